Context: an optimization exercise on an open-source flow, tuned for small area and a short achievable clock period. The choices shown serve that exercise and are no tape-out recipe.
RTL that was checked went through simulation tests only; none was proved equivalent to the original.
Runs are listed by start time; runs that overlapped did not see each other's results, and the first one shown may already differ from the original design.
Some runs may be left out. An edit can pass the tests and still lose a function that they never use.
The RTL of runs 2 to 8, 13, 20 to 22, 26 and 28 was laid out without a check of its function.
The flow treats the clock pin as an ideal source. Dropping or thinning the clock tree relies on that and would not hold on a real chip.

==> design/flow/config.mk <==
export PLATFORM = sky130hd
export DESIGN_NAME = ParallelFIR
export DESIGN_NICKNAME = ParallelFIR
export VERILOG_FILES = /design/flow/design.v
export SDC_FILE = /design/flow/constraint.sdc
export NUM_CORES = 4
export LEC_CHECK = 0
export CAP_MARGIN = 20
export CORE_MARGIN = 2
export CORE_UTILIZATION = 40
export SLEW_MARGIN = 20
==> design/flow/constraint.sdc <==
create_clock -name core_clock -period 11.0 [get_ports {clk}]
set_input_delay 2.2000 -clock core_clock [delete_from_list [all_inputs] [get_ports {clk}]]
set_output_delay 2.2000 -clock core_clock [all_outputs]
set_load 0.01 [all_outputs]
==> design/flow/design.v <==
`timescale 1ns/1ns
module ParallelFIR(input wire       		clk,
				   input wire signed [7:0]  x,
				   output reg signed [17:0] y);
	reg signed [7:0] x1, x2, x3, x4, x5, x6, x7, x8, x9, x10,
					x11, x12, x13, x14, x15, x16, x17, x18, x19, x20, x21;
	wire signed [7:0] mem[0:20];
	assign mem[0] = -2;
	assign mem[1] = 2;
	assign mem[2] = 1;
	assign mem[3] = -10;
	assign mem[4] = -8;
	assign mem[5] = 22;
	assign mem[6] = 20;
	assign mem[7] = -43;
	assign mem[8] = -56;
	assign mem[9] = 50;
	assign mem[10] = 127;
	assign mem[11] = 50;
	assign mem[12] = -56;
	assign mem[13] = -43;
	assign mem[14] = 20;
	assign mem[15] = 22;
	assign mem[16] = -8;
	assign mem[17] = -10;
	assign mem[18] = 1;
	assign mem[19] = 2;
	assign mem[20] = -2;
	always @(posedge clk)
	begin
		x1 <= x;
		x2 <= x1;
		x3 <= x2;
		x4 <= x3;
		x5 <= x4;
		x6 <= x5;
		x7 <= x6;
		x8 <= x7;
		x9 <= x8;
		x10 <= x9;
		x11 <= x10;
		x12 <= x11;
		x13 <= x12;
		x14 <= x13;
		x15 <= x14;
		x16 <= x15;
		x17 <= x16;
		x18 <= x17;
		x19 <= x18;
		x20 <= x19;
		x21 <= x20;
		y <= x1 * mem[0] + x2 * mem[1] + x3 * mem[2] + x4 * mem[3] + x5 * mem[4] +
			 x6 * mem[5] + x7 * mem[6] + x8 * mem[7] + x9 * mem[8] + x10 * mem[9] +
			 x11 * mem[10] + x12 * mem[11] + x13 * mem[12] + x14 * mem[13] + x15 * mem[14] +
			 x16 * mem[15] + x17 * mem[16] + x18 * mem[17] + x19 * mem[18] + x20 * mem[19] +
			 x21 * mem[20];
	end
endmodule
==> design/flow/run.sh <==
#!/bin/bash
# synth_recipe.tcl (not shown) runs the flow's synth.tcl, then flattens the netlist and writes it again
# the make line also repeats each setting of config.mk as NAME=value (left out here)
make -C /OpenROAD-flow-scripts/flow DESIGN_CONFIG=/design/flow/config.mk WORK_HOME=/design/flow/orfs CLKGATE_MAP_FILE= SYNTH_SCRIPT=/design/flow/synth_recipe.tcl finish
==> run summary, run 1 <==
* Status: complete, no violations
- CTS resizes: 0
* Number of max-slew violations in the final report: 0
* Highest metal layer with signal wires: met4
- The tool flagged a number of max-cap violations equal to 0.
* Clock latency of the later-clocked register in the worst-skew pair: roughly 0.50 ns
- Setup slack of the worst register-to-register path: 1.05 ns
- The first global-routing pass estimated 77200 µm of wire.
- The biggest area contributor in the post-synthesis netlist is sky130_fd_sc_hd__fa_1.
- Dividing the detail-routed via count by the number of cells gives around 4.6.
- Setup violation total in the final timing report: 0
- Detailed router's first-iteration violation count: 610
- Transition at the pin with the smallest max-transition slack: about 1.1 ns
* Number of synthesized register bits: 186
- Req. time, crit path: about 11 ns
* Fill cell count: just under 5000
* Number of buffers between clock root and the deepest sink: 2
- Post-Synthesis Mean Instance Area: roughly 11 µm²
* Post-layout min period: 9.95 ns
* Final weighted congestion in routability-driven placement: around 0.93
- After synthesis, the netlist uses 47 different library cells.
* Post-route antenna net violation count: 0
* Wire per inst: roughly 18 µm
* Peak fanout along the critical path: 5
- CTS tree: done
- Critical Path AT: roughly 10 ns
- Met2 wire length: about 23000 µm
- The H-tree was split into 4 levels.
- Share of post-route cells with drive strength above 1: between 2 and 3%
- Counting stages on the worst path, the most repeated cell is sky130_fd_sc_hd__inv_1.
- Clock-pin slew was measured on the worst setup and hold paths at roughly 0.090 ns.
* Initial antenna violation count: 1
- The number of failing hold endpoints at the final stage was 0.
* Critical setup path kind: flip-flop to flip-flop
- Starting Density: between 40% and 50%
* Site row count: 84
- Top cell type's share of synthesized area: a little under two fifths
- During I/O placement, the number of pins put on the boundary was 27.
- Leading cell type in the layout, fill and taps excluded: sky130_fd_sc_hd__inv_1
- In the routed design, unresolved DRC markers number 0.
* Critical-path top delay cell: sky130_fd_sc_hd__xnor2_1
* Detailed-routing iteration count for the pre-antenna-repair pass: 6
* GRT Resource Usage Total: between 10% and 20%
- Counting every sink on the clock net gives between 150 and 200.
- Largest stage delay on the critical path: about 0.85 ns
- After clock tree synthesis, the flow added hold-fix buffers numbering 0.
- Seq/Total Area, Yosys: between 10% and 20%
* Setup repair after global routing missed its margin: no
- Synth-to-layout area growth: 8.22%
* Routed WL: approximately 49000 µm
- Input and output buffers added on the ports amount to 26.
* Number of buffers inserted by post-CTS setup repair: 0
- Measured along the x axis, the die boundary spans about 230 µm.
- Fmax: 101 MHz
- By area the synthesized netlist is led by sky130_fd_sc_hd__fa_1 (38%), sky130_fd_sc_hd__ha_1 (19%), sky130_fd_sc_hd__dfxtp_1 (18%).
- Number of global-route vias before repair: about 14000
- Leaving out fill and tap cells, the most frequent cells in the layout are sky130_fd_sc_hd__inv_1 (592), sky130_fd_sc_hd__fa_1 (402), sky130_fd_sc_hd__ha_1 (327).
* Relative slew slack: 28.0%
* Largest register by flop count: y
* Max reg flops: 18
- Die area: roughly 0.055 mm²
* Warnings from Yosys: 1
* Wl on met1: around 22000 µm
- FFs w/ async S/R, synth: 0%
* Total via count in the routed design: 12356
- The HPWL after detailed placement is approximately 44000 µm.
* Root buffer cell: sky130_fd_sc_hd__clkbuf_16
* Final nets: around 2700
* Worst min-delay path category: flip-flop to flip-flop
- Post-Route Skew: about 0.021 ns
- Crit path launch type: flip-flop
* Core region area: 0.0526 mm²
- The die is between 200 and 250 µm tall.
- After technology mapping, the gate count stands at around 1900.
* CTS buffer count: 17
* Main flop type after synthesis: sky130_fd_sc_hd__dfxtp_1
- Portion of the clock cycle consumed by the worst path in the final layout: ~90%
- Global routing finished with a remaining overflow of 0.
* Area of the mapped netlist: about 0.021 mm²
- Type of destination of the critical path: flip-flop
- Routed wire length on met3: around 1900 µm
* EDFF count, synth: 0
* Sum Neg Setup Slack: 0 ns
- Entering global routing, the biggest net connects 20 pins.
-- area by class of cell --
type,count,area [µm²],area share [%]
multi-input cells,1153,15300,66.5
inverters,595,2230,9.73
well taps,688,861,3.75
diodes,2,5.00,0.0218
repair buffers,29,283,1.23
flip-flops and latches,186,3720,16.2
clock buffers,18,439,1.91
clock inverters,14,150,0.654
-- critical path, delay by kind of cell, from the launching register on --
family                     cells  cell delay [ns]
AOI/OAI and AO/OA              8             1.20
DFF                            1             0.38
buffers and inverters         10             0.70
and+or+nand+nor                4             0.52
adders and majority gates     13             5.68
xor gates and xnor gates       3             1.34
-- metal layers --
layer | vias up | track usage [%]
li1 | 5875 | -
met5 | - | 0
met3 | 59 | 3.47
met4 | 0 | 7.94
met1 | 6221 | 25.4
met2 | 201 | 31.9
-- logic make-up (layout without fill, tap and decap cells) --
group                    Yosys count  after routing  share of synthesized area, %
flip-flops                       186            186                          17.5
XOR/XNOR                         166            166                          7.23
buffers and inverters            595            656                          10.5
AND/OR/NAND/NOR                  106            106                          2.72
adder cells (fa/ha/maj)          729            729                          57.2
other                              0              2                             0
AO/OA/AOI/OAI                    142            142                          4.29
multiplexers                      10             10                         0.495
-- through the flow --
step | utilization, % | std cells | hold slack [ns] | instance area [µm²] | worst slack (ns)
3_5_place_dp | 42.6 | 2651 | 0.339 | 22400 | 1.05
4_1_cts | 43.7 | 2683 | 0.359 | 23000 | 1.03
3_3_place_gp | 42.6 | 2651 | 0.342 | 22400 | 1.13
5_1_grt | 43.7 | 2683 | 0.363 | 23000 | 0.531
2_1_floorplan | - | 1934 | 0.331 | 21200 | 2.00
6_report | 43.7 | 2685 | 0.357 | 23000 | 1.05
-- Yosys cell counts (all sizes together), types with 8 or more instances --
| cell | count |
|---|---|
| inv | 594 |
| o21a | 8 |
| nor2 | 31 |
| xnor2 | 125 |
| o21bai | 21 |
| nand2 | 16 |
| dfxtp | 186 |
| ha | 327 |
| xor2 | 39 |
| a21oi | 54 |
| nor3 | 11 |
| fa | 402 |
| a21o | 22 |
| nor2b | 15 |
| o21ai | 24 |
| nand2b | 9 |
-- path summary, 6_finish.rpt --
check	startpoint	cells after the start	to
min	x2[2]$_DFF_P_	0	x3[2]$_DFF_P_
max reg2reg	x18[1]$_DFF_P_	38	y[17]$_DFF_P_
max	x18[1]$_DFF_P_	38	y[17]$_DFF_P_
min reg2reg	x2[2]$_DFF_P_	0	x3[2]$_DFF_P_
Power of run 1 is not shown: default switching activity piles up to over one toggle a cycle in this logic, so the estimate is an artifact.
==> run 2, diff against run 1 <==
==> design/flow/design.v (replaced) <==
`timescale 1ns/1ns
module ParallelFIR(input wire clk,
                   input wire signed [7:0] x,
                   output reg signed [17:0] y);
  reg [7:0] x1, x2, x3, x4, x5, x6, x7, x8, x9, x10, x11, x12, x13, x14, x15, x16, x17, x18, x19, x20;
  reg p1_0_0, p1_0_1, p1_1_0, p1_1_1, p1_2_0, p1_2_1, p1_3_0, p1_3_1, p1_4_0, p1_4_1, p1_5_0, p1_5_1, p1_6_0, p1_6_1, p1_7_0, p1_7_1, p1_8_0, p1_8_1, p1_9_0, p1_9_1, p1_10_0, p1_10_1, p1_11_0, p1_11_1, p1_12_0, p1_12_1, p1_13_0, p1_13_1, p1_14_0, p1_14_1, p1_15_0, p1_15_1, p1_16_0;
  wire s1, c1;
  FullAdd u1 (.a(1'b1), .b(x8[1]), .c(x9[3]), .s(s1), .co(c1));
  wire s2, c2;
  FullAdd u2 (.a(x8[2]), .b(x9[4]), .c(x11[4]), .s(s2), .co(c2));
  wire s3 = x12[2] ^ x13[5];
  wire c3 = x12[2] & x13[5];
  wire s4, c4;
  FullAdd u4 (.a(1'b1), .b(x8[3]), .c(x9[5]), .s(s4), .co(c4));
  wire s5, c5;
  FullAdd u5 (.a(x8[0]), .b(x9[2]), .c(x10[6]), .s(s5), .co(c5));
  wire s6, c6;
  FullAdd u6 (.a(x9[0]), .b(x11[5]), .c(x11[0]), .s(s6), .co(c6));
  wire s7, c7;
  FullAdd u7 (.a(x12[3]), .b(x13[6]), .c(x13[4]), .s(s7), .co(c7));
  wire s8, c8;
  FullAdd u8 (.a(x11[2]), .b(x12[0]), .c(x13[0]), .s(s8), .co(c8));
  wire s9, c9;
  FullAdd u9 (.a(1'b1), .b(x8[4]), .c(x9[6]), .s(s9), .co(c9));
  wire s10, c10;
  FullAdd u10 (.a(x9[1]), .b(x10[7]), .c(x10[0]), .s(s10), .co(c10));
  wire s11, c11;
  FullAdd u11 (.a(x8[1]), .b(x9[3]), .c(x11[3]), .s(s11), .co(c11));
  wire s12, c12;
  FullAdd u12 (.a(x11[6]), .b(x11[1]), .c(x12[4]), .s(s12), .co(c12));
  wire s13, c13;
  FullAdd u13 (.a(x12[1]), .b(x13[7]), .c(x13[1]), .s(s13), .co(c13));
  wire s14, c14;
  FullAdd u14 (.a(x13[5]), .b(x13[3]), .c(x14[5]), .s(s14), .co(c14));
  wire s15, c15;
  FullAdd u15 (.a(x15[6]), .b(x15[4]), .c(x16[4]), .s(s15), .co(c15));
  wire s16, c16;
  FullAdd u16 (.a(x8[2]), .b(x9[7]), .c(x9[4]), .s(s16), .co(c16));
  wire s17, c17;
  FullAdd u17 (.a(x8[5]), .b(x9[2]), .c(x10[1]), .s(s17), .co(c17));
  wire s18, c18;
  FullAdd u18 (.a(x11[7]), .b(x11[4]), .c(x12[2]), .s(s18), .co(c18));
  wire s19, c19;
  FullAdd u19 (.a(x11[2]), .b(x12[5]), .c(x13[6]), .s(s19), .co(c19));
  wire s20, c20;
  FullAdd u20 (.a(x13[4]), .b(x14[6]), .c(x14[4]), .s(s20), .co(c20));
  wire s21, c21;
  FullAdd u21 (.a(x13[2]), .b(x15[5]), .c(x16[5]), .s(s21), .co(c21));
  wire s22, c22;
  FullAdd u22 (.a(x8[6]), .b(x9[3]), .c(x10[2]), .s(s22), .co(c22));
  wire s23, c23;
  FullAdd u23 (.a(x8[3]), .b(x9[5]), .c(x11[5]), .s(s23), .co(c23));
  wire s24 = x11[3] ^ x12[6];
  wire c24 = x11[3] & x12[6];
  wire s25 = 1'b1 ^ x9[4];
  wire c25 = 1'b1 & x9[4];
  wire s26, c26;
  FullAdd u26 (.a(1'b1), .b(x8[0]), .c(x9[2]), .s(s26), .co(c26));
  wire s27, c27;
  FullAdd u27 (.a(x11[2]), .b(x12[0]), .c(x13[3]), .s(s27), .co(c27));
  wire s28, c28;
  FullAdd u28 (.a(x9[0]), .b(x10[4]), .c(x11[0]), .s(s28), .co(c28));
  wire s29, c29;
  FullAdd u29 (.a(x11[3]), .b(x12[1]), .c(x13[4]), .s(s29), .co(c29));
  wire s30, c30;
  FullAdd u30 (.a(x13[2]), .b(x13[0]), .c(x14[2]), .s(s30), .co(c30));
  wire s31, c31;
  FullAdd u31 (.a(x15[3]), .b(x15[1]), .c(x16[1]), .s(s31), .co(c31));
  wire s32, c32;
  FullAdd u32 (.a(x9[1]), .b(x10[5]), .c(x11[1]), .s(s32), .co(c32));
  wire s33, c33;
  FullAdd u33 (.a(x13[3]), .b(x13[1]), .c(x14[3]), .s(s33), .co(c33));
  wire s34, c34;
  FullAdd u34 (.a(x15[4]), .b(x15[2]), .c(x16[2]), .s(s34), .co(c34));
  wire s35, c35;
  FullAdd u35 (.a(x14[1]), .b(x15[0]), .c(x18[5]), .s(s35), .co(c35));
  wire s36, c36;
  FullAdd u36 (.a(x17[4]), .b(x17[2]), .c(x20[4]), .s(s36), .co(c36));
  wire s37, c37;
  FullAdd u37 (.a(x13[2]), .b(x14[4]), .c(x14[2]), .s(s37), .co(c37));
  wire s38, c38;
  FullAdd u38 (.a(x15[5]), .b(x15[3]), .c(x16[3]), .s(s38), .co(c38));
  wire s39, c39;
  FullAdd u39 (.a(x15[1]), .b(x18[6]), .c(x19[5]), .s(s39), .co(c39));
  wire s40, c40;
  FullAdd u40 (.a(x17[5]), .b(x17[3]), .c(x20[5]), .s(s40), .co(c40));
  wire s41, c41;
  FullAdd u41 (.a(c3), .b(c2), .c(s4), .s(s41), .co(c41));
  wire s42 = s6 ^ s7;
  wire c42 = s6 & s7;
  wire s43, c43;
  FullAdd u43 (.a(x17[6]), .b(x17[4]), .c(x18[7]), .s(s43), .co(c43));
  wire s44, c44;
  FullAdd u44 (.a(x14[3]), .b(x15[2]), .c(x19[6]), .s(s44), .co(c44));
  wire s45, c45;
  FullAdd u45 (.a(c4), .b(c6), .c(c7), .s(s45), .co(c45));
  wire s46, c46;
  FullAdd u46 (.a(x20[6]), .b(c5), .c(c8), .s(s46), .co(c46));
  wire s47, c47;
  FullAdd u47 (.a(s9), .b(s10), .c(s12), .s(s47), .co(c47));
  wire s48, c48;
  FullAdd u48 (.a(s11), .b(s13), .c(s15), .s(s48), .co(c48));
  wire s49, c49;
  FullAdd u49 (.a(x15[7]), .b(x15[3]), .c(x17[7]), .s(s49), .co(c49));
  wire s50, c50;
  FullAdd u50 (.a(x20[7]), .b(c9), .c(c10), .s(s50), .co(c50));
  wire s51, c51;
  FullAdd u51 (.a(x17[5]), .b(x19[7]), .c(c11), .s(s51), .co(c51));
  wire s52, c52;
  FullAdd u52 (.a(c13), .b(c15), .c(s16), .s(s52), .co(c52));
  wire s53, c53;
  FullAdd u53 (.a(c12), .b(c14), .c(s17), .s(s53), .co(c53));
  wire n54 = ~s18;
  wire s55, c55;
  FullAdd u55 (.a(n54), .b(s19), .c(s20), .s(s55), .co(c55));
  wire s56, c56;
  FullAdd u56 (.a(x12[3]), .b(x13[7]), .c(x13[3]), .s(s56), .co(c56));
  wire s57, c57;
  FullAdd u57 (.a(x13[5]), .b(x14[5]), .c(x15[4]), .s(s57), .co(c57));
  wire s58, c58;
  FullAdd u58 (.a(x14[7]), .b(x15[6]), .c(x16[6]), .s(s58), .co(c58));
  wire s59, c59;
  FullAdd u59 (.a(x17[6]), .b(c16), .c(c18), .s(s59), .co(c59));
  wire s60, c60;
  FullAdd u60 (.a(s24), .b(c17), .c(c19), .s(s60), .co(c60));
  wire n61 = ~c21;
  wire s62, c62;
  FullAdd u62 (.a(c20), .b(n61), .c(s22), .s(s62), .co(c62));
  wire s63, c63;
  FullAdd u63 (.a(x8[7]), .b(x8[4]), .c(x9[6]), .s(s63), .co(c63));
  wire s64, c64;
  FullAdd u64 (.a(x11[6]), .b(x12[7]), .c(x12[4]), .s(s64), .co(c64));
  wire s65, c65;
  FullAdd u65 (.a(x10[3]), .b(x11[4]), .c(x13[6]), .s(s65), .co(c65));
  wire s66, c66;
  FullAdd u66 (.a(x14[6]), .b(x15[7]), .c(x15[5]), .s(s66), .co(c66));
  wire s67, c67;
  FullAdd u67 (.a(x16[7]), .b(x17[7]), .c(c24), .s(s67), .co(c67));
  wire n68 = ~x13[4];
  wire s69, c69;
  FullAdd u69 (.a(n68), .b(s25), .c(c22), .s(s69), .co(c69));
  wire s70, c70;
  FullAdd u70 (.a(1'b1), .b(x9[7]), .c(x9[5]), .s(s70), .co(c70));
  wire s71, c71;
  FullAdd u71 (.a(x10[4]), .b(x11[7]), .c(x11[5]), .s(s71), .co(c71));
  wire s72, c72;
  FullAdd u72 (.a(x8[5]), .b(x12[5]), .c(x13[7]), .s(s72), .co(c72));
  wire s73, c73;
  FullAdd u73 (.a(1'b1), .b(x9[1]), .c(x11[1]), .s(s73), .co(c73));
  wire s74 = x13[2] ^ x13[0];
  wire c74 = x13[2] & x13[0];
  wire s75, c75;
  FullAdd u75 (.a(x10[3]), .b(x15[2]), .c(x15[0]), .s(s75), .co(c75));
  wire s76, c76;
  FullAdd u76 (.a(x16[0]), .b(x17[2]), .c(x17[0]), .s(s76), .co(c76));
  wire s77, c77;
  FullAdd u77 (.a(x13[1]), .b(x14[1]), .c(x18[3]), .s(s77), .co(c77));
  wire s78, c78;
  FullAdd u78 (.a(x14[0]), .b(x18[4]), .c(x19[3]), .s(s78), .co(c78));
  wire s79, c79;
  FullAdd u79 (.a(x17[3]), .b(x17[1]), .c(x20[3]), .s(s79), .co(c79));
  wire s80, c80;
  FullAdd u80 (.a(c26), .b(c27), .c(s29), .s(s80), .co(c80));
  wire s81 = s30 ^ s1;
  wire c81 = s30 & s1;
  wire s82, c82;
  FullAdd u82 (.a(x19[4]), .b(s3), .c(c29), .s(s82), .co(c82));
  wire s83, c83;
  FullAdd u83 (.a(c28), .b(c31), .c(s32), .s(s83), .co(c83));
  wire s84, c84;
  FullAdd u84 (.a(c30), .b(c1), .c(s33), .s(s84), .co(c84));
  wire n85 = ~s35;
  wire s86, c86;
  FullAdd u86 (.a(s34), .b(n85), .c(s36), .s(s86), .co(c86));
  wire s87, c87;
  FullAdd u87 (.a(c32), .b(c34), .c(c36), .s(s87), .co(c87));
  wire s88, c88;
  FullAdd u88 (.a(c33), .b(c35), .c(s37), .s(s88), .co(c88));
  wire s89, c89;
  FullAdd u89 (.a(s38), .b(s40), .c(s5), .s(s89), .co(c89));
  wire s90, c90;
  FullAdd u90 (.a(s39), .b(s42), .c(s41), .s(s90), .co(c90));
  wire s91, c91;
  FullAdd u91 (.a(c38), .b(c40), .c(s43), .s(s91), .co(c91));
  wire s92, c92;
  FullAdd u92 (.a(c37), .b(c39), .c(s44), .s(s92), .co(c92));
  wire s93, c93;
  FullAdd u93 (.a(s14), .b(c42), .c(c41), .s(s93), .co(c93));
  wire n94 = ~s46;
  wire s95, c95;
  FullAdd u95 (.a(s45), .b(n94), .c(s47), .s(s95), .co(c95));
  wire s96, c96;
  FullAdd u96 (.a(c44), .b(s49), .c(c45), .s(s96), .co(c96));
  wire s97, c97;
  FullAdd u97 (.a(c43), .b(s21), .c(c46), .s(s97), .co(c97));
  wire s98, c98;
  FullAdd u98 (.a(c48), .b(s51), .c(s52), .s(s98), .co(c98));
  wire s99, c99;
  FullAdd u99 (.a(c47), .b(s50), .c(s53), .s(s99), .co(c99));
  wire s100, c100;
  FullAdd u100 (.a(s56), .b(s58), .c(s23), .s(s100), .co(c100));
  wire s101, c101;
  FullAdd u101 (.a(c49), .b(s57), .c(c50), .s(s101), .co(c101));
  wire s102, c102;
  FullAdd u102 (.a(c51), .b(c52), .c(s59), .s(s102), .co(c102));
  wire s103, c103;
  FullAdd u103 (.a(c53), .b(s60), .c(c55), .s(s103), .co(c103));
  wire s104, c104;
  FullAdd u104 (.a(c56), .b(c58), .c(c23), .s(s104), .co(c104));
  wire s105, c105;
  FullAdd u105 (.a(c57), .b(s65), .c(s66), .s(s105), .co(c105));
  wire s106, c106;
  FullAdd u106 (.a(s63), .b(s64), .c(c59), .s(s106), .co(c106));
  wire s107, c107;
  FullAdd u107 (.a(s67), .b(c60), .c(c62), .s(s107), .co(c107));
  wire s108, c108;
  FullAdd u108 (.a(x13[5]), .b(x14[7]), .c(c63), .s(s108), .co(c108));
  wire s109, c109;
  FullAdd u109 (.a(x15[6]), .b(c25), .c(c65), .s(s109), .co(c109));
  wire s110, c110;
  FullAdd u110 (.a(c66), .b(s70), .c(s71), .s(s110), .co(c110));
  wire n111 = ~c67;
  wire s112, c112;
  FullAdd u112 (.a(c64), .b(s72), .c(n111), .s(s112), .co(c112));
  wire s113, c113;
  FullAdd u113 (.a(1'b1), .b(x9[6]), .c(x10[5]), .s(s113), .co(c113));
  wire s114, c114;
  FullAdd u114 (.a(x8[6]), .b(x12[6]), .c(x13[6]), .s(s114), .co(c114));
  wire s115, c115;
  FullAdd u115 (.a(x11[6]), .b(c70), .c(c71), .s(s115), .co(c115));
  wire s116 = 1'b1 ^ x8[7];
  wire c116 = 1'b1 & x8[7];
  wire s117, c117;
  FullAdd u117 (.a(x9[0]), .b(x11[0]), .c(x13[1]), .s(s117), .co(c117));
  wire s118 = x18[1] ^ x19[0];
  wire c118 = x18[1] & x19[0];
  wire s119, c119;
  FullAdd u119 (.a(x10[2]), .b(x15[1]), .c(x17[1]), .s(s119), .co(c119));
  wire s120, c120;
  FullAdd u120 (.a(x14[0]), .b(x18[2]), .c(x19[1]), .s(s120), .co(c120));
  wire s121 = s74 ^ s73;
  wire c121 = s74 & s73;
  wire s122, c122;
  FullAdd u122 (.a(x19[2]), .b(c74), .c(c73), .s(s122), .co(c122));
  wire s123, c123;
  FullAdd u123 (.a(x20[2]), .b(s75), .c(s76), .s(s123), .co(c123));
  wire s124, c124;
  FullAdd u124 (.a(s77), .b(s26), .c(s27), .s(s124), .co(c124));
  wire s125, c125;
  FullAdd u125 (.a(c75), .b(c76), .c(s79), .s(s125), .co(c125));
  wire s126, c126;
  FullAdd u126 (.a(c77), .b(s78), .c(s81), .s(s126), .co(c126));
  wire n127 = ~s80;
  wire s128, c128;
  FullAdd u128 (.a(s28), .b(s31), .c(n127), .s(s128), .co(c128));
  wire s129, c129;
  FullAdd u129 (.a(c78), .b(s2), .c(c81), .s(s129), .co(c129));
  wire s130, c130;
  FullAdd u130 (.a(c80), .b(s82), .c(s84), .s(s130), .co(c130));
  wire s131, c131;
  FullAdd u131 (.a(c79), .b(s83), .c(s86), .s(s131), .co(c131));
  wire s132, c132;
  FullAdd u132 (.a(s8), .b(c83), .c(s87), .s(s132), .co(c132));
  wire s133, c133;
  FullAdd u133 (.a(c82), .b(c84), .c(s88), .s(s133), .co(c133));
  wire n134 = ~s90;
  wire s135, c135;
  FullAdd u135 (.a(s89), .b(c86), .c(n134), .s(s135), .co(c135));
  wire s136, c136;
  FullAdd u136 (.a(c87), .b(c89), .c(s91), .s(s136), .co(c136));
  wire s137, c137;
  FullAdd u137 (.a(c88), .b(s92), .c(c90), .s(s137), .co(c137));
  wire n138 = ~s48;
  wire s139, c139;
  FullAdd u139 (.a(n138), .b(s93), .c(s95), .s(s139), .co(c139));
  wire s140, c140;
  FullAdd u140 (.a(c92), .b(s55), .c(c93), .s(s140), .co(c140));
  wire s141, c141;
  FullAdd u141 (.a(c91), .b(s97), .c(s98), .s(s141), .co(c141));
  wire s142, c142;
  FullAdd u142 (.a(s96), .b(c95), .c(s99), .s(s142), .co(c142));
  wire s143, c143;
  FullAdd u143 (.a(s62), .b(c96), .c(s101), .s(s143), .co(c143));
  wire s144, c144;
  FullAdd u144 (.a(s100), .b(c97), .c(c98), .s(s144), .co(c144));
  wire n145 = ~s102;
  wire s146, c146;
  FullAdd u146 (.a(c99), .b(n145), .c(s103), .s(s146), .co(c146));
  wire s147, c147;
  FullAdd u147 (.a(s69), .b(s105), .c(c101), .s(s147), .co(c147));
  wire s148, c148;
  FullAdd u148 (.a(c100), .b(s104), .c(c102), .s(s148), .co(c148));
  wire n149 = ~s106;
  wire s150, c150;
  FullAdd u150 (.a(n149), .b(c103), .c(s107), .s(s150), .co(c150));
  wire s151, c151;
  FullAdd u151 (.a(c69), .b(c105), .c(s109), .s(s151), .co(c151));
  wire s152, c152;
  FullAdd u152 (.a(c104), .b(s108), .c(s112), .s(s152), .co(c152));
  wire n153 = ~c106;
  wire s154, c154;
  FullAdd u154 (.a(s110), .b(n153), .c(c107), .s(s154), .co(c154));
  wire s155, c155;
  FullAdd u155 (.a(x15[7]), .b(c72), .c(s114), .s(s155), .co(c155));
  wire s156, c156;
  FullAdd u156 (.a(s113), .b(c109), .c(c110), .s(s156), .co(c156));
  wire n157 = ~s115;
  wire s158, c158;
  FullAdd u158 (.a(c108), .b(n157), .c(c112), .s(s158), .co(c158));
  wire s159, c159;
  FullAdd u159 (.a(x10[6]), .b(x12[7]), .c(x13[7]), .s(s159), .co(c159));
  wire s160, c160;
  FullAdd u160 (.a(x9[7]), .b(x11[7]), .c(c114), .s(s160), .co(c160));
  wire s161, c161;
  FullAdd u161 (.a(s116), .b(c113), .c(c115), .s(s161), .co(c161));
  wire s162, c162;
  FullAdd u162 (.a(x10[1]), .b(x15[0]), .c(x17[0]), .s(s162), .co(c162));
  wire s163, c163;
  FullAdd u163 (.a(c118), .b(c117), .c(s120), .s(s163), .co(c163));
  wire n164 = ~x20[1];
  wire n165 = ~s119;
  wire s166 = n164 ^ n165;
  wire c166 = n164 & n165;
  wire s167, c167;
  FullAdd u167 (.a(c120), .b(c121), .c(s122), .s(s167), .co(c167));
  wire n168 = ~s124;
  wire s169, c169;
  FullAdd u169 (.a(c119), .b(s123), .c(n168), .s(s169), .co(c169));
  wire s170, c170;
  FullAdd u170 (.a(c122), .b(c124), .c(s126), .s(s170), .co(c170));
  wire s171, c171;
  FullAdd u171 (.a(c123), .b(s125), .c(s128), .s(s171), .co(c171));
  wire s172, c172;
  FullAdd u172 (.a(c126), .b(s129), .c(s130), .s(s172), .co(c172));
  wire s173, c173;
  FullAdd u173 (.a(c125), .b(c128), .c(s131), .s(s173), .co(c173));
  wire s174, c174;
  FullAdd u174 (.a(c129), .b(c130), .c(s133), .s(s174), .co(c174));
  wire s175, c175;
  FullAdd u175 (.a(s132), .b(c131), .c(s135), .s(s175), .co(c175));
  wire s176, c176;
  FullAdd u176 (.a(c132), .b(s136), .c(c135), .s(s176), .co(c176));
  wire s177, c177;
  FullAdd u177 (.a(c133), .b(s137), .c(s139), .s(s177), .co(c177));
  wire s178, c178;
  FullAdd u178 (.a(c137), .b(s140), .c(c139), .s(s178), .co(c178));
  wire n179 = ~s142;
  wire s180, c180;
  FullAdd u180 (.a(c136), .b(s141), .c(n179), .s(s180), .co(c180));
  wire s181, c181;
  FullAdd u181 (.a(c140), .b(s143), .c(c142), .s(s181), .co(c181));
  wire n182 = ~s146;
  wire s183, c183;
  FullAdd u183 (.a(s144), .b(c141), .c(n182), .s(s183), .co(c183));
  wire s184, c184;
  FullAdd u184 (.a(c143), .b(s147), .c(c146), .s(s184), .co(c184));
  wire n185 = ~s150;
  wire s186, c186;
  FullAdd u186 (.a(c144), .b(s148), .c(n185), .s(s186), .co(c186));
  wire s187, c187;
  FullAdd u187 (.a(s151), .b(c147), .c(s154), .s(s187), .co(c187));
  wire n188 = ~c150;
  wire s189, c189;
  FullAdd u189 (.a(s152), .b(c148), .c(n188), .s(s189), .co(c189));
  wire s190, c190;
  FullAdd u190 (.a(s155), .b(c152), .c(s158), .s(s190), .co(c190));
  wire s191, c191;
  FullAdd u191 (.a(c151), .b(s156), .c(c154), .s(s191), .co(c191));
  wire s192, c192;
  FullAdd u192 (.a(s159), .b(c156), .c(s161), .s(s192), .co(c192));
  wire s193, c193;
  FullAdd u193 (.a(c155), .b(s160), .c(c158), .s(s193), .co(c193));
  wire s194, c194;
  FullAdd u194 (.a(1'b1), .b(c116), .c(c159), .s(s194), .co(c194));
  wire n195 = ~c161;
  wire s196, c196;
  FullAdd u196 (.a(x10[7]), .b(c160), .c(n195), .s(s196), .co(c196));
  wire s197 = 1'b1 ^ x13[0];
  wire c197 = 1'b1 & x13[0];
  wire n198 = ~s118;
  wire s199, c199;
  FullAdd u199 (.a(x20[0]), .b(n198), .c(s162), .s(s199), .co(c199));
  wire s200, c200;
  FullAdd u200 (.a(s121), .b(s166), .c(s163), .s(s200), .co(c200));
  wire s201, c201;
  FullAdd u201 (.a(c166), .b(c163), .c(s167), .s(s201), .co(c201));
  wire n202 = ~c169;
  wire s203, c203;
  FullAdd u203 (.a(c167), .b(n202), .c(s170), .s(s203), .co(c203));
  wire n204 = ~c171;
  wire s205, c205;
  FullAdd u205 (.a(c170), .b(n204), .c(s172), .s(s205), .co(c205));
  wire n206 = ~c173;
  wire s207, c207;
  FullAdd u207 (.a(c172), .b(s174), .c(n206), .s(s207), .co(c207));
  wire n208 = ~c174;
  wire s209, c209;
  FullAdd u209 (.a(n208), .b(s176), .c(c175), .s(s209), .co(c209));
  wire n210 = ~c176;
  wire s211, c211;
  FullAdd u211 (.a(n210), .b(s178), .c(c177), .s(s211), .co(c211));
  wire n212 = ~c180;
  wire s213, c213;
  FullAdd u213 (.a(c178), .b(s181), .c(n212), .s(s213), .co(c213));
  wire n214 = ~s186;
  wire s215, c215;
  FullAdd u215 (.a(c181), .b(s184), .c(n214), .s(s215), .co(c215));
  wire n216 = ~c186;
  wire s217, c217;
  FullAdd u217 (.a(s187), .b(c184), .c(n216), .s(s217), .co(c217));
  wire n218 = ~s190;
  wire s219, c219;
  FullAdd u219 (.a(n218), .b(c187), .c(s191), .s(s219), .co(c219));
  wire n220 = ~s192;
  wire s221, c221;
  FullAdd u221 (.a(n220), .b(c190), .c(s193), .s(s221), .co(c221));
  wire n222 = ~s196;
  wire s223, c223;
  FullAdd u223 (.a(s194), .b(c192), .c(n222), .s(s223), .co(c223));
  wire s224 = x18[0] ^ s197;
  wire c224 = x18[0] & s197;
  wire n225 = ~s199;
  wire s226, c226;
  FullAdd u226 (.a(c197), .b(s117), .c(n225), .s(s226), .co(c226));
  wire n227 = ~s200;
  wire s228, c228;
  FullAdd u228 (.a(c162), .b(c199), .c(n227), .s(s228), .co(c228));
  wire n229 = ~s169;
  wire s230, c230;
  FullAdd u230 (.a(c200), .b(n229), .c(s201), .s(s230), .co(c230));
  wire n231 = ~s171;
  wire s232, c232;
  FullAdd u232 (.a(c201), .b(n231), .c(s203), .s(s232), .co(c232));
  wire n233 = ~s173;
  wire s234, c234;
  FullAdd u234 (.a(n233), .b(c203), .c(s205), .s(s234), .co(c234));
  wire n235 = ~s175;
  wire s236, c236;
  FullAdd u236 (.a(c205), .b(s207), .c(n235), .s(s236), .co(c236));
  wire n237 = ~s209;
  wire s238, c238;
  FullAdd u238 (.a(c207), .b(s177), .c(n237), .s(s238), .co(c238));
  wire n239 = ~s211;
  wire s240, c240;
  FullAdd u240 (.a(s180), .b(c209), .c(n239), .s(s240), .co(c240));
  wire n241 = ~s183;
  wire s242, c242;
  FullAdd u242 (.a(n241), .b(c211), .c(s213), .s(s242), .co(c242));
  wire n243 = ~c183;
  wire s244, c244;
  FullAdd u244 (.a(n243), .b(c213), .c(s215), .s(s244), .co(c244));
  wire n245 = ~s189;
  wire s246, c246;
  FullAdd u246 (.a(n245), .b(c215), .c(s217), .s(s246), .co(c246));
  wire n247 = ~c189;
  wire s248, c248;
  FullAdd u248 (.a(n247), .b(s219), .c(c217), .s(s248), .co(c248));
  wire n249 = ~s221;
  wire s250, c250;
  FullAdd u250 (.a(c191), .b(n249), .c(c219), .s(s250), .co(c250));
  wire n251 = ~s223;
  wire s252, c252;
  FullAdd u252 (.a(c193), .b(n251), .c(c221), .s(s252), .co(c252));
  wire n253 = ~c196;
  wire s254, c254;
  FullAdd u254 (.a(c194), .b(n253), .c(c223), .s(s254), .co(c254));
  wire s255, c255;
  FullAdd u255 (.a(p1_4_0), .b(p1_4_1), .c(x2[3]), .s(s255), .co(c255));
  wire s256, c256;
  FullAdd u256 (.a(p1_5_0), .b(p1_5_1), .c(x2[4]), .s(s256), .co(c256));
  wire s257, c257;
  FullAdd u257 (.a(x1[4]), .b(x4[4]), .c(x4[2]), .s(s257), .co(c257));
  wire s258, c258;
  FullAdd u258 (.a(p1_6_0), .b(p1_6_1), .c(x2[5]), .s(s258), .co(c258));
  wire s259, c259;
  FullAdd u259 (.a(x1[5]), .b(x4[5]), .c(x4[3]), .s(s259), .co(c259));
  wire s260, c260;
  FullAdd u260 (.a(x5[3]), .b(x6[5]), .c(x6[3]), .s(s260), .co(c260));
  wire s261, c261;
  FullAdd u261 (.a(p1_7_0), .b(p1_7_1), .c(x2[6]), .s(s261), .co(c261));
  wire s262, c262;
  FullAdd u262 (.a(x1[6]), .b(x3[7]), .c(x4[6]), .s(s262), .co(c262));
  wire s263, c263;
  FullAdd u263 (.a(x4[4]), .b(x5[4]), .c(x6[6]), .s(s263), .co(c263));
  wire s264 = x6[2] ^ x7[5];
  wire c264 = x6[2] & x7[5];
  wire s265, c265;
  FullAdd u265 (.a(p1_8_0), .b(x1[7]), .c(x4[7]), .s(s265), .co(c265));
  wire s266, c266;
  FullAdd u266 (.a(p1_8_1), .b(x2[7]), .c(x4[5]), .s(s266), .co(c266));
  wire s267, c267;
  FullAdd u267 (.a(x6[7]), .b(x6[3]), .c(x7[6]), .s(s267), .co(c267));
  wire n268 = ~p1_9_0;
  wire s269 = n268 ^ p1_9_1;
  wire c269 = n268 & p1_9_1;
  wire s270 = p1_2_0 ^ x2[1];
  wire c270 = p1_2_0 & x2[1];
  wire s271, c271;
  FullAdd u271 (.a(p1_3_1), .b(x2[2]), .c(x3[3]), .s(s271), .co(c271));
  wire s272, c272;
  FullAdd u272 (.a(p1_3_0), .b(x1[2]), .c(x4[2]), .s(s272), .co(c272));
  wire n273 = ~x4[0];
  wire n274 = ~x5[0];
  wire s275 = n273 ^ n274;
  wire c275 = n273 & n274;
  wire s276, c276;
  FullAdd u276 (.a(x1[3]), .b(x4[3]), .c(x4[1]), .s(s276), .co(c276));
  wire s277, c277;
  FullAdd u277 (.a(x5[1]), .b(x6[3]), .c(x6[1]), .s(s277), .co(c277));
  wire s278, c278;
  FullAdd u278 (.a(x3[4]), .b(x7[2]), .c(x7[0]), .s(s278), .co(c278));
  wire s279 = x8[4] ^ x8[2];
  wire c279 = x8[4] & x8[2];
  wire s280, c280;
  FullAdd u280 (.a(x5[2]), .b(x6[4]), .c(x6[2]), .s(s280), .co(c280));
  wire s281, c281;
  FullAdd u281 (.a(x3[5]), .b(x6[0]), .c(x7[3]), .s(s281), .co(c281));
  wire s282, c282;
  FullAdd u282 (.a(x7[1]), .b(x8[5]), .c(x8[3]), .s(s282), .co(c282));
  wire s283, c283;
  FullAdd u283 (.a(x8[1]), .b(c255), .c(s256), .s(s283), .co(c283));
  wire s284, c284;
  FullAdd u284 (.a(x3[6]), .b(x6[1]), .c(x7[4]), .s(s284), .co(c284));
  wire s285, c285;
  FullAdd u285 (.a(x7[2]), .b(x8[6]), .c(x8[4]), .s(s285), .co(c285));
  wire s286, c286;
  FullAdd u286 (.a(x8[2]), .b(c256), .c(s258), .s(s286), .co(c286));
  wire s287, c287;
  FullAdd u287 (.a(x8[0]), .b(c257), .c(s259), .s(s287), .co(c287));
  wire s288, c288;
  FullAdd u288 (.a(x7[3]), .b(x8[5]), .c(x8[3]), .s(s288), .co(c288));
  wire s289, c289;
  FullAdd u289 (.a(x6[4]), .b(x8[7]), .c(x8[1]), .s(s289), .co(c289));
  wire s290, c290;
  FullAdd u290 (.a(s264), .b(c258), .c(s261), .s(s290), .co(c290));
  wire s291, c291;
  FullAdd u291 (.a(c259), .b(c260), .c(s262), .s(s291), .co(c291));
  wire s292, c292;
  FullAdd u292 (.a(x7[4]), .b(x8[6]), .c(x8[4]), .s(s292), .co(c292));
  wire s293, c293;
  FullAdd u293 (.a(x5[5]), .b(x6[5]), .c(x8[2]), .s(s293), .co(c293));
  wire s294, c294;
  FullAdd u294 (.a(c264), .b(c261), .c(s265), .s(s294), .co(c294));
  wire s295, c295;
  FullAdd u295 (.a(c262), .b(c263), .c(s266), .s(s295), .co(c295));
  wire s296, c296;
  FullAdd u296 (.a(x4[6]), .b(x5[6]), .c(x6[6]), .s(s296), .co(c296));
  wire s297, c297;
  FullAdd u297 (.a(x6[4]), .b(x7[5]), .c(x8[5]), .s(s297), .co(c297));
  wire s298, c298;
  FullAdd u298 (.a(x7[7]), .b(x8[7]), .c(x8[3]), .s(s298), .co(c298));
  wire s299, c299;
  FullAdd u299 (.a(s269), .b(c265), .c(c267), .s(s299), .co(c299));
  wire s300, c300;
  FullAdd u300 (.a(p1_10_0), .b(p1_10_1), .c(x4[7]), .s(s300), .co(c300));
  wire s301, c301;
  FullAdd u301 (.a(x5[7]), .b(x6[7]), .c(x6[5]), .s(s301), .co(c301));
  wire s302 = x7[6] ^ x8[6];
  wire c302 = x7[6] & x8[6];
  wire s303, c303;
  FullAdd u303 (.a(p1_1_0), .b(p1_1_1), .c(x2[0]), .s(s303), .co(c303));
  wire s304, c304;
  FullAdd u304 (.a(p1_2_1), .b(x1[1]), .c(x4[1]), .s(s304), .co(c304));
  wire s305, c305;
  FullAdd u305 (.a(x3[2]), .b(x7[0]), .c(x8[2]), .s(s305), .co(c305));
  wire s306, c306;
  FullAdd u306 (.a(x7[1]), .b(x8[3]), .c(x8[1]), .s(s306), .co(c306));
  wire s307, c307;
  FullAdd u307 (.a(c270), .b(s275), .c(s271), .s(s307), .co(c307));
  wire n308 = ~x6[2];
  wire n309 = ~x6[0];
  wire s310 = n308 ^ n309;
  wire c310 = n308 & n309;
  wire s311, c311;
  FullAdd u311 (.a(x8[0]), .b(s279), .c(c275), .s(s311), .co(c311));
  wire s312, c312;
  FullAdd u312 (.a(c272), .b(s276), .c(s277), .s(s312), .co(c312));
  wire s313, c313;
  FullAdd u313 (.a(c271), .b(s278), .c(s255), .s(s313), .co(c313));
  wire s314, c314;
  FullAdd u314 (.a(c276), .b(c277), .c(s280), .s(s314), .co(c314));
  wire s315, c315;
  FullAdd u315 (.a(c279), .b(c278), .c(s281), .s(s315), .co(c315));
  wire n316 = ~s257;
  wire s317, c317;
  FullAdd u317 (.a(s282), .b(n316), .c(s283), .s(s317), .co(c317));
  wire s318, c318;
  FullAdd u318 (.a(c281), .b(c282), .c(s284), .s(s318), .co(c318));
  wire s319, c319;
  FullAdd u319 (.a(s285), .b(c283), .c(s286), .s(s319), .co(c319));
  wire s320, c320;
  FullAdd u320 (.a(c280), .b(s260), .c(s287), .s(s320), .co(c320));
  wire s321, c321;
  FullAdd u321 (.a(c284), .b(c285), .c(s288), .s(s321), .co(c321));
  wire s322, c322;
  FullAdd u322 (.a(s289), .b(s263), .c(c287), .s(s322), .co(c322));
  wire n323 = ~s291;
  wire s324, c324;
  FullAdd u324 (.a(c286), .b(s290), .c(n323), .s(s324), .co(c324));
  wire s325, c325;
  FullAdd u325 (.a(c288), .b(s292), .c(s267), .s(s325), .co(c325));
  wire s326, c326;
  FullAdd u326 (.a(c289), .b(s293), .c(c291), .s(s326), .co(c326));
  wire n327 = ~s295;
  wire s328, c328;
  FullAdd u328 (.a(c290), .b(s294), .c(n327), .s(s328), .co(c328));
  wire s329, c329;
  FullAdd u329 (.a(c293), .b(c266), .c(s296), .s(s329), .co(c329));
  wire s330, c330;
  FullAdd u330 (.a(c292), .b(s297), .c(c294), .s(s330), .co(c330));
  wire n331 = ~s299;
  wire s332, c332;
  FullAdd u332 (.a(s298), .b(c295), .c(n331), .s(s332), .co(c332));
  wire s333, c333;
  FullAdd u333 (.a(s302), .b(c269), .c(c297), .s(s333), .co(c333));
  wire s334, c334;
  FullAdd u334 (.a(x8[4]), .b(c296), .c(c298), .s(s334), .co(c334));
  wire s335, c335;
  FullAdd u335 (.a(s300), .b(s301), .c(c299), .s(s335), .co(c335));
  wire s336, c336;
  FullAdd u336 (.a(p1_11_0), .b(p1_11_1), .c(x6[6]), .s(s336), .co(c336));
  wire s337, c337;
  FullAdd u337 (.a(x7[7]), .b(x8[7]), .c(x8[5]), .s(s337), .co(c337));
  wire s338, c338;
  FullAdd u338 (.a(c302), .b(c300), .c(c301), .s(s338), .co(c338));
  wire s339 = p1_12_0 ^ p1_12_1;
  wire c339 = p1_12_0 & p1_12_1;
  wire s340, c340;
  FullAdd u340 (.a(x1[0]), .b(x4[0]), .c(x6[0]), .s(s340), .co(c340));
  wire s341, c341;
  FullAdd u341 (.a(x8[0]), .b(s270), .c(c303), .s(s341), .co(c341));
  wire n342 = ~x6[1];
  wire n343 = ~s304;
  wire s344 = n342 ^ n343;
  wire c344 = n342 & n343;
  wire s345, c345;
  FullAdd u345 (.a(s310), .b(c305), .c(s306), .s(s345), .co(c345));
  wire n346 = ~s307;
  wire s347, c347;
  FullAdd u347 (.a(c304), .b(s272), .c(n346), .s(s347), .co(c347));
  wire s348, c348;
  FullAdd u348 (.a(c310), .b(c306), .c(s311), .s(s348), .co(c348));
  wire n349 = ~s312;
  wire s350, c350;
  FullAdd u350 (.a(c307), .b(n349), .c(s313), .s(s350), .co(c350));
  wire s351, c351;
  FullAdd u351 (.a(c311), .b(c313), .c(s315), .s(s351), .co(c351));
  wire n352 = ~s317;
  wire s353, c353;
  FullAdd u353 (.a(c312), .b(s314), .c(n352), .s(s353), .co(c353));
  wire s354, c354;
  FullAdd u354 (.a(c315), .b(s318), .c(c317), .s(s354), .co(c354));
  wire n355 = ~s319;
  wire s356, c356;
  FullAdd u356 (.a(c314), .b(n355), .c(s320), .s(s356), .co(c356));
  wire s357, c357;
  FullAdd u357 (.a(c318), .b(s321), .c(c319), .s(s357), .co(c357));
  wire n358 = ~s324;
  wire s359, c359;
  FullAdd u359 (.a(c320), .b(s322), .c(n358), .s(s359), .co(c359));
  wire s360, c360;
  FullAdd u360 (.a(c321), .b(s325), .c(c324), .s(s360), .co(c360));
  wire n361 = ~s328;
  wire s362, c362;
  FullAdd u362 (.a(c322), .b(s326), .c(n361), .s(s362), .co(c362));
  wire s363, c363;
  FullAdd u363 (.a(c325), .b(s330), .c(c328), .s(s363), .co(c363));
  wire s364, c364;
  FullAdd u364 (.a(s329), .b(c326), .c(s332), .s(s364), .co(c364));
  wire s365, c365;
  FullAdd u365 (.a(s333), .b(c330), .c(s335), .s(s365), .co(c365));
  wire s366, c366;
  FullAdd u366 (.a(c329), .b(s334), .c(c332), .s(s366), .co(c366));
  wire s367, c367;
  FullAdd u367 (.a(s336), .b(c333), .c(s338), .s(s367), .co(c367));
  wire n368 = ~c335;
  wire s369, c369;
  FullAdd u369 (.a(s337), .b(c334), .c(n368), .s(s369), .co(c369));
  wire s370, c370;
  FullAdd u370 (.a(x6[7]), .b(x8[6]), .c(c337), .s(s370), .co(c370));
  wire s371, c371;
  FullAdd u371 (.a(s339), .b(c336), .c(c338), .s(s371), .co(c371));
  wire s372, c372;
  FullAdd u372 (.a(p1_13_0), .b(p1_13_1), .c(x8[7]), .s(s372), .co(c372));
  wire s373 = p1_0_0 ^ x3[0];
  wire c373 = p1_0_0 & x3[0];
  wire s374, c374;
  FullAdd u374 (.a(x3[1]), .b(x8[1]), .c(s303), .s(s374), .co(c374));
  wire s375, c375;
  FullAdd u375 (.a(s305), .b(s344), .c(s341), .s(s375), .co(c375));
  wire s376, c376;
  FullAdd u376 (.a(c344), .b(c341), .c(s345), .s(s376), .co(c376));
  wire s377, c377;
  FullAdd u377 (.a(c345), .b(s348), .c(s350), .s(s377), .co(c377));
  wire s378, c378;
  FullAdd u378 (.a(c348), .b(c350), .c(s351), .s(s378), .co(c378));
  wire n379 = ~c353;
  wire s380, c380;
  FullAdd u380 (.a(c351), .b(s354), .c(n379), .s(s380), .co(c380));
  wire n381 = ~c356;
  wire s382, c382;
  FullAdd u382 (.a(c354), .b(s357), .c(n381), .s(s382), .co(c382));
  wire n383 = ~c359;
  wire s384, c384;
  FullAdd u384 (.a(c357), .b(s360), .c(n383), .s(s384), .co(c384));
  wire n385 = ~s364;
  wire s386, c386;
  FullAdd u386 (.a(c360), .b(s363), .c(n385), .s(s386), .co(c386));
  wire n387 = ~c364;
  wire s388, c388;
  FullAdd u388 (.a(s365), .b(c363), .c(n387), .s(s388), .co(c388));
  wire n389 = ~s369;
  wire s390, c390;
  FullAdd u390 (.a(s367), .b(c365), .c(n389), .s(s390), .co(c390));
  wire n391 = ~s370;
  wire s392, c392;
  FullAdd u392 (.a(n391), .b(c367), .c(s371), .s(s392), .co(c392));
  wire s393, c393;
  FullAdd u393 (.a(c339), .b(s372), .c(c371), .s(s393), .co(c393));
  wire s394 = p1_14_0 ^ c372;
  wire c394 = p1_14_0 & c372;
  wire s395 = x8[0] ^ s373;
  wire c395 = x8[0] & s373;
  wire n396 = ~s340;
  wire s397, c397;
  FullAdd u397 (.a(c373), .b(n396), .c(s374), .s(s397), .co(c397));
  wire n398 = ~c340;
  wire s399, c399;
  FullAdd u399 (.a(n398), .b(c374), .c(s375), .s(s399), .co(c399));
  wire n400 = ~s347;
  wire s401, c401;
  FullAdd u401 (.a(c375), .b(s376), .c(n400), .s(s401), .co(c401));
  wire n402 = ~c347;
  wire s403, c403;
  FullAdd u403 (.a(c376), .b(n402), .c(s377), .s(s403), .co(c403));
  wire n404 = ~s353;
  wire s405, c405;
  FullAdd u405 (.a(c377), .b(s378), .c(n404), .s(s405), .co(c405));
  wire n406 = ~s356;
  wire s407, c407;
  FullAdd u407 (.a(c378), .b(n406), .c(s380), .s(s407), .co(c407));
  wire n408 = ~s359;
  wire s409, c409;
  FullAdd u409 (.a(n408), .b(c380), .c(s382), .s(s409), .co(c409));
  wire n410 = ~s362;
  wire s411, c411;
  FullAdd u411 (.a(n410), .b(c382), .c(s384), .s(s411), .co(c411));
  wire n412 = ~c362;
  wire s413, c413;
  FullAdd u413 (.a(n412), .b(c384), .c(s386), .s(s413), .co(c413));
  wire n414 = ~s366;
  wire s415, c415;
  FullAdd u415 (.a(n414), .b(s388), .c(c386), .s(s415), .co(c415));
  wire n416 = ~c366;
  wire s417, c417;
  FullAdd u417 (.a(n416), .b(s390), .c(c388), .s(s417), .co(c417));
  wire n418 = ~c369;
  wire s419, c419;
  FullAdd u419 (.a(n418), .b(s392), .c(c390), .s(s419), .co(c419));
  wire n420 = ~c370;
  wire s421, c421;
  FullAdd u421 (.a(n420), .b(c392), .c(s393), .s(s421), .co(c421));
  wire n422 = ~p1_14_1;
  wire s423, c423;
  FullAdd u423 (.a(n422), .b(s394), .c(c393), .s(s423), .co(c423));
  wire n424 = ~p1_15_0;
  wire s425, c425;
  FullAdd u425 (.a(n424), .b(p1_15_1), .c(c394), .s(s425), .co(c425));
  wire [17:0] r0 = {1'b1, c425, c423, c421, c419, c417, c415, c413, c411, c409, c407, c405, c403, c401, c399, c397, c395, s395};
  wire [17:0] r1 = {1'b0, p1_16_0, s425, s423, s421, s419, s417, s415, s413, s411, s409, s407, s405, s403, s401, s399, s397, ~p1_0_1};
  always @(posedge clk) begin
    x1 <= x;
    x2 <= x1;
    x3 <= x2;
    x4 <= x3;
    x5 <= x4;
    x6 <= x5;
    x7 <= x6;
    x8 <= x7;
    x9 <= x8;
    x10 <= x9;
    x11 <= x10;
    x12 <= x11;
    x13 <= x12;
    x14 <= x13;
    x15 <= x14;
    x16 <= x15;
    x17 <= x16;
    x18 <= x17;
    x19 <= x18;
    x20 <= x19;
    p1_0_0 <= s224;
    p1_0_1 <= x10[0];
    p1_1_0 <= c224;
    p1_1_1 <= s226;
    p1_2_0 <= c226;
    p1_2_1 <= s228;
    p1_3_0 <= c228;
    p1_3_1 <= s230;
    p1_4_0 <= c230;
    p1_4_1 <= s232;
    p1_5_0 <= c232;
    p1_5_1 <= s234;
    p1_6_0 <= c234;
    p1_6_1 <= s236;
    p1_7_0 <= c236;
    p1_7_1 <= s238;
    p1_8_0 <= c238;
    p1_8_1 <= s240;
    p1_9_0 <= c240;
    p1_9_1 <= s242;
    p1_10_0 <= c242;
    p1_10_1 <= s244;
    p1_11_0 <= c244;
    p1_11_1 <= s246;
    p1_12_0 <= c246;
    p1_12_1 <= s248;
    p1_13_0 <= c248;
    p1_13_1 <= s250;
    p1_14_0 <= c250;
    p1_14_1 <= s252;
    p1_15_0 <= c252;
    p1_15_1 <= s254;
    p1_16_0 <= c254;
    y <= r0 + r1;
  end
endmodule
module FullAdd(input wire a, input wire b, input wire c,
               output wire s, output wire co);
  assign s = a ^ b ^ c;
  assign co = (a & b) | (a & c) | (b & c);
endmodule
--- a/design/flow/config.mk
+++ b/design/flow/config.mk
@@ -7,5 +7,7 @@
 export LEC_CHECK = 0
 export CAP_MARGIN = 20
 export CORE_MARGIN = 2
-export CORE_UTILIZATION = 40
+export CORE_UTILIZATION = 50
 export SLEW_MARGIN = 20
+export SYNTH_HIERARCHICAL = 1
+export SYNTH_MINIMUM_KEEP_SIZE = 0
==> run 2 against run 1 <==
Against the previous run:
- design area shrank 41%
- sequential share of layout area rose by 15 points
- synthesized cell count down 61%
- worst setup slack better by 5.0 ns
- critical endpoint is now y[14]$_DFF_P_
- sequential cell count rose by 24
- utilization is 14 points higher
- register-to-register slack improved by 5.0 ns
- critical path depth is 24 lower
- largest cell class unchanged
- first-iteration DRC count fell by 53%
- hold slack lost 0.0011 ns
- die area fell by 54%
- count of clock-buffer cells in the layout grew 9
==> run summary, run 2 <==
* Status: complete, no violations
- The count of maximum capacitance violations came to 0 (unchanged).
* Warnings from Yosys: 7 (+6)
- The minimum setup slack among reg-to-reg paths came to 6.07 ns (+5.01 ns).
- The number of antenna violations at the first check in global routing came to 1 (unchanged).
* Number of max-slew violations in the final report: 0 (unchanged)
- Core region area: 0.0235 mm² (-55%)
- Wire per inst: 20.8 µm (+14%)
- The worst register-to-register path begins at x6[3]$_DFF_P_.
- Final nets: 1178 (-57%)
* Remaining global-route overflow: 0 (unchanged)
* Post-CTS Hold Buffers: 0 (unchanged)
- The fraction of layout cells with a size suffix above 1 was 6.11% (+3.2 points).
- Root buffer cell: sky130_fd_sc_hd__clkbuf_16
- Number of hold-slack violations in the final timing report: 0 (unchanged)
- Dominant cell type by area after synthesis: sky130_fd_sc_hd__fa_1
- The count of cell types in the netlist came to 39 (-17%).
- Area of the mapped netlist: 0.0120 mm² (-44%)
- The flip-flop and latch count after synthesis came to 210 (+13%).
- Drt via density: 4.92 (+7.0%)
- The maximum number of pins on one net before global-route repair is 15 (-25%).
- The count of vias placed by the detailed router was 5680 (-54%).
- CTS buffer count: 25 (+8)
- Max reg flops: 18 (unchanged)
- In this run the worst hold path is classified as flip-flop to flip-flop.
* Final weighted congestion in routability-driven placement: 0.971 (+4.2%)
* Post-layout min period: 4.93 ns (-5.01 ns)
- The smallest hold slack came to 0.356 ns (-0.00109 ns).
- The clock-pin slew of the registers on the worst-case setup and hold paths came to 0.06 ns (-0.03 ns).
- On the critical path the largest part of the delay comes from adder cells.
- Number of buffers inserted by post-CTS setup repair: 0 (unchanged)
- The worst setup path is launched from a flip-flop.
- Most numerous cell on the critical path: sky130_fd_sc_hd__fa_1
- After synthesis, the most frequently instantiated cells are sky130_fd_sc_hd__fa_1 (314), sky130_fd_sc_hd__dfxtp_1 (210), sky130_fd_sc_hd__inv_1 (98), sky130_fd_sc_hd__ha_1 (38), sky130_fd_sc_hd__nand2_1 (15).
- Clock sink count: 210 (+13%)
* Sum Neg Setup Slack: 0 ns (unchanged)
* Highest-count cells in the layout ignoring fill and taps: sky130_fd_sc_hd__fa_1 (314), sky130_fd_sc_hd__dfxtp_1 (210), sky130_fd_sc_hd__inv_1 (98)
- Largest register by flop count: y
- CTS resizes: 0 (unchanged)
- The library cell used most frequently in the layout, excluding fill and tap cells, is sky130_fd_sc_hd__fa_1.
* Setup violation total in the final timing report: 0 (unchanged)
- The number of ports placed on the die boundary is 27 (unchanged).
* Cell area after placement: 0.0126 mm² (-44%)
- Wire length of the first global-routing pass: 40100 µm (-48%)
* Clock latency of the later-clocked register in the worst-skew pair: 0.52 ns (+0.02 ns)
- In this run the worst setup path begins at x6[3]$_DFF_P_.
* EDFF count, synth: 0 (unchanged)
- The arrival time reported for the critical path endpoint came to 5.39 ns (-4.95 ns).
- Number of input and output port buffers inserted: 26 (unchanged)
- The site row count came to 56 (-33%).
- The count of antenna-violating nets left after detailed routing came to 0 (unchanged).
- Detailed-routing iteration count for the pre-antenna-repair pass: 4 (-2)
- Post-Synthesis Mean Instance Area: 15.7 µm² (+43%)
- Starting Density: 50.9% (+11 points)
- Peak fanout along the critical path: 5 (unchanged)
- Type of destination of the critical path: flip-flop
- Fmax: 203 MHz (+100%)
- TritonCTS built the clock tree.
* Routed WL: 24000 µm (-51%)
* Post-Route Skew: 0.0139 ns (-0.00685 ns)
- Cell types with the largest area share after synthesis: sky130_fd_sc_hd__fa_1 (53%), sky130_fd_sc_hd__dfxtp_1 (35%), sky130_fd_sc_hd__ha_1 (4.0%)
- The top cell type's share of synthesized area was 52.6% (+15 points).
* Portion of the clock cycle consumed by the worst path in the final layout: 44.9% (-46 points)
- Synth-to-layout area growth: 13.1%
- Die area: 0.0252 mm² (-54%)
- Critical path cell sequence: fa_1, fa_1, inv_1, fa_1, fa_1, inv_1, fa_1, fa_1, ha_1, a21oi_1, o21ai_0, a2111oi_0, mux2i_1, nand3_1
* Total buffers and inverters traversed by the critical path: 2 (-8)
* DRC: 0 (unchanged)
* GRT Resource Usage Total: 21.9% (+2.5 points)
* Number of antenna cells inserted: 0 (-2)
- Seq/Total Area, Yosys: 35.2% (+18 points)
* Main flop type after synthesis: sky130_fd_sc_hd__dfxtp_1
- Worst Min Path Start: x5[0]$_DFF_P_
- Req. time, crit path: 11.46 ns (+0.07 ns)
* Number of buffers between clock root and the deepest sink: 3 (+1)
* Number of global-route vias before repair: 6958 (-49%)
* FFs w/ async S/R, synth: 0% (unchanged)
* Critical-path top delay cell: sky130_fd_sc_hd__a2111oi_0
- The number of H-tree branching levels came to 1 (-3).
- The actual slew at the worst max-slew pin came to 0.690 ns (-0.382 ns).
- Post-synthesis instance total: 760 (-61%)
- Detailed router's first-iteration violation count: 289 (-53%)
* Horizontal die dimension: 159 µm (-32%)
- Largest stage delay on the critical path: 0.50 ns (-0.35 ns)
* Most common cell in the synthesized netlist: sky130_fd_sc_hd__fa_1
- The die extent in y was 159 µm (-32%).
- Summed area of non-filler cells in the final layout: 0.0135 mm² (-41%)
- Relative slew slack: 53.9% (+26 points)
- Setup repair after global routing left no endpoint under its margin.
- Detailed-placement wirelength estimate: 20700 µm (-53%)
- The setup path with the least slack is of type flip-flop to flip-flop.
[run 2: changes by cell type after synthesis, sizes merged, moves of 9 or more]
cell,delta
a21o,-19
fa,-88
xnor2,-117
ha,-289
a21oi,-42
o21ai,-17
dfxtp,+24
inv,-496
nor2b,-14
xor2,-35
nor2,-22
nor3,-9
o21bai,-20
[run 2: logic make-up after synthesis]
| group | Yosys count | synth area share [%] |
|---|---|---|
| adder cells (fa/ha/maj) | 352 | 56.6 |
| flip-flops | 210 | 35.2 |
| buffers and inverters | 101 | 3.19 |
| AO/OA/AOI/OAI | 43 | 2.55 |
| AND/OR/NAND/NOR | 40 | 1.55 |
| XOR/XNOR | 12 | 0.879 |
| other | 1 | 0.0314 |
| multiplexers | 1 | 0.0837 |
[run 2: layout make-up]
class                           instances  area (µm²)
Clock buffer                           27         653
Clock inverter                         18         245
Fill cell                            1844        9950
Inverter                               98         368
Multi-Input combinational cell        456        7400
Sequential cell                       210        4200
Tap cell                              319         399
Timing Repair Buffer                   26         260
[run 2: metrics by stage]
step / worst slack, ns / instances / util, %
final: 6.07 / 1154 / 57.6
after CTS: 6.08 / 1154 / 57.6
after global placement: 6.25 / 1109 / 53.8
after global routing: 5.84 / 1154 / 57.6
after floorplan: 6.51 / 767 / -
after detailed placement: 6.10 / 1109 / 53.8
[run 2: metal layers]
layer | vias up | routed length, µm | global-route usage (%) | part of all wire [%]
met4 | 0 | 514 | 5.36 | 2.1
met5 | - | 0 | 0 | 0
met3 | 35 | 1090 | 3.27 | 4.6
li1 | 2440 | - | - | -
met1 | 3094 | 10700 | 32.7 | 44
met2 | 111 | 11700 | 34.4 | 49
[run 2: modules after synthesis, one instance, submodules excluded]
module / flops+latches / cells inside
FullAdd: 0 / 1
ParallelFIR: 210 / 447
[run 2: worst paths after layout]
path                            depth (start not counted)             to
worst max register to register                         14  y[14]$_DFF_P_
worst min-delay path                                    0  x6[0]$_DFF_P_
worst max-delay path                                   14  y[14]$_DFF_P_
worst min register to register                          0  x6[0]$_DFF_P_
Power of run 2 is left out for the same reason.
==> run 3, diff against run 2 <==
==> design/flow/design.v (replaced) <==
`timescale 1ns/1ns
module ParallelFIR(input wire clk,
                   input wire signed [7:0] x,
                   output reg signed [17:0] y);
  reg [7:0] x1, x2, x3, x4, x5, x6, x7, x8, x9, x10, x11, x12, x13, x14, x15, x16, x17, x18, x19;
  reg p2_0_0, p2_0_1, p2_1_0, p2_1_1, p2_2_0, p2_2_1, p2_3_0, p2_3_1, p2_4_0, p2_4_1, p2_5_0, p2_5_1, p2_6_0, p2_6_1, p2_7_0, p2_7_1, p2_8_0, p2_8_1, p2_9_0, p2_9_1, p2_10_0, p2_10_1, p2_11_0, p2_11_1, p2_12_0, p2_12_1, p2_13_0, p2_13_1, p2_14_0, p2_14_1, p2_15_0, p2_15_1, p2_16_0, p1_0_0, p1_0_1, p1_1_0, p1_1_1, p1_2_0, p1_2_1, p1_3_0, p1_3_1, p1_4_0, p1_4_1, p1_5_0, p1_5_1, p1_6_0, p1_6_1, p1_7_0, p1_7_1, p1_8_0, p1_8_1, p1_9_0, p1_9_1, p1_10_0, p1_10_1, p1_11_0, p1_11_1, p1_12_0, p1_12_1, p1_13_0, p1_13_1, p1_14_0, p1_14_1, p1_15_0, p1_15_1, p1_16_0, p1_16_1;
  wire s1, c1;
  FullAdd u1 (.a(1'b1), .b(x7[1]), .c(x8[3]), .s(s1), .co(c1));
  wire s2, c2;
  FullAdd u2 (.a(x7[2]), .b(x8[4]), .c(x10[4]), .s(s2), .co(c2));
  wire s3 = x11[2] ^ x12[5];
  wire c3 = x11[2] & x12[5];
  wire s4, c4;
  FullAdd u4 (.a(1'b1), .b(x7[3]), .c(x8[5]), .s(s4), .co(c4));
  wire s5, c5;
  FullAdd u5 (.a(x7[0]), .b(x8[2]), .c(x9[6]), .s(s5), .co(c5));
  wire s6, c6;
  FullAdd u6 (.a(x8[0]), .b(x10[5]), .c(x10[0]), .s(s6), .co(c6));
  wire s7, c7;
  FullAdd u7 (.a(x11[3]), .b(x12[6]), .c(x12[4]), .s(s7), .co(c7));
  wire s8, c8;
  FullAdd u8 (.a(x10[2]), .b(x11[0]), .c(x12[0]), .s(s8), .co(c8));
  wire s9, c9;
  FullAdd u9 (.a(1'b1), .b(x7[4]), .c(x8[6]), .s(s9), .co(c9));
  wire s10, c10;
  FullAdd u10 (.a(x8[1]), .b(x9[7]), .c(x9[0]), .s(s10), .co(c10));
  wire s11, c11;
  FullAdd u11 (.a(x7[1]), .b(x8[3]), .c(x10[3]), .s(s11), .co(c11));
  wire s12, c12;
  FullAdd u12 (.a(x10[6]), .b(x10[1]), .c(x11[4]), .s(s12), .co(c12));
  wire s13, c13;
  FullAdd u13 (.a(x11[1]), .b(x12[7]), .c(x12[1]), .s(s13), .co(c13));
  wire s14, c14;
  FullAdd u14 (.a(x12[5]), .b(x12[3]), .c(x13[5]), .s(s14), .co(c14));
  wire s15, c15;
  FullAdd u15 (.a(x14[6]), .b(x14[4]), .c(x15[4]), .s(s15), .co(c15));
  wire s16, c16;
  FullAdd u16 (.a(x7[2]), .b(x8[7]), .c(x8[4]), .s(s16), .co(c16));
  wire s17, c17;
  FullAdd u17 (.a(x7[5]), .b(x8[2]), .c(x9[1]), .s(s17), .co(c17));
  wire s18, c18;
  FullAdd u18 (.a(x10[7]), .b(x10[4]), .c(x11[2]), .s(s18), .co(c18));
  wire s19, c19;
  FullAdd u19 (.a(x10[2]), .b(x11[5]), .c(x12[6]), .s(s19), .co(c19));
  wire s20, c20;
  FullAdd u20 (.a(x12[4]), .b(x13[6]), .c(x13[4]), .s(s20), .co(c20));
  wire s21, c21;
  FullAdd u21 (.a(x12[2]), .b(x14[5]), .c(x15[5]), .s(s21), .co(c21));
  wire s22, c22;
  FullAdd u22 (.a(x7[6]), .b(x8[3]), .c(x9[2]), .s(s22), .co(c22));
  wire s23, c23;
  FullAdd u23 (.a(x7[3]), .b(x8[5]), .c(x10[5]), .s(s23), .co(c23));
  wire s24 = x10[3] ^ x11[6];
  wire c24 = x10[3] & x11[6];
  wire s25 = 1'b1 ^ x8[4];
  wire c25 = 1'b1 & x8[4];
  wire s26, c26;
  FullAdd u26 (.a(1'b1), .b(x7[0]), .c(x8[2]), .s(s26), .co(c26));
  wire s27, c27;
  FullAdd u27 (.a(x10[2]), .b(x11[0]), .c(x12[3]), .s(s27), .co(c27));
  wire s28, c28;
  FullAdd u28 (.a(x8[0]), .b(x9[4]), .c(x10[0]), .s(s28), .co(c28));
  wire s29, c29;
  FullAdd u29 (.a(x10[3]), .b(x11[1]), .c(x12[4]), .s(s29), .co(c29));
  wire s30, c30;
  FullAdd u30 (.a(x12[2]), .b(x12[0]), .c(x13[2]), .s(s30), .co(c30));
  wire s31, c31;
  FullAdd u31 (.a(x14[3]), .b(x14[1]), .c(x15[1]), .s(s31), .co(c31));
  wire s32, c32;
  FullAdd u32 (.a(x8[1]), .b(x9[5]), .c(x10[1]), .s(s32), .co(c32));
  wire s33, c33;
  FullAdd u33 (.a(x12[3]), .b(x12[1]), .c(x13[3]), .s(s33), .co(c33));
  wire s34, c34;
  FullAdd u34 (.a(x14[4]), .b(x14[2]), .c(x15[2]), .s(s34), .co(c34));
  wire s35, c35;
  FullAdd u35 (.a(x13[1]), .b(x14[0]), .c(x17[5]), .s(s35), .co(c35));
  wire s36, c36;
  FullAdd u36 (.a(x16[4]), .b(x16[2]), .c(x19[4]), .s(s36), .co(c36));
  wire s37, c37;
  FullAdd u37 (.a(x12[2]), .b(x13[4]), .c(x13[2]), .s(s37), .co(c37));
  wire s38, c38;
  FullAdd u38 (.a(x14[5]), .b(x14[3]), .c(x15[3]), .s(s38), .co(c38));
  wire s39, c39;
  FullAdd u39 (.a(x14[1]), .b(x17[6]), .c(x18[5]), .s(s39), .co(c39));
  wire s40, c40;
  FullAdd u40 (.a(x16[5]), .b(x16[3]), .c(x19[5]), .s(s40), .co(c40));
  wire s41, c41;
  FullAdd u41 (.a(c3), .b(c2), .c(s4), .s(s41), .co(c41));
  wire s42 = s6 ^ s7;
  wire c42 = s6 & s7;
  wire s43, c43;
  FullAdd u43 (.a(x16[6]), .b(x16[4]), .c(x17[7]), .s(s43), .co(c43));
  wire s44, c44;
  FullAdd u44 (.a(x13[3]), .b(x14[2]), .c(x18[6]), .s(s44), .co(c44));
  wire s45, c45;
  FullAdd u45 (.a(c4), .b(c6), .c(c7), .s(s45), .co(c45));
  wire s46, c46;
  FullAdd u46 (.a(x19[6]), .b(c5), .c(c8), .s(s46), .co(c46));
  wire s47, c47;
  FullAdd u47 (.a(s9), .b(s10), .c(s12), .s(s47), .co(c47));
  wire s48, c48;
  FullAdd u48 (.a(s11), .b(s13), .c(s15), .s(s48), .co(c48));
  wire s49, c49;
  FullAdd u49 (.a(x14[7]), .b(x14[3]), .c(x16[7]), .s(s49), .co(c49));
  wire s50, c50;
  FullAdd u50 (.a(x19[7]), .b(c9), .c(c10), .s(s50), .co(c50));
  wire s51, c51;
  FullAdd u51 (.a(x16[5]), .b(x18[7]), .c(c11), .s(s51), .co(c51));
  wire s52, c52;
  FullAdd u52 (.a(c13), .b(c15), .c(s16), .s(s52), .co(c52));
  wire s53, c53;
  FullAdd u53 (.a(c12), .b(c14), .c(s17), .s(s53), .co(c53));
  wire n54 = ~s18;
  wire s55, c55;
  FullAdd u55 (.a(n54), .b(s19), .c(s20), .s(s55), .co(c55));
  wire s56, c56;
  FullAdd u56 (.a(x11[3]), .b(x12[7]), .c(x12[3]), .s(s56), .co(c56));
  wire s57, c57;
  FullAdd u57 (.a(x12[5]), .b(x13[5]), .c(x14[4]), .s(s57), .co(c57));
  wire s58, c58;
  FullAdd u58 (.a(x13[7]), .b(x14[6]), .c(x15[6]), .s(s58), .co(c58));
  wire s59, c59;
  FullAdd u59 (.a(x16[6]), .b(c16), .c(c18), .s(s59), .co(c59));
  wire s60, c60;
  FullAdd u60 (.a(s24), .b(c17), .c(c19), .s(s60), .co(c60));
  wire n61 = ~c21;
  wire s62, c62;
  FullAdd u62 (.a(c20), .b(n61), .c(s22), .s(s62), .co(c62));
  wire s63, c63;
  FullAdd u63 (.a(x7[7]), .b(x7[4]), .c(x8[6]), .s(s63), .co(c63));
  wire s64, c64;
  FullAdd u64 (.a(x10[6]), .b(x11[7]), .c(x11[4]), .s(s64), .co(c64));
  wire s65, c65;
  FullAdd u65 (.a(x9[3]), .b(x10[4]), .c(x12[6]), .s(s65), .co(c65));
  wire s66, c66;
  FullAdd u66 (.a(x13[6]), .b(x14[7]), .c(x14[5]), .s(s66), .co(c66));
  wire s67, c67;
  FullAdd u67 (.a(x15[7]), .b(x16[7]), .c(c24), .s(s67), .co(c67));
  wire n68 = ~x12[4];
  wire s69, c69;
  FullAdd u69 (.a(n68), .b(s25), .c(c22), .s(s69), .co(c69));
  wire s70, c70;
  FullAdd u70 (.a(1'b1), .b(x8[7]), .c(x8[5]), .s(s70), .co(c70));
  wire s71, c71;
  FullAdd u71 (.a(x9[4]), .b(x10[7]), .c(x10[5]), .s(s71), .co(c71));
  wire s72, c72;
  FullAdd u72 (.a(x7[5]), .b(x11[5]), .c(x12[7]), .s(s72), .co(c72));
  wire s73, c73;
  FullAdd u73 (.a(1'b1), .b(x8[1]), .c(x10[1]), .s(s73), .co(c73));
  wire s74 = x12[2] ^ x12[0];
  wire c74 = x12[2] & x12[0];
  wire s75, c75;
  FullAdd u75 (.a(x9[3]), .b(x14[2]), .c(x14[0]), .s(s75), .co(c75));
  wire s76, c76;
  FullAdd u76 (.a(x15[0]), .b(x16[2]), .c(x16[0]), .s(s76), .co(c76));
  wire s77, c77;
  FullAdd u77 (.a(x12[1]), .b(x13[1]), .c(x17[3]), .s(s77), .co(c77));
  wire s78, c78;
  FullAdd u78 (.a(x13[0]), .b(x17[4]), .c(x18[3]), .s(s78), .co(c78));
  wire s79, c79;
  FullAdd u79 (.a(x16[3]), .b(x16[1]), .c(x19[3]), .s(s79), .co(c79));
  wire s80, c80;
  FullAdd u80 (.a(c26), .b(c27), .c(s29), .s(s80), .co(c80));
  wire s81 = s30 ^ s1;
  wire c81 = s30 & s1;
  wire s82, c82;
  FullAdd u82 (.a(x18[4]), .b(s3), .c(c29), .s(s82), .co(c82));
  wire s83, c83;
  FullAdd u83 (.a(c28), .b(c31), .c(s32), .s(s83), .co(c83));
  wire s84, c84;
  FullAdd u84 (.a(c30), .b(c1), .c(s33), .s(s84), .co(c84));
  wire n85 = ~s35;
  wire s86, c86;
  FullAdd u86 (.a(s34), .b(n85), .c(s36), .s(s86), .co(c86));
  wire s87, c87;
  FullAdd u87 (.a(c32), .b(c34), .c(c36), .s(s87), .co(c87));
  wire s88, c88;
  FullAdd u88 (.a(c33), .b(c35), .c(s37), .s(s88), .co(c88));
  wire s89, c89;
  FullAdd u89 (.a(s38), .b(s40), .c(s5), .s(s89), .co(c89));
  wire s90, c90;
  FullAdd u90 (.a(s39), .b(s42), .c(s41), .s(s90), .co(c90));
  wire s91, c91;
  FullAdd u91 (.a(c38), .b(c40), .c(s43), .s(s91), .co(c91));
  wire s92, c92;
  FullAdd u92 (.a(c37), .b(c39), .c(s44), .s(s92), .co(c92));
  wire s93, c93;
  FullAdd u93 (.a(s14), .b(c42), .c(c41), .s(s93), .co(c93));
  wire n94 = ~s46;
  wire s95, c95;
  FullAdd u95 (.a(s45), .b(n94), .c(s47), .s(s95), .co(c95));
  wire s96, c96;
  FullAdd u96 (.a(c44), .b(s49), .c(c45), .s(s96), .co(c96));
  wire s97, c97;
  FullAdd u97 (.a(c43), .b(s21), .c(c46), .s(s97), .co(c97));
  wire s98, c98;
  FullAdd u98 (.a(c48), .b(s51), .c(s52), .s(s98), .co(c98));
  wire s99, c99;
  FullAdd u99 (.a(c47), .b(s50), .c(s53), .s(s99), .co(c99));
  wire s100, c100;
  FullAdd u100 (.a(s56), .b(s58), .c(s23), .s(s100), .co(c100));
  wire s101, c101;
  FullAdd u101 (.a(c49), .b(s57), .c(c50), .s(s101), .co(c101));
  wire s102, c102;
  FullAdd u102 (.a(c51), .b(c52), .c(s59), .s(s102), .co(c102));
  wire s103, c103;
  FullAdd u103 (.a(c53), .b(s60), .c(c55), .s(s103), .co(c103));
  wire s104, c104;
  FullAdd u104 (.a(c56), .b(c58), .c(c23), .s(s104), .co(c104));
  wire s105, c105;
  FullAdd u105 (.a(c57), .b(s65), .c(s66), .s(s105), .co(c105));
  wire s106, c106;
  FullAdd u106 (.a(s63), .b(s64), .c(c59), .s(s106), .co(c106));
  wire s107, c107;
  FullAdd u107 (.a(s67), .b(c60), .c(c62), .s(s107), .co(c107));
  wire s108, c108;
  FullAdd u108 (.a(x12[5]), .b(x13[7]), .c(c63), .s(s108), .co(c108));
  wire s109, c109;
  FullAdd u109 (.a(x14[6]), .b(c25), .c(c65), .s(s109), .co(c109));
  wire s110, c110;
  FullAdd u110 (.a(c66), .b(s70), .c(s71), .s(s110), .co(c110));
  wire n111 = ~c67;
  wire s112, c112;
  FullAdd u112 (.a(c64), .b(s72), .c(n111), .s(s112), .co(c112));
  wire s113, c113;
  FullAdd u113 (.a(1'b1), .b(x8[6]), .c(x9[5]), .s(s113), .co(c113));
  wire s114, c114;
  FullAdd u114 (.a(x7[6]), .b(x11[6]), .c(x12[6]), .s(s114), .co(c114));
  wire s115, c115;
  FullAdd u115 (.a(x10[6]), .b(c70), .c(c71), .s(s115), .co(c115));
  wire s116 = 1'b1 ^ x7[7];
  wire c116 = 1'b1 & x7[7];
  wire s117, c117;
  FullAdd u117 (.a(x8[0]), .b(x10[0]), .c(x12[1]), .s(s117), .co(c117));
  wire s118 = x17[1] ^ x18[0];
  wire c118 = x17[1] & x18[0];
  wire s119, c119;
  FullAdd u119 (.a(x9[2]), .b(x14[1]), .c(x16[1]), .s(s119), .co(c119));
  wire s120, c120;
  FullAdd u120 (.a(x13[0]), .b(x17[2]), .c(x18[1]), .s(s120), .co(c120));
  wire s121 = s74 ^ s73;
  wire c121 = s74 & s73;
  wire s122, c122;
  FullAdd u122 (.a(x18[2]), .b(c74), .c(c73), .s(s122), .co(c122));
  wire s123, c123;
  FullAdd u123 (.a(x19[2]), .b(s75), .c(s76), .s(s123), .co(c123));
  wire s124, c124;
  FullAdd u124 (.a(s77), .b(s26), .c(s27), .s(s124), .co(c124));
  wire s125, c125;
  FullAdd u125 (.a(c75), .b(c76), .c(s79), .s(s125), .co(c125));
  wire s126, c126;
  FullAdd u126 (.a(c77), .b(s78), .c(s81), .s(s126), .co(c126));
  wire n127 = ~s80;
  wire s128, c128;
  FullAdd u128 (.a(s28), .b(s31), .c(n127), .s(s128), .co(c128));
  wire s129, c129;
  FullAdd u129 (.a(c78), .b(s2), .c(c81), .s(s129), .co(c129));
  wire s130, c130;
  FullAdd u130 (.a(c80), .b(s82), .c(s84), .s(s130), .co(c130));
  wire s131, c131;
  FullAdd u131 (.a(c79), .b(s83), .c(s86), .s(s131), .co(c131));
  wire s132, c132;
  FullAdd u132 (.a(s8), .b(c83), .c(s87), .s(s132), .co(c132));
  wire s133, c133;
  FullAdd u133 (.a(c82), .b(c84), .c(s88), .s(s133), .co(c133));
  wire n134 = ~s90;
  wire s135, c135;
  FullAdd u135 (.a(s89), .b(c86), .c(n134), .s(s135), .co(c135));
  wire s136, c136;
  FullAdd u136 (.a(c87), .b(c89), .c(s91), .s(s136), .co(c136));
  wire s137, c137;
  FullAdd u137 (.a(c88), .b(s92), .c(c90), .s(s137), .co(c137));
  wire n138 = ~s48;
  wire s139, c139;
  FullAdd u139 (.a(n138), .b(s93), .c(s95), .s(s139), .co(c139));
  wire s140, c140;
  FullAdd u140 (.a(c92), .b(s55), .c(c93), .s(s140), .co(c140));
  wire s141, c141;
  FullAdd u141 (.a(c91), .b(s97), .c(s98), .s(s141), .co(c141));
  wire s142, c142;
  FullAdd u142 (.a(s96), .b(c95), .c(s99), .s(s142), .co(c142));
  wire s143, c143;
  FullAdd u143 (.a(s62), .b(c96), .c(s101), .s(s143), .co(c143));
  wire s144, c144;
  FullAdd u144 (.a(s100), .b(c97), .c(c98), .s(s144), .co(c144));
  wire n145 = ~s102;
  wire s146, c146;
  FullAdd u146 (.a(c99), .b(n145), .c(s103), .s(s146), .co(c146));
  wire s147, c147;
  FullAdd u147 (.a(s69), .b(s105), .c(c101), .s(s147), .co(c147));
  wire s148, c148;
  FullAdd u148 (.a(c100), .b(s104), .c(c102), .s(s148), .co(c148));
  wire n149 = ~s106;
  wire s150, c150;
  FullAdd u150 (.a(n149), .b(c103), .c(s107), .s(s150), .co(c150));
  wire s151, c151;
  FullAdd u151 (.a(c69), .b(c105), .c(s109), .s(s151), .co(c151));
  wire s152, c152;
  FullAdd u152 (.a(c104), .b(s108), .c(s112), .s(s152), .co(c152));
  wire n153 = ~c106;
  wire s154, c154;
  FullAdd u154 (.a(s110), .b(n153), .c(c107), .s(s154), .co(c154));
  wire s155, c155;
  FullAdd u155 (.a(x14[7]), .b(c72), .c(s114), .s(s155), .co(c155));
  wire s156, c156;
  FullAdd u156 (.a(s113), .b(c109), .c(c110), .s(s156), .co(c156));
  wire n157 = ~s115;
  wire s158, c158;
  FullAdd u158 (.a(c108), .b(n157), .c(c112), .s(s158), .co(c158));
  wire s159, c159;
  FullAdd u159 (.a(x9[6]), .b(x11[7]), .c(x12[7]), .s(s159), .co(c159));
  wire s160, c160;
  FullAdd u160 (.a(x8[7]), .b(x10[7]), .c(c114), .s(s160), .co(c160));
  wire s161, c161;
  FullAdd u161 (.a(s116), .b(c113), .c(c115), .s(s161), .co(c161));
  wire s162, c162;
  FullAdd u162 (.a(x9[1]), .b(x14[0]), .c(x16[0]), .s(s162), .co(c162));
  wire s163, c163;
  FullAdd u163 (.a(c118), .b(c117), .c(s120), .s(s163), .co(c163));
  wire n164 = ~x19[1];
  wire n165 = ~s119;
  wire s166 = n164 ^ n165;
  wire c166 = n164 & n165;
  wire s167, c167;
  FullAdd u167 (.a(c120), .b(c121), .c(s122), .s(s167), .co(c167));
  wire n168 = ~s124;
  wire s169, c169;
  FullAdd u169 (.a(c119), .b(s123), .c(n168), .s(s169), .co(c169));
  wire s170, c170;
  FullAdd u170 (.a(c122), .b(c124), .c(s126), .s(s170), .co(c170));
  wire s171, c171;
  FullAdd u171 (.a(c123), .b(s125), .c(s128), .s(s171), .co(c171));
  wire s172, c172;
  FullAdd u172 (.a(c126), .b(s129), .c(s130), .s(s172), .co(c172));
  wire s173, c173;
  FullAdd u173 (.a(c125), .b(c128), .c(s131), .s(s173), .co(c173));
  wire s174, c174;
  FullAdd u174 (.a(c129), .b(c130), .c(s133), .s(s174), .co(c174));
  wire s175, c175;
  FullAdd u175 (.a(s132), .b(c131), .c(s135), .s(s175), .co(c175));
  wire s176, c176;
  FullAdd u176 (.a(c132), .b(s136), .c(c135), .s(s176), .co(c176));
  wire s177, c177;
  FullAdd u177 (.a(c133), .b(s137), .c(s139), .s(s177), .co(c177));
  wire s178, c178;
  FullAdd u178 (.a(c137), .b(s140), .c(c139), .s(s178), .co(c178));
  wire n179 = ~s142;
  wire s180, c180;
  FullAdd u180 (.a(c136), .b(s141), .c(n179), .s(s180), .co(c180));
  wire s181, c181;
  FullAdd u181 (.a(c140), .b(s143), .c(c142), .s(s181), .co(c181));
  wire n182 = ~s146;
  wire s183, c183;
  FullAdd u183 (.a(s144), .b(c141), .c(n182), .s(s183), .co(c183));
  wire s184, c184;
  FullAdd u184 (.a(c143), .b(s147), .c(c146), .s(s184), .co(c184));
  wire n185 = ~s150;
  wire s186, c186;
  FullAdd u186 (.a(c144), .b(s148), .c(n185), .s(s186), .co(c186));
  wire s187, c187;
  FullAdd u187 (.a(s151), .b(c147), .c(s154), .s(s187), .co(c187));
  wire n188 = ~c150;
  wire s189, c189;
  FullAdd u189 (.a(s152), .b(c148), .c(n188), .s(s189), .co(c189));
  wire s190, c190;
  FullAdd u190 (.a(s155), .b(c152), .c(s158), .s(s190), .co(c190));
  wire s191, c191;
  FullAdd u191 (.a(c151), .b(s156), .c(c154), .s(s191), .co(c191));
  wire s192, c192;
  FullAdd u192 (.a(s159), .b(c156), .c(s161), .s(s192), .co(c192));
  wire s193, c193;
  FullAdd u193 (.a(c155), .b(s160), .c(c158), .s(s193), .co(c193));
  wire s194, c194;
  FullAdd u194 (.a(1'b1), .b(c116), .c(c159), .s(s194), .co(c194));
  wire n195 = ~c161;
  wire s196, c196;
  FullAdd u196 (.a(x9[7]), .b(c160), .c(n195), .s(s196), .co(c196));
  wire s197 = 1'b1 ^ x12[0];
  wire c197 = 1'b1 & x12[0];
  wire n198 = ~s118;
  wire s199, c199;
  FullAdd u199 (.a(x19[0]), .b(n198), .c(s162), .s(s199), .co(c199));
  wire s200, c200;
  FullAdd u200 (.a(s121), .b(s166), .c(s163), .s(s200), .co(c200));
  wire s201, c201;
  FullAdd u201 (.a(c166), .b(c163), .c(s167), .s(s201), .co(c201));
  wire n202 = ~c169;
  wire s203, c203;
  FullAdd u203 (.a(c167), .b(n202), .c(s170), .s(s203), .co(c203));
  wire n204 = ~c171;
  wire s205, c205;
  FullAdd u205 (.a(c170), .b(n204), .c(s172), .s(s205), .co(c205));
  wire n206 = ~c173;
  wire s207, c207;
  FullAdd u207 (.a(c172), .b(s174), .c(n206), .s(s207), .co(c207));
  wire n208 = ~c174;
  wire s209, c209;
  FullAdd u209 (.a(n208), .b(s176), .c(c175), .s(s209), .co(c209));
  wire n210 = ~c176;
  wire s211, c211;
  FullAdd u211 (.a(n210), .b(s178), .c(c177), .s(s211), .co(c211));
  wire n212 = ~c180;
  wire s213, c213;
  FullAdd u213 (.a(c178), .b(s181), .c(n212), .s(s213), .co(c213));
  wire n214 = ~s186;
  wire s215, c215;
  FullAdd u215 (.a(c181), .b(s184), .c(n214), .s(s215), .co(c215));
  wire n216 = ~c186;
  wire s217, c217;
  FullAdd u217 (.a(s187), .b(c184), .c(n216), .s(s217), .co(c217));
  wire n218 = ~s190;
  wire s219, c219;
  FullAdd u219 (.a(n218), .b(c187), .c(s191), .s(s219), .co(c219));
  wire n220 = ~s192;
  wire s221, c221;
  FullAdd u221 (.a(n220), .b(c190), .c(s193), .s(s221), .co(c221));
  wire n222 = ~s196;
  wire s223, c223;
  FullAdd u223 (.a(s194), .b(c192), .c(n222), .s(s223), .co(c223));
  wire s224 = x17[0] ^ s197;
  wire c224 = x17[0] & s197;
  wire n225 = ~s199;
  wire s226, c226;
  FullAdd u226 (.a(c197), .b(s117), .c(n225), .s(s226), .co(c226));
  wire n227 = ~s200;
  wire s228, c228;
  FullAdd u228 (.a(c162), .b(c199), .c(n227), .s(s228), .co(c228));
  wire n229 = ~s169;
  wire s230, c230;
  FullAdd u230 (.a(c200), .b(n229), .c(s201), .s(s230), .co(c230));
  wire n231 = ~s171;
  wire s232, c232;
  FullAdd u232 (.a(c201), .b(n231), .c(s203), .s(s232), .co(c232));
  wire n233 = ~s173;
  wire s234, c234;
  FullAdd u234 (.a(n233), .b(c203), .c(s205), .s(s234), .co(c234));
  wire n235 = ~s175;
  wire s236, c236;
  FullAdd u236 (.a(c205), .b(s207), .c(n235), .s(s236), .co(c236));
  wire n237 = ~s209;
  wire s238, c238;
  FullAdd u238 (.a(c207), .b(s177), .c(n237), .s(s238), .co(c238));
  wire n239 = ~s211;
  wire s240, c240;
  FullAdd u240 (.a(s180), .b(c209), .c(n239), .s(s240), .co(c240));
  wire n241 = ~s183;
  wire s242, c242;
  FullAdd u242 (.a(n241), .b(c211), .c(s213), .s(s242), .co(c242));
  wire n243 = ~c183;
  wire s244, c244;
  FullAdd u244 (.a(n243), .b(c213), .c(s215), .s(s244), .co(c244));
  wire n245 = ~s189;
  wire s246, c246;
  FullAdd u246 (.a(n245), .b(c215), .c(s217), .s(s246), .co(c246));
  wire n247 = ~c189;
  wire s248, c248;
  FullAdd u248 (.a(n247), .b(s219), .c(c217), .s(s248), .co(c248));
  wire n249 = ~s221;
  wire s250, c250;
  FullAdd u250 (.a(c191), .b(n249), .c(c219), .s(s250), .co(c250));
  wire n251 = ~s223;
  wire s252, c252;
  FullAdd u252 (.a(c193), .b(n251), .c(c221), .s(s252), .co(c252));
  wire n253 = ~c196;
  wire s254, c254;
  FullAdd u254 (.a(c194), .b(n253), .c(c223), .s(s254), .co(c254));
  wire s255 = p2_6_0 ^ p2_6_1;
  wire c255 = p2_6_0 & p2_6_1;
  wire s256, c256;
  FullAdd u256 (.a(x3[6]), .b(x3[4]), .c(x4[4]), .s(s256), .co(c256));
  wire s257 = p2_8_0 ^ x3[7];
  wire c257 = p2_8_0 & x3[7];
  wire n258 = ~p2_3_0;
  wire s259 = n258 ^ p2_3_1;
  wire c259 = n258 & p2_3_1;
  wire s260, c260;
  FullAdd u260 (.a(x3[3]), .b(x3[1]), .c(x4[1]), .s(s260), .co(c260));
  wire s261, c261;
  FullAdd u261 (.a(p2_4_0), .b(p2_4_1), .c(x6[2]), .s(s261), .co(c261));
  wire s262, c262;
  FullAdd u262 (.a(x3[4]), .b(x3[2]), .c(x4[2]), .s(s262), .co(c262));
  wire s263, c263;
  FullAdd u263 (.a(p2_5_0), .b(p2_5_1), .c(x5[0]), .s(s263), .co(c263));
  wire s264, c264;
  FullAdd u264 (.a(x6[3]), .b(x6[1]), .c(x7[5]), .s(s264), .co(c264));
  wire s265, c265;
  FullAdd u265 (.a(x3[5]), .b(x3[3]), .c(x4[3]), .s(s265), .co(c265));
  wire s266, c266;
  FullAdd u266 (.a(x5[1]), .b(x6[4]), .c(x6[2]), .s(s266), .co(c266));
  wire s267, c267;
  FullAdd u267 (.a(x7[6]), .b(x7[4]), .c(x7[2]), .s(s267), .co(c267));
  wire n268 = ~x5[5];
  wire n269 = ~x5[3];
  wire s270 = n268 ^ n269;
  wire c270 = n268 & n269;
  wire s271, c271;
  FullAdd u271 (.a(p2_7_0), .b(p2_7_1), .c(x5[2]), .s(s271), .co(c271));
  wire s272, c272;
  FullAdd u272 (.a(x5[6]), .b(x5[4]), .c(x7[7]), .s(s272), .co(c272));
  wire s273, c273;
  FullAdd u273 (.a(x6[5]), .b(x6[3]), .c(x7[5]), .s(s273), .co(c273));
  wire n274 = ~x7[1];
  wire s275, c275;
  FullAdd u275 (.a(x7[3]), .b(n274), .c(c255), .s(s275), .co(c275));
  wire s276, c276;
  FullAdd u276 (.a(p2_8_1), .b(x3[5]), .c(x4[5]), .s(s276), .co(c276));
  wire s277, c277;
  FullAdd u277 (.a(x5[7]), .b(x5[3]), .c(x6[6]), .s(s277), .co(c277));
  wire s278, c278;
  FullAdd u278 (.a(x6[4]), .b(x7[6]), .c(x7[4]), .s(s278), .co(c278));
  wire s279, c279;
  FullAdd u279 (.a(x5[5]), .b(x7[2]), .c(c256), .s(s279), .co(c279));
  wire s280, c280;
  FullAdd u280 (.a(p2_9_0), .b(x3[6]), .c(x4[6]), .s(s280), .co(c280));
  wire s281, c281;
  FullAdd u281 (.a(p2_9_1), .b(x5[4]), .c(x6[5]), .s(s281), .co(c281));
  wire s282, c282;
  FullAdd u282 (.a(x5[6]), .b(x6[7]), .c(x7[7]), .s(s282), .co(c282));
  wire s283 = x7[5] ^ c257;
  wire c283 = x7[5] & c257;
  wire s284, c284;
  FullAdd u284 (.a(p2_10_0), .b(p2_10_1), .c(x3[7]), .s(s284), .co(c284));
  wire s285, c285;
  FullAdd u285 (.a(x4[7]), .b(x5[7]), .c(x5[5]), .s(s285), .co(c285));
  wire s286 = p2_2_0 ^ x6[0];
  wire c286 = p2_2_0 & x6[0];
  wire s287, c287;
  FullAdd u287 (.a(x3[2]), .b(x3[0]), .c(x4[0]), .s(s287), .co(c287));
  wire s288, c288;
  FullAdd u288 (.a(x6[1]), .b(x7[3]), .c(x7[1]), .s(s288), .co(c288));
  wire s289, c289;
  FullAdd u289 (.a(x6[0]), .b(x7[4]), .c(x7[2]), .s(s289), .co(c289));
  wire s290, c290;
  FullAdd u290 (.a(x5[3]), .b(x5[1]), .c(s260), .s(s290), .co(c290));
  wire s291 = x7[0] ^ c259;
  wire c291 = x7[0] & c259;
  wire s292, c292;
  FullAdd u292 (.a(x5[4]), .b(x5[2]), .c(c260), .s(s292), .co(c292));
  wire s293, c293;
  FullAdd u293 (.a(x7[3]), .b(x7[1]), .c(c261), .s(s293), .co(c293));
  wire n294 = ~s262;
  wire s295, c295;
  FullAdd u295 (.a(n294), .b(s263), .c(s264), .s(s295), .co(c295));
  wire s296, c296;
  FullAdd u296 (.a(s255), .b(s270), .c(c263), .s(s296), .co(c296));
  wire s297, c297;
  FullAdd u297 (.a(x7[0]), .b(c262), .c(s265), .s(s297), .co(c297));
  wire s298, c298;
  FullAdd u298 (.a(c264), .b(s266), .c(s267), .s(s298), .co(c298));
  wire s299, c299;
  FullAdd u299 (.a(c270), .b(c266), .c(c267), .s(s299), .co(c299));
  wire s300, c300;
  FullAdd u300 (.a(c265), .b(s272), .c(s256), .s(s300), .co(c300));
  wire s301, c301;
  FullAdd u301 (.a(s271), .b(s273), .c(s275), .s(s301), .co(c301));
  wire s302, c302;
  FullAdd u302 (.a(s257), .b(c271), .c(c273), .s(s302), .co(c302));
  wire s303, c303;
  FullAdd u303 (.a(s277), .b(s278), .c(c275), .s(s303), .co(c303));
  wire s304, c304;
  FullAdd u304 (.a(c272), .b(s276), .c(s279), .s(s304), .co(c304));
  wire s305, c305;
  FullAdd u305 (.a(x7[3]), .b(c276), .c(s280), .s(s305), .co(c305));
  wire s306, c306;
  FullAdd u306 (.a(c277), .b(c278), .c(s281), .s(s306), .co(c306));
  wire n307 = ~s283;
  wire s308, c308;
  FullAdd u308 (.a(s282), .b(n307), .c(c279), .s(s308), .co(c308));
  wire s309, c309;
  FullAdd u309 (.a(x6[6]), .b(x7[6]), .c(c281), .s(s309), .co(c309));
  wire s310, c310;
  FullAdd u310 (.a(x7[4]), .b(c280), .c(c282), .s(s310), .co(c310));
  wire s311, c311;
  FullAdd u311 (.a(s284), .b(s285), .c(c283), .s(s311), .co(c311));
  wire s312, c312;
  FullAdd u312 (.a(p2_11_0), .b(p2_11_1), .c(x5[6]), .s(s312), .co(c312));
  wire s313, c313;
  FullAdd u313 (.a(x6[7]), .b(x7[7]), .c(x7[5]), .s(s313), .co(c313));
  wire s314 = c284 ^ c285;
  wire c314 = c284 & c285;
  wire s315 = p2_12_0 ^ p2_12_1;
  wire c315 = p2_12_0 & p2_12_1;
  wire s316 = p2_1_0 ^ p2_1_1;
  wire c316 = p2_1_0 & p2_1_1;
  wire s317, c317;
  FullAdd u317 (.a(p2_2_1), .b(x3[1]), .c(x5[1]), .s(s317), .co(c317));
  wire s318 = x7[2] ^ x7[0];
  wire c318 = x7[2] & x7[0];
  wire s319, c319;
  FullAdd u319 (.a(x5[2]), .b(x5[0]), .c(s287), .s(s319), .co(c319));
  wire s320, c320;
  FullAdd u320 (.a(c286), .b(s259), .c(s288), .s(s320), .co(c320));
  wire s321, c321;
  FullAdd u321 (.a(c288), .b(s289), .c(s261), .s(s321), .co(c321));
  wire n322 = ~s291;
  wire s323, c323;
  FullAdd u323 (.a(c287), .b(n322), .c(s290), .s(s323), .co(c323));
  wire s324, c324;
  FullAdd u324 (.a(c289), .b(c291), .c(s293), .s(s324), .co(c324));
  wire n325 = ~s295;
  wire s326, c326;
  FullAdd u326 (.a(c290), .b(s292), .c(n325), .s(s326), .co(c326));
  wire s327, c327;
  FullAdd u327 (.a(c293), .b(s296), .c(s298), .s(s327), .co(c327));
  wire n328 = ~c295;
  wire s329, c329;
  FullAdd u329 (.a(c292), .b(s297), .c(n328), .s(s329), .co(c329));
  wire s330, c330;
  FullAdd u330 (.a(c296), .b(c298), .c(s299), .s(s330), .co(c330));
  wire n331 = ~s301;
  wire s332, c332;
  FullAdd u332 (.a(c297), .b(s300), .c(n331), .s(s332), .co(c332));
  wire s333, c333;
  FullAdd u333 (.a(c299), .b(s302), .c(c301), .s(s333), .co(c333));
  wire n334 = ~s303;
  wire s335, c335;
  FullAdd u335 (.a(c300), .b(n334), .c(s304), .s(s335), .co(c335));
  wire s336, c336;
  FullAdd u336 (.a(c302), .b(s306), .c(c303), .s(s336), .co(c336));
  wire s337, c337;
  FullAdd u337 (.a(s305), .b(c304), .c(s308), .s(s337), .co(c337));
  wire s338, c338;
  FullAdd u338 (.a(c306), .b(s309), .c(s311), .s(s338), .co(c338));
  wire s339, c339;
  FullAdd u339 (.a(c305), .b(s310), .c(c308), .s(s339), .co(c339));
  wire s340, c340;
  FullAdd u340 (.a(s312), .b(s314), .c(c309), .s(s340), .co(c340));
  wire n341 = ~c311;
  wire s342, c342;
  FullAdd u342 (.a(s313), .b(c310), .c(n341), .s(s342), .co(c342));
  wire s343, c343;
  FullAdd u343 (.a(x5[7]), .b(x7[6]), .c(c313), .s(s343), .co(c343));
  wire s344, c344;
  FullAdd u344 (.a(s315), .b(c312), .c(c314), .s(s344), .co(c344));
  wire s345, c345;
  FullAdd u345 (.a(p2_13_0), .b(p2_13_1), .c(x7[7]), .s(s345), .co(c345));
  wire s346 = x7[1] ^ s316;
  wire c346 = x7[1] & s316;
  wire s347, c347;
  FullAdd u347 (.a(c316), .b(s318), .c(s286), .s(s347), .co(c347));
  wire n348 = ~c318;
  wire s349, c349;
  FullAdd u349 (.a(n348), .b(c317), .c(s319), .s(s349), .co(c349));
  wire n350 = ~c319;
  wire s351, c351;
  FullAdd u351 (.a(n350), .b(c320), .c(s321), .s(s351), .co(c351));
  wire n352 = ~c323;
  wire s353, c353;
  FullAdd u353 (.a(c321), .b(n352), .c(s324), .s(s353), .co(c353));
  wire n354 = ~c326;
  wire s355, c355;
  FullAdd u355 (.a(c324), .b(s327), .c(n354), .s(s355), .co(c355));
  wire n356 = ~c329;
  wire s357, c357;
  FullAdd u357 (.a(c327), .b(s330), .c(n356), .s(s357), .co(c357));
  wire n358 = ~c332;
  wire s359, c359;
  FullAdd u359 (.a(c330), .b(s333), .c(n358), .s(s359), .co(c359));
  wire n360 = ~s337;
  wire s361, c361;
  FullAdd u361 (.a(s336), .b(c333), .c(n360), .s(s361), .co(c361));
  wire n362 = ~c337;
  wire s363, c363;
  FullAdd u363 (.a(s338), .b(c336), .c(n362), .s(s363), .co(c363));
  wire n364 = ~s342;
  wire s365, c365;
  FullAdd u365 (.a(s340), .b(c338), .c(n364), .s(s365), .co(c365));
  wire n366 = ~s343;
  wire s367, c367;
  FullAdd u367 (.a(n366), .b(s344), .c(c340), .s(s367), .co(c367));
  wire s368, c368;
  FullAdd u368 (.a(c315), .b(s345), .c(c344), .s(s368), .co(c368));
  wire s369 = p2_14_0 ^ c345;
  wire c369 = p2_14_0 & c345;
  wire s370 = p2_0_0 ^ x7[0];
  wire c370 = p2_0_0 & x7[0];
  wire n371 = ~s346;
  wire s372, c372;
  FullAdd u372 (.a(x3[0]), .b(x5[0]), .c(n371), .s(s372), .co(c372));
  wire n373 = ~s317;
  wire s374, c374;
  FullAdd u374 (.a(n373), .b(c346), .c(s347), .s(s374), .co(c374));
  wire n375 = ~s349;
  wire s376, c376;
  FullAdd u376 (.a(c347), .b(s320), .c(n375), .s(s376), .co(c376));
  wire n377 = ~s351;
  wire s378, c378;
  FullAdd u378 (.a(c349), .b(s323), .c(n377), .s(s378), .co(c378));
  wire n379 = ~s326;
  wire s380, c380;
  FullAdd u380 (.a(c351), .b(n379), .c(s353), .s(s380), .co(c380));
  wire n381 = ~s329;
  wire s382, c382;
  FullAdd u382 (.a(n381), .b(c353), .c(s355), .s(s382), .co(c382));
  wire n383 = ~s332;
  wire s384, c384;
  FullAdd u384 (.a(n383), .b(c355), .c(s357), .s(s384), .co(c384));
  wire n385 = ~s335;
  wire s386, c386;
  FullAdd u386 (.a(n385), .b(c357), .c(s359), .s(s386), .co(c386));
  wire n387 = ~c335;
  wire s388, c388;
  FullAdd u388 (.a(n387), .b(c359), .c(s361), .s(s388), .co(c388));
  wire n389 = ~s339;
  wire s390, c390;
  FullAdd u390 (.a(n389), .b(c361), .c(s363), .s(s390), .co(c390));
  wire n391 = ~c339;
  wire s392, c392;
  FullAdd u392 (.a(n391), .b(s365), .c(c363), .s(s392), .co(c392));
  wire n393 = ~c342;
  wire s394, c394;
  FullAdd u394 (.a(n393), .b(s367), .c(c365), .s(s394), .co(c394));
  wire n395 = ~c343;
  wire s396, c396;
  FullAdd u396 (.a(n395), .b(s368), .c(c367), .s(s396), .co(c396));
  wire n397 = ~p2_14_1;
  wire s398, c398;
  FullAdd u398 (.a(n397), .b(s369), .c(c368), .s(s398), .co(c398));
  wire n399 = ~p2_15_0;
  wire s400, c400;
  FullAdd u400 (.a(n399), .b(p2_15_1), .c(c369), .s(s400), .co(c400));
  wire s401 = p1_1_0 ^ x2[0];
  wire c401 = p1_1_0 & x2[0];
  wire s402, c402;
  FullAdd u402 (.a(p1_2_1), .b(x2[1]), .c(x3[2]), .s(s402), .co(c402));
  wire s403, c403;
  FullAdd u403 (.a(p1_3_0), .b(p1_3_1), .c(x2[2]), .s(s403), .co(c403));
  wire s404, c404;
  FullAdd u404 (.a(p1_4_0), .b(x2[3]), .c(x3[4]), .s(s404), .co(c404));
  wire s405, c405;
  FullAdd u405 (.a(p1_5_1), .b(x2[4]), .c(x3[5]), .s(s405), .co(c405));
  wire s406, c406;
  FullAdd u406 (.a(p1_6_0), .b(p1_6_1), .c(x2[5]), .s(s406), .co(c406));
  wire s407, c407;
  FullAdd u407 (.a(p1_7_0), .b(p1_7_1), .c(x2[6]), .s(s407), .co(c407));
  wire s408 = p1_8_0 ^ p1_8_1;
  wire c408 = p1_8_0 & p1_8_1;
  wire s409 = x3[1] ^ s401;
  wire c409 = x3[1] & s401;
  wire n410 = ~c401;
  wire s411, c411;
  FullAdd u411 (.a(p1_2_0), .b(x1[1]), .c(n410), .s(s411), .co(c411));
  wire s412, c412;
  FullAdd u412 (.a(x3[3]), .b(c402), .c(s403), .s(s412), .co(c412));
  wire n413 = ~c403;
  wire s414, c414;
  FullAdd u414 (.a(p1_4_1), .b(x1[3]), .c(n413), .s(s414), .co(c414));
  wire n415 = ~c404;
  wire s416, c416;
  FullAdd u416 (.a(p1_5_0), .b(x1[4]), .c(n415), .s(s416), .co(c416));
  wire s417, c417;
  FullAdd u417 (.a(x3[6]), .b(c405), .c(s406), .s(s417), .co(c417));
  wire n418 = ~c406;
  wire s419, c419;
  FullAdd u419 (.a(x1[6]), .b(x3[7]), .c(n418), .s(s419), .co(c419));
  wire s420, c420;
  FullAdd u420 (.a(x1[7]), .b(s408), .c(c407), .s(s420), .co(c420));
  wire s421 = p1_9_0 ^ p1_9_1;
  wire c421 = p1_9_0 & p1_9_1;
  wire s422 = p1_0_0 ^ x3[0];
  wire c422 = p1_0_0 & x3[0];
  wire n423 = ~s409;
  wire s424, c424;
  FullAdd u424 (.a(p1_1_1), .b(x1[0]), .c(n423), .s(s424), .co(c424));
  wire n425 = ~s411;
  wire s426, c426;
  FullAdd u426 (.a(s402), .b(c409), .c(n425), .s(s426), .co(c426));
  wire n427 = ~s412;
  wire s428, c428;
  FullAdd u428 (.a(x1[2]), .b(c411), .c(n427), .s(s428), .co(c428));
  wire n429 = ~s414;
  wire s430, c430;
  FullAdd u430 (.a(s404), .b(c412), .c(n429), .s(s430), .co(c430));
  wire n431 = ~s405;
  wire s432, c432;
  FullAdd u432 (.a(n431), .b(c414), .c(s416), .s(s432), .co(c432));
  wire n433 = ~s417;
  wire s434, c434;
  FullAdd u434 (.a(x1[5]), .b(c416), .c(n433), .s(s434), .co(c434));
  wire n435 = ~s419;
  wire s436, c436;
  FullAdd u436 (.a(s407), .b(c417), .c(n435), .s(s436), .co(c436));
  wire n437 = ~s420;
  wire s438, c438;
  FullAdd u438 (.a(x2[7]), .b(c419), .c(n437), .s(s438), .co(c438));
  wire s439, c439;
  FullAdd u439 (.a(s421), .b(c408), .c(c420), .s(s439), .co(c439));
  wire s440, c440;
  FullAdd u440 (.a(p1_10_0), .b(p1_10_1), .c(c421), .s(s440), .co(c440));
  wire s441 = p1_11_0 ^ p1_11_1;
  wire c441 = p1_11_0 & p1_11_1;
  wire s442 = p1_12_0 ^ p1_12_1;
  wire c442 = p1_12_0 & p1_12_1;
  wire s443 = p1_13_0 ^ p1_13_1;
  wire c443 = p1_13_0 & p1_13_1;
  wire s444 = p1_14_0 ^ p1_14_1;
  wire c444 = p1_14_0 & p1_14_1;
  wire s445 = p1_15_0 ^ p1_15_1;
  wire c445 = p1_15_0 & p1_15_1;
  wire s446 = p1_16_0 ^ p1_16_1;
  wire c446 = p1_16_0 & p1_16_1;
  wire [17:0] r0 = {c446, c445, c444, c443, c442, c441, c440, c439, ~c438, c436, ~c434, ~c432, c430, ~c428, c426, ~c424, c422, s422};
  wire [17:0] r1 = {1'b1, s446, s445, s444, s443, s442, s441, s440, s439, ~s438, s436, ~s434, ~s432, s430, ~s428, s426, ~s424, ~p1_0_1};
  always @(posedge clk) begin
    x1 <= x;
    x2 <= x1;
    x3 <= x2;
    x4 <= x3;
    x5 <= x4;
    x6 <= x5;
    x7 <= x6;
    x8 <= x7;
    x9 <= x8;
    x10 <= x9;
    x11 <= x10;
    x12 <= x11;
    x13 <= x12;
    x14 <= x13;
    x15 <= x14;
    x16 <= x15;
    x17 <= x16;
    x18 <= x17;
    x19 <= x18;
    p2_0_0 <= s224;
    p2_0_1 <= x9[0];
    p2_1_0 <= c224;
    p2_1_1 <= s226;
    p2_2_0 <= c226;
    p2_2_1 <= s228;
    p2_3_0 <= c228;
    p2_3_1 <= s230;
    p2_4_0 <= c230;
    p2_4_1 <= s232;
    p2_5_0 <= c232;
    p2_5_1 <= s234;
    p2_6_0 <= c234;
    p2_6_1 <= s236;
    p2_7_0 <= c236;
    p2_7_1 <= s238;
    p2_8_0 <= c238;
    p2_8_1 <= s240;
    p2_9_0 <= c240;
    p2_9_1 <= s242;
    p2_10_0 <= c242;
    p2_10_1 <= s244;
    p2_11_0 <= c244;
    p2_11_1 <= s246;
    p2_12_0 <= c246;
    p2_12_1 <= s248;
    p2_13_0 <= c248;
    p2_13_1 <= s250;
    p2_14_0 <= c250;
    p2_14_1 <= s252;
    p2_15_0 <= c252;
    p2_15_1 <= s254;
    p2_16_0 <= c254;
    p1_0_0 <= s370;
    p1_0_1 <= p2_0_1;
    p1_1_0 <= c370;
    p1_1_1 <= s372;
    p1_2_0 <= c372;
    p1_2_1 <= s374;
    p1_3_0 <= c374;
    p1_3_1 <= s376;
    p1_4_0 <= c376;
    p1_4_1 <= s378;
    p1_5_0 <= c378;
    p1_5_1 <= s380;
    p1_6_0 <= c380;
    p1_6_1 <= s382;
    p1_7_0 <= c382;
    p1_7_1 <= s384;
    p1_8_0 <= c384;
    p1_8_1 <= s386;
    p1_9_0 <= c386;
    p1_9_1 <= s388;
    p1_10_0 <= c388;
    p1_10_1 <= s390;
    p1_11_0 <= c390;
    p1_11_1 <= s392;
    p1_12_0 <= c392;
    p1_12_1 <= s394;
    p1_13_0 <= c394;
    p1_13_1 <= s396;
    p1_14_0 <= c396;
    p1_14_1 <= s398;
    p1_15_0 <= c398;
    p1_15_1 <= s400;
    p1_16_0 <= c400;
    p1_16_1 <= p2_16_0;
    y <= r0 + r1;
  end
endmodule
module FullAdd(input wire a, input wire b, input wire c,
               output wire s, output wire co);
  assign s = a ^ b ^ c;
  assign co = (a & b) | (a & c) | (b & c);
endmodule
==> run 3 against run 2 <==
Against the previous run:
- maximum frequency rose by 18%
- hold slack got worse by 0.015 ns
- clock skew rose by 0.0037 ns
==> run summary, run 3 <==
- The max-slew violation count came to 0 (unchanged).
- Number of buffers inserted by post-CTS setup repair: 0 (unchanged)
- In the synthesized netlist, the cells that appear most often are sky130_fd_sc_hd__fa_1 (313), sky130_fd_sc_hd__dfxtp_1 (235), sky130_fd_sc_hd__inv_1 (116), sky130_fd_sc_hd__ha_1 (51), sky130_fd_sc_hd__nor2_1 (17).
- The remaining max-slew budget at the tightest pin was 60.5% (+6.6 points).
* Portion of the clock cycle consumed by the worst path in the final layout: 38.1% (-6.8 points)
* Count of distinct cell types in the synthesized netlist: 47 (+21%)
- The area share of fa/ha/maj cells after synthesis is 53.8% (-2.8 points).
- The flow ran to the end and the layout has no timing, DRC or antenna violations.
- The number of enable-type register cells in the synthesized netlist is 0 (unchanged).
- Sum Neg Setup Slack: 0 ns (unchanged)
* Total via count in the routed design: 6167 (+8.6%)
- The count of buffers from port buffering is 26 (unchanged).
* Setup violation total in the final timing report: 0 (unchanged)
- Critical Path AT: 4.60 ns (-0.79 ns)
- The post-synthesis xor/xnor area fraction was 0.614% (-0.26 points).
- The setup clock skew after layout came to 0.0177 ns (+0.00373 ns).
- The maximum clock frequency came to 239 MHz (+18%).
* Number of max-cap violations: 0 (unchanged)
- The number of global-route vias before repair is 7161 (+2.9%).
* Final nets: 1267 (+7.6%)
- Complex-gate fraction of the synthesized area: 2.92% (+0.36 points)
* GRT Resource Usage Total: 20.3% (-1.6 points)
- Highest-count cells in the layout ignoring fill and taps: sky130_fd_sc_hd__fa_1 (313), sky130_fd_sc_hd__dfxtp_1 (235), sky130_fd_sc_hd__inv_1 (116)
* Crit path launch type: flip-flop
* CTS buffer count: 26 (+4.0%)
- On the critical path, the stage with the largest delay is an instance of sky130_fd_sc_hd__dfxtp_1.
- By area the synthesized netlist is led by sky130_fd_sc_hd__fa_1 (49%), sky130_fd_sc_hd__dfxtp_1 (37%), sky130_fd_sc_hd__ha_1 (5.0%).
- The number of hold buffers added after CTS came to 0 (unchanged).
* Fill cell count: 1979 (+7.3%)
* Number of synthesized register bits: 235 (+12%)
- Number of antenna cells inserted: 0 (unchanged)
- FFs w/ async S/R, synth: 0% (unchanged)
- Detailed-placement wirelength estimate: 21200 µm (+2.3%)
- The cell count after placement is 1196 (+7.8%).
* Clock sink count: 235 (+12%)
* Synth-to-layout area growth: 12.3%
- The number of antenna violations at the first check in global routing is 0 (-1).
- Share of synthesized area spent on multiplexers: 0% (-0.084 points)
- Horizontal die dimension: 164 µm (+3.5%)
- Setup repair after global routing left no endpoint under its margin.
- The biggest area contributor in the post-synthesis netlist is sky130_fd_sc_hd__fa_1.
- The worst setup path is of the flip-flop to flip-flop kind.
* Hold path cells: 0 (unchanged)
- Largest stage delay on the critical path: 0.69 ns (+0.19 ns)
- Max reg flops: 18 (unchanged)
* Detailed-routing iteration count for the pre-antenna-repair pass: 4 (unchanged)
- Post-layout min period: 4.19 ns (-0.746 ns)
* CTS tree: done
- Most numerous cell on the critical path: sky130_fd_sc_hd__fa_1
* Number of hold-slack violations in the final timing report: 0 (unchanged)
* Peak fanout along the critical path: 7 (+2)
* Drt via density: 4.97 (+0.96%)
* Worst min-delay path category: flip-flop to flip-flop
- Seq/Total Area, Yosys: 36.7% (+1.5 points)
* Endpoint with the worst hold slack: p1_16_1$_DFF_P_
* Req. time, crit path: 11.41 ns (-0.05 ns)
- Detailed router's first-iteration violation count: 256 (-11%)
- Post-route antenna net violation count: 0 (unchanged)
- The fraction of layout cells with a size suffix above 1 was 6.15% (+0.039 points).
- The post-synthesis area per instance is 15.4 µm² (-2.3%).
- The count of synthesis-stage warnings from yosys was 7 (unchanged).
- The final routed wire length divided by cell count is 19.7 µm (-5.4%).
- Starting Density: 51.0% (about the same)
- The cell area after synthesis is 0.0128 mm² (+7.3%).
- Leading cell type in the layout, fill and taps excluded: sky130_fd_sc_hd__fa_1
* Main flop type after synthesis: sky130_fd_sc_hd__dfxtp_1
- Largest family of logic cells by synthesized area: adder cells
- Critical path cell sequence: fa_1, fa_1, fa_1, fa_1, inv_1, fa_1, inv_1, fa_1, fa_1
* Type of destination of the critical path: flip-flop
- The number of H-tree branching levels was 1 (unchanged).
* Non-filler instance count after layout: 1241 (+7.5%)
- IO Count: 27 (unchanged)
- Clock latency of the later-clocked register in the worst-skew pair: 0.54 ns (+0.02 ns)
- The post-route DRC violation count is 0 (unchanged).
- Wire length of the first global-routing pass: 40400 µm (+0.59%)
- The actual slew at the worst max-slew pin was 0.591 ns (-0.0986 ns).
* R2r endpoint: p2_10_1$_DFF_P_
- Site row count: 58 (+3.6%)
- The maximum number of pins on one net before global-route repair came to 14 (-1).
- The worst register-to-register path begins at x7[6]$_DFF_P_.
- CTS placed an instance of sky130_fd_sc_hd__clkbuf_16 at the clock tree root.
- Final weighted congestion in routability-driven placement: 0.916 (-5.6%)
* Remaining global-route overflow: 0 (unchanged)
- Post-synthesis instance total: 835 (+9.9%)
* CTS resizes: 0 (unchanged)
* Routed WL: 24400 µm (+1.8%)
* Die area: 0.0270 mm² (+7.1%)
- Setup slack of the worst register-to-register path: 6.81 ns (+0.75 ns)
- Total buffers and inverters traversed by the critical path: 2 (unchanged)
- CP delay by family, top: adder cells
* Top cell type's share of synthesized area: 48.8% (-3.7 points)
- The number of buffers between clock root and the deepest sink is 3 (unchanged).
- Largest register by flop count: y
- The worst hold path begins at p2_16_0$_DFF_P_.
- The clock-pin slew of the registers on the worst-case setup and hold paths came to 0.06 ns (about the same).
- Basic-gate share of the synthesized area counting and, or, nand and nor cells: 2.45% (+0.90 points)
- The die extent in y was 164 µm (+3.5%).
* Core region area: 0.0252 mm² (+7.3%)
* Worst Reg-to-Reg Cells: 9 (-5)
* Most common cell in the synthesized netlist: sky130_fd_sc_hd__fa_1
run 3: changes by cell type after synthesis, sizes merged, moves of 3 or more:
cell    change
nor3        +3
nand2       -3
a21boi      -3
xnor2       -3
nor2       +10
o21ai       +6
inv        +18
dfxtp      +25
nand3       +4
ha         +13
run 3: per-module statistics from Yosys, one instance, submodules excluded:
| module | times used | cells | cell area (µm²) |
|---|---|---|---|
| FullAdd | 312 | 1 | 20.0 |
| ParallelFIR | 1 | 523 | 6590 |
run 3: routing by layer:
layer	track usage, %	wire, µm	vias up
li1	-	-	2694
met1	29.8	10800	3340
met2	31.8	12000	99
met3	3.81	1210	34
met4	4.78	436	0
met5	0	0	-
run 3: cells by family (layout without fill, tap and decap cells):
| logic type | count (synthesis) | count (layout) |
|---|---|---|
| flops | 235 | 235 |
| buf+inv | 118 | 187 |
| compound gates | 49 | 49 |
| simple gates | 59 | 59 |
| fa+ha+maj | 364 | 364 |
| xor+xnor | 9 | 9 |
| other cells | 1 | 8 |
run 3: worst register-to-register path: stages, from the launching register on:
cell	delay [ns]
sky130_fd_sc_hd__dfxtp_1	0.69
sky130_fd_sc_hd__fa_1	0.51
sky130_fd_sc_hd__fa_1	0.39
sky130_fd_sc_hd__fa_1	0.48
sky130_fd_sc_hd__fa_1	0.49
sky130_fd_sc_hd__inv_1	0.05
sky130_fd_sc_hd__fa_1	0.48
sky130_fd_sc_hd__inv_1	0.05
sky130_fd_sc_hd__fa_1	0.50
sky130_fd_sc_hd__fa_1	0.42
run 3: worst max-delay path by stage:
stage                           end  depth (start not counted)  slack (ns)          start
floorplan            p2_8_1$_DFF_P_                          8        7.08  x7[4]$_DFF_P_
global placement    p2_10_1$_DFF_P_                          9        6.79  x7[6]$_DFF_P_
detailed placement  p2_10_1$_DFF_P_                          9        6.77  x7[6]$_DFF_P_
CTS                 p2_10_1$_DFF_P_                          9        6.75  x7[6]$_DFF_P_
global route        p2_10_1$_DFF_P_                          9        6.65  x7[6]$_DFF_P_
finish              p2_10_1$_DFF_P_                          9        6.81  x7[6]$_DFF_P_
run 3: cell type report:
type	count	area, µm²	share of cell area (%)
multi-input cells	489	7700	53.4
flip-flops and latches	235	4700	32.6
clock buffers	39	779	5.41
inverters	116	435	3.02
well taps	330	413	2.86
repair buffers	26	260	1.81
clock inverters	6	119	0.825
run 3: metrics by stage:
step	hold slack, ns	utilization, %	setup slack [ns]	area, µm²
floorplan	0.310	-	7.08	12900
global placement	0.321	53.7	6.79	13500
detailed placement	0.319	53.7	6.77	13500
CTS	0.343	57.2	6.75	14400
global route	0.345	57.2	6.65	14400
finish	0.341	57.2	6.81	14400
Power of run 3 is not shown: the default activity estimate is doubtful for this run.
==> run 4, diff against run 3 <==
==> design/flow/flow/run.sh (new file) <==
#!/bin/bash
set -e
cp standard.sh standard.sh.txt 2>/dev/null || true
export SETUP_SLACK_MARGIN=${MARGIN:-7.6}
bash standard.sh > standard.log 2>&1
==> design/flow/standard.sh (new file) <==
#!/bin/bash
# synth_recipe.tcl (not shown) runs the flow's synth.tcl, then flattens the netlist and writes it again
# the make line also repeats each setting of config.mk as NAME=value (left out here)
make -C /OpenROAD-flow-scripts/flow DESIGN_CONFIG=/design/flow/config.mk WORK_HOME=/design/flow/orfs CLKGATE_MAP_FILE= SYNTH_SCRIPT=/design/flow/synth_recipe.tcl "${@:-finish}"
removed: design/flow/run.sh
==> run 4 against run 3 <==
Against the previous run:
- still clean on timing, DRC and antenna
- first-iteration DRC count up 5.9%
- critical path depth decreased by 1
- hold slack worse by 0.011 ns
- clock skew shrank 0.0042 ns
- die area stayed put
- utilization up 2.7 points
- routed wire length grew 6.4%
- register-to-register slack better by 0.37 ns
- critical endpoint is now p2_8_1$_DFF_P_
- largest cell class unchanged
==> run summary, run 4 <==
- The area of the placeable core was 0.0252 mm² (unchanged).
* Critical Path AT: 4.24 ns (-0.36 ns)
- The commonest cells after synthesis are sky130_fd_sc_hd__fa_1 (313), sky130_fd_sc_hd__dfxtp_1 (235), sky130_fd_sc_hd__inv_1 (116), sky130_fd_sc_hd__ha_1 (51), sky130_fd_sc_hd__nor2_1 (17).
- CTS tree: done
* Highest-count cells in the layout ignoring fill and taps: sky130_fd_sc_hd__fa_1 (245), sky130_fd_sc_hd__dfxtp_1 (186), sky130_fd_sc_hd__inv_1 (114)
- Detailed router's first-iteration violation count: 271 (+5.9%)
* Total via count in the routed design: 6275 (+1.8%)
- In this run the most critical hold path is launched from p2_16_0$_DFF_P_.
- The max-slew violation count came to 0 (unchanged).
- EDFF count, synth: 0 (unchanged)
- FF/Latch Area: 0.00484 mm² (+2.8%)
* Most common cell in the synthesized netlist: sky130_fd_sc_hd__fa_1
- Setup repair after global routing missed its margin: yes
- Post-Synthesis Mean Instance Area: 15.4 µm² (unchanged)
* Worst Reg-to-Reg Cells: 8 (-1)
- Number of hold-slack violations in the final timing report: 0 (unchanged)
* Area of the mapped netlist: 0.0128 mm² (unchanged)
- CTS buffer count: 27 (+3.8%)
* Initial antenna violation count: 0 (unchanged)
- The final routed wire length divided by cell count came to 20.3 µm (+3.2%).
- From synthesis to final layout, the design area changed by 17.7%.
- The overflow left after global routing came to 0 (unchanged).
- The maximum clock frequency is 262 MHz (+9.8%).
- The path with the worst hold slack has its endpoint at p1_16_1$_DFF_P_.
* Final nets: 1302 (+2.8%)
* Status: complete, no violations
* Horizontal die dimension: 164 µm (unchanged)
- The worst setup slack after layout came to 7.19 ns (+0.374 ns).
- Leaving out fill and tap cells, the most frequent cell in the layout is sky130_fd_sc_hd__fa_1.
* Fill cell count: 1917 (-3.1%)
* Largest register by flop count: y
- The share of synthesized flip-flops with an asynchronous set or reset is 0% (unchanged).
- Chip Height: 164 µm (unchanged)
- The cell that appears most often on the critical path is sky130_fd_sc_hd__fa_2.
- The post-layout utilization of the core came to 60.0% (+2.7 points).
- Req. time, crit path: 11.42 ns (about the same)
- The initial core utilization came to 51.0% (unchanged).
* Number of input and output port buffers inserted: 26 (unchanged)
* Seq/Total Area, Yosys: 36.7% (unchanged)
- Clock latency of the later-clocked register in the worst-skew pair: 0.55 ns (about the same)
* Post-route antenna net violation count: 0 (unchanged)
- Number of max-cap violations: 0 (unchanged)
- The number of flip-flops under the largest register name is 18 (unchanged).
- The number of ports placed on the die boundary came to 27 (unchanged).
- The number of global-route vias before repair is 7407 (+3.4%).
- The number of instances on the worst hold path came to 0 (unchanged).
- The post-detailed-placement half-perimeter wirelength was 21300 µm (+0.58%).
- The number of H-tree branching levels is 1 (unchanged).
- The sum of negative setup slack came to 0 ns (unchanged).
- Post-Route Skew: 0.0135 ns (-0.00417 ns)
* Detailed-routing iteration count for the pre-antenna-repair pass: 4 (unchanged)
* Dominant cell type by area after synthesis: sky130_fd_sc_hd__fa_1
- The maximum number of pins on one net before global-route repair came to 15 (+1).
- Post-CTS Hold Buffers: 0 (unchanged)
- The final critical delay including setup and external delays was 3.81 ns (-0.374 ns).
* Top cell type's share of synthesized area: 48.8% (unchanged)
* DP Worst Slack: 7.13 ns (+0.361 ns)
* Drt via density: 4.91 (-1.3%)
- Main flop type after synthesis: sky130_fd_sc_hd__dfxtp_1
* Setup violation total in the final timing report: 0 (unchanged)
* R2r endpoint: p2_8_1$_DFF_P_
* Site row count: 58 (unchanged)
- Wire length of the first global-routing pass: 42300 µm (+4.8%)
- Count of distinct cell types in the synthesized netlist: 47 (unchanged)
- Root buffer cell: sky130_fd_sc_hd__clkbuf_16
- The count of synthesis-stage warnings from yosys is 7 (unchanged).
- Critical-path top delay cell: sky130_fd_sc_hd__fa_2
* Clock slew at the register clock pins of the worst setup and hold paths: 0.06 ns (about the same)
- Type of destination of the critical path: flip-flop
- The largest fanout on the critical path came to 4 (-3).
- Traced cell by cell, the critical path runs through fa_2, fa_1, fa_2, fa_2, fa_2, fa_1, inv_1, fa_1.
- Number of antenna cells inserted: 0 (unchanged)
- Share of post-route cells with drive strength above 1: 23.6% (+17 points)
* Crit Reg-Reg Startpoint: x10[6]$_DFF_P_
- The post-route DRC violation count is 0 (unchanged).
* Number of buffers between clock root and the deepest sink: 3 (unchanged)
* Worst min-delay path category: flip-flop to flip-flop
- The combined area of the multi-input logic cells came to 0.00791 mm² (+2.7%).
- Portion of the clock cycle consumed by the worst path in the final layout: 34.7% (-3.4 points)
- The die footprint is 0.0270 mm² (unchanged).
- Ranked by total cell area, the synthesized netlist is headed by sky130_fd_sc_hd__fa_1 (49%), sky130_fd_sc_hd__dfxtp_1 (37%), sky130_fd_sc_hd__ha_1 (5.0%).
- The critical path in this run is classified as flip-flop to flip-flop.
* Routed WL: 26000 µm (+6.4%)
* GRT Resource Usage Total: 21.4% (+1.0 points)
* Number of synthesized register bits: 235 (unchanged)
- Post-synthesis instance total: 835 (unchanged)
- Crit path launch type: flip-flop
* Setup slack of the worst register-to-register path: 7.19 ns (+0.37 ns)
- The number of sinks driven by the clock tree was 235 (unchanged).
* Final weighted congestion in routability-driven placement: 0.909 (-0.81%)
* Largest stage delay on the critical path: 0.58 ns (-0.11 ns)
## run 4: cell counts after synthesis
Identical to the previous run, type by type.
## run 4: cell families (layout without fill, tap and decap cells)
family	after synthesis	in the layout	synth area share [%]
AO/OA/AOI/OAI	49	49	2.92
XOR/XNOR	9	9	0.614
adder cells (fa/ha/maj)	364	364	53.8
buffers and inverters	118	225	3.54
flip-flops	235	235	36.7
other	1	8	0.0292
AND/OR/NAND/NOR	59	59	2.45
## run 4: critical path, delay by kind of cell (launching register included)
| kind | cells | cell delay, ns |
|---|---|---|
| adder cells (fa/ha/maj) | 7 | 3.27 |
| buffers and inverters | 1 | 0.06 |
| flip-flops | 1 | 0.38 |
## run 4: worst max-delay path by stage
stage | from | endpoint | depth (start not counted)
2_1_floorplan | x7[5]$_DFF_P_ | p2_9_1$_DFF_P_ | 7
3_3_place_gp | x7[7]$_DFF_P_ | p2_10_1$_DFF_P_ | 9
3_5_place_dp | x7[3]$_DFF_P_ | p2_8_1$_DFF_P_ | 8
4_1_cts | x10[4]$_DFF_P_ | p2_10_1$_DFF_P_ | 10
5_1_grt | x8[6]$_DFF_P_ | p2_8_1$_DFF_P_ | 8
6_report | x10[6]$_DFF_P_ | p2_8_1$_DFF_P_ | 8
## run 4: through the flow
stage	cells	area (µm²)	hold WS [ns]
after detailed placement	1196	13600	0.320
after floorplan	842	13000	0.310
after global routing	1279	15100	0.336
after CTS	1262	14900	0.335
final	1279	15100	0.330
after global placement	1196	13600	0.323
## run 4: cell type report
cell class / instances / share of cell area [%]
Tap cell: 330 / 2.73
Clock buffer: 34 / 5.12
Multi-Input combinational cell: 489 / 52.4
Timing Repair Buffer: 60 / 3.36
Inverter: 116 / 2.88
Clock inverter: 15 / 1.51
Sequential cell: 235 / 32.0
## run 4: Yosys stat by module, one instance, submodules excluded
module	flip-flops and latches	cells inside
ParallelFIR	235	523
FullAdd	0	1
## run 4: what timing repair did
item                                    CTS  global route
endpoints found under the setup margin   38            27
pin swaps                                22            19
buffers inserted                         17            17
gates resized for setup                  83            37
hold endpoints to repair                  0             0
## run 4: layer usage
layer  part of all wire (%)  GRT usage (%)  vias up
met5                      0              0        -
met4                    2.2           5.06        0
met3                    3.6           3.51       36
met2                     50           34.3      101
met1                     44           31.0     3375
li1                       -              -     2763
Power of run 4 is not shown: the default activity estimate is doubtful for this run.
--- run 5: outline of the changes from run 4 ---
design/flow/design.v: 898 -> 949 lines; modules unchanged: 1
  ParallelFIR: edited, 892 -> 943 lines, not shown
==> design/flow/flow/run.sh (replaced) <==
#!/bin/bash
# The standard layout, with repair_timing asked to keep extra setup margin
# (the SDC and its clock period are unchanged) so that it sizes the design for
# a shorter achieved period.  Each tool's output is in the ORFS logs; make's
# output is in standard.log.
set -e
export SETUP_SLACK_MARGIN=7.5
bash standard.sh > standard.log 2>&1
==> run 5 against run 4 <==
Against the previous run:
- global-route usage fell by 2.5 points
- maximum frequency is 10% higher
- sequential cell count rose by 13
- sequential share of layout area rose by 2.2 points
- non-clock buffer count shrank 34
- count of clock-buffer cells in the layout rose by 2
- final cell count down 0.86%
- still clean on timing, DRC and antenna
- utilization decreased by 3.1 points
- critical path type unchanged
- area after synthesis grew 2.0%
==> run summary, run 5 <==
* Status: complete, no violations
- The area share of fa/ha/maj cells after synthesis was 53.0% (-0.81 points).
- The number of buffers between clock root and the deepest sink was 3 (unchanged).
- Count of distinct cell types in the synthesized netlist: 42 (-11%)
- Transition at the pin with the smallest max-transition slack: ~0.65 ns
* Multi-input combinational cell area: 0.00766 mm² (-3.1%)
* Req. time, crit path: 11.45 ns (+0.03 ns)
* Largest family of logic cells by synthesized area: adder cells
- The maximum clock frequency was 290 MHz (+10%).
- The via density per instance is 4.88 (-0.43%).
* Pin count of the biggest net entering global routing: 14 (-1)
- Worst Min Path Start: x16[0]$_DFF_P_
- In this run the critical register-to-register path is launched from p1_3_0$_DFF_P_.
* Wl on met1: 10200 µm (-12%)
- The violation count after the first detailed-routing iteration came to 259 (-4.4%).
- Number of antenna cells inserted: 0 (unchanged)
- Number of max-cap violations: 0 (unchanged)
- In this run the clock root is driven by a sky130_fd_sc_hd__clkbuf_16.
- The smallest hold slack is 0.338 ns (+0.00852 ns).
* DP Worst Slack: 7.25 ns (+0.121 ns)
* DRC: 0 (unchanged)
- Worst Reg-to-Reg Cells: 11 (+3)
* Initial antenna violation count: 0 (unchanged)
* Hold path cells: 0 (unchanged)
- Post-route antenna net violation count: 0 (unchanged)
* GRT Resource Usage Total: 18.9% (-2.5 points)
- Chip Height: 166 µm (+0.96%)
* Number of input and output port buffers inserted: 26 (unchanged)
- The max-slew violation count is 0 (unchanged).
- Max reg flops: 18 (unchanged)
- The post-synthesis xor/xnor area fraction came to 0.870% (+0.26 points).
* Final nets: 1293 (-0.69%)
- Routed WL: 23600 µm (-9.2%)
- The sequential share of the synthesized area was 37.9% (+1.3 points).
- Among all cell types in the netlist, the one instantiated most often is sky130_fd_sc_hd__fa_1.
* Routed wire length on met3: 917 µm (-2.7%)
* Area of the mapped netlist: 0.0131 mm² (+2.0%)
- The worst setup slack after layout was 7.55 ns (+0.362 ns).
- The final routed wire length divided by cell count was 18.6 µm (-8.4%).
- Tracing the worst setup path back leads to its startpoint at p1_3_0$_DFF_P_.
- The number of sinks driven by the clock tree is 248 (+5.5%).
- Detailed-placement wirelength estimate: 19500 µm (-8.4%)
* Top cell type's share of synthesized area: 47.7% (-1.1 points)
- Clock latency of the later-clocked register in the worst-skew pair: 0.53 ns (-0.02 ns)
* Post-synthesis instance total: 860 (+3.0%)
- The horizontal die dimension was 166 µm (+0.96%).
- The overflow left after global routing was 0 (unchanged).
- IO Count: 27 (unchanged)
* Peak fanout along the critical path: 5 (+1)
- The fraction of layout cells with a size suffix above 1 was 10.4% (-13 points).
* Critical Path AT: 3.90 ns (-0.34 ns)
* Post-Route Skew: 0.0114 ns (-0.00205 ns)
- The path with the worst hold slack has its endpoint at x17[0]$_DFF_P_.
- The number of enable-type register cells in the synthesized netlist came to 0 (unchanged).
* Number of global-route vias before repair: 7305 (-1.4%)
* Basic-gate share of the synthesized area counting and, or, nand and nor cells: 1.67% (-0.77 points)
* Relative slew slack: between 50% and 60%
- Highest metal layer with signal wires: met4
- Leading cell types by count after synthesis: sky130_fd_sc_hd__fa_1 (312), sky130_fd_sc_hd__dfxtp_1 (248), sky130_fd_sc_hd__inv_1 (136), sky130_fd_sc_hd__ha_1 (55), sky130_fd_sc_hd__nor2_1 (14)
* Final weighted congestion in routability-driven placement: 0.893 (-1.8%)
- The worst setup path is captured at a flip-flop.
- For this run, the leading register cell type out of synthesis is sky130_fd_sc_hd__dfxtp_1.
- The count of vias placed by the detailed router came to 6194 (-1.3%).
- The worst setup path is launched from a flip-flop.
- The number of setup violations in the final report came to 0 (unchanged).
- The met2 wire length is 12000 µm (-6.8%).
- The flip-flop and latch count after synthesis was 248 (+5.5%).
- Post-Synthesis Mean Instance Area: 15.2 µm² (-0.99%)
- The library cells used most frequently in the layout, excluding fill and tap cells, are sky130_fd_sc_hd__fa_1 (310), sky130_fd_sc_hd__dfxtp_1 (206), sky130_fd_sc_hd__inv_1 (136).
- Core region area: 0.0259 mm² (+2.9%)
* Leading cell type in the layout, fill and taps excluded: sky130_fd_sc_hd__fa_1
* Wire length of the first global-routing pass: 40200 µm (-4.9%)
- The minimum setup slack among reg-to-reg paths came to 7.55 ns (+0.36 ns).
- Post-layout min period: 3.45 ns (-0.362 ns)
- Warnings from Yosys: 7 (unchanged)
* CTS tree: done
* FFs w/ async S/R, synth: 0% (unchanged)
- More flip-flops sit in one register than any other, and that register is y.
* Site row count: 59 (+1.7%)
- The number of detailed-route iterations in the first pass is 4 (unchanged).
- The number of H-tree branching levels came to 1 (unchanged).
- The final-layout fill cell count is 2104 (+9.8%).
- Die area: 0.0275 mm² (+1.9%)
* FF/Latch Area: 0.00504 mm² (+4.3%)
- Dominant cell type by area after synthesis: sky130_fd_sc_hd__fa_1
* Cell types with the largest area share after synthesis: sky130_fd_sc_hd__fa_1 (48%), sky130_fd_sc_hd__dfxtp_1 (38%), sky130_fd_sc_hd__ha_1 (5.3%)
* Sum Neg Setup Slack: 0 ns (unchanged)
- The compound-cell area share of the yosys netlist is 2.49% (-0.43 points).
- Critical setup path kind: flip-flop to flip-flop
- Setup repair after global routing could not meet its margin everywhere.
- Worst min-delay path category: flip-flop to flip-flop
- Starting Density: 50.5% (-0.45 points)
- The number of failing hold endpoints at the final stage came to 0 (unchanged).
- Clock slew at the register clock pins of the worst setup and hold paths: 0.06 ns (about the same)
- The mux cell area share after synthesis came to 0% (unchanged).
- The endpoint identified for the worst register-to-register timing path is y[15]$_DFF_P_.
* Synth-to-layout area growth: 12.5%
- The post-route clock period utilization was 31.4% (-3.3 points).
- CTS buffer count: 27 (unchanged)
-- run 5: cell count changes in the layout (fill, tap and decap cells not counted), moves of 11 or more --
| cell | change |
|---|---|
| sky130_fd_sc_hd__fa_2 | -66 |
| sky130_fd_sc_hd__fa_1 | +65 |
| sky130_fd_sc_hd__buf_4 | -30 |
| sky130_fd_sc_hd__inv_1 | +22 |
| sky130_fd_sc_hd__dfxtp_1 | +20 |
| sky130_fd_sc_hd__dfxtp_4 | -18 |
| sky130_fd_sc_hd__dfxtp_2 | +11 |
-- run 5: timing repair --
item | 4_1_cts | 5_1_grt
buffers inserted | 0 | 0
gates resized for setup | 42 | 40
endpoints found under the setup margin | 40 | 23
hold buffers | 0 | 0
-- run 5: metrics by stage --
step	instances	cell area, µm²	utilization [%]
final	1268	14700	56.8
after detailed placement	1223	13800	53.2
after global placement	1223	13800	53.2
after global routing	1268	14700	56.8
after CTS	1268	14600	56.5
after floorplan	866	13100	-
-- run 5: area by class of cell --
cell class              instances  share of cell area, %
multi-input cells             478                   52.1
flip-flops and latches        248                   34.2
clock buffers                  36                   5.23
inverters                     136                   3.47
well taps                     335                   2.85
repair buffers                 26                   1.61
clock inverters                 9                  0.544
-- run 5: kinds of logic after synthesis --
logic type,after synthesis
XOR/XNOR,13
flip-flops,248
AND/OR/NAND/NOR,45
AO/OA/AOI/OAI,46
other,1
adder cells (fa/ha/maj),367
buffers and inverters,140
-- run 5: worst max path at each step --
stage	end	slack [ns]	cells after the start
6_report	y[15]$_DFF_P_	7.55	11
5_1_grt	y[15]$_DFF_P_	7.43	11
4_1_cts	y[8]$_DFF_P_	7.49	9
3_5_place_dp	p1_7_1$_DFF_P_	7.25	8
3_3_place_gp	p1_7_1$_DFF_P_	7.36	8
2_1_floorplan	p1_7_1$_DFF_P_	7.58	8
-- run 5: critical path, stage by stage (launching register included) --
cell	delay [ns]
sky130_fd_sc_hd__dfxtp_1	0.32
sky130_fd_sc_hd__fa_1	0.48
sky130_fd_sc_hd__fa_1	0.49
sky130_fd_sc_hd__inv_1	0.05
sky130_fd_sc_hd__fa_1	0.48
sky130_fd_sc_hd__inv_1	0.05
sky130_fd_sc_hd__ha_2	0.36
sky130_fd_sc_hd__nand3_1	0.11
sky130_fd_sc_hd__nor2_2	0.17
sky130_fd_sc_hd__and4bb_4	0.29
sky130_fd_sc_hd__o41ai_2	0.36
sky130_fd_sc_hd__xor2_1	0.20
-- run 5: modules after synthesis (local to each module, per instance) --
module       flip-flops and latches  times used  area (µm²)
ParallelFIR                     248           1        6860
FullAdd                           0         311        20.0
-- run 5: routing by layer --
metal | global-route usage, % | vias up
met1 | 27.2 | 3344
met3 | 3.17 | 34
li1 | - | 2734
met5 | 0 | -
met4 | 4.57 | 0
met2 | 30.5 | 82
Power of run 5 is not shown: the default activity estimate is doubtful for this run.
## Run 6: large edit since run 5, in outline
design/flow/design.v: 949 -> 1029 lines; modules unchanged: 1
  ParallelFIR: edited, 943 -> 1023 lines, shown in part
==> module ParallelFIR as of run 6, first 4 of 1023 lines <==
module ParallelFIR(input wire clk,
                   input wire signed [7:0] x,
                   output reg signed [17:0] y);
  reg [7:0] x1, x2, x3, x4, x5, x6, x7, x8, x9, x10, x11, x12, x13, x14, x15, x16, x17;
--- a/design/flow/flow/run.sh
+++ b/design/flow/flow/run.sh
@@ -4,5 +4,5 @@
 # a shorter achieved period.  Each tool's output is in the ORFS logs; make's
 # output is in standard.log.
 set -e
-export SETUP_SLACK_MARGIN=7.5
+export SETUP_SLACK_MARGIN=7.7
 bash standard.sh > standard.log 2>&1
==> run 6 against run 5 <==
Against the previous run:
- worst setup slack better by 0.19 ns
- sequential cell count grew 28
- first-iteration DRC count fell by 25%
- critical path type is now flip-flop to output pin
- sequential share of layout area grew 1.3 points
- via count increased by 2.1%
- routed wire length is 3.9% lower
- critical path depth decreased by 10
- area after synthesis rose by 6.0%
- largest cell class unchanged
==> run summary, run 6 <==
* Relative slew slack: 63.1% (+6.3 points)
* Post-Synthesis Mean Instance Area: 15.3 µm² (+0.81%)
* Critical Path AT: 1.06 ns (-2.84 ns)
- The worst setup path is of the flip-flop to output pin kind.
- In this run the critical register-to-register path is captured at p3_8_1$_DFF_P_.
* Type of destination of the critical path: output pin
- The share of synthesized flip-flops with an asynchronous set or reset is 0% (unchanged).
- Clock slew at the register clock pins of the worst setup and hold paths: 0.06 ns (about the same)
- Portion of the clock cycle consumed by the worst path in the final layout: 29.6% (-1.7 points)
* Crit Reg-Reg Startpoint: x9[7]$_DFF_P_
* Level count of the clock H-tree: 1 (unchanged)
- In the post-synthesis netlist, the cell with the most instances is sky130_fd_sc_hd__fa_1.
- The final critical delay including setup and external delays is 3.26 ns (-0.192 ns).
* Top cell type's share of synthesized area: 45.0% (-2.7 points)
- Leading cell types by count after synthesis: sky130_fd_sc_hd__fa_1 (312), sky130_fd_sc_hd__dfxtp_1 (276), sky130_fd_sc_hd__inv_1 (149), sky130_fd_sc_hd__ha_1 (69), sky130_fd_sc_hd__xnor2_1 (14)
* Total buffers and inverters traversed by the critical path: 1 (-1)
- The number of setup violations in the final report is 0 (unchanged).
- The count of buffers from port buffering was 26 (unchanged).
- Main flop type after synthesis: sky130_fd_sc_hd__dfxtp_1
* Peak fanout along the critical path: 1 (-4)
* CTS buffer count: 30 (+11%)
- The final routed wire length divided by cell count came to 16.7 µm (-10%).
* Final weighted congestion in routability-driven placement: 0.777 (-13%)
* Seq/Total Area, Yosys: 39.8% (+1.9 points)
- The number of antenna violations at the first check in global routing came to 0 (unchanged).
- Site row count: 60 (+1.7%)
* Number of synthesized register bits: 276 (+11%)
- The maximum number of pins on one net before global-route repair is 15 (+1).
* Endpoint with the worst hold slack: x16[0]$_DFF_P_
- The worst setup path is launched from a flip-flop.
- Number of hold-slack violations in the final timing report: 0 (unchanged)
* Core region area: 0.0271 mm² (+4.6%)
- Drt via density: 4.65 (-4.7%)
- The number of buffers between clock root and the deepest sink was 3 (unchanged).
* DRC: 0 (unchanged)
* Status: complete, no violations
* Post-Route Skew: 0.0145 ns (+0.00304 ns)
* Starting Density: 51.2% (+0.66 points)
* Detailed-routing iteration count for the pre-antenna-repair pass: 4 (unchanged)
- Count of distinct cell types in the synthesized netlist: 39 (-7.1%)
* Area of the mapped netlist: 0.0139 mm² (+6.0%)
* Final nets: 1354 (+4.7%)
- The global-route wire length before repair came to 38700 µm (-3.8%).
- The synthesized design spends more area on one cell type than any other, namely sky130_fd_sc_hd__fa_1.
- CTS tree: done
* Post-synthesis instance total: 904 (+5.1%)
- The actual slew at the worst max-slew pin came to 0.553 ns (-0.0950 ns).
* Worst Min Path Start: x15[0]$_DFF_P_
- The number of flip-flops under the largest register name came to 18 (unchanged).
* Fmax: 307 MHz (+5.9%)
- CP delay by family, top: flip-flops
- Setup slack of the worst register-to-register path: 7.80 ns (+0.25 ns)
- The clock insertion delay at the later pin of the skew report was 0.55 ns (+0.02 ns).
- Sum Neg Setup Slack: 0 ns (unchanged)
* Post-layout util: 57.5% (+0.66 points)
- Largest register by flop count: y
* Critical path cell sequence: clkdlybuf4s15_2
- Post-CTS Hold Buffers: 0 (unchanged)
- Setup repair after global routing left no endpoint under its margin.
- Root buffer cell: sky130_fd_sc_hd__clkbuf_16
- The count of maximum capacitance violations is 0 (unchanged).
* Routed WL: 22700 µm (-3.9%)
- The number of inserted diodes was 0 (unchanged).
- The number of instances on the worst hold path is 0 (unchanged).
* Summed area of non-filler cells in the final layout: 0.0156 mm² (+5.8%)
- The worst hold path belongs to the class flip-flop to flip-flop.
- Die area: 0.0291 mm² (+5.8%)
- Number of max-slew violations in the final report: 0 (unchanged)
- The library cells used most frequently in the layout, excluding fill and tap cells, are sky130_fd_sc_hd__fa_1 (312), sky130_fd_sc_hd__dfxtp_1 (271), sky130_fd_sc_hd__inv_1 (149).
* Warnings from Yosys: 7 (unchanged)
* Remaining global-route overflow: 0 (unchanged)
* Critical-path top delay cell: sky130_fd_sc_hd__dfxtp_1
- The fraction of layout cells with a size suffix above 1 is 8.92% (-1.5 points).
* Number of placed instances with taps included: 1304 (+6.6%)
* EDFF count, synth: 0 (unchanged)
- Total via count in the routed design: 6326 (+2.1%)
- Non-filler instance count after layout: 1359 (+7.2%)
- The violation count after the first detailed-routing iteration is 195 (-25%).
- Post-route antenna net violation count: 0 (unchanged)
* Chip Height: 171 µm (+2.9%)
- Largest stage delay on the critical path: 0.31 ns (-0.18 ns)
- Horizontal die dimension: 171 µm (+2.9%)
- Worst Reg-to-Reg Cells: 5 (-6)
* Synth-to-layout area growth: 12.3%
* Number of global-route vias before repair: 7319 (+0.19%)
- Ranked by total cell area, the synthesized netlist is headed by sky130_fd_sc_hd__fa_1 (45%), sky130_fd_sc_hd__dfxtp_1 (40%), sky130_fd_sc_hd__ha_1 (6.2%).
* Cell area after placement: 0.0146 mm² (+5.9%)
- Leading cell type in the layout, fill and taps excluded: sky130_fd_sc_hd__fa_1
- Req. time, crit path: 8.80 ns (-2.65 ns)
- Fill cell count: 2227 (+5.8%)
- The number of ports placed on the die boundary was 27 (unchanged).
- The number of sinks driven by the clock tree came to 276 (+11%).
- Detailed-placement wirelength estimate: 18400 µm (-5.7%)
* GRT Resource Usage Total: 17.6% (-1.3 points)
run 6: changes by cell type in the layout (fill, tap and decap cells not counted), sizes merged, moves of 7 or more:
cell,change
dfxtp,+28
dlygate4sd2,-18
ha,+14
clkbuf,+12
inv,+12
buf,+9
xnor2,+7
run 6: stage by stage:
| step | setup slack, ns | hold slack [ns] |
|---|---|---|
| floorplan | 8.04 | 0.310 |
| global placement | 7.73 | 0.312 |
| detailed placement | 7.73 | 0.316 |
| CTS | 7.67 | 0.331 |
| global route | 7.70 | 0.358 |
| finish | 7.74 | 0.330 |
run 6: kinds of logic (layout without fill, tap and decap cells):
logic type | count (synthesis) | count (layout) | synth area share (%)
xor+xnor | 16 | 16 | 1.01
flops | 276 | 276 | 39.8
compound gates | 41 | 41 | 2.27
other cells | 1 | 8 | 0.0270
buf+inv | 154 | 230 | 4.30
fa+ha+maj | 381 | 381 | 51.3
simple gates | 35 | 35 | 1.28
run 6: cell type report:
class | count | area (µm²) | area share, %
Multi-Input combinational cell | 481 | 7770 | 49.9
Sequential cell | 276 | 5530 | 35.5
Clock buffer | 42 | 897 | 5.76
Inverter | 149 | 559 | 3.59
Tap cell | 372 | 465 | 2.99
Timing Repair Buffer | 26 | 189 | 1.21
Clock inverter | 13 | 165 | 1.06
run 6: modules after synthesis, one instance, submodules excluded:
module | cells inside | area, µm²
FullAdd | 1 | 20.0
ParallelFIR | 593 | 7640
run 6: timing repair:
action / 4_1_cts / 5_1_grt
gates resized for setup: 50 / 19
gates cloned: 0 / 0
setup endpoints to repair: 18 / 22
buffers inserted: 0 / 0
run 6: layer usage:
layer	part of all wire [%]	track usage (%)	vias up
met5	0	0	-
met4	2.0	3.98	0
met3	3.3	2.57	31
met2	50	28.6	71
met1	45	25.3	3363
li1	-	-	2861
run 6: worst max path at each step:
stage	startpoint	endpoint	slack, ns	depth (start not counted)
after floorplan	x9[2]$_DFF_P_	p3_8_1$_DFF_P_	8.04	5
after global placement	x9[2]$_DFF_P_	p3_8_1$_DFF_P_	7.73	5
after detailed placement	x9[4]$_DFF_P_	p3_8_1$_DFF_P_	7.73	6
after CTS	y[17]$_DFF_P_	y[17]	7.67	1
after global routing	y[4]$_DFF_P_	y[4]	7.70	1
final	y[4]$_DFF_P_	y[4]	7.74	1
Power of run 6 is not shown: the default activity estimate is doubtful for this run.
==> run 7, diff against run 6 <==
==> design/flow/flow/run.sh (replaced) <==
#!/bin/bash
# The standard layout, with repair_timing asked to keep extra setup margin
# (the SDC and its clock period are unchanged) so that it sizes the design for
# a shorter achieved period, and a clock tree of smaller buffers without dummy
# loads.  Each tool's output is in the ORFS logs; make's output is in standard.log.
set -e
export SETUP_SLACK_MARGIN=7.7
export CTS_ARGS="-sink_clustering_enable -repair_clock_nets -dont_use_dummy_load -buf_list {sky130_fd_sc_hd__clkbuf_4 sky130_fd_sc_hd__clkbuf_8} -sink_clustering_size 25"
bash standard.sh > standard.log 2>&1
==> run 7 against run 6 <==
Against the previous run:
- via count grew 0.57%
- register-to-register slack gained 0.02 ns
- global-route usage grew 0.13 points
- synthesized cell count is the same
- area after synthesis is the same
- first-iteration DRC count grew 5.1%
- routed wire length shrank 0.39%
- critical path depth is the same
- sequential share of layout area grew 0.97 points
- final cell count shrank 0.59%
- utilization shrank 1.5 points
- critical endpoint is now y[14]
- largest cell class unchanged
==> run summary, run 7 <==
- The run finished with no timing, DRC or antenna violations.
- Max reg flops: 18 (unchanged)
- The worst setup path is captured at an output pin.
- The startpoint identified for the worst hold timing path is x15[0]$_DFF_P_.
- Post-CTS Hold Buffers: 0 (unchanged)
* Top cell type's share of synthesized area: 45.0% (unchanged)
* Core region area: 0.0271 mm² (unchanged)
- Number of synthesized register bits: 276 (unchanged)
* DRC: 0 (unchanged)
- Final weighted congestion in routability-driven placement: 0.777 (unchanged)
- Instance count on the critical path: 1 (unchanged)
- Initial antenna violation count: 0 (unchanged)
* Adder and majority cell fraction of the synthesized area: 51.3% (unchanged)
- Dominant cell type by area after synthesis: sky130_fd_sc_hd__fa_1
* Remaining global-route overflow: 0 (unchanged)
- Critical Path AT: 1.05 ns (about the same)
- Site row count: 60 (unchanged)
* Main flop type after synthesis: sky130_fd_sc_hd__dfxtp_1
- Share of post-route cells with drive strength above 1: 8.17% (-0.74 points)
* Wire length of the first global-routing pass: 38600 µm (-0.18%)
- The cell sitting at the root of the clock tree is a sky130_fd_sc_hd__clkbuf_8.
- The number of enable-type register cells in the synthesized netlist is 0 (unchanged).
- The maximum single-stage delay on the critical path is 0.30 ns (about the same).
- Cell types with the largest area share after synthesis: sky130_fd_sc_hd__fa_1 (45%), sky130_fd_sc_hd__dfxtp_1 (40%), sky130_fd_sc_hd__ha_1 (6.2%)
- The max-slew violation count came to 0 (unchanged).
- The simple-gate share of the synthesized area came to 1.28% (unchanged).
- The required time of the critical path is 8.80 ns (about the same).
* CTS tree: done
- In this run the worst setup path terminates at y[14].
* Routed WL: 22600 µm (-0.39%)
- The overall routing resource usage is 17.7% (+0.13 points).
- The commonest cells after synthesis are sky130_fd_sc_hd__fa_1 (312), sky130_fd_sc_hd__dfxtp_1 (276), sky130_fd_sc_hd__inv_1 (149), sky130_fd_sc_hd__ha_1 (69), sky130_fd_sc_hd__xnor2_1 (14).
- The cell area after synthesis was 0.0139 mm² (unchanged).
* Drt via density: 4.71 (+1.2%)
* Post-layout min period: 3.25 ns (-0.00843 ns)
- By instance count, the leading cell after synthesis is sky130_fd_sc_hd__fa_1.
- From synthesis to final layout, the design area changed by 9.36%.
* Number of input and output port buffers inserted: 26 (unchanged)
- The initial core utilization is 51.2% (unchanged).
- CTS buffer count: 47 (+57%)
- The post-placement cell area came to 0.0146 mm² (unchanged).
- The post-route clock period utilization came to 29.6% (-0.077 points).
* Critical-path top delay cell: sky130_fd_sc_hd__dfxtp_1
- Clock slew at the register clock pins of the worst setup and hold paths: 0.05 ns (about the same)
- The number of buffer and inverter stages on the critical path came to 1 (unchanged).
* Level count of the clock H-tree: 2 (+1)
* Horizontal die dimension: 171 µm (unchanged)
- Fmax: 308 MHz (+0.26%)
* Post-Synthesis Mean Instance Area: 15.3 µm² (unchanged)
* Worst min-delay path category: flip-flop to flip-flop
- The number of setup violations in the final report is 0 (unchanged).
* Post-synthesis instance total: 904 (unchanged)
- Clock sink count: 276 (unchanged)
- Number of buffers between clock root and the deepest sink: 3 (unchanged)
- Critical path cell sequence: clkdlybuf4s15_1
- R2r endpoint: p3_8_1$_DFF_P_
- The compound-cell area share of the yosys netlist is 2.27% (unchanged).
- Summed area of non-filler cells in the final layout: 0.0152 mm² (-2.7%)
- The final-layout fill cell count is 2272 (+2.0%).
* Number of hold-slack violations in the final timing report: 0 (unchanged)
- The register with the most flip-flops in the final layout is y.
* Xor/xnor share of the synthesized area: 1.01% (unchanged)
- FF/Latch Area: 0.00553 mm² (unchanged)
* CP delay by family, top: flip-flops
- Peak fanout along the critical path: 1 (unchanged)
* Post-Route Skew: 0.0326 ns (+0.0181 ns)
- The number of inserted diodes was 0 (unchanged).
- Sum Neg Setup Slack: 0 ns (unchanged)
* FFs w/ async S/R, synth: 0% (unchanged)
- Post-route antenna net violation count: 0 (unchanged)
- Setup repair after global routing missed its margin: no
- Leading cell type in the layout, fill and taps excluded: sky130_fd_sc_hd__fa_1
- Detailed-routing iteration count for the pre-antenna-repair pass: 4 (unchanged)
* Transition at the pin with the smallest max-transition slack: 0.540 ns (-0.0132 ns)
- Worst Reg-to-Reg Cells: 5 (unchanged)
- Pin count of the biggest net entering global routing: 12 (-3)
* IO Count: 27 (unchanged)
* Detailed-placement wirelength estimate: 18400 µm (unchanged)
* Count of distinct cell types in the synthesized netlist: 39 (unchanged)
* Highest-count cells in the layout ignoring fill and taps: sky130_fd_sc_hd__fa_1 (312), sky130_fd_sc_hd__dfxtp_1 (271), sky130_fd_sc_hd__inv_1 (149)
- Crit path launch type: flip-flop
- Number of buffers inserted by post-CTS setup repair: 0 (unchanged)
- The sequential share of the synthesized area came to 39.8% (unchanged).
- Chip Height: 171 µm (unchanged)
- Multi-input combinational cell area: 0.00777 mm² (unchanged)
- Detailed router's first-iteration violation count: 205 (+5.1%)
- After synthesis, the largest family of logic cells by area is adder cells.
* Launch point of the critical path: y[14]$_DFF_P_
- In this run the critical register-to-register path is launched from x9[7]$_DFF_P_.
- Wire per inst: 16.7 µm (+0.20%)
- Share of synthesized area spent on multiplexers: 0% (unchanged)
- The clock insertion delay at the later pin of the skew report came to 0.55 ns (about the same).
- Total via count in the routed design: 6362 (+0.57%)
- The minimum setup slack among reg-to-reg paths is 7.82 ns (+0.02 ns).
* Warnings from Yosys: 7 (unchanged)
- Die area: 0.0291 mm² (unchanged)
- Relative slew slack: 64.0% (+0.88 points)
* Critical setup path kind: flip-flop to output pin
* Number of max-cap violations: 0 (unchanged)
* Number of global-route vias before repair: 7380 (+0.83%)
* Final nets: 1371 (+1.3%)
run 7: cell counts after synthesis:
Identical to the previous run, type by type.
run 7: final cells by class:
type / count / area share (%)
inverters: 149 / 3.69
well taps: 372 / 3.07
multi-input cells: 481 / 51.2
repair buffers: 26 / 1.26
flip-flops and latches: 276 / 36.5
clock buffers: 47 / 4.26
run 7: cell families after synthesis:
| kind of cell | Yosys count |
|---|---|
| AO/OA/AOI/OAI | 41 |
| XOR/XNOR | 16 |
| flip-flops | 276 |
| buffers and inverters | 154 |
| AND/OR/NAND/NOR | 35 |
| other | 1 |
| adder cells (fa/ha/maj) | 381 |
run 7: timing repair:
action / CTS / global route
hold endpoints to repair: 0 / 0
setup endpoints to repair: 18 / 17
resized for setup: 52 / 15
run 7: how the worst min path moves through the flow:
stage                      to  slack (ns)  cells after the start
2_1_floorplan  x16[0]$_DFF_P_        0.31                      0
3_5_place_dp   x16[0]$_DFF_P_        0.32                      0
5_1_grt        x16[0]$_DFF_P_        0.36                      0
3_3_place_gp   x16[0]$_DFF_P_        0.31                      0
4_1_cts        x16[0]$_DFF_P_        0.33                      0
6_report       x16[0]$_DFF_P_        0.33                      0
run 7: per-layer routing:
layer,track usage [%],vias to the layer above,share of wire (%),routed length (µm)
met5,0,-,0,0
met2,28.4,87,50,11300
met3,3.22,48,3.8,866
li1,-,2871,-,-
met4,5.24,0,2.4,545
met1,24.9,3356,44,9930
run 7: metrics by stage:
step	hold slack, ns	cells	setup slack [ns]	util [%]
floorplan	0.310	911	8.04	-
global placement	0.312	1304	7.73	53.8
detailed placement	0.316	1304	7.73	53.8
CTS	0.329	1351	7.68	56.1
global route	0.356	1351	7.70	56.0
finish	0.327	1351	7.75	56.0
run 7: modules after synthesis (local to each module, per instance):
module / cells inside / area (µm²) / flops+latches
FullAdd: 1 / 20.0 / 0
ParallelFIR: 593 / 7640 / 276
Power of run 7 is not shown: the default activity estimate is doubtful for this run.
==> run 8, diff against run 7 <==
==> design/flow/flow/run.sh (replaced) <==
#!/bin/bash
# The standard layout, with repair_timing asked to keep extra setup margin
# (the SDC and its clock period are unchanged) so that it sizes the design for
# a shorter achieved period, and a clock tree without dummy loads.  Each tool's
# output is in the ORFS logs; make's output is in standard.log.
set -e
export SETUP_SLACK_MARGIN=7.7
export CTS_ARGS="-sink_clustering_enable -repair_clock_nets -dont_use_dummy_load"
bash standard.sh > standard.log 2>&1
==> run 8 against run 7 <==
Against the previous run:
- maximum frequency is 0.28% lower
- worst setup slack lost 0.0091 ns
- final cell count down 1.3%
- sequential cell count unchanged
- synthesized cell count did not move
- global-route usage fell by 0.21 points
- area after synthesis unchanged
- register-to-register slack worse by 0.02 ns
- largest cell class unchanged
==> run summary, run 8 <==
* Status: complete, no violations
- Multi-input combinational cell area: 0.00777 mm² (unchanged)
- The clock insertion delay at the later pin of the skew report is 0.55 ns (about the same).
- The die footprint came to 0.0291 mm² (unchanged).
- Critical-path top delay cell: sky130_fd_sc_hd__dfxtp_1
* EDFF count, synth: 0 (unchanged)
* Detailed-placement wirelength estimate: 18400 µm (unchanged)
- The overall routing resource usage is 17.5% (-0.21 points).
* CTS buffer count: 30 (-36%)
- TritonCTS built the clock tree.
- The total routed wirelength is 22600 µm (-0.14%).
- Top cell type's share of synthesized area: 45.0% (unchanged)
- The post-synthesis xor/xnor area fraction was 1.01% (unchanged).
- Summed over all instances, the cell type with the most area after synthesis is sky130_fd_sc_hd__fa_1.
- Number of hold-slack violations in the final timing report: 0 (unchanged)
- Area of the mapped netlist: 0.0139 mm² (unchanged)
* Number of buffers between clock root and the deepest sink: 3 (unchanged)
- The count of buffers from port buffering was 26 (unchanged).
- Non-filler instance count after layout: 1334 (-1.3%)
- The global-route wire length before repair was 38500 µm (-0.34%).
- Clock sink count: 276 (unchanged)
- Critical Path AT: 1.06 ns (about the same)
- Number of global-route vias before repair: 7310 (-0.95%)
* Setup violation total in the final timing report: 0 (unchanged)
* Type of destination of the critical path: output pin
- Transition at the pin with the smallest max-transition slack: 0.530 ns (-0.0103 ns)
* Number of buffers inserted by post-CTS setup repair: 0 (unchanged)
* Post-Route Skew: 0.0214 ns (-0.0112 ns)
- The largest fanout on the critical path is 1 (unchanged).
- The number of inserted diodes came to 0 (unchanged).
- The count of maximum capacitance violations came to 0 (unchanged).
- Adder and majority cell fraction of the synthesized area: 51.3% (unchanged)
- CTS resizes: 42 (-19%)
- Portion of the clock cycle consumed by the worst path in the final layout: 29.6% (+0.083 points)
* Detailed router's first-iteration violation count: 199 (-2.9%)
- DRC: 0 (unchanged)
- The required time of the critical path is 8.80 ns (about the same).
- The number of detailed-route iterations in the first pass came to 4 (unchanged).
- The site row count is 60 (unchanged).
- Cell types with the largest area share after synthesis: sky130_fd_sc_hd__fa_1 (45%), sky130_fd_sc_hd__dfxtp_1 (40%), sky130_fd_sc_hd__ha_1 (6.2%)
- The number of ports placed on the die boundary is 27 (unchanged).
- The count of vias placed by the detailed router is 6232 (-2.0%).
- The count of antenna-violating nets left after detailed routing is 0 (unchanged).
- The maximum clock frequency is 307 MHz (-0.28%).
- The pre-CTS setup slack came to 7.73 ns (unchanged).
- Final weighted congestion in routability-driven placement: 0.777 (unchanged)
- In the layout the commonest cells are sky130_fd_sc_hd__fa_1 (312), sky130_fd_sc_hd__dfxtp_1 (271), sky130_fd_sc_hd__inv_1 (149).
- Fill cell count: 2247 (-1.1%)
* Worst min-delay path category: flip-flop to flip-flop
* Relative slew slack: 64.6% (+0.69 points)
- Max reg flops: 18 (unchanged)
* CP delay by family, top: flip-flops
- Drt via density: 4.67 (-0.80%)
- Level count of the clock H-tree: 1 (-1)
- The share of synthesized flip-flops with an asynchronous set or reset came to 0% (unchanged).
* Seq/Total Area, Yosys: 39.8% (unchanged)
- Walking the worst path, the cells encountered are clkdlybuf4s15_1.
- The sum of negative setup slack came to 0 ns (unchanged).
* Setup repair after global routing missed its margin: yes
- The die extent in y was 171 µm (unchanged).
- The flip-flop and latch count after synthesis came to 276 (unchanged).
- The library cell used most frequently in the layout, excluding fill and tap cells, is sky130_fd_sc_hd__fa_1.
* Post-layout min period: 3.26 ns (+0.00908 ns)
- The number of antenna violations at the first check in global routing is 0 (unchanged).
- Number of placed instances with taps included: 1304 (unchanged)
- Complex-gate fraction of the synthesized area: 2.27% (unchanged)
- FF/Latch Area: 0.00553 mm² (unchanged)
- Warnings from Yosys: 7 (unchanged)
- Final nets: 1354 (-1.2%)
* Critical setup path kind: flip-flop to output pin
* Remaining global-route overflow: 0 (unchanged)
- By area, the combinational part of the netlist is dominated by adder cells.
- Number of max-slew violations in the final report: 0 (unchanged)
- The mux cell area share after synthesis was 0% (unchanged).
- Horizontal die dimension: 171 µm (unchanged)
* Post-Synthesis Mean Instance Area: 15.3 µm² (unchanged)
- Wire per inst: 16.9 µm (+1.1%)
- Main flop type after synthesis: sky130_fd_sc_hd__dfxtp_1
- Largest register by flop count: y
* PnR worst setup slack: 7.74 ns (-0.00908 ns)
- Basic-gate share of the synthesized area counting and, or, nand and nor cells: 1.28% (unchanged)
- The number of hold buffers added after CTS is 0 (unchanged).
- The count of cell types in the netlist is 39 (unchanged).
- The clock-pin slew of the registers on the worst-case setup and hold paths came to 0.06 ns (about the same).
* Starting Density: 51.2% (unchanged)
- Pin count of the biggest net entering global routing: 15 (+3)
- The maximum single-stage delay on the critical path is 0.30 ns (about the same).
- Core region area: 0.0271 mm² (unchanged)
* Leading cell types by count after synthesis: sky130_fd_sc_hd__fa_1 (312), sky130_fd_sc_hd__dfxtp_1 (276), sky130_fd_sc_hd__inv_1 (149), sky130_fd_sc_hd__ha_1 (69), sky130_fd_sc_hd__xnor2_1 (14)
- Most common cell in the synthesized netlist: sky130_fd_sc_hd__fa_1
- The number of buffer and inverter stages on the critical path came to 1 (unchanged).
- The post-synthesis instance total is 904 (unchanged).
- Compared with the post-synthesis result, the final layout area differs by 10.1%.
* Crit path launch type: flip-flop
* Final-layout worst hold slack: 0.329 ns (+0.00184 ns)
- The tree is rooted in a sky130_fd_sc_hd__clkbuf_16.
* Share of post-route cells with drive strength above 1: 6.55% (-1.6 points)
## run 8: cell counts after synthesis
Identical to the previous run, type by type.
## run 8: final timing paths
path	from	endpoint	slack, ns	depth (start not counted)
hold reg to reg	x15[0]$_DFF_P_	x16[0]$_DFF_P_	0.33	0
hold / removal	x15[0]$_DFF_P_	x16[0]$_DFF_P_	0.33	0
setup reg to reg	x9[7]$_DFF_P_	p3_8_1$_DFF_P_	7.80	5
setup / recovery	y[14]$_DFF_P_	y[14]	7.74	1
## run 8: logic make-up (layout without fill, tap and decap cells)
logic type,after synthesis,in the layout
simple gates,35,35
buf+inv,154,205
xor+xnor,16,16
fa+ha+maj,381,381
compound gates,41,41
flops,276,276
other cells,1,8
## run 8: metal layers
layer / part of all wire [%] / GRT usage, % / up-vias
met5: 0 / 0 / -
met4: 2.5 / 4.38 / 0
met3: 2.7 / 2.17 / 32
met2: 50 / 28.7 / 61
met1: 45 / 25.1 / 3306
li1: - / - / 2833
## run 8: area by class of cell
type | instances | share of cell area, %
inverters | 149 | 3.66
clock buffers | 30 | 4.92
multi-input cells | 481 | 50.9
well taps | 372 | 3.05
flip-flops and latches | 276 | 36.2
repair buffers | 26 | 1.25
## run 8: metrics by stage
step / util, % / cell area, µm²
6_report: 56.3 / 15300
5_1_grt: 56.3 / 15300
4_1_cts: 56.6 / 15300
3_5_place_dp: 53.8 / 14600
3_3_place_gp: 53.8 / 14600
2_1_floorplan: - / 13900
## run 8: Yosys stat by module, one instance, submodules excluded
module	times used	flip-flops and latches	cells inside
FullAdd	311	0	1
ParallelFIR	1	276	593
Power of run 8 is not shown: the default activity estimate is doubtful for this run.
==> run 9, diff against run 8 <==
--- a/design/flow/design.v
+++ b/design/flow/design.v
@@ -7,16 +7,16 @@
   wire [7:0] xo = {~x[7], x[6:0]};
   wire s1 = 1'b1 ^ x12[1];
   wire c1 = 1'b1 & x12[1];
-  wire s2, c2;
-  FullAdd u2 (.a(1'b1), .b(x12[2]), .c(x15[7]), .s(s2), .co(c2));
-  wire s3, c3;
-  FullAdd u3 (.a(1'b1), .b(x15[3]), .c(x16[2]), .s(s3), .co(c3));
+  wire s2 = 1'b1 ^ x12[2] ^ x15[7];
+  wire c2 = (1'b1 & x12[2]) | (1'b1 & x15[7]) | (x12[2] & x15[7]);
+  wire s3 = 1'b1 ^ x15[3] ^ x16[2];
+  wire c3 = (1'b1 & x15[3]) | (1'b1 & x16[2]) | (x15[3] & x16[2]);
   wire n4 = ~x12[2];
   wire n5 = ~x12[0];
   wire s6 = n4 ^ n5;
   wire c6 = n4 & n5;
-  wire s7, c7;
-  FullAdd u7 (.a(1'b1), .b(x15[4]), .c(x16[3]), .s(s7), .co(c7));
+  wire s7 = 1'b1 ^ x15[4] ^ x16[3];
+  wire c7 = (1'b1 & x15[4]) | (1'b1 & x16[3]) | (x15[4] & x16[3]);
   wire s8, c8;
   FullAdd u8 (.a(x12[3]), .b(x12[1]), .c(x13[1]), .s(s8), .co(c8));
   wire n9 = ~x14[3];
@@ -52,8 +52,8 @@
   wire c25 = n24 & x12[4];
   wire s26 = x15[1] ^ x16[0];
   wire c26 = x15[1] & x16[0];
-  wire s27, c27;
-  FullAdd u27 (.a(1'b1), .b(x15[2]), .c(x16[1]), .s(s27), .co(c27));
+  wire s27 = 1'b1 ^ x15[2] ^ x16[1];
+  wire c27 = (1'b1 & x15[2]) | (1'b1 & x16[1]) | (x15[2] & x16[1]);
   wire n28 = ~x12[1];
   wire s29 = n28 ^ n10;
   wire c29 = n28 & n10;
@@ -93,8 +93,8 @@
   FullAdd u49 (.a(s25), .b(n48), .c(c23), .s(s49), .co(c49));
   wire s50, c50;
   FullAdd u50 (.a(x12[7]), .b(x13[7]), .c(x14[7]), .s(s50), .co(c50));
-  wire s51, c51;
-  FullAdd u51 (.a(1'b1), .b(x12[5]), .c(c25), .s(s51), .co(c51));
+  wire s51 = 1'b1 ^ x12[5] ^ c25;
+  wire c51 = (1'b1 & x12[5]) | (1'b1 & c25) | (x12[5] & c25);
   wire n52 = ~x14[0];
   wire s53 = n5 ^ n52;
   wire c53 = n5 & n52;
@@ -123,8 +123,8 @@
   wire n68 = ~s51;
   wire s69, c69;
   FullAdd u69 (.a(s50), .b(n68), .c(c47), .s(s69), .co(c69));
-  wire s70, c70;
-  FullAdd u70 (.a(1'b1), .b(x12[6]), .c(c51), .s(s70), .co(c70));
+  wire s70 = 1'b1 ^ x12[6] ^ c51;
+  wire c70 = (1'b1 & x12[6]) | (1'b1 & c51) | (x12[6] & c51);
   wire s71 = s26 ^ s53;
   wire c71 = s26 & s53;
   wire n72 = ~x17[1];
@@ -157,8 +157,8 @@
   wire n90 = ~s70;
   wire s91, c91;
   FullAdd u91 (.a(c50), .b(n90), .c(c69), .s(s91), .co(c91));
-  wire s92, c92;
-  FullAdd u92 (.a(1'b1), .b(x12[7]), .c(c70), .s(s92), .co(c92));
+  wire s92 = 1'b1 ^ x12[7] ^ c70;
+  wire c92 = (1'b1 & x12[7]) | (1'b1 & c70) | (x12[7] & c70);
   wire s93 = p4_4_0 ^ p4_4_1;
   wire c93 = p4_4_0 & p4_4_1;
   wire s94, c94;
@@ -344,8 +344,8 @@
   wire n194 = ~s179;
   wire s195, c195;
   FullAdd u195 (.a(s178), .b(n194), .c(c176), .s(s195), .co(c195));
-  wire s196, c196;
-  FullAdd u196 (.a(1'b1), .b(c149), .c(c178), .s(s196), .co(c196));
+  wire s196 = 1'b1 ^ c149 ^ c178;
+  wire c196 = (1'b1 & c149) | (1'b1 & c178) | (c149 & c178);
   wire s197 = 1'b1 ^ p4_0_0;
   wire c197 = 1'b1 & p4_0_0;
   wire n198 = ~p4_1_1;
==> design/flow/flow/run.sh (replaced) <==
#!/bin/bash
# The standard layout, with repair_timing asked to keep extra setup margin
# (the SDC and its clock period are unchanged) so that it sizes the design for
# a shorter achieved period, and a smaller clock tree without dummy loads.
# Each tool's output is in the ORFS logs; make's output is in standard.log.
set -e
export SETUP_SLACK_MARGIN=7.7
export CTS_ARGS="-sink_clustering_enable -repair_clock_nets -dont_use_dummy_load -buf_list sky130_fd_sc_hd__clkbuf_16 -sink_clustering_size 30 -sink_clustering_max_diameter 200"
bash standard.sh > standard.log 2>&1
==> run 9 against run 8 <==
Against the previous run:
- synthesized cell count is 0.44% higher
- first-iteration DRC count is 8.5% lower
- count of clock-buffer cells in the layout is 17 lower
- clock skew is 0.043 ns higher
- final cell count is 3.4% lower
- sequential cell count stayed put
- die area is 0.80% lower
- critical endpoint is now y[16]$_DFF_P_
- highest routed layer unchanged
==> run summary, run 9 <==
- Setup violation total in the final timing report: 0 (unchanged)
- Post-Route Skew: 0.0646 ns (+0.0432 ns)
- Fill cell count: 2246 (-0.045%)
- The worst setup path is captured at a flip-flop.
- Critical setup path kind: flip-flop to flip-flop
- Seq/Total Area, Yosys: 40.2% (+0.33 points)
- Routed WL: 21600 µm (-4.1%)
* Total via count in the routed design: 6089 (-2.3%)
- Dominant cell type by area after synthesis: sky130_fd_sc_hd__fa_1
- The clock insertion delay at the later pin of the skew report came to 0.49 ns (-0.06 ns).
- Highest-count cells in the layout ignoring fill and taps: sky130_fd_sc_hd__fa_1 (304), sky130_fd_sc_hd__dfxtp_1 (271), sky130_fd_sc_hd__inv_1 (170)
* Largest register by flop count: y
- The number of cells traversed by the worst register-to-register path came to 11 (+6).
- Crit path launch type: flip-flop
- TritonCTS built the clock tree.
- The number of detailed-route iterations in the first pass came to 4 (unchanged).
- Remaining global-route overflow: 0 (unchanged)
- Chip Height: 170 µm (-0.40%)
- Final weighted congestion in routability-driven placement: 0.764 (-1.7%)
* Most common cell in the synthesized netlist: sky130_fd_sc_hd__fa_1
- The count of antenna-violating nets left after detailed routing is 0 (unchanged).
- Site row count: 60 (unchanged)
- The flip-flop and latch count after synthesis is 276 (unchanged).
- The largest fanout on the critical path is 4 (+3).
- The share of synthesized flip-flops with an asynchronous set or reset was 0% (unchanged).
- PnR worst setup slack: 7.73 ns (-0.0133 ns)
* Number of max-slew violations in the final report: 0 (unchanged)
* Post-layout util: 54.8% (-1.5 points)
* Multi-input combinational cell area: 0.00759 mm² (-2.3%)
* Number of global-route vias before repair: 7007 (-4.1%)
- Leading cell type in the layout, fill and taps excluded: sky130_fd_sc_hd__fa_1
* Number of placed instances with taps included: 1274 (-2.3%)
- Count of distinct cell types in the synthesized netlist: 31 (-21%)
* Share of post-route cells with drive strength above 1: 2.64% (-3.9 points)
- The number of sinks driven by the clock tree is 276 (unchanged).
- The flow ran to the end and the layout has no timing, DRC or antenna violations.
- Setup repair after global routing could not meet its margin everywhere.
* Max reg flops: 18 (unchanged)
- The number of H-tree branching levels was 1 (unchanged).
* Number of buffers between clock root and the deepest sink: 3 (unchanged)
* FF/Latch Area: 0.00553 mm² (unchanged)
- CTS buffer count: 13 (-57%)
- The final-stage net count came to 1339 (-1.1%).
* Req. time, crit path: 11.38 ns (+2.58 ns)
- Relative slew slack: 64.4% (-0.24 points)
- The final routed wire length divided by cell count was 16.8 µm (-0.69%).
* Root buffer cell: sky130_fd_sc_hd__clkbuf_16
- The post-layout instance count excluding filler cells is 1288 (-3.4%).
- By area the synthesized netlist is led by sky130_fd_sc_hd__fa_1 (44%), sky130_fd_sc_hd__dfxtp_1 (40%), sky130_fd_sc_hd__ha_1 (7.0%).
* Number of max-cap violations: 0 (unchanged)
- Pin count of the biggest net entering global routing: 31 (+16)
- Horizontal die dimension: 170 µm (-0.40%)
- Initial antenna violation count: 0 (unchanged)
- The post-synthesis instance total is 908 (+0.44%).
- The number of instances on the worst hold path is 0 (unchanged).
- From synthesis to final layout, the design area changed by 7.43%.
- The global-route wire length before repair came to 37100 µm (-3.6%).
* DRC: 0 (unchanged)
* Critical path cell sequence: inv_1, fa_1, inv_1, fa_1, ha_1, and2b_1, o31ai_2, a211oi_4, a31oi_1, o31ai_2, xor2_1
* Leading cell types by count after synthesis: sky130_fd_sc_hd__fa_1 (304), sky130_fd_sc_hd__dfxtp_1 (276), sky130_fd_sc_hd__inv_1 (170), sky130_fd_sc_hd__ha_1 (77), sky130_fd_sc_hd__a21oi_1 (14)
* Portion of the clock cycle consumed by the worst path in the final layout: 29.8% (+0.12 points)
- The sum of negative setup slack came to 0 ns (unchanged).
- The number of enable-type register cells in the synthesized netlist is 0 (unchanged).
- Largest stage delay on the critical path: 0.49 ns (+0.19 ns)
- Drt via density: 4.73 (+1.2%)
- Warnings from Yosys: 7 (unchanged)
- Worst min-delay path category: flip-flop to flip-flop
* Critical-path top delay cell: sky130_fd_sc_hd__fa_1
- The initial core utilization was 51.0% (-0.13 points).
* Transition at the pin with the smallest max-transition slack: 0.533 ns (+0.00361 ns)
- Post-layout min period: 3.27 ns (+0.0133 ns)
- Number of hold-slack violations in the final timing report: 0 (unchanged)
- The arrival time reported for the critical path endpoint is 3.65 ns (+2.59 ns).
- The violation count after the first detailed-routing iteration came to 182 (-8.5%).
- Core region area: 0.0270 mm² (-0.55%)
- Main flop type after synthesis: sky130_fd_sc_hd__dfxtp_1
* Top cell type's share of synthesized area: 44.2% (-0.80 points)
- The post-synthesis area per instance came to 15.1 µm² (-1.2%).
- The cell area after synthesis is 0.0138 mm² (-0.81%).
- Number of input and output port buffers inserted: 26 (unchanged)
- The pre-CTS setup slack is 7.75 ns (+0.0180 ns).
- The number of inserted diodes was 0 (unchanged).
- Clock slew at the register clock pins of the worst setup and hold paths: 0.11 ns (+0.05 ns)
- Die area: 0.0289 mm² (-0.80%)
* Detailed-placement wirelength estimate: 18100 µm (-1.9%)
* GRT Resource Usage Total: 17.0% (-0.49 points)
- Fmax: 305 MHz (-0.41%)
* IO Count: 27 (unchanged)
## run 9: cell type report
| cell class | count | share of cell area (%) |
|---|---|---|
| multi-input cells | 461 | 51.4 |
| well taps | 341 | 2.89 |
| inverters | 170 | 4.32 |
| clock buffers | 13 | 2.20 |
| repair buffers | 27 | 1.77 |
| flip-flops and latches | 276 | 37.4 |
## run 9: cell families after synthesis
family	after synthesis	synth area share, %
adders and majority gates	381	51.2
DFF	276	40.2
buffers and inverters	171	4.68
AOI/OAI and AO/OA	43	2.12
and+or+nand+nor	22	0.837
xor gates and xnor gates	15	0.955
## run 9: path summary, 6_finish.rpt
check	slack, ns	start	to
worst min-delay path	0.34	x15[0]$_DFF_P_	x16[0]$_DFF_P_
worst max register to register	7.73	p1_2_1$_DFF_P_	y[16]$_DFF_P_
worst min register to register	0.34	x15[0]$_DFF_P_	x16[0]$_DFF_P_
worst max-delay path	7.73	p1_2_1$_DFF_P_	y[16]$_DFF_P_
## run 9: Yosys stat by module (local to each module, per instance)
module / copies in the design / flip-flops and latches
FullAdd: 303 / 0
ParallelFIR: 1 / 276
## run 9: timing repair
action | 4_1_cts | 5_1_grt
gates resized for setup | 18 | 24
setup endpoints to repair | 18 | 24
hold buffers | 0 | 0
pin swaps | 0 | 1
hold endpoints to repair | 0 | 0
setup buffers | 0 | 1
## run 9: worst max-delay path: cells and delay by family (launching register included)
kind	cells	cell delay, ns
fa+ha+maj	3	1.31
compound gates	4	1.08
flops	1	0.33
simple gates	1	0.21
xor+xnor	1	0.15
buf+inv	2	0.10
## run 9: routing by layer
layer | part of all wire (%) | up-vias | GRT usage (%) | wire (µm)
met2 | 50 | 54 | 27.3 | 10700
li1 | - | 2800 | - | -
met5 | 0 | - | 0 | 0
met1 | 47 | 3218 | 25.8 | 10100
met4 | 1.6 | 0 | 2.86 | 337
met3 | 2.1 | 17 | 1.77 | 456
## run 9: stage by stage
step,cell area [µm²],hold slack [ns]
2_1_floorplan,13800,0.310
3_3_place_gp,14400,0.310
3_5_place_dp,14400,0.319
4_1_cts,14700,0.341
5_1_grt,14800,0.358
6_report,14800,0.338
Power of run 9 is not shown: the default activity estimate is doubtful for this run.
## Run 10: large edit since run 9, in outline
design/flow/design.v: 1029 -> 1015 lines; modules unchanged: 1
  ParallelFIR: edited, 1023 -> 1009 lines, not shown
==> run 10 against run 9 <==
Against the previous run:
- maximum frequency is 1.0% higher
- critical path depth is 10 lower
- sequential share of layout area is 0.44 points lower
- worst setup slack better by 0.033 ns
- register-to-register slack better by 0.12 ns
- largest cell class unchanged
- still clean
- highest routed layer unchanged
==> run summary, run 10 <==
- The fraction of layout cells with a size suffix above 1 came to 2.00% (-0.64 points).
- Total buffers and inverters traversed by the critical path: 1 (-1)
- Req. time, crit path: 8.80 ns (-2.58 ns)
* Critical Path AT: 1.04 ns (-2.61 ns)
* Number of buffers between clock root and the deepest sink: 3 (unchanged)
* Number of placed instances with taps included: 1279 (+0.39%)
- The die footprint is 0.0286 mm² (-0.90%).
- The post-route DRC violation count came to 0 (unchanged).
- The share of synthesized flip-flops with an asynchronous set or reset was 0% (unchanged).
- The number of hold buffers added after CTS was 0 (unchanged).
- Detailed router's first-iteration violation count: 203 (+12%)
- Root buffer cell: sky130_fd_sc_hd__clkbuf_16
- Clock latency of the later-clocked register in the worst-skew pair: 0.49 ns (about the same)
- The count of vias placed by the detailed router was 6160 (+1.2%).
* CTS tree: done
- Post-layout min period: 3.24 ns (-0.0327 ns)
- By startpoint and endpoint, the worst setup path is classified as flip-flop to output pin.
- Horizontal die dimension: 169 µm (-0.45%)
* Critical-path top delay cell: sky130_fd_sc_hd__dfxtp_1
* Portion of the clock cycle consumed by the worst path in the final layout: 29.5% (-0.30 points)
- The number of detailed-route iterations in the first pass was 4 (unchanged).
* Number of global-route vias before repair: 7572 (+8.1%)
- The number of H-tree branching levels was 1 (unchanged).
- The maximum single-stage delay on the critical path came to 0.33 ns (-0.16 ns).
- The number of failing hold endpoints at the final stage was 0 (unchanged).
- Count of distinct cell types in the synthesized netlist: 36 (+16%)
- The worst setup slack after layout came to 7.76 ns (+0.0327 ns).
- The maximum number of pins on one net before global-route repair is 31 (unchanged).
- The largest fanout on the critical path was 1 (-3).
- EDFF count, synth: 0 (unchanged)
- The area of the placeable core came to 0.0269 mm² (-0.28%).
- After synthesis, the cell types taking the most area are sky130_fd_sc_hd__fa_1 (45%), sky130_fd_sc_hd__dfxtp_1 (40%), sky130_fd_sc_hd__ha_1 (6.2%).
- Leading cell type in the layout, fill and taps excluded: sky130_fd_sc_hd__fa_1
- The count of buffers from port buffering is 26 (unchanged).
* Type of destination of the critical path: output pin
* Post-Synthesis Mean Instance Area: 14.9 µm² (-1.4%)
- The number of flip-flops under the largest register name came to 18 (unchanged).
* Post-synthesis instance total: 912 (+0.44%)
* Non-filler instance count after layout: 1291 (+0.23%)
* CTS buffer count: 12 (-1)
- Chip Height: 169 µm (-0.45%)
- Top cell type's share of synthesized area: 44.8% (+0.56 points)
- The sequential share of the synthesized area is 39.7% (-0.51 points).
- Warnings from Yosys: 7 (unchanged)
* Most common cell in the synthesized netlist: sky130_fd_sc_hd__fa_1
* Setup repair after global routing missed its margin: no
- Post-route antenna net violation count: 0 (unchanged)
- Summed over all instances, the cell type with the most area after synthesis is sky130_fd_sc_hd__fa_1.
* Largest register by flop count: y
- The global-route wire length before repair came to 38600 µm (+4.1%).
- Sorting the synthesized cells by how often they occur yields sky130_fd_sc_hd__fa_1 (305), sky130_fd_sc_hd__dfxtp_1 (270), sky130_fd_sc_hd__inv_1 (188), sky130_fd_sc_hd__ha_1 (67), sky130_fd_sc_hd__a21oi_1 (12).
- Detailed-placement wirelength estimate: 17900 µm (-1.0%)
- Multi-input combinational cell area: 0.00752 mm² (-1.0%)
- The final-stage net count is 1333 (-0.45%).
- Initial antenna violation count: 0 (unchanged)
- Crit path launch type: flip-flop
- The clock-pin slew of the registers on the worst-case setup and hold paths came to 0.12 ns (about the same).
- DP Worst Slack: 7.82 ns (+0.0689 ns)
- The number of inserted diodes is 0 (unchanged).
* Synth-to-layout area growth: 7.21%
- The sum of negative setup slack came to 0 ns (unchanged).
- The area taken by flip-flops and latches came to 0.00541 mm² (-2.3%).
- Starting Density: 50.7% (-0.33 points)
- The number of ports placed on the die boundary is 27 (unchanged).
- Area of the mapped netlist: 0.0136 mm² (-0.93%)
* Relative slew slack: 51.7% (-13 points)
* Number of max-slew violations in the final report: 0 (unchanged)
- GRT Resource Usage Total: 17.6% (+0.65 points)
* Fmax: 309 MHz (+1.0%)
* Number of max-cap violations: 0 (unchanged)
- Number of synthesized register bits: 270 (-2.2%)
- The number of setup violations in the final report came to 0 (unchanged).
- The final-layout fill cell count is 2232 (-0.62%).
- Drt via density: 4.77 (+0.93%)
- The site row count came to 60 (unchanged).
- The overflow left after global routing was 0 (unchanged).
* Critical path cell sequence: clkdlybuf4s15_1
- The library cells used most frequently in the layout, excluding fill and tap cells, are sky130_fd_sc_hd__fa_1 (305), sky130_fd_sc_hd__dfxtp_1 (270), sky130_fd_sc_hd__inv_1 (188).
* Main flop type after synthesis: sky130_fd_sc_hd__dfxtp_1
- Clock sink count: 270 (-2.2%)
- The final routed wire length divided by cell count was 16.4 µm (-2.6%).
* Final weighted congestion in routability-driven placement: 0.780 (+2.1%)
- The run finished with no timing, DRC or antenna violations.
- The actual slew at the worst max-slew pin was 0.717 ns (+0.184 ns).
- Routed WL: 21100 µm (-2.4%)
- Post-Route Skew: 0.0307 ns (-0.0339 ns)
- CP delay by family, top: flip-flops
- The path class of the tightest hold or removal check is flip-flop to flip-flop.
-- run 10: cell types whose count changed after synthesis, sizes merged, moves of 2 or more --
| cell | change |
|---|---|
| a21oi | -2 |
| o31ai | -3 |
| nand2b | +2 |
| a211oi | +3 |
| nand2 | +2 |
| a21o | -2 |
| xnor2 | -2 |
| inv | +18 |
| or2 | -2 |
| o21ai | +2 |
| ha | -10 |
| dfxtp | -6 |
| a31oi | -4 |
| a211o | +2 |
-- run 10: stage by stage --
step	utilization, %	instance area, µm²	hold WS, ns
after floorplan	-	13600	0.310
after global placement	53.3	14300	0.312
after detailed placement	53.3	14300	0.315
after CTS	54.3	14600	0.344
after global routing	54.4	14600	0.353
final	54.4	14600	0.340
-- run 10: layout make-up --
class	instances	share of cell area, %
clock buffers	12	2.06
inverters	188	4.83
multi-input cells	454	51.5
flip-flops and latches	270	37.0
well taps	341	2.92
repair buffers	26	1.75
-- run 10: final timing paths --
kind | startpoint | to | slack [ns] | depth (start not counted)
setup / recovery | y[9]$_DFF_P_ | y[9] | 7.76 | 1
hold reg to reg | x15[0]$_DFF_P_ | x16[0]$_DFF_P_ | 0.34 | 0
setup reg to reg | x9[4]$_DFF_P_ | p3_8_1$_DFF_P_ | 7.85 | 5
hold / removal | x15[0]$_DFF_P_ | x16[0]$_DFF_P_ | 0.34 | 0
-- run 10: modules after synthesis (local to each module, per instance) --
module	area, µm²	cells	flops+latches
ParallelFIR	7540	608	270
FullAdd	20.0	1	0
-- run 10: cells by family (layout without fill, tap and decap cells) --
group	count (synthesis)	in the layout	share of synthesized area (%)
fa+ha+maj	372	372	51.0
mux	1	1	0.0735
buf+inv	188	226	5.18
xor+xnor	13	13	0.835
compound gates	43	43	2.19
simple gates	25	25	1.11
flops	270	270	39.7
-- run 10: repair_timing --
action                                  CTS  global route
setup buffers                             0             0
cloned                                    0             0
endpoints found under the hold margin     0             0
endpoints found under the setup margin   18            14
resized for setup                        18            14
-- run 10: routing by layer --
layer	vias up	wire length [µm]	part of all wire (%)	track usage, %
met5	-	0	0	0
met2	52	10800	51	30.5
met1	3294	9400	45	24.6
li1	2793	-	-	-
met4	0	455	2.2	3.49
met3	21	440	2.1	1.89
Power of run 10 is not shown: the default activity estimate is doubtful for this run.
==> run 11, diff against run 10 <==
==> design/flow/flow/run.sh (replaced) <==
#!/bin/bash
# The standard layout with three changes to how it is made (the SDC and
# its clock period are unchanged): repair_timing keeps extra setup margin, so
# that it sizes the design for a shorter achieved period; the clock tree uses
# larger clusters and no dummy loads; the port buffers are buf_2 cells.
# Each tool's output is in the ORFS logs; make's output is in standard.log.
set -e
export SETUP_SLACK_MARGIN=7.7
export CTS_ARGS="-sink_clustering_enable -repair_clock_nets -dont_use_dummy_load -buf_list sky130_fd_sc_hd__clkbuf_16 -sink_clustering_size 30 -sink_clustering_max_diameter 200"
export BUFFER_PORTS_ARGS="-buffer_cell sky130_fd_sc_hd__buf_2"
bash standard.sh > standard.log 2>&1
==> run 11 against run 10 <==
Against the previous run:
- highest routed layer unchanged
- final cell count unchanged
- worst setup slack better by 0.089 ns
- critical endpoint is now p3_8_1$_DFF_P_
- maximum frequency up 2.8%
- first-iteration DRC count up 15%
- utilization down 0.46 points
- non-clock buffer count unchanged
- count of clock-buffer cells in the layout unchanged
==> run summary, run 11 <==
- Number of buffers between clock root and the deepest sink: 3 (unchanged)
- Transition at the pin with the smallest max-transition slack: 0.663 ns (-0.0542 ns)
* Top cell type's share of synthesized area: 44.8% (unchanged)
- Clock sink count: 270 (unchanged)
* Pin count of the biggest net entering global routing: 31 (unchanged)
- The share of synthesized flip-flops with an asynchronous set or reset was 0% (unchanged).
- The worst hold path belongs to the class flip-flop to flip-flop.
- Wire per inst: 16.2 µm (-0.93%)
- The site row count came to 60 (unchanged).
- Core region area: 0.0269 mm² (unchanged)
* Detailed-routing iteration count for the pre-antenna-repair pass: 4 (unchanged)
- Clock latency of the later-clocked register in the worst-skew pair: 0.48 ns (about the same)
* Hold path cells: 0 (unchanged)
* Share of post-route cells with drive strength above 1: 4.84% (+2.8 points)
- The number of enable-type register cells in the synthesized netlist is 0 (unchanged).
* Cell types with the largest area share after synthesis: sky130_fd_sc_hd__fa_1 (45%), sky130_fd_sc_hd__dfxtp_1 (40%), sky130_fd_sc_hd__ha_1 (6.2%)
- Final weighted congestion in routability-driven placement: 0.764 (-2.0%)
* Peak fanout along the critical path: 6 (+5)
* Number of input and output port buffers inserted: 26 (unchanged)
* Critical path cell sequence: fa_1, fa_1, fa_1, fa_1, fa_1
- Fill cell count: 2260 (+1.3%)
- Critical Path AT: 3.52 ns (+2.48 ns)
- Seq/Total Area, Yosys: 39.7% (unchanged)
- The most used flip-flop cell after synthesis is sky130_fd_sc_hd__dfxtp_1.
- Largest register by flop count: y
- Count of distinct cell types in the synthesized netlist: 36 (unchanged)
- Portion of the clock cycle consumed by the worst path in the final layout: 28.7% (-0.81 points)
- The required time of the critical path was 11.37 ns (+2.57 ns).
* Leading cell types by count after synthesis: sky130_fd_sc_hd__fa_1 (305), sky130_fd_sc_hd__dfxtp_1 (270), sky130_fd_sc_hd__inv_1 (188), sky130_fd_sc_hd__ha_1 (67), sky130_fd_sc_hd__a21oi_1 (12)
* CP delay by family, top: adder cells
* IO Count: 27 (unchanged)
- The number of buffer and inverter stages on the critical path came to 0 (-1).
- Post-route antenna net violation count: 0 (unchanged)
* Number of max-cap violations: 0 (unchanged)
- The violation count after the first detailed-routing iteration is 234 (+15%).
- Max reg flops: 18 (unchanged)
- Setup slack of the worst register-to-register path: 7.85 ns (about the same)
- Final nets: 1333 (unchanged)
- Number of synthesized register bits: 270 (unchanged)
- Most numerous cell on the critical path: sky130_fd_sc_hd__fa_1
- The clock-pin slew of the registers on the worst-case setup and hold paths came to 0.11 ns (about the same).
* Level count of the clock H-tree: 1 (unchanged)
- The remaining max-slew budget at the tightest pin is 55.3% (+3.7 points).
- Chip Height: 169 µm (unchanged)
- Highest-count cells in the layout ignoring fill and taps: sky130_fd_sc_hd__fa_1 (305), sky130_fd_sc_hd__dfxtp_1 (269), sky130_fd_sc_hd__inv_1 (188)
- Total via count in the routed design: 6056 (-1.7%)
* GRT Resource Usage Total: 17.2% (-0.47 points)
* Number of max-slew violations in the final report: 0 (unchanged)
- The sum of negative setup slack came to 0 ns (unchanged).
- Detailed-placement wirelength estimate: 17600 µm (-1.7%)
- The maximum clock frequency came to 317 MHz (+2.8%).
* Post-CTS Hold Buffers: 0 (unchanged)
- Area of the mapped netlist: 0.0136 mm² (unchanged)
- The slowest stage of the critical path belongs to the cell sky130_fd_sc_hd__dfxtp_1.
- CTS buffer count: 12 (unchanged)
- Post-Synthesis Mean Instance Area: 14.9 µm² (unchanged)
- The root buffer cell chosen for the clock tree is sky130_fd_sc_hd__clkbuf_16.
- Worst Reg-to-Reg Cells: 5 (unchanged)
- Die area: 0.0286 mm² (unchanged)
* Leading cell type in the layout, fill and taps excluded: sky130_fd_sc_hd__fa_1
- The post-layout utilization of the core came to 53.9% (-0.46 points).
- Number of global-route vias before repair: 7295 (-3.7%)
- The initial core utilization is 50.7% (unchanged).
- The global-route wire length before repair is 37700 µm (-2.5%).
- The worst setup path is captured at a flip-flop.
* Number of hold-slack violations in the final timing report: 0 (unchanged)
- Remaining global-route overflow: 0 (unchanged)
- Synth-to-layout area growth: 6.30%
* Horizontal die dimension: 169 µm (unchanged)
- DRC: 0 (unchanged)
- Post-synthesis instance total: 912 (unchanged)
* Largest stage delay on the critical path: 0.65 ns (+0.32 ns)
- FF/Latch Area: 0.00541 mm² (about the same)
- The number of antenna violations at the first check in global routing was 0 (unchanged).
- Drt via density: 4.69 (-1.7%)
- The number of setup violations in the final report was 0 (unchanged).
- CTS tree: done
- The number of inserted diodes came to 0 (unchanged).
- Instance count on the critical path: 5 (+4)
* Post-Route Skew: 0.00906 ns (-0.0217 ns)
- Setup repair after global routing missed its margin: no
- Multi-input combinational cell area: 0.00752 mm² (unchanged)
- STA classifies the critical path startpoint as a flip-flop.
* Critical setup path kind: flip-flop to flip-flop
- Status: complete, no violations
- By instance count, the leading cell after synthesis is sky130_fd_sc_hd__fa_1.
- The count of synthesis-stage warnings from yosys was 7 (unchanged).
* Routed WL: 20900 µm (-0.93%)
- Of all cell types, the one taking the most synthesized area is sky130_fd_sc_hd__fa_1.
* Post-layout min period: 3.15 ns (-0.0891 ns)
## run 11: cell counts after synthesis
No cell type changed its count.
## run 11: final timing paths
path / end / from
min reg2reg: p1_16_1$_DFF_P_ / p2_16_0$_DFF_P_
max reg2reg: p3_8_1$_DFF_P_ / x9[3]$_DFF_P_
min: p1_16_1$_DFF_P_ / p2_16_0$_DFF_P_
max: p3_8_1$_DFF_P_ / x9[3]$_DFF_P_
## run 11: layout make-up
type | instances | area share [%]
Timing Repair Buffer | 26 | 0.898
Sequential cell | 270 | 37.3
Clock buffer | 12 | 2.07
Tap cell | 341 | 2.95
Multi-Input combinational cell | 454 | 51.9
Inverter | 188 | 4.87
## run 11: metal layers
layer	up-vias	wire length, µm	track usage [%]
met3	15	498	2.13
met1	3205	9490	23.9
met4	0	354	3.08
met2	49	10600	29.7
li1	2787	-	-
met5	-	0	0
## run 11: stage by stage
step | worst slack [ns] | area (µm²) | std cells | hold WS [ns]
floorplan | 8.06 | 13600 | 912 | 0.310
global placement | 7.88 | 14200 | 1279 | 0.312
detailed placement | 7.83 | 14200 | 1279 | 0.314
CTS | 7.79 | 14500 | 1291 | 0.342
global route | 7.72 | 14500 | 1291 | 0.357
finish | 7.85 | 14500 | 1291 | 0.339
## run 11: cell families (layout without fill, tap and decap cells)
group	after synthesis	after routing	synth area share [%]
multiplexers	1	1	0.0735
buffers and inverters	188	226	5.18
flip-flops	270	270	39.7
AO/OA/AOI/OAI	43	43	2.19
XOR/XNOR	13	13	0.835
AND/OR/NAND/NOR	25	25	1.11
adder cells (fa/ha/maj)	372	372	51.0
## run 11: repair_timing
action,in CTS,in global routing
gates resized for setup,0,1
buffers inserted,0,0
endpoints found under the setup margin,0,1
## run 11: Yosys stat by module, one instance, submodules excluded
module       cells  area [µm²]  copies in the design
FullAdd          1        20.0                   304
ParallelFIR    608        7540                     1
Power of run 11 is not shown: the default activity estimate is doubtful for this run.
==> run 12, diff against run 11 <==
--- a/design/flow/config.mk
+++ b/design/flow/config.mk
@@ -7,7 +7,7 @@
 export LEC_CHECK = 0
 export CAP_MARGIN = 20
 export CORE_MARGIN = 2
-export CORE_UTILIZATION = 50
+export CORE_UTILIZATION = 65
 export SLEW_MARGIN = 20
 export SYNTH_HIERARCHICAL = 1
 export SYNTH_MINIMUM_KEEP_SIZE = 0
==> run 12 against run 11 <==
Against the previous run:
- still clean
- synthesized cell count stayed put
- area after synthesis stayed put
- die area is 23% lower
- final cell count is 5.5% lower
- highest routed layer unchanged
==> run summary, run 12 <==
- The run finished with no timing, DRC or antenna violations.
* Number of placed instances with taps included: 1208 (-5.6%)
- Relative to the synthesized area, the layout overhead comes to 5.64%.
- TritonCTS built the clock tree.
- Number of buffers inserted by post-CTS setup repair: 0 (unchanged)
* FFs w/ async S/R, synth: 0% (unchanged)
* Seq/Total Area, Yosys: 39.7% (unchanged)
* Post-Synthesis Mean Instance Area: 14.9 µm² (unchanged)
* GRT Resource Usage Total: 23.1% (+5.9 points)
* CTS resizes: 0 (unchanged)
- The horizontal die dimension came to 149 µm (-12%).
- The setup clock skew after layout was 0.0250 ns (+0.0159 ns).
* Leading cell type in the layout, fill and taps excluded: sky130_fd_sc_hd__fa_1
- Critical path cell sequence: fa_1, fa_1, fa_1, fa_1, fa_1
- The global-route wire length before repair came to 38700 µm (+2.7%).
- The post-detailed-placement half-perimeter wirelength is 18100 µm (+3.1%).
- The post-layout utilization of the core was 70.5% (+17 points).
* Post-synthesis instance total: 912 (unchanged)
- The number of enable-type register cells in the synthesized netlist is 0 (unchanged).
* Number of buffers between clock root and the deepest sink: 3 (unchanged)
* Cell types with the largest area share after synthesis: sky130_fd_sc_hd__fa_1 (45%), sky130_fd_sc_hd__dfxtp_1 (40%), sky130_fd_sc_hd__ha_1 (6.2%)
* Number of global-route vias before repair: 7603 (+4.2%)
- Dominant cell type by area after synthesis: sky130_fd_sc_hd__fa_1
* Starting Density: 66.7% (+16 points)
- The post-route clock period utilization came to 29.1% (+0.40 points).
* Largest stage delay on the critical path: 0.68 ns (+0.03 ns)
- The final critical delay including setup and external delays is 3.20 ns (+0.0443 ns).
- The number of hold buffers added after CTS came to 0 (unchanged).
* FF/Latch Area: 0.00541 mm² (about the same)
- Initial antenna violation count: 0 (unchanged)
- The count of buffers from port buffering was 26 (unchanged).
* Total via count in the routed design: 6235 (+3.0%)
- The largest fanout on the critical path is 6 (unchanged).
- By instance count, the leading cell after synthesis is sky130_fd_sc_hd__fa_1.
- DRC: 0 (unchanged)
- Highest-count cells in the layout ignoring fill and taps: sky130_fd_sc_hd__fa_1 (305), sky130_fd_sc_hd__dfxtp_1 (270), sky130_fd_sc_hd__inv_1 (188)
* Routed WL: 21800 µm (+4.2%)
- Clock sink count: 270 (unchanged)
- Count of distinct cell types in the synthesized netlist: 36 (unchanged)
* Crit path launch type: flip-flop
- Multi-input combinational cell area: 0.00752 mm² (unchanged)
- The clock-pin slew of the registers on the worst-case setup and hold paths is 0.12 ns (about the same).
- The count of maximum capacitance violations came to 0 (unchanged).
- The number of setup violations in the final report is 0 (unchanged).
* Req. time, crit path: 11.36 ns (about the same)
- The number of H-tree branching levels is 1 (unchanged).
- Share of post-route cells with drive strength above 1: 4.74% (-0.11 points)
* Setup repair after global routing missed its margin: no
- The arrival time reported for the critical path endpoint was 3.56 ns (+0.04 ns).
* CTS buffer count: 12 (unchanged)
* Largest register by flop count: y
- The max-slew violation count was 0 (unchanged).
- Detailed-routing iteration count for the pre-antenna-repair pass: 6 (+2)
- The final-stage net count is 1333 (unchanged).
- Transition at the pin with the smallest max-transition slack: 0.575 ns (-0.0880 ns)
* Root buffer cell: sky130_fd_sc_hd__clkbuf_16
* Fill cell count: 1418 (-37%)
- Relative slew slack: 61.4% (+6.1 points)
* Top cell type's share of synthesized area: 44.8% (unchanged)
- Die area: 0.0221 mm² (-23%)
- Wire per inst: 17.9 µm (+10%)
* Number of synthesized register bits: 270 (unchanged)
- The area of the placeable core came to 0.0204 mm² (-24%).
- The cell area after synthesis was 0.0136 mm² (unchanged).
* Site row count: 52 (-13%)
- Non-filler instance count after layout: 1220 (-5.5%)
- Number of antenna cells inserted: 0 (unchanged)
- Detailed router's first-iteration violation count: 184 (-21%)
* Pin count of the biggest net entering global routing: 31 (unchanged)
* Final-layout worst hold slack: 0.338 ns (-0.00165 ns)
- Type of destination of the critical path: flip-flop
- Warnings from Yosys: 7 (unchanged)
- Drt via density: 5.11 (+8.9%)
- The number of ports placed on the die boundary came to 27 (unchanged).
* Post-route antenna net violation count: 0 (unchanged)
* Sum Neg Setup Slack: 0 ns (unchanged)
- Clock latency of the later-clocked register in the worst-skew pair: 0.48 ns (about the same)
- The maximum clock frequency came to 313 MHz (-1.4%).
- Most numerous cell on the critical path: sky130_fd_sc_hd__fa_1
- Leading cell types by count after synthesis: sky130_fd_sc_hd__fa_1 (305), sky130_fd_sc_hd__dfxtp_1 (270), sky130_fd_sc_hd__inv_1 (188), sky130_fd_sc_hd__ha_1 (67), sky130_fd_sc_hd__a21oi_1 (12)
- Remaining global-route overflow: 0 (unchanged)
- Main flop type after synthesis: sky130_fd_sc_hd__dfxtp_1
* Worst min-delay path category: flip-flop to flip-flop
* Final weighted congestion in routability-driven placement: 0.854 (+12%)
- Critical setup path kind: flip-flop to flip-flop
- For this design, the slowest cell found on the critical path is sky130_fd_sc_hd__dfxtp_1.
- The die extent in y was 149 µm (-12%).
- Max reg flops: 18 (unchanged)
- Number of hold-slack violations in the final timing report: 0 (unchanged)
==> run 12: cell counts after synthesis <==
Identical to the previous run, type by type.
==> run 12: worst paths after layout <==
path,from,end,slack (ns),cells past startpoint
worst max register to register,x9[4]$_DFF_P_,p3_8_1$_DFF_P_,7.80,5
worst max-delay path,x9[4]$_DFF_P_,p3_8_1$_DFF_P_,7.80,5
worst min-delay path,x15[0]$_DFF_P_,x16[0]$_DFF_P_,0.34,0
worst min register to register,x15[0]$_DFF_P_,x16[0]$_DFF_P_,0.34,0
==> run 12: logic make-up after synthesis <==
family                   count (synthesis)  synth area share [%]
adder cells (fa/ha/maj)                372                  51.0
flip-flops                             270                  39.7
buffers and inverters                  188                  5.18
AO/OA/AOI/OAI                           43                  2.19
AND/OR/NAND/NOR                         25                  1.11
XOR/XNOR                                13                 0.835
multiplexers                             1                0.0735
==> run 12: Yosys stat by module (local to each module, per instance) <==
module | copies in the design | flops+latches | cells inside | area [µm²]
ParallelFIR | 1 | 270 | 608 | 7540
FullAdd | 304 | 0 | 1 | 20.0
==> run 12: cell type report <==
class	count	share of cell area, %
clock buffers	12	2.09
inverters	188	4.90
multi-input cells	454	52.2
flip-flops and latches	270	37.5
well taps	270	2.35
repair buffers	26	0.904
==> run 12: metal layers <==
| metal | GRT usage, % | wire length (µm) |
|---|---|---|
| met5 | 0 | 0 |
| met4 | 4.86 | 450 |
| met3 | 3.00 | 608 |
| met2 | 41.6 | 11800 |
| met1 | 30.6 | 8980 |
==> run 12: stage by stage <==
step	cell area (µm²)	setup slack (ns)
2_1_floorplan	13600	8.06
3_3_place_gp	14100	7.88
3_5_place_dp	14100	7.81
4_1_cts	14400	7.79
5_1_grt	14400	7.71
6_report	14400	7.80
==> run 12: critical path, delay by kind of cell (launching register included) <==
kind,cells,cell delay (ns)
adders and majority gates,5,2.39
DFF,1,0.68
Power of run 12 is not shown: the default activity estimate is doubtful for this run.
==> run 13: too many edits to list; what changed since run 12 <==
design/flow/design.v: 1015 -> 970 lines; modules unchanged: 1
  ParallelFIR: edited, 1009 -> 964 lines, not shown
--- a/design/flow/flow/run.sh
+++ b/design/flow/flow/run.sh
@@ -5,7 +5,7 @@
 # larger clusters and no dummy loads; the port buffers are buf_2 cells.
 # Each tool's output is in the ORFS logs; make's output is in standard.log.
 set -e
-export SETUP_SLACK_MARGIN=7.7
+export SETUP_SLACK_MARGIN=8.0
 export CTS_ARGS="-sink_clustering_enable -repair_clock_nets -dont_use_dummy_load -buf_list sky130_fd_sc_hd__clkbuf_16 -sink_clustering_size 30 -sink_clustering_max_diameter 200"
 export BUFFER_PORTS_ARGS="-buffer_cell sky130_fd_sc_hd__buf_2"
 bash standard.sh > standard.log 2>&1
--- a/design/flow/config.mk
+++ b/design/flow/config.mk
@@ -7,7 +7,7 @@
 export LEC_CHECK = 0
 export CAP_MARGIN = 20
 export CORE_MARGIN = 2
-export CORE_UTILIZATION = 65
+export CORE_UTILIZATION = 50
 export SLEW_MARGIN = 20
 export SYNTH_HIERARCHICAL = 1
 export SYNTH_MINIMUM_KEEP_SIZE = 0
==> run 13 against run 12 <==
Against the previous run:
- area after synthesis about the same
- clock skew increased by 0.051 ns
- via count decreased by 3.2%
- sequential cell count increased by 2
- utilization decreased by 16 points
- hold slack improved by 0.0036 ns
- final cell count increased by 5.2%
- critical endpoint is now y[9]
- highest routed layer unchanged
==> run summary, run 13 <==
* CTS buffer count: 13 (+1)
- The final-layout fill cell count is 2245 (+58%).
- Final nets: 1325 (-0.60%)
* Die area: 0.0286 mm² (+29%)
- Chip Height: 169 µm (+14%)
* Adder and majority cell fraction of the synthesized area: 50.9% (about the same)
- Number of max-cap violations: 0 (unchanged)
* Core region area: 0.0269 mm² (+32%)
- Highest-count cells in the layout ignoring fill and taps: sky130_fd_sc_hd__fa_1 (304), sky130_fd_sc_hd__dfxtp_1 (238), sky130_fd_sc_hd__inv_1 (160)
- Clock tree synthesis selected as its root buffer the cell sky130_fd_sc_hd__clkbuf_16.
- The startpoint identified for the worst hold timing path is x15[0]$_DFF_P_.
* Post-Route Skew: 0.0758 ns (+0.0508 ns)
- Critical path cell sequence: buf_2
- Type of destination of the critical path: output pin
- The final critical delay including setup and external delays was 3.14 ns (-0.0513 ns).
* Horizontal die dimension: 169 µm (+14%)
- The max-slew violation count is 0 (unchanged).
- Initial antenna violation count: 0 (unchanged)
- The maximum clock frequency is 318 MHz (+1.6%).
- Post-Synthesis Mean Instance Area: 15.2 µm² (+1.7%)
* Number of buffers between clock root and the deepest sink: 3 (unchanged)
* Routed WL: 21800 µm (-0.20%)
- The number of setup violations in the final report came to 0 (unchanged).
* GRT Resource Usage Total: 17.2% (-5.8 points)
- Ranked by flip-flop count, first place goes to y.
- The count of vias placed by the detailed router was 6038 (-3.2%).
- The cell area after synthesis was 0.0136 mm² (about the same).
- Critical setup path kind: flip-flop to output pin
- The clock insertion delay at the later pin of the skew report was 0.49 ns (about the same).
- The flip-flop and latch count after synthesis came to 272 (+0.74%).
- Setup repair after global routing missed its margin: yes
- STA classifies the critical path startpoint as a flip-flop.
- The share of synthesized flip-flops with an asynchronous set or reset came to 0% (unchanged).
* Wire per inst: 17.0 µm (-5.1%)
- The post-synthesis instance total was 897 (-1.6%).
* Synth-to-layout area growth: 7.54%
* Clock sink count: 272 (+0.74%)
- The post-detailed-placement half-perimeter wirelength is 18000 µm (-0.87%).
- Cell types with the largest area share after synthesis: sky130_fd_sc_hd__fa_1 (45%), sky130_fd_sc_hd__dfxtp_1 (40%), sky130_fd_sc_hd__ha_1 (6.1%)
- The via density per instance came to 4.71 (-7.9%).
- Detailed router's first-iteration violation count: 234 (+27%)
- TritonCTS built the clock tree.
- Summed over all instances, the cell type with the most area after synthesis is sky130_fd_sc_hd__fa_1.
* Max reg flops: 18 (unchanged)
- The actual slew at the worst max-slew pin was 0.485 ns (-0.0897 ns).
* Seq/Total Area, Yosys: 39.9% (+0.28 points)
- The number of ports placed on the die boundary was 27 (unchanged).
* Top cell type's share of synthesized area: 44.8% (about the same)
* Peak fanout along the critical path: 1 (-5)
- The arrival time reported for the critical path endpoint came to 0.94 ns (-2.62 ns).
* Wire length of the first global-routing pass: 37800 µm (-2.4%)
- The count of cell types in the netlist was 37 (+2.8%).
- The sum of negative setup slack came to 0 ns (unchanged).
* Leading cell types by count after synthesis: sky130_fd_sc_hd__fa_1 (305), sky130_fd_sc_hd__dfxtp_1 (272), sky130_fd_sc_hd__inv_1 (160), sky130_fd_sc_hd__ha_1 (67), sky130_fd_sc_hd__nand2_1 (10)
- Among all flip-flop cells after synthesis, the most frequent one is sky130_fd_sc_hd__dfxtp_1.
- The critical path starts at y[9]$_DFF_P_.
- Site row count: 60 (+15%)
- The number of hold buffers added after CTS is 0 (unchanged).
* Number of input and output port buffers inserted: 26 (unchanged)
- The mux cell area share after synthesis is 0% (-0.073 points).
- The post-route DRC violation count was 0 (unchanged).
* EDFF count, synth: 0 (unchanged)
* Req. time, crit path: 8.80 ns (-2.56 ns)
- The number of global-route vias before repair is 7340 (-3.5%).
* Basic-gate share of the synthesized area counting and, or, nand and nor cells: 0.872% (-0.24 points)
- The fraction of layout cells with a size suffix above 1 came to 10.2% (+5.5 points).
* Clock slew at the register clock pins of the worst setup and hold paths: 0.12 ns (about the same)
* Total buffers and inverters traversed by the critical path: 1 (+1)
- Xor/xnor share of the synthesized area: 0.964% (+0.13 points)
* Portion of the clock cycle consumed by the worst path in the final layout: 28.6% (-0.47 points)
- Leading cell type in the layout, fill and taps excluded: sky130_fd_sc_hd__fa_1
- Complex-gate fraction of the synthesized area: 2.65% (+0.47 points)
* Most common cell in the synthesized netlist: sky130_fd_sc_hd__fa_1
- The startpoint identified for the worst register-to-register timing path is x6[5]$_DFF_P_.
- Number of antenna cells inserted: 0 (unchanged)
- Number of hold-slack violations in the final timing report: 0 (unchanged)
* Pin count of the biggest net entering global routing: 31 (unchanged)
* Post-route antenna net violation count: 0 (unchanged)
* Largest stage delay on the critical path: 0.33 ns (-0.35 ns)
* Starting Density: 50.7% (-16 points)
* Status: complete, no violations
* Remaining global-route overflow: 0 (unchanged)
* Relative slew slack: 67.5% (+6.0 points)
* Warnings from Yosys: 7 (unchanged)
- The cell family contributing the most delay on the critical path is flip-flops.
* Largest family of logic cells by synthesized area: adder cells
- The number of H-tree branching levels came to 1 (unchanged).
- Critical-path top delay cell: sky130_fd_sc_hd__dfxtp_1
- The number of detailed-route iterations in the first pass was 4 (-2).
* Worst min-delay path category: flip-flop to flip-flop
- Final weighted congestion in routability-driven placement: 0.810 (-5.2%)
-- run 13: worst paths after layout --
path	endpoint	slack, ns	cells past startpoint
setup / recovery	y[9]	7.86	1
hold / removal	x16[0]$_DFF_P_	0.34	0
setup reg to reg	p2_8_1$_DFF_P_	8.04	5
hold reg to reg	x16[0]$_DFF_P_	0.34	0
-- run 13: per-layer routing --
metal / vias up / wire length (µm) / part of all wire [%] / GRT usage, %
met2: 50 / 11500 / 53 / 31.2
li1: 2787 / - / - / -
met5: - / 0 / 0 / 0
met4: 0 / 331 / 1.5 / 2.86
met1: 3184 / 9380 / 43 / 23.1
met3: 17 / 521 / 2.4 / 1.64
-- run 13: metrics by stage --
stage,setup WS [ns],hold slack [ns],util [%],cell area (µm²),instances
final,7.86,0.341,54.6,14700,1283
after global placement,7.86,0.312,52.7,14200,1259
after floorplan,8.01,0.310,-,13600,897
after CTS,7.83,0.347,54.0,14500,1272
after global routing,7.82,0.350,54.6,14700,1283
after detailed placement,7.78,0.319,52.7,14200,1259
-- run 13: kinds of logic (layout without fill, tap and decap cells) --
logic type	count (synthesis)	count (layout)
AOI/OAI and AO/OA	48	48
xor gates and xnor gates	15	15
adders and majority gates	372	372
buffers and inverters	165	210
DFF	272	272
and+or+nand+nor	25	25
-- run 13: worst register-to-register path: stages, from the launching register on --
cell,delay (ns)
sky130_fd_sc_hd__dfxtp_4,0.40
sky130_fd_sc_hd__fa_1,0.58
sky130_fd_sc_hd__fa_2,0.46
sky130_fd_sc_hd__fa_1,0.50
sky130_fd_sc_hd__fa_1,0.52
sky130_fd_sc_hd__fa_1,0.41
-- run 13: repair_timing --
item | CTS | global route
setup buffers | 0 | 11
cloned | 0 | 0
setup endpoints to repair | 43 | 34
pin swaps | 0 | 0
resized for setup | 17 | 32
-- run 13: final cells by class --
cell class	instances	area [µm²]	share of cell area (%)
multi-input combinational	460	7560	51.6
sequential	272	5510	37.6
inverter	160	601	4.10
tap	341	427	2.91
clock buffer	13	325	2.22
timing repair buffer	37	238	1.62
-- run 13: per-module statistics from Yosys, one instance, submodules excluded --
module       area [µm²]  times used  cells
FullAdd            20.0         304      1
ParallelFIR        7550           1    593
Power of run 13 is not shown: the default activity estimate is doubtful for this run.
==> run 14, diff against run 13 <==
==> design/flow/design.v: back to that of run 10 <==
--- a/design/flow/flow/run.sh
+++ b/design/flow/flow/run.sh
@@ -5,7 +5,7 @@
 # larger clusters and no dummy loads; the port buffers are buf_2 cells.
 # Each tool's output is in the ORFS logs; make's output is in standard.log.
 set -e
-export SETUP_SLACK_MARGIN=8.0
+export SETUP_SLACK_MARGIN=8.2
 export CTS_ARGS="-sink_clustering_enable -repair_clock_nets -dont_use_dummy_load -buf_list sky130_fd_sc_hd__clkbuf_16 -sink_clustering_size 30 -sink_clustering_max_diameter 200"
 export BUFFER_PORTS_ARGS="-buffer_cell sky130_fd_sc_hd__buf_2"
 bash standard.sh > standard.log 2>&1
==> run 14 against run 13 <==
Against the previous run:
- still clean
- synthesized cell count grew 1.7%
- global-route usage grew 0.46 points
- register-to-register slack lost 0.03 ns
- highest routed layer unchanged
==> run summary, run 14 <==
- The run finished with no timing, DRC or antenna violations.
- The global routing usage on met2 is 30.8% (-0.48 points).
- The global routing usage on met1 was 24.6% (+1.5 points).
* Core region area: 0.0269 mm² (unchanged)
- The number of ports placed on the die boundary was 27 (unchanged).
* Basic-gate share of the synthesized area counting and, or, nand and nor cells: 1.11% (+0.24 points)
- Root buffer cell: sky130_fd_sc_hd__clkbuf_16
- Setup repair after global routing could not meet its margin everywhere.
- CTS buffer count: 12 (-1)
- Detailed-placement wirelength estimate: 17800 µm (-1.2%)
* Post-Route Skew: 0.0301 ns (-0.0457 ns)
- The compound-cell area share of the yosys netlist is 2.19% (-0.47 points).
- The overall routing resource usage is 17.7% (+0.46 points).
- The number of enable-type register cells in the synthesized netlist is 0 (unchanged).
* Total buffers and inverters traversed by the critical path: 1 (unchanged)
- Endpoint with the worst hold slack: p1_16_1$_DFF_P_
* Worst min-delay path category: flip-flop to flip-flop
- The minimum setup slack among reg-to-reg paths was 8.01 ns (-0.03 ns).
* Remaining global-route overflow: 0 (unchanged)
- The top cell type's share of synthesized area was 44.8% (about the same).
- Total via count in the routed design: 6337 (+5.0%)
* Post-route antenna net violation count: 0 (unchanged)
* Max reg flops: 18 (unchanged)
* Count of distinct cell types in the synthesized netlist: 36 (-2.7%)
- The clock-pin slew of the registers on the worst-case setup and hold paths was 0.11 ns (about the same).
- The arrival time reported for the critical path endpoint is 0.93 ns (about the same).
- sky130_fd_sc_hd__fa_1 is the most common cell in the netlist.
- The area of all placed cells without fillers is 0.0152 mm² (+3.8%).
- Largest stage delay on the critical path: 0.34 ns (about the same)
- The number of cells traversed by the worst register-to-register path came to 6 (+1).
- More flip-flops sit in one register than any other, and that register is y.
- Req. time, crit path: 8.80 ns (about the same)
- The post-placement cell area came to 0.0142 mm² (+0.36%).
* Area of the mapped netlist: 0.0136 mm² (about the same)
- The initial core utilization came to 50.7% (about the same).
* Drt via density: 4.74 (+0.79%)
- Portion of the clock cycle consumed by the worst path in the final layout: 28.5% (-0.093 points)
- Post-Synthesis Mean Instance Area: 14.9 µm² (-1.7%)
* CTS tree: done
- Detailed-routing iteration count for the pre-antenna-repair pass: 4 (unchanged)
- sky130_fd_sc_hd__fa_1 takes more of the synthesized area than any other cell.
- The number of global-route vias before repair was 7601 (+3.6%).
* FF/Latch Area: 0.00558 mm² (+1.3%)
- Adder and majority cell fraction of the synthesized area: 51.0% (about the same)
- The final-layout fill cell count is 2213 (-1.4%).
* Post-synthesis instance total: 912 (+1.7%)
- Type of destination of the critical path: output pin
* Highest-count cells in the layout ignoring fill and taps: sky130_fd_sc_hd__fa_1 (237), sky130_fd_sc_hd__dfxtp_1 (205), sky130_fd_sc_hd__inv_1 (172)
- The number of sinks driven by the clock tree is 270 (-0.74%).
- Crit path launch type: flip-flop
- The post-synthesis xor/xnor area fraction came to 0.835% (-0.13 points).
- Worst Min Path Start: p2_16_0$_DFF_P_
- Level count of the clock H-tree: 1 (unchanged)
- The pre-CTS setup slack is 7.98 ns (+0.204 ns).
* Site row count: 60 (unchanged)
- The fraction of layout cells with a size suffix above 1 came to 24.2% (+14 points).
- The maximum number of pins on one net before global-route repair is 31 (unchanged).
- Leading cell type in the layout, fill and taps excluded: sky130_fd_sc_hd__fa_1
- On the critical path, the stage with the largest delay is an instance of sky130_fd_sc_hd__dfxtp_2.
- Sum Neg Setup Slack: 0 ns (unchanged)
- Number of buffers between clock root and the deepest sink: 3 (unchanged)
- Setup violation total in the final timing report: 0 (unchanged)
- Post-layout min period: 3.13 ns (-0.0103 ns)
* Clock latency of the later-clocked register in the worst-skew pair: 0.49 ns (about the same)
* Final nets: 1378 (+4.0%)
* Number of synthesized register bits: 270 (-0.74%)
- The combined area of the multi-input logic cells was 0.00770 mm² (+1.9%).
* Largest family of logic cells by synthesized area: adder cells
* Critical setup path kind: flip-flop to output pin
* Initial antenna violation count: 0 (unchanged)
- Hold path cells: 0 (unchanged)
* Relative slew slack: 55.4% (-12 points)
- The critical path goes through buf_6.
* Detailed router's first-iteration violation count: 244 (+4.3%)
- Chip Height: 169 µm (about the same)
* Fmax: 319 MHz (+0.33%)
- Routed WL: 21900 µm (+0.40%)
* Horizontal die dimension: 169 µm (about the same)
- Most Crowded Layer GR: met2
- The actual slew at the worst max-slew pin is 0.662 ns (+0.177 ns).
- Met3 demand-to-capacity share in global routing: 1.78% (+0.14 points)
- The sequential share of the synthesized area is 39.7% (-0.28 points).
- Number of input and output port buffers inserted: 26 (unchanged)
* Number of antenna cells inserted: 0 (unchanged)
- In this run the critical register-to-register path is captured at p2_7_1$_DFF_P_.
- PnR worst setup slack: 7.87 ns (+0.0103 ns)
* Synth-to-layout area growth: 11.6%
- By area the synthesized netlist is led by sky130_fd_sc_hd__fa_1 (45%), sky130_fd_sc_hd__dfxtp_1 (40%), sky130_fd_sc_hd__ha_1 (6.2%).
* Post-CTS Hold Buffers: 0 (unchanged)
- Die area: 0.0286 mm² (about the same)
- The max-slew violation count is 0 (unchanged).
* Main flop type after synthesis: sky130_fd_sc_hd__dfxtp_1
* FFs w/ async S/R, synth: 0% (unchanged)
- The global-route wire length before repair was 38700 µm (+2.6%).
* DRC: 0 (unchanged)
- Warnings from Yosys: 7 (unchanged)
- The cell family contributing the most delay on the critical path is flip-flops.
- Wire per inst: 16.4 µm (-3.6%)
- Peak fanout along the critical path: 1 (unchanged)
- Leading cell types by count after synthesis: sky130_fd_sc_hd__fa_1 (305), sky130_fd_sc_hd__dfxtp_1 (270), sky130_fd_sc_hd__inv_1 (188), sky130_fd_sc_hd__ha_1 (67), sky130_fd_sc_hd__a21oi_1 (12)
* Final weighted congestion in routability-driven placement: 0.764 (-5.7%)
* Number of max-cap violations: 0 (unchanged)
- Crit Reg-Reg Startpoint: x8[6]$_DFF_P_
* Number of hold-slack violations in the final timing report: 0 (unchanged)
- The mux cell area share after synthesis came to 0.0734% (+0.073 points).
[run 14: area by class of cell]
type                            count  area share [%]
Tap cell                          341            2.80
Multi-Input combinational cell    454            50.6
Clock buffer                       12            1.97
Sequential cell                   270            36.7
Inverter                          188            4.64
Timing Repair Buffer               71            3.24
[run 14: cell families after synthesis]
family,Yosys count
adder cells (fa/ha/maj),372
XOR/XNOR,13
buffers and inverters,188
AO/OA/AOI/OAI,43
AND/OR/NAND/NOR,25
multiplexers,1
flip-flops,270
[run 14: metal layers]
layer / vias up / share of wire, %
met5: - / 0
met4: 0 / 2.1
met3: 24 / 1.9
met2: 51 / 52
met1: 3375 / 44
li1: 2887 / -
[run 14: Yosys stat by module, one instance, submodules excluded]
module       cell area, µm²  cells inside  flops+latches
FullAdd                20.0             1              0
ParallelFIR            7540           608            270
[run 14: how the worst max path moves through the flow]
stage,from,endpoint,slack [ns],cells after the start
2_1_floorplan,x8[6]$_DFF_P_,p2_7_1$_DFF_P_,8.15,6
3_3_place_gp,x7[4]$_DFF_P_,p2_7_1$_DFF_P_,7.97,6
3_5_place_dp,x7[4]$_DFF_P_,p2_7_1$_DFF_P_,7.98,6
4_1_cts,y[7]$_DFF_P_,y[7],7.84,1
5_1_grt,y[7]$_DFF_P_,y[7],7.81,1
6_report,y[12]$_DFF_P_,y[12],7.87,1
[run 14: metrics by stage]
stage               cells  utilization, %  hold slack [ns]
finish               1336            56.6            0.339
global placement     1279            52.9            0.311
CTS                  1318            55.7            0.346
floorplan             912               -            0.310
global route         1336            56.6            0.353
detailed placement   1279            52.9            0.319
[run 14: what timing repair did]
item | CTS | global route
pin swaps | 32 | 39
gates cloned | 0 | 0
gates resized for setup | 119 | 58
buffers inserted | 27 | 18
endpoints found under the setup margin | 57 | 56
Power of run 14 is not shown: the default activity estimate is doubtful for this run.
==> run 15, diff against run 14 <==
==> design/flow/flow/run.sh (replaced) <==
#!/bin/bash
# The standard layout with these changes to how it is made (the SDC and
# its clock period are unchanged):
#  - repair_timing keeps extra setup margin, so that it sizes the design for a
#    shorter achieved period;
#  - the clock tree uses larger sink clusters and no dummy loads, and after CTS
#    its branch level is removed (flatten_clock.tcl), so every register is
#    clocked through the root buffer and one leaf buffer;
#  - the port buffers are buf_2 cells.
# Each tool's full output is in the ORFS logs; make's output is in
# standard_cts.log and standard.log, the clock edit's in flatten_clock.log.
set -e
export SETUP_SLACK_MARGIN=8.0
export CTS_ARGS="-sink_clustering_enable -repair_clock_nets -dont_use_dummy_load -buf_list sky130_fd_sc_hd__clkbuf_16 -sink_clustering_size 30 -sink_clustering_max_diameter 200"
export BUFFER_PORTS_ARGS="-buffer_cell sky130_fd_sc_hd__buf_2"
bash standard.sh cts > standard_cts.log 2>&1
CTS_ODB=$PWD/orfs/results/$FLOW_PLATFORM/ParallelFIR/base/4_cts.odb openroad -no_init -exit flow/flatten_clock.tcl > flatten_clock.log 2>&1
bash standard.sh > standard.log 2>&1
==> design/flow/flow/flatten_clock.tcl (new file) <==
# Make the clock tree two levels deep: the leaf buffers that CTS hung below
# intermediate branch buffers are moved onto the root buffer's net, and the
# branch buffers removed.  Every register keeps the same number of buffers
# (root + leaf) between the clock port and its clock pin.
set odb_file $::env(CTS_ODB)
read_db $odb_file
set block [ord::get_db_block]
set clk [$block findNet clk]
set roots {}
foreach it [$clk getITerms] { lappend roots [$it getInst] }
if {[llength $roots] != 1} { puts "root count [llength $roots], nothing done"; exit 0 }
set root [lindex $roots 0]
set rootnet [[$root findITerm X] getNet]
puts "root [$root getName] ([[$root getMaster] getName]) net [$rootnet getName]"
set mids {}
foreach it [$rootnet getITerms] {
  set inst [$it getInst]
  if {$inst eq $root} continue
  set m [[$inst getMaster] getName]
  if {![string match "sky130_fd_sc_hd__clkbuf_*" $m]} { puts "non-buffer load [$inst getName] $m, nothing done"; exit 0 }
  lappend mids $inst
}
set moved 0
foreach mid $mids {
  set out [[$mid findITerm X] getNet]
  set loads {}
  foreach it [$out getITerms] {
    if {[$it getInst] ne $mid} { lappend loads $it }
  }
  # only flatten if every load below is itself a clock buffer (a leaf)
  set ok 1
  foreach it $loads {
    if {![string match "sky130_fd_sc_hd__clkbuf_*" [[[$it getInst] getMaster] getName]]} { set ok 0 }
  }
  if {!$ok} { puts "[$mid getName] drives registers, kept"; continue }
  foreach it $loads {
    $it disconnect
    $it connect $rootnet
    incr moved
  }
  puts "removed [$mid getName] ([llength $loads] leaves)"
  odb::dbInst_destroy $mid
  odb::dbNet_destroy $out
}
puts "moved $moved leaf buffers onto [$rootnet getName]"
write_db $odb_file
==> run 15 against run 14 <==
Against the previous run:
- synthesized cell count unchanged
- highest routed layer unchanged
- maximum frequency up 2.2%
- still clean on timing, DRC and antenna
- count of clock-buffer cells in the layout down 2
- die area unchanged
- hold slack about the same
- critical path depth unchanged
- final cell count down 3.0%
==> run summary, run 15 <==
* Req. time, crit path: 8.80 ns (about the same)
- Tracing the worst setup path back leads to its startpoint at y[5]$_DFF_P_.
- Wire per inst: 16.2 µm (-1.2%)
- The area of the placeable core is 0.0269 mm² (unchanged).
- Drt via density: 4.68 (-1.4%)
* Max reg flops: 18 (unchanged)
- Critical setup path kind: flip-flop to output pin
* Total via count in the routed design: 6062 (-4.3%)
- The violation count after the first detailed-routing iteration came to 260 (+6.6%).
* Relative slew slack: 55.5% (about the same)
- EDFF count, synth: 0 (unchanged)
- Final weighted congestion in routability-driven placement: 0.764 (about the same)
* Fmax: 326 MHz (+2.2%)
- Area of the mapped netlist: 0.0136 mm² (unchanged)
* Post-route antenna net violation count: 0 (unchanged)
- Share of post-route cells with drive strength above 1: 9.84% (-14 points)
- The global-route wire length before repair came to 37600 µm (-3.0%).
* Highest-count cells in the layout ignoring fill and taps: sky130_fd_sc_hd__fa_1 (304), sky130_fd_sc_hd__dfxtp_1 (228), sky130_fd_sc_hd__inv_1 (188)
- Horizontal die dimension: 169 µm (unchanged)
* Synth-to-layout area growth: 7.11%
* Worst Min Path Start: p2_16_0$_DFF_P_
- IO Count: 27 (unchanged)
- Critical-path top delay cell: sky130_fd_sc_hd__dfxtp_1
- The number of antenna violations at the first check in global routing is 0 (unchanged).
- The maximum number of pins on one net before global-route repair came to 31 (unchanged).
- The number of failing hold endpoints at the final stage was 0 (unchanged).
- Leading cell types by count after synthesis: sky130_fd_sc_hd__fa_1 (305), sky130_fd_sc_hd__dfxtp_1 (270), sky130_fd_sc_hd__inv_1 (188), sky130_fd_sc_hd__ha_1 (67), sky130_fd_sc_hd__a21oi_1 (12)
* Clock sink count: 270 (unchanged)
- Sum Neg Setup Slack: 0 ns (unchanged)
- Worst min-delay path category: flip-flop to flip-flop
- Site row count: 60 (unchanged)
- FFs w/ async S/R, synth: 0% (unchanged)
- Largest register by flop count: y
- The kind of cell with the highest combined delay along the critical path is flip-flops.
* Critical path cell sequence: buf_2
- The post-synthesis area per instance is 14.9 µm² (unchanged).
- Most common cell in the synthesized netlist: sky130_fd_sc_hd__fa_1
- The number of cells traversed by the worst register-to-register path came to 6 (unchanged).
- DRC: 0 (unchanged)
- The clock insertion delay at the later pin of the skew report came to 0.42 ns (-0.07 ns).
* Post-CTS Hold Buffers: 0 (unchanged)
- Top cell type's share of synthesized area: 44.8% (unchanged)
- Non-filler instance count after layout: 1296 (-3.0%)
* R2r endpoint: p2_7_1$_DFF_P_
* Met2 GRT Util: 29.7% (-1.1 points)
- Post-layout min period: 3.07 ns (-0.0689 ns)
- The minimum setup slack among reg-to-reg paths was 8.04 ns (+0.03 ns).
* Endpoint with the worst hold slack: p1_16_1$_DFF_P_
* Number of global-route vias before repair: 7264 (-4.4%)
- The initial core utilization was 50.7% (unchanged).
- In the synthesized netlist the dominant register cell turns out to be sky130_fd_sc_hd__dfxtp_1.
* Transition at the pin with the smallest max-transition slack: 0.661 ns (-0.000546 ns)
- Number of max-slew violations in the final report: 0 (unchanged)
- STA classifies the critical path endpoint as an output pin.
- Leaving out fill and tap cells, the most frequent cell in the layout is sky130_fd_sc_hd__fa_1.
* Count of distinct cell types in the synthesized netlist: 36 (unchanged)
* Critical Path AT: 0.87 ns (-0.06 ns)
- Routed WL: 20900 µm (-4.2%)
* Clock slew at the register clock pins of the worst setup and hold paths: 0.11 ns (about the same)
* Post-layout util: 54.3% (-2.3 points)
* Peak fanout along the critical path: 1 (unchanged)
- Setup repair after global routing could not meet its margin everywhere.
* Hold path cells: 0 (unchanged)
- The overall routing resource usage came to 17.7% (+0.020 points).
- The number of detailed-route iterations in the first pass came to 4 (unchanged).
- The post-detailed-placement half-perimeter wirelength was 17600 µm (-0.95%).
- The post-route clock period utilization came to 27.9% (-0.63 points).
- Setup violation total in the final timing report: 0 (unchanged)
* Number of placed instances with taps included: 1279 (unchanged)
- The global routing usage on met1 was 23.9% (-0.75 points).
- The flip-flop and latch count after synthesis was 270 (unchanged).
- Remaining global-route overflow: 0 (unchanged)
- Post-synthesis instance total: 912 (unchanged)
- The number of inserted diodes was 0 (unchanged).
- Status: complete, no violations
- The met3 layer usage reported by global route came to 3.34% (+1.6 points).
* Die area: 0.0286 mm² (unchanged)
- sky130_fd_sc_hd__fa_1 takes more of the synthesized area than any other cell.
- STA classifies the critical path startpoint as a flip-flop.
- Number of input and output port buffers inserted: 26 (unchanged)
- Seq/Total Area, Yosys: 39.7% (unchanged)
* Final nets: 1338 (-2.9%)
* Largest stage delay on the critical path: 0.32 ns (-0.02 ns)
* Number of max-cap violations: 0 (unchanged)
- Crit Reg-Reg Startpoint: x8[3]$_DFF_P_
- Cell types with the largest area share after synthesis: sky130_fd_sc_hd__fa_1 (45%), sky130_fd_sc_hd__dfxtp_1 (40%), sky130_fd_sc_hd__ha_1 (6.2%)
* Post-Route Skew: 0.00777 ns (-0.0223 ns)
* Most Crowded Layer GR: met2
- The die extent in y came to 169 µm (unchanged).
- The number of buffer and inverter stages on the critical path came to 1 (unchanged).
- Warnings from Yosys: 7 (unchanged)
-- run 15: worst max path at each step --
stage	slack, ns	cells after the start	end
after floorplan	8.06	5	p3_8_1$_DFF_P_
final	7.93	1	y[5]
after CTS	7.84	1	y[5]
after global placement	7.88	5	p3_8_1$_DFF_P_
after detailed placement	7.83	5	p3_7_1$_DFF_P_
after global routing	7.87	1	y[5]
-- run 15: repair_timing --
| item | in CTS | in global routing |
|---|---|---|
| endpoints found under the setup margin | 43 | 38 |
| resized for setup | 19 | 43 |
| setup buffers | 0 | 7 |
| pin swaps | 0 | 5 |
-- run 15: routing by layer --
metal / share of wire [%] / vias to the layer above
li1: - / 2798
met1: 46 / 3208
met2: 51 / 43
met3: 2.1 / 13
met4: 1.5 / 0
met5: 0 / -
-- run 15: final cells by class --
cell class / count / area [µm²]
inverters: 188 / 706
well taps: 341 / 427
clock buffers: 10 / 250
flip-flops and latches: 270 / 5500
fillers: 2243 / 12300
repair buffers: 33 / 189
multi-input cells: 454 / 7520
-- run 15: per-stage QoR --
step                hold WS [ns]  area [µm²]  worst slack (ns)
floorplan                  0.310       13600              8.06
global placement           0.312       14200              7.88
detailed placement         0.314       14200              7.83
CTS                        0.342       14500              7.84
global route               0.357       14600              7.87
finish                     0.339       14600              7.93
-- run 15: modules after synthesis (local to each module, per instance) --
module       cells  flip-flops and latches  area [µm²]
ParallelFIR    608                     270        7540
FullAdd          1                       0        20.0
-- run 15: worst register-to-register path, cell delays in order (launching register included) --
cell and delay, ns:
sky130_fd_sc_hd__dfxtp_4 0.37, sky130_fd_sc_hd__fa_1 0.56, sky130_fd_sc_hd__fa_1 0.45, sky130_fd_sc_hd__fa_2 0.59
sky130_fd_sc_hd__fa_1 0.40, sky130_fd_sc_hd__inv_1 0.07, sky130_fd_sc_hd__fa_1 0.41
-- run 15: kinds of logic (layout without fill, tap and decap cells) --
group                    count (synthesis)  after routing  share of synthesized area [%]
flip-flops                             270            270                           39.7
multiplexers                             1              1                         0.0735
AO/OA/AOI/OAI                           43             43                           2.19
adder cells (fa/ha/maj)                372            372                           51.0
AND/OR/NAND/NOR                         25             25                           1.11
XOR/XNOR                                13             13                          0.835
buffers and inverters                  188            231                           5.18
Power of run 15 is not shown: the default activity estimate is doubtful for this run.
==> run 16, diff against run 15 <==
==> design/flow/flow/run.sh (replaced) <==
#!/bin/bash
# The standard layout with three changes to how it is made (the SDC and
# its clock period are unchanged): repair_timing keeps extra setup margin, so
# that it sizes the design for a shorter achieved period; the clock tree uses
# larger clusters and no dummy loads; the port buffers are buf_2 cells.
# Each tool's output is in the ORFS logs; make's output is in standard.log.
set -e
export SETUP_SLACK_MARGIN=8.0
export CTS_ARGS="-sink_clustering_enable -repair_clock_nets -dont_use_dummy_load -buf_list sky130_fd_sc_hd__clkbuf_16 -sink_clustering_size 30 -sink_clustering_max_diameter 200"
export BUFFER_PORTS_ARGS="-buffer_cell sky130_fd_sc_hd__buf_2"
bash standard.sh > standard.log 2>&1
removed: design/flow/flow/flatten_clock.tcl
==> run 16 against run 15 <==
Against the previous run:
- still clean
- clock skew is 0.0031 ns higher
- synthesized cell count unchanged
- critical path depth unchanged
- maximum frequency down 1.9%
- sequential share of layout area fell by 0.16 points
- sequential cell count unchanged
- die area stayed put
- count of clock-buffer cells in the layout rose by 2
- final cell count up 0.15%
==> run summary, run 16 <==
- Post-synthesis instance total: 912 (unchanged)
- Level count of the clock H-tree: 1
- For hold timing, the worst endpoint is x16[0]$_DFF_P_.
* Wire per inst: 16.1 µm (-0.23%)
- The final-layout fill cell count was 2235 (-0.36%).
- The site row count is 60 (unchanged).
* Detailed router's first-iteration violation count: 238 (-8.5%)
- The count of synthesis-stage warnings from yosys came to 7 (unchanged).
- GRT Resource Usage Total: 17.2% (-0.55 points)
* Critical path cell sequence: buf_2
* Clock latency of the later-clocked register in the worst-skew pair: 0.49 ns (+0.07 ns)
- The run finished with no timing, DRC or antenna violations.
- The remaining max-slew budget at the tightest pin is 61.0% (+5.5 points).
- On the critical path the largest part of the delay comes from flip-flops.
- The final-stage net count came to 1340 (+0.15%).
- Share of post-route cells with drive strength above 1: 10.3% (+0.50 points)
- The combined area of the multi-input logic cells came to 0.00753 mm² (about the same).
- Hold path cells: 0 (unchanged)
* Worst Reg-to-Reg Cells: 6 (unchanged)
* Remaining global-route overflow: 0 (unchanged)
- The number of flip-flops under the largest register name is 18 (unchanged).
- The area share of fa/ha/maj cells after synthesis is 51.0% (unchanged).
- FFs w/ async S/R, synth: 0% (unchanged)
- The setup clock skew after layout was 0.0108 ns (+0.00306 ns).
* Largest register by flop count: y
- Crit Reg-Reg Startpoint: x8[6]$_DFF_P_
* Die area: 0.0286 mm² (unchanged)
- DRC: 0 (unchanged)
- Largest family of logic cells by synthesized area: adder cells
- TritonCTS created 12 clock buffers.
- The count of maximum capacitance violations is 0 (unchanged).
- CTS tree: done
- EDFF count, synth: 0 (unchanged)
- Area of the mapped netlist: 0.0136 mm² (unchanged)
* Number of global-route vias before repair: 7295 (+0.43%)
* Routed WL: 20900 µm (about the same)
* Wire length of the first global-routing pass: 37700 µm (+0.22%)
- Initial antenna violation count: 0 (unchanged)
- The post-route clock period utilization came to 28.4% (+0.55 points).
* Most common cell in the synthesized netlist: sky130_fd_sc_hd__fa_1
* Leading cell types by count after synthesis: sky130_fd_sc_hd__fa_1 (305), sky130_fd_sc_hd__dfxtp_1 (270), sky130_fd_sc_hd__inv_1 (188), sky130_fd_sc_hd__ha_1 (67), sky130_fd_sc_hd__a21oi_1 (12)
- By area the synthesized netlist is led by sky130_fd_sc_hd__fa_1 (45%), sky130_fd_sc_hd__dfxtp_1 (40%), sky130_fd_sc_hd__ha_1 (6.2%).
- The sequential share of the synthesized area is 39.7% (unchanged).
- The worst setup slack after layout came to 7.87 ns (-0.0600 ns).
- Complex-gate fraction of the synthesized area: 2.19% (unchanged)
- Type of destination of the critical path: output pin
* Peak fanout along the critical path: 1 (unchanged)
- Synth-to-layout area growth: 7.45%
* Drt via density: 4.69 (+0.18%)
- The sum of negative setup slack came to 0 ns (unchanged).
- Launch point of the critical path: y[5]$_DFF_P_
- Number of hold-slack violations in the final timing report: 0 (unchanged)
* Xor/xnor share of the synthesized area: 0.835% (unchanged)
- Post-Synthesis Mean Instance Area: 14.9 µm² (unchanged)
* Critical-path top delay cell: sky130_fd_sc_hd__dfxtp_1
* Chip Height: 169 µm (unchanged)
- Total buffers and inverters traversed by the critical path: 1 (unchanged)
* Final weighted congestion in routability-driven placement: 0.764 (unchanged)
- Largest stage delay on the critical path: 0.32 ns (about the same)
- The worst hold path belongs to the class flip-flop to flip-flop.
* Post-layout min period: 3.13 ns (+0.0600 ns)
- The clock passes through at most 3 buffers.
* Root buffer cell: sky130_fd_sc_hd__clkbuf_16
* Basic-gate share of the synthesized area counting and, or, nand and nor cells: 1.11% (unchanged)
- The endpoint identified for the worst register-to-register timing path is p2_7_1$_DFF_P_.
- The minimum setup slack among reg-to-reg paths is 8.05 ns (about the same).
- The max-slew violation count came to 0 (unchanged).
* Core region area: 0.0269 mm² (unchanged)
- The number of detailed-route iterations in the first pass was 4 (unchanged).
* Critical setup path kind: flip-flop to output pin
* Post-route antenna net violation count: 0 (unchanged)
- Detailed-placement wirelength estimate: 17600 µm (unchanged)
* Fmax: 320 MHz (-1.9%)
- The number of inserted diodes is 0 (unchanged).
- The mux cell area share after synthesis came to 0.0734% (unchanged).
- Pin count of the biggest net entering global routing: 31 (unchanged)
- Leaving out fill and tap cells, the most frequent cell in the layout is sky130_fd_sc_hd__fa_1.
- Setup repair after global routing could not meet its margin everywhere.
- The flip-flop and latch count after synthesis is 270 (unchanged).
- Setup violation total in the final timing report: 0 (unchanged)
* Instance count on the critical path: 1 (unchanged)
- Clock sink count: 270 (unchanged)
- The clock-pin slew of the registers on the worst-case setup and hold paths is 0.11 ns (about the same).
- IO Count: 27 (unchanged)
* Number of input and output port buffers inserted: 26 (unchanged)
- Critical Path AT: 0.93 ns (+0.06 ns)
* Transition at the pin with the smallest max-transition slack: 0.580 ns (-0.0817 ns)
- The initial core utilization was 50.7% (unchanged).
- The area taken by flip-flops and latches was 0.00550 mm² (about the same).
- Horizontal die dimension: 169 µm (unchanged)
- In the layout the commonest cells are sky130_fd_sc_hd__fa_1 (303), sky130_fd_sc_hd__dfxtp_1 (226), sky130_fd_sc_hd__inv_1 (188).
- Total via count in the routed design: 6082 (+0.33%)
- The required time of the critical path is 8.80 ns (about the same).
- Top cell type's share of synthesized area: 44.8% (unchanged)
- STA classifies the critical path startpoint as a flip-flop.
- Main flop type after synthesis: sky130_fd_sc_hd__dfxtp_1
- Dominant cell type by area after synthesis: sky130_fd_sc_hd__fa_1
- The pre-CTS setup slack is 7.83 ns (unchanged).
- In this run the most critical hold path is launched from x15[0]$_DFF_P_.
- Count of distinct cell types in the synthesized netlist: 36 (unchanged)
run 16: cell types whose count changed in the layout (fill, tap and decap cells not counted):
cell / previous run / this run
sky130_fd_sc_hd__fa_1: 304 / 303
sky130_fd_sc_hd__clkbuf_16: 10 / 12
sky130_fd_sc_hd__dfxtp_1: 228 / 226
sky130_fd_sc_hd__dfxtp_2: 25 / 30
sky130_fd_sc_hd__dfxtp_4: 17 / 14
sky130_fd_sc_hd__fa_2: 1 / 2
run 16: what timing repair did:
| action | CTS | global route |
|---|---|---|
| endpoints found under the hold margin | 0 | 0 |
| resized for setup | 19 | 43 |
| setup endpoints to repair | 43 | 38 |
| buffers inserted | 0 | 7 |
| hold buffers | 0 | 0 |
run 16: worst max-delay path by stage:
stage | to | slack, ns
2_1_floorplan | p3_8_1$_DFF_P_ | 8.06
3_3_place_gp | p3_8_1$_DFF_P_ | 7.88
3_5_place_dp | p3_7_1$_DFF_P_ | 7.83
4_1_cts | y[5] | 7.84
5_1_grt | y[5] | 7.82
6_report | y[5] | 7.87
run 16: cells by family after synthesis:
group                    Yosys count
adder cells (fa/ha/maj)          372
flip-flops                       270
buffers and inverters            188
AO/OA/AOI/OAI                     43
AND/OR/NAND/NOR                   25
XOR/XNOR                          13
multiplexers                       1
run 16: through the flow:
step                hold slack [ns]  util [%]  area (µm²)  std cells
detailed placement            0.314      52.8       14200       1279
finish                        0.340      54.5       14600       1298
CTS                           0.342      54.0       14500       1291
floorplan                     0.310         -       13600        912
global route                  0.357      54.5       14600       1298
global placement              0.312      52.8       14200       1279
run 16: cell type report:
| class | instances | share of cell area, % |
|---|---|---|
| Multi-Input combinational cell | 454 | 51.4 |
| Sequential cell | 270 | 37.5 |
| Inverter | 188 | 4.82 |
| Tap cell | 341 | 2.91 |
| Clock buffer | 12 | 2.05 |
| Timing Repair Buffer | 33 | 1.29 |
run 16: routing by layer:
layer	up-vias	GRT usage, %	share of wire, %
li1	2800	-	-
met1	3226	23.9	45
met2	43	29.7	51
met3	13	2.13	2.2
met4	0	3.08	1.6
met5	-	0	0
run 16: per-module statistics from Yosys (local to each module, per instance):
module / cell area, µm² / times used / flops+latches / cells inside
ParallelFIR: 7540 / 1 / 270 / 608
FullAdd: 20.0 / 304 / 0 / 1
Power of run 16 is not shown: the default activity estimate is doubtful for this run.
==> run 17, diff against run 16 <==
==> design/flow/flow/run.sh (replaced) <==
#!/bin/bash
# The standard layout with these changes to how it is made (the SDC and
# its clock period are unchanged):
#  - repair_timing keeps extra setup margin, so that it sizes the design for a
#    shorter achieved period;
#  - the clock tree uses larger sink clusters and no dummy loads, and after CTS
#    its branch level is removed (flatten_clock.tcl), so every register is
#    clocked through the root buffer and one leaf buffer;
#  - the port buffers are buf_2 cells.
# Each tool's full output is in the ORFS logs; make's output is in
# standard_cts.log and standard.log, the clock edit's in flatten_clock.log.
set -e
export SETUP_SLACK_MARGIN=7.95
export CTS_ARGS="-sink_clustering_enable -repair_clock_nets -dont_use_dummy_load -buf_list sky130_fd_sc_hd__clkbuf_16 -sink_clustering_size 30 -sink_clustering_max_diameter 200"
export BUFFER_PORTS_ARGS="-buffer_cell sky130_fd_sc_hd__buf_2"
bash standard.sh cts > standard_cts.log 2>&1
CTS_ODB=$PWD/orfs/results/$FLOW_PLATFORM/ParallelFIR/base/4_cts.odb openroad -no_init -exit flow/flatten_clock.tcl > flatten_clock.log 2>&1
bash standard.sh > standard.log 2>&1
==> design/flow/flow/flatten_clock.tcl (new file) <==
# Make the clock tree two levels deep: the leaf buffers that CTS hung below
# intermediate branch buffers are moved onto the root buffer's net, and the
# branch buffers removed.  Every register keeps the same number of buffers
# (root + leaf) between the clock port and its clock pin.
set odb_file $::env(CTS_ODB)
read_db $odb_file
set block [ord::get_db_block]
set clk [$block findNet clk]
set roots {}
foreach it [$clk getITerms] { lappend roots [$it getInst] }
if {[llength $roots] != 1} { puts "root count [llength $roots], nothing done"; exit 0 }
set root [lindex $roots 0]
set rootnet [[$root findITerm X] getNet]
puts "root [$root getName] ([[$root getMaster] getName]) net [$rootnet getName]"
set mids {}
foreach it [$rootnet getITerms] {
  set inst [$it getInst]
  if {$inst eq $root} continue
  set m [[$inst getMaster] getName]
  if {![string match "sky130_fd_sc_hd__clkbuf_*" $m]} { puts "non-buffer load [$inst getName] $m, nothing done"; exit 0 }
  lappend mids $inst
}
set moved 0
foreach mid $mids {
  set out [[$mid findITerm X] getNet]
  set loads {}
  foreach it [$out getITerms] {
    if {[$it getInst] ne $mid} { lappend loads $it }
  }
  # only flatten if every load below is itself a clock buffer (a leaf)
  set ok 1
  foreach it $loads {
    if {![string match "sky130_fd_sc_hd__clkbuf_*" [[[$it getInst] getMaster] getName]]} { set ok 0 }
  }
  if {!$ok} { puts "[$mid getName] drives registers, kept"; continue }
  foreach it $loads {
    $it disconnect
    $it connect $rootnet
    incr moved
  }
  puts "removed [$mid getName] ([llength $loads] leaves)"
  odb::dbInst_destroy $mid
  odb::dbNet_destroy $out
}
puts "moved $moved leaf buffers onto [$rootnet getName]"
write_db $odb_file
==> run 17 against run 16 <==
Against the previous run:
- still clean on timing, DRC and antenna
- area after synthesis stayed put
- utilization decreased by 0.54 points
- maximum frequency is 2.0% higher
- non-clock buffer count shrank 7
- final cell count is 0.69% lower
- register-to-register slack about the same
- highest routed layer unchanged
==> run summary, run 17 <==
- The run finished with no timing, DRC or antenna violations.
- The post-route clock period utilization is 27.9% (-0.54 points).
* Pin count of the biggest net entering global routing: 31 (unchanged)
- Peak fanout along the critical path: 1 (unchanged)
- Clock slew at the register clock pins of the worst setup and hold paths: 0.11 ns (about the same)
- The biggest area contributor in the post-synthesis netlist is sky130_fd_sc_hd__fa_1.
* Highest-count cells in the layout ignoring fill and taps: sky130_fd_sc_hd__fa_1 (305), sky130_fd_sc_hd__dfxtp_1 (236), sky130_fd_sc_hd__inv_1 (188)
* Critical path cell sequence: buf_2
- The initial core utilization was 50.7% (unchanged).
- Post-route antenna net violation count: 0 (unchanged)
- The horizontal die dimension came to 169 µm (unchanged).
* FFs w/ async S/R, synth: 0% (unchanged)
- Leaving out fill and tap cells, the most frequent cell in the layout is sky130_fd_sc_hd__fa_1.
* FF/Latch Area: 0.00546 mm² (-0.59%)
* Top cell type's share of synthesized area: 44.8% (unchanged)
- Setup repair after global routing could not meet its margin everywhere.
- The count of synthesis-stage warnings from yosys came to 7 (unchanged).
- Detailed-routing iteration count for the pre-antenna-repair pass: 4 (unchanged)
* Transition at the pin with the smallest max-transition slack: 0.649 ns (+0.0698 ns)
* Setup violation total in the final timing report: 0 (unchanged)
- Cell types with the largest area share after synthesis: sky130_fd_sc_hd__fa_1 (45%), sky130_fd_sc_hd__dfxtp_1 (40%), sky130_fd_sc_hd__ha_1 (6.2%)
- The final critical delay including setup and external delays is 3.07 ns (-0.0599 ns).
- The post-synthesis instance total came to 912 (unchanged).
- The maximum single-stage delay on the critical path is 0.32 ns (about the same).
- The post-route DRC violation count came to 0 (unchanged).
- The largest individual stage delay along the critical path comes from the cell sky130_fd_sc_hd__dfxtp_1.
- Number of max-cap violations: 0 (unchanged)
* Total via count in the routed design: 6047 (-0.58%)
- The maximum clock frequency was 326 MHz (+2.0%).
- The sum of negative setup slack came to 0 ns (unchanged).
* Final weighted congestion in routability-driven placement: 0.764 (unchanged)
* Worst min-delay path category: flip-flop to flip-flop
- Clock sink count: 270 (unchanged)
- Relative slew slack: 56.2% (-4.7 points)
- Critical setup path kind: flip-flop to output pin
* Most common cell in the synthesized netlist: sky130_fd_sc_hd__fa_1
- The violation count after the first detailed-routing iteration came to 233 (-2.1%).
- Crit path launch type: flip-flop
- The number of failing hold endpoints at the final stage came to 0 (unchanged).
* Share of post-route cells with drive strength above 1: 8.12% (-2.2 points)
- GRT Resource Usage Total: 17.7% (+0.55 points)
* Initial antenna violation count: 0 (unchanged)
* Core region area: 0.0269 mm² (unchanged)
* IO Count: 27 (unchanged)
- Site row count: 60 (unchanged)
- The combined area of the multi-input logic cells came to 0.00752 mm² (-0.13%).
* EDFF count, synth: 0 (unchanged)
- Number of antenna cells inserted: 0 (unchanged)
- Remaining global-route overflow: 0 (unchanged)
- The required time of the critical path came to 8.80 ns (about the same).
- Number of max-slew violations in the final report: 0 (unchanged)
- In the synthesized netlist the dominant register cell turns out to be sky130_fd_sc_hd__dfxtp_1.
- Wire length of the first global-routing pass: 37600 µm (-0.22%)
* Final nets: 1331 (-0.67%)
* Number of synthesized register bits: 270 (unchanged)
- The number of global-route vias before repair is 7264 (-0.42%).
- The final routed wire length divided by cell count was 16.2 µm (+0.40%).
- The die footprint is 0.0286 mm² (unchanged).
* Chip Height: 169 µm (unchanged)
- Area of the mapped netlist: 0.0136 mm² (unchanged)
- By count the netlist is led by sky130_fd_sc_hd__fa_1 (305), sky130_fd_sc_hd__dfxtp_1 (270), sky130_fd_sc_hd__inv_1 (188), sky130_fd_sc_hd__ha_1 (67), sky130_fd_sc_hd__a21oi_1 (12).
- The final-layout fill cell count came to 2251 (+0.72%).
- Seq/Total Area, Yosys: 39.7% (unchanged)
- y holds more flip-flops than any other register.
- Post-Synthesis Mean Instance Area: 14.9 µm² (unchanged)
- Relative to the synthesized area, the layout overhead comes to 6.39%.
- Clock latency of the later-clocked register in the worst-skew pair: 0.43 ns (-0.06 ns)
* Count of distinct cell types in the synthesized netlist: 36 (unchanged)
- Number of input and output port buffers inserted: 26 (unchanged)
- CP delay by family, top: flip-flops
- The post-detailed-placement half-perimeter wirelength came to 17600 µm (unchanged).
* Post-CTS Hold Buffers: 0 (unchanged)
- The setup clock skew after layout came to 0.00797 ns (-0.00286 ns).
- Drt via density: 4.69 (+0.12%)
* Type of destination of the critical path: output pin
* Total buffers and inverters traversed by the critical path: 1 (unchanged)
- The total routed wirelength came to 20900 µm (-0.30%).
* Max reg flops: 18 (unchanged)
- The arrival time reported for the critical path endpoint came to 0.87 ns (-0.06 ns).
-- run 17: area by class of cell --
type / count / area share, %
clock buffer: 10 / 1.73
sequential: 270 / 37.7
tap: 341 / 2.94
inverter: 188 / 4.87
multi-input combinational: 454 / 51.8
timing repair buffer: 26 / 0.941
-- run 17: path summary, 6_finish.rpt --
kind | from | endpoint | slack (ns) | depth (start not counted)
worst min-delay path | p2_16_0$_DFF_P_ | p1_16_1$_DFF_P_ | 0.34 | 0
worst min register to register | p2_16_0$_DFF_P_ | p1_16_1$_DFF_P_ | 0.34 | 0
worst max-delay path | y[5]$_DFF_P_ | y[5] | 7.93 | 1
worst max register to register | x7[3]$_DFF_P_ | p2_7_1$_DFF_P_ | 8.04 | 6
-- run 17: kinds of logic (layout without fill, tap and decap cells) --
group           Yosys count  in the layout  synth area share [%]
fa+ha+maj               372            372                  51.0
flops                   270            270                  39.7
buf+inv                 188            224                  5.18
compound gates           43             43                  2.19
simple gates             25             25                  1.11
xor+xnor                 13             13                 0.835
mux                       1              1                0.0735
-- run 17: metrics by stage --
| step | worst slack (ns) | hold slack (ns) | util (%) | std cells | instance area, µm² |
|---|---|---|---|---|---|
| final | 7.93 | 0.339 | 53.9 | 1289 | 14500 |
| after global routing | 7.87 | 0.357 | 53.9 | 1289 | 14500 |
| after CTS | 7.84 | 0.342 | 54.0 | 1291 | 14500 |
| after detailed placement | 7.83 | 0.314 | 52.8 | 1279 | 14200 |
| after global placement | 7.88 | 0.312 | 52.8 | 1279 | 14200 |
| after floorplan | 8.06 | 0.310 | - | 912 | 13600 |
-- run 17: timing repair --
item,CTS,global route
endpoints found under the setup margin,36,28
resized for setup,15,26
buffers inserted,0,0
-- run 17: per-layer routing --
| layer | vias to the layer above | part of all wire [%] | GRT usage [%] |
|---|---|---|---|
| li1 | 2782 | - | - |
| met1 | 3201 | 45 | 23.9 |
| met4 | 0 | 1.5 | 5.13 |
| met2 | 51 | 51 | 29.7 |
| met5 | - | 0 | 0 |
| met3 | 13 | 2.6 | 3.34 |
-- run 17: modules after synthesis (local to each module, per instance) --
module | copies in the design | flops+latches | cell area [µm²]
FullAdd | 304 | 0 | 20.0
ParallelFIR | 1 | 270 | 7540
-- run 17: worst register-to-register path, cell delays in order, from the launching register on --
cell                      delay (ns)
sky130_fd_sc_hd__dfxtp_1        0.38
sky130_fd_sc_hd__fa_1           0.46
sky130_fd_sc_hd__fa_1           0.57
sky130_fd_sc_hd__fa_1           0.44
sky130_fd_sc_hd__fa_1           0.51
sky130_fd_sc_hd__inv_1          0.04
sky130_fd_sc_hd__fa_1           0.43
Power of run 17 is not shown: the default activity estimate is doubtful for this run.
==> run 18, diff against run 17 <==
--- a/design/flow/flow/run.sh
+++ b/design/flow/flow/run.sh
@@ -10,8 +10,8 @@
 # Each tool's full output is in the ORFS logs; make's output is in
 # standard_cts.log and standard.log, the clock edit's in flatten_clock.log.
 set -e
-export SETUP_SLACK_MARGIN=7.95
-export CTS_ARGS="-sink_clustering_enable -repair_clock_nets -dont_use_dummy_load -buf_list sky130_fd_sc_hd__clkbuf_16 -sink_clustering_size 30 -sink_clustering_max_diameter 200"
+export SETUP_SLACK_MARGIN=8.0
+export CTS_ARGS="-sink_clustering_enable -repair_clock_nets -dont_use_dummy_load -buf_list sky130_fd_sc_hd__clkbuf_16 -sink_clustering_size 24 -sink_clustering_max_diameter 200"
 export BUFFER_PORTS_ARGS="-buffer_cell sky130_fd_sc_hd__buf_2"
 bash standard.sh cts > standard_cts.log 2>&1
 CTS_ODB=$PWD/orfs/results/$FLOW_PLATFORM/ParallelFIR/base/4_cts.odb openroad -no_init -exit flow/flatten_clock.tcl > flatten_clock.log 2>&1
==> run 18 against run 17 <==
Against the previous run:
- still clean on timing, DRC and antenna
- sequential share of layout area shrank 0.21 points
- count of clock-buffer cells in the layout grew 3
- final cell count grew 0.85%
- synthesized cell count is the same
- global-route usage grew 0.18 points
- hold slack lost 0.018 ns
- first-iteration DRC count shrank 22%
- non-clock buffer count grew 8
- largest cell class unchanged
- highest routed layer unchanged
==> run summary, run 18 <==
- The post-synthesis area per instance came to 14.9 µm² (unchanged).
- Number of global-route vias before repair: 7314 (+0.69%)
- Wire length of the first global-routing pass: 37800 µm (+0.57%)
* Total buffers and inverters traversed by the critical path: 1 (unchanged)
- The biggest area contributor in the post-synthesis netlist is sky130_fd_sc_hd__fa_1.
- Site row count: 60 (unchanged)
* Portion of the clock cycle consumed by the worst path in the final layout: 27.9% (+0.069 points)
- The area of the placeable core came to 0.0269 mm² (unchanged).
- Final-layout worst hold slack: 0.321 ns (-0.0184 ns)
* Post-Route Skew: 0.0502 ns (+0.0422 ns)
- IO Count: 27 (unchanged)
* DRC: 0 (unchanged)
- Largest family of logic cells by synthesized area: adder cells
- Sum Neg Setup Slack: 0 ns (unchanged)
- The largest fanout on the critical path came to 1 (unchanged).
- The worst register-to-register path begins at x8[3]$_DFF_P_.
- Transition at the pin with the smallest max-transition slack: 0.667 ns (+0.0176 ns)
- Relative slew slack: 55.1% (-1.2 points)
- Main flop type after synthesis: sky130_fd_sc_hd__dfxtp_1
- The compound-cell area share of the yosys netlist is 2.19% (unchanged).
- Starting Density: 50.7% (unchanged)
- Setup repair after global routing missed its margin: yes
- Number of input and output port buffers inserted: 26 (unchanged)
- The cell count after placement was 1279 (unchanged).
- Routed WL: 21000 µm (+0.79%)
* Endpoint with the worst hold slack: x14[6]$_DFF_P_
* FFs w/ async S/R, synth: 0% (unchanged)
* Warnings from Yosys: 7 (unchanged)
* Most Crowded Layer GR: met2
- Worst min-delay path category: flip-flop to flip-flop
* Final weighted congestion in routability-driven placement: 0.764 (unchanged)
- The overflow left after global routing came to 0 (unchanged).
- Total via count in the routed design: 6092 (+0.74%)
* Non-filler instance count after layout: 1300 (+0.85%)
* R2r endpoint: p2_7_1$_DFF_P_
* Die area: 0.0286 mm² (unchanged)
- The maximum number of pins on one net before global-route repair was 25 (-19%).
- Cell types with the largest area share after synthesis: sky130_fd_sc_hd__fa_1 (45%), sky130_fd_sc_hd__dfxtp_1 (40%), sky130_fd_sc_hd__ha_1 (6.2%)
- Hold path cells: 0 (unchanged)
- The top cell type's share of synthesized area came to 44.8% (unchanged).
- Crit path launch type: flip-flop
- The flip-flop and latch count after synthesis was 270 (unchanged).
- Setup slack of the worst register-to-register path: 8.04 ns (about the same)
- The cell area after synthesis was 0.0136 mm² (unchanged).
- Horizontal die dimension: 169 µm (unchanged)
- The simple-gate share of the synthesized area is 1.11% (unchanged).
* Worst Reg-to-Reg Cells: 6 (unchanged)
* GRT Resource Usage Total: 17.9% (+0.18 points)
- Max reg flops: 18 (unchanged)
* Clock sink count: 270 (unchanged)
- The required time of the critical path is 8.80 ns (about the same).
* Seq/Total Area, Yosys: 39.7% (unchanged)
- Leading cell type in the layout, fill and taps excluded: sky130_fd_sc_hd__fa_1
- In this run the most critical hold path is launched from x13[6]$_DFF_P_.
* Most common cell in the synthesized netlist: sky130_fd_sc_hd__fa_1
- Xor/xnor share of the synthesized area: 0.835% (unchanged)
* Post-layout min period: 3.07 ns (+0.00761 ns)
- Highest-count cells in the layout ignoring fill and taps: sky130_fd_sc_hd__fa_1 (302), sky130_fd_sc_hd__dfxtp_1 (227), sky130_fd_sc_hd__inv_1 (187)
* Number of max-cap violations: 0 (unchanged)
- The slowest stage of the critical path is the sky130_fd_sc_hd__dfxtp_1 cell.
- The area share of fa/ha/maj cells after synthesis was 51.0% (unchanged).
- Fmax: 325 MHz (-0.25%)
- The number of hold buffers added after CTS came to 0 (unchanged).
- Number of antenna cells inserted: 0 (unchanged)
- The number of setup violations in the final report came to 0 (unchanged).
* Count of distinct cell types in the synthesized netlist: 36 (unchanged)
* Synth-to-layout area growth: 7.76%
* Initial antenna violation count: 0 (unchanged)
- The violation count after the first detailed-routing iteration was 181 (-22%).
- Critical setup path kind: flip-flop to output pin
- The global routing usage on met1 came to 24.0% (+0.10 points).
* Detailed-routing iteration count for the pre-antenna-repair pass: 4 (unchanged)
* EDFF count, synth: 0 (unchanged)
* Post-synthesis instance total: 912 (unchanged)
- Final nets: 1342 (+0.83%)
* Met3 demand-to-capacity share in global routing: 3.46% (+0.12 points)
- Critical path cell sequence: buf_2
* Detailed-placement wirelength estimate: 17600 µm (unchanged)
- Number of hold-slack violations in the final timing report: 0 (unchanged)
- The die extent in y came to 169 µm (unchanged).
- Largest stage delay on the critical path: 0.31 ns (about the same)
- The kind of cell with the highest combined delay along the critical path is flip-flops.
- The max-slew violation count came to 0 (unchanged).
* Largest register by flop count: y
- STA classifies the critical path endpoint as an output pin.
- Met2 GRT Util: 29.8% (+0.14 points)
- The via density per instance was 4.69 (-0.11%).
- Clock latency of the later-clocked register in the worst-skew pair: 0.44 ns (about the same)
- Leading cell types by count after synthesis: sky130_fd_sc_hd__fa_1 (305), sky130_fd_sc_hd__dfxtp_1 (270), sky130_fd_sc_hd__inv_1 (188), sky130_fd_sc_hd__ha_1 (67), sky130_fd_sc_hd__a21oi_1 (12)
* Share of synthesized area spent on multiplexers: 0.0734% (unchanged)
- The count of antenna-violating nets left after detailed routing was 0 (unchanged).
- The fraction of layout cells with a size suffix above 1 was 10.6% (+2.5 points).
- Critical Path AT: 0.87 ns (about the same)
- Clock slew at the register clock pins of the worst setup and hold paths: 0.09 ns (-0.02 ns)
- The flow ran to the end and the layout has no timing, DRC or antenna violations.
- Wire per inst: 16.2 µm (about the same)
## run 18: cell counts after synthesis
Identical to the previous run, type by type.
## run 18: worst max path at each step
stage | start | cells after the start | endpoint | slack, ns
after global placement | x9[4]$_DFF_P_ | 5 | p3_8_1$_DFF_P_ | 7.88
after floorplan | x9[3]$_DFF_P_ | 5 | p3_8_1$_DFF_P_ | 8.06
final | y[5]$_DFF_P_ | 1 | y[5] | 7.93
after detailed placement | x9[5]$_DFF_P_ | 5 | p3_7_1$_DFF_P_ | 7.83
after CTS | y[8]$_DFF_P_ | 1 | y[8] | 7.85
after global routing | y[5]$_DFF_P_ | 1 | y[5] | 7.87
## run 18: cell families after synthesis
group / Yosys count
fa+ha+maj: 372
flops: 270
buf+inv: 188
compound gates: 43
simple gates: 25
xor+xnor: 13
mux: 1
## run 18: per-module statistics from Yosys (local to each module, per instance)
module	copies in the design	cell area [µm²]	flip-flops and latches
ParallelFIR	1	7540	270
FullAdd	304	20.0	0
## run 18: per-layer routing
layer | share of wire [%] | up-vias
met5 | 0 | -
met4 | 1.6 | 0
met3 | 2.6 | 19
met2 | 51 | 43
met1 | 45 | 3218
li1 | - | 2812
## run 18: area by class of cell
class	instances	area (µm²)
sequential	270	5500
timing repair buffer	34	196
fill	2236	12200
clock buffer	13	325
tap	341	427
inverter	188	706
multi-input combinational	454	7530
## run 18: metrics by stage
step                util (%)  instance area [µm²]  worst slack, ns
finish                  54.6                14700             7.93
CTS                     54.3                14600             7.85
global placement        52.8                14200             7.88
detailed placement      52.8                14200             7.83
floorplan                  -                13600             8.06
global route            54.6                14700             7.87
## run 18: repair_timing
action | in CTS | in global routing
hold endpoints to repair | 0 | 0
buffers inserted | 0 | 8
pin swaps | 0 | 7
gates cloned | 0 | 0
setup endpoints to repair | 43 | 38
gates resized for setup | 19 | 47
Power of run 18 is not shown: the default activity estimate is doubtful for this run.
==> run 19, diff against run 18 <==
==> design/flow/flow/run.sh (replaced) <==
#!/bin/bash
# The standard layout with these changes to how it is made (the SDC and
# its clock period are unchanged):
#  - repair_timing keeps extra setup margin, so that it sizes the design for a
#    shorter achieved period;
#  - the clock tree uses larger sink clusters and no dummy loads, and after CTS
#    its branch level is removed and the root split in two (flatten_clock.tcl),
#    so every register is clocked through one root buffer and one leaf buffer;
#  - the port buffers are buf_2 cells.
# Each tool's full output is in the ORFS logs; make's output is in
# standard_cts.log and standard.log, the clock edit's in flatten_clock.log.
set -e
export SETUP_SLACK_MARGIN=7.95
export CTS_ARGS="-sink_clustering_enable -repair_clock_nets -dont_use_dummy_load -buf_list sky130_fd_sc_hd__clkbuf_16 -sink_clustering_size 30 -sink_clustering_max_diameter 200"
export BUFFER_PORTS_ARGS="-buffer_cell sky130_fd_sc_hd__buf_2"
bash standard.sh cts > standard_cts.log 2>&1
CLK_TWO_ROOTS=1 CTS_ODB=$PWD/orfs/results/$FLOW_PLATFORM/ParallelFIR/base/4_cts.odb openroad -no_init -exit flow/flatten_clock.tcl > flatten_clock.log 2>&1
bash standard.sh > standard.log 2>&1
--- a/design/flow/flow/flatten_clock.tcl
+++ b/design/flow/flow/flatten_clock.tcl
@@ -1,7 +1,9 @@
 # Make the clock tree two levels deep: the leaf buffers that CTS hung below
-# intermediate branch buffers are moved onto the root buffer's net, and the
-# branch buffers removed.  Every register keeps the same number of buffers
-# (root + leaf) between the clock port and its clock pin.
+# intermediate branch buffers are moved onto the root, and the branch buffers
+# removed; then the leaves are split between two root buffers (east and west
+# halves), each placed at the middle of its leaves.  Every register keeps the
+# same structure (one root buffer + one leaf buffer) between the clock port and
+# its clock pin.
 set odb_file $::env(CTS_ODB)
 read_db $odb_file
 set block [ord::get_db_block]
@@ -27,7 +29,6 @@
   foreach it [$out getITerms] {
     if {[$it getInst] ne $mid} { lappend loads $it }
   }
-  # only flatten if every load below is itself a clock buffer (a leaf)
   set ok 1
   foreach it $loads {
     if {![string match "sky130_fd_sc_hd__clkbuf_*" [[[$it getInst] getMaster] getName]]} { set ok 0 }
@@ -43,4 +44,45 @@
   odb::dbNet_destroy $out
 }
 puts "moved $moved leaf buffers onto [$rootnet getName]"
+
+if {[info exists ::env(CLK_TWO_ROOTS)] && $::env(CLK_TWO_ROOTS)} {
+  set leaves {}
+  foreach it [$rootnet getITerms] {
+    if {[$it getInst] ne $root} { lappend leaves $it }
+  }
+  if {[llength $leaves] >= 4} {
+    # split by x at the median
+    set xs {}
+    foreach it $leaves { lappend xs [list [lindex [[$it getInst] getLocation] 0] $it] }
+    set xs [lsort -integer -index 0 $xs]
+    set half [expr {[llength $xs] / 2}]
+    set west [lrange $xs 0 [expr {$half - 1}]]
+    set east [lrange $xs $half end]
+    set master [$root getMaster]
+    set root2 [odb::dbInst_create $block $master "clkbuf_0b_clk"]
+    set net2 [odb::dbNet_create $block "clknet_0b_clk"]
+    $net2 setSigType CLOCK
+    [$root2 findITerm A] connect $clk
+    [$root2 findITerm X] connect $net2
+    foreach e $east {
+      set it [lindex $e 1]
+      $it disconnect
+      $it connect $net2
+    }
+    # place each root at the centroid of its leaves
+    foreach pair [list [list $root $west] [list $root2 $east]] {
+      set inst [lindex $pair 0]
+      set sx 0; set sy 0; set n 0
+      foreach e [lindex $pair 1] {
+        set loc [[[lindex $e 1] getInst] getLocation]
+        incr sx [lindex $loc 0]; incr sy [lindex $loc 1]; incr n
+      }
+      $inst setLocation [expr {$sx / $n}] [expr {$sy / $n}]
+      $inst setPlacementStatus PLACED
+    }
+    puts "two roots: [llength $west] west, [llength $east] east leaves"
+    detailed_placement
+    check_placement
+  }
+}
 write_db $odb_file
==> run 19 against run 18 <==
Against the previous run:
- still clean on timing, DRC and antenna
- count of clock-buffer cells in the layout down 3
- hold slack better by 0.018 ns
- die area unchanged
- sequential cell count unchanged
- register-to-register slack barely moved
- worst setup slack improved by 0.079 ns
- area after synthesis is the same
- critical path type unchanged
==> run summary, run 19 <==
* Post-synthesis instance total: 912 (unchanged)
- Detailed-routing iteration count for the pre-antenna-repair pass: 4 (unchanged)
* Pin count of the biggest net entering global routing: 31 (+24%)
- The flip-flop and latch count after synthesis was 270 (unchanged).
- The share of synthesized flip-flops with an asynchronous set or reset is 0% (unchanged).
* Cell types with the largest area share after synthesis: sky130_fd_sc_hd__fa_1 (45%), sky130_fd_sc_hd__dfxtp_1 (40%), sky130_fd_sc_hd__ha_1 (6.2%)
- Drt via density: 4.69 (about the same)
* Core region area: 0.0269 mm² (unchanged)
* Top cell type's share of synthesized area: 44.8% (unchanged)
- Peak fanout along the critical path: 1 (unchanged)
- The maximum single-stage delay on the critical path came to 0.32 ns (about the same).
- The critical path is of the flip-flop to output pin type.
- Met2 wire length: 10600 µm (-1.7%)
- Wire per inst: 16.2 µm (about the same)
* Fill cell count: 2252 (+0.72%)
- Detailed router's first-iteration violation count: 239 (+32%)
- The number of buffers added for setup after CTS came to 0 (unchanged).
- The number of flip-flops under the largest register name was 18 (unchanged).
* Setup violation total in the final timing report: 0 (unchanged)
- Sum Neg Setup Slack: 0 ns (unchanged)
- DRC: 0 (unchanged)
- Share of post-route cells with drive strength above 1: 8.01% (-2.6 points)
- The number of antenna violations at the first check in global routing was 0 (unchanged).
- The post-synthesis area per instance came to 14.9 µm² (unchanged).
* Routed wire length on met3: 452 µm (-17%)
- Counting flops per register, the top entry is y.
* Seq/Total Area, Yosys: 39.7% (unchanged)
* Count of distinct cell types in the synthesized netlist: 36 (unchanged)
* Area of the mapped netlist: 0.0136 mm² (unchanged)
* GRT Resource Usage Total: 17.5% (-0.45 points)
- Setup repair after global routing missed its margin: yes
- Worst min-delay path category: flip-flop to flip-flop
* Final weighted congestion in routability-driven placement: 0.764 (unchanged)
- IO Count: 27 (unchanged)
* Clock sink count: 270 (unchanged)
- The maximum clock frequency was 334 MHz (+2.6%).
* Number of max-slew violations in the final report: 0 (unchanged)
* Type of destination of the critical path: output pin
* Post-Route Skew: 0.0185 ns (-0.0317 ns)
* Number of input and output port buffers inserted: 26 (unchanged)
- CP delay by family, top: flip-flops
* Die area: 0.0286 mm² (unchanged)
- Critical path cell sequence: buf_2
- The number of enable-type register cells in the synthesized netlist was 0 (unchanged).
* Multi-input combinational cell area: 0.00752 mm² (-0.17%)
- Worst Reg-to-Reg Cells: 6 (unchanged)
- The required time of the critical path came to 8.80 ns (about the same).
* Status: complete, no violations
* Crit path launch type: flip-flop
- Leading cell types by count after synthesis: sky130_fd_sc_hd__fa_1 (305), sky130_fd_sc_hd__dfxtp_1 (270), sky130_fd_sc_hd__inv_1 (188), sky130_fd_sc_hd__ha_1 (67), sky130_fd_sc_hd__a21oi_1 (12)
- Instance count on the critical path: 1 (unchanged)
* Critical Path AT: 0.79 ns (-0.08 ns)
- Compared with the post-synthesis result, the final layout area differs by 6.49%.
- Highest-count cells in the layout ignoring fill and taps: sky130_fd_sc_hd__fa_1 (305), sky130_fd_sc_hd__dfxtp_1 (238), sky130_fd_sc_hd__inv_1 (188)
* Final nets: 1332 (-0.75%)
- The post-route clock period utilization was 27.2% (-0.72 points).
- Site row count: 60 (unchanged)
* Main flop type after synthesis: sky130_fd_sc_hd__dfxtp_1
* Post-route antenna net violation count: 0 (unchanged)
* Total via count in the routed design: 6051 (-0.67%)
* Wl on met1: 9520 µm (+1.4%)
- The actual slew at the worst max-slew pin was 0.648 ns (-0.0191 ns).
* Remaining global-route overflow: 0 (unchanged)
* Number of global-route vias before repair: 7263 (-0.70%)
- The count of maximum capacitance violations is 0 (unchanged).
- Detailed-placement wirelength estimate: 17600 µm (unchanged)
- Most common cell in the synthesized netlist: sky130_fd_sc_hd__fa_1
* Critical-path top delay cell: sky130_fd_sc_hd__dfxtp_1
- The global-route wire length before repair came to 37600 µm (-0.49%).
- The remaining max-slew budget at the tightest pin was 56.3% (+1.3 points).
- Post-CTS Hold Buffers: 0 (unchanged)
- The clock insertion delay at the later pin of the skew report is 0.35 ns (-0.09 ns).
- Highest metal layer with signal wires: met4
- Post-layout min period: 2.99 ns (-0.0792 ns)
- Starting Density: 50.7% (unchanged)
- The clock-pin slew of the registers on the worst-case setup and hold paths was 0.11 ns (+0.02 ns).
- Leaving out fill and tap cells, the most frequent cell in the layout is sky130_fd_sc_hd__fa_1.
- Warnings from Yosys: 7 (unchanged)
- The area taken by flip-flops and latches came to 0.00546 mm² (-0.80%).
- Number of hold-slack violations in the final timing report: 0 (unchanged)
- The die extent in y was 169 µm (unchanged).
* Hold path cells: 0 (unchanged)
* Total buffers and inverters traversed by the critical path: 1 (unchanged)
* Routed WL: 20900 µm (-0.81%)
* Dominant cell type by area after synthesis: sky130_fd_sc_hd__fa_1
- The number of inserted diodes came to 0 (unchanged).
- The horizontal die dimension is 169 µm (unchanged).
==> run 19: changes by cell type in the layout (fill, tap and decap cells not counted), moves of 2 or more <==
cell and delta:
sky130_fd_sc_hd__clkbuf_16 -2, sky130_fd_sc_hd__fa_2 -3, sky130_fd_sc_hd__dfxtp_1 +11, sky130_fd_sc_hd__buf_4 -8, sky130_fd_sc_hd__dfxtp_4 -12, sky130_fd_sc_hd__fa_1 +3
==> run 19: layer usage <==
layer / vias up / GRT usage [%]
met1: 3214 / 24.0
li1: 2788 / -
met5: - / 0
met2: 36 / 29.8
met3: 13 / 2.38
met4: 0 / 4.31
==> run 19: path summary, 6_finish.rpt <==
kind,from,endpoint,slack (ns)
min reg2reg,p2_16_0$_DFF_P_,p1_16_1$_DFF_P_,0.34
min,p2_16_0$_DFF_P_,p1_16_1$_DFF_P_,0.34
max,y[5]$_DFF_P_,y[5],8.01
max reg2reg,x7[3]$_DFF_P_,p2_7_1$_DFF_P_,8.04
==> run 19: final cells by class <==
type,instances,share of cell area (%)
clock buffers,10,1.72
plain buffers,1,0.172
well taps,341,2.94
flip-flops and latches,270,37.6
multi-input cells,454,51.8
repair buffers,26,0.897
inverters,188,4.86
==> run 19: worst register-to-register path, delay by kind of cell, from the launching register on <==
| family | cells | cell delay, ns |
|---|---|---|
| adders and majority gates | 5 | 2.42 |
| buffers and inverters | 1 | 0.04 |
| DFF | 1 | 0.38 |
==> run 19: through the flow <==
stage | util [%] | cells | area, µm² | hold WS, ns | setup WS, ns
floorplan | - | 912 | 13600 | 0.310 | 8.06
global placement | 52.8 | 1279 | 14200 | 0.312 | 7.88
detailed placement | 52.8 | 1279 | 14200 | 0.314 | 7.83
CTS | 54.0 | 1291 | 14500 | 0.342 | 7.84
global route | 54.0 | 1290 | 14500 | 0.357 | 7.94
finish | 54.0 | 1290 | 14500 | 0.339 | 8.01
==> run 19: what timing repair did <==
| item | CTS | global route |
|---|---|---|
| cloned | 0 | 0 |
| gates resized for setup | 15 | 22 |
| setup endpoints to repair | 36 | 10 |
| endpoints found under the hold margin | 0 | 0 |
==> run 19: cells by family (layout without fill, tap and decap cells) <==
group	after synthesis	in the layout	share of synthesized area, %
adder cells (fa/ha/maj)	372	372	51.0
flip-flops	270	270	39.7
buffers and inverters	188	225	5.18
AO/OA/AOI/OAI	43	43	2.19
AND/OR/NAND/NOR	25	25	1.11
XOR/XNOR	13	13	0.835
multiplexers	1	1	0.0735
==> run 19: per-module statistics from Yosys, one instance, submodules excluded <==
module / cells / area, µm² / flip-flops and latches / times used
ParallelFIR: 608 / 7540 / 270 / 1
FullAdd: 1 / 20.0 / 0 / 304
Power of run 19 is not shown: the default activity estimate is doubtful for this run.
==> run 20, diff against run 19 <==
--- a/design/flow/design.v
+++ b/design/flow/design.v
@@ -866,6 +866,51 @@
   wire c502 = p1_16_0 & p1_16_1;
   wire [17:0] r0 = {c502, c501, c500, c499, c498, c497, c496, c495, c494, c492, ~c490, ~c488, c486, c484, c482, c480, s480, p1_0_0};
   wire [17:0] r1 = {1'b1, s502, s501, s500, s499, s498, s497, s496, s495, s494, s492, ~s490, ~s488, s486, s484, s482, ~x1[0], ~p1_0_1};
+  wire [17:0] gp = r0 & r1;
+  wire [17:0] pp = r0 ^ r1;
+  wire g503 = gp[1] | (pp[1] & gp[0]);
+  wire g504 = gp[3] | (pp[3] & gp[2]);
+  wire q504 = pp[3] & pp[2];
+  wire g505 = gp[5] | (pp[5] & gp[4]);
+  wire q505 = pp[5] & pp[4];
+  wire g506 = gp[7] | (pp[7] & gp[6]);
+  wire q506 = pp[7] & pp[6];
+  wire g507 = gp[9] | (pp[9] & gp[8]);
+  wire q507 = pp[9] & pp[8];
+  wire g508 = gp[11] | (pp[11] & gp[10]);
+  wire q508 = pp[11] & pp[10];
+  wire g509 = gp[13] | (pp[13] & gp[12]);
+  wire q509 = pp[13] & pp[12];
+  wire g510 = gp[15] | (pp[15] & gp[14]);
+  wire q510 = pp[15] & pp[14];
+  wire g511 = gp[17] | (pp[17] & gp[16]);
+  wire q511 = pp[17] & pp[16];
+  wire g512 = g504 | (q504 & g503);
+  wire g513 = g506 | (q506 & g505);
+  wire q513 = q506 & q505;
+  wire g514 = g508 | (q508 & g507);
+  wire q514 = q508 & q507;
+  wire g515 = g510 | (q510 & g509);
+  wire q515 = q510 & q509;
+  wire g516 = g513 | (q513 & g512);
+  wire g517 = g515 | (q515 & g514);
+  wire q517 = q515 & q514;
+  wire g518 = g517 | (q517 & g516);
+  wire g519 = g514 | (q514 & g516);
+  wire g520 = g505 | (q505 & g512);
+  wire g521 = g507 | (q507 & g516);
+  wire g522 = g509 | (q509 & g519);
+  wire g523 = g511 | (q511 & g518);
+  wire g524 = gp[2] | (pp[2] & g503);
+  wire g525 = gp[4] | (pp[4] & g512);
+  wire g526 = gp[6] | (pp[6] & g520);
+  wire g527 = gp[8] | (pp[8] & g516);
+  wire g528 = gp[10] | (pp[10] & g521);
+  wire g529 = gp[12] | (pp[12] & g519);
+  wire g530 = gp[14] | (pp[14] & g522);
+  wire g531 = gp[16] | (pp[16] & g518);
+  wire [17:0] cy = {g531, g518, g530, g522, g529, g519, g528, g521, g527, g516, g526, g520, g525, g512, g524, g503, gp[0], 1'b0};
+  wire [17:0] sum = pp ^ cy;
   always @(posedge clk) begin
     x1 <= xo;
     x2 <= x1;
@@ -1005,7 +1050,7 @@
     p1_15_1 <= s479;
     p1_16_0 <= c479;
     p1_16_1 <= p2_16_0;
-    y <= r0 + r1;
+    y <= sum;
   end
 endmodule
 module FullAdd(input wire a, input wire b, input wire c,
==> run 20 against run 19 <==
Against the previous run:
- still clean
- clock skew is 0.0094 ns higher
- maximum frequency hardly changed
- final cell count is 2.0% lower
- utilization hardly changed
- worst setup slack better by 0.0018 ns
- first-iteration DRC count is 21% lower
- sequential share of layout area is 0.35 points higher
==> run summary, run 20 <==
* Post-layout min period: 2.99 ns (-0.00185 ns)
- Post-layout util: 54.0% (about the same)
- The required time of the critical path came to 8.80 ns (about the same).
* Fmax: 334 MHz (about the same)
* Final weighted congestion in routability-driven placement: 0.765 (about the same)
- Status: complete, no violations
- The number of buffer and inverter stages on the critical path is 1 (unchanged).
* Cell types with the largest area share after synthesis: sky130_fd_sc_hd__fa_1 (46%), sky130_fd_sc_hd__dfxtp_1 (40%), sky130_fd_sc_hd__ha_1 (6.0%)
- Clock sink count: 270 (unchanged)
- Pin count of the biggest net entering global routing: 31 (unchanged)
- Site row count: 60 (unchanged)
- In this design, the largest share of critical-path delay is due to flip-flops.
- Setup repair after global routing missed its margin: yes
- The count of antenna-violating nets left after detailed routing was 0 (unchanged).
* Routed WL: 20200 µm (-3.3%)
- The worst hold path begins at p2_16_0$_DFF_P_.
- FF/Latch Area: 0.00547 mm² (+0.30%)
- Starting Density: 50.5% (-0.23 points)
- The share of synthesized flip-flops with an asynchronous set or reset came to 0% (unchanged).
- Critical Path AT: 0.79 ns (about the same)
* R2r endpoint: p3_8_1$_DFF_P_
* Multi-input combinational cell area: 0.00735 mm² (-2.2%)
* Critical-path top delay cell: sky130_fd_sc_hd__dfxtp_1
* Warnings from Yosys: 7 (unchanged)
- Endpoint with the worst hold slack: p1_16_1$_DFF_P_
- The sequential share of the synthesized area is 40.1% (+0.40 points).
- Type of destination of the critical path: output pin
- Drt via density: 4.62 (-1.5%)
- The post-synthesis area per instance came to 15.3 µm² (+2.1%).
- The library cells used most frequently in the layout, excluding fill and tap cells, are sky130_fd_sc_hd__fa_1 (312), sky130_fd_sc_hd__dfxtp_1 (233), sky130_fd_sc_hd__inv_1 (199).
- EDFF count, synth: 0 (unchanged)
- The final-layout fill cell count is 2244 (-0.36%).
- The top cell type's share of synthesized area came to 46.4% (+1.6 points).
- The number of antenna violations at the first check in global routing came to 0 (unchanged).
- Number of max-slew violations in the final report: 0 (unchanged)
- Worst min-delay path category: flip-flop to flip-flop
- Core region area: 0.0267 mm² (-0.56%)
* Number of antenna cells inserted: 0 (unchanged)
- The final routed wire length divided by cell count was 16.0 µm (-1.3%).
* Detailed-placement wirelength estimate: 16900 µm (-3.8%)
* Total via count in the routed design: 5843 (-3.4%)
- Most common cell in the synthesized netlist: sky130_fd_sc_hd__fa_1
- The count of maximum capacitance violations was 0 (unchanged).
- The die footprint is 0.0283 mm² (-0.99%).
- The violation count after the first detailed-routing iteration came to 188 (-21%).
* Setup violation total in the final timing report: 0 (unchanged)
- Area of the mapped netlist: 0.0135 mm² (-1.0%)
- The area of all placed cells without fillers came to 0.0144 mm² (-0.64%).
- The biggest area contributor in the post-synthesis netlist is sky130_fd_sc_hd__fa_1.
- The number of instances on the worst hold path was 0 (unchanged).
* Number of placed instances with taps included: 1251 (-2.2%)
* Crit Reg-Reg Startpoint: x9[3]$_DFF_P_
- Largest stage delay on the critical path: 0.32 ns (about the same)
- Critical setup path kind: flip-flop to output pin
- Largest register by flop count: y
- Crit path launch type: flip-flop
- Counting instances in the post-synthesis netlist gives the leading cell types as sky130_fd_sc_hd__fa_1 (313), sky130_fd_sc_hd__dfxtp_1 (270), sky130_fd_sc_hd__inv_1 (199), sky130_fd_sc_hd__ha_1 (65), sky130_fd_sc_hd__xnor2_1 (5).
* Max reg flops: 18 (unchanged)
- Count of distinct cell types in the synthesized netlist: 22 (-39%)
* Transition at the pin with the smallest max-transition slack: 0.481 ns (-0.167 ns)
- The setup clock skew after layout was 0.0280 ns (+0.00944 ns).
- The overflow left after global routing is 0 (unchanged).
* Horizontal die dimension: 168 µm (-0.49%)
* Cell area after placement: 0.0140 mm² (-0.97%)
- Detailed-routing iteration count for the pre-antenna-repair pass: 4 (unchanged)
* Number of input and output port buffers inserted: 26 (unchanged)
- The signal on the critical path passes through buf_2.
- Share of post-route cells with drive strength above 1: 8.56% (+0.55 points)
- The post-route clock period utilization was 27.2% (about the same).
* Relative slew slack: 67.9% (+12 points)
- Leading cell type in the layout, fill and taps excluded: sky130_fd_sc_hd__fa_1
* Number of synthesized register bits: 270 (unchanged)
- The number of cells traversed by the worst register-to-register path was 5 (-1).
- The clock insertion delay at the later pin of the skew report came to 0.36 ns (about the same).
- Synth-to-layout area growth: 6.89%
- The post-synthesis instance total came to 884 (-3.1%).
- The post-layout instance count excluding filler cells came to 1264 (-2.0%).
- Number of global-route vias before repair: 7236 (-0.37%)
- Chip Height: 168 µm (-0.49%)
* Final nets: 1312 (-1.5%)
- The number of ports placed on the die boundary came to 27 (unchanged).
- Among all flip-flop cells after synthesis, the most frequent one is sky130_fd_sc_hd__dfxtp_1.
- The number of failing hold endpoints at the final stage came to 0 (unchanged).
* Wire length of the first global-routing pass: 36600 µm (-2.7%)
- The post-route DRC violation count was 0 (unchanged).
* Clock slew at the register clock pins of the worst setup and hold paths: 0.11 ns (about the same)
- The overall routing resource usage came to 16.9% (-0.59 points).
* Peak fanout along the critical path: 1 (unchanged)
- The sum of negative setup slack was 0 ns (unchanged).
- Setup slack of the worst register-to-register path: 8.03 ns (about the same)
[run 20: worst reg2reg max path, stage by stage, from the launching register on]
cell and delay [ns]:
sky130_fd_sc_hd__dfxtp_4 0.42, sky130_fd_sc_hd__fa_1 0.48, sky130_fd_sc_hd__fa_1 0.57, sky130_fd_sc_hd__fa_2 0.45, sky130_fd_sc_hd__fa_1 0.53, sky130_fd_sc_hd__fa_1 0.40
[run 20: cell families after synthesis]
logic type | share of synthesized area (%)
buf+inv | 5.54
compound gates | 1.17
xor+xnor | 0.519
fa+ha+maj | 52.5
flops | 40.1
simple gates | 0.232
[run 20: cell type report]
class,instances,share of cell area [%]
repair buffers,28,1.01
flip-flops and latches,270,38.0
well taps,341,2.96
multi-input cells,415,51.0
inverters,199,5.18
clock buffers,10,1.74
plain buffers,1,0.174
[run 20: worst max path at each step]
stage | end | startpoint | cells after the start | slack (ns)
2_1_floorplan | p3_8_1$_DFF_P_ | x9[3]$_DFF_P_ | 5 | 8.06
3_3_place_gp | p3_8_1$_DFF_P_ | x9[4]$_DFF_P_ | 5 | 7.85
3_5_place_dp | p3_8_1$_DFF_P_ | x9[3]$_DFF_P_ | 5 | 7.78
4_1_cts | y[2] | y[2]$_DFF_P_ | 1 | 7.84
5_1_grt | p3_8_1$_DFF_P_ | x9[3]$_DFF_P_ | 5 | 7.91
6_report | y[11] | y[11]$_DFF_P_ | 1 | 8.01
[run 20: per-layer routing]
metal	vias up	part of all wire, %	global-route usage (%)
met2	45	54	30.5
li1	2651	-	-
met4	0	1.4	3.97
met1	3130	43	21.7
met5	-	0	0
met3	17	2.0	2.23
[run 20: modules after synthesis, one instance, submodules excluded]
module | cells inside | flops+latches | area [µm²] | copies in the design
ParallelFIR | 580 | 270 | 7400 | 1
FullAdd | 1 | 0 | 20.0 | 304
[run 20: what timing repair did]
item	4_1_cts	5_1_grt
hold endpoints to repair	0	0
setup endpoints to repair	39	22
pin swaps	1	4
gates resized for setup	14	34
setup buffers	1	1
hold buffers	0	0
[run 20: through the flow]
step           setup slack (ns)  hold WS [ns]
2_1_floorplan              8.06         0.310
3_3_place_gp               7.85         0.313
3_5_place_dp               7.78         0.318
4_1_cts                    7.84         0.344
5_1_grt                    7.91         0.344
6_report                   8.01         0.339
Power of run 20 is not shown: the default activity estimate is doubtful for this run.
==> run 21, diff against run 20 <==
--- a/design/flow/design.v
+++ b/design/flow/design.v
@@ -885,31 +885,43 @@
   wire q510 = pp[15] & pp[14];
   wire g511 = gp[17] | (pp[17] & gp[16]);
   wire q511 = pp[17] & pp[16];
-  wire g512 = g504 | (q504 & g503);
-  wire g513 = g506 | (q506 & g505);
-  wire q513 = q506 & q505;
-  wire g514 = g508 | (q508 & g507);
-  wire q514 = q508 & q507;
-  wire g515 = g510 | (q510 & g509);
-  wire q515 = q510 & q509;
-  wire g516 = g513 | (q513 & g512);
-  wire g517 = g515 | (q515 & g514);
-  wire q517 = q515 & q514;
-  wire g518 = g517 | (q517 & g516);
-  wire g519 = g514 | (q514 & g516);
-  wire g520 = g505 | (q505 & g512);
-  wire g521 = g507 | (q507 & g516);
-  wire g522 = g509 | (q509 & g519);
-  wire g523 = g511 | (q511 & g518);
-  wire g524 = gp[2] | (pp[2] & g503);
-  wire g525 = gp[4] | (pp[4] & g512);
-  wire g526 = gp[6] | (pp[6] & g520);
-  wire g527 = gp[8] | (pp[8] & g516);
-  wire g528 = gp[10] | (pp[10] & g521);
-  wire g529 = gp[12] | (pp[12] & g519);
-  wire g530 = gp[14] | (pp[14] & g522);
-  wire g531 = gp[16] | (pp[16] & g518);
-  wire [17:0] cy = {g531, g518, g530, g522, g529, g519, g528, g521, g527, g516, g526, g520, g525, g512, g524, g503, gp[0], 1'b0};
+  wire g512 = gp[2] | (pp[2] & g503);
+  wire g513 = g504 | (q504 & g503);
+  wire g514 = gp[6] | (pp[6] & g505);
+  wire q514 = pp[6] & q505;
+  wire g515 = g506 | (q506 & g505);
+  wire q515 = q506 & q505;
+  wire g516 = gp[10] | (pp[10] & g507);
+  wire q516 = pp[10] & q507;
+  wire g517 = g508 | (q508 & g507);
+  wire q517 = q508 & q507;
+  wire g518 = gp[14] | (pp[14] & g509);
+  wire q518 = pp[14] & q509;
+  wire g519 = g510 | (q510 & g509);
+  wire q519 = q510 & q509;
+  wire g520 = gp[4] | (pp[4] & g513);
+  wire g521 = g505 | (q505 & g513);
+  wire g522 = g514 | (q514 & g513);
+  wire g523 = g515 | (q515 & g513);
+  wire g524 = gp[12] | (pp[12] & g517);
+  wire q524 = pp[12] & q517;
+  wire g525 = g509 | (q509 & g517);
+  wire q525 = q509 & q517;
+  wire g526 = g518 | (q518 & g517);
+  wire q526 = q518 & q517;
+  wire g527 = g519 | (q519 & g517);
+  wire q527 = q519 & q517;
+  wire g528 = gp[8] | (pp[8] & g523);
+  wire g529 = g507 | (q507 & g523);
+  wire g530 = g516 | (q516 & g523);
+  wire g531 = g517 | (q517 & g523);
+  wire g532 = g524 | (q524 & g523);
+  wire g533 = g525 | (q525 & g523);
+  wire g534 = g526 | (q526 & g523);
+  wire g535 = g527 | (q527 & g523);
+  wire g536 = gp[16] | (pp[16] & g535);
+  wire g537 = g511 | (q511 & g535);
+  wire [17:0] cy = {g536, g535, g534, g533, g532, g531, g530, g529, g528, g523, g522, g521, g520, g513, g512, g503, gp[0], 1'b0};
   wire [17:0] sum = pp ^ cy;
   always @(posedge clk) begin
     x1 <= xo;
==> run 21 against run 20 <==
Against the previous run:
- die area about the same
- first-iteration DRC count is 23% lower
- area after synthesis about the same
- critical path depth is the same
- worst setup slack got worse by 0.0097 ns
- global-route usage grew 0.075 points
- register-to-register slack barely moved
- largest cell class unchanged
- utilization about the same
- sequential cell count stayed put
- routed wire length is 1.1% lower
- non-clock buffer count down 2
- synthesized cell count increased by 0.68%
==> run summary, run 21 <==
- Final weighted congestion in routability-driven placement: 0.783 (+2.5%)
* DRC: 0 (unchanged)
- The fraction of layout cells with a size suffix above 1 came to 8.63% (+0.071 points).
- The final routed wire length divided by cell count came to 15.7 µm (-1.4%).
- Final nets: 1312 (unchanged)
- Req. time, crit path: 8.80 ns (about the same)
* Remaining global-route overflow: 0 (unchanged)
* Post-route antenna net violation count: 0 (unchanged)
* Clock latency of the later-clocked register in the worst-skew pair: 0.35 ns (about the same)
- Post-layout min period: 3.00 ns (+0.00973 ns)
* Worst Reg-to-Reg Cells: 5 (unchanged)
- The post-detailed-placement half-perimeter wirelength is 16500 µm (-2.7%).
* DP Worst Slack: 7.71 ns (-0.0645 ns)
* Routed WL: 20000 µm (-1.1%)
- FFs w/ async S/R, synth: 0% (unchanged)
- The number of instances on the worst hold path is 0 (unchanged).
* Peak fanout along the critical path: 1 (unchanged)
* Transition at the pin with the smallest max-transition slack: 0.698 ns (+0.216 ns)
* IO Count: 27 (unchanged)
- Pin count of the biggest net entering global routing: 31 (unchanged)
* CP delay by family, top: flip-flops
- Warnings from Yosys: 7 (unchanged)
- The overall routing resource usage came to 16.9% (+0.075 points).
- The violation count after the first detailed-routing iteration is 145 (-23%).
- Leading cell types by count after synthesis: sky130_fd_sc_hd__fa_1 (309), sky130_fd_sc_hd__dfxtp_1 (270), sky130_fd_sc_hd__inv_1 (190), sky130_fd_sc_hd__ha_1 (65)
- The maximum clock frequency was 333 MHz (-0.32%).
* Synth-to-layout area growth: 6.83% (about the same)
- The startpoint identified for the worst hold timing path is x15[0]$_DFF_P_.
* Chip Height: 168 µm (about the same)
- The smallest hold slack was 0.341 ns (+0.00156 ns).
- The cell area after synthesis is 0.0135 mm² (about the same).
* Setup repair after global routing missed its margin: yes
* Worst min-delay path category: flip-flop to flip-flop
- The endpoint identified for the worst register-to-register timing path is p3_8_1$_DFF_P_.
- Portion of the clock cycle consumed by the worst path in the final layout: 27.3% (+0.088 points)
* Setup violation total in the final timing report: 0 (unchanged)
- The number of flip-flops under the largest register name was 18 (unchanged).
* Wire length of the first global-routing pass: 36900 µm (+0.77%)
- STA classifies the critical path startpoint as a flip-flop.
- The number of global-route vias before repair came to 7322 (+1.2%).
* Number of synthesized register bits: 270 (unchanged)
- The library cells used most frequently in the layout, excluding fill and tap cells, are sky130_fd_sc_hd__fa_1 (309), sky130_fd_sc_hd__dfxtp_1 (235), sky130_fd_sc_hd__inv_1 (190).
* Sum Neg Setup Slack: 0 ns (unchanged)
* Clock sink count: 270 (unchanged)
- Detailed-routing iteration count for the pre-antenna-repair pass: 4 (unchanged)
* Summed area of non-filler cells in the final layout: 0.0144 mm² (about the same)
* Largest register by flop count: y
- The post-synthesis instance total came to 890 (+0.68%).
- The number of enable-type register cells in the synthesized netlist is 0 (unchanged).
- Seq/Total Area, Yosys: 40.1% (about the same)
* Initial antenna violation count: 0 (unchanged)
* Critical path cell sequence: buf_2
- Fill cell count: 2250 (+0.27%)
- Cell area after placement: 0.0140 mm² (about the same)
- Largest stage delay on the critical path: 0.33 ns (about the same)
- Setup slack of the worst register-to-register path: 8.02 ns (about the same)
- The via density per instance is 4.66 (+0.88%).
* Total buffers and inverters traversed by the critical path: 1 (unchanged)
- Number of antenna cells inserted: 0 (unchanged)
- Post-CTS Hold Buffers: 0 (unchanged)
* Number of max-cap violations: 0 (unchanged)
- Critical-path top delay cell: sky130_fd_sc_hd__dfxtp_2
- Total via count in the routed design: 5913 (+1.2%)
* Number of input and output port buffers inserted: 26 (unchanged)
* Starting Density: 50.5% (about the same)
- Horizontal die dimension: 168 µm (about the same)
* Number of hold-slack violations in the final timing report: 0 (unchanged)
- The site row count is 60 (unchanged).
- In this run the critical register-to-register path is launched from x9[7]$_DFF_P_.
* Post-Route Skew: 0.0222 ns (-0.00577 ns)
* Die area: 0.0283 mm² (about the same)
- In this run the worst setup path begins at y[3]$_DFF_P_.
- The number of buffers added for setup after CTS is 0 (-1).
* PnR worst setup slack: 8.00 ns (-0.00973 ns)
- Number of max-slew violations in the final report: 0 (unchanged)
* Core region area: 0.0267 mm² (unchanged)
* Endpoint with the worst hold slack: x16[0]$_DFF_P_
- Among all flip-flop cells after synthesis, the most frequent one is sky130_fd_sc_hd__dfxtp_1.
- STA classifies the critical path endpoint as an output pin.
* Cell types with the largest area share after synthesis: sky130_fd_sc_hd__fa_1 (46%), sky130_fd_sc_hd__dfxtp_1 (40%), sky130_fd_sc_hd__ha_1 (6.0%)
* Critical setup path kind: flip-flop to output pin
- Status: complete, no violations
- Leaving out fill and tap cells, the most frequent cell in the layout is sky130_fd_sc_hd__fa_1.
- Most common cell in the synthesized netlist: sky130_fd_sc_hd__fa_1
* Post-Synthesis Mean Instance Area: 15.2 µm² (-0.68%)
* Top cell type's share of synthesized area: 45.9% (-0.59 points)
- Of all cell types, the one taking the most synthesized area is sky130_fd_sc_hd__fa_1.
- The count of cell types in the netlist is 29 (+32%).
* Relative slew slack: 53.2% (-15 points)
- The arrival time reported for the critical path endpoint came to 0.80 ns (about the same).
* Clock slew at the register clock pins of the worst setup and hold paths: 0.11 ns (about the same)
run 21: cell types whose count changed in the layout (fill, tap and decap cells not counted), sizes merged, moves of 3 or more:
cell / before / now
fa: 313 / 309
inv: 199 / 190
nor2: 3 / 6
xor2: 3 / 6
run 21: final cells by class:
cell class | count | area (µm²) | share of cell area [%]
inverter | 190 | 713 | 4.95
multi-input combinational | 430 | 7390 | 51.3
sequential | 270 | 5470 | 37.9
clock buffer | 10 | 250 | 1.74
tap | 341 | 427 | 2.96
buffer | 1 | 25.0 | 0.174
timing repair buffer | 26 | 136 | 0.946
run 21: how the worst max path moves through the flow:
stage          cells after the start  slack [ns]             end
2_1_floorplan                      5        8.06  p3_8_1$_DFF_P_
3_3_place_gp                      10        7.76   y[16]$_DFF_P_
3_5_place_dp                      10        7.71   y[16]$_DFF_P_
4_1_cts                            1        7.84            y[3]
5_1_grt                           10        7.91   y[16]$_DFF_P_
6_report                           1        8.00            y[3]
run 21: through the flow:
step                utilization (%)  cells
finish                         53.9   1268
global route                   53.9   1268
CTS                            53.8   1269
detailed placement             52.6   1257
global placement               52.6   1257
floorplan                         -    890
run 21: metal layers:
| layer | global-route usage [%] | vias up | wire [µm] |
|---|---|---|---|
| li1 | - | 2692 | - |
| met1 | 22.6 | 3161 | 8720 |
| met2 | 29.5 | 41 | 10300 |
| met3 | 2.54 | 19 | 532 |
| met4 | 4.20 | 0 | 366 |
| met5 | 0 | - | 0 |
run 21: cells by family after synthesis:
| family | synth area share (%) |
|---|---|
| AO/OA/AOI/OAI | 1.10 |
| XOR/XNOR | 0.584 |
| adder cells (fa/ha/maj) | 51.9 |
| buffers and inverters | 5.29 |
| flip-flops | 40.1 |
| multiplexers | 0.148 |
| AND/OR/NAND/NOR | 0.918 |
run 21: timing repair:
action                                  in CTS  in global routing
cloned                                       0                  0
endpoints found under the setup margin      38                 17
pin swaps                                    0                  1
gates resized for setup                     17                 31
run 21: modules after synthesis, one instance, submodules excluded:
| module | cell area (µm²) | cells inside | times used | flops+latches |
|---|---|---|---|---|
| ParallelFIR | 7400 | 586 | 1 | 270 |
| FullAdd | 20.0 | 1 | 304 | 0 |
Power of run 21 is not shown: the default activity estimate is doubtful for this run.
==> run 22: too many edits to list; what changed since run 21 <==
design/flow/design.v: 1072 -> 986 lines; modules unchanged: 1
  ParallelFIR: edited, 1066 -> 980 lines, not shown
==> run 22 against run 21 <==
Against the previous run:
- still clean on timing, DRC and antenna
- maximum frequency about the same
- register-to-register slack about the same
- sequential share of layout area increased by 0.53 points
- final cell count decreased by 3.2%
- largest cell class unchanged
- highest routed layer unchanged
==> run summary, run 22 <==
- Status: complete, no violations
- Share of post-route cells with drive strength above 1: 8.41% (-0.22 points)
* Synth-to-layout area growth: 6.96%
- The overall routing resource usage came to 17.3% (+0.33 points).
- Highest-count cells in the layout ignoring fill and taps: sky130_fd_sc_hd__fa_1 (309), sky130_fd_sc_hd__dfxtp_1 (246), sky130_fd_sc_hd__inv_1 (149)
- Post-Route Skew: 0.0646 ns (+0.0424 ns)
* Number of max-slew violations in the final report: 0 (unchanged)
* Routed WL: 20600 µm (+3.3%)
- Leaving out fill and tap cells, the most frequent cell in the layout is sky130_fd_sc_hd__fa_1.
- Horizontal die dimension: 168 µm (-0.25%)
- The count of maximum capacitance violations is 0 (unchanged).
- Die area: 0.0282 mm² (-0.50%)
* Clock latency of the later-clocked register in the worst-skew pair: 0.35 ns (about the same)
- Post-Synthesis Mean Instance Area: 15.8 µm² (+3.9%)
* Seq/Total Area, Yosys: 40.9% (+0.81 points)
- The flip-flop and latch count after synthesis came to 274 (+1.5%).
- The number of inserted diodes came to 0 (unchanged).
- Crit Reg-Reg Startpoint: x9[7]$_DFF_P_
- The share of synthesized flip-flops with an asynchronous set or reset is 0% (unchanged).
- Non-filler instance count after layout: 1227 (-3.2%)
- IO Count: 27 (unchanged)
- The initial core utilization came to 51.2% (+0.73 points).
* Post-synthesis instance total: 852 (-4.3%)
- The violation count after the first detailed-routing iteration came to 176 (+21%).
* Type of destination of the critical path: output pin
- Cell types with the largest area share after synthesis: sky130_fd_sc_hd__fa_1 (46%), sky130_fd_sc_hd__dfxtp_1 (41%), sky130_fd_sc_hd__ha_1 (6.1%)
- The number of hold buffers added after CTS came to 0 (unchanged).
- The cell area after synthesis is 0.0134 mm² (-0.52%).
* Max reg flops: 18 (unchanged)
- The number of enable-type register cells in the synthesized netlist is 0 (unchanged).
- The count of buffers from port buffering came to 26 (unchanged).
- Warnings from Yosys: 7 (unchanged)
* Main flop type after synthesis: sky130_fd_sc_hd__dfxtp_1
- CP delay by family, top: flip-flops
* Sum Neg Setup Slack: 0 ns (unchanged)
- The critical path goes through buf_2.
* Most common cell in the synthesized netlist: sky130_fd_sc_hd__fa_1
- Total via count in the routed design: 5817 (-1.6%)
- The via density per instance is 4.74 (+1.7%).
- Post-route antenna net violation count: 0 (unchanged)
* Critical-path top delay cell: sky130_fd_sc_hd__dfxtp_2
* Critical Path AT: 0.80 ns (about the same)
* Peak fanout along the critical path: 1 (unchanged)
- Largest stage delay on the critical path: 0.33 ns (about the same)
- The worst hold path begins at x13[6]$_DFF_P_.
- The actual slew at the worst max-slew pin is 0.698 ns (-0.00000215 ns).
- The tightest min-delay check is of the flip-flop to flip-flop type.
* Wire per inst: 16.8 µm (+6.8%)
- The post-detailed-placement half-perimeter wirelength is 17100 µm (+4.1%).
* Number of hold-slack violations in the final timing report: 0 (unchanged)
- Core region area: 0.0262 mm² (-1.9%)
* Largest register by flop count: y
- The number of setup violations in the final report was 0 (unchanged).
- Site row count: 59 (-1.7%)
* Detailed-routing iteration count for the pre-antenna-repair pass: 4 (unchanged)
- Clock sink count: 274 (+1.5%)
- The required time of the critical path was 8.80 ns (about the same).
* Launch point of the critical path: y[15]$_DFF_P_
* Initial antenna violation count: 0 (unchanged)
- The remaining max-slew budget at the tightest pin is 53.2% (about the same).
- The worst setup path is launched from a flip-flop.
* Dominant cell type by area after synthesis: sky130_fd_sc_hd__fa_1
* Top cell type's share of synthesized area: 46.1% (+0.24 points)
* Number of global-route vias before repair: 7293 (-0.40%)
* Post-layout min period: 3.00 ns (+0.00245 ns)
* Chip Height: 168 µm (-0.25%)
* Fmax: 333 MHz (about the same)
* Count of distinct cell types in the synthesized netlist: 27 (-6.9%)
- The overflow left after global routing was 0 (unchanged).
- Setup repair after global routing could not meet its margin everywhere.
- DRC: 0 (unchanged)
- The number of buffer and inverter stages on the critical path is 1 (unchanged).
- The final-stage net count is 1277 (-2.7%).
* Number of placed instances with taps included: 1213 (-3.5%)
- Pin count of the biggest net entering global routing: 31 (unchanged)
- Final weighted congestion in routability-driven placement: 0.759 (-3.1%)
- Critical setup path kind: flip-flop to output pin
- Wire length of the first global-routing pass: 37500 µm (+1.8%)
- The clock-pin slew of the registers on the worst-case setup and hold paths came to 0.11 ns (about the same).
- After synthesis, the most frequently instantiated cells are sky130_fd_sc_hd__fa_1 (309), sky130_fd_sc_hd__dfxtp_1 (274), sky130_fd_sc_hd__inv_1 (149), sky130_fd_sc_hd__ha_1 (65), sky130_fd_sc_hd__a21oi_1 (7).
- Portion of the clock cycle consumed by the worst path in the final layout: 27.3% (about the same)
run 22: cell count changes after synthesis, sizes merged, moves of 2 or more:
cell,previous run,this run
dfxtp,270,274
inv,190,149
nand2,5,3
nor3,2,4
run 22: final timing paths:
check	to	slack, ns	depth (start not counted)
setup / recovery	y[15]	8.00	1
hold / removal	x14[6]$_DFF_P_	0.29	0
setup reg to reg	p3_9_1$_DFF_P_	8.03	5
hold reg to reg	x14[6]$_DFF_P_	0.29	0
run 22: per-layer routing:
metal	vias up	global-route usage (%)	wire, µm
li1	2621	-	-
met1	3145	23.5	9260
met2	37	29.9	10600
met3	14	2.42	412
met4	0	3.97	312
met5	-	0	0
run 22: cells by family (layout without fill, tap and decap cells):
logic type	after synthesis	count (layout)	share of synthesized area, %
compound gates	22	22	1.22
simple gates	23	23	0.914
fa+ha+maj	374	374	52.2
xor+xnor	9	9	0.587
flops	274	274	40.9
buf+inv	149	189	4.17
mux	1	1	0.0746
run 22: timing repair:
item | CTS | global route
setup buffers | 0 | 2
endpoints found under the setup margin | 38 | 13
pin swaps | 0 | 2
gates resized for setup | 17 | 18
run 22: cell type report:
| type | count | area (µm²) |
|---|---|---|
| clock buffers | 11 | 275 |
| fillers | 2125 | 11900 |
| multi-input cells | 429 | 7400 |
| repair buffers | 28 | 158 |
| inverters | 149 | 559 |
| flip-flops and latches | 274 | 5520 |
| well taps | 335 | 419 |
| plain buffers | 1 | 25.0 |
run 22: modules after synthesis, one instance, submodules excluded:
module       times used  flops+latches  area (µm²)  cells
FullAdd             304              0        20.0      1
ParallelFIR           1            274        7330    548
run 22: per-stage QoR:
step	setup WS, ns	area, µm²	hold slack (ns)	utilization, %
after floorplan	8.08	13400	0.310	-
after detailed placement	7.69	14000	0.314	53.3
after global routing	7.92	14400	0.303	54.8
after global placement	7.75	14000	0.315	53.3
after CTS	7.83	14300	0.294	54.7
final	8.00	14400	0.292	54.8
Power of run 22 is not shown: the default activity estimate is doubtful for this run.
==> run 23, diff against run 22 <==
--- a/design/flow/design.v
+++ b/design/flow/design.v
@@ -799,43 +799,31 @@
   wire q424 = pp[15] & pp[14];
   wire g425 = gp[17] | (pp[17] & gp[16]);
   wire q425 = pp[17] & pp[16];
-  wire g426 = gp[2] | (pp[2] & g417);
-  wire g427 = g418 | (q418 & g417);
-  wire g428 = gp[6] | (pp[6] & g419);
-  wire q428 = pp[6] & q419;
-  wire g429 = g420 | (q420 & g419);
-  wire q429 = q420 & q419;
-  wire g430 = gp[10] | (pp[10] & g421);
-  wire q430 = pp[10] & q421;
-  wire g431 = g422 | (q422 & g421);
-  wire q431 = q422 & q421;
-  wire g432 = gp[14] | (pp[14] & g423);
-  wire q432 = pp[14] & q423;
-  wire g433 = g424 | (q424 & g423);
-  wire q433 = q424 & q423;
-  wire g434 = gp[4] | (pp[4] & g427);
-  wire g435 = g419 | (q419 & g427);
-  wire g436 = g428 | (q428 & g427);
-  wire g437 = g429 | (q429 & g427);
-  wire g438 = gp[12] | (pp[12] & g431);
-  wire q438 = pp[12] & q431;
-  wire g439 = g423 | (q423 & g431);
-  wire q439 = q423 & q431;
-  wire g440 = g432 | (q432 & g431);
-  wire q440 = q432 & q431;
-  wire g441 = g433 | (q433 & g431);
-  wire q441 = q433 & q431;
-  wire g442 = gp[8] | (pp[8] & g437);
-  wire g443 = g421 | (q421 & g437);
-  wire g444 = g430 | (q430 & g437);
-  wire g445 = g431 | (q431 & g437);
-  wire g446 = g438 | (q438 & g437);
-  wire g447 = g439 | (q439 & g437);
-  wire g448 = g440 | (q440 & g437);
-  wire g449 = g441 | (q441 & g437);
-  wire g450 = gp[16] | (pp[16] & g449);
-  wire g451 = g425 | (q425 & g449);
-  wire [17:0] cy = {g450, g449, g448, g447, g446, g445, g444, g443, g442, g437, g436, g435, g434, g427, g426, g417, gp[0], 1'b0};
+  wire g426 = g418 | (q418 & g417);
+  wire g427 = g420 | (q420 & g419);
+  wire q427 = q420 & q419;
+  wire g428 = g422 | (q422 & g421);
+  wire q428 = q422 & q421;
+  wire g429 = g424 | (q424 & g423);
+  wire q429 = q424 & q423;
+  wire g430 = g427 | (q427 & g426);
+  wire g431 = g429 | (q429 & g428);
+  wire q431 = q429 & q428;
+  wire g432 = g431 | (q431 & g430);
+  wire g433 = g428 | (q428 & g430);
+  wire g434 = g419 | (q419 & g426);
+  wire g435 = g421 | (q421 & g430);
+  wire g436 = g423 | (q423 & g433);
+  wire g437 = g425 | (q425 & g432);
+  wire g438 = gp[2] | (pp[2] & g417);
+  wire g439 = gp[4] | (pp[4] & g426);
+  wire g440 = gp[6] | (pp[6] & g434);
+  wire g441 = gp[8] | (pp[8] & g430);
+  wire g442 = gp[10] | (pp[10] & g435);
+  wire g443 = gp[12] | (pp[12] & g433);
+  wire g444 = gp[14] | (pp[14] & g436);
+  wire g445 = gp[16] | (pp[16] & g432);
+  wire [17:0] cy = {g445, g432, g444, g436, g443, g433, g442, g435, g441, g430, g440, g434, g439, g426, g438, g417, gp[0], 1'b0};
   wire [17:0] sum = pp ^ cy;
   always @(posedge clk) begin
     x1 <= xo;
==> run 23 against run 22 <==
Against the previous run:
- worst setup slack gained 0.0065 ns
- routed wire length shrank 1.2%
- global-route usage grew 0.26 points
- non-clock buffer count shrank 1
- sequential cell count is the same
- critical path type unchanged
- largest cell class unchanged
==> run summary, run 23 <==
- The worst hold path belongs to the class flip-flop to flip-flop.
- The largest fanout on the critical path came to 1 (unchanged).
- The global-route wire length before repair is 38200 µm (+1.9%).
* Horizontal die dimension: 168 µm (about the same)
- Setup violation total in the final timing report: 0 (unchanged)
* Chip Height: 168 µm (about the same)
- In this run the worst setup path terminates at y[11].
* Launch point of the critical path: y[11]$_DFF_P_
- R2r endpoint: p3_9_1$_DFF_P_
- Final-layout worst hold slack: 0.345 ns (+0.0532 ns)
- The clock-pin slew of the registers on the worst-case setup and hold paths is 0.11 ns (about the same).
* Cell types with the largest area share after synthesis: sky130_fd_sc_hd__fa_1 (47%), sky130_fd_sc_hd__dfxtp_1 (41%), sky130_fd_sc_hd__ha_1 (6.1%)
- Leaving out fill and tap cells, the most frequent cell in the layout is sky130_fd_sc_hd__fa_1.
- Relative slew slack: 66.1% (+13 points)
- CP delay by family, top: flip-flops
- The final-stage net count was 1277 (unchanged).
* DRC: 0 (unchanged)
- Top cell type's share of synthesized area: 46.7% (+0.58 points)
- In the post-synthesis netlist, the cell with the most instances is sky130_fd_sc_hd__fa_1.
- The count of antenna-violating nets left after detailed routing was 0 (unchanged).
- Crit path launch type: flip-flop
- Number of input and output port buffers inserted: 26 (unchanged)
- The critical path is of the flip-flop to output pin type.
- Critical path cell sequence: buf_2
* PnR worst setup slack: 8.00 ns (+0.00647 ns)
- Number of max-slew violations in the final report: 0 (unchanged)
- The number of enable-type register cells in the synthesized netlist came to 0 (unchanged).
- The post-route clock period utilization was 27.3% (-0.059 points).
- Worst Reg-to-Reg Cells: 5 (unchanged)
* Sum Neg Setup Slack: 0 ns (unchanged)
* Total buffers and inverters traversed by the critical path: 1 (unchanged)
- Count of distinct cell types in the synthesized netlist: 22 (-19%)
- Type of destination of the critical path: output pin
* Drt via density: 4.68 (-1.3%)
* Max reg flops: 18 (unchanged)
* Crit Reg-Reg Startpoint: x9[3]$_DFF_P_
* Largest stage delay on the critical path: 0.32 ns (about the same)
- The final routed wire length divided by cell count is 16.7 µm (-0.88%).
* Main flop type after synthesis: sky130_fd_sc_hd__dfxtp_1
* Status: complete, no violations
- The die footprint came to 0.0282 mm² (about the same).
- The flip-flop and latch count after synthesis was 274 (unchanged).
* Post-Synthesis Mean Instance Area: 15.8 µm² (+0.39%)
- Routed WL: 20400 µm (-1.2%)
- The pre-CTS setup slack is 7.87 ns (+0.182 ns).
- The site row count was 59 (unchanged).
* Seq/Total Area, Yosys: 40.9% (about the same)
* Instance count on the critical path: 1 (unchanged)
- The fraction of layout cells with a size suffix above 1 came to 7.43% (-0.98 points).
- The number of ports placed on the die boundary is 27 (unchanged).
- Detailed router's first-iteration violation count: 155 (-12%)
- The weighted congestion reported at the end of routability-driven placement came to 0.803 (+5.7%).
- The post-synthesis instance total is 849 (-0.35%).
- The number of sinks driven by the clock tree was 274 (unchanged).
- The number of detailed-route iterations in the first pass came to 4 (unchanged).
* Pin count of the biggest net entering global routing: 31 (unchanged)
* Post-Route Skew: 0.0658 ns (+0.00119 ns)
- The combined area of the multi-input logic cells came to 0.00736 mm² (-0.51%).
- Ranked by flip-flop count, first place goes to y.
* Transition at the pin with the smallest max-transition slack: 0.507 ns (-0.191 ns)
- The post-detailed-placement half-perimeter wirelength came to 17200 µm (+0.35%).
- Area of the mapped netlist: 0.0134 mm² (about the same)
- The initial core utilization was 51.2% (about the same).
- The final critical delay including setup and external delays was 3.00 ns (-0.00647 ns).
- Number of max-cap violations: 0 (unchanged)
- Critical Path AT: 0.80 ns (about the same)
* Non-filler instance count after layout: 1223 (-0.33%)
- The overall routing resource usage is 17.5% (+0.26 points).
- FFs w/ async S/R, synth: 0% (unchanged)
* Fill cell count: 2165 (+1.9%)
- Initial antenna violation count: 0 (unchanged)
- Synth-to-layout area growth: 6.78%
- After synthesis, the most frequently instantiated cells are sky130_fd_sc_hd__fa_1 (313), sky130_fd_sc_hd__dfxtp_1 (274), sky130_fd_sc_hd__inv_1 (160), sky130_fd_sc_hd__ha_1 (65), sky130_fd_sc_hd__xnor2_1 (5).
* Setup repair after global routing missed its margin: no
- Remaining global-route overflow: 0 (unchanged)
- The area taken by flip-flops and latches is 0.00552 mm² (about the same).
- Clock latency of the later-clocked register in the worst-skew pair: 0.35 ns (about the same)
- Number of global-route vias before repair: 7336 (+0.59%)
- The cell count after placement is 1210 (-0.25%).
* Req. time, crit path: 8.80 ns (about the same)
- The largest individual stage delay along the critical path comes from the cell sky130_fd_sc_hd__dfxtp_1.
* Fmax: 334 MHz (+0.22%)
* Setup slack of the worst register-to-register path: 8.06 ns (+0.03 ns)
- The number of inserted diodes is 0 (unchanged).
* Number of hold-slack violations in the final timing report: 0 (unchanged)
- Dominant cell type by area after synthesis: sky130_fd_sc_hd__fa_1
* Highest-count cells in the layout ignoring fill and taps: sky130_fd_sc_hd__fa_1 (313), sky130_fd_sc_hd__dfxtp_1 (250), sky130_fd_sc_hd__inv_1 (160)
- The count of synthesis-stage warnings from yosys came to 7 (unchanged).
* Core region area: 0.0262 mm² (unchanged)
- Total via count in the routed design: 5723 (-1.6%)
## run 23: worst min path at each step
| stage | start | endpoint | slack, ns | cells past startpoint |
|---|---|---|---|---|
| floorplan | p2_16_0$_DFF_P_ | p1_16_1$_DFF_P_ | 0.31 | 0 |
| finish | x15[0]$_DFF_P_ | x16[0]$_DFF_P_ | 0.35 | 0 |
| CTS | x15[0]$_DFF_P_ | x16[0]$_DFF_P_ | 0.35 | 0 |
| global placement | x15[0]$_DFF_P_ | x16[0]$_DFF_P_ | 0.32 | 0 |
| global route | x15[0]$_DFF_P_ | x16[0]$_DFF_P_ | 0.36 | 0 |
| detailed placement | x15[0]$_DFF_P_ | x16[0]$_DFF_P_ | 0.32 | 0 |
## run 23: what timing repair did
| action | CTS | global route |
|---|---|---|
| hold buffers | 0 | 0 |
| setup buffers | 1 | 0 |
| gates resized for setup | 12 | 15 |
| setup endpoints to repair | 33 | 14 |
| endpoints found under the hold margin | 0 | 0 |
| pin swaps | 1 | 2 |
## run 23: cell families after synthesis
logic type                 synth area share [%]
AOI/OAI and AO/OA                          1.17
xor gates and xnor gates                  0.522
adders and majority gates                  52.7
buffers and inverters                      4.47
DFF                                        40.9
and+or+nand+nor                           0.233
## run 23: layout make-up
type | instances | area share (%)
inverters | 160 | 4.19
plain buffers | 1 | 0.175
clock buffers | 11 | 1.92
multi-input cells | 415 | 51.3
well taps | 335 | 2.92
flip-flops and latches | 274 | 38.5
repair buffers | 27 | 0.960
## run 23: modules after synthesis, one instance, submodules excluded
module       flip-flops and latches  area, µm²
ParallelFIR                     274       7340
FullAdd                           0       20.0
## run 23: metrics by stage
step	cell area (µm²)	utilization (%)
after detailed placement	14000	53.3
after global placement	14000	53.3
after global routing	14300	54.7
final	14300	54.7
after floorplan	13400	-
after CTS	14300	54.6
## run 23: layer usage
layer / track usage, % / share of wire (%) / wire length [µm] / vias up
met4: 4.12 / 1.5 / 308 / 0
li1: - / - / - / 2580
met3: 2.37 / 2.2 / 440 / 15
met1: 24.7 / 45 / 9170 / 3088
met5: 0 / 0 / 0 / -
met2: 29.3 / 51 / 10500 / 40
Power of run 23 is not shown: the default activity estimate is doubtful for this run.
==> run 24, diff against run 23 <==
==> design/flow/flow/run.sh (replaced) <==
#!/bin/bash
# The standard layout with these changes to how it is made (the SDC and
# its clock period are unchanged):
#  - repair_timing keeps extra setup margin, so that it sizes the design for a
#    shorter achieved period;
#  - the clock tree uses larger sink clusters and no dummy loads, and after CTS
#    its branch level is removed and the root split in four (flatten_clock.tcl),
#    so every register is clocked through one root buffer and one leaf buffer;
#  - the port buffers are buf_2 cells.
# Each tool's full output is in the ORFS logs; make's output is in
# standard_cts.log and standard.log, the clock edit's in flatten_clock.log.
set -e
export SETUP_SLACK_MARGIN=8.05
export CTS_ARGS="-sink_clustering_enable -repair_clock_nets -dont_use_dummy_load -buf_list sky130_fd_sc_hd__clkbuf_16 -sink_clustering_size 30 -sink_clustering_max_diameter 200"
export BUFFER_PORTS_ARGS="-buffer_cell sky130_fd_sc_hd__buf_2"
bash standard.sh cts > standard_cts.log 2>&1
CLK_ROOTS=4 CTS_ODB=$PWD/orfs/results/$FLOW_PLATFORM/ParallelFIR/base/4_cts.odb openroad -no_init -exit flow/flatten_clock.tcl > flatten_clock.log 2>&1
bash standard.sh > standard.log 2>&1
==> design/flow/flow/flatten_clock.tcl (replaced) <==
# Make the clock tree two levels deep: the leaf buffers that CTS hung below
# intermediate branch buffers are moved onto the root, and the branch buffers
# removed; then the leaves are split between CLK_ROOTS root buffers (2: west and
# east halves, 4: quarters), each placed at the middle of its leaves.  Every register keeps the
# same structure (one root buffer + one leaf buffer) between the clock port and
# its clock pin.
set odb_file $::env(CTS_ODB)
read_db $odb_file
set block [ord::get_db_block]
set clk [$block findNet clk]
set roots {}
foreach it [$clk getITerms] { lappend roots [$it getInst] }
if {[llength $roots] != 1} { puts "root count [llength $roots], nothing done"; exit 0 }
set root [lindex $roots 0]
set rootnet [[$root findITerm X] getNet]
puts "root [$root getName] ([[$root getMaster] getName]) net [$rootnet getName]"
set mids {}
foreach it [$rootnet getITerms] {
  set inst [$it getInst]
  if {$inst eq $root} continue
  set m [[$inst getMaster] getName]
  if {![string match "sky130_fd_sc_hd__clkbuf_*" $m]} { puts "non-buffer load [$inst getName] $m, nothing done"; exit 0 }
  lappend mids $inst
}
set moved 0
foreach mid $mids {
  set out [[$mid findITerm X] getNet]
  set loads {}
  foreach it [$out getITerms] {
    if {[$it getInst] ne $mid} { lappend loads $it }
  }
  set ok 1
  foreach it $loads {
    if {![string match "sky130_fd_sc_hd__clkbuf_*" [[[$it getInst] getMaster] getName]]} { set ok 0 }
  }
  if {!$ok} { puts "[$mid getName] drives registers, kept"; continue }
  foreach it $loads {
    $it disconnect
    $it connect $rootnet
    incr moved
  }
  puts "removed [$mid getName] ([llength $loads] leaves)"
  odb::dbInst_destroy $mid
  odb::dbNet_destroy $out
}
puts "moved $moved leaf buffers onto [$rootnet getName]"

set nroots 1
if {[info exists ::env(CLK_ROOTS)]} { set nroots $::env(CLK_ROOTS) }
if {$nroots > 1} {
  set leaves {}
  foreach it [$rootnet getITerms] {
    if {[$it getInst] ne $root} { lappend leaves $it }
  }
  if {[llength $leaves] >= 2 * $nroots} {
    # split the leaves into nroots groups of neighbours: by x, then each
    # half by y when there are four
    set xs {}
    foreach it $leaves { lappend xs [list [lindex [[$it getInst] getLocation] 0] [lindex [[$it getInst] getLocation] 1] $it] }
    set xs [lsort -integer -index 0 $xs]
    set half [expr {[llength $xs] / 2}]
    set groups [list [lrange $xs 0 [expr {$half - 1}]] [lrange $xs $half end]]
    if {$nroots == 4} {
      set g4 {}
      foreach g $groups {
        set g [lsort -integer -index 1 $g]
        set h [expr {[llength $g] / 2}]
        lappend g4 [lrange $g 0 [expr {$h - 1}]] [lrange $g $h end]
      }
      set groups $g4
    }
    set master [$root getMaster]
    set k 0
    foreach g $groups {
      if {$k == 0} {
        set inst $root
      } else {
        set inst [odb::dbInst_create $block $master "clkbuf_0_${k}_clk"]
        set net [odb::dbNet_create $block "clknet_0_${k}_clk"]
        $net setSigType CLOCK
        [$inst findITerm A] connect $clk
        [$inst findITerm X] connect $net
        foreach e $g {
          set it [lindex $e 2]
          $it disconnect
          $it connect $net
        }
      }
      set sx 0; set sy 0; set n 0
      foreach e $g { incr sx [lindex $e 0]; incr sy [lindex $e 1]; incr n }
      $inst setLocation [expr {$sx / $n}] [expr {$sy / $n}]
      $inst setPlacementStatus PLACED
      incr k
    }
    puts "$nroots roots: [join [lmap g $groups {llength $g}] { }] leaves"
    detailed_placement
    check_placement
  }
}
write_db $odb_file
==> run 24 against run 23 <==
Against the previous run:
- critical path depth did not move
- worst setup slack improved by 0.035 ns
- final cell count rose by 1.5%
- clock skew rose by 0.015 ns
- maximum frequency rose by 1.2%
- utilization rose by 1.1 points
- highest routed layer unchanged
- first-iteration DRC count fell by 5.2%
- area after synthesis did not move
- hold slack barely moved
- sequential cell count did not move
- via count rose by 1.6%
==> run summary, run 24 <==
- Total via count in the routed design: 5815 (+1.6%)
- The die footprint was 0.0282 mm² (unchanged).
- Synth-to-layout area growth: 8.86%
* Max reg flops: 18 (unchanged)
- By area the synthesized netlist is led by sky130_fd_sc_hd__fa_1 (47%), sky130_fd_sc_hd__dfxtp_1 (41%), sky130_fd_sc_hd__ha_1 (6.1%).
* Number of synthesized register bits: 274 (unchanged)
- The count of antenna-violating nets left after detailed routing was 0 (unchanged).
* Area of the mapped netlist: 0.0134 mm² (unchanged)
* Horizontal die dimension: 168 µm (unchanged)
- By area, the combinational part of the netlist is dominated by adder cells.
* Detailed router's first-iteration violation count: 147 (-5.2%)
- Leading cell types by count after synthesis: sky130_fd_sc_hd__fa_1 (313), sky130_fd_sc_hd__dfxtp_1 (274), sky130_fd_sc_hd__inv_1 (160), sky130_fd_sc_hd__ha_1 (65), sky130_fd_sc_hd__xnor2_1 (5)
* Main flop type after synthesis: sky130_fd_sc_hd__dfxtp_1
- The number of failing hold endpoints at the final stage was 0 (unchanged).
- The maximum clock frequency was 338 MHz (+1.2%).
- The actual slew at the worst max-slew pin was 0.490 ns (-0.0168 ns).
- Share of post-route cells with drive strength above 1: 12.6% (+5.2 points)
* Adder and majority cell fraction of the synthesized area: 52.7% (unchanged)
- The max-slew violation count is 0 (unchanged).
- Number of max-cap violations: 0 (unchanged)
- Routed WL: 20600 µm (+1.1%)
- The top cell type's share of synthesized area was 46.7% (unchanged).
* Detailed-routing iteration count for the pre-antenna-repair pass: 4 (unchanged)
* Share of synthesized area spent on multiplexers: 0% (unchanged)
- Number of input and output port buffers inserted: 26 (unchanged)
- Crit path launch type: flip-flop
- The signal on the critical path passes through buf_2.
- DRC: 0 (unchanged)
* Final nets: 1295 (+1.4%)
- Setup repair after global routing could not meet its margin everywhere.
- The simple-gate share of the synthesized area is 0.233% (unchanged).
- The number of enable-type register cells in the synthesized netlist came to 0 (unchanged).
- DP Worst Slack: 7.87 ns (unchanged)
- Critical Path AT: 0.76 ns (-0.04 ns)
* Wire length of the first global-routing pass: 38400 µm (+0.49%)
- IO Count: 27 (unchanged)
- Peak fanout along the critical path: 1 (unchanged)
* Type of destination of the critical path: output pin
- The count of synthesis-stage warnings from yosys was 7 (unchanged).
- The number of inserted diodes came to 0 (unchanged).
- The share of synthesized flip-flops with an asynchronous set or reset was 0% (unchanged).
- Xor/xnor share of the synthesized area: 0.522% (unchanged)
- The final routed wire length divided by cell count came to 16.6 µm (-0.39%).
- Seq/Total Area, Yosys: 40.9% (unchanged)
- Count of distinct cell types in the synthesized netlist: 22 (unchanged)
* CP delay by family, top: flip-flops
* Highest-count cells in the layout ignoring fill and taps: sky130_fd_sc_hd__fa_1 (309), sky130_fd_sc_hd__dfxtp_1 (226), sky130_fd_sc_hd__inv_1 (160)
- The post-synthesis instance total was 849 (unchanged).
* Final weighted congestion in routability-driven placement: 0.803 (unchanged)
- Detailed-placement wirelength estimate: 17200 µm (unchanged)
* Portion of the clock cycle consumed by the worst path in the final layout: 26.9% (-0.32 points)
- Number of global-route vias before repair: 7392 (+0.76%)
- Starting Density: 51.2% (unchanged)
* Cell area after placement: 0.0140 mm² (unchanged)
- The number of buffer and inverter stages on the critical path came to 1 (unchanged).
- Worst min-delay path category: flip-flop to flip-flop
* Drt via density: 4.69 (+0.13%)
* Initial antenna violation count: 0 (unchanged)
- The maximum single-stage delay on the critical path was 0.32 ns (about the same).
- Ranked by flip-flop count, first place goes to y.
- Req. time, crit path: 8.80 ns (about the same)
- The area of all placed cells without fillers was 0.0146 mm² (+2.0%).
* Status: complete, no violations
* Critical setup path kind: flip-flop to output pin
- Site row count: 59 (unchanged)
* PnR worst setup slack: 8.04 ns (+0.0354 ns)
* Post-CTS Hold Buffers: 0 (unchanged)
- Relative slew slack: 67.3% (+1.1 points)
* Clock sink count: 274 (unchanged)
- The overflow left after global routing is 0 (unchanged).
- The overall routing resource usage is 17.6% (+0.062 points).
* Most common cell in the synthesized netlist: sky130_fd_sc_hd__fa_1
- Setup violation total in the final timing report: 0 (unchanged)
- Post-Route Skew: 0.0812 ns (+0.0153 ns)
- The final critical delay including setup and external delays was 2.96 ns (-0.0354 ns).
- The post-synthesis area per instance is 15.8 µm² (unchanged).
- Clock latency of the later-clocked register in the worst-skew pair: 0.32 ns (-0.03 ns)
- The largest total area in the synthesized netlist belongs to sky130_fd_sc_hd__fa_1.
* Chip Height: 168 µm (unchanged)
* Critical-path top delay cell: sky130_fd_sc_hd__dfxtp_1
- Sum Neg Setup Slack: 0 ns (unchanged)
- Core region area: 0.0262 mm² (unchanged)
* Complex-gate fraction of the synthesized area: 1.17% (unchanged)
- The clock-pin slew of the registers on the worst-case setup and hold paths is 0.11 ns (about the same).
- Leaving out fill and tap cells, the most frequent cell in the layout is sky130_fd_sc_hd__fa_1.
- Pin count of the biggest net entering global routing: 31 (unchanged)
run 24: cell types whose count changed in the layout (fill, tap and decap cells not counted), sizes merged:
cell,before,now
clkbuf,12,14
buf,27,43
run 24: modules after synthesis (local to each module, per instance):
| module | area, µm² | flops+latches | times used |
|---|---|---|---|
| FullAdd | 20.0 | 0 | 304 |
| ParallelFIR | 7340 | 274 | 1 |
run 24: worst paths after layout:
path	from	end	slack, ns	depth (start not counted)
hold / removal	x15[0]$_DFF_P_	x16[0]$_DFF_P_	0.35	0
setup reg to reg	x8[6]$_DFF_P_	p2_7_1$_DFF_P_	8.08	5
hold reg to reg	x15[0]$_DFF_P_	x16[0]$_DFF_P_	0.35	0
setup / recovery	y[11]$_DFF_P_	y[11]	8.04	1
run 24: stage by stage:
| stage | utilization, % | instances | hold WS, ns |
|---|---|---|---|
| after CTS | 54.8 | 1225 | 0.353 |
| after floorplan | - | 849 | 0.310 |
| after global routing | 55.8 | 1241 | 0.359 |
| final | 55.8 | 1241 | 0.345 |
| after detailed placement | 53.3 | 1210 | 0.322 |
| after global placement | 53.3 | 1210 | 0.315 |
run 24: cell families after synthesis:
family / after synthesis
AND/OR/NAND/NOR: 8
adder cells (fa/ha/maj): 378
XOR/XNOR: 8
AO/OA/AOI/OAI: 21
flip-flops: 274
buffers and inverters: 160
run 24: final cells by class:
class,instances,area (µm²)
fillers,2141,11600
multi-input cells,415,7390
flip-flops and latches,274,5580
inverters,160,601
well taps,335,419
repair buffers,43,277
clock buffers,11,275
plain buffers,3,75.1
run 24: repair_timing:
item / in CTS / in global routing
setup endpoints to repair: 44 / 42
pin swaps: 5 / 2
resized for setup: 28 / 45
setup buffers: 2 / 15
run 24: per-layer routing:
layer / up-vias / part of all wire (%) / GRT usage, % / routed length, µm
li1: 2620 / - / - / -
met1: 3135 / 45 / 24.7 / 9280
met2: 39 / 51 / 29.4 / 10500
met3: 21 / 2.1 / 2.40 / 429
met4: 0 / 1.7 / 4.42 / 340
met5: - / 0 / 0 / 0
Power of run 24 is not shown: the default activity estimate is doubtful for this run.
==> run 25, diff against run 24 <==
--- a/design/flow/flow/run.sh
+++ b/design/flow/flow/run.sh
@@ -10,7 +10,7 @@
 # Each tool's full output is in the ORFS logs; make's output is in
 # standard_cts.log and standard.log, the clock edit's in flatten_clock.log.
 set -e
-export SETUP_SLACK_MARGIN=8.05
+export SETUP_SLACK_MARGIN=7.95
 export CTS_ARGS="-sink_clustering_enable -repair_clock_nets -dont_use_dummy_load -buf_list sky130_fd_sc_hd__clkbuf_16 -sink_clustering_size 30 -sink_clustering_max_diameter 200"
 export BUFFER_PORTS_ARGS="-buffer_cell sky130_fd_sc_hd__buf_2"
 bash standard.sh cts > standard_cts.log 2>&1
==> run 25 against run 24 <==
Against the previous run:
- register-to-register slack got worse by 0.02 ns
- design area fell by 1.6%
- sequential cell count did not move
- utilization fell by 0.87 points
- worst setup slack got worse by 0.0011 ns
- final cell count fell by 1.3%
- critical path type unchanged
- largest cell class unchanged
- highest routed layer unchanged
==> run summary, run 25 <==
- Broken down by cell family, the worst path's largest delay share belongs to flip-flops.
- Crit path launch type: flip-flop
- Setup repair after global routing missed its margin: no
- Detailed-routing iteration count for the pre-antenna-repair pass: 4 (unchanged)
* Number of max-slew violations in the final report: 0 (unchanged)
* DRC: 0 (unchanged)
- Type of destination of the critical path: output pin
- The setup clock skew after layout was 0.0826 ns (+0.00146 ns).
* Post-layout min period: 2.96 ns (+0.00112 ns)
- Post-Synthesis Mean Instance Area: 15.8 µm² (unchanged)
- Final weighted congestion in routability-driven placement: 0.803 (unchanged)
- The via density per instance was 4.69 (+0.12%).
- The site row count is 59 (unchanged).
- Routed WL: 20500 µm (-0.59%)
- Clock latency of the later-clocked register in the worst-skew pair: 0.32 ns (about the same)
* Horizontal die dimension: 168 µm (unchanged)
- The final-layout fill cell count is 2160 (+0.89%).
- Remaining global-route overflow: 0 (unchanged)
- Count of distinct cell types in the synthesized netlist: 22 (unchanged)
- The maximum number of pins on one net before global-route repair came to 31 (unchanged).
- The number of inserted diodes came to 0 (unchanged).
- The signal on the critical path passes through buf_2.
- The remaining max-slew budget at the tightest pin is 66.4% (-0.82 points).
- The die extent in y came to 168 µm (unchanged).
- FFs w/ async S/R, synth: 0% (unchanged)
- The flip-flop and latch count after synthesis was 274 (unchanged).
- Relative to the synthesized area, the layout overhead comes to 7.17%.
- Post-CTS Hold Buffers: 0 (unchanged)
- Total buffers and inverters traversed by the critical path: 1 (unchanged)
* Critical-path top delay cell: sky130_fd_sc_hd__dfxtp_1
- The maximum clock frequency came to 337 MHz (about the same).
- The number of ports placed on the die boundary is 27 (unchanged).
- Number of hold-slack violations in the final timing report: 0 (unchanged)
- Total via count in the routed design: 5747 (-1.2%)
* Leading cell type in the layout, fill and taps excluded: sky130_fd_sc_hd__fa_1
- The final-stage net count is 1279 (-1.2%).
- Area of the mapped netlist: 0.0134 mm² (unchanged)
- The actual slew at the worst max-slew pin is 0.503 ns (+0.0123 ns).
* Top cell type's share of synthesized area: 46.7% (unchanged)
- The biggest area contributor in the post-synthesis netlist is sky130_fd_sc_hd__fa_1.
- The violation count after the first detailed-routing iteration came to 144 (-2.0%).
* Number of global-route vias before repair: 7361 (-0.42%)
- Portion of the clock cycle consumed by the worst path in the final layout: 26.9% (about the same)
- In this run the worst hold path is classified as flip-flop to flip-flop.
- The arrival time reported for the critical path endpoint came to 0.76 ns (about the same).
* Share of post-route cells with drive strength above 1: 7.64% (-4.9 points)
* Seq/Total Area, Yosys: 40.9% (unchanged)
- Peak fanout along the critical path: 1 (unchanged)
- The die footprint came to 0.0282 mm² (unchanged).
* Max reg flops: 18 (unchanged)
- The smallest hold slack is 0.346 ns (+0.0000230 ns).
* Clock slew at the register clock pins of the worst setup and hold paths: 0.11 ns (about the same)
- The post-detailed-placement half-perimeter wirelength came to 17200 µm (unchanged).
* EDFF count, synth: 0 (unchanged)
- The required time of the critical path came to 8.80 ns (about the same).
* Clock sink count: 274 (unchanged)
* Setup violation total in the final timing report: 0 (unchanged)
* Highest-count cells in the layout ignoring fill and taps: sky130_fd_sc_hd__fa_1 (313), sky130_fd_sc_hd__dfxtp_1 (250), sky130_fd_sc_hd__inv_1 (160)
* Initial antenna violation count: 0 (unchanged)
- Post-synthesis instance total: 849 (unchanged)
* Critical setup path kind: flip-flop to output pin
- Number of input and output port buffers inserted: 26 (unchanged)
- The count of maximum capacitance violations came to 0 (unchanged).
* GRT Resource Usage Total: 17.5% (-0.047 points)
- The run finished with no timing, DRC or antenna violations.
* Wire per inst: 16.7 µm (+0.71%)
* Core region area: 0.0262 mm² (unchanged)
- Starting Density: 51.2% (unchanged)
- Among all cell types in the netlist, the one instantiated most often is sky130_fd_sc_hd__fa_1.
- Cell types with the largest area share after synthesis: sky130_fd_sc_hd__fa_1 (47%), sky130_fd_sc_hd__dfxtp_1 (41%), sky130_fd_sc_hd__ha_1 (6.1%)
- By count the netlist is led by sky130_fd_sc_hd__fa_1 (313), sky130_fd_sc_hd__dfxtp_1 (274), sky130_fd_sc_hd__inv_1 (160), sky130_fd_sc_hd__ha_1 (65), sky130_fd_sc_hd__xnor2_1 (5).
* Warnings from Yosys: 7 (unchanged)
* Wire length of the first global-routing pass: 38300 µm (-0.23%)
* Sum Neg Setup Slack: 0 ns (unchanged)
* Largest stage delay on the critical path: 0.32 ns (about the same)
- Counting flops per register, the top entry is y.
* Main flop type after synthesis: sky130_fd_sc_hd__dfxtp_1
* Post-route antenna net violation count: 0 (unchanged)
run 25: cell count changes in the layout (fill, tap and decap cells not counted):
cell	delta
sky130_fd_sc_hd__dfxtp_4	-12
sky130_fd_sc_hd__buf_2	+3
sky130_fd_sc_hd__fa_1	+4
sky130_fd_sc_hd__ha_1	+1
sky130_fd_sc_hd__buf_4	-16
sky130_fd_sc_hd__dfxtp_2	-12
sky130_fd_sc_hd__buf_6	-3
sky130_fd_sc_hd__ha_4	-1
sky130_fd_sc_hd__o2bb2ai_1	+1
sky130_fd_sc_hd__fa_2	-4
sky130_fd_sc_hd__dfxtp_1	+24
sky130_fd_sc_hd__o2bb2ai_2	-1
run 25: cells by family after synthesis:
group	synth area share [%]
fa+ha+maj	52.7
flops	40.9
buf+inv	4.47
compound gates	1.17
xor+xnor	0.522
simple gates	0.233
run 25: modules after synthesis, one instance, submodules excluded:
module	copies in the design	cells	flops+latches	cell area [µm²]
ParallelFIR	1	545	274	7340
FullAdd	304	1	0	20.0
run 25: metal layers:
metal  up-vias  GRT usage, %  wire length [µm]
met2        43          29.2             10500
li1       2587             -                 -
met1      3098          24.8              9190
met5         -             0                 0
met3        19          2.40               450
met4         0          4.42               338
run 25: final timing paths:
check                                    start        endpoint  slack [ns]  cells after the start
worst max register to register   x9[2]$_DFF_P_  p3_8_1$_DFF_P_        8.06                      5
worst max-delay path             y[11]$_DFF_P_           y[11]        8.04                      1
worst min-delay path            x15[0]$_DFF_P_  x16[0]$_DFF_P_        0.35                      0
worst min register to register  x15[0]$_DFF_P_  x16[0]$_DFF_P_        0.35                      0
run 25: final cells by class:
class                           instances  area (µm²)  share of cell area (%)
Timing Repair Buffer                   27         138                   0.957
Multi-Input combinational cell        415        7360                    51.1
Clock buffer                           11         275                    1.91
Buffer                                  3        75.1                   0.522
Inverter                              160         601                    4.17
Tap cell                              335         419                    2.91
Sequential cell                       274        5520                    38.4
run 25: per-stage QoR:
| stage | instance area, µm² | worst slack, ns | std cells | utilization, % |
|---|---|---|---|---|
| after detailed placement | 14000 | 7.87 | 1210 | 53.3 |
| final | 14400 | 8.04 | 1225 | 54.9 |
| after floorplan | 13400 | 8.08 | 849 | - |
| after global placement | 14000 | 7.94 | 1210 | 53.3 |
| after CTS | 14300 | 7.83 | 1224 | 54.6 |
| after global routing | 14400 | 7.95 | 1225 | 54.9 |
run 25: repair_timing:
| action | CTS | global route |
|---|---|---|
| setup buffers | 1 | 0 |
| pin swaps | 1 | 2 |
| endpoints found under the hold margin | 0 | 0 |
| gates resized for setup | 12 | 16 |
| gates cloned | 0 | 0 |
| endpoints found under the setup margin | 33 | 14 |
Power of run 25 is not shown: the default activity estimate is doubtful for this run.
==> run 26, diff against run 25 <==
==> design/flow/design.v (replaced) <==
`timescale 1ns/1ns
module ParallelFIR(input wire clk,
                   input wire signed [7:0] x,
                   output reg signed [17:0] y);
  reg [7:0] x1, x2, x3, x4, x5, x6, x7, x8, x9, x10, x11, x12, x13, x14, x15, x16, x17;
  reg p4_1_0, p4_2_0, p4_3_0, p4_4_0, p4_5_0, p4_6_0, p4_7_0, p4_8_0, p3_0_0, p3_1_0, p3_1_1, p3_2_0, p3_2_1, p3_3_0, p3_3_1, p3_4_0, p3_4_1, p3_5_0, p3_5_1, p3_6_0, p3_6_1, p3_7_0, p3_7_1, p3_8_0, p3_8_1, p3_9_0, p3_9_1, p3_10_0, p3_10_1, p3_11_0, p3_11_1, p3_12_0, p2_0_0, p2_0_1, p2_1_0, p2_1_1, p2_2_0, p2_2_1, p2_3_0, p2_3_1, p2_4_0, p2_4_1, p2_5_0, p2_5_1, p2_6_0, p2_6_1, p2_7_0, p2_7_1, p2_8_0, p2_8_1, p2_9_0, p2_9_1, p2_10_0, p2_10_1, p2_11_0, p2_11_1, p2_12_0, p2_12_1, p2_13_0, p2_13_1, p2_14_0, p2_14_1, p2_15_0, p2_15_1, p1_0_0, p1_0_1, p1_1_0, p1_1_1, p1_2_0, p1_2_1, p1_3_0, p1_3_1, p1_4_0, p1_4_1, p1_5_0, p1_5_1, p1_6_0, p1_6_1, p1_7_0, p1_7_1, p1_8_0, p1_8_1, p1_9_0, p1_9_1, p1_10_0, p1_10_1, p1_11_0, p1_11_1, p1_12_0, p1_12_1, p1_13_0, p1_13_1, p1_14_0, p1_14_1, p1_15_0, p1_15_1, p1_16_0, p1_16_1;
  reg [8:0] pa7;
  reg [8:0] pa5;
  reg [8:0] pa9;
  wire [8:0] pa7_d = {1'b0, x5} + {1'b0, x11};
  wire [8:0] pa5_d = {1'b0, x4} + {1'b0, x14};
  wire [8:0] pa9_d = {1'b0, x7} + {1'b0, x9};
  wire [7:0] xo = {~x[7], x[6:0]};
  wire s1 = x12[1] ^ x16[3];
  wire c1 = x12[1] & x16[3];
  wire s2, c2;
  FullAdd u2 (.a(x12[2]), .b(x12[0]), .c(x16[4]), .s(s2), .co(c2));
  wire n3 = ~p4_4_0;
  wire n4 = ~x14[1];
  wire s5 = n3 ^ n4;
  wire c5 = n3 & n4;
  wire s6, c6;
  FullAdd u6 (.a(x12[3]), .b(x12[1]), .c(x16[5]), .s(s6), .co(c6));
  wire s7, c7;
  FullAdd u7 (.a(p4_5_0), .b(x14[2]), .c(x15[4]), .s(s7), .co(c7));
  wire s8, c8;
  FullAdd u8 (.a(x12[4]), .b(x12[2]), .c(x16[6]), .s(s8), .co(c8));
  wire s9, c9;
  FullAdd u9 (.a(p4_6_0), .b(x14[3]), .c(x15[5]), .s(s9), .co(c9));
  wire s10, c10;
  FullAdd u10 (.a(x12[5]), .b(x12[3]), .c(x16[7]), .s(s10), .co(c10));
  wire s11, c11;
  FullAdd u11 (.a(p4_7_0), .b(x14[4]), .c(x15[6]), .s(s11), .co(c11));
  wire s12, c12;
  FullAdd u12 (.a(p4_8_0), .b(x14[5]), .c(x15[7]), .s(s12), .co(c12));
  wire s13 = x12[6] ^ x12[4];
  wire c13 = x12[6] & x12[4];
  wire s14 = x12[0] ^ x16[2];
  wire c14 = x12[0] & x16[2];
  wire s15, c15;
  FullAdd u15 (.a(p4_3_0), .b(x14[0]), .c(x15[2]), .s(s15), .co(c15));
  wire s16 = x17[2] ^ s1;
  wire c16 = x17[2] & s1;
  wire s17, c17;
  FullAdd u17 (.a(x17[3]), .b(c1), .c(s5), .s(s17), .co(c17));
  wire n18 = ~s2;
  wire s19, c19;
  FullAdd u19 (.a(x15[3]), .b(x15[1]), .c(n18), .s(s19), .co(c19));
  wire s20, c20;
  FullAdd u20 (.a(x17[4]), .b(c5), .c(c2), .s(s20), .co(c20));
  wire n21 = ~s6;
  wire s22, c22;
  FullAdd u22 (.a(x15[2]), .b(n21), .c(s7), .s(s22), .co(c22));
  wire s23, c23;
  FullAdd u23 (.a(x17[5]), .b(c6), .c(s8), .s(s23), .co(c23));
  wire s24, c24;
  FullAdd u24 (.a(x15[3]), .b(c7), .c(s9), .s(s24), .co(c24));
  wire s25, c25;
  FullAdd u25 (.a(x17[6]), .b(c8), .c(s10), .s(s25), .co(c25));
  wire s26, c26;
  FullAdd u26 (.a(x15[4]), .b(c9), .c(s11), .s(s26), .co(c26));
  wire s27, c27;
  FullAdd u27 (.a(x17[7]), .b(s13), .c(c10), .s(s27), .co(c27));
  wire s28, c28;
  FullAdd u28 (.a(x15[5]), .b(c11), .c(s12), .s(s28), .co(c28));
  wire s29, c29;
  FullAdd u29 (.a(x12[7]), .b(x12[5]), .c(c13), .s(s29), .co(c29));
  wire s30, c30;
  FullAdd u30 (.a(x14[6]), .b(x15[6]), .c(c12), .s(s30), .co(c30));
  wire n31 = ~x14[7];
  wire s32 = x12[6] ^ n31;
  wire c32 = x12[6] & n31;
  wire s33 = x16[1] ^ x17[0];
  wire c33 = x16[1] & x17[0];
  wire n34 = ~x17[1];
  wire s35, c35;
  FullAdd u35 (.a(p4_2_0), .b(x15[1]), .c(n34), .s(s35), .co(c35));
  wire n36 = ~c14;
  wire s37, c37;
  FullAdd u37 (.a(x15[0]), .b(n36), .c(s15), .s(s37), .co(c37));
  wire n38 = ~c15;
  wire s39, c39;
  FullAdd u39 (.a(n38), .b(c16), .c(s17), .s(s39), .co(c39));
  wire n40 = ~c19;
  wire s41, c41;
  FullAdd u41 (.a(c17), .b(s20), .c(n40), .s(s41), .co(c41));
  wire n42 = ~s24;
  wire s43, c43;
  FullAdd u43 (.a(c20), .b(s23), .c(n42), .s(s43), .co(c43));
  wire n44 = ~c24;
  wire s45, c45;
  FullAdd u45 (.a(c23), .b(n44), .c(s25), .s(s45), .co(c45));
  wire n46 = ~c26;
  wire s47, c47;
  FullAdd u47 (.a(c25), .b(n46), .c(s27), .s(s47), .co(c47));
  wire n48 = ~c28;
  wire s49, c49;
  FullAdd u49 (.a(s29), .b(c27), .c(n48), .s(s49), .co(c49));
  wire n50 = ~x15[7];
  wire s51, c51;
  FullAdd u51 (.a(n50), .b(s32), .c(c29), .s(s51), .co(c51));
  wire n52 = ~p4_1_0;
  wire n53 = ~x15[0];
  wire s54 = n52 ^ n53;
  wire c54 = n52 & n53;
  wire n55 = ~s35;
  wire s56, c56;
  FullAdd u56 (.a(c33), .b(s14), .c(n55), .s(s56), .co(c56));
  wire n57 = ~s16;
  wire s58, c58;
  FullAdd u58 (.a(c35), .b(n57), .c(s37), .s(s58), .co(c58));
  wire n59 = ~s39;
  wire s60, c60;
  FullAdd u60 (.a(c37), .b(s19), .c(n59), .s(s60), .co(c60));
  wire n61 = ~s22;
  wire s62, c62;
  FullAdd u62 (.a(n61), .b(c39), .c(s41), .s(s62), .co(c62));
  wire n63 = ~c22;
  wire s64, c64;
  FullAdd u64 (.a(n63), .b(c41), .c(s43), .s(s64), .co(c64));
  wire n65 = ~s26;
  wire s66, c66;
  FullAdd u66 (.a(n65), .b(c43), .c(s45), .s(s66), .co(c66));
  wire n67 = ~s28;
  wire s68, c68;
  FullAdd u68 (.a(n67), .b(c45), .c(s47), .s(s68), .co(c68));
  wire n69 = ~s30;
  wire s70, c70;
  FullAdd u70 (.a(n69), .b(c47), .c(s49), .s(s70), .co(c70));
  wire n71 = ~c30;
  wire s72, c72;
  FullAdd u72 (.a(n71), .b(s51), .c(c49), .s(s72), .co(c72));
  wire s73, c73;
  FullAdd u73 (.a(x12[7]), .b(c32), .c(c51), .s(s73), .co(c73));
  wire s74, c74;
  FullAdd u74 (.a(p3_5_1), .b(pa9[4]), .c(pa9[1]), .s(s74), .co(c74));
  wire s75, c75;
  FullAdd u75 (.a(p3_6_0), .b(p3_6_1), .c(pa9[5]), .s(s75), .co(c75));
  wire s76, c76;
  FullAdd u76 (.a(pa7[6]), .b(pa7[5]), .c(pa7[3]), .s(s76), .co(c76));
  wire s77, c77;
  FullAdd u77 (.a(p3_7_0), .b(p3_7_1), .c(pa9[6]), .s(s77), .co(c77));
  wire s78, c78;
  FullAdd u78 (.a(pa9[3]), .b(pa9[2]), .c(x9[0]), .s(s78), .co(c78));
  wire s79, c79;
  FullAdd u79 (.a(pa7[7]), .b(pa7[6]), .c(pa7[4]), .s(s79), .co(c79));
  wire s80, c80;
  FullAdd u80 (.a(p3_8_0), .b(p3_8_1), .c(pa9[7]), .s(s80), .co(c80));
  wire s81, c81;
  FullAdd u81 (.a(pa7[8]), .b(pa7[7]), .c(pa7[5]), .s(s81), .co(c81));
  wire s82, c82;
  FullAdd u82 (.a(pa9[4]), .b(pa9[3]), .c(x9[1]), .s(s82), .co(c82));
  wire s83, c83;
  FullAdd u83 (.a(p3_9_0), .b(p3_9_1), .c(pa9[8]), .s(s83), .co(c83));
  wire s84, c84;
  FullAdd u84 (.a(pa9[5]), .b(pa9[4]), .c(x9[2]), .s(s84), .co(c84));
  wire n85 = ~pa7[8];
  wire n86 = ~pa7[6];
  wire s87 = n85 ^ n86;
  wire c87 = n85 & n86;
  wire s88, c88;
  FullAdd u88 (.a(p3_10_0), .b(p3_10_1), .c(pa9[6]), .s(s88), .co(c88));
  wire s89 = pa9[5] ^ x9[3];
  wire c89 = pa9[5] & x9[3];
  wire s90 = p3_11_0 ^ p3_11_1;
  wire c90 = p3_11_0 & p3_11_1;
  wire s91, c91;
  FullAdd u91 (.a(p3_3_1), .b(pa7[3]), .c(pa7[2]), .s(s91), .co(c91));
  wire s92, c92;
  FullAdd u92 (.a(p3_4_0), .b(p3_4_1), .c(pa7[4]), .s(s92), .co(c92));
  wire s93, c93;
  FullAdd u93 (.a(pa9[3]), .b(pa9[0]), .c(x11[1]), .s(s93), .co(c93));
  wire s94, c94;
  FullAdd u94 (.a(p3_5_0), .b(pa7[5]), .c(pa7[4]), .s(s94), .co(c94));
  wire s95, c95;
  FullAdd u95 (.a(pa9[0]), .b(x11[2]), .c(s74), .s(s95), .co(c95));
  wire n96 = ~pa7[2];
  wire n97 = ~pa7[0];
  wire s98 = n96 ^ n97;
  wire c98 = n96 & n97;
  wire s99, c99;
  FullAdd u99 (.a(pa9[2]), .b(pa9[1]), .c(x11[3]), .s(s99), .co(c99));
  wire s100, c100;
  FullAdd u100 (.a(pa7[1]), .b(x9[6]), .c(x11[0]), .s(s100), .co(c100));
  wire n101 = ~s76;
  wire s102, c102;
  FullAdd u102 (.a(c74), .b(s75), .c(n101), .s(s102), .co(c102));
  wire s103, c103;
  FullAdd u103 (.a(pa7[2]), .b(x9[7]), .c(x11[1]), .s(s103), .co(c103));
  wire s104, c104;
  FullAdd u104 (.a(x11[4]), .b(c75), .c(s77), .s(s104), .co(c104));
  wire n105 = ~s78;
  wire s106, c106;
  FullAdd u106 (.a(c76), .b(n105), .c(s79), .s(s106), .co(c106));
  wire s107, c107;
  FullAdd u107 (.a(x11[5]), .b(c77), .c(c78), .s(s107), .co(c107));
  wire s108, c108;
  FullAdd u108 (.a(pa7[3]), .b(x11[2]), .c(c79), .s(s108), .co(c108));
  wire n109 = ~s81;
  wire s110, c110;
  FullAdd u110 (.a(s80), .b(n109), .c(s82), .s(s110), .co(c110));
  wire s111, c111;
  FullAdd u111 (.a(x11[6]), .b(s87), .c(c80), .s(s111), .co(c111));
  wire s112, c112;
  FullAdd u112 (.a(c82), .b(s83), .c(s84), .s(s112), .co(c112));
  wire s113, c113;
  FullAdd u113 (.a(pa7[4]), .b(x11[3]), .c(c81), .s(s113), .co(c113));
  wire s114, c114;
  FullAdd u114 (.a(x11[7]), .b(s89), .c(c87), .s(s114), .co(c114));
  wire s115, c115;
  FullAdd u115 (.a(c83), .b(c84), .c(s88), .s(s115), .co(c115));
  wire s116, c116;
  FullAdd u116 (.a(pa7[7]), .b(pa7[5]), .c(x11[4]), .s(s116), .co(c116));
  wire s117, c117;
  FullAdd u117 (.a(pa9[7]), .b(pa9[6]), .c(x9[4]), .s(s117), .co(c117));
  wire s118, c118;
  FullAdd u118 (.a(c89), .b(s90), .c(c88), .s(s118), .co(c118));
  wire s119, c119;
  FullAdd u119 (.a(pa7[8]), .b(pa7[6]), .c(x11[5]), .s(s119), .co(c119));
  wire s120, c120;
  FullAdd u120 (.a(p3_12_0), .b(pa9[8]), .c(pa9[7]), .s(s120), .co(c120));
  wire n121 = ~x9[5];
  wire s122, c122;
  FullAdd u122 (.a(pa7[7]), .b(n121), .c(x11[6]), .s(s122), .co(c122));
  wire s123, c123;
  FullAdd u123 (.a(p3_1_0), .b(p3_1_1), .c(pa9[0]), .s(s123), .co(c123));
  wire s124, c124;
  FullAdd u124 (.a(p3_2_0), .b(p3_2_1), .c(pa9[1]), .s(s124), .co(c124));
  wire n125 = ~pa7[1];
  wire s126 = n96 ^ n125;
  wire c126 = n96 & n125;
  wire s127, c127;
  FullAdd u127 (.a(p3_3_0), .b(pa9[2]), .c(x11[0]), .s(s127), .co(c127));
  wire s128, c128;
  FullAdd u128 (.a(pa7[0]), .b(x9[3]), .c(s91), .s(s128), .co(c128));
  wire s129, c129;
  FullAdd u129 (.a(pa7[3]), .b(pa7[1]), .c(x9[4]), .s(s129), .co(c129));
  wire n130 = ~s93;
  wire s131, c131;
  FullAdd u131 (.a(c91), .b(s92), .c(n130), .s(s131), .co(c131));
  wire s132, c132;
  FullAdd u132 (.a(s98), .b(c93), .c(s95), .s(s132), .co(c132));
  wire s133, c133;
  FullAdd u133 (.a(x9[5]), .b(c92), .c(s94), .s(s133), .co(c133));
  wire s134, c134;
  FullAdd u134 (.a(c98), .b(s99), .c(c95), .s(s134), .co(c134));
  wire n135 = ~s102;
  wire s136, c136;
  FullAdd u136 (.a(c94), .b(s100), .c(n135), .s(s136), .co(c136));
  wire s137, c137;
  FullAdd u137 (.a(c99), .b(s104), .c(c102), .s(s137), .co(c137));
  wire s138, c138;
  FullAdd u138 (.a(c100), .b(s103), .c(s106), .s(s138), .co(c138));
  wire s139, c139;
  FullAdd u139 (.a(c104), .b(s107), .c(s110), .s(s139), .co(c139));
  wire s140, c140;
  FullAdd u140 (.a(c103), .b(s108), .c(c106), .s(s140), .co(c140));
  wire s141, c141;
  FullAdd u141 (.a(c107), .b(s111), .c(s112), .s(s141), .co(c141));
  wire n142 = ~c110;
  wire s143, c143;
  FullAdd u143 (.a(c108), .b(s113), .c(n142), .s(s143), .co(c143));
  wire s144, c144;
  FullAdd u144 (.a(s114), .b(c111), .c(c112), .s(s144), .co(c144));
  wire n145 = ~s115;
  wire s146, c146;
  FullAdd u146 (.a(s116), .b(c113), .c(n145), .s(s146), .co(c146));
  wire s147, c147;
  FullAdd u147 (.a(s117), .b(c114), .c(c115), .s(s147), .co(c147));
  wire n148 = ~s118;
  wire s149, c149;
  FullAdd u149 (.a(c116), .b(s119), .c(n148), .s(s149), .co(c149));
  wire s150, c150;
  FullAdd u150 (.a(c90), .b(c117), .c(s120), .s(s150), .co(c150));
  wire n151 = ~c118;
  wire s152, c152;
  FullAdd u152 (.a(c119), .b(s122), .c(n151), .s(s152), .co(c152));
  wire s153, c153;
  FullAdd u153 (.a(pa9[8]), .b(x9[6]), .c(c120), .s(s153), .co(c153));
  wire s154, c154;
  FullAdd u154 (.a(pa7[8]), .b(x11[7]), .c(c122), .s(s154), .co(c154));
  wire s155 = n125 ^ n97;
  wire c155 = n125 & n97;
  wire s156, c156;
  FullAdd u156 (.a(s126), .b(c123), .c(s124), .s(s156), .co(c156));
  wire s157, c157;
  FullAdd u157 (.a(c126), .b(c124), .c(s127), .s(s157), .co(c157));
  wire s158, c158;
  FullAdd u158 (.a(s129), .b(c128), .c(s131), .s(s158), .co(c158));
  wire s159, c159;
  FullAdd u159 (.a(c129), .b(s133), .c(c131), .s(s159), .co(c159));
  wire n160 = ~c133;
  wire s161, c161;
  FullAdd u161 (.a(n160), .b(c132), .c(s134), .s(s161), .co(c161));
  wire n162 = ~c136;
  wire s163, c163;
  FullAdd u163 (.a(c134), .b(s137), .c(n162), .s(s163), .co(c163));
  wire n164 = ~c137;
  wire s165, c165;
  FullAdd u165 (.a(n164), .b(c138), .c(s140), .s(s165), .co(c165));
  wire n166 = ~c140;
  wire s167, c167;
  FullAdd u167 (.a(n166), .b(s141), .c(c139), .s(s167), .co(c167));
  wire n168 = ~c143;
  wire s169, c169;
  FullAdd u169 (.a(c141), .b(s144), .c(n168), .s(s169), .co(c169));
  wire n170 = ~c146;
  wire s171, c171;
  FullAdd u171 (.a(c144), .b(s147), .c(n170), .s(s171), .co(c171));
  wire n172 = ~c149;
  wire s173, c173;
  FullAdd u173 (.a(s150), .b(c147), .c(n172), .s(s173), .co(c173));
  wire n174 = ~s154;
  wire s175, c175;
  FullAdd u175 (.a(c150), .b(s153), .c(n174), .s(s175), .co(c175));
  wire s176 = x9[7] ^ c153;
  wire c176 = x9[7] & c153;
  wire s177 = p3_0_0 ^ n97;
  wire c177 = p3_0_0 & n97;
  wire n178 = ~x9[1];
  wire s179, c179;
  FullAdd u179 (.a(n178), .b(s155), .c(s123), .s(s179), .co(c179));
  wire n180 = ~x9[2];
  wire s181, c181;
  FullAdd u181 (.a(n180), .b(c155), .c(s156), .s(s181), .co(c181));
  wire n182 = ~s128;
  wire s183, c183;
  FullAdd u183 (.a(c156), .b(s157), .c(n182), .s(s183), .co(c183));
  wire n184 = ~s158;
  wire s185, c185;
  FullAdd u185 (.a(c127), .b(c157), .c(n184), .s(s185), .co(c185));
  wire n186 = ~s132;
  wire s187, c187;
  FullAdd u187 (.a(n186), .b(c158), .c(s159), .s(s187), .co(c187));
  wire n188 = ~s161;
  wire s189, c189;
  FullAdd u189 (.a(c159), .b(s136), .c(n188), .s(s189), .co(c189));
  wire n190 = ~s138;
  wire s191, c191;
  FullAdd u191 (.a(n190), .b(c161), .c(s163), .s(s191), .co(c191));
  wire n192 = ~s165;
  wire s193, c193;
  FullAdd u193 (.a(s139), .b(n192), .c(c163), .s(s193), .co(c193));
  wire n194 = ~s167;
  wire s195, c195;
  FullAdd u195 (.a(s143), .b(c165), .c(n194), .s(s195), .co(c195));
  wire n196 = ~s146;
  wire s197, c197;
  FullAdd u197 (.a(n196), .b(c167), .c(s169), .s(s197), .co(c197));
  wire n198 = ~s149;
  wire s199, c199;
  FullAdd u199 (.a(n198), .b(c169), .c(s171), .s(s199), .co(c199));
  wire n200 = ~s152;
  wire s201, c201;
  FullAdd u201 (.a(n200), .b(c171), .c(s173), .s(s201), .co(c201));
  wire n202 = ~c152;
  wire s203, c203;
  FullAdd u203 (.a(n202), .b(s175), .c(c173), .s(s203), .co(c203));
  wire n204 = ~c154;
  wire s205, c205;
  FullAdd u205 (.a(n204), .b(s176), .c(c175), .s(s205), .co(c205));
  wire s206 = 1'b1 ^ p2_4_0 ^ p2_4_1;
  wire c206 = (1'b1 & p2_4_0) | (1'b1 & p2_4_1) | (p2_4_0 & p2_4_1);
  wire s207 = pa5[3] ^ pa5[2];
  wire c207 = pa5[3] & pa5[2];
  wire s208, c208;
  FullAdd u208 (.a(p2_5_0), .b(pa5[4]), .c(pa5[3]), .s(s208), .co(c208));
  wire s209, c209;
  FullAdd u209 (.a(pa5[1]), .b(x6[3]), .c(x6[1]), .s(s209), .co(c209));
  wire s210 = 1'b1 ^ pa5[5] ^ pa5[4];
  wire c210 = (1'b1 & pa5[5]) | (1'b1 & pa5[4]) | (pa5[5] & pa5[4]);
  wire s211, c211;
  FullAdd u211 (.a(pa5[2]), .b(x6[4]), .c(x6[2]), .s(s211), .co(c211));
  wire s212, c212;
  FullAdd u212 (.a(p2_6_0), .b(p2_6_1), .c(x3[5]), .s(s212), .co(c212));
  wire s213, c213;
  FullAdd u213 (.a(p2_7_1), .b(pa5[6]), .c(pa5[5]), .s(s213), .co(c213));
  wire s214, c214;
  FullAdd u214 (.a(p2_7_0), .b(x3[6]), .c(x3[4]), .s(s214), .co(c214));
  wire s215, c215;
  FullAdd u215 (.a(pa5[3]), .b(x6[5]), .c(x6[3]), .s(s215), .co(c215));
  wire s216, c216;
  FullAdd u216 (.a(p2_8_0), .b(p2_8_1), .c(pa5[7]), .s(s216), .co(c216));
  wire s217, c217;
  FullAdd u217 (.a(pa5[6]), .b(pa5[4]), .c(x6[6]), .s(s217), .co(c217));
  wire s218, c218;
  FullAdd u218 (.a(x3[7]), .b(x3[5]), .c(x4[5]), .s(s218), .co(c218));
  wire s219 = 1'b1 ^ p2_9_0 ^ pa5[8];
  wire c219 = (1'b1 & p2_9_0) | (1'b1 & pa5[8]) | (p2_9_0 & pa5[8]);
  wire s220, c220;
  FullAdd u220 (.a(pa5[7]), .b(pa5[5]), .c(x6[7]), .s(s220), .co(c220));
  wire s221, c221;
  FullAdd u221 (.a(p2_9_1), .b(x3[6]), .c(x4[6]), .s(s221), .co(c221));
  wire s222, c222;
  FullAdd u222 (.a(p2_10_1), .b(pa5[8]), .c(pa5[6]), .s(s222), .co(c222));
  wire s223 = x6[6] ^ x8[7];
  wire c223 = x6[6] & x8[7];
  wire s224 = 1'b1 ^ p2_2_0;
  wire c224 = 1'b1 & p2_2_0;
  wire s225, c225;
  FullAdd u225 (.a(p2_3_0), .b(p2_3_1), .c(pa5[2]), .s(s225), .co(c225));
  wire s226, c226;
  FullAdd u226 (.a(pa5[1]), .b(x6[1]), .c(x8[0]), .s(s226), .co(c226));
  wire s227, c227;
  FullAdd u227 (.a(pa5[0]), .b(x6[2]), .c(x6[0]), .s(s227), .co(c227));
  wire s228, c228;
  FullAdd u228 (.a(x8[1]), .b(s207), .c(s206), .s(s228), .co(c228));
  wire n229 = ~x3[3];
  wire n230 = ~x3[1];
  wire s231 = n229 ^ n230;
  wire c231 = n229 & n230;
  wire s232, c232;
  FullAdd u232 (.a(x8[2]), .b(c207), .c(c206), .s(s232), .co(c232));
  wire s233, c233;
  FullAdd u233 (.a(p2_5_1), .b(x3[4]), .c(x3[2]), .s(s233), .co(c233));
  wire n234 = ~x4[2];
  wire s235, c235;
  FullAdd u235 (.a(n234), .b(s208), .c(s209), .s(s235), .co(c235));
  wire s236, c236;
  FullAdd u236 (.a(x8[3]), .b(c208), .c(c209), .s(s236), .co(c236));
  wire s237, c237;
  FullAdd u237 (.a(x3[3]), .b(x4[3]), .c(x8[0]), .s(s237), .co(c237));
  wire n238 = ~s212;
  wire s239, c239;
  FullAdd u239 (.a(s210), .b(s211), .c(n238), .s(s239), .co(c239));
  wire s240, c240;
  FullAdd u240 (.a(x8[4]), .b(c210), .c(c211), .s(s240), .co(c240));
  wire s241, c241;
  FullAdd u241 (.a(x4[4]), .b(x8[1]), .c(c212), .s(s241), .co(c241));
  wire n242 = ~s214;
  wire s243, c243;
  FullAdd u243 (.a(s213), .b(n242), .c(s215), .s(s243), .co(c243));
  wire s244, c244;
  FullAdd u244 (.a(x6[4]), .b(x8[5]), .c(c213), .s(s244), .co(c244));
  wire s245, c245;
  FullAdd u245 (.a(c215), .b(s216), .c(s217), .s(s245), .co(c245));
  wire s246, c246;
  FullAdd u246 (.a(x8[2]), .b(c214), .c(s218), .s(s246), .co(c246));
  wire s247, c247;
  FullAdd u247 (.a(x6[5]), .b(x8[6]), .c(c216), .s(s247), .co(c247));
  wire s248, c248;
  FullAdd u248 (.a(c217), .b(s219), .c(s220), .s(s248), .co(c248));
  wire s249, c249;
  FullAdd u249 (.a(x8[3]), .b(c218), .c(s221), .s(s249), .co(c249));
  wire s250, c250;
  FullAdd u250 (.a(p2_10_0), .b(x3[7]), .c(x4[7]), .s(s250), .co(c250));
  wire s251, c251;
  FullAdd u251 (.a(s223), .b(c219), .c(c220), .s(s251), .co(c251));
  wire n252 = ~s222;
  wire s253, c253;
  FullAdd u253 (.a(x8[4]), .b(c221), .c(n252), .s(s253), .co(c253));
  wire s254 = 1'b1 ^ p2_11_0 ^ p2_11_1;
  wire c254 = (1'b1 & p2_11_0) | (1'b1 & p2_11_1) | (p2_11_0 & p2_11_1);
  wire s255, c255;
  FullAdd u255 (.a(pa5[7]), .b(x6[7]), .c(c223), .s(s255), .co(c255));
  wire n256 = ~x8[5];
  wire s257 = n256 ^ c222;
  wire c257 = n256 & c222;
  wire s258 = 1'b1 ^ p2_12_0 ^ p2_12_1;
  wire c258 = (1'b1 & p2_12_0) | (1'b1 & p2_12_1) | (p2_12_0 & p2_12_1);
  wire s259, c259;
  FullAdd u259 (.a(p2_2_1), .b(pa5[1]), .c(pa5[0]), .s(s259), .co(c259));
  wire s260, c260;
  FullAdd u260 (.a(c224), .b(s225), .c(s226), .s(s260), .co(c260));
  wire n261 = ~x3[2];
  wire n262 = ~x3[0];
  wire s263 = n261 ^ n262;
  wire c263 = n261 & n262;
  wire s264, c264;
  FullAdd u264 (.a(s231), .b(c225), .c(c226), .s(s264), .co(c264));
  wire n265 = ~x4[1];
  wire s266, c266;
  FullAdd u266 (.a(n265), .b(s227), .c(s228), .s(s266), .co(c266));
  wire s267, c267;
  FullAdd u267 (.a(c231), .b(c227), .c(c228), .s(s267), .co(c267));
  wire n268 = ~s233;
  wire s269, c269;
  FullAdd u269 (.a(n268), .b(s232), .c(s235), .s(s269), .co(c269));
  wire s270, c270;
  FullAdd u270 (.a(c232), .b(c235), .c(s236), .s(s270), .co(c270));
  wire n271 = ~s239;
  wire s272, c272;
  FullAdd u272 (.a(c233), .b(s237), .c(n271), .s(s272), .co(c272));
  wire s273, c273;
  FullAdd u273 (.a(c236), .b(s240), .c(c239), .s(s273), .co(c273));
  wire n274 = ~s243;
  wire s275, c275;
  FullAdd u275 (.a(c237), .b(s241), .c(n274), .s(s275), .co(c275));
  wire s276, c276;
  FullAdd u276 (.a(c240), .b(s244), .c(s245), .s(s276), .co(c276));
  wire n277 = ~c243;
  wire s278, c278;
  FullAdd u278 (.a(c241), .b(s246), .c(n277), .s(s278), .co(c278));
  wire s279, c279;
  FullAdd u279 (.a(c244), .b(c245), .c(s247), .s(s279), .co(c279));
  wire n280 = ~s248;
  wire s281, c281;
  FullAdd u281 (.a(c246), .b(n280), .c(s249), .s(s281), .co(c281));
  wire s282, c282;
  FullAdd u282 (.a(c247), .b(c248), .c(s251), .s(s282), .co(c282));
  wire s283, c283;
  FullAdd u283 (.a(s250), .b(c249), .c(s253), .s(s283), .co(c283));
  wire s284, c284;
  FullAdd u284 (.a(s254), .b(s257), .c(s255), .s(s284), .co(c284));
  wire n285 = ~c251;
  wire s286, c286;
  FullAdd u286 (.a(c250), .b(n285), .c(c253), .s(s286), .co(c286));
  wire s287, c287;
  FullAdd u287 (.a(pa5[8]), .b(c254), .c(s258), .s(s287), .co(c287));
  wire n288 = ~x8[6];
  wire s289, c289;
  FullAdd u289 (.a(n288), .b(c255), .c(c257), .s(s289), .co(c289));
  wire s290, c290;
  FullAdd u290 (.a(p2_13_0), .b(p2_13_1), .c(c258), .s(s290), .co(c290));
  wire s291 = p2_1_0 ^ p2_1_1;
  wire c291 = p2_1_0 & p2_1_1;
  wire s292, c292;
  FullAdd u292 (.a(x6[0]), .b(s224), .c(s259), .s(s292), .co(c292));
  wire s293, c293;
  FullAdd u293 (.a(s263), .b(c259), .c(s260), .s(s293), .co(c293));
  wire s294, c294;
  FullAdd u294 (.a(c263), .b(c260), .c(s264), .s(s294), .co(c294));
  wire s295, c295;
  FullAdd u295 (.a(c264), .b(c266), .c(s267), .s(s295), .co(c295));
  wire s296, c296;
  FullAdd u296 (.a(c267), .b(c269), .c(s270), .s(s296), .co(c296));
  wire n297 = ~c272;
  wire s298, c298;
  FullAdd u298 (.a(c270), .b(s273), .c(n297), .s(s298), .co(c298));
  wire n299 = ~c275;
  wire s300, c300;
  FullAdd u300 (.a(c273), .b(s276), .c(n299), .s(s300), .co(c300));
  wire n301 = ~c278;
  wire s302, c302;
  FullAdd u302 (.a(c276), .b(s279), .c(n301), .s(s302), .co(c302));
  wire n303 = ~c281;
  wire s304, c304;
  FullAdd u304 (.a(c279), .b(s282), .c(n303), .s(s304), .co(c304));
  wire n305 = ~c283;
  wire s306, c306;
  FullAdd u306 (.a(s284), .b(c282), .c(n305), .s(s306), .co(c306));
  wire s307, c307;
  FullAdd u307 (.a(s287), .b(c284), .c(s289), .s(s307), .co(c307));
  wire s308, c308;
  FullAdd u308 (.a(c287), .b(s290), .c(c289), .s(s308), .co(c308));
  wire s309 = 1'b1 ^ p2_14_0 ^ p2_14_1;
  wire c309 = (1'b1 & p2_14_0) | (1'b1 & p2_14_1) | (p2_14_0 & p2_14_1);
  wire s310 = 1'b1 ^ p2_15_0;
  wire c310 = 1'b1 & p2_15_0;
  wire s311 = pa5[0] ^ s291;
  wire c311 = pa5[0] & s291;
  wire s312, c312;
  FullAdd u312 (.a(n230), .b(c291), .c(s292), .s(s312), .co(c312));
  wire n313 = ~x4[0];
  wire s314, c314;
  FullAdd u314 (.a(n313), .b(c292), .c(s293), .s(s314), .co(c314));
  wire s315, c315;
  FullAdd u315 (.a(c293), .b(s294), .c(s266), .s(s315), .co(c315));
  wire s316, c316;
  FullAdd u316 (.a(c294), .b(s269), .c(s295), .s(s316), .co(c316));
  wire n317 = ~s272;
  wire s318, c318;
  FullAdd u318 (.a(n317), .b(c295), .c(s296), .s(s318), .co(c318));
  wire n319 = ~s275;
  wire s320, c320;
  FullAdd u320 (.a(n319), .b(c296), .c(s298), .s(s320), .co(c320));
  wire n321 = ~s278;
  wire s322, c322;
  FullAdd u322 (.a(n321), .b(c298), .c(s300), .s(s322), .co(c322));
  wire n323 = ~s281;
  wire s324, c324;
  FullAdd u324 (.a(n323), .b(c300), .c(s302), .s(s324), .co(c324));
  wire n325 = ~s283;
  wire s326, c326;
  FullAdd u326 (.a(n325), .b(c302), .c(s304), .s(s326), .co(c326));
  wire n327 = ~s286;
  wire s328, c328;
  FullAdd u328 (.a(n327), .b(c304), .c(s306), .s(s328), .co(c328));
  wire n329 = ~c286;
  wire s330, c330;
  FullAdd u330 (.a(n329), .b(s307), .c(c306), .s(s330), .co(c330));
  wire n331 = ~x8[7];
  wire s332, c332;
  FullAdd u332 (.a(n331), .b(c307), .c(s308), .s(s332), .co(c332));
  wire s333, c333;
  FullAdd u333 (.a(s309), .b(c290), .c(c308), .s(s333), .co(c333));
  wire s334, c334;
  FullAdd u334 (.a(p2_15_1), .b(s310), .c(c309), .s(s334), .co(c334));
  wire s335 = p1_1_0 ^ x2[0];
  wire c335 = p1_1_0 & x2[0];
  wire s336, c336;
  FullAdd u336 (.a(p1_2_0), .b(p1_2_1), .c(x2[1]), .s(s336), .co(c336));
  wire s337, c337;
  FullAdd u337 (.a(p1_3_0), .b(p1_3_1), .c(x2[2]), .s(s337), .co(c337));
  wire s338, c338;
  FullAdd u338 (.a(p1_4_0), .b(p1_4_1), .c(x2[3]), .s(s338), .co(c338));
  wire s339, c339;
  FullAdd u339 (.a(p1_5_0), .b(p1_5_1), .c(x2[4]), .s(s339), .co(c339));
  wire s340, c340;
  FullAdd u340 (.a(p1_6_0), .b(p1_6_1), .c(x2[5]), .s(s340), .co(c340));
  wire s341, c341;
  FullAdd u341 (.a(p1_7_0), .b(p1_7_1), .c(x2[6]), .s(s341), .co(c341));
  wire s342 = p1_8_0 ^ p1_8_1;
  wire c342 = p1_8_0 & p1_8_1;
  wire s343 = x3[1] ^ s335;
  wire c343 = x3[1] & s335;
  wire s344, c344;
  FullAdd u344 (.a(x3[2]), .b(c335), .c(s336), .s(s344), .co(c344));
  wire s345, c345;
  FullAdd u345 (.a(x3[3]), .b(c336), .c(s337), .s(s345), .co(c345));
  wire s346, c346;
  FullAdd u346 (.a(x3[4]), .b(c337), .c(s338), .s(s346), .co(c346));
  wire s347, c347;
  FullAdd u347 (.a(x3[5]), .b(c338), .c(s339), .s(s347), .co(c347));
  wire s348, c348;
  FullAdd u348 (.a(x3[6]), .b(c339), .c(s340), .s(s348), .co(c348));
  wire s349, c349;
  FullAdd u349 (.a(x3[7]), .b(c340), .c(s341), .s(s349), .co(c349));
  wire s350, c350;
  FullAdd u350 (.a(x2[7]), .b(s342), .c(c341), .s(s350), .co(c350));
  wire s351 = p1_9_0 ^ p1_9_1;
  wire c351 = p1_9_0 & p1_9_1;
  wire s352 = p1_0_0 ^ x3[0];
  wire c352 = p1_0_0 & x3[0];
  wire n353 = ~s343;
  wire s354, c354;
  FullAdd u354 (.a(p1_1_1), .b(x1[0]), .c(n353), .s(s354), .co(c354));
  wire n355 = ~x1[1];
  wire s356, c356;
  FullAdd u356 (.a(n355), .b(c343), .c(s344), .s(s356), .co(c356));
  wire n357 = ~x1[2];
  wire s358, c358;
  FullAdd u358 (.a(n357), .b(c344), .c(s345), .s(s358), .co(c358));
  wire n359 = ~x1[3];
  wire s360, c360;
  FullAdd u360 (.a(n359), .b(c345), .c(s346), .s(s360), .co(c360));
  wire n361 = ~x1[4];
  wire s362, c362;
  FullAdd u362 (.a(n361), .b(c346), .c(s347), .s(s362), .co(c362));
  wire n363 = ~x1[5];
  wire s364, c364;
  FullAdd u364 (.a(n363), .b(c347), .c(s348), .s(s364), .co(c364));
  wire n365 = ~x1[6];
  wire s366, c366;
  FullAdd u366 (.a(n365), .b(c348), .c(s349), .s(s366), .co(c366));
  wire n367 = ~x1[7];
  wire s368, c368;
  FullAdd u368 (.a(n367), .b(c349), .c(s350), .s(s368), .co(c368));
  wire s369, c369;
  FullAdd u369 (.a(s351), .b(c342), .c(c350), .s(s369), .co(c369));
  wire s370, c370;
  FullAdd u370 (.a(p1_10_0), .b(p1_10_1), .c(c351), .s(s370), .co(c370));
  wire s371 = p1_11_0 ^ p1_11_1;
  wire c371 = p1_11_0 & p1_11_1;
  wire s372 = p1_12_0 ^ p1_12_1;
  wire c372 = p1_12_0 & p1_12_1;
  wire s373 = p1_13_0 ^ p1_13_1;
  wire c373 = p1_13_0 & p1_13_1;
  wire s374 = p1_14_0 ^ p1_14_1;
  wire c374 = p1_14_0 & p1_14_1;
  wire s375 = p1_15_0 ^ p1_15_1;
  wire c375 = p1_15_0 & p1_15_1;
  wire s376 = p1_16_0 ^ p1_16_1;
  wire c376 = p1_16_0 & p1_16_1;
  wire [17:0] r0 = {c376, c375, c374, c373, c372, c371, c370, c369, c368, c366, c364, c362, c360, c358, c356, ~c354, c352, s352};
  wire [17:0] r1 = {1'b1, s376, s375, s374, s373, s372, s371, s370, s369, s368, s366, s364, s362, s360, s358, s356, ~s354, ~p1_0_1};
  wire [17:0] gp = r0 & r1;
  wire [17:0] pp = r0 ^ r1;
  wire g377 = gp[1] | (pp[1] & gp[0]);
  wire g378 = gp[3] | (pp[3] & gp[2]);
  wire q378 = pp[3] & pp[2];
  wire g379 = gp[5] | (pp[5] & gp[4]);
  wire q379 = pp[5] & pp[4];
  wire g380 = gp[7] | (pp[7] & gp[6]);
  wire q380 = pp[7] & pp[6];
  wire g381 = gp[9] | (pp[9] & gp[8]);
  wire q381 = pp[9] & pp[8];
  wire g382 = gp[11] | (pp[11] & gp[10]);
  wire q382 = pp[11] & pp[10];
  wire g383 = gp[13] | (pp[13] & gp[12]);
  wire q383 = pp[13] & pp[12];
  wire g384 = gp[15] | (pp[15] & gp[14]);
  wire q384 = pp[15] & pp[14];
  wire g385 = gp[17] | (pp[17] & gp[16]);
  wire q385 = pp[17] & pp[16];
  wire g386 = g378 | (q378 & g377);
  wire g387 = g380 | (q380 & g379);
  wire q387 = q380 & q379;
  wire g388 = g382 | (q382 & g381);
  wire q388 = q382 & q381;
  wire g389 = g384 | (q384 & g383);
  wire q389 = q384 & q383;
  wire g390 = g387 | (q387 & g386);
  wire g391 = g389 | (q389 & g388);
  wire q391 = q389 & q388;
  wire g392 = g391 | (q391 & g390);
  wire g393 = g388 | (q388 & g390);
  wire g394 = g379 | (q379 & g386);
  wire g395 = g381 | (q381 & g390);
  wire g396 = g383 | (q383 & g393);
  wire g397 = g385 | (q385 & g392);
  wire g398 = gp[2] | (pp[2] & g377);
  wire g399 = gp[4] | (pp[4] & g386);
  wire g400 = gp[6] | (pp[6] & g394);
  wire g401 = gp[8] | (pp[8] & g390);
  wire g402 = gp[10] | (pp[10] & g395);
  wire g403 = gp[12] | (pp[12] & g393);
  wire g404 = gp[14] | (pp[14] & g396);
  wire g405 = gp[16] | (pp[16] & g392);
  wire [17:0] cy = {g405, g392, g404, g396, g403, g393, g402, g395, g401, g390, g400, g394, g399, g386, g398, g377, gp[0], 1'b0};
  wire [17:0] sum = pp ^ cy;
  always @(posedge clk) begin
    x1 <= xo;
    x2 <= x1;
    x3 <= x2;
    x4 <= x3;
    x5 <= x4;
    x6 <= x5;
    x7 <= x6;
    x8 <= x7;
    x9 <= x8;
    x10 <= x9;
    x11 <= x10;
    x12 <= x11;
    x13 <= x12;
    x14 <= x13;
    x15 <= x14;
    x16 <= x15;
    x17 <= x16;
    p4_1_0 <= x17[0];
    p4_2_0 <= x17[1];
    p4_3_0 <= x17[2];
    p4_4_0 <= x17[3];
    p4_5_0 <= x17[4];
    p4_6_0 <= x17[5];
    p4_7_0 <= x17[6];
    p4_8_0 <= x17[7];
    p3_0_0 <= x16[0];
    p3_1_0 <= s54;
    p3_1_1 <= s33;
    p3_2_0 <= c54;
    p3_2_1 <= s56;
    p3_3_0 <= c56;
    p3_3_1 <= s58;
    p3_4_0 <= c58;
    p3_4_1 <= s60;
    p3_5_0 <= c60;
    p3_5_1 <= s62;
    p3_6_0 <= c62;
    p3_6_1 <= s64;
    p3_7_0 <= c64;
    p3_7_1 <= s66;
    p3_8_0 <= c66;
    p3_8_1 <= s68;
    p3_9_0 <= c68;
    p3_9_1 <= s70;
    p3_10_0 <= c70;
    p3_10_1 <= s72;
    p3_11_0 <= c72;
    p3_11_1 <= s73;
    p3_12_0 <= c73;
    p2_0_0 <= s177;
    p2_0_1 <= x9[0];
    p2_1_0 <= c177;
    p2_1_1 <= s179;
    p2_2_0 <= c179;
    p2_2_1 <= s181;
    p2_3_0 <= c181;
    p2_3_1 <= s183;
    p2_4_0 <= c183;
    p2_4_1 <= s185;
    p2_5_0 <= c185;
    p2_5_1 <= s187;
    p2_6_0 <= c187;
    p2_6_1 <= s189;
    p2_7_0 <= c189;
    p2_7_1 <= s191;
    p2_8_0 <= c191;
    p2_8_1 <= s193;
    p2_9_0 <= c193;
    p2_9_1 <= s195;
    p2_10_0 <= c195;
    p2_10_1 <= s197;
    p2_11_0 <= c197;
    p2_11_1 <= s199;
    p2_12_0 <= c199;
    p2_12_1 <= s201;
    p2_13_0 <= c201;
    p2_13_1 <= s203;
    p2_14_0 <= c203;
    p2_14_1 <= s205;
    p2_15_0 <= c205;
    p2_15_1 <= c176;
    p1_0_0 <= p2_0_0;
    p1_0_1 <= p2_0_1;
    p1_1_0 <= s311;
    p1_1_1 <= x3[0];
    p1_2_0 <= c311;
    p1_2_1 <= s312;
    p1_3_0 <= c312;
    p1_3_1 <= s314;
    p1_4_0 <= c314;
    p1_4_1 <= s315;
    p1_5_0 <= c315;
    p1_5_1 <= s316;
    p1_6_0 <= c316;
    p1_6_1 <= s318;
    p1_7_0 <= c318;
    p1_7_1 <= s320;
    p1_8_0 <= c320;
    p1_8_1 <= s322;
    p1_9_0 <= c322;
    p1_9_1 <= s324;
    p1_10_0 <= c324;
    p1_10_1 <= s326;
    p1_11_0 <= c326;
    p1_11_1 <= s328;
    p1_12_0 <= c328;
    p1_12_1 <= s330;
    p1_13_0 <= c330;
    p1_13_1 <= s332;
    p1_14_0 <= c332;
    p1_14_1 <= s333;
    p1_15_0 <= c333;
    p1_15_1 <= s334;
    p1_16_0 <= c334;
    p1_16_1 <= c310;
    pa7 <= pa7_d;
    pa5 <= pa5_d;
    pa9 <= pa9_d;
    y <= sum;
  end
endmodule
module FullAdd(input wire a, input wire b, input wire c,
               output wire s, output wire co);
  assign s = a ^ b ^ c;
  assign co = (a & b) | (a & c) | (b & c);
endmodule
==> run 26 against run 25 <==
Against the previous run:
- non-clock buffer count rose by 2
- clock skew fell by 0.010 ns
- die area fell by 4.6%
- count of clock-buffer cells in the layout did not move
- critical path type is now flip-flop to flip-flop
- critical path depth rose by 10
- maximum frequency fell by 21%
- still clean on timing, DRC and antenna
- sequential share of layout area rose by 1.8 points
- register-to-register slack got worse by 0.82 ns
- worst setup slack got worse by 0.80 ns
- global-route usage rose by 0.65 points
==> run summary, run 26 <==
* Status: complete, no violations
- The sequential share of the synthesized area came to 43.0% (+2.2 points).
- The post-placement cell area is 0.0134 mm² (-4.4%).
- The area growth from synthesis to layout is 7.88%.
* Wire length of the first global-routing pass: 35900 µm (-6.4%)
- In this run the most critical hold path is launched from x10[6]$_DFF_P_.
- Detailed-routing iteration count for the pre-antenna-repair pass: 4 (unchanged)
- Yosys attributes the largest share of cell area to sky130_fd_sc_hd__dfxtp_1 (43%), sky130_fd_sc_hd__fa_1 (38%), sky130_fd_sc_hd__ha_1 (7.7%).
* Remaining global-route overflow: 0 (unchanged)
- Number of max-cap violations: 0 (unchanged)
- Wire per inst: 16.9 µm (+1.1%)
* Share of post-route cells with drive strength above 1: 8.50% (+0.86 points)
- The post-synthesis area per instance is 14.4 µm² (-8.7%).
* Die area: 0.0269 mm² (-4.6%)
* DRC: 0 (unchanged)
- Final nets: 1264 (-1.2%)
- In the layout the commonest cells are sky130_fd_sc_hd__dfxtp_1 (255), sky130_fd_sc_hd__fa_1 (239), sky130_fd_sc_hd__inv_1 (166).
* Area of the mapped netlist: 0.0128 mm² (-4.7%)
- The number of enable-type register cells in the synthesized netlist was 0 (unchanged).
* Core region area: 0.0252 mm² (-3.9%)
* Starting Density: 50.8% (-0.43 points)
* FFs w/ async S/R, synth: 0% (unchanged)
- The remaining max-slew budget at the tightest pin was 70.0% (+3.5 points).
* R2r endpoint: y[14]$_DFF_P_
- Pin count of the biggest net entering global routing: 31 (unchanged)
- GRT Resource Usage Total: 18.2% (+0.65 points)
- STA classifies the critical path endpoint as a flip-flop.
- The area taken by flip-flops and latches is 0.00554 mm² (+0.32%).
- Warnings from Yosys: 7 (unchanged)
* Post-layout min period: 3.76 ns (+0.796 ns)
- The number of cells traversed by the worst register-to-register path is 11 (+6).
- Number of input and output port buffers inserted: 26 (unchanged)
- Transition at the pin with the smallest max-transition slack: 0.444 ns (-0.0583 ns)
* Top cell type's share of synthesized area: 43.0% (-3.6 points)
- Number of hold-slack violations in the final timing report: 0 (unchanged)
* Critical Path AT: 4.04 ns (+3.28 ns)
* Setup repair after global routing missed its margin: yes
* Site row count: 58 (-1.7%)
- Number of max-slew violations in the final report: 0 (unchanged)
- Among all cell types in the netlist, the one instantiated most often is sky130_fd_sc_hd__dfxtp_1.
- The post-synthesis instance total came to 886 (+4.4%).
- Leading cell type in the layout, fill and taps excluded: sky130_fd_sc_hd__dfxtp_1
- In this run the critical register-to-register path is launched from p1_2_0$_DFF_P_.
- Multi-input combinational cell area: 0.00671 mm² (-8.8%)
- The post-route clock period utilization came to 34.2% (+7.2 points).
* Critical-path top delay cell: sky130_fd_sc_hd__fa_1
* Fill cell count: 2119 (-1.9%)
- The violation count after the first detailed-routing iteration is 214 (+49%).
- Post-route antenna net violation count: 0 (unchanged)
- The total routed wirelength came to 21300 µm (+3.9%).
- The area of all placed cells without fillers was 0.0138 mm² (-4.1%).
* Largest register by flop count: y
- The flip-flop and latch count after synthesis came to 275 (+0.36%).
- Dominant cell type by area after synthesis: sky130_fd_sc_hd__dfxtp_1
- The worst setup path is of the flip-flop to flip-flop kind.
- The minimum setup slack among reg-to-reg paths was 7.24 ns (-0.82 ns).
- The horizontal die dimension was 164 µm (-2.3%).
- Clock latency of the later-clocked register in the worst-skew pair: 0.32 ns (about the same)
- Fmax: 266 MHz (-21%)
- The number of buffer and inverter stages on the critical path is 1 (unchanged).
- The die extent in y was 164 µm (-2.3%).
- The sum of negative setup slack was 0 ns (unchanged).
* Crit path launch type: flip-flop
- On the critical path the largest part of the delay comes from adder cells.
- Most numerous cell on the critical path: sky130_fd_sc_hd__fa_1
* Number of global-route vias before repair: 6796 (-7.7%)
* Detailed-placement wirelength estimate: 18000 µm (+4.6%)
- Initial antenna violation count: 0 (unchanged)
- Critical path cell sequence: fa_1, fa_1, fa_1, ha_1, nor2b_4, o211ai_2, a21oi_2, a2111o_1, a31oi_2, fa_1, inv_1
- The clock-pin slew of the registers on the worst-case setup and hold paths came to 0.12 ns (about the same).
- Total via count in the routed design: 5862 (+2.0%)
- Main flop type after synthesis: sky130_fd_sc_hd__dfxtp_1
- Post-Route Skew: 0.0724 ns (-0.0102 ns)
* Drt via density: 4.66 (-0.75%)
- The number of setup violations in the final report came to 0 (unchanged).
- The worst hold path terminates at x11[6]$_DFF_P_.
- Largest stage delay on the critical path: 0.55 ns (+0.23 ns)
- Worst min-delay path category: flip-flop to flip-flop
- Clock sink count: 275 (+0.36%)
- IO Count: 27 (unchanged)
* Leading cell types by count after synthesis: sky130_fd_sc_hd__dfxtp_1 (275), sky130_fd_sc_hd__fa_1 (245), sky130_fd_sc_hd__inv_1 (167), sky130_fd_sc_hd__ha_1 (79), sky130_fd_sc_hd__xnor2_1 (16)
- The count of cell types in the netlist came to 31 (+41%).
- The largest fanout on the critical path came to 3 (+2).
- Final weighted congestion in routability-driven placement: 0.771 (-3.9%)
- Hold path cells: 0 (unchanged)
- Max reg flops: 18 (unchanged)
- The required time of the critical path came to 11.28 ns (+2.48 ns).
* Post-CTS Hold Buffers: 0 (unchanged)
- The number of inserted diodes came to 0 (unchanged).
## run 26: changes by cell type in the layout (fill, tap and decap cells not counted), sizes merged, moves of 8 or more
| cell | change |
|---|---|
| a21oi | +8 |
| xnor2 | +11 |
| fa | -68 |
| ha | +14 |
| nor2b | +8 |
| nor3 | +10 |
## run 26: worst register-to-register path: cells and delay by family, from the launching register on
kind                       cells  cell delay, ns
AOI/OAI and AO/OA              4            1.03
and+or+nand+nor                1            0.13
buffers and inverters          1            0.05
DFF                            1            0.34
adders and majority gates      5            2.16
## run 26: layout make-up
cell class | instances | area share (%)
Inverter | 167 | 4.54
Sequential cell | 275 | 40.1
Timing Repair Buffer | 29 | 1.18
Buffer | 3 | 0.544
Clock buffer | 11 | 1.99
Tap cell | 330 | 2.99
Multi-Input combinational cell | 444 | 48.6
## run 26: how the worst max path moves through the flow
stage | start | to | slack, ns | cells after the start
2_1_floorplan | p1_2_0$_DFF_P_ | y[14]$_DFF_P_ | 7.54 | 11
3_3_place_gp | p1_2_0$_DFF_P_ | y[14]$_DFF_P_ | 7.30 | 11
3_5_place_dp | p1_2_0$_DFF_P_ | y[14]$_DFF_P_ | 7.27 | 11
4_1_cts | p1_2_0$_DFF_P_ | y[14]$_DFF_P_ | 7.25 | 11
5_1_grt | p1_2_0$_DFF_P_ | y[14]$_DFF_P_ | 7.09 | 11
6_report | p1_2_0$_DFF_P_ | y[14]$_DFF_P_ | 7.24 | 11
## run 26: cell families after synthesis
| group | share of synthesized area [%] |
|---|---|
| simple gates | 2.17 |
| compound gates | 2.02 |
| fa+ha+maj | 46.1 |
| xor+xnor | 1.78 |
| buf+inv | 4.90 |
| flops | 43.0 |
## run 26: routing by layer
layer  global-route usage [%]  wire [µm]  vias up
li1                         -          -     2764
met1                     23.8       9450     3030
met2                     32.5      11100       50
met3                     2.17        364       18
met4                     4.35        321        0
met5                        0          0        -
## run 26: per-module statistics from Yosys (local to each module, per instance)
module	times used	cells	cell area [µm²]	flops+latches
ParallelFIR	1	653	8130	275
FullAdd	233	1	20.0	0
## run 26: metrics by stage
| stage | instances | hold WS (ns) | setup WS [ns] | utilization (%) |
|---|---|---|---|---|
| 3_3_place_gp | 1242 | 0.310 | 7.30 | 53.0 |
| 4_1_cts | 1255 | 0.321 | 7.25 | 54.4 |
| 2_1_floorplan | 886 | 0.310 | 7.54 | - |
| 5_1_grt | 1259 | 0.337 | 7.09 | 54.8 |
| 3_5_place_dp | 1242 | 0.312 | 7.27 | 53.0 |
| 6_report | 1259 | 0.322 | 7.24 | 54.8 |
## run 26: timing repair
action	in CTS	in global routing
gates cloned	0	0
setup buffers	0	3
resized for setup	17	17
endpoints found under the setup margin	36	22
pin swaps	1	4
Power of run 26 is left out: the tool's default activity adds up to more than one toggle a clock period on the data nets, which glitch-free logic cannot reach.
==> run 27, diff against run 26 <==
==> design/flow/design.v (replaced) <==
`timescale 1ns/1ns
module ParallelFIR(input wire clk,
                   input wire signed [7:0] x,
                   output reg signed [17:0] y);
  reg [7:0] x1, x2, x3, x4, x5, x6, x7, x8, x9, x10, x11, x12, x13, x14, x15, x16, x17;
  reg p4_1_0, p4_2_0, p4_3_0, p4_4_0, p4_5_0, p4_6_0, p4_7_0, p4_8_0, p3_0_0, p3_1_0, p3_1_1, p3_2_0, p3_2_1, p3_3_0, p3_3_1, p3_4_0, p3_4_1, p3_5_0, p3_5_1, p3_6_0, p3_6_1, p3_7_0, p3_7_1, p3_8_0, p3_8_1, p3_9_0, p3_9_1, p3_10_0, p3_10_1, p3_11_0, p3_11_1, p3_12_0, p3_12_1, p3_13_0, p2_0_0, p2_0_1, p2_1_0, p2_1_1, p2_2_0, p2_2_1, p2_3_0, p2_3_1, p2_4_0, p2_4_1, p2_5_0, p2_5_1, p2_6_0, p2_6_1, p2_7_0, p2_7_1, p2_8_0, p2_8_1, p2_9_0, p2_9_1, p2_10_0, p2_10_1, p2_11_0, p2_11_1, p2_12_0, p2_12_1, p2_13_0, p2_13_1, p2_14_0, p2_14_1, p2_15_0, p1_0_0, p1_0_1, p1_1_0, p1_1_1, p1_2_0, p1_2_1, p1_3_0, p1_3_1, p1_4_0, p1_4_1, p1_5_0, p1_5_1, p1_6_0, p1_6_1, p1_7_0, p1_7_1, p1_8_0, p1_8_1, p1_9_0, p1_9_1, p1_10_0, p1_10_1, p1_11_0, p1_11_1, p1_12_0, p1_12_1, p1_13_0, p1_13_1, p1_14_0, p1_14_1, p1_15_0, p1_15_1, p1_16_0, p1_16_1;
  reg [8:0] pa7;
  reg [8:0] pa5;
  reg [8:0] pa9;
  wire [8:0] pa7_d = {1'b0, x5} + {1'b0, x11};
  wire [8:0] pa5_d = {1'b0, x2} + {1'b0, x12};
  wire [8:0] pa9_d = {1'b0, x7} + {1'b0, x9};
  wire [7:0] xo = {~x[7], x[6:0]};
  wire s1, c1;
  FullAdd u1 (.a(pa5[2]), .b(pa5[1]), .c(x16[3]), .s(s1), .co(c1));
  wire s2, c2;
  FullAdd u2 (.a(pa5[3]), .b(pa5[2]), .c(pa5[0]), .s(s2), .co(c2));
  wire s3, c3;
  FullAdd u3 (.a(p4_4_0), .b(x14[1]), .c(x15[3]), .s(s3), .co(c3));
  wire s4, c4;
  FullAdd u4 (.a(pa5[4]), .b(pa5[3]), .c(pa5[1]), .s(s4), .co(c4));
  wire s5, c5;
  FullAdd u5 (.a(p4_5_0), .b(x14[2]), .c(x15[4]), .s(s5), .co(c5));
  wire s6 = x16[5] ^ x17[4];
  wire c6 = x16[5] & x17[4];
  wire s7, c7;
  FullAdd u7 (.a(pa5[5]), .b(pa5[4]), .c(pa5[2]), .s(s7), .co(c7));
  wire s8, c8;
  FullAdd u8 (.a(p4_6_0), .b(x14[3]), .c(x15[5]), .s(s8), .co(c8));
  wire n9 = ~x15[3];
  wire s10, c10;
  FullAdd u10 (.a(n9), .b(x16[6]), .c(x17[5]), .s(s10), .co(c10));
  wire s11, c11;
  FullAdd u11 (.a(pa5[6]), .b(pa5[5]), .c(pa5[3]), .s(s11), .co(c11));
  wire s12, c12;
  FullAdd u12 (.a(p4_7_0), .b(x14[4]), .c(x15[6]), .s(s12), .co(c12));
  wire n13 = ~x15[4];
  wire s14, c14;
  FullAdd u14 (.a(n13), .b(x16[7]), .c(x17[6]), .s(s14), .co(c14));
  wire s15, c15;
  FullAdd u15 (.a(pa5[7]), .b(pa5[6]), .c(pa5[4]), .s(s15), .co(c15));
  wire s16, c16;
  FullAdd u16 (.a(p4_8_0), .b(x14[5]), .c(x15[7]), .s(s16), .co(c16));
  wire n17 = ~x15[5];
  wire s18 = n17 ^ x17[7];
  wire c18 = n17 & x17[7];
  wire s19, c19;
  FullAdd u19 (.a(pa5[8]), .b(pa5[7]), .c(pa5[5]), .s(s19), .co(c19));
  wire s20 = pa5[0] ^ x16[1];
  wire c20 = pa5[0] & x16[1];
  wire s21, c21;
  FullAdd u21 (.a(pa5[1]), .b(pa5[0]), .c(x16[2]), .s(s21), .co(c21));
  wire n22 = ~p4_2_0;
  wire n23 = ~x15[1];
  wire s24 = n22 ^ n23;
  wire c24 = n22 & n23;
  wire s25, c25;
  FullAdd u25 (.a(p4_3_0), .b(x14[0]), .c(x15[2]), .s(s25), .co(c25));
  wire n26 = ~x15[0];
  wire s27, c27;
  FullAdd u27 (.a(n26), .b(x17[2]), .c(s1), .s(s27), .co(c27));
  wire s28, c28;
  FullAdd u28 (.a(x16[4]), .b(x17[3]), .c(c1), .s(s28), .co(c28));
  wire n29 = ~s2;
  wire s30, c30;
  FullAdd u30 (.a(x15[1]), .b(n29), .c(s3), .s(s30), .co(c30));
  wire s31, c31;
  FullAdd u31 (.a(s6), .b(c2), .c(s4), .s(s31), .co(c31));
  wire s32, c32;
  FullAdd u32 (.a(x15[2]), .b(c3), .c(s5), .s(s32), .co(c32));
  wire s33, c33;
  FullAdd u33 (.a(c6), .b(c4), .c(s7), .s(s33), .co(c33));
  wire n34 = ~s10;
  wire s35, c35;
  FullAdd u35 (.a(c5), .b(s8), .c(n34), .s(s35), .co(c35));
  wire s36, c36;
  FullAdd u36 (.a(c7), .b(c10), .c(s11), .s(s36), .co(c36));
  wire n37 = ~s14;
  wire s38, c38;
  FullAdd u38 (.a(c8), .b(s12), .c(n37), .s(s38), .co(c38));
  wire s39, c39;
  FullAdd u39 (.a(s18), .b(c11), .c(c14), .s(s39), .co(c39));
  wire n40 = ~s15;
  wire s41, c41;
  FullAdd u41 (.a(c12), .b(n40), .c(s16), .s(s41), .co(c41));
  wire s42, c42;
  FullAdd u42 (.a(c18), .b(c15), .c(s19), .s(s42), .co(c42));
  wire s43, c43;
  FullAdd u43 (.a(x14[6]), .b(x15[6]), .c(c16), .s(s43), .co(c43));
  wire s44, c44;
  FullAdd u44 (.a(pa5[8]), .b(pa5[6]), .c(c19), .s(s44), .co(c44));
  wire n45 = ~x14[7];
  wire n46 = ~x15[7];
  wire s47 = n45 ^ n46;
  wire c47 = n45 & n46;
  wire s48 = x17[0] ^ s20;
  wire c48 = x17[0] & s20;
  wire s49, c49;
  FullAdd u49 (.a(x17[1]), .b(c20), .c(s24), .s(s49), .co(c49));
  wire s50, c50;
  FullAdd u50 (.a(c24), .b(c21), .c(s27), .s(s50), .co(c50));
  wire n51 = ~c25;
  wire s52, c52;
  FullAdd u52 (.a(n51), .b(c27), .c(s28), .s(s52), .co(c52));
  wire n53 = ~s32;
  wire s54, c54;
  FullAdd u54 (.a(c28), .b(s31), .c(n53), .s(s54), .co(c54));
  wire n55 = ~c32;
  wire s56, c56;
  FullAdd u56 (.a(c31), .b(n55), .c(s33), .s(s56), .co(c56));
  wire n57 = ~c35;
  wire s58, c58;
  FullAdd u58 (.a(c33), .b(s36), .c(n57), .s(s58), .co(c58));
  wire n59 = ~c38;
  wire s60, c60;
  FullAdd u60 (.a(c36), .b(s39), .c(n59), .s(s60), .co(c60));
  wire n61 = ~s43;
  wire s62, c62;
  FullAdd u62 (.a(c39), .b(n61), .c(s42), .s(s62), .co(c62));
  wire s63, c63;
  FullAdd u63 (.a(s47), .b(c42), .c(s44), .s(s63), .co(c63));
  wire s64 = pa5[7] ^ c47;
  wire c64 = pa5[7] & c47;
  wire n65 = ~p4_1_0;
  wire s66 = n65 ^ n26;
  wire c66 = n65 & n26;
  wire s67, c67;
  FullAdd u67 (.a(s21), .b(c48), .c(s49), .s(s67), .co(c67));
  wire n68 = ~s25;
  wire s69, c69;
  FullAdd u69 (.a(n68), .b(c49), .c(s50), .s(s69), .co(c69));
  wire n70 = ~s30;
  wire s71, c71;
  FullAdd u71 (.a(n70), .b(c50), .c(s52), .s(s71), .co(c71));
  wire n72 = ~c30;
  wire s73, c73;
  FullAdd u73 (.a(n72), .b(c52), .c(s54), .s(s73), .co(c73));
  wire n74 = ~s35;
  wire s75, c75;
  FullAdd u75 (.a(n74), .b(c54), .c(s56), .s(s75), .co(c75));
  wire n76 = ~s38;
  wire s77, c77;
  FullAdd u77 (.a(n76), .b(c56), .c(s58), .s(s77), .co(c77));
  wire n78 = ~s41;
  wire s79, c79;
  FullAdd u79 (.a(n78), .b(c58), .c(s60), .s(s79), .co(c79));
  wire n80 = ~c41;
  wire s81, c81;
  FullAdd u81 (.a(n80), .b(s62), .c(c60), .s(s81), .co(c81));
  wire n82 = ~c43;
  wire s83, c83;
  FullAdd u83 (.a(n82), .b(c62), .c(s63), .s(s83), .co(c83));
  wire s84, c84;
  FullAdd u84 (.a(s64), .b(c44), .c(c63), .s(s84), .co(c84));
  wire s85 = pa5[8] ^ c64;
  wire c85 = pa5[8] & c64;
  wire s86 = p3_4_0 ^ p3_4_1;
  wire c86 = p3_4_0 & p3_4_1;
  wire s87, c87;
  FullAdd u87 (.a(p3_5_0), .b(p3_5_1), .c(pa9[4]), .s(s87), .co(c87));
  wire s88, c88;
  FullAdd u88 (.a(pa9[1]), .b(pa9[0]), .c(x11[2]), .s(s88), .co(c88));
  wire s89, c89;
  FullAdd u89 (.a(p3_6_0), .b(p3_6_1), .c(pa9[5]), .s(s89), .co(c89));
  wire s90, c90;
  FullAdd u90 (.a(pa9[2]), .b(pa9[1]), .c(x11[3]), .s(s90), .co(c90));
  wire s91, c91;
  FullAdd u91 (.a(pa7[6]), .b(pa7[5]), .c(pa7[3]), .s(s91), .co(c91));
  wire s92, c92;
  FullAdd u92 (.a(p3_7_0), .b(p3_7_1), .c(pa9[6]), .s(s92), .co(c92));
  wire s93, c93;
  FullAdd u93 (.a(pa9[3]), .b(pa9[2]), .c(x11[4]), .s(s93), .co(c93));
  wire s94, c94;
  FullAdd u94 (.a(pa7[7]), .b(pa7[6]), .c(pa7[4]), .s(s94), .co(c94));
  wire s95 = x13[5] ^ x13[3];
  wire c95 = x13[5] & x13[3];
  wire s96, c96;
  FullAdd u96 (.a(p3_8_0), .b(p3_8_1), .c(pa9[7]), .s(s96), .co(c96));
  wire s97, c97;
  FullAdd u97 (.a(pa9[4]), .b(pa9[3]), .c(x11[5]), .s(s97), .co(c97));
  wire s98, c98;
  FullAdd u98 (.a(pa7[8]), .b(pa7[7]), .c(pa7[5]), .s(s98), .co(c98));
  wire n99 = ~x13[6];
  wire s100, c100;
  FullAdd u100 (.a(pa7[3]), .b(x11[2]), .c(n99), .s(s100), .co(c100));
  wire s101, c101;
  FullAdd u101 (.a(p3_9_0), .b(p3_9_1), .c(pa9[8]), .s(s101), .co(c101));
  wire s102, c102;
  FullAdd u102 (.a(pa9[5]), .b(pa9[4]), .c(x11[6]), .s(s102), .co(c102));
  wire s103, c103;
  FullAdd u103 (.a(pa7[8]), .b(pa7[6]), .c(pa7[4]), .s(s103), .co(c103));
  wire s104 = x13[7] ^ x13[5];
  wire c104 = x13[7] & x13[5];
  wire s105, c105;
  FullAdd u105 (.a(p3_10_0), .b(p3_10_1), .c(pa9[6]), .s(s105), .co(c105));
  wire s106, c106;
  FullAdd u106 (.a(pa9[5]), .b(x11[7]), .c(x13[6]), .s(s106), .co(c106));
  wire s107 = p3_11_0 ^ p3_11_1;
  wire c107 = p3_11_0 & p3_11_1;
  wire s108, c108;
  FullAdd u108 (.a(p3_3_0), .b(p3_3_1), .c(pa9[2]), .s(s108), .co(c108));
  wire s109, c109;
  FullAdd u109 (.a(pa9[3]), .b(pa9[0]), .c(x11[1]), .s(s109), .co(c109));
  wire s110, c110;
  FullAdd u110 (.a(x13[2]), .b(x13[0]), .c(s86), .s(s110), .co(c110));
  wire s111, c111;
  FullAdd u111 (.a(x13[3]), .b(x13[1]), .c(c86), .s(s111), .co(c111));
  wire s112, c112;
  FullAdd u112 (.a(pa7[5]), .b(pa7[4]), .c(pa7[2]), .s(s112), .co(c112));
  wire s113 = s87 ^ s88;
  wire c113 = s87 & s88;
  wire s114, c114;
  FullAdd u114 (.a(x13[4]), .b(x13[2]), .c(c87), .s(s114), .co(c114));
  wire s115, c115;
  FullAdd u115 (.a(c88), .b(s89), .c(s90), .s(s115), .co(c115));
  wire s116, c116;
  FullAdd u116 (.a(pa7[1]), .b(x11[0]), .c(s91), .s(s116), .co(c116));
  wire s117, c117;
  FullAdd u117 (.a(s95), .b(c89), .c(c90), .s(s117), .co(c117));
  wire s118, c118;
  FullAdd u118 (.a(pa7[2]), .b(x11[1]), .c(c91), .s(s118), .co(c118));
  wire n119 = ~s94;
  wire s120, c120;
  FullAdd u120 (.a(s92), .b(s93), .c(n119), .s(s120), .co(c120));
  wire s121, c121;
  FullAdd u121 (.a(x13[4]), .b(c95), .c(c92), .s(s121), .co(c121));
  wire s122, c122;
  FullAdd u122 (.a(c93), .b(s96), .c(s97), .s(s122), .co(c122));
  wire s123, c123;
  FullAdd u123 (.a(c94), .b(s98), .c(s100), .s(s123), .co(c123));
  wire s124, c124;
  FullAdd u124 (.a(s104), .b(c96), .c(c97), .s(s124), .co(c124));
  wire s125, c125;
  FullAdd u125 (.a(x11[3]), .b(c98), .c(c100), .s(s125), .co(c125));
  wire n126 = ~s103;
  wire s127, c127;
  FullAdd u127 (.a(s101), .b(s102), .c(n126), .s(s127), .co(c127));
  wire s128, c128;
  FullAdd u128 (.a(c104), .b(c101), .c(c102), .s(s128), .co(c128));
  wire s129, c129;
  FullAdd u129 (.a(pa7[7]), .b(pa7[5]), .c(x11[4]), .s(s129), .co(c129));
  wire n130 = ~c103;
  wire s131, c131;
  FullAdd u131 (.a(n130), .b(s105), .c(s106), .s(s131), .co(c131));
  wire s132, c132;
  FullAdd u132 (.a(pa9[7]), .b(pa9[6]), .c(x13[7]), .s(s132), .co(c132));
  wire s133, c133;
  FullAdd u133 (.a(s107), .b(c105), .c(c106), .s(s133), .co(c133));
  wire s134, c134;
  FullAdd u134 (.a(pa7[8]), .b(pa7[6]), .c(x11[5]), .s(s134), .co(c134));
  wire s135, c135;
  FullAdd u135 (.a(p3_12_0), .b(p3_12_1), .c(pa9[8]), .s(s135), .co(c135));
  wire n136 = ~pa9[7];
  wire s137, c137;
  FullAdd u137 (.a(pa7[7]), .b(n136), .c(x11[6]), .s(s137), .co(c137));
  wire s138 = p3_1_0 ^ p3_1_1;
  wire c138 = p3_1_0 & p3_1_1;
  wire s139, c139;
  FullAdd u139 (.a(p3_2_0), .b(p3_2_1), .c(pa9[1]), .s(s139), .co(c139));
  wire n140 = ~pa7[2];
  wire n141 = ~pa7[1];
  wire s142 = n140 ^ n141;
  wire c142 = n140 & n141;
  wire s143, c143;
  FullAdd u143 (.a(x11[0]), .b(x13[1]), .c(s108), .s(s143), .co(c143));
  wire s144, c144;
  FullAdd u144 (.a(pa7[3]), .b(pa7[2]), .c(pa7[0]), .s(s144), .co(c144));
  wire s145, c145;
  FullAdd u145 (.a(c108), .b(s109), .c(s110), .s(s145), .co(c145));
  wire s146, c146;
  FullAdd u146 (.a(pa7[4]), .b(pa7[3]), .c(pa7[1]), .s(s146), .co(c146));
  wire s147, c147;
  FullAdd u147 (.a(c109), .b(c110), .c(s111), .s(s147), .co(c147));
  wire n148 = ~s113;
  wire s149, c149;
  FullAdd u149 (.a(pa7[0]), .b(s112), .c(n148), .s(s149), .co(c149));
  wire s150, c150;
  FullAdd u150 (.a(c111), .b(c113), .c(s114), .s(s150), .co(c150));
  wire n151 = ~s115;
  wire s152, c152;
  FullAdd u152 (.a(c112), .b(n151), .c(s116), .s(s152), .co(c152));
  wire s153, c153;
  FullAdd u153 (.a(c114), .b(c115), .c(s117), .s(s153), .co(c153));
  wire n154 = ~s120;
  wire s155, c155;
  FullAdd u155 (.a(c116), .b(s118), .c(n154), .s(s155), .co(c155));
  wire s156, c156;
  FullAdd u156 (.a(c117), .b(s121), .c(s122), .s(s156), .co(c156));
  wire n157 = ~c120;
  wire s158, c158;
  FullAdd u158 (.a(c118), .b(n157), .c(s123), .s(s158), .co(c158));
  wire s159, c159;
  FullAdd u159 (.a(c121), .b(c122), .c(s124), .s(s159), .co(c159));
  wire n160 = ~s127;
  wire s161, c161;
  FullAdd u161 (.a(c123), .b(s125), .c(n160), .s(s161), .co(c161));
  wire s162, c162;
  FullAdd u162 (.a(c124), .b(s128), .c(c127), .s(s162), .co(c162));
  wire n163 = ~s131;
  wire s164, c164;
  FullAdd u164 (.a(s129), .b(c125), .c(n163), .s(s164), .co(c164));
  wire s165, c165;
  FullAdd u165 (.a(s132), .b(c128), .c(c131), .s(s165), .co(c165));
  wire n166 = ~s133;
  wire s167, c167;
  FullAdd u167 (.a(c129), .b(s134), .c(n166), .s(s167), .co(c167));
  wire s168, c168;
  FullAdd u168 (.a(c107), .b(c132), .c(s135), .s(s168), .co(c168));
  wire n169 = ~c133;
  wire s170, c170;
  FullAdd u170 (.a(c134), .b(s137), .c(n169), .s(s170), .co(c170));
  wire s171, c171;
  FullAdd u171 (.a(p3_13_0), .b(pa9[8]), .c(c135), .s(s171), .co(c171));
  wire s172, c172;
  FullAdd u172 (.a(pa7[8]), .b(x11[7]), .c(c137), .s(s172), .co(c172));
  wire s173 = pa9[0] ^ s138;
  wire c173 = pa9[0] & s138;
  wire s174, c174;
  FullAdd u174 (.a(x13[0]), .b(c138), .c(s142), .s(s174), .co(c174));
  wire s175, c175;
  FullAdd u175 (.a(c142), .b(c139), .c(s143), .s(s175), .co(c175));
  wire n176 = ~c143;
  wire s177, c177;
  FullAdd u177 (.a(c144), .b(s146), .c(n176), .s(s177), .co(c177));
  wire n178 = ~c146;
  wire s179, c179;
  FullAdd u179 (.a(n178), .b(c145), .c(s147), .s(s179), .co(c179));
  wire n180 = ~c149;
  wire s181, c181;
  FullAdd u181 (.a(c147), .b(n180), .c(s150), .s(s181), .co(c181));
  wire n182 = ~c152;
  wire s183, c183;
  FullAdd u183 (.a(c150), .b(s153), .c(n182), .s(s183), .co(c183));
  wire n184 = ~c155;
  wire s185, c185;
  FullAdd u185 (.a(c153), .b(s156), .c(n184), .s(s185), .co(c185));
  wire n186 = ~c158;
  wire s187, c187;
  FullAdd u187 (.a(c156), .b(s159), .c(n186), .s(s187), .co(c187));
  wire n188 = ~c161;
  wire s189, c189;
  FullAdd u189 (.a(c159), .b(s162), .c(n188), .s(s189), .co(c189));
  wire n190 = ~c164;
  wire s191, c191;
  FullAdd u191 (.a(c162), .b(s165), .c(n190), .s(s191), .co(c191));
  wire n192 = ~c167;
  wire s193, c193;
  FullAdd u193 (.a(s168), .b(c165), .c(n192), .s(s193), .co(c193));
  wire n194 = ~s172;
  wire s195, c195;
  FullAdd u195 (.a(c168), .b(s171), .c(n194), .s(s195), .co(c195));
  wire n196 = ~pa7[0];
  wire s197 = n141 ^ n196;
  wire c197 = n141 & n196;
  wire s198, c198;
  FullAdd u198 (.a(s139), .b(c173), .c(s174), .s(s198), .co(c198));
  wire n199 = ~s144;
  wire s200, c200;
  FullAdd u200 (.a(n199), .b(c174), .c(s175), .s(s200), .co(c200));
  wire n201 = ~s177;
  wire s202, c202;
  FullAdd u202 (.a(s145), .b(c175), .c(n201), .s(s202), .co(c202));
  wire n203 = ~s179;
  wire s204, c204;
  FullAdd u204 (.a(s149), .b(c177), .c(n203), .s(s204), .co(c204));
  wire n205 = ~s152;
  wire s206, c206;
  FullAdd u206 (.a(n205), .b(c179), .c(s181), .s(s206), .co(c206));
  wire n207 = ~s155;
  wire s208, c208;
  FullAdd u208 (.a(n207), .b(c181), .c(s183), .s(s208), .co(c208));
  wire n209 = ~s158;
  wire s210, c210;
  FullAdd u210 (.a(n209), .b(c183), .c(s185), .s(s210), .co(c210));
  wire n211 = ~s161;
  wire s212, c212;
  FullAdd u212 (.a(n211), .b(c185), .c(s187), .s(s212), .co(c212));
  wire n213 = ~s164;
  wire s214, c214;
  FullAdd u214 (.a(n213), .b(c187), .c(s189), .s(s214), .co(c214));
  wire n215 = ~s167;
  wire s216, c216;
  FullAdd u216 (.a(n215), .b(c189), .c(s191), .s(s216), .co(c216));
  wire n217 = ~s170;
  wire s218, c218;
  FullAdd u218 (.a(n217), .b(c191), .c(s193), .s(s218), .co(c218));
  wire n219 = ~c170;
  wire s220, c220;
  FullAdd u220 (.a(n219), .b(s195), .c(c193), .s(s220), .co(c220));
  wire n221 = ~c172;
  wire s222, c222;
  FullAdd u222 (.a(c171), .b(n221), .c(c195), .s(s222), .co(c222));
  wire s223 = p2_3_0 ^ p2_3_1;
  wire c223 = p2_3_0 & p2_3_1;
  wire s224 = 1'b1 ^ p2_4_0 ^ p2_4_1;
  wire c224 = (1'b1 & p2_4_0) | (1'b1 & p2_4_1) | (p2_4_0 & p2_4_1);
  wire s225, c225;
  FullAdd u225 (.a(x1[3]), .b(x2[4]), .c(x6[2]), .s(s225), .co(c225));
  wire s226, c226;
  FullAdd u226 (.a(p2_5_1), .b(x3[4]), .c(x3[2]), .s(s226), .co(c226));
  wire s227, c227;
  FullAdd u227 (.a(p2_5_0), .b(x1[4]), .c(x2[5]), .s(s227), .co(c227));
  wire s228 = 1'b1 ^ p2_6_1 ^ x1[5];
  wire c228 = (1'b1 & p2_6_1) | (1'b1 & x1[5]) | (p2_6_1 & x1[5]);
  wire s229, c229;
  FullAdd u229 (.a(x2[6]), .b(x6[4]), .c(x6[2]), .s(s229), .co(c229));
  wire s230, c230;
  FullAdd u230 (.a(p2_6_0), .b(x3[5]), .c(x3[3]), .s(s230), .co(c230));
  wire s231, c231;
  FullAdd u231 (.a(p2_7_0), .b(p2_7_1), .c(x1[6]), .s(s231), .co(c231));
  wire s232, c232;
  FullAdd u232 (.a(x2[7]), .b(x6[5]), .c(x6[3]), .s(s232), .co(c232));
  wire s233, c233;
  FullAdd u233 (.a(x3[6]), .b(x3[4]), .c(x4[4]), .s(s233), .co(c233));
  wire s234 = x8[4] ^ x10[0];
  wire c234 = x8[4] & x10[0];
  wire s235, c235;
  FullAdd u235 (.a(p2_8_0), .b(p2_8_1), .c(x1[7]), .s(s235), .co(c235));
  wire s236, c236;
  FullAdd u236 (.a(x6[6]), .b(x6[4]), .c(x8[5]), .s(s236), .co(c236));
  wire s237, c237;
  FullAdd u237 (.a(x3[7]), .b(x3[5]), .c(x4[5]), .s(s237), .co(c237));
  wire s238 = 1'b1 ^ p2_9_0 ^ p2_9_1;
  wire c238 = (1'b1 & p2_9_0) | (1'b1 & p2_9_1) | (p2_9_0 & p2_9_1);
  wire s239, c239;
  FullAdd u239 (.a(x6[7]), .b(x6[5]), .c(x8[6]), .s(s239), .co(c239));
  wire s240 = p2_10_0 ^ p2_10_1;
  wire c240 = p2_10_0 & p2_10_1;
  wire s241 = 1'b1 ^ p2_2_0 ^ p2_2_1;
  wire c241 = (1'b1 & p2_2_0) | (1'b1 & p2_2_1) | (p2_2_0 & p2_2_1);
  wire s242, c242;
  FullAdd u242 (.a(x1[2]), .b(x2[3]), .c(x6[1]), .s(s242), .co(c242));
  wire s243, c243;
  FullAdd u243 (.a(x3[2]), .b(x3[0]), .c(x4[0]), .s(s243), .co(c243));
  wire s244, c244;
  FullAdd u244 (.a(x6[0]), .b(x8[1]), .c(c223), .s(s244), .co(c244));
  wire s245, c245;
  FullAdd u245 (.a(x3[3]), .b(x3[1]), .c(x4[1]), .s(s245), .co(c245));
  wire s246 = s224 ^ s225;
  wire c246 = s224 & s225;
  wire s247, c247;
  FullAdd u247 (.a(x6[3]), .b(x6[1]), .c(x8[2]), .s(s247), .co(c247));
  wire s248, c248;
  FullAdd u248 (.a(c224), .b(c225), .c(s227), .s(s248), .co(c248));
  wire s249, c249;
  FullAdd u249 (.a(x4[2]), .b(x10[5]), .c(s226), .s(s249), .co(c249));
  wire s250, c250;
  FullAdd u250 (.a(x4[3]), .b(x8[0]), .c(x10[6]), .s(s250), .co(c250));
  wire s251, c251;
  FullAdd u251 (.a(x8[3]), .b(c227), .c(s228), .s(s251), .co(c251));
  wire n252 = ~s229;
  wire s253, c253;
  FullAdd u253 (.a(c226), .b(n252), .c(s230), .s(s253), .co(c253));
  wire s254, c254;
  FullAdd u254 (.a(s234), .b(c228), .c(c229), .s(s254), .co(c254));
  wire s255, c255;
  FullAdd u255 (.a(x8[1]), .b(x10[7]), .c(c230), .s(s255), .co(c255));
  wire n256 = ~s233;
  wire s257, c257;
  FullAdd u257 (.a(s231), .b(s232), .c(n256), .s(s257), .co(c257));
  wire s258, c258;
  FullAdd u258 (.a(x10[1]), .b(c234), .c(c231), .s(s258), .co(c258));
  wire s259, c259;
  FullAdd u259 (.a(c232), .b(s235), .c(s236), .s(s259), .co(c259));
  wire s260, c260;
  FullAdd u260 (.a(x8[2]), .b(c233), .c(s237), .s(s260), .co(c260));
  wire s261, c261;
  FullAdd u261 (.a(x10[2]), .b(c235), .c(c236), .s(s261), .co(c261));
  wire s262, c262;
  FullAdd u262 (.a(x3[6]), .b(x4[6]), .c(x8[3]), .s(s262), .co(c262));
  wire n263 = ~c237;
  wire s264, c264;
  FullAdd u264 (.a(n263), .b(s238), .c(s239), .s(s264), .co(c264));
  wire s265, c265;
  FullAdd u265 (.a(x6[6]), .b(x8[7]), .c(x10[3]), .s(s265), .co(c265));
  wire s266, c266;
  FullAdd u266 (.a(s240), .b(c238), .c(c239), .s(s266), .co(c266));
  wire s267, c267;
  FullAdd u267 (.a(x3[7]), .b(x4[7]), .c(x8[4]), .s(s267), .co(c267));
  wire s268 = 1'b1 ^ p2_11_0 ^ p2_11_1;
  wire c268 = (1'b1 & p2_11_0) | (1'b1 & p2_11_1) | (p2_11_0 & p2_11_1);
  wire s269, c269;
  FullAdd u269 (.a(x6[7]), .b(x10[4]), .c(c240), .s(s269), .co(c269));
  wire s270 = 1'b1 ^ p2_12_0;
  wire c270 = 1'b1 & p2_12_0;
  wire s271, c271;
  FullAdd u271 (.a(p2_1_0), .b(p2_1_1), .c(x1[0]), .s(s271), .co(c271));
  wire s272, c272;
  FullAdd u272 (.a(x1[1]), .b(x2[2]), .c(x6[0]), .s(s272), .co(c272));
  wire n273 = ~x3[1];
  wire n274 = ~x10[2];
  wire s275 = n273 ^ n274;
  wire c275 = n273 & n274;
  wire s276, c276;
  FullAdd u276 (.a(x8[0]), .b(s223), .c(c241), .s(s276), .co(c276));
  wire n277 = ~s242;
  wire s278, c278;
  FullAdd u278 (.a(x10[3]), .b(n277), .c(s243), .s(s278), .co(c278));
  wire s279, c279;
  FullAdd u279 (.a(c242), .b(s244), .c(s246), .s(s279), .co(c279));
  wire s280, c280;
  FullAdd u280 (.a(x10[4]), .b(c243), .c(s245), .s(s280), .co(c280));
  wire s281, c281;
  FullAdd u281 (.a(s247), .b(c244), .c(c246), .s(s281), .co(c281));
  wire n282 = ~s248;
  wire s283, c283;
  FullAdd u283 (.a(c245), .b(n282), .c(s249), .s(s283), .co(c283));
  wire s284, c284;
  FullAdd u284 (.a(c247), .b(c248), .c(s251), .s(s284), .co(c284));
  wire s285, c285;
  FullAdd u285 (.a(s250), .b(c249), .c(s253), .s(s285), .co(c285));
  wire s286, c286;
  FullAdd u286 (.a(c251), .b(s254), .c(s257), .s(s286), .co(c286));
  wire s287, c287;
  FullAdd u287 (.a(c250), .b(s255), .c(c253), .s(s287), .co(c287));
  wire s288, c288;
  FullAdd u288 (.a(c254), .b(s258), .c(s259), .s(s288), .co(c288));
  wire n289 = ~c257;
  wire s290, c290;
  FullAdd u290 (.a(c255), .b(s260), .c(n289), .s(s290), .co(c290));
  wire s291, c291;
  FullAdd u291 (.a(c258), .b(c259), .c(s261), .s(s291), .co(c291));
  wire n292 = ~s264;
  wire s293, c293;
  FullAdd u293 (.a(s262), .b(c260), .c(n292), .s(s293), .co(c293));
  wire s294, c294;
  FullAdd u294 (.a(s265), .b(c261), .c(c264), .s(s294), .co(c294));
  wire n295 = ~s266;
  wire s296, c296;
  FullAdd u296 (.a(c262), .b(s267), .c(n295), .s(s296), .co(c296));
  wire s297, c297;
  FullAdd u297 (.a(c265), .b(s268), .c(s269), .s(s297), .co(c297));
  wire n298 = ~c266;
  wire s299, c299;
  FullAdd u299 (.a(x8[5]), .b(c267), .c(n298), .s(s299), .co(c299));
  wire s300, c300;
  FullAdd u300 (.a(p2_12_1), .b(x10[5]), .c(s270), .s(s300), .co(c300));
  wire n301 = ~x8[6];
  wire s302, c302;
  FullAdd u302 (.a(n301), .b(c268), .c(c269), .s(s302), .co(c302));
  wire s303, c303;
  FullAdd u303 (.a(p2_13_0), .b(p2_13_1), .c(x10[6]), .s(s303), .co(c303));
  wire n304 = ~x8[7];
  wire s305 = n304 ^ c270;
  wire c305 = n304 & c270;
  wire s306 = 1'b1 ^ p2_14_0 ^ p2_14_1;
  wire c306 = (1'b1 & p2_14_0) | (1'b1 & p2_14_1) | (p2_14_0 & p2_14_1);
  wire s307 = p2_0_0 ^ x2[0];
  wire c307 = p2_0_0 & x2[0];
  wire n308 = ~x2[1];
  wire s309, c309;
  FullAdd u309 (.a(n308), .b(x3[0]), .c(x10[1]), .s(s309), .co(c309));
  wire s310, c310;
  FullAdd u310 (.a(s275), .b(c271), .c(s272), .s(s310), .co(c310));
  wire s311, c311;
  FullAdd u311 (.a(c275), .b(c272), .c(s276), .s(s311), .co(c311));
  wire n312 = ~c276;
  wire s313, c313;
  FullAdd u313 (.a(n312), .b(s280), .c(c278), .s(s313), .co(c313));
  wire n314 = ~c280;
  wire s315, c315;
  FullAdd u315 (.a(n314), .b(c279), .c(s281), .s(s315), .co(c315));
  wire n316 = ~c283;
  wire s317, c317;
  FullAdd u317 (.a(c281), .b(n316), .c(s284), .s(s317), .co(c317));
  wire n318 = ~c284;
  wire s319, c319;
  FullAdd u319 (.a(n318), .b(c285), .c(s287), .s(s319), .co(c319));
  wire n320 = ~c287;
  wire s321, c321;
  FullAdd u321 (.a(n320), .b(s288), .c(c286), .s(s321), .co(c321));
  wire n322 = ~c290;
  wire s323, c323;
  FullAdd u323 (.a(c288), .b(s291), .c(n322), .s(s323), .co(c323));
  wire n324 = ~c293;
  wire s325, c325;
  FullAdd u325 (.a(c291), .b(s294), .c(n324), .s(s325), .co(c325));
  wire n326 = ~c296;
  wire s327, c327;
  FullAdd u327 (.a(s297), .b(c294), .c(n326), .s(s327), .co(c327));
  wire s328, c328;
  FullAdd u328 (.a(s300), .b(c297), .c(s302), .s(s328), .co(c328));
  wire s329, c329;
  FullAdd u329 (.a(s303), .b(s305), .c(c300), .s(s329), .co(c329));
  wire s330, c330;
  FullAdd u330 (.a(x10[7]), .b(c303), .c(s306), .s(s330), .co(c330));
  wire s331 = 1'b1 ^ p2_15_0;
  wire c331 = 1'b1 & p2_15_0;
  wire n332 = ~p2_0_1;
  wire n333 = ~x10[0];
  wire s334 = n332 ^ n333;
  wire c334 = n332 & n333;
  wire n335 = ~s309;
  wire s336, c336;
  FullAdd u336 (.a(c307), .b(s271), .c(n335), .s(s336), .co(c336));
  wire n337 = ~c309;
  wire s338, c338;
  FullAdd u338 (.a(n337), .b(s241), .c(s310), .s(s338), .co(c338));
  wire n339 = ~s278;
  wire s340, c340;
  FullAdd u340 (.a(c310), .b(n339), .c(s311), .s(s340), .co(c340));
  wire n341 = ~s313;
  wire s342, c342;
  FullAdd u342 (.a(s279), .b(c311), .c(n341), .s(s342), .co(c342));
  wire n343 = ~s315;
  wire s344, c344;
  FullAdd u344 (.a(c313), .b(s283), .c(n343), .s(s344), .co(c344));
  wire n345 = ~s285;
  wire s346, c346;
  FullAdd u346 (.a(n345), .b(c315), .c(s317), .s(s346), .co(c346));
  wire n347 = ~s319;
  wire s348, c348;
  FullAdd u348 (.a(s286), .b(c317), .c(n347), .s(s348), .co(c348));
  wire n349 = ~s321;
  wire s350, c350;
  FullAdd u350 (.a(s290), .b(c319), .c(n349), .s(s350), .co(c350));
  wire n351 = ~s293;
  wire s352, c352;
  FullAdd u352 (.a(n351), .b(c321), .c(s323), .s(s352), .co(c352));
  wire n353 = ~s296;
  wire s354, c354;
  FullAdd u354 (.a(n353), .b(c323), .c(s325), .s(s354), .co(c354));
  wire n355 = ~s299;
  wire s356, c356;
  FullAdd u356 (.a(n355), .b(c325), .c(s327), .s(s356), .co(c356));
  wire n357 = ~c299;
  wire s358, c358;
  FullAdd u358 (.a(n357), .b(s328), .c(c327), .s(s358), .co(c358));
  wire s359, c359;
  FullAdd u359 (.a(c302), .b(s329), .c(c328), .s(s359), .co(c359));
  wire s360, c360;
  FullAdd u360 (.a(c305), .b(s330), .c(c329), .s(s360), .co(c360));
  wire s361, c361;
  FullAdd u361 (.a(s331), .b(c306), .c(c330), .s(s361), .co(c361));
  wire s362 = p1_1_0 ^ p1_1_1;
  wire c362 = p1_1_0 & p1_1_1;
  wire n363 = ~x1[1];
  wire s364, c364;
  FullAdd u364 (.a(p1_2_0), .b(p1_2_1), .c(n363), .s(s364), .co(c364));
  wire n365 = ~x1[2];
  wire s366, c366;
  FullAdd u366 (.a(p1_3_0), .b(p1_3_1), .c(n365), .s(s366), .co(c366));
  wire n367 = ~x1[3];
  wire s368, c368;
  FullAdd u368 (.a(p1_4_0), .b(p1_4_1), .c(n367), .s(s368), .co(c368));
  wire n369 = ~p1_5_0;
  wire s370, c370;
  FullAdd u370 (.a(n369), .b(p1_5_1), .c(x1[4]), .s(s370), .co(c370));
  wire n371 = ~p1_6_1;
  wire s372, c372;
  FullAdd u372 (.a(p1_6_0), .b(n371), .c(x1[5]), .s(s372), .co(c372));
  wire n373 = ~x1[6];
  wire s374, c374;
  FullAdd u374 (.a(p1_7_0), .b(p1_7_1), .c(n373), .s(s374), .co(c374));
  wire n375 = ~p1_8_0;
  wire s376, c376;
  FullAdd u376 (.a(n375), .b(p1_8_1), .c(x1[7]), .s(s376), .co(c376));
  wire n377 = ~p1_9_0;
  wire s378 = n377 ^ p1_9_1;
  wire c378 = n377 & p1_9_1;
  wire s379 = p1_10_0 ^ p1_10_1;
  wire c379 = p1_10_0 & p1_10_1;
  wire s380 = p1_11_0 ^ p1_11_1;
  wire c380 = p1_11_0 & p1_11_1;
  wire s381 = p1_12_0 ^ p1_12_1;
  wire c381 = p1_12_0 & p1_12_1;
  wire s382 = p1_13_0 ^ p1_13_1;
  wire c382 = p1_13_0 & p1_13_1;
  wire s383 = p1_14_0 ^ p1_14_1;
  wire c383 = p1_14_0 & p1_14_1;
  wire s384 = p1_15_0 ^ p1_15_1;
  wire c384 = p1_15_0 & p1_15_1;
  wire s385 = p1_16_0 ^ p1_16_1;
  wire c385 = p1_16_0 & p1_16_1;
  wire [17:0] r0 = {c385, c384, c383, c382, c381, c380, c379, c378, ~c376, c374, ~c372, ~c370, c368, c366, c364, c362, s362, p1_0_0};
  wire [17:0] r1 = {1'b1, s385, s384, s383, s382, s381, s380, s379, s378, ~s376, s374, ~s372, ~s370, s368, s366, s364, ~x1[0], p1_0_1};
  wire [17:0] gp = r0 & r1;
  wire [17:0] pp = r0 ^ r1;
  wire g386 = gp[1] | (pp[1] & gp[0]);
  wire g387 = gp[3] | (pp[3] & gp[2]);
  wire q387 = pp[3] & pp[2];
  wire g388 = gp[5] | (pp[5] & gp[4]);
  wire q388 = pp[5] & pp[4];
  wire g389 = gp[7] | (pp[7] & gp[6]);
  wire q389 = pp[7] & pp[6];
  wire g390 = gp[9] | (pp[9] & gp[8]);
  wire q390 = pp[9] & pp[8];
  wire g391 = gp[11] | (pp[11] & gp[10]);
  wire q391 = pp[11] & pp[10];
  wire g392 = gp[13] | (pp[13] & gp[12]);
  wire q392 = pp[13] & pp[12];
  wire g393 = gp[15] | (pp[15] & gp[14]);
  wire q393 = pp[15] & pp[14];
  wire g394 = gp[17] | (pp[17] & gp[16]);
  wire q394 = pp[17] & pp[16];
  wire g395 = g387 | (q387 & g386);
  wire g396 = g389 | (q389 & g388);
  wire q396 = q389 & q388;
  wire g397 = g391 | (q391 & g390);
  wire q397 = q391 & q390;
  wire g398 = g393 | (q393 & g392);
  wire q398 = q393 & q392;
  wire g399 = g396 | (q396 & g395);
  wire g400 = g398 | (q398 & g397);
  wire q400 = q398 & q397;
  wire g401 = g400 | (q400 & g399);
  wire g402 = g397 | (q397 & g399);
  wire g403 = g388 | (q388 & g395);
  wire g404 = g390 | (q390 & g399);
  wire g405 = g392 | (q392 & g402);
  wire g406 = g394 | (q394 & g401);
  wire g407 = gp[2] | (pp[2] & g386);
  wire g408 = gp[4] | (pp[4] & g395);
  wire g409 = gp[6] | (pp[6] & g403);
  wire g410 = gp[8] | (pp[8] & g399);
  wire g411 = gp[10] | (pp[10] & g404);
  wire g412 = gp[12] | (pp[12] & g402);
  wire g413 = gp[14] | (pp[14] & g405);
  wire g414 = gp[16] | (pp[16] & g401);
  wire [17:0] cy = {g414, g401, g413, g405, g412, g402, g411, g404, g410, g399, g409, g403, g408, g395, g407, g386, gp[0], 1'b0};
  wire [17:0] sum = pp ^ cy;
  always @(posedge clk) begin
    x1 <= xo;
    x2 <= x1;
    x3 <= x2;
    x4 <= x3;
    x5 <= x4;
    x6 <= x5;
    x7 <= x6;
    x8 <= x7;
    x9 <= x8;
    x10 <= x9;
    x11 <= x10;
    x12 <= x11;
    x13 <= x12;
    x14 <= x13;
    x15 <= x14;
    x16 <= x15;
    x17 <= x16;
    p4_1_0 <= x17[0];
    p4_2_0 <= x17[1];
    p4_3_0 <= x17[2];
    p4_4_0 <= x17[3];
    p4_5_0 <= x17[4];
    p4_6_0 <= x17[5];
    p4_7_0 <= x17[6];
    p4_8_0 <= x17[7];
    p3_0_0 <= x16[0];
    p3_1_0 <= s66;
    p3_1_1 <= s48;
    p3_2_0 <= c66;
    p3_2_1 <= s67;
    p3_3_0 <= c67;
    p3_3_1 <= s69;
    p3_4_0 <= c69;
    p3_4_1 <= s71;
    p3_5_0 <= c71;
    p3_5_1 <= s73;
    p3_6_0 <= c73;
    p3_6_1 <= s75;
    p3_7_0 <= c75;
    p3_7_1 <= s77;
    p3_8_0 <= c77;
    p3_8_1 <= s79;
    p3_9_0 <= c79;
    p3_9_1 <= s81;
    p3_10_0 <= c81;
    p3_10_1 <= s83;
    p3_11_0 <= c83;
    p3_11_1 <= s84;
    p3_12_0 <= c84;
    p3_12_1 <= s85;
    p3_13_0 <= c85;
    p2_0_0 <= p3_0_0;
    p2_0_1 <= pa7[0];
    p2_1_0 <= s197;
    p2_1_1 <= s173;
    p2_2_0 <= c197;
    p2_2_1 <= s198;
    p2_3_0 <= c198;
    p2_3_1 <= s200;
    p2_4_0 <= c200;
    p2_4_1 <= s202;
    p2_5_0 <= c202;
    p2_5_1 <= s204;
    p2_6_0 <= c204;
    p2_6_1 <= s206;
    p2_7_0 <= c206;
    p2_7_1 <= s208;
    p2_8_0 <= c208;
    p2_8_1 <= s210;
    p2_9_0 <= c210;
    p2_9_1 <= s212;
    p2_10_0 <= c212;
    p2_10_1 <= s214;
    p2_11_0 <= c214;
    p2_11_1 <= s216;
    p2_12_0 <= c216;
    p2_12_1 <= s218;
    p2_13_0 <= c218;
    p2_13_1 <= s220;
    p2_14_0 <= c220;
    p2_14_1 <= s222;
    p2_15_0 <= c222;
    p1_0_0 <= s334;
    p1_0_1 <= s307;
    p1_1_0 <= c334;
    p1_1_1 <= s336;
    p1_2_0 <= c336;
    p1_2_1 <= s338;
    p1_3_0 <= c338;
    p1_3_1 <= s340;
    p1_4_0 <= c340;
    p1_4_1 <= s342;
    p1_5_0 <= c342;
    p1_5_1 <= s344;
    p1_6_0 <= c344;
    p1_6_1 <= s346;
    p1_7_0 <= c346;
    p1_7_1 <= s348;
    p1_8_0 <= c348;
    p1_8_1 <= s350;
    p1_9_0 <= c350;
    p1_9_1 <= s352;
    p1_10_0 <= c352;
    p1_10_1 <= s354;
    p1_11_0 <= c354;
    p1_11_1 <= s356;
    p1_12_0 <= c356;
    p1_12_1 <= s358;
    p1_13_0 <= c358;
    p1_13_1 <= s359;
    p1_14_0 <= c359;
    p1_14_1 <= s360;
    p1_15_0 <= c360;
    p1_15_1 <= s361;
    p1_16_0 <= c361;
    p1_16_1 <= c331;
    pa7 <= pa7_d;
    pa5 <= pa5_d;
    pa9 <= pa9_d;
    y <= sum;
  end
endmodule
module FullAdd(input wire a, input wire b, input wire c,
               output wire s, output wire co);
  assign s = a ^ b ^ c;
  assign co = (a & b) | (a & c) | (b & c);
endmodule
==> run 27 against run 26 <==
Against the previous run:
- worst setup slack better by 0.80 ns
- area after synthesis increased by 0.74%
- die area grew 0.73%
- register-to-register slack better by 0.80 ns
- clock skew grew 0.011 ns
- sequential share of layout area increased by 0.30 points
- final cell count increased by 0.79%
- critical path type unchanged
- critical endpoint is now p1_7_1$_DFF_P_
==> run summary, run 27 <==
* Status: complete, no violations
- Seq/Total Area, Yosys: 43.2% (+0.15 points)
* Number of antenna cells inserted: 0 (unchanged)
- The setup clock skew after layout is 0.0834 ns (+0.0110 ns).
* GRT Resource Usage Total: 17.9% (-0.28 points)
- The horizontal die dimension was 165 µm (+0.36%).
- Warnings from Yosys: 7 (unchanged)
- The met2 wire length was 10700 µm (-3.5%).
- The post-synthesis instance total came to 898 (+1.4%).
- The actual slew at the worst max-slew pin is 0.429 ns (-0.0152 ns).
- Final weighted congestion in routability-driven placement: 0.799 (+3.6%)
- The largest individual stage delay along the critical path comes from the cell sky130_fd_sc_hd__fa_1.
- The number of global-route vias before repair was 6766 (-0.44%).
- The number of enable-type register cells in the synthesized netlist is 0 (unchanged).
* Leading cell types by count after synthesis: sky130_fd_sc_hd__dfxtp_1 (278), sky130_fd_sc_hd__fa_1 (245), sky130_fd_sc_hd__inv_1 (180), sky130_fd_sc_hd__ha_1 (80), sky130_fd_sc_hd__xnor2_1 (17)
* Worst Reg-to-Reg Cells: 7 (-4)
* Core region area: 0.0253 mm² (+0.29%)
* Wl on met1: 9910 µm (+4.9%)
- Drt via density: 4.65 (-0.18%)
- Critical Path AT: 3.15 ns (-0.89 ns)
- Dominant cell type by area after synthesis: sky130_fd_sc_hd__dfxtp_1
* Pin count of the biggest net entering global routing: 31 (unchanged)
- Total buffers and inverters traversed by the critical path: 2 (+1)
- The count of vias placed by the detailed router came to 5898 (+0.61%).
- Number of max-slew violations in the final report: 0 (unchanged)
* Starting Density: 51.0% (+0.23 points)
- Number of input and output port buffers inserted: 26 (unchanged)
* Clock sink count: 278 (+1.1%)
- The die extent in y came to 165 µm (+0.36%).
- Largest stage delay on the critical path: 0.51 ns (-0.04 ns)
- The final-layout fill cell count was 2116 (-0.14%).
* Count of distinct cell types in the synthesized netlist: 33 (+6.5%)
* Highest-count cells in the layout ignoring fill and taps: sky130_fd_sc_hd__dfxtp_1 (256), sky130_fd_sc_hd__fa_1 (245), sky130_fd_sc_hd__inv_1 (180)
- On the critical path the largest part of the delay comes from adder cells.
* Largest register by flop count: y
* Setup violation total in the final timing report: 0 (unchanged)
- Post-route antenna net violation count: 0 (unchanged)
- Detailed router's first-iteration violation count: 303 (+42%)
* Site row count: 58 (unchanged)
- The final routed wire length divided by cell count is 17.0 µm (+0.33%).
- Post-CTS Hold Buffers: 0 (unchanged)
- The die footprint came to 0.0271 mm² (+0.73%).
- Type of destination of the critical path: flip-flop
* Detailed-placement wirelength estimate: 18100 µm (+0.49%)
- The count of maximum capacitance violations is 0 (unchanged).
- Fmax: 338 MHz (+27%)
- The number of ports placed on the die boundary is 27 (unchanged).
* Hold path cells: 0 (unchanged)
- Initial antenna violation count: 0 (unchanged)
- The post-route clock period utilization is 26.9% (-7.3 points).
* Synth-to-layout area growth: 7.44%
- Worst Min Path Start: p2_15_0$_DFF_P_
- The sum of negative setup slack was 0 ns (unchanged).
- Crit path launch type: flip-flop
- The number of failing hold endpoints at the final stage was 0 (unchanged).
- The post-route DRC violation count came to 0 (unchanged).
- Remaining global-route overflow: 0 (unchanged)
- Critical path cell sequence: fa_1, inv_1, fa_1, fa_1, fa_1, inv_1, fa_1
- Highest metal layer with signal wires: met4
* FFs w/ async S/R, synth: 0% (unchanged)
- Worst min-delay path category: flip-flop to flip-flop
* Most common cell in the synthesized netlist: sky130_fd_sc_hd__dfxtp_1
- The required time of the critical path came to 11.19 ns (-0.09 ns).
- Relative slew slack: 71.0% (+1.0 points)
- Clock latency of the later-clocked register in the worst-skew pair: 0.33 ns (about the same)
- Clock slew at the register clock pins of the worst setup and hold paths: 0.11 ns (about the same)
- The flip-flop and latch count after synthesis was 278 (+1.1%).
- The top cell type's share of synthesized area is 43.2% (+0.15 points).
* Leading cell type in the layout, fill and taps excluded: sky130_fd_sc_hd__dfxtp_1
- The minimum setup slack among reg-to-reg paths was 8.04 ns (+0.80 ns).
- By instance count, the cell type seen most on the critical path is sky130_fd_sc_hd__fa_1.
- Final nets: 1275 (+0.87%)
- The final critical delay including setup and external delays came to 2.96 ns (-0.800 ns).
- For hold timing, the worst endpoint is p1_16_1$_DFF_P_.
- Max reg flops: 18 (unchanged)
- Routed WL: 21500 µm (+1.1%)
* Area of the mapped netlist: 0.0129 mm² (+0.74%)
- The sum of met3 wire segment lengths after detailed routing is 484 µm (+33%).
- By area the synthesized netlist is led by sky130_fd_sc_hd__dfxtp_1 (43%), sky130_fd_sc_hd__fa_1 (38%), sky130_fd_sc_hd__ha_1 (7.8%).
* Crit Reg-Reg Startpoint: x6[2]$_DFF_P_
- The number of detailed-route iterations in the first pass was 4 (unchanged).
- The post-synthesis area per instance is 14.3 µm² (-0.60%).
- Among all flip-flop cells after synthesis, the most frequent one is sky130_fd_sc_hd__dfxtp_1.
- Share of post-route cells with drive strength above 1: 7.03% (-1.5 points)
- Setup repair after global routing could not meet its margin everywhere.
- The worst setup path is of the flip-flop to flip-flop kind.
* Peak fanout along the critical path: 3 (unchanged)
- The global-route wire length before repair came to 35800 µm (-0.25%).
- R2r endpoint: p1_7_1$_DFF_P_
==> run 27: cell types whose count changed after synthesis, sizes merged, moves of 2 or more <==
cell	previous run	this run
inv	167	180
nor2b	8	3
a21o	3	6
dfxtp	275	278
nor3	11	8
a211oi	6	4
and2	0	2
nand4	1	3
==> run 27: how the worst max path moves through the flow <==
stage	start	end	slack (ns)	cells past startpoint
global route	pa7[5]$_DFF_P_	p2_11_0$_DFF_P_	7.93	6
CTS	y[16]$_DFF_P_	y[16]	7.82	1
detailed placement	x1[1]$_DFF_P_	y[17]$_DFF_P_	7.93	10
global placement	pa9[7]$_DFF_P_	p2_8_1$_DFF_P_	7.94	5
floorplan	x6[6]$_DFF_P_	p1_8_1$_DFF_P_	8.16	6
finish	x6[2]$_DFF_P_	p1_7_1$_DFF_P_	8.04	7
==> run 27: kinds of logic (layout without fill, tap and decap cells) <==
logic type                 count (synthesis)  after routing  share of synthesized area, %
AOI/OAI and AO/OA                         41             41                          2.15
adders and majority gates                325            325                          45.8
buffers and inverters                    180            221                          5.24
and+or+nand+nor                           48             48                          1.82
DFF                                      278            278                          43.2
xor gates and xnor gates                  26             26                          1.77
==> run 27: per-stage QoR <==
step	hold WS, ns	std cells	instance area, µm²	setup WS (ns)	util (%)
after global placement	0.314	1254	13400	7.94	53.2
after floorplan	0.310	898	12900	8.16	-
after global routing	0.304	1269	13800	7.93	54.8
after detailed placement	0.314	1254	13400	7.93	53.2
final	0.300	1269	13800	8.04	54.8
after CTS	0.308	1268	13800	7.82	54.6
==> run 27: modules after synthesis (local to each module, per instance) <==
module,cells,flip-flops and latches,copies in the design
ParallelFIR,665,278,1
FullAdd,1,0,233
==> run 27: worst reg2reg max path, cell delays in order, from the launching register on <==
cell and delay, ns:
sky130_fd_sc_hd__dfxtp_1 0.47, sky130_fd_sc_hd__fa_1 0.47, sky130_fd_sc_hd__inv_1 0.09, sky130_fd_sc_hd__fa_1 0.44
sky130_fd_sc_hd__fa_1 0.40, sky130_fd_sc_hd__fa_1 0.51, sky130_fd_sc_hd__inv_1 0.05, sky130_fd_sc_hd__fa_1 0.42
==> run 27: metal layers <==
metal  vias up  track usage, %
li1       2790               -
met1      3030            24.9
met2        57            30.2
met3        21            2.21
met4         0            4.58
met5         -               0
==> run 27: final cells by class <==
class,instances,area [µm²],area share (%)
flip-flops and latches,278,5600,40.4
multi-input cells,440,6640,48.0
plain buffers,3,75.1,0.542
repair buffers,27,163,1.17
clock buffers,11,275,1.99
well taps,330,413,2.98
inverters,180,676,4.88
==> run 27: what timing repair did <==
item | in CTS | in global routing
gates resized for setup | 9 | 20
setup buffers | 1 | 0
setup endpoints to repair | 20 | 11
pin swaps | 1 | 0
Power of run 27 is not shown: the default activity estimate is doubtful for this run.
==> run 28: too many edits to list; what changed since run 27 <==
design/flow/design.v: 849 -> 906 lines; modules unchanged: 1
  ParallelFIR: edited, 843 -> 900 lines, not shown
==> run 28 against run 27 <==
Against the previous run:
- still clean
- clock skew fell by 0.0011 ns
- count of clock-buffer cells in the layout stayed put
- critical path depth is 2 lower
- utilization down 0.071 points
- routed wire length is 0.28% higher
- register-to-register slack worse by 0.08 ns
- non-clock buffer count is 1 lower
- die area down 0.34%
- sequential cell count stayed put
- first-iteration DRC count is 20% lower
- area after synthesis down 0.35%
==> run summary, run 28 <==
- Largest register by flop count: y
- In this run the most critical hold path is launched from x16[0]$_DFF_P_.
* Synth-to-layout area growth: 7.37% (about the same)
* Transition at the pin with the smallest max-transition slack: 0.434 ns (+0.00502 ns)
* Main flop type after synthesis: sky130_fd_sc_hd__dfxtp_1
* Setup violation total in the final timing report: 0 (unchanged)
* Number of global-route vias before repair: 6849 (+1.2%)
- Number of hold-slack violations in the final timing report: 0 (unchanged)
* Remaining global-route overflow: 0 (unchanged)
- The clock insertion delay at the later pin of the skew report came to 0.32 ns (about the same).
- Launch point of the critical path: pa9[4]$_DFF_P_
- The number of detailed-route iterations in the first pass came to 4 (unchanged).
- Post-synthesis instance total: 864 (-3.8%)
* Grt met1 use: 25.6% (+0.66 points)
- Leaving out fill and tap cells, the most frequent cell in the layout is sky130_fd_sc_hd__dfxtp_1.
- The site row count is 58 (unchanged).
- The maximum clock frequency was 329 MHz (-2.7%).
- Among all cell types in the netlist, the one instantiated most often is sky130_fd_sc_hd__dfxtp_1.
* Starting Density: 51.0% (about the same)
- Setup repair after global routing could not meet its margin everywhere.
- The via density per instance is 4.64 (-0.16%).
- The overall routing resource usage is 18.4% (+0.46 points).
* Wire per inst: 17.5 µm (+3.1%)
- Summed over all instances, the cell type with the most area after synthesis is sky130_fd_sc_hd__dfxtp_1.
- The global routing usage on met2 was 30.9% (+0.72 points).
- STA classifies the critical path startpoint as a flip-flop.
- The number of sinks driven by the clock tree was 278 (unchanged).
* Number of synthesized register bits: 278 (unchanged)
* Final nets: 1246 (-2.3%)
* EDFF count, synth: 0 (unchanged)
- The sum of negative setup slack was 0 ns (unchanged).
* Top cell type's share of synthesized area: 43.3% (+0.15 points)
- The die footprint was 0.0270 mm² (-0.34%).
- Leading cell types by count after synthesis: sky130_fd_sc_hd__dfxtp_1 (278), sky130_fd_sc_hd__fa_1 (254), sky130_fd_sc_hd__inv_1 (176), sky130_fd_sc_hd__ha_1 (77)
* Highest-count cells in the layout ignoring fill and taps: sky130_fd_sc_hd__dfxtp_1 (262), sky130_fd_sc_hd__fa_1 (254), sky130_fd_sc_hd__inv_1 (176)
* Relative slew slack: 70.7% (-0.27 points)
- The violation count after the first detailed-routing iteration is 243 (-20%).
- Cell types with the largest area share after synthesis: sky130_fd_sc_hd__dfxtp_1 (43%), sky130_fd_sc_hd__fa_1 (40%), sky130_fd_sc_hd__ha_1 (7.5%)
- Number of max-cap violations: 0 (unchanged)
- The setup clock skew after layout came to 0.0822 ns (-0.00115 ns).
- The critical path in this run is classified as flip-flop to flip-flop.
* DRC: 0 (unchanged)
* Post-Synthesis Mean Instance Area: 14.9 µm² (+3.6%)
- Count of distinct cell types in the synthesized netlist: 28 (-15%)
- The area of the placeable core came to 0.0252 mm² (-0.29%).
- The number of hold buffers added after CTS is 0 (unchanged).
- IO Count: 27 (unchanged)
- The cell area after synthesis came to 0.0128 mm² (-0.35%).
* Most Crowded Layer GR: met2
- The number of antenna violations at the first check in global routing is 0 (unchanged).
- Post-route antenna net violation count: 0 (unchanged)
- FFs w/ async S/R, synth: 0% (unchanged)
- The met3 layer usage reported by global route came to 2.40% (+0.19 points).
- Seq/Total Area, Yosys: 43.3% (+0.15 points)
* Status: complete, no violations
- The number of inserted diodes is 0 (unchanged).
* Peak fanout along the critical path: 3 (unchanged)
- Warnings from Yosys: 7 (unchanged)
- Number of input and output port buffers inserted: 26 (unchanged)
- The post-detailed-placement half-perimeter wirelength was 18500 µm (+2.1%).
- The min-delay analysis places its worst path in the category flip-flop to flip-flop.
- The count of vias placed by the detailed router is 5726 (-2.9%).
* Max reg flops: 18 (unchanged)
* Number of max-slew violations in the final report: 0 (unchanged)
- Horizontal die dimension: 164 µm (-0.17%)
* Critical Path AT: 3.22 ns (+0.07 ns)
- Chip Height: 164 µm (-0.17%)
* Number of buffers inserted by post-CTS setup repair: 0 (-1)
- Type of destination of the critical path: flip-flop
- Final weighted congestion in routability-driven placement: 0.871 (+9.0%)
- Share of post-route cells with drive strength above 1: 7.63% (+0.60 points)
- The clock-pin slew of the registers on the worst-case setup and hold paths was 0.12 ns (about the same).
- The global-route wire length before repair is 36900 µm (+3.2%).
- Crit Reg-Reg Startpoint: pa9[4]$_DFF_P_
- The maximum number of pins on one net before global-route repair was 31 (unchanged).
- The required time of the critical path is 11.18 ns (about the same).
- The post-route clock period utilization came to 27.7% (+0.75 points).
- The final critical delay including setup and external delays was 3.04 ns (+0.0828 ns).
- Routed WL: 21600 µm (+0.28%)
==> run 28: cell families after synthesis <==
group	synth area share (%)
AOI/OAI and AO/OA	2.08
xor gates and xnor gates	1.16
and+or+nand+nor	1.17
adders and majority gates	47.1
buffers and inverters	5.15
DFF	43.3
==> run 28: layout make-up <==
class | instances | area (µm²)
inverter | 176 | 661
buffer | 3 | 75.1
tap | 330 | 413
fill | 2087 | 11400
timing repair buffer | 26 | 155
sequential | 278 | 5590
clock buffer | 11 | 275
multi-input combinational | 410 | 6620
==> run 28: timing repair <==
action	CTS	global route
endpoints found under the hold margin	0	0
resized for setup	14	7
pin swaps	0	0
endpoints found under the setup margin	19	6
==> run 28: worst max-delay path, cell delays in order, from the launching register on <==
cell	delay [ns]
sky130_fd_sc_hd__dfxtp_1	0.50
sky130_fd_sc_hd__fa_1	0.46
sky130_fd_sc_hd__fa_1	0.51
sky130_fd_sc_hd__fa_1	0.44
sky130_fd_sc_hd__fa_1	0.54
sky130_fd_sc_hd__fa_1	0.45
==> run 28: modules after synthesis, one instance, submodules excluded <==
| module | area, µm² | flops+latches | copies in the design |
|---|---|---|---|
| FullAdd | 20.0 | 0 | 233 |
| ParallelFIR | 8180 | 278 | 1 |
==> run 28: path summary, 6_finish.rpt <==
kind / endpoint / slack, ns / cells past startpoint
setup / recovery: p2_8_1$_DFF_P_ / 7.96 / 5
hold / removal: x17[0]$_DFF_P_ / 0.34 / 0
setup reg to reg: p2_8_1$_DFF_P_ / 7.96 / 5
hold reg to reg: x17[0]$_DFF_P_ / 0.34 / 0
==> run 28: routing by layer <==
metal	part of all wire, %	routed length (µm)	vias to the layer above
li1	-	-	2643
met1	45	9750	3023
met2	51	11000	43
met3	2.3	487	17
met4	1.5	323	0
met5	0	0	-
==> run 28: stage by stage <==
| stage | utilization [%] | instance area [µm²] | setup slack (ns) | std cells | hold WS [ns] |
|---|---|---|---|---|---|
| finish | 54.7 | 13800 | 7.96 | 1234 | 0.339 |
| global route | 54.7 | 13800 | 7.87 | 1234 | 0.364 |
| CTS | 54.6 | 13700 | 7.84 | 1233 | 0.342 |
| detailed placement | 53.1 | 13400 | 7.93 | 1220 | 0.316 |
| global placement | 53.1 | 13400 | 7.91 | 1220 | 0.314 |
| floorplan | - | 12800 | 8.15 | 864 | 0.310 |
Power of run 28 is not shown: the default activity estimate is doubtful for this run.
==> run 29, diff against run 28 <==
==> design/flow/design.v: back to that of run 27 <==
--- a/design/flow/flow/run.sh
+++ b/design/flow/flow/run.sh
@@ -11,7 +11,7 @@
 # standard_cts.log and standard.log, the clock edit's in flatten_clock.log.
 set -e
 export SETUP_SLACK_MARGIN=7.95
-export CTS_ARGS="-sink_clustering_enable -repair_clock_nets -dont_use_dummy_load -buf_list sky130_fd_sc_hd__clkbuf_16 -sink_clustering_size 30 -sink_clustering_max_diameter 200"
+export CTS_ARGS="-sink_clustering_enable -repair_clock_nets -dont_use_dummy_load -buf_list {sky130_fd_sc_hd__clkbuf_8 sky130_fd_sc_hd__clkbuf_16} -sink_clustering_size 16 -sink_clustering_max_diameter 120"
 export BUFFER_PORTS_ARGS="-buffer_cell sky130_fd_sc_hd__buf_2"
 bash standard.sh cts > standard_cts.log 2>&1
 CLK_ROOTS=4 CTS_ODB=$PWD/orfs/results/$FLOW_PLATFORM/ParallelFIR/base/4_cts.odb openroad -no_init -exit flow/flatten_clock.tcl > flatten_clock.log 2>&1
==> run 29 against run 28 <==
Against the previous run:
- non-clock buffer count increased by 1
- area after synthesis is 0.35% higher
- first-iteration DRC count grew 13%
- routed wire length is 1.2% higher
- worst setup slack gained 0.074 ns
- hold slack worse by 0.0080 ns
- sequential cell count unchanged
- sequential share of layout area shrank 0.70 points
- clock skew decreased by 0.038 ns
- design area rose by 1.8%
- count of clock-buffer cells in the layout rose by 8
- highest routed layer unchanged
==> run summary, run 29 <==
* Detailed router's first-iteration violation count: 274 (+13%)
- The post-synthesis xor/xnor area fraction is 1.77% (+0.61 points).
- Number of hold-slack violations in the final timing report: 0 (unchanged)
- Fmax: 337 MHz (+2.5%)
- The remaining max-slew budget at the tightest pin is 72.5% (+1.7 points).
- The final-layout fill cell count was 2098 (+0.53%).
- Final nets: 1283 (+3.0%)
- Critical setup path kind: flip-flop to flip-flop
- Launch point of the critical path: p2_8_0$_DFF_P_
- The number of sinks driven by the clock tree is 278 (unchanged).
- The sequential share of the synthesized area is 43.2% (-0.15 points).
- Initial antenna violation count: 0 (unchanged)
- The worst register-to-register path begins at p2_8_0$_DFF_P_.
- Setup repair after global routing missed its margin: yes
- The combined area of the multi-input logic cells came to 0.00664 mm² (+0.34%).
* Number of synthesized register bits: 278 (unchanged)
- Worst setup path end: p1_8_1$_DFF_P_
* Drt via density: 4.67 (+0.62%)
* Status: complete, no violations
* Clock slew at the register clock pins of the worst setup and hold paths: 0.08 ns (-0.04 ns)
- Grt met1 use: 25.1% (-0.45 points)
- The total routed wirelength came to 21800 µm (+1.2%).
- Setup slack of the worst register-to-register path: 8.03 ns (+0.07 ns)
- Detailed-placement wirelength estimate: 18100 µm (-2.1%)
* Post-Synthesis Mean Instance Area: 14.3 µm² (-3.4%)
- Horizontal die dimension: 165 µm (+0.17%)
* Starting Density: 51.0% (about the same)
- The overall routing resource usage was 18.3% (-0.040 points).
- The area share of fa/ha/maj cells after synthesis came to 45.8% (-1.3 points).
- Cell types with the largest area share after synthesis: sky130_fd_sc_hd__dfxtp_1 (43%), sky130_fd_sc_hd__fa_1 (38%), sky130_fd_sc_hd__ha_1 (7.8%)
- The weighted congestion reported at the end of routability-driven placement is 0.799 (-8.2%).
- The top cell type's share of synthesized area was 43.2% (-0.15 points).
* Post-layout min period: 2.97 ns (-0.0740 ns)
- The overflow left after global routing was 0 (unchanged).
- Die area: 0.0271 mm² (+0.34%)
* Number of max-cap violations: 0 (unchanged)
- Count of distinct cell types in the synthesized netlist: 33 (+18%)
* Portion of the clock cycle consumed by the worst path in the final layout: 27.0% (-0.67 points)
- The count of vias placed by the detailed router is 5962 (+4.1%).
- Met3 demand-to-capacity share in global routing: 3.34% (+0.94 points)
- Worst Min Path Start: x7[7]$_DFF_P_
* Critical Path AT: 3.15 ns (-0.07 ns)
- Wire length of the first global-routing pass: 36200 µm (-1.9%)
- Share of synthesized area spent on multiplexers: 0% (unchanged)
- Site row count: 58 (unchanged)
- FFs w/ async S/R, synth: 0% (unchanged)
- Core region area: 0.0253 mm² (+0.29%)
* Largest family of logic cells by synthesized area: adder cells
- The post-route DRC violation count was 0 (unchanged).
- The max-slew violation count is 0 (unchanged).
* Synth-to-layout area growth: 8.91%
* Dominant cell type by area after synthesis: sky130_fd_sc_hd__dfxtp_1
* Worst Reg-to-Reg Cells: 6 (+1)
- The worst setup path is launched from a flip-flop.
- The layer flagged by global routing as most heavily used is met2.
- The largest fanout on the critical path was 1 (-2).
- The actual slew at the worst max-slew pin came to 0.408 ns (-0.0264 ns).
- Sum Neg Setup Slack: 0 ns (unchanged)
- Area of the mapped netlist: 0.0129 mm² (+0.35%)
- The simple-gate share of the synthesized area was 1.82% (+0.65 points).
- The library cell used most frequently in the layout, excluding fill and tap cells, is sky130_fd_sc_hd__dfxtp_1.
- The setup clock skew after layout was 0.0442 ns (-0.0380 ns).
* Share of post-route cells with drive strength above 1: 7.39% (-0.24 points)
* Detailed-routing iteration count for the pre-antenna-repair pass: 4 (unchanged)
- The count of synthesis-stage warnings from yosys was 7 (unchanged).
- The number of global-route vias before repair was 6849 (unchanged).
* Post-synthesis instance total: 898 (+3.9%)
- In the synthesized netlist, the cells that appear most often are sky130_fd_sc_hd__dfxtp_1 (278), sky130_fd_sc_hd__fa_1 (245), sky130_fd_sc_hd__inv_1 (180), sky130_fd_sc_hd__ha_1 (80), sky130_fd_sc_hd__xnor2_1 (17).
* Type of destination of the critical path: flip-flop
- Met2 GRT Util: 30.2% (-0.67 points)
* Largest register by flop count: y
* Number of input and output port buffers inserted: 26 (unchanged)
- Complex-gate fraction of the synthesized area: 2.15% (+0.070 points)
* IO Count: 27 (unchanged)
- The tightest min-delay check is of the flip-flop to flip-flop type.
* Pin count of the biggest net entering global routing: 17 (-45%)
- The required time of the critical path came to 11.18 ns (about the same).
- The number of flip-flops under the largest register name came to 18 (unchanged).
- The die extent in y was 165 µm (+0.17%).
* Most common cell in the synthesized netlist: sky130_fd_sc_hd__dfxtp_1
* Clock latency of the later-clocked register in the worst-skew pair: 0.32 ns (about the same)
- The area taken by flip-flops and latches was 0.00559 mm² (about the same).
* Post-route antenna net violation count: 0 (unchanged)
- Number of antenna cells inserted: 0 (unchanged)
- Wire per inst: 17.1 µm (-2.3%)
- Setup violation total in the final timing report: 0 (unchanged)
- The number of enable-type register cells in the synthesized netlist is 0 (unchanged).
- Main flop type after synthesis: sky130_fd_sc_hd__dfxtp_1
* Highest-count cells in the layout ignoring fill and taps: sky130_fd_sc_hd__dfxtp_1 (260), sky130_fd_sc_hd__fa_1 (245), sky130_fd_sc_hd__inv_1 (180)
* R2r endpoint: p1_8_1$_DFF_P_
-- run 29: layout make-up --
type,count,area share (%)
Tap cell,330,2.94
Multi-Input combinational cell,440,47.3
Sequential cell,278,39.8
Buffer,3,0.535
Inverter,180,4.81
Clock buffer,19,3.39
Timing Repair Buffer,27,1.16
-- run 29: worst max-delay path, stage by stage, from the launching register on --
cell,delay [ns]
sky130_fd_sc_hd__dfxtp_1,0.35
sky130_fd_sc_hd__fa_1,0.51
sky130_fd_sc_hd__fa_1,0.54
sky130_fd_sc_hd__fa_1,0.44
sky130_fd_sc_hd__fa_1,0.51
sky130_fd_sc_hd__inv_1,0.05
sky130_fd_sc_hd__fa_1,0.44
-- run 29: logic make-up (layout without fill, tap and decap cells) --
kind of cell	Yosys count	count (layout)
compound gates	41	41
xor+xnor	26	26
fa+ha+maj	325	325
buf+inv	180	229
flops	278	278
simple gates	48	48
-- run 29: routing by layer --
layer  part of all wire, %  up-vias
met4                   2.1        0
met2                    49       68
met1                    46     3050
met3                   3.1       30
li1                      -     2814
met5                     0        -
-- run 29: modules after synthesis, one instance, submodules excluded --
| module | times used | cells inside | cell area, µm² | flip-flops and latches |
|---|---|---|---|---|
| FullAdd | 233 | 1 | 20.0 | 0 |
| ParallelFIR | 1 | 665 | 8220 | 278 |
-- run 29: how the worst min path moves through the flow --
stage | depth (start not counted) | to
after floorplan | 0 | x17[0]$_DFF_P_
after global placement | 0 | x17[0]$_DFF_P_
after detailed placement | 0 | x17[0]$_DFF_P_
after CTS | 0 | x17[0]$_DFF_P_
after global routing | 0 | x8[7]$_DFF_P_
final | 0 | x8[7]$_DFF_P_
-- run 29: through the flow --
step | setup slack (ns) | hold WS (ns) | area, µm² | std cells | utilization (%)
2_1_floorplan | 8.16 | 0.310 | 12900 | 898 | -
3_3_place_gp | 7.94 | 0.314 | 13400 | 1254 | 53.2
3_5_place_dp | 7.93 | 0.314 | 13400 | 1254 | 53.2
4_1_cts | 7.82 | 0.334 | 14000 | 1276 | 55.4
5_1_grt | 7.93 | 0.342 | 14000 | 1277 | 55.6
6_report | 8.03 | 0.331 | 14000 | 1277 | 55.6
-- run 29: what timing repair did --
action                     CTS  global route
setup endpoints to repair   20             9
gates resized for setup      9            14
buffers inserted             1             0
pin swaps                    1             0
hold buffers                 0             0
Power of run 29 is not shown: the default activity estimate is doubtful for this run.
==> run 30, diff against run 29 <==
--- a/design/flow/flow/run.sh
+++ b/design/flow/flow/run.sh
@@ -10,8 +10,8 @@
 # Each tool's full output is in the ORFS logs; make's output is in
 # standard_cts.log and standard.log, the clock edit's in flatten_clock.log.
 set -e
-export SETUP_SLACK_MARGIN=7.95
-export CTS_ARGS="-sink_clustering_enable -repair_clock_nets -dont_use_dummy_load -buf_list {sky130_fd_sc_hd__clkbuf_8 sky130_fd_sc_hd__clkbuf_16} -sink_clustering_size 16 -sink_clustering_max_diameter 120"
+export SETUP_SLACK_MARGIN=8.0
+export CTS_ARGS="-sink_clustering_enable -repair_clock_nets -dont_use_dummy_load -buf_list sky130_fd_sc_hd__clkbuf_16 -sink_clustering_size 30 -sink_clustering_max_diameter 200"
 export BUFFER_PORTS_ARGS="-buffer_cell sky130_fd_sc_hd__buf_2"
 bash standard.sh cts > standard_cts.log 2>&1
 CLK_ROOTS=4 CTS_ODB=$PWD/orfs/results/$FLOW_PLATFORM/ParallelFIR/base/4_cts.odb openroad -no_init -exit flow/flatten_clock.tcl > flatten_clock.log 2>&1
==> run 30 against run 29 <==
Against the previous run:
- design area fell by 0.91%
- hold slack got worse by 0.031 ns
- non-clock buffer count rose by 3
- clock skew rose by 0.040 ns
- utilization fell by 0.51 points
- final cell count fell by 0.39%
- first-iteration DRC count rose by 6.2%
- via count fell by 0.99%
- count of clock-buffer cells in the layout fell by 8
- die area did not move
- area after synthesis did not move
==> run summary, run 30 <==
- Relative slew slack: 71.3% (-1.1 points)
- Type of destination of the critical path: output pin
* Post-layout min period: 2.96 ns (-0.0112 ns)
- Status: complete, no violations
* Hold path cells: 0 (unchanged)
* Synth-to-layout area growth: 7.92%
* Crit path launch type: flip-flop
- Post-route antenna net violation count: 0 (unchanged)
- The critical path is of the flip-flop to output pin type.
- The number of inserted diodes came to 0 (unchanged).
- The required time of the critical path was 8.80 ns (-2.38 ns).
- The maximum clock frequency came to 338 MHz (+0.38%).
- The site row count was 58 (unchanged).
- Number of input and output port buffers inserted: 26 (unchanged)
- Core region area: 0.0253 mm² (unchanged)
* Highest-count cells in the layout ignoring fill and taps: sky130_fd_sc_hd__dfxtp_1 (244), sky130_fd_sc_hd__fa_1 (241), sky130_fd_sc_hd__inv_1 (179)
- Post-synthesis instance total: 898 (unchanged)
- Detailed-placement wirelength estimate: 18100 µm (unchanged)
- Share of post-route cells with drive strength above 1: 9.24% (+1.8 points)
* Endpoint with the worst hold slack: p1_16_1$_DFF_P_
* Clock slew at the register clock pins of the worst setup and hold paths: 0.11 ns (+0.03 ns)
* Wire length of the first global-routing pass: 35800 µm (-1.3%)
* Main flop type after synthesis: sky130_fd_sc_hd__dfxtp_1
- The post-route DRC violation count came to 0 (unchanged).
- Number of max-cap violations: 0 (unchanged)
- EDFF count, synth: 0 (unchanged)
- By count the netlist is led by sky130_fd_sc_hd__dfxtp_1 (278), sky130_fd_sc_hd__fa_1 (245), sky130_fd_sc_hd__inv_1 (180), sky130_fd_sc_hd__ha_1 (80), sky130_fd_sc_hd__xnor2_1 (17).
- The cell count along the critical path came to 1 (-5).
- Starting Density: 51.0% (unchanged)
* Post-Route Skew: 0.0838 ns (+0.0396 ns)
* R2r endpoint: p2_11_0$_DFF_P_
* Area of the mapped netlist: 0.0129 mm² (unchanged)
- Multi-input combinational cell area: 0.00666 mm² (+0.21%)
* Number of synthesized register bits: 278 (unchanged)
- FFs w/ async S/R, synth: 0% (unchanged)
* Largest stage delay on the critical path: 0.34 ns (-0.20 ns)
* Critical Path AT: 0.76 ns (-2.39 ns)
- The horizontal die dimension is 165 µm (unchanged).
* Post-Synthesis Mean Instance Area: 14.3 µm² (unchanged)
- The number of setup violations in the final report was 0 (unchanged).
- Total via count in the routed design: 5903 (-0.99%)
- In the post-synthesis netlist, the cell with the most instances is sky130_fd_sc_hd__dfxtp_1.
* Sum Neg Setup Slack: 0 ns (unchanged)
- The number of ports placed on the die boundary is 27 (unchanged).
- By area the synthesized netlist is led by sky130_fd_sc_hd__dfxtp_1 (43%), sky130_fd_sc_hd__fa_1 (38%), sky130_fd_sc_hd__ha_1 (7.8%).
- The die extent in y is 165 µm (unchanged).
- Max reg flops: 18 (unchanged)
* Final weighted congestion in routability-driven placement: 0.799 (unchanged)
* Top cell type's share of synthesized area: 43.2% (unchanged)
- Setup slack of the worst register-to-register path: 8.06 ns (+0.03 ns)
- Die area: 0.0271 mm² (unchanged)
- Warnings from Yosys: 7 (unchanged)
* Pin count of the biggest net entering global routing: 31 (+14)
* Final nets: 1278 (-0.39%)
- The area taken by flip-flops and latches is 0.00562 mm² (+0.54%).
* Non-filler instance count after layout: 1272 (-0.39%)
- The overflow left after global routing was 0 (unchanged).
- Broken down by cell family, the worst path's largest delay share belongs to flip-flops.
- The post-route clock period utilization is 26.9% (-0.10 points).
- Drt via density: 4.64 (-0.60%)
- Worst Reg-to-Reg Cells: 8 (+2)
- The number of sinks driven by the clock tree was 278 (unchanged).
* Routed WL: 21500 µm (-1.3%)
- Crit Reg-Reg Startpoint: pa7[8]$_DFF_P_
- Leaving out fill and tap cells, the most frequent cell in the layout is sky130_fd_sc_hd__dfxtp_1.
- The number of antenna violations at the first check in global routing was 0 (unchanged).
- The actual slew at the worst max-slew pin came to 0.424 ns (+0.0166 ns).
- Fill cell count: 2104 (+0.29%)
- Worst Min Path Start: p2_15_0$_DFF_P_
- The number of global-route vias before repair was 6766 (-1.2%).
- sky130_fd_sc_hd__dfxtp_1 takes more of the synthesized area than any other cell.
* Largest register by flop count: y
* Worst min-delay path category: flip-flop to flip-flop
- The max-slew violation count was 0 (unchanged).
* Total buffers and inverters traversed by the critical path: 1 (unchanged)
- The number of detailed-route iterations in the first pass was 4 (unchanged).
- The sequential share of the synthesized area was 43.2% (unchanged).
* GRT Resource Usage Total: 17.9% (-0.42 points)
- Wire per inst: 16.9 µm (-0.87%)
- The cell count after placement was 1254 (unchanged).
- On the critical path, the stage with the largest delay is an instance of sky130_fd_sc_hd__dfxtp_2.
- The number of failing hold endpoints at the final stage was 0 (unchanged).
* Post-CTS Hold Buffers: 0 (unchanged)
- Setup repair after global routing missed its margin: yes
- The clock insertion delay at the later pin of the skew report is 0.33 ns (about the same).
- The largest fanout on the critical path is 1 (unchanged).
* Detailed router's first-iteration violation count: 291 (+6.2%)
* Count of distinct cell types in the synthesized netlist: 33 (unchanged)
* Critical path cell sequence: buf_6
run 30: cell counts after synthesis:
Identical to the previous run, type by type.
run 30: logic make-up after synthesis:
| family | synth area share, % |
|---|---|
| flops | 43.2 |
| compound gates | 2.15 |
| simple gates | 1.82 |
| xor+xnor | 1.77 |
| fa+ha+maj | 45.8 |
| buf+inv | 5.24 |
run 30: what timing repair did:
action / in CTS / in global routing
gates resized for setup: 14 / 36
cloned: 0 / 0
setup buffers: 1 / 3
pin swaps: 1 / 2
endpoints found under the setup margin: 26 / 21
run 30: modules after synthesis (local to each module, per instance):
module       area, µm²  times used
ParallelFIR       8220           1
FullAdd           20.0         233
run 30: through the flow:
step	utilization (%)	worst slack (ns)	cell area, µm²	hold slack [ns]
after floorplan	-	8.16	12900	0.310
after global placement	53.2	7.94	13400	0.314
after detailed placement	53.2	7.93	13400	0.314
after CTS	54.6	7.82	13800	0.308
after global routing	55.1	7.96	13900	0.304
final	55.1	8.04	13900	0.300
run 30: worst reg2reg max path, stage by stage (launching register included):
cell	delay, ns
sky130_fd_sc_hd__dfxtp_4	0.38
sky130_fd_sc_hd__fa_1	0.54
sky130_fd_sc_hd__inv_1	0.05
sky130_fd_sc_hd__fa_1	0.48
sky130_fd_sc_hd__inv_1	0.05
sky130_fd_sc_hd__fa_1	0.35
sky130_fd_sc_hd__inv_1	0.08
sky130_fd_sc_hd__fa_2	0.44
sky130_fd_sc_hd__fa_1	0.37
run 30: cell type report:
cell class	instances	area share [%]
clock buffers	11	1.98
flip-flops and latches	278	40.4
multi-input cells	440	47.9
inverters	180	4.86
plain buffers	3	0.540
well taps	330	2.97
repair buffers	30	1.38
run 30: how the worst max path moves through the flow:
stage,startpoint,endpoint
5_1_grt,pa7[8]$_DFF_P_,p2_11_0$_DFF_P_
3_3_place_gp,pa9[7]$_DFF_P_,p2_8_1$_DFF_P_
6_report,y[16]$_DFF_P_,y[16]
3_5_place_dp,x1[1]$_DFF_P_,y[17]$_DFF_P_
4_1_cts,y[16]$_DFF_P_,y[16]
2_1_floorplan,x6[6]$_DFF_P_,p1_8_1$_DFF_P_
run 30: routing by layer:
layer	global-route usage, %	routed length (µm)	up-vias
li1	-	-	2793
met1	24.9	9950	3037
met2	30.2	10800	53
met3	2.21	455	20
met4	4.58	363	0
met5	0	0	-
Power of run 30 is not shown: the default activity estimate is doubtful for this run.
==> run 31, diff against run 30 <==
--- a/design/flow/config.mk
+++ b/design/flow/config.mk
@@ -7,7 +7,8 @@
 export LEC_CHECK = 0
 export CAP_MARGIN = 20
 export CORE_MARGIN = 2
-export CORE_UTILIZATION = 50
+export CORE_UTILIZATION = 60
+export PLACE_DENSITY = 0.75
 export SLEW_MARGIN = 20
 export SYNTH_HIERARCHICAL = 1
 export SYNTH_MINIMUM_KEEP_SIZE = 0
==> run 31 against run 30 <==
Against the previous run:
- design area decreased by 0.58%
- worst setup slack improved by 0.0069 ns
- non-clock buffer count unchanged
- clock skew fell by 0.013 ns
- critical path type unchanged
- hold slack gained 0.038 ns
==> run summary, run 31 <==
- Hold path cells: 0 (unchanged)
- Number of max-slew violations in the final report: 0 (unchanged)
- Critical path cell sequence: buf_6
* Detailed-placement wirelength estimate: 17900 µm (-1.1%)
- The commonest cells after synthesis are sky130_fd_sc_hd__dfxtp_1 (278), sky130_fd_sc_hd__fa_1 (245), sky130_fd_sc_hd__inv_1 (180), sky130_fd_sc_hd__ha_1 (80), sky130_fd_sc_hd__xnor2_1 (17).
- Setup repair after global routing missed its margin: yes
- The critical path is of the flip-flop to output pin type.
* Highest metal layer with signal wires: met4
- The number of ports placed on the die boundary came to 27 (unchanged).
- The min-delay analysis places its worst path in the category flip-flop to flip-flop.
* Crit Reg-Reg Startpoint: x2[6]$_DFF_P_
- The violation count after the first detailed-routing iteration came to 223 (-23%).
* Site row count: 53 (-8.6%)
- By area the synthesized netlist is led by sky130_fd_sc_hd__dfxtp_1 (43%), sky130_fd_sc_hd__fa_1 (38%), sky130_fd_sc_hd__ha_1 (7.8%).
- The number of inserted diodes came to 0 (unchanged).
* Max reg flops: 18 (unchanged)
- Count of distinct cell types in the synthesized netlist: 33 (unchanged)
- Transition at the pin with the smallest max-transition slack: 0.375 ns (-0.0495 ns)
* Post-synthesis instance total: 898 (unchanged)
* Relative slew slack: 74.7% (+3.3 points)
- The overall routing resource usage is 21.3% (+3.4 points).
* Top cell type's share of synthesized area: 43.2% (unchanged)
- Setup violation total in the final timing report: 0 (unchanged)
- FFs w/ async S/R, synth: 0% (unchanged)
- EDFF count, synth: 0 (unchanged)
* Clock sink count: 278 (unchanged)
- Main flop type after synthesis: sky130_fd_sc_hd__dfxtp_1
- The met2 wire length came to 11400 µm (+6.1%).
- The arrival time reported for the critical path endpoint came to 0.75 ns (about the same).
- The clock-pin slew of the registers on the worst-case setup and hold paths was 0.10 ns (about the same).
* Post-route antenna net violation count: 0 (unchanged)
- The minimum setup slack among reg-to-reg paths was 8.06 ns (about the same).
* Leading cell type in the layout, fill and taps excluded: sky130_fd_sc_hd__dfxtp_1
* Most common cell in the synthesized netlist: sky130_fd_sc_hd__dfxtp_1
- The run finished with no timing, DRC or antenna violations.
- Total buffers and inverters traversed by the critical path: 1 (unchanged)
- Type of destination of the critical path: output pin
* Launch point of the critical path: y[16]$_DFF_P_
* Pin count of the biggest net entering global routing: 31 (unchanged)
- Number of hold-slack violations in the final timing report: 0 (unchanged)
- The worst setup path is launched from a flip-flop.
* Wire per inst: 17.7 µm (+4.5%)
- The fraction of layout cells with a size suffix above 1 was 9.02% (-0.21 points).
- Post-Synthesis Mean Instance Area: 14.3 µm² (unchanged)
* Peak fanout along the critical path: 1 (unchanged)
- The post-route DRC violation count was 0 (unchanged).
- The maximum clock frequency is 339 MHz (+0.23%).
- The count of vias placed by the detailed router came to 6021 (+2.0%).
- The final-stage net count came to 1278 (unchanged).
- Fill cell count: 1454 (-31%)
* R2r endpoint: p1_7_1$_DFF_P_
- The via density per instance is 4.95 (+6.6%).
- Post-Route Skew: 0.0712 ns (-0.0127 ns)
- Remaining global-route overflow: 0 (unchanged)
- The count of buffers from port buffering was 26 (unchanged).
- The maximum single-stage delay on the critical path was 0.34 ns (about the same).
- Number of global-route vias before repair: 6978 (+3.1%)
- The sum of met3 wire segment lengths after detailed routing was 782 µm (+72%).
* Starting Density: 61.3% (+10 points)
- The horizontal die dimension is 151 µm (-8.5%).
- CP delay by family, top: flip-flops
* Warnings from Yosys: 7 (unchanged)
- The flip-flop and latch count after synthesis is 278 (unchanged).
- Portion of the clock cycle consumed by the worst path in the final layout: 26.8% (-0.063 points)
- The cell area after synthesis is 0.0129 mm² (unchanged).
- Core region area: 0.0210 mm² (-17%)
- sky130_fd_sc_hd__dfxtp_1 takes more of the synthesized area than any other cell.
- The final critical delay including setup and external delays came to 2.95 ns (-0.00689 ns).
- The number of cells traversed by the worst register-to-register path came to 7 (-1).
- Number of max-cap violations: 0 (unchanged)
- The routed length on met1 is 8900 µm (-11%).
* Sum Neg Setup Slack: 0 ns (unchanged)
- In this run the most critical hold path is launched from x16[0]$_DFF_P_.
- For this design, the slowest cell found on the critical path is sky130_fd_sc_hd__dfxtp_2.
* Largest register by flop count: y
* Detailed-routing iteration count for the pre-antenna-repair pass: 4 (unchanged)
* Highest-count cells in the layout ignoring fill and taps: sky130_fd_sc_hd__dfxtp_1 (246), sky130_fd_sc_hd__fa_1 (242), sky130_fd_sc_hd__inv_1 (179)
- Initial antenna violation count: 0 (unchanged)
* Routed WL: 21500 µm (about the same)
* Req. time, crit path: 8.80 ns (about the same)
* Final weighted congestion in routability-driven placement: 0.857 (+7.2%)
- Die area: 0.0227 mm² (-16%)
- Endpoint with the worst hold slack: x17[0]$_DFF_P_
- Chip Height: 151 µm (-8.5%)
- Relative to the synthesized area, the layout overhead comes to 7.29%.
* Wire length of the first global-routing pass: 35700 µm (-0.29%)
- The sequential share of the synthesized area was 43.2% (unchanged).
- Clock latency of the later-clocked register in the worst-skew pair: 0.31 ns (-0.02 ns)
[run 31: cell types whose count changed in the layout (fill, tap and decap cells not counted)]
cell / delta
sky130_fd_sc_hd__dfxtp_2: -4
sky130_fd_sc_hd__a31oi_2: +1
sky130_fd_sc_hd__fa_1: +1
sky130_fd_sc_hd__buf_2: +3
sky130_fd_sc_hd__fa_2: -1
sky130_fd_sc_hd__buf_6: -3
sky130_fd_sc_hd__dfxtp_1: +2
sky130_fd_sc_hd__a31oi_1: -1
sky130_fd_sc_hd__dfxtp_4: +2
[run 31: per-module statistics from Yosys (local to each module, per instance)]
module	cells inside	times used
ParallelFIR	665	1
FullAdd	1	233
[run 31: worst max-delay path by stage]
stage,to,slack (ns),depth (start not counted)
after floorplan,p1_8_1$_DFF_P_,8.16,6
after global placement,p2_8_1$_DFF_P_,7.99,5
after detailed placement,y[17]$_DFF_P_,7.98,10
after CTS,y[16],7.84,1
after global routing,p1_7_1$_DFF_P_,7.97,7
final,y[16],8.05,1
[run 31: cells by family (layout without fill, tap and decap cells)]
kind of cell	after synthesis	count (layout)	share of synthesized area, %
fa+ha+maj	325	325	45.8
flops	278	278	43.2
buf+inv	180	224	5.24
simple gates	48	48	1.82
compound gates	41	41	2.15
xor+xnor	26	26	1.77
[run 31: per-stage QoR]
step / worst slack, ns / instance area (µm²) / hold slack (ns) / std cells / utilization, %
finish: 8.05 / 13800 / 0.338 / 1217 / 65.8
floorplan: 8.16 / 12900 / 0.310 / 898 / -
CTS: 7.84 / 13700 / 0.341 / 1213 / 65.2
global route: 7.97 / 13800 / 0.348 / 1217 / 65.8
global placement: 7.99 / 13400 / 0.315 / 1199 / 63.5
detailed placement: 7.98 / 13400 / 0.317 / 1199 / 63.5
[run 31: metal layers]
| metal | vias up | track usage (%) |
|---|---|---|
| li1 | 2789 | - |
| met1 | 3116 | 27.9 |
| met2 | 92 | 37.2 |
| met3 | 24 | 3.39 |
| met4 | 0 | 5.85 |
| met5 | - | 0 |
[run 31: cell type report]
class / count / area, µm² / area share, %
buffer: 3 / 75.1 / 0.543
clock buffer: 11 / 275 / 1.99
inverter: 180 / 676 / 4.89
multi-input combinational: 440 / 6660 / 48.2
sequential: 278 / 5620 / 40.7
tap: 275 / 344 / 2.49
timing repair buffer: 30 / 173 / 1.25
[run 31: repair_timing]
action | in CTS | in global routing
buffers inserted | 1 | 3
resized for setup | 10 | 37
hold buffers | 0 | 0
pin swaps | 1 | 3
setup endpoints to repair | 25 | 19
Power of run 31 is not shown: the default activity estimate is doubtful for this run.
==> run 32, diff against run 31 <==
==> design/flow/config.mk (replaced) <==
export PLATFORM = sky130hd
export DESIGN_NAME = ParallelFIR
export DESIGN_NICKNAME = ParallelFIR
export VERILOG_FILES = /design/flow/design.v
export SDC_FILE = /design/flow/constraint.sdc
export NUM_CORES = 4
export LEC_CHECK = 0
export CAP_MARGIN = 5
export CORE_MARGIN = 2
export CORE_UTILIZATION = 50
export SLEW_MARGIN = 5
export SYNTH_HIERARCHICAL = 1
export SYNTH_MINIMUM_KEEP_SIZE = 0
==> run 32 against run 31 <==
Against the previous run:
- still clean on timing, DRC and antenna
- sequential share of layout area decreased by 0.26 points
- routed wire length is essentially flat
- register-to-register slack about the same
- worst setup slack got worse by 0.0069 ns
- critical path type unchanged
- highest routed layer unchanged
==> run summary, run 32 <==
* Status: complete, no violations
* Portion of the clock cycle consumed by the worst path in the final layout: 26.9% (+0.063 points)
- DRC: 0 (unchanged)
- Die area: 0.0271 mm² (+19%)
* Critical Path AT: 0.76 ns (about the same)
- STA classifies the critical path startpoint as a flip-flop.
* Total buffers and inverters traversed by the critical path: 1 (unchanged)
* Total via count in the routed design: 5903 (-2.0%)
- The flip-flop and latch count after synthesis was 278 (unchanged).
- Share of post-route cells with drive strength above 1: 9.24% (+0.21 points)
- The startpoint identified for the worst register-to-register timing path is pa7[8]$_DFF_P_.
- Post-synthesis instance total: 898 (unchanged)
- Among all flip-flop cells after synthesis, the most frequent one is sky130_fd_sc_hd__dfxtp_1.
- In this run the critical register-to-register path is captured at p2_11_0$_DFF_P_.
- Final nets: 1278 (unchanged)
- Warnings from Yosys: 7 (unchanged)
- The horizontal die dimension is 165 µm (+9.3%).
* Dominant cell type by area after synthesis: sky130_fd_sc_hd__dfxtp_1
- The count of cell types in the netlist came to 33 (unchanged).
* Top cell type's share of synthesized area: 43.2% (unchanged)
- The weighted congestion reported at the end of routability-driven placement is 0.799 (-6.7%).
- Post-route antenna net violation count: 0 (unchanged)
- Req. time, crit path: 8.80 ns (about the same)
- Detailed router's first-iteration violation count: 291 (+30%)
- Wl on met1: 9950 µm (+12%)
- The sequential share of the synthesized area came to 43.2% (unchanged).
* Wire length of the first global-routing pass: 35800 µm (+0.29%)
- The number of failing hold endpoints at the final stage was 0 (unchanged).
- Clock sink count: 278 (unchanged)
- Largest register by flop count: y
- Highest-count cells in the layout ignoring fill and taps: sky130_fd_sc_hd__dfxtp_1 (244), sky130_fd_sc_hd__fa_1 (241), sky130_fd_sc_hd__inv_1 (179)
* Transition at the pin with the smallest max-transition slack: 0.424 ns (+0.0495 ns)
* Most common cell in the synthesized netlist: sky130_fd_sc_hd__dfxtp_1
* Number of global-route vias before repair: 6766 (-3.0%)
- Number of max-cap violations: 0 (unchanged)
- Fmax: 338 MHz (-0.23%)
- The min-delay analysis places its worst path in the category flip-flop to flip-flop.
- The cell area after synthesis is 0.0129 mm² (unchanged).
* Core region area: 0.0253 mm² (+20%)
- The sum of negative setup slack came to 0 ns (unchanged).
* Launch point of the critical path: y[16]$_DFF_P_
* Site row count: 58 (+9.4%)
* Chip Height: 165 µm (+9.3%)
* Pin count of the biggest net entering global routing: 31 (unchanged)
- Clock latency of the later-clocked register in the worst-skew pair: 0.33 ns (+0.02 ns)
- Synth-to-layout area growth: 7.92%
- IO Count: 27 (unchanged)
- Remaining global-route overflow: 0 (unchanged)
* Post-layout min period: 2.96 ns (+0.00689 ns)
* Wire per inst: 16.9 µm (-4.3%)
* Number of antenna cells inserted: 0 (unchanged)
- Routed WL: 21500 µm (about the same)
- CP delay by family, top: flip-flops
* Setup repair after global routing missed its margin: yes
* Initial antenna violation count: 0 (unchanged)
- Instance count on the critical path: 1 (unchanged)
- Post-CTS Hold Buffers: 0 (unchanged)
- The signal on the critical path passes through buf_6.
- Critical setup path kind: flip-flop to output pin
* Type of destination of the critical path: output pin
- The slowest stage of the critical path is the sky130_fd_sc_hd__dfxtp_2 cell.
- Relative slew slack: 71.3% (-3.3 points)
* Post-Route Skew: 0.0838 ns (+0.0127 ns)
- In the synthesized netlist, the cells that appear most often are sky130_fd_sc_hd__dfxtp_1 (278), sky130_fd_sc_hd__fa_1 (245), sky130_fd_sc_hd__inv_1 (180), sky130_fd_sc_hd__ha_1 (80), sky130_fd_sc_hd__xnor2_1 (17).
- The post-detailed-placement half-perimeter wirelength came to 18100 µm (+1.1%).
- The largest fanout on the critical path came to 1 (unchanged).
- The clock-pin slew of the registers on the worst-case setup and hold paths came to 0.11 ns (about the same).
- Drt via density: 4.64 (-6.2%)
- The count of buffers from port buffering was 26 (unchanged).
- The number of setup violations in the final report was 0 (unchanged).
- Cell types with the largest area share after synthesis: sky130_fd_sc_hd__dfxtp_1 (43%), sky130_fd_sc_hd__fa_1 (38%), sky130_fd_sc_hd__ha_1 (7.8%)
- Following the worst setup path forward leads to its endpoint at y[16].
- Post-Synthesis Mean Instance Area: 14.3 µm² (unchanged)
* Number of max-slew violations in the final report: 0 (unchanged)
* Starting Density: 51.0% (-10 points)
- The detailed router used layers up to and including met4.
- EDFF count, synth: 0 (unchanged)
- Leading cell type in the layout, fill and taps excluded: sky130_fd_sc_hd__dfxtp_1
- The number of flip-flops under the largest register name is 18 (unchanged).
* Worst Reg-to-Reg Cells: 8 (+1)
* FFs w/ async S/R, synth: 0% (unchanged)
- Detailed-routing iteration count for the pre-antenna-repair pass: 4 (unchanged)
* GRT Resource Usage Total: 17.9% (-3.4 points)
- Routed wire length on met3: 455 µm (-42%)
* Met2 wire length: 10800 µm (-5.7%)
* Setup slack of the worst register-to-register path: 8.06 ns (about the same)
- Largest stage delay on the critical path: 0.34 ns (about the same)
-- run 32: cell types whose count changed in the layout (fill, tap and decap cells not counted) --
cell | previous run | this run
sky130_fd_sc_hd__a31oi_2 | 1 | 0
sky130_fd_sc_hd__fa_1 | 242 | 241
sky130_fd_sc_hd__buf_6 | 2 | 5
sky130_fd_sc_hd__dfxtp_2 | 26 | 30
sky130_fd_sc_hd__dfxtp_4 | 6 | 4
sky130_fd_sc_hd__buf_2 | 24 | 21
sky130_fd_sc_hd__dfxtp_1 | 246 | 244
sky130_fd_sc_hd__a31oi_1 | 1 | 2
sky130_fd_sc_hd__fa_2 | 3 | 4
-- run 32: what timing repair did --
item | in CTS | in global routing
endpoints found under the setup margin | 26 | 21
pin swaps | 1 | 2
setup buffers | 1 | 3
gates resized for setup | 14 | 36
-- run 32: per-stage QoR --
stage          hold WS, ns  setup slack, ns  util (%)  std cells  area (µm²)
3_3_place_gp         0.314             7.94      53.2       1254       13400
4_1_cts              0.308             7.82      54.6       1268       13800
5_1_grt              0.304             7.96      55.1       1272       13900
2_1_floorplan        0.310             8.16         -        898       12900
6_report             0.300             8.04      55.1       1272       13900
3_5_place_dp         0.314             7.93      53.2       1254       13400
-- run 32: worst min-delay path by stage --
stage / start / slack (ns) / to / cells after the start
floorplan: x16[0]$_DFF_P_ / 0.31 / x17[0]$_DFF_P_ / 0
global placement: x16[0]$_DFF_P_ / 0.31 / x17[0]$_DFF_P_ / 0
detailed placement: x16[0]$_DFF_P_ / 0.31 / x17[0]$_DFF_P_ / 0
CTS: p2_15_0$_DFF_P_ / 0.31 / p1_16_1$_DFF_P_ / 0
global route: p2_15_0$_DFF_P_ / 0.30 / p1_16_1$_DFF_P_ / 0
finish: p2_15_0$_DFF_P_ / 0.30 / p1_16_1$_DFF_P_ / 0
-- run 32: modules after synthesis (local to each module, per instance) --
module | cells | flops+latches | cell area, µm² | copies in the design
FullAdd | 1 | 0 | 20.0 | 233
ParallelFIR | 665 | 278 | 8220 | 1
-- run 32: metal layers --
metal | up-vias | global-route usage, %
met2 | 53 | 30.2
met3 | 20 | 2.21
li1 | 2793 | -
met5 | - | 0
met4 | 0 | 4.58
met1 | 3037 | 24.9
-- run 32: logic make-up after synthesis --
family	count (synthesis)	synth area share, %
AOI/OAI and AO/OA	41	2.15
and+or+nand+nor	48	1.82
xor gates and xnor gates	26	1.77
buffers and inverters	180	5.24
adders and majority gates	325	45.8
DFF	278	43.2
-- run 32: layout make-up --
cell class	count	area (µm²)
timing repair buffer	30	191
buffer	3	75.1
tap	330	413
fill	2104	11300
sequential	278	5620
inverter	180	676
multi-input combinational	440	6660
clock buffer	11	275
Power of run 32 is not shown: the default activity estimate is doubtful for this run.
==> run 33: too many edits to list; what changed since run 32 <==
design/flow/design.v: 849 -> 896 lines; modules unchanged: 1
  ParallelFIR: edited, 843 -> 890 lines, shown in part
==> module ParallelFIR as of run 33, first 4 of 890 lines <==
module ParallelFIR(input wire clk,
                   input wire signed [7:0] x,
                   output reg signed [17:0] y);
  reg [7:0] x1, x2, x3, x4, x5, x6, x7, x8, x9, x10, x11, x12, x13, x14, x15, x16, x17;
--- a/design/flow/config.mk
+++ b/design/flow/config.mk
@@ -5,9 +5,9 @@
 export SDC_FILE = /design/flow/constraint.sdc
 export NUM_CORES = 4
 export LEC_CHECK = 0
-export CAP_MARGIN = 5
+export CAP_MARGIN = 20
 export CORE_MARGIN = 2
 export CORE_UTILIZATION = 50
-export SLEW_MARGIN = 5
+export SLEW_MARGIN = 20
 export SYNTH_HIERARCHICAL = 1
 export SYNTH_MINIMUM_KEEP_SIZE = 0
==> run 33 against run 32 <==
Against the previous run:
- first-iteration DRC count is 3.8% lower
- hold slack better by 0.028 ns
- clock skew is 0.036 ns lower
- register-to-register slack worse by 0.02 ns
- routed wire length is 12% higher
- synthesized cell count is 6.0% lower
- maximum frequency is 0.31% lower
==> run summary, run 33 <==
- The sum of negative setup slack was 0 ns (unchanged).
- The simple-gate share of the synthesized area is 1.18% (-0.64 points).
- The path class of the tightest hold or removal check is flip-flop to flip-flop.
- In the layout the commonest cells are sky130_fd_sc_hd__fa_1 (252), sky130_fd_sc_hd__dfxtp_1 (239), sky130_fd_sc_hd__inv_1 (154).
- The count of buffers from port buffering was 26 (unchanged).
* Main flop type after synthesis: sky130_fd_sc_hd__dfxtp_1
- Largest stage delay on the critical path: 0.34 ns (about the same)
- The slowest stage of the critical path is the sky130_fd_sc_hd__dfxtp_2 cell.
- Post-Synthesis Mean Instance Area: 15.1 µm² (+5.3%)
* Critical setup path kind: flip-flop to output pin
* Relative slew slack: 65.5% (-5.8 points)
* CP delay by family, top: flip-flops
- Cell types with the largest area share after synthesis: sky130_fd_sc_hd__dfxtp_1 (44%), sky130_fd_sc_hd__fa_1 (40%), sky130_fd_sc_hd__ha_1 (7.5%)
- The count of cell types in the netlist was 26 (-21%).
- The arrival time reported for the critical path endpoint is 0.77 ns (about the same).
* Number of max-cap violations: 0 (unchanged)
- The maximum number of pins on one net before global-route repair was 31 (unchanged).
- The clock insertion delay at the later pin of the skew report came to 0.32 ns (about the same).
- Of all cell types, the one taking the most synthesized area is sky130_fd_sc_hd__dfxtp_1.
* Post-layout min period: 2.97 ns (+0.00928 ns)
- Walking the worst path, the cells encountered are buf_6.
- Share of synthesized area spent on multiplexers: 0% (unchanged)
- Worst Min Path Start: x15[4]$_DFF_P_
* Transition at the pin with the smallest max-transition slack: 0.511 ns (+0.0870 ns)
- The final-stage net count is 1230 (-3.8%).
- The number of sinks driven by the clock tree is 278 (unchanged).
- Routed WL: 24200 µm (+12%)
* Fmax: 337 MHz (-0.31%)
* Starting Density: 50.8% (-0.26 points)
- Chip Height: 164 µm (-0.53%)
- Status: complete, no violations
- The number of failing hold endpoints at the final stage was 0 (unchanged).
- EDFF count, synth: 0 (unchanged)
- DRC: 0 (unchanged)
- After synthesis, the largest family of logic cells by area is adder cells.
* Site row count: 58 (unchanged)
- The area growth from synthesis to layout is 8.35%.
* Die area: 0.0268 mm² (-1.1%)
- The number of buffer and inverter stages on the critical path is 1 (unchanged).
- The overall routing resource usage came to 20.3% (+2.3 points).
- Post-layout util: 55.0% (-0.060 points)
- Post-Route Skew: 0.0478 ns (-0.0360 ns)
- Multi-input combinational cell area: 0.00660 mm² (-0.81%)
* Launch point of the critical path: y[13]$_DFF_P_
* Xor/xnor share of the synthesized area: 1.17% (-0.60 points)
* Area of the mapped netlist: 0.0127 mm² (-1.1%)
- The largest fanout on the critical path is 1 (unchanged).
- The post-detailed-placement half-perimeter wirelength was 20800 µm (+15%).
* Max reg flops: 18 (unchanged)
- Number of synthesized register bits: 278 (unchanged)
- Clock slew at the register clock pins of the worst setup and hold paths: 0.11 ns (about the same)
* Post-synthesis instance total: 844 (-6.0%)
- Fill cell count: 2018 (-4.1%)
* Detailed router's first-iteration violation count: 280 (-3.8%)
- Setup repair after global routing missed its margin: yes
- STA classifies the critical path startpoint as a flip-flop.
- The max-slew violation count was 0 (unchanged).
- The count of synthesis-stage warnings from yosys came to 7 (unchanged).
- Type of destination of the critical path: output pin
* Total via count in the routed design: 5787 (-2.0%)
- The startpoint identified for the worst register-to-register timing path is pa7[4]$_DFF_P_.
* Adder and majority cell fraction of the synthesized area: 47.4% (+1.5 points)
- The number of ports placed on the die boundary is 27 (unchanged).
- The global-route wire length before repair is 39200 µm (+9.4%).
- The area of the placeable core is 0.0251 mm² (-0.57%).
- The library cell used most frequently in the layout, excluding fill and tap cells, is sky130_fd_sc_hd__fa_1.
- FF/Latch Area: 0.00564 mm² (+0.33%)
- Number of global-route vias before repair: 6968 (+3.0%)
* Final weighted congestion in routability-driven placement: 0.892 (+12%)
- The commonest cells after synthesis are sky130_fd_sc_hd__dfxtp_1 (278), sky130_fd_sc_hd__fa_1 (254), sky130_fd_sc_hd__inv_1 (157), sky130_fd_sc_hd__ha_1 (76), sky130_fd_sc_hd__xor2_1 (12).
* Largest register by flop count: y
- The pre-CTS setup slack came to 7.92 ns (-0.00343 ns).
* Detailed-routing iteration count for the pre-antenna-repair pass: 4 (unchanged)
- The worst setup slack after layout came to 8.03 ns (-0.00928 ns).
- The fraction of layout cells with a size suffix above 1 came to 11.5% (+2.2 points).
- The count of antenna-violating nets left after detailed routing was 0 (unchanged).
* Number of antenna cells inserted: 0 (unchanged)
- Horizontal die dimension: 164 µm (-0.53%)
- The post-route clock period utilization was 27.0% (+0.084 points).
- FFs w/ async S/R, synth: 0% (unchanged)
* Setup violation total in the final timing report: 0 (unchanged)
- The required time of the critical path was 8.80 ns (about the same).
* Complex-gate fraction of the synthesized area: 2.01% (-0.13 points)
* Seq/Total Area, Yosys: 43.7% (+0.47 points)
* Drt via density: 4.75 (+2.3%)
* Remaining global-route overflow: 0 (unchanged)
- The top cell type's share of synthesized area came to 43.7% (+0.47 points).
- Most common cell in the synthesized netlist: sky130_fd_sc_hd__dfxtp_1
- The number of antenna violations at the first check in global routing was 0 (unchanged).
- Wire per inst: 19.9 µm (+17%)
-- run 33: cell count changes after synthesis, moves of 5 or more --
cell                      previous run  this run
sky130_fd_sc_hd__nor3_1              8         3
sky130_fd_sc_hd__xnor2_1            17         5
sky130_fd_sc_hd__o21ai_0             2         9
sky130_fd_sc_hd__nand2_1            10         2
sky130_fd_sc_hd__fa_1              245       254
sky130_fd_sc_hd__inv_1             180       157
sky130_fd_sc_hd__nand3_1             6         0
-- run 33: layout make-up --
class                      instances  area share, %
timing repair buffer              31           1.58
buffer                             3          0.544
tap                              330           2.99
sequential                       278           40.8
inverter                         157           4.27
clock buffer                      11           1.99
multi-input combinational        409           47.8
-- run 33: kinds of logic after synthesis --
kind of cell,count (synthesis)
adders and majority gates,330
DFF,278
buffers and inverters,157
AOI/OAI and AO/OA,33
and+or+nand+nor,29
xor gates and xnor gates,17
-- run 33: stage by stage --
step	cells	hold WS (ns)	instance area (µm²)
2_1_floorplan	844	0.310	12700
3_3_place_gp	1200	0.310	13300
5_1_grt	1219	0.328	13800
4_1_cts	1214	0.335	13700
6_report	1219	0.328	13800
3_5_place_dp	1200	0.312	13300
-- run 33: metal layers --
metal / share of wire (%) / track usage (%)
met1: 45 / 26.8
met2: 49 / 33.9
met3: 4.6 / 4.60
met4: 2.2 / 5.66
met5: 0 / 0
-- run 33: repair_timing --
item / CTS / global route
hold buffers: 0 / 0
pin swaps: 1 / 6
resized for setup: 24 / 38
setup buffers: 1 / 4
endpoints found under the setup margin: 43 / 23
-- run 33: path summary, 6_finish.rpt --
check	cells past startpoint	to	slack, ns
setup reg to reg	8	p2_10_1$_DFF_P_	8.04
hold reg to reg	0	x16[4]$_DFF_P_	0.33
hold / removal	0	x16[4]$_DFF_P_	0.33
setup / recovery	1	y[13]	8.03
-- run 33: per-module statistics from Yosys, one instance, submodules excluded --
module       cells inside  copies in the design  area, µm²
ParallelFIR           611                     1       8080
FullAdd                 1                   233       20.0
Power of run 33 is not shown: the default activity estimate is doubtful for this run.

## port drivers added, routing unchanged
Ports are ideal in the flow. The routed layouts listed here were re-timed in OpenROAD.
Step 1 (the two cells are an assumption about what drives the block):
set clk [get_ports {clk}]
set_driving_cell -lib_cell sky130_fd_sc_hd__clkbuf_16 $clk
set_driving_cell -lib_cell sky130_fd_sc_hd__buf_2 [delete_from_list [all_inputs] $clk]
Step 2 moves the port delays by t, midway between the first and last clock arrival at a register: inputs arrive t later, outputs are due t later. That takes back most of the time a late clock gives input paths.
Slacks: ideal / step 1 / step 2; pairs: ideal / step 1.
| run | shift t [ns] | setup WS [ns] | worst setup path after step 2 | worst register clock-pin slew, ns | worst data-port slew with drivers (ns) |
|---|---|---|---|---|---|
| run 1 | 0.543 | 1.051 / 1.051 / 1.051 | register to register | 0.09 / 0.09 | 0.04 |
| run 2 | 0.567 | 6.065 / 6.065 / 6.065 | register to register | 0.06 / 0.06 | 0.04 |
| run 3 | 0.580 | 6.812 / 6.812 / 6.812 | register to register | 0.06 / 0.06 | 0.03 |
| run 4 | 0.591 | 7.186 / 7.186 / 7.186 | register to register | 0.06 / 0.06 | 0.03 |
| run 5 | 0.578 | 7.548 / 7.548 / 7.548 | register to register | 0.06 / 0.06 | 0.03 |
| run 6 | 0.589 | 7.740 / 7.690 / 7.799 | register to register | 0.06 / 0.06 | 0.03 |
| run 7 | 0.583 | 7.749 / 7.705 / 7.820 | register to register | 0.06 / 0.06 | 0.03 |
| run 8 | 0.586 | 7.740 / 7.689 / 7.800 | register to register | 0.06 / 0.06 | 0.03 |
| run 9 | 0.502 | 7.726 / 7.706 / 7.726 | register to register | 0.12 / 0.12 | 0.03 |
| run 10 | 0.526 | 7.759 / 7.710 / 7.845 | register to register | 0.12 / 0.12 | 0.03 |
| run 11 | 0.528 | 7.848 / 7.827 / 7.848 | register to register | 0.11 / 0.11 | 0.03 |
| run 12 | 0.519 | 7.804 / 7.804 / 7.804 | register to register | 0.12 / 0.12 | 0.03 |
| run 13 | 0.503 | 7.855 / 7.807 / 8.041 | register to register | 0.12 / 0.12 | 0.03 |
| run 14 | 0.526 | 7.866 / 7.818 / 8.007 | register to register | 0.12 / 0.12 | 0.03 |
| run 15 | 0.469 | 7.934 / 7.887 / 8.043 | register to register | 0.11 / 0.11 | 0.03 |
| run 16 | 0.528 | 7.874 / 7.827 / 8.053 | register to register | 0.11 / 0.11 | 0.03 |
| run 17 | 0.469 | 7.934 / 7.887 / 8.044 | register to register | 0.11 / 0.11 | 0.03 |
| run 18 | 0.470 | 7.927 / 7.876 / 8.043 | register to register | 0.10 / 0.10 | 0.03 |
| run 19 | 0.411 | 8.006 / 7.939 / 8.043 | register to register | 0.11 / 0.11 | 0.03 |
| run 20 | 0.406 | 8.008 / 7.945 / 8.027 | register to register | 0.12 / 0.12 | 0.03 |
| run 21 | 0.404 | 7.998 / 7.936 / 8.024 | register to register | 0.12 / 0.12 | 0.03 |
| run 22 | 0.386 | 7.996 / 7.928 / 8.034 | register to register | 0.11 / 0.11 | 0.03 |
| run 23 | 0.386 | 8.002 / 7.938 / 8.062 | register to register | 0.12 / 0.12 | 0.03 |
| run 24 | 0.381 | 8.037 / 7.940 / 8.075 | register to register | 0.12 / 0.12 | 0.03 |
| run 25 | 0.381 | 8.036 / 7.939 / 8.056 | register to register | 0.12 / 0.12 | 0.03 |
| run 26 | 0.385 | 7.241 / 7.241 / 7.241 | register to register | 0.12 / 0.12 | 0.04 |
| run 27 | 0.383 | 8.041 / 7.947 / 8.041 | register to register | 0.12 / 0.12 | 0.03 |
| run 28 | 0.382 | 7.958 / 7.942 / 7.958 | register to register | 0.12 / 0.12 | 0.04 |
| run 29 | 0.401 | 8.032 / 7.956 / 8.032 | register to register | 0.08 / 0.08 | 0.03 |
| run 30 | 0.384 | 8.043 / 7.946 / 8.062 | register to register | 0.12 / 0.12 | 0.03 |
| run 31 | 0.377 | 8.050 / 7.956 / 8.063 | register to register | 0.11 / 0.11 | 0.03 |
| run 32 | 0.384 | 8.043 / 7.946 / 8.062 | register to register | 0.12 / 0.12 | 0.03 |
| run 33 | 0.394 | 8.034 / 7.934 / 8.043 | register to register | 0.11 / 0.11 | 0.03 |
After both steps every run listed still meets setup and hold.
